Context: an optimization exercise on an open-source flow, tuned for small area. The choices shown serve that exercise and are no tape-out recipe. In this exercise RTL edits were held to simulation tests only and were not proved equivalent to the original. Runs are listed by start time; runs that overlapped did not see each other's results, and the first one shown may already differ from the original design. The series may have gaps, and a smaller design here may also do less where the tests do not look. No activity file was given, so power comes from the tool's default toggle rates.

$ cat design.v
parameter	INIT_PER	   =	24000;
parameter	REF_PER		=	1024;
parameter	SC_CL		  =	3;
parameter	SC_RCD		=	3;
parameter	SC_RRD		=	7;
parameter	SC_PM		  =	1;
parameter	SC_BL		  =	1;
parameter	SDR_BL		=	(SC_PM == 1) ? 3'b111	:
							        (SC_BL == 1) ? 3'b000	:
							        (SC_BL == 2) ? 3'b001 :
							        (SC_BL == 4) ? 3'b010 : 3'b011;
parameter	SDR_BT		=	1'b0;	 
parameter	SDR_CL		=	(SC_CL == 2) ? 3'b10 : 3'b11;
module control_interface(
        CLK,
        RESET_N,
        CMD,
        ADDR,
        REF_ACK,
		INIT_ACK,
        CM_ACK,
        NOP,
        READA,
        WRITEA,
        REFRESH,
        PRECHARGE,
        LOAD_MODE,
        SADDR,
        REF_REQ,
		INIT_REQ,
        CMD_ACK
        );
parameter	INIT_PER	   =	24000;
parameter	REF_PER		=	1024;
parameter	SC_CL		  =	3;
parameter	SC_RCD		=	3;
parameter	SC_RRD		=	7;
parameter	SC_PM		  =	1;
parameter	SC_BL		  =	1;
parameter	SDR_BL		=	(SC_PM == 1) ? 3'b111	:
							        (SC_BL == 1) ? 3'b000	:
							        (SC_BL == 2) ? 3'b001 :
							        (SC_BL == 4) ? 3'b010 : 3'b011;
parameter	SDR_BT		=	1'b0;	 
parameter	SDR_CL		=	(SC_CL == 2) ? 3'b10 : 3'b11;
input                           CLK;                     
input                           RESET_N;                 
input   [2:0]                   CMD;                     
input   [23-1:0]            ADDR;                    
input                           REF_ACK;                 
input							INIT_ACK;				 
input                           CM_ACK;                  
output                          NOP;                     
output                          READA;                   
output                          WRITEA;                  
output                          REFRESH;                 
output                          PRECHARGE;               
output                          LOAD_MODE;               
output  [23-1:0]            SADDR;                   
output                          REF_REQ;                 
output                          INIT_REQ;                
output                          CMD_ACK;                 
reg                             NOP;
reg                             READA;
reg                             WRITEA;
reg                             REFRESH;
reg                             PRECHARGE;
reg                             LOAD_MODE;
reg     [23-1:0]            SADDR;
reg                             REF_REQ;
reg                             INIT_REQ;
reg                             CMD_ACK;
reg     [15:0]                  timer;
reg		[15:0]					init_timer;
always @(posedge CLK or negedge RESET_N)
begin
        if (RESET_N == 0) 
        begin
                NOP             <= 0;
                READA           <= 0;
                WRITEA          <= 0;
                SADDR           <= 0;
        end
        else
        begin
                SADDR <= ADDR;                                   
                if (CMD == 3'b000)                               
                        NOP <= 1;
                else
                        NOP <= 0;
                if (CMD == 3'b001)                               
                        READA <= 1;
                else
                        READA <= 0;
                if (CMD == 3'b010)                               
                        WRITEA <= 1;
                else
                        WRITEA <= 0;
        end
end
always @(posedge CLK or negedge RESET_N)
begin
        if (RESET_N == 0)
                CMD_ACK <= 0;
        else
                if ((CM_ACK == 1) & (CMD_ACK == 0))
                        CMD_ACK <= 1;
                else
                        CMD_ACK <= 0;
end
always @(posedge CLK or negedge RESET_N) begin
        if (RESET_N == 0) 
        begin
                timer           <= 0;
                REF_REQ         <= 0;
        end        
        else 
        begin
                if (REF_ACK == 1)
				begin
                	timer <= REF_PER;
					REF_REQ	<=0;
				end
				else if (INIT_REQ == 1)
				begin
                	timer <= REF_PER+200;
					REF_REQ	<=0;					
				end
                else
                	timer <= timer - 1'b1;
                if (timer==0)
                    REF_REQ    <= 1;
        end
end
always @(posedge CLK or negedge RESET_N) begin
        if (RESET_N == 0) 
        begin
                init_timer      <= 0;
				REFRESH         <= 0;
                PRECHARGE      	<= 0; 
				LOAD_MODE		<= 0;
				INIT_REQ		<= 0;
        end        
        else 
        begin
                if ( init_timer  < (INIT_PER+201))
					init_timer 	<= init_timer+1;
				if (init_timer < INIT_PER)
				begin
					REFRESH		<=0;
					PRECHARGE	<=0;
					LOAD_MODE	<=0;
					INIT_REQ	<=1;
				end
				else if(init_timer == (INIT_PER+20))
				begin
					REFRESH		<=0;
					PRECHARGE	<=1;
					LOAD_MODE	<=0;
					INIT_REQ	<=0;
				end
				else if( 	(init_timer == (INIT_PER+40))	||
							(init_timer == (INIT_PER+60))	||
							(init_timer == (INIT_PER+80))	||
							(init_timer == (INIT_PER+100))	||
							(init_timer == (INIT_PER+120))	||
							(init_timer == (INIT_PER+140))	||
							(init_timer == (INIT_PER+160))	||
							(init_timer == (INIT_PER+180))	)
				begin
					REFRESH		<=1;
					PRECHARGE	<=0;
					LOAD_MODE	<=0;
					INIT_REQ	<=0;
				end
				else if(init_timer == (INIT_PER+200))
				begin
					REFRESH		<=0;
					PRECHARGE	<=0;
					LOAD_MODE	<=1;
					INIT_REQ	<=0;				
				end
				else
				begin
					REFRESH		<=0;
					PRECHARGE	<=0;
					LOAD_MODE	<=0;
					INIT_REQ	<=0;									
				end
        end
end
endmodule
module command(
        CLK,
        RESET_N,
        SADDR,
        NOP,
        READA,
        WRITEA,
        REFRESH,
        PRECHARGE,
        LOAD_MODE,
        REF_REQ,
		INIT_REQ,
		PM_STOP,
		PM_DONE,
        REF_ACK,
        CM_ACK,
        OE,
        SA,
        BA,
        CS_N,
        CKE,
        RAS_N,
        CAS_N,
        WE_N
        );
parameter	INIT_PER	   =	24000;
parameter	REF_PER		=	1024;
parameter	SC_CL		  =	3;
parameter	SC_RCD		=	3;
parameter	SC_RRD		=	7;
parameter	SC_PM		  =	1;
parameter	SC_BL		  =	1;
parameter	SDR_BL		=	(SC_PM == 1) ? 3'b111	:
							        (SC_BL == 1) ? 3'b000	:
							        (SC_BL == 2) ? 3'b001 :
							        (SC_BL == 4) ? 3'b010 : 3'b011;
parameter	SDR_BT		=	1'b0;	 
parameter	SDR_CL		=	(SC_CL == 2) ? 3'b10 : 3'b11;
input                           CLK;                     
input                           RESET_N;                 
input   [23-1:0]            SADDR;                   
input                           NOP;                     
input                           READA;                   
input                           WRITEA;                  
input                           REFRESH;                 
input                           PRECHARGE;               
input                           LOAD_MODE;               
input                           REF_REQ;                 
input							INIT_REQ;				 
input							PM_STOP;				 
input							PM_DONE;				 
output                          REF_ACK;                 
output                          CM_ACK;                  
output                          OE;                      
output  [11:0]                  SA;                      
output  [1:0]                   BA;                      
output  [1:0]                   CS_N;                    
output                          CKE;                     
output                          RAS_N;                   
output                          CAS_N;                   
output                          WE_N;                    
reg                             CM_ACK;
reg                             REF_ACK;
reg                             OE;
reg     [11:0]                  SA;
reg     [1:0]                   BA;
reg     [1:0]                   CS_N;
reg                             CKE;
reg                             RAS_N;
reg                             CAS_N;
reg                             WE_N;
reg                             do_reada;
reg                             do_writea;
reg                             do_refresh;
reg                             do_precharge;
reg                             do_load_mode;
reg								do_initial;
reg                             command_done;
reg     [7:0]                   command_delay;
reg     [1:0]                   rw_shift;
reg                             do_act;
reg                             rw_flag;
reg                             do_rw;
reg     [6:0]                   oe_shift;
reg                             oe1;
reg                             oe2;
reg                             oe3;
reg                             oe4;
reg     [3:0]                   rp_shift;
reg                             rp_done;
reg								ex_read;
reg								ex_write;
wire    [12 - 1:0]        rowaddr;
wire    [8 - 1:0]        coladdr;
wire    [2 - 1:0]       bankaddr;
assign   rowaddr   = SADDR[8 + 12 - 1: 8];           
assign   coladdr   = SADDR[0 + 8 - 1:0];            
assign   bankaddr  = SADDR[20 + 2 - 1:20];         
always @(posedge CLK or negedge RESET_N)
begin
        if (RESET_N == 0) 
        begin
                do_reada        <= 0;
                do_writea       <= 0;
                do_refresh      <= 0;
                do_precharge    <= 0;
                do_load_mode    <= 0;
				do_initial		<= 0;
                command_done    <= 0;
                command_delay   <= 0;
                rw_flag         <= 0;
                rp_shift        <= 0;
                rp_done         <= 0;
				ex_read			<= 0;
				ex_write		<= 0;
        end
        else
        begin
			if( INIT_REQ == 1 )
			begin
                do_reada        <= 0;
                do_writea       <= 0;
                do_refresh      <= 0;
                do_precharge    <= 0;
                do_load_mode    <= 0;
				do_initial		<= 1;
                command_done    <= 0;
                command_delay   <= 0;
                rw_flag         <= 0;
                rp_shift        <= 0;
                rp_done         <= 0;
				ex_read			<= 0;
				ex_write		<= 0;
			end
			else
			begin
				do_initial		<= 0;
                if ((REF_REQ == 1 | REFRESH == 1) & command_done == 0 & do_refresh == 0 & rp_done == 0          
                        & do_reada == 0 & do_writea == 0)
                        do_refresh <= 1;         
                else
                        do_refresh <= 0;
                if ((READA == 1) & (command_done == 0) & (do_reada == 0) & (rp_done == 0) & (REF_REQ == 0))     
                begin
				        do_reada <= 1;
						ex_read <= 1;
				end
                else
                        do_reada <= 0;
                if ((WRITEA == 1) & (command_done == 0) & (do_writea == 0) & (rp_done == 0) & (REF_REQ == 0))   
                begin
				        do_writea <= 1;
						ex_write <= 1;
				end
                else
                        do_writea <= 0;
                if ((PRECHARGE == 1) & (command_done == 0) & (do_precharge == 0))	 
                        do_precharge <= 1;
                else
                        do_precharge <= 0;
                if ((LOAD_MODE == 1) & (command_done == 0) & (do_load_mode == 0))	 
                        do_load_mode <= 1;
                else
                        do_load_mode <= 0;
                if ((do_refresh == 1) | (do_reada == 1) | (do_writea == 1) | (do_precharge == 1)
                     | (do_load_mode == 1))
                begin
                        command_delay <= 8'b11111111;
                        command_done  <= 1;
                        rw_flag <= do_reada;                                                  
                end
                else
                begin
                        command_done        <= command_delay[0];                 
                        command_delay		<= (command_delay>>1);
                end 
                if (command_delay[0] == 0 & command_done == 1)
                begin
                	rp_shift <= 4'b1111;
                	rp_done <= 1;
                end
                else
                begin						
					if(SC_PM == 0)
					begin
						rp_shift	<= (rp_shift>>1);
                    	rp_done		<= rp_shift[0];
					end
					else
					begin
						if( (ex_read == 0) && (ex_write == 0) )
						begin
							rp_shift	<= (rp_shift>>1);
        	            	rp_done		<= rp_shift[0];
						end
						else
						begin
							if( PM_STOP==1 )
							begin
								rp_shift	<= (rp_shift>>1);
        	      		      	rp_done     <= rp_shift[0];
								ex_read		<= 1'b0;
								ex_write	<= 1'b0;
							end					
						end
					end
                end
			end
        end
end
always @(posedge CLK or negedge RESET_N)
begin
        if (RESET_N == 0)
        begin
                oe_shift <= 0;
                oe1      <= 0;
                oe2      <= 0;
                oe3      <= 0;
                oe4      <= 0;
                OE       <= 0;
        end
        else
        begin
                if (SC_PM == 0)
                begin
                        if (do_writea == 1)
                        begin
                                if (SC_BL == 1)				 
                                        oe_shift <= 0;		 
                                else if (SC_BL == 2)
                                        oe_shift <= 1;
                                else if (SC_BL == 4)
                                        oe_shift <= 7;
                                else if (SC_BL == 8)
                                        oe_shift <= 127;
                                oe1 <= 1;
                        end
                        else 
                        begin
                                oe_shift <= (oe_shift>>1);
                                oe1  <= oe_shift[0];
                                oe2  <= oe1;
                                oe3  <= oe2;
                                oe4  <= oe3;
                                if (SC_RCD == 2)
                                        OE <= oe3;
                                else
                                        OE <= oe4;
                        end
                end
                else
                begin
                        if (do_writea == 1)					  
                                oe4   <= 1;
                        else if (do_precharge == 1 | do_reada == 1 | do_refresh==1 | do_initial == 1 | PM_STOP==1 )
                                oe4   <= 0;
                        OE <= oe4;
                end
        end
end
always @(posedge CLK or negedge RESET_N)
begin
        if (RESET_N == 0)
        begin
                rw_shift <= 0;
                do_rw    <= 0;
        end
        else
        begin
                if ((do_reada == 1) | (do_writea == 1))
                begin
                        if (SC_RCD == 1)                           
                                do_rw <= 1;
                        else if (SC_RCD == 2)
                                rw_shift <= 1;
                        else if (SC_RCD == 3)
                                rw_shift <= 2;
                end
                else
                begin
                        rw_shift <= (rw_shift>>1);
                        do_rw    <= rw_shift[0];
                end 
        end
end              
always @(posedge CLK or negedge RESET_N) 
begin
        if (RESET_N == 0) 
        begin
                CM_ACK   <= 0;
                REF_ACK  <= 0;
        end
        else
        begin
                if (do_refresh == 1 & REF_REQ == 1)                    
                        REF_ACK <= 1;
                else if ((do_refresh == 1) | (do_reada == 1) | (do_writea == 1) | (do_precharge == 1)    
                         | (do_load_mode))
                        CM_ACK <= 1;
                else
                begin
                        REF_ACK <= 0;
                        CM_ACK  <= 0;
                end
        end
end 
always @(posedge CLK ) begin
        if (RESET_N==0) begin
                SA    <= 0;
                BA    <= 0;
                CS_N  <= 1;
                RAS_N <= 1;
                CAS_N <= 1;
                WE_N  <= 1;
                CKE   <= 0;
        end
        else begin
                CKE <= 1;
                if (do_writea == 1 | do_reada == 1)     
                        SA <= rowaddr;
                else
                        SA <= coladdr;                  
                if ((do_rw==1) | (do_precharge))
                        SA[10] <= !SC_PM;               
                if (do_precharge==1 | do_load_mode==1)
                        BA <= 0;                        
                else
                        BA <= bankaddr[1:0];            
                if (do_refresh==1 | do_precharge==1 | do_load_mode==1 | do_initial==1)
                        CS_N <= 0;                                     
                else                                                   
                begin
                        CS_N[0] <= SADDR[23-1];                    
                        CS_N[1] <= ~SADDR[23-1];                   
                end
				if(do_load_mode==1)
				SA	  <= {2'b00,SDR_CL,SDR_BT,SDR_BL};
                if ( do_refresh==1 ) begin                         
                        RAS_N <= 0;
                        CAS_N <= 0;
                        WE_N  <= 1;
                end
                else if ((do_precharge==1) & ((oe4 == 1) | (rw_flag == 1))) begin       
                        RAS_N <= 1;
                        CAS_N <= 1;
                        WE_N  <= 0;
                end
                else if (do_precharge==1) begin                  
                        RAS_N <= 0;
                        CAS_N <= 1;
                        WE_N  <= 0;
                end
                else if (do_load_mode==1) begin                  
                        RAS_N <= 0;
                        CAS_N <= 0;
                        WE_N  <= 0;
                end
                else if (do_reada == 1 | do_writea == 1) begin   
                        RAS_N <= 0;
                        CAS_N <= 1;
                        WE_N  <= 1;
                end
                else if (do_rw == 1) begin                       
                        RAS_N <= 1;
                        CAS_N <= 0;
                        WE_N  <= rw_flag;
                end
				else if (do_initial ==1) begin
                        RAS_N <= 1;
                        CAS_N <= 1;
                        WE_N  <= 1;				
				end
                else begin                                       
                        RAS_N <= 1;
                        CAS_N <= 1;
                        WE_N  <= 1;
                end
        end 
end
endmodule
module sdr_data_path(
        CLK,
        RESET_N,
        DATAIN,
        DM,
        DQOUT,
        DQM
        );
parameter	INIT_PER	   =	24000;
parameter	REF_PER		=	1024;
parameter	SC_CL		  =	3;
parameter	SC_RCD		=	3;
parameter	SC_RRD		=	7;
parameter	SC_PM		  =	1;
parameter	SC_BL		  =	1;
parameter	SDR_BL		=	(SC_PM == 1) ? 3'b111	:
							        (SC_BL == 1) ? 3'b000	:
							        (SC_BL == 2) ? 3'b001 :
							        (SC_BL == 4) ? 3'b010 : 3'b011;
parameter	SDR_BT		=	1'b0;	 
parameter	SDR_CL		=	(SC_CL == 2) ? 3'b10 : 3'b11;
input                           CLK;                     
input                           RESET_N;                 
input   [16-1:0]            DATAIN;                  
input   [16/8-1:0]          DM;                      
output  [16-1:0]            DQOUT;
output  [16/8-1:0]          DQM;                     
reg     [16/8-1:0]          DQM;
always @(posedge CLK or negedge RESET_N)
begin
        if (RESET_N == 0) 
		DQM		<= 16/8-1'hF;
        else
 		DQM		<=	DM;                 
end
assign DQOUT = DATAIN;
endmodule
module Sdram_Control (
		RESET_N,
		CLK,
		WR1_ADDR,
		WR1_MAX_ADDR,
		WR1_LENGTH,
		WR1_LOAD,
		WR1_FIFO_Q,
		WR1_FIFO_RUSEDW,
		WR1_FIFO_RDREQ,
		RD1_ADDR,
		RD1_MAX_ADDR,
		RD1_LENGTH,
		RD1_LOAD,
		RD1_FIFO_DATA,
		RD1_FIFO_WRREQ,
		RD1_FIFO_WUSEDW,
		SA,
		BA,
		CS_N,
		CKE,
		RAS_N,
		CAS_N,
		WE_N,
		DQ_IN,
		DQ_OUT,
		DQ_OE,
		DQM
);
parameter	INIT_PER	   =	24000;
parameter	REF_PER		=	1024;
parameter	SC_CL		  =	3;
parameter	SC_RCD		=	3;
parameter	SC_RRD		=	7;
parameter	SC_PM		  =	1;
parameter	SC_BL		  =	1;
parameter	SDR_BL		=	(SC_PM == 1) ? 3'b111	:
							        (SC_BL == 1) ? 3'b000	:
							        (SC_BL == 2) ? 3'b001 :
							        (SC_BL == 4) ? 3'b010 : 3'b011;
parameter	SDR_BT		=	1'b0;	 
parameter	SDR_CL		=	(SC_CL == 2) ? 3'b10 : 3'b11;
input                           RESET_N;                 
input                           CLK;
input   [23-1:0]            WR1_ADDR;                
input   [23-1:0]            WR1_MAX_ADDR;            
input          [10:0]           WR1_LENGTH;              
input                           WR1_LOAD;                
input   [16-1:0]            WR1_FIFO_Q;              
input           [9:0]           WR1_FIFO_RUSEDW;         
output                          WR1_FIFO_RDREQ;          
input   [23-1:0]            RD1_ADDR;                
input   [23-1:0]            RD1_MAX_ADDR;            
input          [10:0]           RD1_LENGTH;              
input                           RD1_LOAD;                
output  [16-1:0]            RD1_FIFO_DATA;           
output                          RD1_FIFO_WRREQ;          
input           [9:0]           RD1_FIFO_WUSEDW;         
output        [11:0]            SA;                      
output         [1:0]            BA;                      
output         [1:0]            CS_N;                    
output                          CKE;                     
output                          RAS_N;                   
output                          CAS_N;                   
output                          WE_N;                    
input   [16-1:0]            DQ_IN;                   
output  [16-1:0]            DQ_OUT;                  
output                          DQ_OE;                   
output [16/8-1:0]           DQM;                     
reg		[23-1:0]			        mADDR;					         
reg		       [10:0]			        mLENGTH;				         
reg		[23-1:0]			        rWR1_ADDR;			         
reg		[23-1:0]			        rWR1_MAX_ADDR;	         
reg		       [10:0]		 	        rWR1_LENGTH;		         
reg		[23-1:0]			        rRD1_ADDR;			         
reg		[23-1:0]			        rRD1_MAX_ADDR;	         
reg		       [10:0]			        rRD1_LENGTH;		         
reg		       [1:0]			        WR_MASK;				         
reg		       [1:0]			        RD_MASK;				         
reg								              mWR_DONE;				         
reg								              mRD_DONE;				         
reg								              mWR,Pre_WR;			         
reg							      	        mRD,Pre_RD;			         
reg 	          [9:0] 		          ST;						           
reg		       [1:0] 			        CMD;					           
reg								              PM_STOP;				         
reg								              PM_DONE;				         
reg								              Read;					           
reg								              Write;					         
reg	   [16-1:0]             mDATAOUT;                
wire   [16-1:0]             mDATAIN;                 
wire   [16-1:0]             mDATAIN1;                
wire                            CMDACK;                  
reg  [16/8-1:0]             DQM;                     
reg          [11:0]             SA;                      
reg           [1:0]             BA;                      
reg           [1:0]             CS_N;                    
reg                             CKE;                     
reg                             RAS_N;                   
reg                             CAS_N;                   
reg                             WE_N;                    
wire    [16-1:0]            DQOUT;					         
wire  [16/8-1:0]            IDQM;                    
wire          [12:0]            ISA;                     
wire           [1:0]            IBA;                     
wire           [1:0]            ICS_N;                   
wire                            ICKE;                    
wire                            IRAS_N;                  
wire                            ICAS_N;                  
wire                            IWE_N;                   
reg						      		        OUT_VALID;			         
reg								              IN_REQ;					         
wire           [10:0]		        write_side_fifo_rusedw1;
wire           [10:0]		        read_side_fifo_wusedw1;
wire    [23-1:0]            saddr;
wire                            load_mode;
wire                            nop;
wire                            reada;
wire                            writea;
wire                            refresh;
wire                            precharge;
wire                            oe;
wire							              ref_ack;
wire							              ref_req;
wire							              init_req;
wire							              cm_ack;
wire							              active;
control_interface  u_control_interface (
        .CLK(CLK),
        .RESET_N(RESET_N),
        .CMD(CMD),
        .ADDR(mADDR),
        .REF_ACK(ref_ack),
        .CM_ACK(cm_ack),
        .NOP(nop),
        .READA(reada),
        .WRITEA(writea),
        .REFRESH(refresh),
        .PRECHARGE(precharge),
        .LOAD_MODE(load_mode),
        .SADDR(saddr),
        .REF_REQ(ref_req),
				.INIT_REQ(init_req),
        .CMD_ACK(CMDACK) );
command  u_command (
         .CLK(CLK),
         .RESET_N(RESET_N),
         .SADDR(saddr),
         .NOP(nop),
         .READA(reada),
         .WRITEA(writea),
         .REFRESH(refresh),
				 .LOAD_MODE(load_mode),
         .PRECHARGE(precharge),
         .REF_REQ(ref_req),
				 .INIT_REQ(init_req),
         .REF_ACK(ref_ack),
         .CM_ACK(cm_ack),
         .OE(oe),
				 .PM_STOP(PM_STOP),
				 .PM_DONE(PM_DONE),
         .SA(ISA),
         .BA(IBA),
         .CS_N(ICS_N),
         .CKE(ICKE),
         .RAS_N(IRAS_N),
         .CAS_N(ICAS_N),
         .WE_N(IWE_N) );
sdr_data_path  u_sdr_data_path (
         .CLK(CLK),
         .RESET_N(RESET_N),
         .DATAIN(mDATAIN),
         .DM(2'b00),
         .DQOUT(DQOUT),
         .DQM(IDQM) );
assign mDATAIN1                = WR1_FIFO_Q;
assign write_side_fifo_rusedw1 = {1'b0, WR1_FIFO_RUSEDW};
assign WR1_FIFO_RDREQ          = IN_REQ && WR_MASK[0];
assign read_side_fifo_wusedw1  = {1'b0, RD1_FIFO_WUSEDW};
assign RD1_FIFO_WRREQ          = OUT_VALID && RD_MASK[0];
assign RD1_FIFO_DATA           = mDATAOUT;
assign mDATAIN = mDATAIN1; 
assign DQ_OUT = DQOUT;
assign DQ_OE  = oe;
wire   [16-1:0]             DQ = oe ? DQOUT : DQ_IN;
assign active	=	Read | Write;
always @ (posedge CLK)
begin
	  SA      <= (ST==SC_CL+mLENGTH) ? 12'h200	:	ISA;
    BA      <= IBA;
    CS_N    <= ICS_N;
    CKE     <= ICKE;
    RAS_N   <= (ST==SC_CL+mLENGTH) ? 1'b0 : IRAS_N;
    CAS_N   <= (ST==SC_CL+mLENGTH) ? 1'b1 : ICAS_N;
    WE_N    <= (ST==SC_CL+mLENGTH) ? 1'b0 : IWE_N;
	  PM_STOP	<= (ST==SC_CL+mLENGTH) ? 1'b1 : 1'b0;
	  PM_DONE	<= (ST==SC_CL+SC_RCD+mLENGTH+2)	?	1'b1 : 1'b0;
	  DQM		  <= (active && (ST>=SC_CL) )	 ? (((ST==SC_CL+mLENGTH) && Write)?	2'b11	:	2'b0	)	:	2'b11;
	  mDATAOUT<= DQ;
end
always@(posedge CLK or negedge RESET_N)
begin
	if(!RESET_N)
	begin
		CMD			  <= 0;
		ST			  <= 0;
		Pre_RD	  <= 0;
		Pre_WR	  <= 0;
		Read		  <= 0;
		Write		  <= 0;
		OUT_VALID	<= 0;
		IN_REQ		<= 0;
		mWR_DONE	<= 0;
		mRD_DONE	<= 0;
	end
	else
	begin
		Pre_RD	<=	mRD;
		Pre_WR	<=	mWR;
		case (ST)
		0:	begin
				if (!Pre_WR && mWR)
				begin
					Read	<=	0;
					Write	<=	1;
					CMD		<=	2'b10;
					ST		<=	1;
				end
				else if (!Pre_RD && mRD)
				begin
					Read	<=	1;
					Write	<=	0;
					CMD		<=	2'b01;
					ST		<=	1;
				end
		end
		1:	begin
				if (CMDACK)
				begin
					CMD   <=  2'b00;
					ST    <=  2;
				end
		end
		default:  begin	
				if (ST!=SC_CL+SC_RCD+mLENGTH+1)
				  ST    <=  ST+1;
				else
				  ST    <=  0;
		end
		endcase
		if (Write)
		begin
			if (ST==SC_CL-1)
			  IN_REQ	<=	1;
			else if (ST==SC_CL+mLENGTH-1)
			  IN_REQ	<=	0;
			else if (ST==SC_CL+SC_RCD+mLENGTH)
			begin
				Write 	<=	0;
				mWR_DONE<=	1;
			end
		end
		else
		  mWR_DONE  <=	0;
		if (Read)
		begin
			if (ST==SC_CL+SC_RCD+1)
			  OUT_VALID	<=	1;
			else if (ST==SC_CL+SC_RCD+mLENGTH+1)
			begin
				OUT_VALID	<=	0;
				Read		  <=	0;
				mRD_DONE	<=	1;
			end
		end
		else
		  mRD_DONE	  <=	0;
	end
end
always@(posedge CLK)
	if (!RESET_N)
	begin
		rWR1_ADDR		  <=	WR1_ADDR;
		rRD1_ADDR		  <=	RD1_ADDR;
		rWR1_MAX_ADDR	<=	WR1_MAX_ADDR;
		rRD1_MAX_ADDR	<=	RD1_MAX_ADDR;
		rWR1_LENGTH		<=	WR1_LENGTH;
		rRD1_LENGTH		<=	RD1_LENGTH;
	end
	else
	begin
    if (mWR_DONE&&WR_MASK[0])
		begin
			if(rWR1_ADDR < rWR1_MAX_ADDR-rWR1_LENGTH)
				rWR1_ADDR	<= rWR1_ADDR+rWR1_LENGTH;
			else
				rWR1_ADDR	<= WR1_ADDR;
		end
		if (mRD_DONE&&RD_MASK[0])
		begin
			if(rRD1_ADDR<rRD1_MAX_ADDR-rRD1_LENGTH)
				rRD1_ADDR	<=	rRD1_ADDR+rRD1_LENGTH;
			else
				rRD1_ADDR	<=	RD1_ADDR;
		end
	end
always@(posedge CLK or negedge RESET_N)
	if (!RESET_N)
	begin
		mWR		<=	0;
		mRD		<=	0;
		mADDR   <=	0;
		mLENGTH	<=	0;
		RD_MASK <=	0;  
		WR_MASK <=	0;
	end
	else
	begin
		if ( (mWR==0) && (mRD==0) && (ST==0) &&
			(WR_MASK==0)	&&	(RD_MASK==0) &&
			(WR1_LOAD==0)	
			&&	(RD1_LOAD==0)
			)
		begin
			if ( ( write_side_fifo_rusedw1 >= rWR1_LENGTH  ) && (rWR1_LENGTH!=0) )
			begin
				mADDR	  <=	rWR1_ADDR;
				mLENGTH	<=	rWR1_LENGTH;
				WR_MASK	<=	2'b01;
				RD_MASK	<=	2'b00;
				mWR		  <=	1;
				mRD		  <=	0;
			end
			else if ( (read_side_fifo_wusedw1 < rRD1_LENGTH) )
			begin
				mADDR	  <=	rRD1_ADDR;
				mLENGTH	<=	rRD1_LENGTH;
				WR_MASK	<=	2'b00;
				RD_MASK	<=	2'b01;
				mWR		  <=	0;
				mRD		  <=	1;				
			end
		end
		if (mRD_DONE)
		begin
			RD_MASK	<=	0;
			mRD		  <=	0;
		end		
		else if (mWR_DONE)
		begin
			WR_MASK	<=	0;
			mWR		  <=	0;
		end
	end
endmodule
$ cat run.sh
#!/bin/bash
# synth_recipe.tcl (not shown) runs the flow's synth.tcl, then flattens the netlist and writes it again
# the make line also repeats each setting of config.mk as NAME=value (left out here)
make -C /OpenROAD-flow-scripts/flow DESIGN_CONFIG=/design/flow/config.mk WORK_HOME=/design/flow/orfs CLKGATE_MAP_FILE= SYNTH_SCRIPT=/design/flow/synth_recipe.tcl finish
$ cat config.mk
export PLATFORM = sky130hd
export DESIGN_NAME = Sdram_Control
export DESIGN_NICKNAME = Sdram_Control
export VERILOG_FILES = /design/flow/design.v
export SDC_FILE = /design/flow/constraint.sdc
export NUM_CORES = 8
export LEC_CHECK = 0
export CAP_MARGIN = 20
export CORE_MARGIN = 2
export CORE_UTILIZATION = 40
export SLEW_MARGIN = 20
$ cat constraint.sdc
create_clock -name core_clock -period 10.0 [get_ports {CLK}]
set_input_delay 2.0000 -clock core_clock [delete_from_list [all_inputs] [get_ports {CLK}]]
set_output_delay 2.0000 -clock core_clock [all_outputs]
set_load 0.01 [all_outputs]
==> results.toml, run 1 <==
[floorplan]
coreArea_um2 = 43900
io-pin-count = 227
fp.dieArea_um2 = 45900
rows = 77
die_y_um = 214
start_util_pct = 40.2
die_x_um = 214

[sta]
timing.final.crit_share_pct = 51.9
rsz0062_at_grt = "no"
setup_viol = 0
fin_ws_ns = 4.81
maxSlewViolCount = 0
tns_ns = 0
max_freq_ghz = 0.193
fin_worst_skew_ns = 0.0121
tightest_slew_ns = 1.04
finalHoldViolations = 0
min_period_ns = 5.19
max_slew_margin_pct = 30.5

[final_layout]
layout_commonest_cell = "clkdlybuf4s50_1"
antenna_cells = 0
fin_nets = 2193
layout_common_cells = "225 x clkdlybuf4s50_1, 151 x dfrtp_1, 124 x nor2_1"
drive_above_1_share_pct = 7.21
post-route-cell-area_um2 = 21600
areaGrowthSynthToFinish_pct = 22.1

[power]
p_switching_mw = 1.56
power_density_nw_per_um2 = 213
comb_power_share_pct = 30.2
clkPwrFrac_pct = 29.2
p_total_mw = 4.59
p_int_mw = 3.04
p_seq_share_pct = 40.5
p_leak_nw = 8.82
swShare_pct = 33.9
peakVddDrop_v = 0.000129

[routing]
post_drt_wl_per_cell_um = 18.3
highest_layer = "met4"
routed-wl-met2_mm = 21.2
viasPerCell = 5.35
wl_met3_mm = 2.62
routed_wl_mm = 46.1
drt_first_iter_violations = 775
dr.pass1.iters = 5
wl_met1_mm = 20.7
final_antenna_net_count = 0
vias = 13500
remaining_drc_errors = 0

[grt]
grt-ovfl-total = 0
antenna_found_initial = 0
grt_max_degree = 75
grt_pass1_wl_mm = 73.2
grtUsageTotal_pct = 20.0
grt_pass1_vias = 13500

[synth]
synth.top_cell.area_share_pct = 21.4
synthArstFlopShare_pct = 46.7
synthTopCellsByArea = "dfrtp_1 21%, edfxtp_1 19%, ha_1 8.6%, dfxtp_1 6.6%, xnor2_1 5.4%"
synth_area_leader_cell = "dfrtp_1"
synth-edff-count = 114
synth_area_um2 = 17700
yosysSeqAreaShare_pct = 47.3
synth_cell_type_count = 80
synth_nets = 1992
syn_avg_cell_area_um2 = 10.4
synth_flop_cell = "dfrtp_1"
synth_cells = 1697
ys.warnings.count = 7
synth-seq-cells = 323

[setup_path]
r2r-end = "rWR1_ADDR[6]"
reg2reg_depth = 19
r2r_slack_ns = 4.81
r2r-start = "rWR1_LENGTH[1]"
startpoint_type = "flip-flop"
endpoint = "rWR1_ADDR[6]"
arrival_ns = 5.50
cp_max_fo = 22
worstSetupPathType = "reg -> reg"
crit_required_ns = 10.31
crit_start = "rWR1_LENGTH[1]"
critPathCaptureType = "flip-flop"

[status]
status = "timing/DRC/antenna clean"

[clock_tree]
cts_tree = "built"
path_clk_slew_ns = 0.05
cts_setup_buffers = 0
cts_hold_buf = 0
htree_num_levels = 2
cts_resized = 0
numCtsBuffers = 38
clock-sinks = 323
cts_max_path_buffers = 3
clockRootBuffer = "clkbuf_16"
worstSkewPairLatency_ns = 0.56

[worst_hold_path]
hp-class = "reg -> reg"
min_from = "u_command.CKE"

[placed_design]
postPlaceCellArea_um2 = 20400
post-dp-hpwl_mm = 35.3
gp_congestion = 0.960
io_buffers = 226
pre_cts_ws_ns = 4.64

[run]
maxCapViolCount = 0
[cells by family after synthesis]
kind of cell | share of synthesized area (%)
xor+xnor | 7.97
simple gates | 16.8
buf+inv | 3.67
compound gates | 12.2
flops | 47.3
mux | 3.01
fa+ha+maj | 9.02
[worst max-delay path: stages, from the launching register on]
cell	delay [ns]
edfxtp_1	0.43
inv_1	0.23
ha_1	0.28
nor2b_1	0.12
o21ai_0	0.25
a21boi_0	0.15
o21ai_0	0.36
a211oi_1	0.17
o31ai_1	0.74
nor3b_1	0.32
xnor2_1	0.16
ha_1	0.26
nor2b_1	0.13
o21ai_0	0.15
a21oi_1	0.09
o21a_1	0.16
o21ai_0	0.19
o211ai_1	0.16
buf_4	0.27
mux2_2	0.31
[synthesized netlist by cell type, types with 15 or more instances]
| master | count |
|---|---|
| dfrtp_1 | 151 |
| nor2_1 | 124 |
| ha_1 | 121 |
| edfxtp_1 | 114 |
| nand2_1 | 108 |
| xnor2_1 | 108 |
| a21oi_1 | 83 |
| o21ai_0 | 80 |
| inv_1 | 70 |
| dfxtp_1 | 58 |
| nor3_1 | 58 |
| xor2_1 | 51 |
| nand3_1 | 50 |
| mux2_2 | 41 |
| and3_1 | 38 |
| clkbuf_1 | 37 |
| a221o_1 | 34 |
| and2_1 | 31 |
| nor2b_1 | 29 |
| a31oi_1 | 20 |
| a21o_1 | 19 |
| buf_4 | 19 |
| nor4_1 | 19 |
| or3_1 | 19 |
| nand2b_1 | 18 |
| o21a_1 | 15 |
[per-stage QoR]
stage,cells,utilization [%],hold slack (ns)
after floorplan,1697,-,0.310
after global placement,2450,46.4,0.313
after detailed placement,2450,46.4,0.312
after CTS,2519,49.1,0.333
after global routing,2519,49.1,0.340
final,2519,49.1,0.331
[flip-flops by register name, indices dropped and copies added, names as in the netlist, 8 cells and up]
name / count
u_command.SA: 12
rRD1_MAX_ADDR: 23
rWR1_MAX_ADDR: 23
u_control_interface.init_timer: 16
u_control_interface.timer: 16
mLENGTH: 11
u_control_interface.SADDR: 23
rRD1_LENGTH: 11
rWR1_LENGTH: 11
mDATAOUT: 16
u_command.command_delay: 8
ST: 10
mADDR: 23
SA: 12
rRD1_ADDR: 23
rWR1_ADDR: 23
[cell type report]
type,count,area (um2)
Clock buffer,53,1100
Clock inverter,16,114
Fill cell,4089,22300
Inverter,71,268
Multi-Input combinational cell,1230,8680
Sequential cell,323,8360
Tap cell,592,741
Timing Repair Buffer,234,2320
[routing by layer]
metal  GRT usage (%)  vias to the layer above
li1                -                     6531
met1            26.8                     6433
met2            32.7                      447
met3            2.99                       78
met4            7.59                        0
met5               0                        -
[worst min-delay path by stage]
stage / endpoint / slack (ns) / depth (start not counted)
2_1_floorplan: BA[0] / 0.31 / 0
3_3_place_gp: BA[0] / 0.31 / 0
3_5_place_dp: CS_N[0] / 0.31 / 0
4_1_cts: CS_N[0] / 0.33 / 0
5_1_grt: CS_N[0] / 0.34 / 0
6_report: CKE / 0.33 / 0
[power groups by stage]
stage                     clock network [mW]  logic, mW  registers (mW)
after CTS                               1.38       1.38            1.86
after floorplan                            0       1.08            1.73
after detailed placement                   0       1.38            1.88
final                                   1.34       1.39            1.86
after global routing                    1.43       1.54            1.90
after global placement                     0       1.35            1.88
==> inputs of run 2 (changes only) <==
==> design.v (replaced) <==
parameter	INIT_PER	   =	24000;
parameter	REF_PER		=	1024;
parameter	SC_CL		  =	3;
parameter	SC_RCD		=	3;
parameter	SC_RRD		=	7;
parameter	SC_PM		  =	1;
parameter	SC_BL		  =	1;
parameter	SDR_BL		=	(SC_PM == 1) ? 3'b111	:
							        (SC_BL == 1) ? 3'b000	:
							        (SC_BL == 2) ? 3'b001 :
							        (SC_BL == 4) ? 3'b010 : 3'b011;
parameter	SDR_BT		=	1'b0;	 
parameter	SDR_CL		=	(SC_CL == 2) ? 3'b10 : 3'b11;
module Sdram_Control (
		RESET_N, CLK,
		WR1_ADDR, WR1_MAX_ADDR, WR1_LENGTH, WR1_LOAD,
		WR1_FIFO_Q, WR1_FIFO_RUSEDW, WR1_FIFO_RDREQ,
		RD1_ADDR, RD1_MAX_ADDR, RD1_LENGTH, RD1_LOAD,
		RD1_FIFO_DATA, RD1_FIFO_WRREQ, RD1_FIFO_WUSEDW,
		SA, BA, CS_N, CKE, RAS_N, CAS_N, WE_N,
		DQ_IN, DQ_OUT, DQ_OE, DQM
);
parameter	INIT_PER	   =	24000;
parameter	REF_PER		=	1024;
parameter	SC_CL		  =	3;
parameter	SC_RCD		=	3;
parameter	SC_RRD		=	7;
parameter	SC_PM		  =	1;
parameter	SC_BL		  =	1;
parameter	SDR_BL		=	(SC_PM == 1) ? 3'b111	:
							        (SC_BL == 1) ? 3'b000	:
							        (SC_BL == 2) ? 3'b001 :
							        (SC_BL == 4) ? 3'b010 : 3'b011;
parameter	SDR_BT		=	1'b0;	 
parameter	SDR_CL		=	(SC_CL == 2) ? 3'b10 : 3'b11;
input                           RESET_N;
input                           CLK;
input   [23-1:0]            WR1_ADDR;
input   [23-1:0]            WR1_MAX_ADDR;
input          [10:0]           WR1_LENGTH;
input                           WR1_LOAD;
input   [16-1:0]            WR1_FIFO_Q;
input           [9:0]           WR1_FIFO_RUSEDW;
output                          WR1_FIFO_RDREQ;
input   [23-1:0]            RD1_ADDR;
input   [23-1:0]            RD1_MAX_ADDR;
input          [10:0]           RD1_LENGTH;
input                           RD1_LOAD;
output  [16-1:0]            RD1_FIFO_DATA;
output                          RD1_FIFO_WRREQ;
input           [9:0]           RD1_FIFO_WUSEDW;
output        [11:0]            SA;
output         [1:0]            BA;
output         [1:0]            CS_N;
output                          CKE;
output                          RAS_N;
output                          CAS_N;
output                          WE_N;
input   [16-1:0]            DQ_IN;
output  [16-1:0]            DQ_OUT;
output                          DQ_OE;
output [16/8-1:0]           DQM;
localparam [15:0] T_TOP  = INIT_PER + REF_PER + 201;    
localparam [15:0] T_REF  = REF_PER;
reg  [22:0] rWR1_ADDR, rRD1_ADDR, rWR1_MAX, rRD1_MAX;
reg   [8:0] rWR1_LEN, rRD1_LEN;
reg         mWR, mRD;         
reg   [2:0] U;                
reg   [8:0] R;                
reg         in_req, out_valid, rdone, cmd_d, CMD_ACK, dqm_r;
reg  [22:0] A;                
reg  [15:0] mDATAOUT;
wire cnt   = U[2] | U[1];
wire st0   = (U == 3'd0);
wire st1   = (U == 3'd1);
wire endc  = cnt & (R == 9'h1FB);    
wire frc   = cnt & (R == 9'h1FF);    
wire rq0   = cnt & (R == 9'h000);    
wire Write = mWR & ~st0 & ~endc;
wire Read  = mRD & ~st0;
wire start = st0 & (mWR | (mRD & ~rdone));
wire idle  = ~mWR & ~mRD & st0 & ~WR1_LOAD & ~RD1_LOAD;
wire wcond = ({1'b0, WR1_FIFO_RUSEDW} >= {2'b0, rWR1_LEN}) && (rWR1_LEN != 9'd0);
wire rcond = ({1'b0, RD1_FIFO_WUSEDW} <  {2'b0, rRD1_LEN});
wire  [8:0] len_s = mWR ? rWR1_LEN : rRD1_LEN;
wire [22:0] max_s = mWR ? rWR1_MAX : rRD1_MAX;
wire [23:0] nxt   = {1'b0, A} + {15'd0, len_s};
wire        mflag = (max_s[22:9] == 14'd0) && (max_s[8:0] < len_s);
wire        cont  = nxt < {mflag, max_s};
reg  [15:0] T;
reg         REF_REQ, LOAD_MODE, do_initial;
wire INIT_REQ  = ~REF_REQ & (T >= REF_PER + 201) & (T <= REF_PER + INIT_PER + 200);
wire PRECHARGE = ~REF_REQ & (T == REF_PER + 180);
wire REFRESH   = ~REF_REQ & ((T == REF_PER + 160) | (T == REF_PER + 140) |
                             (T == REF_PER + 120) | (T == REF_PER + 100) |
                             (T == REF_PER +  80) | (T == REF_PER +  60) |
                             (T == REF_PER +  40) | (T == REF_PER +  20));
reg do_reada, do_writea, do_refresh, do_precharge, do_load_mode;
reg [3:0] J;           
reg [2:0] P;           
reg rw_flag, ex, oe4, OE, do_rw, CM_ACK, REF_ACK;
reg [1:0] rw_shift;
wire command_done = (J != 4'd0);
wire rp_done      = (P != 3'd0);
wire do_any = do_refresh | do_reada | do_writea | do_precharge | do_load_mode;
wire READA  = cmd_d & mRD;
wire WRITEA = cmd_d & mWR;
wire PM_STOP;
reg c_r1, c_ras, c_cas, c_we, c_act, c_a10, c_lm, c_baz, c_csall;
reg s_r2, s_ras, s_cas, s_we, s_act, s_a10, s_lm, s_baz, s_csall, s_frc;
assign PM_STOP = s_frc;
always @(posedge CLK)
	if (!RESET_N) begin
		rWR1_ADDR <= WR1_ADDR;
		rRD1_ADDR <= RD1_ADDR;
		rWR1_MAX  <= WR1_MAX_ADDR;
		rRD1_MAX  <= RD1_MAX_ADDR;
		rWR1_LEN  <= WR1_LENGTH[8:0];
		rRD1_LEN  <= RD1_LENGTH[8:0];
	end else begin
		if (endc & mWR)
			rWR1_ADDR <= cont ? nxt[22:0] : WR1_ADDR;
		if (rdone)
			rRD1_ADDR <= cont ? nxt[22:0] : RD1_ADDR;
	end
always @(posedge CLK or negedge RESET_N)
	if (!RESET_N) begin
		mWR <= 1'b0; mRD <= 1'b0; U <= 3'd0;
		in_req <= 1'b0; out_valid <= 1'b0; rdone <= 1'b0;
		cmd_d <= 1'b0; CMD_ACK <= 1'b0; A <= 23'd0;
	end else begin
		if (idle & wcond)
			mWR <= 1'b1;
		else if (idle & rcond)
			mRD <= 1'b1;
		if (rdone)
			mRD <= 1'b0;
		else if (endc & mWR)
			mWR <= 1'b0;
		if (st0) begin
			if (start) U <= 3'd1;
		end else if (st1) begin
			if (CMD_ACK) U <= 3'd2;
		end else if (endc)
			U <= 3'd0;
		else if (U != 3'd7)
			U <= U + 3'd1;
		if (mWR & (U == 3'd2))
			in_req <= 1'b1;
		else if (mWR & rq0)
			in_req <= 1'b0;
		out_valid <= Read & (U == 3'd7) & ~endc;
		rdone     <= Read & endc;
		cmd_d     <= st1;
		CMD_ACK   <= CM_ACK & ~CMD_ACK;
		if (cmd_d)
			A <= mWR ? rWR1_ADDR : rRD1_ADDR;
	end
always @(posedge CLK) begin
	if (st0)
		R <= len_s;
	else if (cnt)
		R <= R - 9'd1;
	dqm_r    <= ~(Read | Write) | ~(U[2] | (U[1] & U[0])) | (frc & Write);
	mDATAOUT <= OE ? WR1_FIFO_Q : DQ_IN;
end
always @(posedge CLK or negedge RESET_N)
	if (!RESET_N) begin
		T <= T_TOP; REF_REQ <= 1'b0; LOAD_MODE <= 1'b0; do_initial <= 1'b0;
	end else begin
		T          <= REF_ACK ? T_REF : T - 16'd1;
		REF_REQ    <= (T == 16'd0) | (REF_REQ & ~REF_ACK);
		LOAD_MODE  <= ~REF_REQ & (T == REF_PER + 1);
		do_initial <= INIT_REQ;
	end
always @(posedge CLK or negedge RESET_N)
	if (!RESET_N) begin
		do_reada <= 0; do_writea <= 0; do_refresh <= 0; do_precharge <= 0; do_load_mode <= 0;
		J <= 0; P <= 0; rw_flag <= 0; ex <= 0;
	end else if (INIT_REQ) begin
		do_reada <= 0; do_writea <= 0; do_refresh <= 0; do_precharge <= 0; do_load_mode <= 0;
		J <= 0; P <= 0; rw_flag <= 0; ex <= 0;
	end else begin
		do_refresh   <= (REF_REQ | REFRESH) & ~command_done & ~do_refresh & ~rp_done & ~do_reada & ~do_writea;
		do_reada     <= READA  & ~command_done & ~do_reada  & ~rp_done & ~REF_REQ;
		do_writea    <= WRITEA & ~command_done & ~do_writea & ~rp_done & ~REF_REQ;
		if ((READA  & ~command_done & ~do_reada  & ~rp_done & ~REF_REQ) |
		    (WRITEA & ~command_done & ~do_writea & ~rp_done & ~REF_REQ))
			ex <= 1'b1;
		do_precharge <= PRECHARGE & ~command_done & ~do_precharge;
		do_load_mode <= LOAD_MODE & ~command_done & ~do_load_mode;
		if (do_any) begin
			J <= 4'd9;
			rw_flag <= do_reada;
		end else if (J != 4'd0)
			J <= J - 4'd1;
		if (J == 4'd1)
			P <= 3'd5;
		else if (~ex) begin
			if (P != 3'd0) P <= P - 3'd1;
		end else if (PM_STOP) begin
			if (P != 3'd0) P <= P - 3'd1;
			ex <= 1'b0;
		end
	end
always @(posedge CLK or negedge RESET_N)
	if (!RESET_N) begin
		oe4 <= 0; OE <= 0; rw_shift <= 0; do_rw <= 0; CM_ACK <= 0; REF_ACK <= 0;
	end else begin
		if (do_writea)
			oe4 <= 1'b1;
		else if (do_precharge | do_reada | do_refresh | do_initial | PM_STOP)
			oe4 <= 1'b0;
		OE <= oe4;
		if (do_reada | do_writea)
			rw_shift <= 2'b10;
		else begin
			rw_shift <= rw_shift >> 1;
			do_rw    <= rw_shift[0];
		end
		if (do_refresh & REF_REQ)
			REF_ACK <= 1'b1;
		else if (do_any)
			CM_ACK <= 1'b1;
		else begin
			REF_ACK <= 1'b0;
			CM_ACK  <= 1'b0;
		end
	end
always @(posedge CLK or negedge RESET_N)
	if (!RESET_N) begin
		c_r1 <= 0; c_ras <= 1; c_cas <= 1; c_we <= 1;
		c_act <= 0; c_a10 <= 0; c_lm <= 0; c_baz <= 0; c_csall <= 0;
		s_r2 <= 0; s_ras <= 1; s_cas <= 1; s_we <= 1;
		s_act <= 0; s_a10 <= 0; s_lm <= 0; s_baz <= 0; s_csall <= 0; s_frc <= 0;
	end else begin
		c_r1    <= 1'b1;
		c_act   <= do_writea | do_reada;
		c_a10   <= do_rw | do_precharge;
		c_lm    <= do_load_mode;
		c_baz   <= do_precharge | do_load_mode;
		c_csall <= do_refresh | do_precharge | do_load_mode | do_initial;
		if (do_refresh)                              {c_ras, c_cas, c_we} <= 3'b001;
		else if (do_precharge & (oe4 | rw_flag))     {c_ras, c_cas, c_we} <= 3'b110;
		else if (do_precharge)                       {c_ras, c_cas, c_we} <= 3'b010;
		else if (do_load_mode)                       {c_ras, c_cas, c_we} <= 3'b000;
		else if (do_reada | do_writea)               {c_ras, c_cas, c_we} <= 3'b011;
		else if (do_rw)                              {c_ras, c_cas, c_we} <= {2'b10, rw_flag};
		else                                         {c_ras, c_cas, c_we} <= 3'b111;
		s_r2    <= c_r1;
		s_act   <= c_act;
		s_a10   <= c_a10;
		s_lm    <= c_lm;
		s_baz   <= c_baz;
		s_csall <= c_csall;
		s_frc   <= frc;
		s_ras   <= frc ? 1'b0 : c_ras;
		s_cas   <= frc ? 1'b1 : c_cas;
		s_we    <= frc ? 1'b0 : c_we;
	end
wire [11:0] sa_rc = s_act ? {A[19], A[18] & ~s_a10, A[17:8]} : {4'd0, A[7:0]};
assign SA    = s_frc ? 12'h200 : s_lm ? {2'b00, SDR_CL, SDR_BT, SDR_BL} : sa_rc;
assign BA    = s_baz ? 2'b00 : A[21:20];
assign CS_N  = ~s_r2 ? 2'b01 : s_csall ? 2'b00 : {~A[22], A[22]};
assign CKE   = s_r2;
assign RAS_N = s_ras;
assign CAS_N = s_cas;
assign WE_N  = s_we;
assign DQM   = {dqm_r, dqm_r};
assign DQ_OUT = WR1_FIFO_Q;
assign DQ_OE  = OE;
assign WR1_FIFO_RDREQ = in_req;
assign RD1_FIFO_WRREQ = out_valid;
assign RD1_FIFO_DATA  = mDATAOUT;
endmodule
==> run 2 against run 1 <==
Compared with the run above:
- register-to-register slack lost 0.89 ns
- sequential cell count is 96 lower
- clock power is about 30% lower
- critical path type unchanged
- still clean on timing, DRC and antenna
- utilization is 3.0 points higher
- first-iteration DRC count fell by 44%
- via count shrank 39%
- fmax decreased by 15%
- power fell by 48%
==> results.toml, run 2 <==
[synth]
syn_avg_cell_area_um2 = 11.5
synth_cell_type_count = 85
synth_area_um2 = 11800
synth_area_leader_cell = "edfxtp_1"
synth.top_cell.area_share_pct = 30.4
synthArstFlopShare_pct = 40.1
synth_cells = 1019
yosysMostFrequentCell = "edfxtp_1"
synth-seq-cells = 227
synth_nets = 1263
yosysSeqAreaShare_pct = 52.7
synthTopCellsByArea = "edfxtp_1 30%, dfrtp_1 17%, ha_1 7.8%, mux2_2 5.0%, mux2i_1 4.3%"
synth-edff-count = 119
synth_top_cells_by_count = "119 x edfxtp_1, 93 x nor2_1, 79 x dfrtp_1"
ys.warnings.count = 1
synth_flop_cell = "edfxtp_1"

[placed_design]
placed_cells = 1579
post-dp-hpwl_mm = 20.8
io_buffers = 222
gp_congestion = 0.857
postPlaceCellArea_um2 = 14200

[floorplan]
coreArea_um2 = 28900
rows = 62
start_util_pct = 40.8
die_x_um = 176
fp.dieArea_um2 = 30800
io-pin-count = 227
die_y_um = 176

[sta]
finalHoldViolations = 0
max_slew_margin_pct = 36.9
fin_worst_skew_ns = 0.0245
setup_viol = 0
rsz0062_at_grt = "no"
tightest_slew_ns = 0.942
tns_ns = 0
max_freq_ghz = 0.164
min_period_ns = 6.08
timing.final.crit_share_pct = 60.8
maxSlewViolCount = 0

[setup_path]
endpoint = "rWR1_ADDR[20]"
path_depth = 15
r2r-end = "rWR1_ADDR[20]"
arrival_ns = 6.34
worstSetupPathType = "reg -> reg"
cp_max_fo = 51
crit_buf_inv = 2
crit_required_ns = 10.25
r2r-start = "mWR"
crit_family = "compound AO/OA/AOI/OAI gates"
cp_cell_sequence = "o21ai_0, inv_1, fa_1, and2b_1, o31ai_2, a221oi_2, o211ai_1, xnor2_1, ha_1, nand4_1, nor4_1, o311ai_1, nand3_2, buf_4, mux2_2"
startpoint_type = "flip-flop"
r2r_slack_ns = 3.92
slowest_stage = "dfrtp_4"
max_stage_delay_ns = 0.67
crit_start = "mWR"
reg2reg_depth = 15
critPathCaptureType = "flip-flop"

[routing]
final_antenna_net_count = 0
viasPerCell = 5.07
remaining_drc_errors = 0
dr.pass1.iters = 7
routed_wl_mm = 28.3
vias = 8229
drt_first_iter_violations = 433
post_drt_wl_per_cell_um = 17.4

[final_layout]
post-route-cell-area_um2 = 15100
instances_no_fill = 1624
antenna_cells = 0
final_util_pct = 52.2
layout_commonest_cell = "clkdlybuf4s50_1"
drive_above_1_share_pct = 10.9
areaGrowthSynthToFinish_pct = 27.9
fin_nets = 1466
layout_common_cells = "221 x clkdlybuf4s50_1, 119 x edfxtp_1, 93 x nor2_1"

[run]
maxCapViolCount = 0

[grt]
busiest_layer = "met2"
grtUsageMet2_pct = 30.8
grt_pass1_vias = 8239
grt_max_degree = 69
grt.met3_usage_pct = 2.32
antenna_found_initial = 0
grtUsageTotal_pct = 18.2
grt-ovfl-total = 0
grt_pass1_wl_mm = 44.3
grtUsageMet1_pct = 25.2

[clock_tree]
htree_num_levels = 1
cts_resized = 0
cts_hold_buf = 0
worstSkewPairLatency_ns = 0.52
cts_setup_buffers = 0
clock-sinks = 227
cts_tree = "built"
cts_max_path_buffers = 3
path_clk_slew_ns = 0.06
numCtsBuffers = 25
clockRootBuffer = "clkbuf_16"

[worst_hold_path]
hold-path-cell-count = 0
hp-class = "reg -> reg"

[power]
peakVddDrop_v = 0.000105
p_leak_nw = 6.35
power_density_nw_per_um2 = 159

[status]
status = "timing/DRC/antenna clean"
## run 2: stage by stage
stage          setup WS (ns)  power, mW  hold WS [ns]
3_5_place_dp            3.88       1.48         0.335
3_3_place_gp            4.01       1.47         0.333
2_1_floorplan           5.44       1.31         0.331
5_1_grt                 3.36       2.51         0.355
6_report                3.92       2.40         0.348
4_1_cts                 3.85       2.42         0.346
## run 2: worst min path at each step
stage	from	end	slack, ns
2_1_floorplan	c_a10	s_a10	0.33
3_3_place_gp	c_a10	s_a10	0.33
3_5_place_dp	c_a10	s_a10	0.33
4_1_cts	c_a10	s_a10	0.35
5_1_grt	c_csall	s_csall	0.36
6_report	c_csall	s_csall	0.35
## run 2: power by group
part,switching [mW],total [mW],internal (mW)
Sequential,0.0266,1.08,1.05
Clock,0.364,0.936,0.573
Combinational,0.186,0.379,0.193
Total,0.576,2.40,1.82
## run 2: layout make-up
cell class / count / area, um2
Fill cell: 2583 / 13800
Sequential cell: 227 / 6210
Multi-Input combinational cell: 671 / 4990
Timing Repair Buffer: 232 / 2290
Clock buffer: 31 / 668
Tap cell: 384 / 480
Inverter: 65 / 244
Clock inverter: 14 / 163
## run 2: layer usage
layer	up-vias	part of all wire, %
li1	4070	-
met1	3936	46
met2	188	48
met3	35	4.3
met4	0	1.6
met5	-	0
## run 2: cells by family (layout without fill, tap and decap cells)
kind of cell | Yosys count | in the layout | share of synthesized area (%)
simple gates | 279 | 279 | 12.1
other cells | 1 | 1 | 0.0319
buf+inv | 121 | 342 | 4.92
flops | 227 | 227 | 52.7
mux | 108 | 108 | 9.82
fa+ha+maj | 74 | 74 | 7.93
compound gates | 167 | 167 | 9.28
xor+xnor | 42 | 42 | 3.13
==> inputs of run 3 (changes only) <==
==> flow/run.sh (new file) <==
#!/bin/bash
# Standard ORFS layout; the port buffers use the smallest buffer cell.
set -euo pipefail
bash standard.sh finish 'BUFFER_PORTS_ARGS=-buffer_cell sky130_fd_sc_hd__buf_1' > standard_make.log 2>&1
==> standard.sh (new file) <==
#!/bin/bash
# synth_recipe.tcl (not shown) runs the flow's synth.tcl, then flattens the netlist and writes it again
# the make line also repeats each setting of config.mk as NAME=value (left out here)
make -C /OpenROAD-flow-scripts/flow DESIGN_CONFIG=/design/flow/config.mk WORK_HOME=/design/flow/orfs CLKGATE_MAP_FILE= SYNTH_SCRIPT=/design/flow/synth_recipe.tcl "${@:-finish}"
removed: run.sh
==> run 3 against run 2 <==
Compared with the run above:
- still clean
- critical path depth unchanged
- sequential share of layout area is 3.9 points higher
- sequential power barely moved
- die area is the same
- worst setup slack better by 0.037 ns
- synthesized area did not move
- worst hold slack lost 0.00089 ns
- critical endpoint is now rWR1_ADDR[22]
- largest power group unchanged
==> results.toml, run 3 <==
[synth]
synth-edff-count = 119
synth_area_leader_cell = "edfxtp_1"
synth_top_family_by_area = "simple AND/OR/NAND/NOR gates"
synthXorXnorAreaFrac_pct = 3.13
synth_nets = 1263
synth_flop_cell = "edfxtp_1"
synth_cell_type_count = 85
synth.top_cell.area_share_pct = 30.4
synthArstFlopShare_pct = 40.1
synth_fa_ha_area_share_pct = 7.93
synth.area.mux_share_pct = 9.82
synth_compound_area_share_pct = 9.28
synth-seq-cells = 227
syn_avg_cell_area_um2 = 11.5
synthSimpleGateAreaFrac_pct = 12.1
yosysMostFrequentCell = "edfxtp_1"
yosysSeqAreaShare_pct = 52.7
synthTopCellsByArea = "edfxtp_1 30%, dfrtp_1 17%, ha_1 7.8%, mux2_2 5.0%, mux2i_1 4.3%"
synth_area_um2 = 11800
synth_cells = 1019
ys.warnings.count = 1
synth_top_cells_by_count = "119 x edfxtp_1, 93 x nor2_1, 79 x dfrtp_1"

[clock_tree]
cts_setup_buffers = 0
numCtsBuffers = 27
clock-sinks = 227
cts_hold_buf = 0
clockRootBuffer = "clkbuf_16"
path_clk_slew_ns = 0.06
worstSkewPairLatency_ns = 0.53
cts_tree = "built"
cts_max_path_buffers = 3
htree_num_levels = 1
cts_resized = 0

[final_layout]
layout_common_cells = "221 x buf_1, 119 x edfxtp_1, 93 x nor2_1"
drive_above_1_share_pct = 11.6
final_util_pct = 47.6
layout_commonest_cell = "buf_1"
post-route-cell-area_um2 = 13700
areaGrowthSynthToFinish_pct = 16.8
antenna_cells = 0
fillers = 2681
fin_nets = 1468

[grt]
grtUsageTotal_pct = 18.0
grt-ovfl-total = 0
grt_pass1_vias = 8283
grt_pass1_wl_mm = 44.0
grt_max_degree = 67
antenna_found_initial = 0

[setup_path]
crit_buf_inv = 2
max_stage_delay_ns = 0.71
crit_family = "compound AO/OA/AOI/OAI gates"
arrival_ns = 6.32
cp_max_fo = 51
crit_required_ns = 10.28
slowest_stage = "dfrtp_4"
critPathCaptureType = "flip-flop"
cp_cell_sequence = "o21ai_0, inv_1, fa_1, and2b_1, o31ai_2, a221oi_2, o211ai_1, xnor2_1, ha_1, nand4_1, nor4_1, o311ai_1, nand3_2, buf_4, mux2_2"
startpoint_type = "flip-flop"
worstSetupPathType = "reg -> reg"

[sta]
min_period_ns = 6.05
maxSlewViolCount = 0
max_freq_ghz = 0.165
max_slew_margin_pct = 37.3
tns_ns = 0
finalHoldViolations = 0
rsz0062_at_grt = "no"
tightest_slew_ns = 0.937
setup_viol = 0
fin_worst_skew_ns = 0.0148
timing.final.crit_share_pct = 60.5

[placed_design]
post-dp-hpwl_mm = 20.4
io_buffers = 222
gp_congestion = 0.802
postPlaceCellArea_um2 = 12800

[floorplan]
rows = 62
die_x_um = 176
fp.dieArea_um2 = 30800
start_util_pct = 40.8
die_y_um = 176
coreArea_um2 = 28900
io-pin-count = 227

[power]
p_leak_nw = 5.79
peakVddDrop_v = 0.000126
power_density_nw_per_um2 = 175

[routing]
post_drt_wl_per_cell_um = 17.2
viasPerCell = 5.07
routed_wl_mm = 28.0
remaining_drc_errors = 0
final_antenna_net_count = 0
drt_first_iter_violations = 567
dr.pass1.iters = 5
vias = 8259

[run]
maxCapViolCount = 0

[worst_hold_path]
hp-class = "reg -> reg"

[status]
status = "timing/DRC/antenna clean"
## run 3: cell counts after synthesis
Identical to the previous run, type by type.
## run 3: worst paths after layout
path / start / endpoint / slack (ns) / cells after the start
setup / recovery: mWR / rWR1_ADDR[22] / 3.95 / 15
hold / removal: c_r1 / s_r2 / 0.35 / 0
setup reg to reg: mWR / rWR1_ADDR[22] / 3.95 / 15
hold reg to reg: c_r1 / s_r2 / 0.35 / 0
max in group asynchronous: RESET_N / s_csall / 7.35 / 2
min in group asynchronous: RESET_N / A[4] / 1.45 / 1
## run 3: layout make-up
type / instances / area (um2) / area share (%)
tap: 384 / 480 / 3.50
clock buffer: 35 / 726 / 5.28
timing repair buffer: 232 / 912 / 6.64
sequential: 227 / 6210 / 45.2
multi-input combinational: 671 / 4990 / 36.3
clock inverter: 14 / 180 / 1.31
inverter: 65 / 244 / 1.77
## run 3: logic make-up (layout without fill, tap and decap cells)
logic type,count (synthesis),in the layout
compound gates,167,167
xor+xnor,42,42
fa+ha+maj,74,74
flops,227,227
other cells,1,1
simple gates,279,279
mux,108,108
buf+inv,121,346
## run 3: worst register-to-register path, stage by stage, from the launching register on
cell and delay, ns:
dfrtp_4 0.71, o21ai_0 0.65, inv_1 0.20, fa_1 0.46
and2b_1 0.27, o31ai_2 0.09, a221oi_2 0.60, o211ai_1 0.22
xnor2_1 0.43, ha_1 0.24, nand4_1 0.15, nor4_1 0.46
o311ai_1 0.22, nand3_2 0.11, buf_4 0.53, mux2_2 0.44
## run 3: per-layer routing
| metal | track usage [%] | vias to the layer above | part of all wire, % |
|---|---|---|---|
| met5 | 0 | - | 0 |
| met4 | 4.86 | 0 | 2.1 |
| met3 | 2.77 | 46 | 5.3 |
| met2 | 29.5 | 229 | 47 |
| met1 | 24.9 | 3908 | 46 |
| li1 | - | 4076 | - |
## run 3: power by group
| part | total [mW] | switching [mW] | internal (mW) | leakage, nW |
|---|---|---|---|---|
| Sequential | 1.08 | 0.0269 | 1.05 | 2.40 |
| Combinational | 0.322 | 0.186 | 0.136 | 2.95 |
| Clock | 1.00 | 0.390 | 0.614 | 0.436 |
## run 3: metrics by stage
stage	hold WS (ns)	setup WS, ns	power, mW	instances
after floorplan	0.331	5.44	1.31	1019
after global placement	0.333	4.02	1.42	1579
after detailed placement	0.335	3.92	1.42	1579
after CTS	0.348	3.91	2.43	1628
after global routing	0.357	3.67	2.52	1628
final	0.347	3.95	2.41	1628
==> inputs of run 4 (changes only) <==
==> run.sh (new file) <==
#!/bin/bash
# synth_recipe.tcl (not shown) runs the flow's synth.tcl, then flattens the netlist and writes it again
# the make line also repeats each setting of config.mk as NAME=value (left out here)
make -C /OpenROAD-flow-scripts/flow DESIGN_CONFIG=/design/flow/config.mk WORK_HOME=/design/flow/orfs CLKGATE_MAP_FILE= SYNTH_SCRIPT=/design/flow/synth_recipe.tcl finish
--- a/config.mk
+++ b/config.mk
@@ -8,4 +8,5 @@
 export CAP_MARGIN = 20
 export CORE_MARGIN = 2
 export CORE_UTILIZATION = 40
+export CTS_BUF_LIST = sky130_fd_sc_hd__clkbuf_4
 export SLEW_MARGIN = 20
removed: flow/run.sh
removed: standard.sh
==> run 4 against run 3 <==
Compared with the run above:
- fmax shrank 0.84%
- wire length grew 2.3%
- via count grew 3.4%
- power shrank 3.4%
- clock power shrank 13%
- global-route usage grew 0.44 points
- die area is the same
- worst hold slack lost 0.0042 ns
- worst setup slack lost 0.051 ns
- combinational power grew 18%
- final area grew 9.7%
- highest routed layer unchanged
==> results.toml, run 4 <==
[status]
status = "timing/DRC/antenna clean"

[clock_tree]
worstSkewPairLatency_ns = 0.71
clock-sinks = 227
cts_max_path_buffers = 3
clockRootBuffer = "clkbuf_4"
cts_setup_buffers = 0
path_clk_slew_ns = 0.07
cts_hold_buf = 0
cts_resized = 0
cts_tree = "built"
htree_num_levels = 2
numCtsBuffers = 61

[final_layout]
fin_nets = 1502
instances_no_fill = 1695
regArea_um2 = 6210
areaGrowthSynthToFinish_pct = 28.1
drive_above_1_share_pct = 15.8
fillers = 2621
layout_commonest_cell = "clkdlybuf4s50_1"
layout_common_cells = "221 x clkdlybuf4s50_1, 119 x edfxtp_1, 103 x clkbuf_4"
multiInputGateArea_um2 = 4990

[setup_path]
cp_max_fo = 51
startpoint_type = "flip-flop"
r2r-end = "rRD1_ADDR[22]"
reg2reg_depth = 15
crit_required_ns = 10.43
r2r_slack_ns = 3.90
worstSetupPathType = "reg -> reg"
r2r-start = "mWR"
arrival_ns = 6.53
critPathCaptureType = "flip-flop"

[synth]
synth-edff-count = 119
synth_top_cells_by_count = "119 x edfxtp_1, 93 x nor2_1, 79 x dfrtp_1"
synth_cell_type_count = 85
synth_flop_cell = "edfxtp_1"
synthTopCellsByArea = "edfxtp_1 30%, dfrtp_1 17%, ha_1 7.8%, mux2_2 5.0%, mux2i_1 4.3%"
synth_cells = 1019
ys.warnings.count = 1
yosysMostFrequentCell = "edfxtp_1"
synthArstFlopShare_pct = 40.1
synth_area_um2 = 11800
synth_area_leader_cell = "edfxtp_1"
syn_avg_cell_area_um2 = 11.5
synth_nets = 1263
synth.top_cell.area_share_pct = 30.4
yosysSeqAreaShare_pct = 52.7
synth-seq-cells = 227

[grt]
grtUsageTotal_pct = 18.4
grt_pass1_wl_mm = 44.5
grt_pass1_vias = 8506
antenna_found_initial = 1
grt-ovfl-total = 0
grt_max_degree = 69

[power]
power_density_nw_per_um2 = 154
p_leak_nw = 6.46
peakVddDrop_v = 0.0000640

[sta]
max_freq_ghz = 0.164
fin_worst_skew_ns = 0.0558
maxSlewViolCount = 0
tns_ns = 0
tightest_slew_ns = 0.948
finalHoldViolations = 0
timing.final.crit_share_pct = 61.0
min_period_ns = 6.10
setup_viol = 0
max_slew_margin_pct = 36.5
rsz0062_at_grt = "no"

[placed_design]
gp_congestion = 0.857
io_buffers = 222
post-dp-hpwl_mm = 20.8
placed_cells = 1579

[worst_hold_path]
hold-path-cell-count = 0
hp-class = "reg -> reg"
min_to = "s_lm"
min_from = "c_lm"

[run]
maxCapViolCount = 0

[routing]
viasPerCell = 5.04
final_antenna_net_count = 0
vias = 8540
drt_first_iter_violations = 438
routed_wl_mm = 28.6
dr.pass1.iters = 5
remaining_drc_errors = 0
post_drt_wl_per_cell_um = 16.9

[floorplan]
coreArea_um2 = 28900
fp.dieArea_um2 = 30800
rows = 62
start_util_pct = 40.8
io-pin-count = 227
die_y_um = 176
die_x_um = 176
==> run 4: metal layers <==
| layer | share of wire, % | up-vias | routed length (um) | global-route usage, % |
|---|---|---|---|---|
| met5 | 0 | - | 0 | 0 |
| met4 | 1.8 | 0 | 513 | 5.44 |
| met3 | 5.3 | 41 | 1530 | 3.33 |
| met2 | 48 | 230 | 13700 | 30.5 |
| met1 | 45 | 4074 | 12900 | 24.8 |
| li1 | - | 4195 | - | - |
==> run 4: report_power, final <==
group          internal, mW  switching (mW)  total [mW]  leakage, nW
clock                 0.486           0.380       0.866        0.504
sequential             1.05          0.0266        1.08         2.40
combinational         0.193           0.186       0.379         3.55
==> run 4: worst max-delay path, cell delays in order (launching register included) <==
cell,delay [ns]
dfrtp_4,0.67
o21ai_0,0.63
inv_1,0.22
fa_1,0.47
and2b_1,0.27
o31ai_2,0.09
a221oi_2,0.59
o211ai_1,0.21
xnor2_1,0.47
ha_1,0.24
nand4_1,0.15
nor4_1,0.51
o311ai_1,0.23
nand3_2,0.12
buf_4,0.52
mux2_2,0.41
==> run 4: kinds of logic after synthesis <==
group,Yosys count,share of synthesized area [%]
AND/OR/NAND/NOR,279,12.1
flip-flops,227,52.7
AO/OA/AOI/OAI,167,9.28
buffers and inverters,121,4.92
multiplexers,108,9.82
adder cells (fa/ha/maj),74,7.93
XOR/XNOR,42,3.13
other,1,0.0319
==> run 4: how the worst max path moves through the flow <==
stage	from	to	slack, ns
after floorplan	mWR	rRD1_ADDR[4]	5.44
after global placement	mWR	rWR1_ADDR[21]	4.01
after detailed placement	mWR	rRD1_ADDR[17]	3.88
after CTS	mWR	rWR1_ADDR[2]	3.86
after global routing	mWR	rRD1_ADDR[22]	3.36
final	mWR	rRD1_ADDR[22]	3.90
==> run 4: stage by stage <==
| step | worst slack (ns) | hold WS [ns] | utilization [%] | power [mW] | instance area, um2 |
|---|---|---|---|---|---|
| global route | 3.36 | 0.349 | 52.2 | 2.45 | 15100 |
| global placement | 4.01 | 0.333 | 49.3 | 1.47 | 14200 |
| CTS | 3.86 | 0.341 | 52.2 | 2.36 | 15100 |
| floorplan | 5.44 | 0.331 | - | 1.31 | 11800 |
| finish | 3.90 | 0.343 | 52.2 | 2.32 | 15100 |
| detailed placement | 3.88 | 0.335 | 49.3 | 1.48 | 14200 |
==> run 4: layout make-up <==
cell class | instances | share of cell area [%]
tap | 384 | 3.19
clock buffer | 103 | 5.13
timing repair buffer | 232 | 15.2
inverter | 65 | 1.62
antenna | 1 | 0.0166
clock inverter | 12 | 0.498
multi-input combinational | 671 | 33.1
sequential | 227 | 41.2
==> inputs of run 5 (changes only) <==
--- a/design.v
+++ b/design.v
@@ -62,6 +62,44 @@
 output [16/8-1:0]           DQM;
 localparam [15:0] T_TOP  = INIT_PER + REF_PER + 201;    
 localparam [15:0] T_REF  = REF_PER;
+function automatic lt23(input [22:0] a, input [22:0] b);
+	integer i; reg l;
+	begin
+		l = 1'b0;
+		for (i = 0; i < 23; i = i + 1)
+			l = (~a[i] & b[i]) | (~a[i] & l) | (b[i] & l);
+		lt23 = l;
+	end
+endfunction
+function automatic [8:0] dec9(input [8:0] x);
+	integer i; reg b;
+	begin
+		b = 1'b1;
+		for (i = 0; i < 9; i = i + 1) begin
+			dec9[i] = x[i] ^ b;
+			b = b & ~x[i];
+		end
+	end
+endfunction
+function automatic [15:0] dec16(input [15:0] x);
+	integer i; reg b;
+	begin
+		b = 1'b1;
+		for (i = 0; i < 16; i = i + 1) begin
+			dec16[i] = x[i] ^ b;
+			b = b & ~x[i];
+		end
+	end
+endfunction
+function automatic lt10(input [9:0] a, input [9:0] b);
+	integer i; reg l;
+	begin
+		l = 1'b0;
+		for (i = 0; i < 10; i = i + 1)
+			l = (~a[i] & b[i]) | (~a[i] & l) | (b[i] & l);
+		lt10 = l;
+	end
+endfunction
 reg  [22:0] rWR1_ADDR, rRD1_ADDR, rWR1_MAX, rRD1_MAX;
 reg   [8:0] rWR1_LEN, rRD1_LEN;
 reg         mWR, mRD;         
@@ -80,13 +118,22 @@
 wire Read  = mRD & ~st0;
 wire start = st0 & (mWR | (mRD & ~rdone));
 wire idle  = ~mWR & ~mRD & st0 & ~WR1_LOAD & ~RD1_LOAD;
-wire wcond = ({1'b0, WR1_FIFO_RUSEDW} >= {2'b0, rWR1_LEN}) && (rWR1_LEN != 9'd0);
-wire rcond = ({1'b0, RD1_FIFO_WUSEDW} <  {2'b0, rRD1_LEN});
+wire wcond = ~lt10(WR1_FIFO_RUSEDW, {1'b0, rWR1_LEN}) && (rWR1_LEN != 9'd0);
+wire rcond = lt10(RD1_FIFO_WUSEDW, {1'b0, rRD1_LEN});
 wire  [8:0] len_s = mWR ? rWR1_LEN : rRD1_LEN;
 wire [22:0] max_s = mWR ? rWR1_MAX : rRD1_MAX;
-wire [23:0] nxt   = {1'b0, A} + {15'd0, len_s};
-wire        mflag = (max_s[22:9] == 14'd0) && (max_s[8:0] < len_s);
-wire        cont  = nxt < {mflag, max_s};
+reg  [23:0] nxt;             
+always @* begin : add_nxt
+	integer i; reg c;
+	c = 1'b0;
+	for (i = 0; i < 23; i = i + 1) begin
+		nxt[i] = A[i] ^ (i < 9 ? len_s[i] : 1'b0) ^ c;
+		c = (A[i] & (i < 9 ? len_s[i] : 1'b0)) | (c & (A[i] ^ (i < 9 ? len_s[i] : 1'b0)));
+	end
+	nxt[23] = c;
+end
+wire        mflag = (max_s[22:9] == 14'd0) && lt10({1'b0, max_s[8:0]}, {1'b0, len_s});
+wire        cont  = nxt[23] ? (mflag & lt23(nxt[22:0], max_s)) : (mflag | lt23(nxt[22:0], max_s));
 reg  [15:0] T;
 reg         REF_REQ, LOAD_MODE, do_initial;
 wire INIT_REQ  = ~REF_REQ & (T >= REF_PER + 201) & (T <= REF_PER + INIT_PER + 200);
@@ -106,8 +153,10 @@
 wire READA  = cmd_d & mRD;
 wire WRITEA = cmd_d & mWR;
 wire PM_STOP;
-reg c_r1, c_ras, c_cas, c_we, c_act, c_a10, c_lm, c_baz, c_csall;
-reg s_r2, s_ras, s_cas, s_we, s_act, s_a10, s_lm, s_baz, s_csall, s_frc;
+reg c_r1, c_ras, c_cas, c_we, c_init;
+reg s_r2, s_ras, s_cas, s_we, s_init, s_frc;
+wire c_act = rw_shift[1];      
+wire s_act = rw_shift[0];      
 assign PM_STOP = s_frc;
 always @(posedge CLK)
 	if (!RESET_N) begin
@@ -123,7 +172,7 @@
 		if (rdone)
 			rRD1_ADDR <= cont ? nxt[22:0] : RD1_ADDR;
 	end
-always @(posedge CLK or negedge RESET_N)
+always @(posedge CLK)
 	if (!RESET_N) begin
 		mWR <= 1'b0; mRD <= 1'b0; U <= 3'd0;
 		in_req <= 1'b0; out_valid <= 1'b0; rdone <= 1'b0;
@@ -160,20 +209,20 @@
 	if (st0)
 		R <= len_s;
 	else if (cnt)
-		R <= R - 9'd1;
+		R <= dec9(R);
 	dqm_r    <= ~(Read | Write) | ~(U[2] | (U[1] & U[0])) | (frc & Write);
-	mDATAOUT <= OE ? WR1_FIFO_Q : DQ_IN;
+	mDATAOUT <= DQ_IN;    
 end
-always @(posedge CLK or negedge RESET_N)
+always @(posedge CLK)
 	if (!RESET_N) begin
 		T <= T_TOP; REF_REQ <= 1'b0; LOAD_MODE <= 1'b0; do_initial <= 1'b0;
 	end else begin
-		T          <= REF_ACK ? T_REF : T - 16'd1;
+		T          <= REF_ACK ? T_REF : dec16(T);
 		REF_REQ    <= (T == 16'd0) | (REF_REQ & ~REF_ACK);
 		LOAD_MODE  <= ~REF_REQ & (T == REF_PER + 1);
 		do_initial <= INIT_REQ;
 	end
-always @(posedge CLK or negedge RESET_N)
+always @(posedge CLK)
 	if (!RESET_N) begin
 		do_reada <= 0; do_writea <= 0; do_refresh <= 0; do_precharge <= 0; do_load_mode <= 0;
 		J <= 0; P <= 0; rw_flag <= 0; ex <= 0;
@@ -203,7 +252,7 @@
 			ex <= 1'b0;
 		end
 	end
-always @(posedge CLK or negedge RESET_N)
+always @(posedge CLK)
 	if (!RESET_N) begin
 		oe4 <= 0; OE <= 0; rw_shift <= 0; do_rw <= 0; CM_ACK <= 0; REF_ACK <= 0;
 	end else begin
@@ -227,19 +276,13 @@
 			CM_ACK  <= 1'b0;
 		end
 	end
-always @(posedge CLK or negedge RESET_N)
-	if (!RESET_N) begin
-		c_r1 <= 0; c_ras <= 1; c_cas <= 1; c_we <= 1;
-		c_act <= 0; c_a10 <= 0; c_lm <= 0; c_baz <= 0; c_csall <= 0;
-		s_r2 <= 0; s_ras <= 1; s_cas <= 1; s_we <= 1;
-		s_act <= 0; s_a10 <= 0; s_lm <= 0; s_baz <= 0; s_csall <= 0; s_frc <= 0;
+always @(posedge CLK)
+	if (!RESET_N) begin
+		c_r1 <= 0; c_ras <= 1; c_cas <= 1; c_we <= 1; c_init <= 0;
+		s_r2 <= 0; s_ras <= 1; s_cas <= 1; s_we <= 1; s_init <= 0; s_frc <= 0;
 	end else begin
 		c_r1    <= 1'b1;
-		c_act   <= do_writea | do_reada;
-		c_a10   <= do_rw | do_precharge;
-		c_lm    <= do_load_mode;
-		c_baz   <= do_precharge | do_load_mode;
-		c_csall <= do_refresh | do_precharge | do_load_mode | do_initial;
+		c_init  <= do_initial;
 		if (do_refresh)                              {c_ras, c_cas, c_we} <= 3'b001;
 		else if (do_precharge & (oe4 | rw_flag))     {c_ras, c_cas, c_we} <= 3'b110;
 		else if (do_precharge)                       {c_ras, c_cas, c_we} <= 3'b010;
@@ -248,24 +291,22 @@
 		else if (do_rw)                              {c_ras, c_cas, c_we} <= {2'b10, rw_flag};
 		else                                         {c_ras, c_cas, c_we} <= 3'b111;
 		s_r2    <= c_r1;
-		s_act   <= c_act;
-		s_a10   <= c_a10;
-		s_lm    <= c_lm;
-		s_baz   <= c_baz;
-		s_csall <= c_csall;
+		s_init  <= c_init;
 		s_frc   <= frc;
-		s_ras   <= frc ? 1'b0 : c_ras;
-		s_cas   <= frc ? 1'b1 : c_cas;
-		s_we    <= frc ? 1'b0 : c_we;
-	end
+		{s_ras, s_cas, s_we} <= {c_ras, c_cas, c_we};
+	end
+wire s_lm    = ~s_ras & ~s_cas & ~s_we;                  
+wire s_baz   = ~s_we & (s_cas | ~s_ras);                 
+wire s_csall = (~s_ras & (~s_cas | ~s_we)) | (s_cas & ~s_we) | s_init;   
+wire s_a10   = (s_ras & ~s_cas) | (s_cas & ~s_we);       
 wire [11:0] sa_rc = s_act ? {A[19], A[18] & ~s_a10, A[17:8]} : {4'd0, A[7:0]};
 assign SA    = s_frc ? 12'h200 : s_lm ? {2'b00, SDR_CL, SDR_BT, SDR_BL} : sa_rc;
 assign BA    = s_baz ? 2'b00 : A[21:20];
 assign CS_N  = ~s_r2 ? 2'b01 : s_csall ? 2'b00 : {~A[22], A[22]};
 assign CKE   = s_r2;
-assign RAS_N = s_ras;
-assign CAS_N = s_cas;
-assign WE_N  = s_we;
+assign RAS_N = s_ras & ~s_frc;
+assign CAS_N = s_cas | s_frc;
+assign WE_N  = s_we & ~s_frc;
 assign DQM   = {dqm_r, dqm_r};
 assign DQ_OUT = WR1_FIFO_Q;
 assign DQ_OE  = OE;
==> flow/run.sh (new file) <==
#!/bin/bash
# Standard ORFS layout; the port buffers use the smallest buffer cell.
set -euo pipefail
bash standard.sh finish 'BUFFER_PORTS_ARGS=-buffer_cell sky130_fd_sc_hd__buf_1' > standard_make.log 2>&1
==> standard.sh (new file) <==
#!/bin/bash
# synth_recipe.tcl (not shown) runs the flow's synth.tcl, then flattens the netlist and writes it again
# the make line also repeats each setting of config.mk as NAME=value (left out here)
make -C /OpenROAD-flow-scripts/flow DESIGN_CONFIG=/design/flow/config.mk WORK_HOME=/design/flow/orfs CLKGATE_MAP_FILE= SYNTH_SCRIPT=/design/flow/synth_recipe.tcl "${@:-finish}"
--- a/config.mk
+++ b/config.mk
@@ -8,5 +8,6 @@
 export CAP_MARGIN = 20
 export CORE_MARGIN = 2
 export CORE_UTILIZATION = 40
-export CTS_BUF_LIST = sky130_fd_sc_hd__clkbuf_4
+export CTS_CLUSTER_DIAMETER = 80
+export CTS_CLUSTER_SIZE = 20
 export SLEW_MARGIN = 20
removed: run.sh
==> run 5 against run 4 <==
Compared with the run above:
- first-iteration DRC count grew 35%
- sequential share of layout area increased by 6.6 points
- fmax fell by 32%
- worst setup slack worse by 2.8 ns
- power grew 3.3%
- clock power fell by 31%
- final cell count is 17% lower
- count of clock-buffer cells in the layout shrank 81
- clock skew down 0.040 ns
- critical path type unchanged
==> results.toml, run 5 <==
[sta]
min_period_ns = 8.92
holdWs_ns = 0.411
rsz0062_at_grt = "no"
fin_worst_skew_ns = 0.0159
tightest_slew_ns = 0.805
max_freq_ghz = 0.112
maxSlewViolCount = 0
timing.final.crit_share_pct = 89.2
max_slew_margin_pct = 46.3
setup_viol = 0
tns_ns = 0
finalHoldViolations = 0

[status]
status = "timing/DRC/antenna clean"

[grt]
grt_max_degree = 56
grtUsageTotal_pct = 17.9
grt_pass1_vias = 7093
grt-ovfl-total = 0
antenna_found_initial = 0
grt_pass1_wl_mm = 37.9

[clock_tree]
cts_max_path_buffers = 3
clockRootBuffer = "clkbuf_16"
path_clk_slew_ns = 0.08
cts_setup_buffers = 0
cts_resized = 0
worstSkewPairLatency_ns = 0.48
cts_tree = "built"
numCtsBuffers = 15
clock-sinks = 220
cts_hold_buf = 0
htree_num_levels = 1

[synth]
synthTopCellsByArea = "edfxtp_1 35%, dfxtp_1 20%, ha_1 5.8%, mux2i_1 5.8%, nor2_1 2.8%"
synth-edff-count = 119
synth_cells = 898
synth_area_leader_cell = "edfxtp_1"
syn_avg_cell_area_um2 = 11.5
synth_nets = 1124
synth_area_um2 = 10300
synthArstFlopShare_pct = 0
synth_cell_type_count = 69
ys.warnings.count = 1
synth_top_cells_by_count = "119 x edfxtp_1, 101 x dfxtp_1, 77 x nor2_1"
synth-seq-cells = 220
yosysSeqAreaShare_pct = 54.2
synth_flop_cell = "edfxtp_1"
yosysMostFrequentCell = "edfxtp_1"
synth.top_cell.area_share_pct = 34.6

[setup_path]
crit_path_frequent_cell = "ha_1"
max_stage_delay_ns = 0.69
reg2reg_depth = 36
critPathCaptureType = "flip-flop"
startpoint_type = "flip-flop"
crit_required_ns = 10.24
arrival_ns = 9.16
cp_max_fo = 42
worstSetupPathType = "reg -> reg"
slowest_stage = "dfxtp_4"

[final_layout]
final_util_pct = 46.4
layout_commonest_cell = "buf_1"
fin_nets = 1292
instances_no_fill = 1404
drive_above_1_share_pct = 6.42
antenna_cells = 0
areaGrowthSynthToFinish_pct = 13.4
layout_common_cells = "190 x buf_1, 119 x edfxtp_1, 100 x dfxtp_1"

[routing]
viasPerCell = 5.23
vias = 7345
final_antenna_net_count = 0
remaining_drc_errors = 0
post_drt_wl_per_cell_um = 17.6
routed_wl_mm = 24.7
drt_first_iter_violations = 590
dr.pass1.iters = 5

[placed_design]
io_buffers = 190
post-dp-hpwl_mm = 18.3
gp_congestion = 0.823
placed_cells = 1379

[power]
power_density_nw_per_um2 = 205
p_leak_nw = 4.32
peakVddDrop_v = 0.000156

[floorplan]
die_x_um = 165
io-pin-count = 227
fp.dieArea_um2 = 27100
rows = 58
die_y_um = 165
start_util_pct = 40.9
coreArea_um2 = 25300

[run]
maxCapViolCount = 0

[worst_hold_path]
hp-class = "reg -> reg"
hold-path-cell-count = 1
==> run 5: path summary, 6_finish.rpt <==
| path | from | to | slack, ns |
|---|---|---|---|
| setup / recovery | mWR | rWR1_ADDR[3] | 1.08 |
| hold / removal | c_we | s_we | 0.41 |
| setup reg to reg | mWR | rWR1_ADDR[3] | 1.08 |
| hold reg to reg | c_we | s_we | 0.41 |
==> run 5: layout make-up <==
cell class                 instances  area, um2
sequential                       220       5600
fill                            2398      13500
inverter                          64        241
tap                              330        413
clock inverter                     3       27.5
clock buffer                      22        402
multi-input combinational        564       4230
timing repair buffer             201        796
==> run 5: kinds of logic (layout without fill, tap and decap cells) <==
group	after synthesis	count (layout)	synth area share (%)
XOR/XNOR	5	5	0.424
adder cells (fa/ha/maj)	69	69	8.71
AND/OR/NAND/NOR	230	230	11.2
AO/OA/AOI/OAI	177	177	12.3
multiplexers	83	83	8.32
buffers and inverters	114	290	4.97
flip-flops	220	220	54.2
==> run 5: stage by stage <==
step,instance area [um2],setup slack (ns),power (mW)
3_3_place_gp,11300,1.16,1.81
3_5_place_dp,11300,1.12,1.82
6_report,11700,1.08,2.40
4_1_cts,11700,1.09,2.42
2_1_floorplan,10300,1.32,1.64
5_1_grt,11700,0.530,2.54
==> run 5: power by group <==
part / switching [mW] / internal [mW]
Clock: 0.311 / 0.285
Sequential: 0.0801 / 1.10
Combinational: 0.368 / 0.261
Total: 0.759 / 1.64
==> run 5: critical path: cells and delay by family, from the launching register on <==
family | cells | cell delay [ns]
flops | 1 | 0.69
buf+inv | 4 | 0.22
mux | 2 | 0.86
fa+ha+maj | 22 | 5.37
simple gates | 3 | 0.75
compound gates | 5 | 0.75
==> run 5: metal layers <==
metal / global-route usage [%] / wire, um / vias up
met3: 3.89 / 1690 / 28
met2: 29.0 / 11300 / 198
met1: 25.1 / 11400 / 3488
met5: 0 / 0 / -
li1: - / - / 3631
met4: 3.28 / 322 / 0
==> inputs of run 6 (changes only) <==
--- a/config.mk
+++ b/config.mk
@@ -8,6 +8,6 @@
 export CAP_MARGIN = 20
 export CORE_MARGIN = 2
 export CORE_UTILIZATION = 40
-export CTS_CLUSTER_DIAMETER = 80
-export CTS_CLUSTER_SIZE = 20
+export CTS_CLUSTER_DIAMETER = 60
+export CTS_CLUSTER_SIZE = 26
 export SLEW_MARGIN = 20
==> run 6 against run 5 <==
Compared with the run above:
- clock power is 48% higher
- final area is 3.2% higher
- register-to-register slack hardly changed
- count of clock-buffer cells in the layout is 3 higher
- power is 12% higher
- die area stayed put
- combinational power hardly changed
- via count is 1.0% higher
- non-clock buffer count stayed put
- clock skew is 0.00057 ns higher
- global-route usage is 0.18 points higher
- utilization is 1.5 points higher
==> results.toml, run 6 <==
[floorplan]
start_util_pct = 40.9
coreArea_um2 = 25300
io-pin-count = 227
rows = 58
fp.dieArea_um2 = 27100
die_y_um = 165
die_x_um = 165

[clock_tree]
numCtsBuffers = 22
cts_setup_buffers = 0
htree_num_levels = 1
cts_max_path_buffers = 3
worstSkewPairLatency_ns = 0.52
cts_hold_buf = 0
cts_resized = 0
path_clk_slew_ns = 0.08
clockRootBuffer = "clkbuf_16"
cts_tree = "built"
clock-sinks = 220

[synth]
synth_cell_type_count = 69
yosysSeqAreaShare_pct = 54.2
synth_area_leader_cell = "edfxtp_1"
synth_top_cells_by_count = "119 x edfxtp_1, 101 x dfxtp_1, 77 x nor2_1"
synth_nets = 1124
synth_cells = 898
synth_area_um2 = 10300
ys.warnings.count = 1
syn_avg_cell_area_um2 = 11.5
synth.top_cell.area_share_pct = 34.6
yosysMostFrequentCell = "edfxtp_1"
synthTopCellsByArea = "edfxtp_1 35%, dfxtp_1 20%, ha_1 5.8%, mux2i_1 5.8%, nor2_1 2.8%"
synth_flop_cell = "edfxtp_1"
synthArstFlopShare_pct = 0
synth-edff-count = 119
synth-seq-cells = 220

[routing]
final_antenna_net_count = 0
remaining_drc_errors = 0
dr.pass1.iters = 4
routed_wl_mm = 24.9
viasPerCell = 5.23
drt_first_iter_violations = 607
vias = 7420
post_drt_wl_per_cell_um = 17.5

[sta]
fin_ws_ns = 1.07
tns_ns = 0
rsz0062_at_grt = "no"
finalHoldViolations = 0
maxSlewViolCount = 0
fin_worst_skew_ns = 0.0164
timing.final.crit_share_pct = 89.3
setup_viol = 0
tightest_slew_ns = 0.814
min_period_ns = 8.93
max_freq_ghz = 0.112
holdWs_ns = 0.408
max_slew_margin_pct = 45.7

[grt]
busiest_layer = "met2"
grtUsageMet2_pct = 29.0
grt_max_degree = 56
grt_pass1_wl_mm = 38.2
grtUsageTotal_pct = 18.1
grt-ovfl-total = 0
antenna_found_initial = 0
grt_pass1_vias = 7160
grtUsageMet1_pct = 25.0
grt.met3_usage_pct = 3.84

[final_layout]
layout_commonest_cell = "buf_1"
drive_above_1_share_pct = 8.26
antenna_cells = 0
fin_nets = 1299
fillers = 2360
areaGrowthSynthToFinish_pct = 17.0
final_util_pct = 47.9
layout_common_cells = "190 x buf_1, 119 x edfxtp_1, 100 x dfxtp_1"

[setup_path]
crit_path_frequent_cell = "ha_1"
crit_required_ns = 10.26
critPathCaptureType = "flip-flop"
slowest_stage = "dfxtp_4"
startpoint_type = "flip-flop"
arrival_ns = 9.19
cp_max_fo = 42
worstSetupPathType = "reg -> reg"
max_stage_delay_ns = 0.68

[worst_hold_path]
hp-class = "reg -> reg"

[placed_design]
io_buffers = 190
gp_congestion = 0.823
pre_cts_ws_ns = 1.12
post-dp-hpwl_mm = 18.3

[power]
p_leak_nw = 4.49
p_total_mw = 2.69
power_density_nw_per_um2 = 222
peakVddDrop_v = 0.000167

[status]
status = "timing/DRC/antenna clean"

[run]
maxCapViolCount = 0
## run 6: cell count changes in the layout (fill, tap and decap cells not counted)
cell       change
clkbuf_16      +9
clkinv_8       +7
clkbuf_1       -6
inv_6          +3
clkinv_4       +2
clkinv_2       -1
inv_12         +1
inv_4          -1
inv_8          +1
## run 6: logic make-up after synthesis
| kind of cell | synth area share, % |
|---|---|
| AO/OA/AOI/OAI | 12.3 |
| XOR/XNOR | 0.424 |
| adder cells (fa/ha/maj) | 8.71 |
| buffers and inverters | 4.97 |
| flip-flops | 54.2 |
| multiplexers | 8.32 |
| AND/OR/NAND/NOR | 11.2 |
## run 6: area by class of cell
cell class | count | area [um2] | area share (%)
clock buffers | 25 | 604 | 5.00
repair buffers | 201 | 796 | 6.58
well taps | 330 | 413 | 3.42
multi-input cells | 564 | 4230 | 35.0
clock inverters | 15 | 201 | 1.67
inverters | 64 | 241 | 2.00
flip-flops and latches | 220 | 5600 | 46.3
## run 6: power breakdown
part,internal [mW],total (mW),switching [mW]
Combinational,0.261,0.632,0.370
Clock,0.467,0.882,0.414
Sequential,1.10,1.18,0.0797
## run 6: path summary, 6_finish.rpt
path,slack (ns),start,end,cells past startpoint
max,1.07,mWR,rRD1_ADDR[7],36
min,0.41,c_we,s_we,1
min reg2reg,0.41,c_we,s_we,1
max reg2reg,1.07,mWR,rRD1_ADDR[7],36
## run 6: through the flow
step | instances | cell area, um2
finish | 1419 | 12100
global route | 1419 | 12100
CTS | 1419 | 12100
detailed placement | 1379 | 11300
global placement | 1379 | 11300
floorplan | 898 | 10300
## run 6: worst max-delay path: cells and delay by family (launching register included)
family	cells	cell delay [ns]
buffers and inverters	4	0.22
multiplexers	2	0.85
flip-flops	1	0.68
adder cells (fa/ha/maj)	22	5.38
AND/OR/NAND/NOR	3	0.74
AO/OA/AOI/OAI	5	0.76
## run 6: per-layer routing
| layer | wire length (um) | vias up |
|---|---|---|
| met4 | 421 | 0 |
| met5 | 0 | - |
| met1 | 11500 | 3519 |
| met2 | 11300 | 200 |
| met3 | 1650 | 34 |
| li1 | - | 3667 |
==> inputs of run 7 (changes only) <==
==> flow/run.sh (replaced) <==
#!/bin/bash
set -euo pipefail
bash standard.sh finish 'BUFFER_PORTS_ARGS=-buffer_cell sky130_fd_sc_hd__buf_1' 'CTS_ARGS=-sink_clustering_enable -repair_clock_nets -sink_clustering_size 24 -sink_clustering_max_diameter 90 -dont_use_dummy_load' > standard_make.log 2>&1
--- a/config.mk
+++ b/config.mk
@@ -8,6 +8,4 @@
 export CAP_MARGIN = 20
 export CORE_MARGIN = 2
 export CORE_UTILIZATION = 40
-export CTS_CLUSTER_DIAMETER = 60
-export CTS_CLUSTER_SIZE = 26
 export SLEW_MARGIN = 20
==> run 7 against run 6 <==
Compared with the run above:
- via count down 1.5%
- sequential share of layout area up 1.8 points
- final cell count is 1.8% lower
- synthesized cell count unchanged
- final area down 3.8%
- clock skew grew 0.039 ns
- combinational power is essentially flat
- sequential cell count is the same
- register-to-register slack better by 0.03 ns
- power down 13%
- largest power group unchanged
- global-route usage is 0.34 points lower
- non-clock buffer count unchanged
==> results.toml, run 7 <==
[setup_path]
max_stage_delay_ns = 0.69
endpoint = "rRD1_ADDR[7]"
r2r_slack_ns = 1.10
slowest_stage = "dfxtp_4"
startpoint_type = "flip-flop"
cp_max_fo = 42
crit_required_ns = 10.24
reg2reg_depth = 36
r2r-end = "rRD1_ADDR[7]"
crit_start = "mWR"
arrival_ns = 9.14
critPathCaptureType = "flip-flop"
r2r-start = "mWR"
crit_path_frequent_cell = "ha_1"
worstSetupPathType = "reg -> reg"

[floorplan]
rows = 58
fp.dieArea_um2 = 27100
start_util_pct = 40.9
die_y_um = 165
io-pin-count = 227
coreArea_um2 = 25300
die_x_um = 165

[synth]
synth_flop_cell = "edfxtp_1"
synth-edff-count = 119
yosysSeqAreaShare_pct = 54.2
synth.top_cell.area_share_pct = 34.6
synth_cells = 898
yosysMostFrequentCell = "edfxtp_1"
synth_area_leader_cell = "edfxtp_1"
ys.warnings.count = 1
synth-seq-cells = 220
synth_area_um2 = 10300
synth_cell_type_count = 69
synth_nets = 1124
synthArstFlopShare_pct = 0
synthTopCellsByArea = "edfxtp_1 35%, dfxtp_1 20%, ha_1 5.8%, mux2i_1 5.8%, nor2_1 2.8%"
syn_avg_cell_area_um2 = 11.5
synth_top_cells_by_count = "119 x edfxtp_1, 101 x dfxtp_1, 77 x nor2_1"

[clock_tree]
cts_max_path_buffers = 3
cts_resized = 0
worstSkewPairLatency_ns = 0.50
htree_num_levels = 1
path_clk_slew_ns = 0.09
cts_tree = "built"
clockRootBuffer = "clkbuf_16"
clock-sinks = 220
cts_hold_buf = 0
numCtsBuffers = 14
cts_setup_buffers = 0

[power]
p_leak_nw = 4.28
power_density_nw_per_um2 = 201
peakVddDrop_v = 0.000168
p_total_mw = 2.34

[grt]
grt_pass1_wl_mm = 37.6
antenna_found_initial = 0
grt-ovfl-total = 0
grt.met3_usage_pct = 3.57
busiest_layer = "met2"
grtUsageMet2_pct = 29.1
grt_max_degree = 56
grt_pass1_vias = 7050
grtUsageTotal_pct = 17.8
grtUsageMet1_pct = 24.8

[final_layout]
drive_above_1_share_pct = 6.11
layout_commonest_cell = "buf_1"
post-route-cell-area_um2 = 11600
fin_nets = 1291
instances_no_fill = 1393
antenna_cells = 0
areaGrowthSynthToFinish_pct = 12.6
layout_common_cells = "190 x buf_1, 119 x edfxtp_1, 100 x dfxtp_1"
fillers = 2398

[sta]
max_freq_ghz = 0.112
min_period_ns = 8.90
rsz0062_at_grt = "no"
finalHoldViolations = 0
tns_ns = 0
maxSlewViolCount = 0
timing.final.crit_share_pct = 89.0
fin_worst_skew_ns = 0.0556
max_slew_margin_pct = 45.4
tightest_slew_ns = 0.811
setup_viol = 0
fin_ws_ns = 1.10

[status]
status = "timing/DRC/antenna clean"

[placed_design]
placed_cells = 1379
pre_cts_ws_ns = 1.12
gp_congestion = 0.823
postPlaceCellArea_um2 = 11300
post-dp-hpwl_mm = 18.3
io_buffers = 190

[routing]
remaining_drc_errors = 0
drt_first_iter_violations = 533
routed_wl_mm = 24.5
post_drt_wl_per_cell_um = 17.6
dr.pass1.iters = 5
viasPerCell = 5.24
final_antenna_net_count = 0
vias = 7306

[run]
maxCapViolCount = 0

[worst_hold_path]
hp-class = "reg -> reg"
-- run 7: where the power goes --
group	switching (mW)	internal, mW	total (mW)
Combinational	0.368	0.261	0.629
Clock	0.287	0.251	0.538
Sequential	0.0795	1.10	1.18
Total	0.735	1.61	2.34
-- run 7: layout make-up --
| type | count | area (um2) | share of cell area (%) |
|---|---|---|---|
| tap | 330 | 413 | 3.55 |
| multi-input combinational | 564 | 4230 | 36.4 |
| clock buffer | 14 | 350 | 3.01 |
| timing repair buffer | 201 | 796 | 6.84 |
| sequential | 220 | 5600 | 48.1 |
| inverter | 64 | 241 | 2.08 |
-- run 7: cells by family (layout without fill, tap and decap cells) --
logic type      Yosys count  after routing  synth area share, %
flops                   220            220                 54.2
buf+inv                 114            279                 4.97
compound gates          177            177                 12.3
simple gates            230            230                 11.2
fa+ha+maj                69             69                 8.71
xor+xnor                  5              5                0.424
mux                      83             83                 8.32
-- run 7: worst min-delay path by stage --
stage	startpoint	end	slack [ns]	depth (start not counted)
after floorplan	c_cas	s_cas	0.39	1
after global placement	c_ras	s_ras	0.39	1
after detailed placement	c_ras	s_ras	0.39	1
after CTS	c_we	s_we	0.37	1
after global routing	c_we	s_we	0.38	1
final	c_we	s_we	0.37	1
-- run 7: per-layer routing --
metal,share of wire [%],wire length (um)
met3,6.6,1620
met2,46,11300
met1,46,11300
met5,0,0
met4,1.2,297
-- run 7: metrics by stage --
step	util [%]	hold WS, ns
2_1_floorplan	-	0.386
4_1_cts	46.1	0.374
5_1_grt	46.1	0.382
3_3_place_gp	44.7	0.388
3_5_place_dp	44.7	0.395
6_report	46.1	0.368
-- run 7: critical path, delay by kind of cell (launching register included) --
family / cells / cell delay (ns)
buf+inv: 4 / 0.22
fa+ha+maj: 22 / 5.36
compound gates: 5 / 0.75
mux: 2 / 0.85
flops: 1 / 0.69
simple gates: 3 / 0.74
==> inputs of run 8 (changes only) <==
==> flow/run.sh (replaced) <==
#!/bin/bash
set -euo pipefail
bash standard.sh finish 'BUFFER_PORTS_ARGS=-buffer_cell sky130_fd_sc_hd__buf_1' 'CTS_ARGS=-sink_clustering_enable -repair_clock_nets -sink_clustering_size 30 -sink_clustering_max_diameter 100 -dont_use_dummy_load' > standard_make.log 2>&1
==> run 8 against run 7 <==
Compared with the run above:
- clock power fell by 7.2%
- sequential share of layout area rose by 0.21 points
- synthesized area stayed put
- non-clock buffer count is the same
- critical endpoint is now rWR1_ADDR[1]
- largest cell class unchanged
- highest routed layer unchanged
==> results.toml, run 8 <==
[status]
status = "timing/DRC/antenna clean"

[grt]
grt_pass1_wl_mm = 37.5
grt-ovfl-total = 0
grtUsageTotal_pct = 17.8
grt_pass1_vias = 7011
antenna_found_initial = 0
grt_max_degree = 56

[synth]
synth_area_um2 = 10300
synth_compound_area_share_pct = 12.3
synth_top_family_by_area = "compound AO/OA/AOI/OAI gates"
synthSimpleGateAreaFrac_pct = 11.2
ys.warnings.count = 1
synth_top_cells_by_count = "119 x edfxtp_1, 101 x dfxtp_1, 77 x nor2_1"
synth.top_cell.area_share_pct = 34.6
synth.area.mux_share_pct = 8.32
yosysMostFrequentCell = "edfxtp_1"
synth_cell_type_count = 69
synth-edff-count = 119
synth_cells = 898
synth-seq-cells = 220
synthTopCellsByArea = "edfxtp_1 35%, dfxtp_1 20%, ha_1 5.8%, mux2i_1 5.8%, nor2_1 2.8%"
synthArstFlopShare_pct = 0
synth_flop_cell = "edfxtp_1"
synthXorXnorAreaFrac_pct = 0.424
synth_nets = 1124
synth_area_leader_cell = "edfxtp_1"
syn_avg_cell_area_um2 = 11.5
yosysSeqAreaShare_pct = 54.2
synth_fa_ha_area_share_pct = 8.71

[placed_design]
gp_congestion = 0.823
placed_cells = 1379
io_buffers = 190
post-dp-hpwl_mm = 18.3

[floorplan]
fp.dieArea_um2 = 27100
coreArea_um2 = 25300
start_util_pct = 40.9
io-pin-count = 227
die_x_um = 165
rows = 58
die_y_um = 165

[setup_path]
crit_path_frequent_cell = "ha_1"
slowest_stage = "dfxtp_4"
worstSetupPathType = "reg -> reg"
max_stage_delay_ns = 0.70
cp_max_fo = 42
critPathCaptureType = "flip-flop"
crit_required_ns = 10.30
arrival_ns = 9.21
startpoint_type = "flip-flop"

[sta]
tns_ns = 0
timing.final.crit_share_pct = 89.0
min_period_ns = 8.90
tightest_slew_ns = 0.789
holdWs_ns = 0.407
setup_viol = 0
max_freq_ghz = 0.112
max_slew_margin_pct = 47.4
finalHoldViolations = 0
fin_worst_skew_ns = 0.0715
rsz0062_at_grt = "no"
maxSlewViolCount = 0

[clock_tree]
cts_max_path_buffers = 3
path_clk_slew_ns = 0.12
cts_resized = 0
cts_tree = "built"
htree_num_levels = 1
cts_hold_buf = 0
clock-sinks = 220
cts_setup_buffers = 0
numCtsBuffers = 12
clockRootBuffer = "clkbuf_16"
worstSkewPairLatency_ns = 0.50

[routing]
vias = 7341
final_antenna_net_count = 0
routed_wl_mm = 24.6
post_drt_wl_per_cell_um = 17.7
drt_first_iter_violations = 543
viasPerCell = 5.28
remaining_drc_errors = 0
dr.pass1.iters = 5

[final_layout]
instances_no_fill = 1391
fin_nets = 1289
layout_common_cells = "190 x buf_1, 119 x edfxtp_1, 100 x dfxtp_1"
layout_commonest_cell = "buf_1"
areaGrowthSynthToFinish_pct = 12.1
drive_above_1_share_pct = 5.94
antenna_cells = 0

[power]
power_density_nw_per_um2 = 199
p_leak_nw = 4.25
p_total_mw = 2.31
peakVddDrop_v = 0.000113

[worst_hold_path]
hp-class = "reg -> reg"

[run]
maxCapViolCount = 0
-- run 8: per-stage QoR --
stage | util [%] | instance area (um2) | setup WS (ns)
2_1_floorplan | - | 10300 | 1.32
3_3_place_gp | 44.7 | 11300 | 1.16
3_5_place_dp | 44.7 | 11300 | 1.12
4_1_cts | 45.9 | 11600 | 1.08
5_1_grt | 45.9 | 11600 | 0.488
6_report | 45.9 | 11600 | 1.10
-- run 8: layout make-up --
class                           count  area, um2
Fill cell                        2402      13700
Sequential cell                   220       5600
Multi-Input combinational cell    564       4230
Timing Repair Buffer              201        796
Tap cell                          330        413
Clock buffer                       12        300
Inverter                           64        241
-- run 8: kinds of logic after synthesis --
family / count (synthesis)
simple gates: 230
xor+xnor: 5
fa+ha+maj: 69
buf+inv: 114
mux: 83
compound gates: 177
flops: 220
-- run 8: critical path: cells and delay by family (launching register included) --
kind,cells,cell delay (ns)
buffers and inverters,5,0.51
flip-flops,1,0.70
AO/OA/AOI/OAI,5,0.74
AND/OR/NAND/NOR,3,0.73
adder cells (fa/ha/maj),22,5.36
multiplexers,2,0.65
-- run 8: per-layer routing --
metal  routed length [um]  GRT usage, %
met5                    0             0
met4                  251          2.69
met3                 1960          3.69
met2                11200          28.9
met1                11200          25.0
-- run 8: final timing paths --
kind              from           end  slack [ns]  depth (start not counted)
hold reg to reg   c_we          s_we        0.41                          1
hold / removal    c_we          s_we        0.41                          1
setup / recovery   mWR  rWR1_ADDR[1]        1.10                         37
setup reg to reg   mWR  rWR1_ADDR[1]        1.10                         37
-- run 8: report_power, final --
group          leakage (nW)  internal, mW  switching [mW]
clock                 0.148         0.217           0.282
sequential             2.00          1.10          0.0801
combinational          2.10         0.261           0.370
==> inputs of run 9 (changes only) <==
--- a/config.mk
+++ b/config.mk
@@ -5,7 +5,7 @@
 export SDC_FILE = /design/flow/constraint.sdc
 export NUM_CORES = 8
 export LEC_CHECK = 0
-export CAP_MARGIN = 20
+export CAP_MARGIN = 0
 export CORE_MARGIN = 2
 export CORE_UTILIZATION = 40
-export SLEW_MARGIN = 20
+export SLEW_MARGIN = 0
==> run 9 against run 8 <==
Compared with the run above:
- still clean
- final area stayed put
- fmax stayed put
- first-iteration DRC count stayed put
- combinational power hardly changed
- sequential power hardly changed
- worst setup slack stayed put
- critical path depth stayed put
- clock power hardly changed
- synthesized cell count stayed put
- sequential share of layout area stayed put
- clock skew stayed put
- power stayed put
- critical path type unchanged
- largest cell class unchanged
==> results.toml, run 9 <==
[status]
status = "timing/DRC/antenna clean"

[synth]
synth_top_family_by_area = "compound AO/OA/AOI/OAI gates"
synth_area_leader_cell = "edfxtp_1"
synthTopCellsByArea = "edfxtp_1 35%, dfxtp_1 20%, ha_1 5.8%, mux2i_1 5.8%, nor2_1 2.8%"
synth_compound_area_share_pct = 12.3
synth_fa_ha_area_share_pct = 8.71
synth_cells = 898
synth.top_cell.area_share_pct = 34.6
synth_cell_type_count = 69
synthSimpleGateAreaFrac_pct = 11.2
synthArstFlopShare_pct = 0
synth-edff-count = 119
syn_avg_cell_area_um2 = 11.5
yosysMostFrequentCell = "edfxtp_1"
synth_flop_cell = "edfxtp_1"
synthXorXnorAreaFrac_pct = 0.424
synth_top_cells_by_count = "119 x edfxtp_1, 101 x dfxtp_1, 77 x nor2_1"
ys.warnings.count = 1
synth-seq-cells = 220
synth_nets = 1124
yosysSeqAreaShare_pct = 54.2
synth.area.mux_share_pct = 8.32
synth_area_um2 = 10300

[routing]
drt_first_iter_violations = 543
viasPerCell = 5.28
remaining_drc_errors = 0
final_antenna_net_count = 0
vias = 7341
dr.pass1.iters = 5
routed_wl_mm = 24.6
post_drt_wl_per_cell_um = 17.7

[worst_hold_path]
min_from = "c_we"
min_to = "s_we"
hp-class = "reg -> reg"
hold-path-cell-count = 1

[final_layout]
layout_common_cells = "190 x buf_1, 119 x edfxtp_1, 100 x dfxtp_1"
drive_above_1_share_pct = 5.94
antenna_cells = 0
fin_nets = 1289
fillers = 2402
areaGrowthSynthToFinish_pct = 12.1
final_util_pct = 45.9
layout_commonest_cell = "buf_1"

[run]
maxCapViolCount = 0

[setup_path]
reg2reg_depth = 37
crit_required_ns = 10.30
crit_family = "adder cells"
slowest_stage = "dfxtp_4"
critPathCaptureType = "flip-flop"
worstSetupPathType = "reg -> reg"
crit_path_frequent_cell = "ha_1"
r2r-end = "rWR1_ADDR[1]"
cp_max_fo = 42
crit_buf_inv = 5
max_stage_delay_ns = 0.70
arrival_ns = 9.21
r2r-start = "mWR"
r2r_slack_ns = 1.10
startpoint_type = "flip-flop"

[floorplan]
die_x_um = 165
coreArea_um2 = 25300
fp.dieArea_um2 = 27100
start_util_pct = 40.9
io-pin-count = 227
rows = 58
die_y_um = 165

[clock_tree]
htree_num_levels = 1
path_clk_slew_ns = 0.12
cts_hold_buf = 0
cts_setup_buffers = 0
clockRootBuffer = "clkbuf_16"
cts_resized = 0
worstSkewPairLatency_ns = 0.50
cts_max_path_buffers = 3
clock-sinks = 220
cts_tree = "built"
numCtsBuffers = 12

[sta]
fin_worst_skew_ns = 0.0715
rsz0062_at_grt = "no"
maxSlewViolCount = 0
max_slew_margin_pct = 47.4
min_period_ns = 8.90
fin_ws_ns = 1.10
finalHoldViolations = 0
timing.final.crit_share_pct = 89.0
holdWs_ns = 0.407
setup_viol = 0
tns_ns = 0
tightest_slew_ns = 0.789
max_freq_ghz = 0.112

[grt]
antenna_found_initial = 0
grt_pass1_wl_mm = 37.5
grt-ovfl-total = 0
grt_pass1_vias = 7011
grtUsageTotal_pct = 17.8
grt_max_degree = 56

[power]
p_int_mw = 1.57
swShare_pct = 31.8
clkPwrFrac_pct = 21.6
p_seq_share_pct = 51.0
power_density_nw_per_um2 = 199
peakVddDrop_v = 0.000113
p_leak_nw = 4.25
p_switching_mw = 0.732
comb_power_share_pct = 27.4

[placed_design]
gp_congestion = 0.823
post-dp-hpwl_mm = 18.3
io_buffers = 190
pre_cts_ws_ns = 1.12
-- run 9: logic make-up after synthesis --
group / after synthesis
simple gates: 230
flops: 220
compound gates: 177
buf+inv: 114
mux: 83
fa+ha+maj: 69
xor+xnor: 5
-- run 9: cell type report --
| cell class | instances | area (um2) | area share, % |
|---|---|---|---|
| Tap cell | 330 | 413 | 3.56 |
| Multi-Input combinational cell | 564 | 4230 | 36.6 |
| Inverter | 64 | 241 | 2.08 |
| Sequential cell | 220 | 5600 | 48.3 |
| Timing Repair Buffer | 201 | 796 | 6.87 |
| Clock buffer | 12 | 300 | 2.59 |
-- run 9: worst max-delay path by stage --
stage,startpoint,end,slack [ns],depth (start not counted)
5_1_grt,mWR,rWR1_ADDR[1],0.49,37
3_5_place_dp,mWR,rRD1_ADDR[2],1.12,36
4_1_cts,mWR,rWR1_ADDR[1],1.08,37
2_1_floorplan,mWR,rRD1_ADDR[0],1.32,41
3_3_place_gp,mWR,rWR1_ADDR[7],1.16,36
6_report,mWR,rWR1_ADDR[1],1.10,37
-- run 9: per-stage QoR --
stage | power, mW | cell area, um2 | std cells
after detailed placement | 1.82 | 11300 | 1379
after CTS | 2.32 | 11600 | 1391
after floorplan | 1.64 | 10300 | 898
after global placement | 1.81 | 11300 | 1379
after global routing | 2.44 | 11600 | 1391
final | 2.31 | 11600 | 1391
-- run 9: worst register-to-register path: cells and delay by family (launching register included) --
| kind | cells | cell delay (ns) |
|---|---|---|
| fa+ha+maj | 22 | 5.36 |
| simple gates | 3 | 0.74 |
| compound gates | 5 | 0.74 |
| flops | 1 | 0.70 |
| mux | 2 | 0.66 |
| buf+inv | 5 | 0.52 |
-- run 9: layer usage --
| metal | up-vias | global-route usage, % | share of wire, % | routed length (um) |
|---|---|---|---|---|
| li1 | 3614 | - | - | - |
| met1 | 3461 | 25.0 | 45 | 11200 |
| met2 | 237 | 28.9 | 46 | 11200 |
| met3 | 29 | 3.69 | 8.0 | 1960 |
| met4 | 0 | 2.69 | 1.0 | 251 |
| met5 | - | 0 | 0 | 0 |
-- run 9: power by group through the flow --
| stage | registers, mW | clock network (mW) | logic, mW |
|---|---|---|---|
| detailed placement | 1.20 | 0 | 0.625 |
| global route | 1.19 | 0.545 | 0.704 |
| global placement | 1.19 | 0 | 0.614 |
| floorplan | 1.17 | 0 | 0.469 |
| finish | 1.18 | 0.499 | 0.631 |
| CTS | 1.18 | 0.516 | 0.629 |
==> inputs of run 10 (changes only) <==
==> flow/run.sh (replaced) <==
#!/bin/bash
set -euo pipefail
bash standard.sh finish 'BUFFER_PORTS_ARGS=-buffer_cell sky130_fd_sc_hd__buf_1' 'CTS_ARGS=-sink_clustering_enable -repair_clock_nets -sink_clustering_size 30 -sink_clustering_max_diameter 160 -dont_use_dummy_load' > standard_make.log 2>&1
--- a/config.mk
+++ b/config.mk
@@ -5,7 +5,7 @@
 export SDC_FILE = /design/flow/constraint.sdc
 export NUM_CORES = 8
 export LEC_CHECK = 0
-export CAP_MARGIN = 0
+export CAP_MARGIN = 20
 export CORE_MARGIN = 2
 export CORE_UTILIZATION = 40
-export SLEW_MARGIN = 0
+export SLEW_MARGIN = 20
==> run 10 against run 9 <==
Compared with the run above:
- highest routed layer unchanged
- worst hold slack better by 0.011 ns
- synthesized area unchanged
- register-to-register slack worse by 0.03 ns
- utilization down 0.099 points
- worst setup slack worse by 0.034 ns
- sequential cell count unchanged
- largest cell class unchanged
- count of clock-buffer cells in the layout down 1
- via count down 0.53%
- wire length down 0.50%
- critical endpoint is now rWR1_ADDR[8]
- fmax down 0.38%
==> results.toml, run 10 <==
[synth]
synth_area_um2 = 10300
synth-edff-count = 119
synth-seq-cells = 220
synth_flop_cell = "edfxtp_1"
yosysMostFrequentCell = "edfxtp_1"
ys.warnings.count = 1
synth.top_cell.area_share_pct = 34.6
yosysSeqAreaShare_pct = 54.2
synth_top_cells_by_count = "119 x edfxtp_1, 101 x dfxtp_1, 77 x nor2_1"
synth_cell_type_count = 69
synth_cells = 898
synthArstFlopShare_pct = 0
synthTopCellsByArea = "edfxtp_1 35%, dfxtp_1 20%, ha_1 5.8%, mux2i_1 5.8%, nor2_1 2.8%"
synth_nets = 1124
synth_area_leader_cell = "edfxtp_1"
syn_avg_cell_area_um2 = 11.5

[power]
peakVddDrop_v = 0.000130
power_density_nw_per_um2 = 197
p_leak_nw = 4.24

[grt]
grt_max_degree = 56
grt_pass1_vias = 6998
grtUsageTotal_pct = 17.7
grt-ovfl-total = 0
antenna_found_initial = 0
grt_pass1_wl_mm = 37.5

[run]
maxCapViolCount = 0

[setup_path]
r2r_slack_ns = 1.06
cp_max_fo = 42
slowest_stage = "dfxtp_4"
crit_path_frequent_cell = "ha_1"
worstSetupPathType = "reg -> reg"
startpoint_type = "flip-flop"
crit_required_ns = 10.28
max_stage_delay_ns = 0.70
arrival_ns = 9.21
critPathCaptureType = "flip-flop"

[clock_tree]
cts_max_path_buffers = 3
worstSkewPairLatency_ns = 0.48
cts_hold_buf = 0
numCtsBuffers = 11
cts_resized = 0
htree_num_levels = 1
cts_tree = "built"
clockRootBuffer = "clkbuf_16"
cts_setup_buffers = 0
path_clk_slew_ns = 0.12
clock-sinks = 220

[final_layout]
post-route-cell-area_um2 = 11600
drive_above_1_share_pct = 5.85
areaGrowthSynthToFinish_pct = 11.9
fin_nets = 1288
layout_common_cells = "190 x buf_1, 119 x edfxtp_1, 100 x dfxtp_1"
layout_commonest_cell = "buf_1"
antenna_cells = 0

[floorplan]
io-pin-count = 227
fp.dieArea_um2 = 27100
rows = 58
die_x_um = 165
start_util_pct = 40.9
coreArea_um2 = 25300
die_y_um = 165

[sta]
finalHoldViolations = 0
fin_worst_skew_ns = 0.0528
maxSlewViolCount = 0
setup_viol = 0
max_freq_ghz = 0.112
tns_ns = 0
rsz0062_at_grt = "no"
fin_ws_ns = 1.06
tightest_slew_ns = 0.805
max_slew_margin_pct = 46.3
min_period_ns = 8.94
timing.final.crit_share_pct = 89.4

[routing]
dr.pass1.iters = 6
drt_first_iter_violations = 556
vias = 7302
final_antenna_net_count = 0
post_drt_wl_per_cell_um = 17.6
remaining_drc_errors = 0
routed_wl_mm = 24.5
viasPerCell = 5.25

[worst_hold_path]
hp-class = "reg -> reg"

[status]
status = "timing/DRC/antenna clean"

[placed_design]
gp_congestion = 0.823
postPlaceCellArea_um2 = 11300
post-dp-hpwl_mm = 18.3
io_buffers = 190
pre_cts_ws_ns = 1.12
==> run 10: power breakdown <==
part           internal [mW]  switching (mW)
Combinational          0.261           0.370
Clock                  0.200           0.275
Sequential              1.10          0.0797
==> run 10: critical path: cells and delay by family, from the launching register on <==
family	cells	cell delay, ns
buffers and inverters	5	0.50
DFF	1	0.70
AOI/OAI and AO/OA	5	0.76
and+or+nand+nor	3	0.73
adders and majority gates	22	5.37
muxes	2	0.64
==> run 10: logic make-up (layout without fill, tap and decap cells) <==
group,Yosys count,in the layout,synth area share (%)
AND/OR/NAND/NOR,230,230,11.2
flip-flops,220,220,54.2
AO/OA/AOI/OAI,177,177,12.3
buffers and inverters,114,276,4.97
multiplexers,83,83,8.32
adder cells (fa/ha/maj),69,69,8.71
XOR/XNOR,5,5,0.424
==> run 10: final timing paths <==
| kind | start | to | depth (start not counted) |
|---|---|---|---|
| hold reg to reg | c_we | s_we | 1 |
| hold / removal | c_we | s_we | 1 |
| setup reg to reg | mWR | rWR1_ADDR[8] | 37 |
| setup / recovery | mWR | rWR1_ADDR[8] | 37 |
==> run 10: cell type report <==
class | instances | area [um2]
fill | 2402 | 13700
multi-input combinational | 564 | 4230
tap | 330 | 413
timing repair buffer | 201 | 796
sequential | 220 | 5600
inverter | 64 | 241
clock buffer | 11 | 275
==> run 10: layer usage <==
layer / global-route usage, % / vias to the layer above / wire, um
met5: 0 / - / 0
met4: 2.89 / 0 / 239
met3: 3.64 / 21 / 1710
met2: 28.9 / 204 / 11200
met1: 24.9 / 3465 / 11300
li1: - / 3612 / -
==> run 10: through the flow <==
step	power (mW)	hold WS, ns	utilization [%]	std cells
3_3_place_gp	1.81	0.388	44.7	1379
6_report	2.28	0.418	45.8	1390
3_5_place_dp	1.82	0.395	44.7	1379
4_1_cts	2.30	0.421	45.8	1390
2_1_floorplan	1.64	0.386	-	898
5_1_grt	2.42	0.432	45.8	1390
==> inputs of run 11 (changes only) <==
--- a/design.v
+++ b/design.v
@@ -105,7 +105,8 @@
 reg         mWR, mRD;         
 reg   [2:0] U;                
 reg   [8:0] R;                
-reg         in_req, out_valid, rdone, cmd_d, CMD_ACK, dqm_r;
+reg         out_valid, rdone, cmd_d, CMD_ACK;
+reg         cont_r, wdone;
 reg  [22:0] A;                
 reg  [15:0] mDATAOUT;
 wire cnt   = U[2] | U[1];
@@ -114,7 +115,7 @@
 wire endc  = cnt & (R == 9'h1FB);    
 wire frc   = cnt & (R == 9'h1FF);    
 wire rq0   = cnt & (R == 9'h000);    
-wire Write = mWR & ~st0 & ~endc;
+wire Write = mWR & ~st0 & ~wdone;
 wire Read  = mRD & ~st0;
 wire start = st0 & (mWR | (mRD & ~rdone));
 wire idle  = ~mWR & ~mRD & st0 & ~WR1_LOAD & ~RD1_LOAD;
@@ -142,16 +143,17 @@
                              (T == REF_PER + 120) | (T == REF_PER + 100) |
                              (T == REF_PER +  80) | (T == REF_PER +  60) |
                              (T == REF_PER +  40) | (T == REF_PER +  20));
-reg do_reada, do_writea, do_refresh, do_precharge, do_load_mode;
+reg do_rwa, do_refresh, do_precharge, do_load_mode;    
 reg [3:0] J;           
 reg [2:0] P;           
-reg rw_flag, ex, oe4, OE, do_rw, CM_ACK, REF_ACK;
+reg rw_flag, ex, oe4, OE, do_rw, REF_ACK;
+wire CM_ACK = J[3] & J[0] & ~REF_ACK;
 reg [1:0] rw_shift;
 wire command_done = (J != 4'd0);
 wire rp_done      = (P != 3'd0);
-wire do_any = do_refresh | do_reada | do_writea | do_precharge | do_load_mode;
-wire READA  = cmd_d & mRD;
-wire WRITEA = cmd_d & mWR;
+wire do_any = do_refresh | do_rwa | do_precharge | do_load_mode;
+wire do_reada  = do_rwa & mRD;
+wire do_writea = do_rwa & mWR;
 wire PM_STOP;
 reg c_r1, c_ras, c_cas, c_we, c_init;
 reg s_r2, s_ras, s_cas, s_we, s_init, s_frc;
@@ -167,24 +169,26 @@
 		rWR1_LEN  <= WR1_LENGTH[8:0];
 		rRD1_LEN  <= RD1_LENGTH[8:0];
 	end else begin
-		if (endc & mWR)
-			rWR1_ADDR <= cont ? nxt[22:0] : WR1_ADDR;
+		if (wdone)
+			rWR1_ADDR <= cont_r ? nxt[22:0] : WR1_ADDR;
 		if (rdone)
-			rRD1_ADDR <= cont ? nxt[22:0] : RD1_ADDR;
+			rRD1_ADDR <= cont_r ? nxt[22:0] : RD1_ADDR;
 	end
 always @(posedge CLK)
 	if (!RESET_N) begin
 		mWR <= 1'b0; mRD <= 1'b0; U <= 3'd0;
-		in_req <= 1'b0; out_valid <= 1'b0; rdone <= 1'b0;
+		out_valid <= 1'b0; rdone <= 1'b0; wdone <= 1'b0;
 		cmd_d <= 1'b0; CMD_ACK <= 1'b0; A <= 23'd0;
 	end else begin
+		cont_r <= cont;
+		wdone  <= mWR & cnt & (R == 9'h1FC);    
 		if (idle & wcond)
 			mWR <= 1'b1;
 		else if (idle & rcond)
 			mRD <= 1'b1;
 		if (rdone)
 			mRD <= 1'b0;
-		else if (endc & mWR)
+		else if (wdone)
 			mWR <= 1'b0;
 		if (st0) begin
 			if (start) U <= 3'd1;
@@ -194,10 +198,6 @@
 			U <= 3'd0;
 		else if (U != 3'd7)
 			U <= U + 3'd1;
-		if (mWR & (U == 3'd2))
-			in_req <= 1'b1;
-		else if (mWR & rq0)
-			in_req <= 1'b0;
 		out_valid <= Read & (U == 3'd7) & ~endc;
 		rdone     <= Read & endc;
 		cmd_d     <= st1;
@@ -210,7 +210,6 @@
 		R <= len_s;
 	else if (cnt)
 		R <= dec9(R);
-	dqm_r    <= ~(Read | Write) | ~(U[2] | (U[1] & U[0])) | (frc & Write);
 	mDATAOUT <= DQ_IN;    
 end
 always @(posedge CLK)
@@ -224,17 +223,15 @@
 	end
 always @(posedge CLK)
 	if (!RESET_N) begin
-		do_reada <= 0; do_writea <= 0; do_refresh <= 0; do_precharge <= 0; do_load_mode <= 0;
+		do_rwa <= 0; do_refresh <= 0; do_precharge <= 0; do_load_mode <= 0;
 		J <= 0; P <= 0; rw_flag <= 0; ex <= 0;
 	end else if (INIT_REQ) begin
-		do_reada <= 0; do_writea <= 0; do_refresh <= 0; do_precharge <= 0; do_load_mode <= 0;
+		do_rwa <= 0; do_refresh <= 0; do_precharge <= 0; do_load_mode <= 0;
 		J <= 0; P <= 0; rw_flag <= 0; ex <= 0;
 	end else begin
-		do_refresh   <= (REF_REQ | REFRESH) & ~command_done & ~do_refresh & ~rp_done & ~do_reada & ~do_writea;
-		do_reada     <= READA  & ~command_done & ~do_reada  & ~rp_done & ~REF_REQ;
-		do_writea    <= WRITEA & ~command_done & ~do_writea & ~rp_done & ~REF_REQ;
-		if ((READA  & ~command_done & ~do_reada  & ~rp_done & ~REF_REQ) |
-		    (WRITEA & ~command_done & ~do_writea & ~rp_done & ~REF_REQ))
+		do_refresh   <= (REF_REQ | REFRESH) & ~command_done & ~do_refresh & ~rp_done & ~do_rwa;
+		do_rwa       <= cmd_d & ~command_done & ~do_rwa & ~rp_done & ~REF_REQ;
+		if (cmd_d & ~command_done & ~do_rwa & ~rp_done & ~REF_REQ)
 			ex <= 1'b1;
 		do_precharge <= PRECHARGE & ~command_done & ~do_precharge;
 		do_load_mode <= LOAD_MODE & ~command_done & ~do_load_mode;
@@ -254,27 +251,20 @@
 	end
 always @(posedge CLK)
 	if (!RESET_N) begin
-		oe4 <= 0; OE <= 0; rw_shift <= 0; do_rw <= 0; CM_ACK <= 0; REF_ACK <= 0;
+		oe4 <= 0; OE <= 0; rw_shift <= 0; do_rw <= 0; REF_ACK <= 0;
 	end else begin
 		if (do_writea)
 			oe4 <= 1'b1;
 		else if (do_precharge | do_reada | do_refresh | do_initial | PM_STOP)
 			oe4 <= 1'b0;
 		OE <= oe4;
-		if (do_reada | do_writea)
+		if (do_rwa)
 			rw_shift <= 2'b10;
 		else begin
 			rw_shift <= rw_shift >> 1;
 			do_rw    <= rw_shift[0];
 		end
-		if (do_refresh & REF_REQ)
-			REF_ACK <= 1'b1;
-		else if (do_any)
-			CM_ACK <= 1'b1;
-		else begin
-			REF_ACK <= 1'b0;
-			CM_ACK  <= 1'b0;
-		end
+		REF_ACK <= do_refresh & REF_REQ;
 	end
 always @(posedge CLK)
 	if (!RESET_N) begin
@@ -287,7 +277,7 @@
 		else if (do_precharge & (oe4 | rw_flag))     {c_ras, c_cas, c_we} <= 3'b110;
 		else if (do_precharge)                       {c_ras, c_cas, c_we} <= 3'b010;
 		else if (do_load_mode)                       {c_ras, c_cas, c_we} <= 3'b000;
-		else if (do_reada | do_writea)               {c_ras, c_cas, c_we} <= 3'b011;
+		else if (do_rwa)                             {c_ras, c_cas, c_we} <= 3'b011;
 		else if (do_rw)                              {c_ras, c_cas, c_we} <= {2'b10, rw_flag};
 		else                                         {c_ras, c_cas, c_we} <= 3'b111;
 		s_r2    <= c_r1;
@@ -307,10 +297,11 @@
 assign RAS_N = s_ras & ~s_frc;
 assign CAS_N = s_cas | s_frc;
 assign WE_N  = s_we & ~s_frc;
-assign DQM   = {dqm_r, dqm_r};
+wire dqm_n = (U[2] & ~(mWR & s_frc)) | rdone;
+assign DQM   = {~dqm_n, ~dqm_n};
 assign DQ_OUT = WR1_FIFO_Q;
 assign DQ_OE  = OE;
-assign WR1_FIFO_RDREQ = in_req;
+assign WR1_FIFO_RDREQ = mWR & (U[2] | (U[1] & U[0])) & ~R[8];    
 assign RD1_FIFO_WRREQ = out_valid;
 assign RD1_FIFO_DATA  = mDATAOUT;
 endmodule
==> run 11 against run 10 <==
Compared with the run above:
- non-clock buffer count down 3
- clock skew up 0.0028 ns
- register-to-register slack better by 1.6 ns
==> results.toml, run 11 <==
[final_layout]
final_util_pct = 45.3
fin_nets = 1342
layout_commonest_cell = "buf_1"
drive_above_1_share_pct = 3.59
antenna_cells = 0
layout_common_cells = "190 x buf_1, 153 x nand2_1, 120 x edfxtp_1"
areaGrowthSynthToFinish_pct = 11.7
fillers = 2476

[synth]
synth_area_um2 = 10200
syn_avg_cell_area_um2 = 10.7
synth_cell_type_count = 63
synth-edff-count = 120
ys.warnings.count = 1
synth_area_leader_cell = "edfxtp_1"
synthArstFlopShare_pct = 0
synth-seq-cells = 218
yosysMostFrequentCell = "nand2_1"
synth_flop_cell = "edfxtp_1"
synth_nets = 1182
synthTopCellsByArea = "edfxtp_1 35%, dfxtp_1 19%, ha_1 5.9%, nand2_1 5.7%, mux2i_1 5.4%"
yosysSeqAreaShare_pct = 54.6
synth.top_cell.area_share_pct = 35.4
synth_top_cells_by_count = "154 x nand2_1, 120 x edfxtp_1, 98 x dfxtp_1"
synth_cells = 956

[sta]
finalHoldViolations = 0
fin_worst_skew_ns = 0.0556
rsz0062_at_grt = "no"
timing.final.crit_share_pct = 73.6
maxSlewViolCount = 0
max_freq_ghz = 0.136
tns_ns = 0
setup_viol = 0
max_slew_margin_pct = 38.1
min_period_ns = 7.36
tightest_slew_ns = 0.925

[grt]
grtUsageTotal_pct = 17.4
grt-ovfl-total = 0
grt_pass1_vias = 7151
antenna_found_initial = 0
grt_pass1_wl_mm = 36.9
grt_max_degree = 54

[power]
comb_power_share_pct = 28.1
p_seq_share_pct = 51.4
p_switching_mw = 0.728
peakVddDrop_v = 0.000119
clkPwrFrac_pct = 20.6
p_leak_nw = 4.27
swShare_pct = 32.1
power_density_nw_per_um2 = 199
p_int_mw = 1.54

[floorplan]
start_util_pct = 40.6
coreArea_um2 = 25100
rows = 58
die_y_um = 164
die_x_um = 164
io-pin-count = 227
fp.dieArea_um2 = 26800

[clock_tree]
numCtsBuffers = 11
cts_setup_buffers = 0
cts_tree = "built"
clockRootBuffer = "clkbuf_16"
clock-sinks = 218
cts_max_path_buffers = 3
cts_hold_buf = 0
htree_num_levels = 1
worstSkewPairLatency_ns = 0.46
path_clk_slew_ns = 0.12
cts_resized = 0

[setup_path]
worstSetupPathType = "reg -> reg"
cp_max_fo = 29
startpoint_type = "flip-flop"
crit_required_ns = 10.34
crit_path_frequent_cell = "ha_1"
reg2reg_depth = 33
r2r-end = "cont_r"
slowest_stage = "dfxtp_4"
max_stage_delay_ns = 0.58
r2r-start = "mWR"
critPathCaptureType = "flip-flop"
crit_start = "mWR"
r2r_slack_ns = 2.64
arrival_ns = 7.69

[worst_hold_path]
min_from = "c_ras"
min_to = "s_ras"
hp-class = "reg -> reg"
hold-path-cell-count = 1

[status]
status = "timing/DRC/antenna clean"

[placed_design]
post-dp-hpwl_mm = 17.2
gp_congestion = 0.798
io_buffers = 190

[routing]
viasPerCell = 5.05
final_antenna_net_count = 0
vias = 7293
drt_first_iter_violations = 407
post_drt_wl_per_cell_um = 16.2
routed_wl_mm = 23.4
dr.pass1.iters = 4
remaining_drc_errors = 0

[run]
maxCapViolCount = 0
[run 11: cell count changes in the layout (fill, tap and decap cells not counted), sizes merged, moves of 4 or more]
cell / previous run / this run
a22o: 30 / 0
mux2: 23 / 6
mux2i: 60 / 55
o21ai: 16 / 25
nand2: 41 / 154
nand2b: 10 / 14
[run 11: metrics by stage]
step / power, mW / setup WS (ns) / cell area [um2] / hold slack (ns) / cells
floorplan: 1.64 / 2.10 / 10200 / 0.386 / 956
global placement: 1.81 / 2.77 / 11100 / 0.392 / 1433
detailed placement: 1.82 / 2.68 / 11100 / 0.391 / 1433
CTS: 2.29 / 2.64 / 11400 / 0.420 / 1444
global route: 2.42 / 2.23 / 11400 / 0.433 / 1444
finish: 2.27 / 2.64 / 11400 / 0.418 / 1444
[run 11: kinds of logic after synthesis]
| family | synth area share (%) |
|---|---|
| AO/OA/AOI/OAI | 10.0 |
| XOR/XNOR | 0.602 |
| adder cells (fa/ha/maj) | 8.73 |
| buffers and inverters | 4.97 |
| flip-flops | 54.6 |
| multiplexers | 6.10 |
| AND/OR/NAND/NOR | 14.9 |
[run 11: cell type report]
class                   count  area [um2]  share of cell area [%]
clock buffers              11         275                    2.42
inverters                  61         230                    2.02
multi-input cells         626        4120                    36.2
flip-flops and latches    218        5570                    48.9
well taps                 330         413                    3.63
repair buffers            198         773                    6.79
[run 11: power groups by stage]
| stage | Sequential [mW] | Combinational (mW) | Clock [mW] |
|---|---|---|---|
| after CTS | 1.17 | 0.640 | 0.486 |
| after global routing | 1.18 | 0.722 | 0.514 |
| after global placement | 1.18 | 0.628 | 0 |
| final | 1.16 | 0.636 | 0.466 |
| after floorplan | 1.16 | 0.484 | 0 |
| after detailed placement | 1.19 | 0.635 | 0 |
[run 11: worst max-delay path, delay by kind of cell (launching register included)]
family                     cells  cell delay, ns
buffers and inverters          4            0.23
and+or+nand+nor                3            0.42
adders and majority gates     23            5.43
AOI/OAI and AO/OA              2            0.16
muxes                          1            0.40
DFF                            1            0.58
[run 11: how the worst max path moves through the flow]
stage                     slack (ns)  cells past startpoint     end
after floorplan                 2.10                     39  cont_r
after global placement          2.77                     33  cont_r
after detailed placement        2.68                     33  cont_r
after CTS                       2.64                     33  cont_r
after global routing            2.23                     31  cont_r
final                           2.64                     33  cont_r
[run 11: routing by layer]
layer	vias to the layer above	global-route usage [%]	part of all wire, %
li1	3678	-	-
met1	3429	23.5	46
met2	169	30.3	49
met3	17	2.11	4.5
met4	0	3.39	1.2
met5	-	0	0
==> inputs of run 12 (changes only) <==
--- a/design.v
+++ b/design.v
@@ -91,6 +91,36 @@
 		end
 	end
 endfunction
+function automatic [3:0] dec4(input [3:0] x);
+	integer i; reg b;
+	begin
+		b = 1'b1;
+		for (i = 0; i < 4; i = i + 1) begin
+			dec4[i] = x[i] ^ b;
+			b = b & ~x[i];
+		end
+	end
+endfunction
+function automatic [2:0] dec3(input [2:0] x);
+	integer i; reg b;
+	begin
+		b = 1'b1;
+		for (i = 0; i < 3; i = i + 1) begin
+			dec3[i] = x[i] ^ b;
+			b = b & ~x[i];
+		end
+	end
+endfunction
+function automatic [2:0] inc3(input [2:0] x);
+	integer i; reg c;
+	begin
+		c = 1'b1;
+		for (i = 0; i < 3; i = i + 1) begin
+			inc3[i] = x[i] ^ c;
+			c = c & x[i];
+		end
+	end
+endfunction
 function automatic lt10(input [9:0] a, input [9:0] b);
 	integer i; reg l;
 	begin
@@ -146,17 +176,18 @@
 reg do_rwa, do_refresh, do_precharge, do_load_mode;    
 reg [3:0] J;           
 reg [2:0] P;           
-reg rw_flag, ex, oe4, OE, do_rw, REF_ACK;
+reg rw_flag, ex, oe4, OE, do_rw;
+reg c_ras, c_cas, c_we, c_init;
+reg s_ras, s_cas, s_we, s_init, s_frc;
+wire REF_ACK = ~c_ras & ~c_cas & c_we & REF_REQ;
 wire CM_ACK = J[3] & J[0] & ~REF_ACK;
 reg [1:0] rw_shift;
 wire command_done = (J != 4'd0);
-wire rp_done      = (P != 3'd0);
+wire rp_done      = P[2] | (P[1] & P[0]);
 wire do_any = do_refresh | do_rwa | do_precharge | do_load_mode;
 wire do_reada  = do_rwa & mRD;
 wire do_writea = do_rwa & mWR;
 wire PM_STOP;
-reg c_r1, c_ras, c_cas, c_we, c_init;
-reg s_r2, s_ras, s_cas, s_we, s_init, s_frc;
 wire c_act = rw_shift[1];      
 wire s_act = rw_shift[0];      
 assign PM_STOP = s_frc;
@@ -197,7 +228,7 @@
 		end else if (endc)
 			U <= 3'd0;
 		else if (U != 3'd7)
-			U <= U + 3'd1;
+			U <= inc3(U);
 		out_valid <= Read & (U == 3'd7) & ~endc;
 		rdone     <= Read & endc;
 		cmd_d     <= st1;
@@ -239,19 +270,19 @@
 			J <= 4'd9;
 			rw_flag <= do_reada;
 		end else if (J != 4'd0)
-			J <= J - 4'd1;
+			J <= dec4(J);
 		if (J == 4'd1)
-			P <= 3'd5;
+			P <= 3'd7;
 		else if (~ex) begin
-			if (P != 3'd0) P <= P - 3'd1;
+			if (P != 3'd0) P <= dec3(P);
 		end else if (PM_STOP) begin
-			if (P != 3'd0) P <= P - 3'd1;
+			if (P != 3'd0) P <= dec3(P);
 			ex <= 1'b0;
 		end
 	end
 always @(posedge CLK)
 	if (!RESET_N) begin
-		oe4 <= 0; OE <= 0; rw_shift <= 0; do_rw <= 0; REF_ACK <= 0;
+		oe4 <= 0; OE <= 0; rw_shift <= 0; do_rw <= 0;
 	end else begin
 		if (do_writea)
 			oe4 <= 1'b1;
@@ -264,14 +295,12 @@
 			rw_shift <= rw_shift >> 1;
 			do_rw    <= rw_shift[0];
 		end
-		REF_ACK <= do_refresh & REF_REQ;
 	end
 always @(posedge CLK)
 	if (!RESET_N) begin
-		c_r1 <= 0; c_ras <= 1; c_cas <= 1; c_we <= 1; c_init <= 0;
-		s_r2 <= 0; s_ras <= 1; s_cas <= 1; s_we <= 1; s_init <= 0; s_frc <= 0;
+		c_ras <= 1; c_cas <= 1; c_we <= 1; c_init <= 0;
+		s_ras <= 1; s_cas <= 1; s_we <= 1; s_init <= 0; s_frc <= 0;
 	end else begin
-		c_r1    <= 1'b1;
 		c_init  <= do_initial;
 		if (do_refresh)                              {c_ras, c_cas, c_we} <= 3'b001;
 		else if (do_precharge & (oe4 | rw_flag))     {c_ras, c_cas, c_we} <= 3'b110;
@@ -280,7 +309,6 @@
 		else if (do_rwa)                             {c_ras, c_cas, c_we} <= 3'b011;
 		else if (do_rw)                              {c_ras, c_cas, c_we} <= {2'b10, rw_flag};
 		else                                         {c_ras, c_cas, c_we} <= 3'b111;
-		s_r2    <= c_r1;
 		s_init  <= c_init;
 		s_frc   <= frc;
 		{s_ras, s_cas, s_we} <= {c_ras, c_cas, c_we};
@@ -292,8 +320,8 @@
 wire [11:0] sa_rc = s_act ? {A[19], A[18] & ~s_a10, A[17:8]} : {4'd0, A[7:0]};
 assign SA    = s_frc ? 12'h200 : s_lm ? {2'b00, SDR_CL, SDR_BT, SDR_BL} : sa_rc;
 assign BA    = s_baz ? 2'b00 : A[21:20];
-assign CS_N  = ~s_r2 ? 2'b01 : s_csall ? 2'b00 : {~A[22], A[22]};
-assign CKE   = s_r2;
+assign CS_N  = ~CKE ? 2'b01 : s_csall ? 2'b00 : {~A[22], A[22]};
+assign CKE   = ~(((T == T_TOP) | (T == T_TOP - 16'd1)) & ~REF_REQ);
 assign RAS_N = s_ras & ~s_frc;
 assign CAS_N = s_cas | s_frc;
 assign WE_N  = s_we & ~s_frc;
==> flow/run.sh (replaced) <==
#!/bin/bash
# Standard ORFS layout with three changes to how it is made:
#  - synthesis maps with an area-oriented ABC script (flow/abc_area.script);
#    everything before ABC, and so every register, is the standard synthesis;
#  - the port buffers use the smallest buffer cell;
#  - clock tree sinks are clustered into fewer, larger clusters, without dummy loads.
set -euo pipefail
rm -rf scripts_abc
cp -r "$FLOW_HOME/scripts" scripts_abc
cp flow/abc_area.script scripts_abc/abc_speed.script
bash standard.sh finish \
  "SCRIPTS_DIR=$PWD/scripts_abc" \
  'BUFFER_PORTS_ARGS=-buffer_cell sky130_fd_sc_hd__buf_1' \
  'CTS_ARGS=-sink_clustering_enable -repair_clock_nets -sink_clustering_size 28 -sink_clustering_max_diameter 160 -dont_use_dummy_load' \
  > standard_make.log 2>&1
==> flow/abc_area.script (new file) <==
strash
&get -n
&st
&deepsyn -T 120 -t
&dch -f
&nf -a -R 1000
&put
==> run 12 against run 11 <==
Compared with the run above:
- sequential cell count down 3
- fmax is 0.25% higher
- synthesized cell count is 11% lower
- worst hold slack improved by 0.0095 ns
- final area decreased by 5.2%
- largest power group unchanged
==> results.toml, run 12 <==
[setup_path]
cp_max_fo = 40
arrival_ns = 7.56
crit_path_frequent_cell = "ha_1"
critPathCaptureType = "flip-flop"
worstSetupPathType = "reg -> reg"
crit_required_ns = 10.22
max_stage_delay_ns = 0.55
startpoint_type = "flip-flop"
slowest_stage = "buf_4"
reg2reg_depth = 29

[synth]
ys.warnings.count = 1
synth_top_cells_by_count = "160 x nand2_1, 120 x edfxtp_1, 95 x dfxtp_1"
synth_area_um2 = 9460
synthArstFlopShare_pct = 0
synthTopCellsByArea = "edfxtp_1 38%, dfxtp_1 20%, ha_1 6.5%, nand2_1 6.3%, clkinv_1 3.3%"
synth.top_cell.area_share_pct = 38.1
synth_area_leader_cell = "edfxtp_1"
synth_cells = 853
synth_flop_cell = "edfxtp_1"
synth-seq-cells = 215
yosysMostFrequentCell = "nand2_1"
yosysSeqAreaShare_pct = 58.2
synth_cell_type_count = 51
syn_avg_cell_area_um2 = 11.1
synth-edff-count = 120
synth_nets = 1080

[final_layout]
drive_above_1_share_pct = 2.11
antenna_cells = 0
fin_nets = 1274
areaGrowthSynthToFinish_pct = 14.0
fillers = 2223
layout_commonest_cell = "buf_1"
layout_common_cells = "190 x buf_1, 159 x nand2_1, 120 x edfxtp_1"
post-route-cell-area_um2 = 10800

[floorplan]
rows = 56
fp.dieArea_um2 = 24900
coreArea_um2 = 23300
die_x_um = 158
die_y_um = 158
start_util_pct = 40.6
io-pin-count = 227

[grt]
grtUsageTotal_pct = 17.6
grt_pass1_wl_mm = 34.2
grt_max_degree = 57
antenna_found_initial = 0
grt_pass1_vias = 6652
grt-ovfl-total = 0

[clock_tree]
numCtsBuffers = 11
clockRootBuffer = "clkbuf_16"
worstSkewPairLatency_ns = 0.47
cts_hold_buf = 0
htree_num_levels = 1
clock-sinks = 215
cts_tree = "built"
cts_resized = 0
cts_setup_buffers = 0
path_clk_slew_ns = 0.11
cts_max_path_buffers = 3

[routing]
remaining_drc_errors = 0
routed_wl_mm = 22.2
final_antenna_net_count = 0
vias = 7034
drt_first_iter_violations = 497
post_drt_wl_per_cell_um = 16.3
dr.pass1.iters = 6
viasPerCell = 5.16

[power]
power_density_nw_per_um2 = 186
peakVddDrop_v = 0.000141
p_total_mw = 2.00
p_leak_nw = 4.04

[sta]
timing.final.crit_share_pct = 73.4
fin_ws_ns = 2.66
tns_ns = 0
maxSlewViolCount = 0
holdWs_ns = 0.427
tightest_slew_ns = 1.02
min_period_ns = 7.34
max_slew_margin_pct = 32.3
finalHoldViolations = 0
max_freq_ghz = 0.136
rsz0062_at_grt = "no"
setup_viol = 0
fin_worst_skew_ns = 0.0266

[placed_design]
io_buffers = 190
gp_congestion = 0.839
postPlaceCellArea_um2 = 10500
pre_cts_ws_ns = 2.64
post-dp-hpwl_mm = 16.4

[worst_hold_path]
hp-class = "reg -> reg"
hold-path-cell-count = 2

[run]
maxCapViolCount = 0

[status]
status = "timing/DRC/antenna clean"
run 12: logic make-up (layout without fill, tap and decap cells):
family                     after synthesis  in the layout  synth area share [%]
muxes                                   32             32                  3.48
DFF                                    215            215                  58.2
and+or+nand+nor                        296            296                  13.8
adders and majority gates               62             62                  8.70
buffers and inverters                  101            293                  4.68
AOI/OAI and AO/OA                      144            144                  10.9
xor gates and xnor gates                 3              3                 0.278
run 12: path summary, 6_finish.rpt:
kind	start	endpoint	slack [ns]
hold reg to reg	LOAD_MODE	do_load_mode	0.43
setup / recovery	mWR	cont_r	2.66
hold / removal	LOAD_MODE	do_load_mode	0.43
setup reg to reg	mWR	cont_r	2.66
run 12: report_power, final:
group / switching, mW / leakage (nW) / internal (mW) / total, mW
clock: 0.267 / 0.136 / 0.199 / 0.466
combinational: 0.262 / 1.94 / 0.165 / 0.428
sequential: 0.0591 / 1.96 / 1.05 / 1.11
run 12: worst max-delay path: cells and delay by family (launching register included):
kind	cells	cell delay [ns]
DFF	1	0.36
adders and majority gates	20	5.07
muxes	1	0.50
AOI/OAI and AO/OA	5	0.52
buffers and inverters	3	0.68
run 12: area by class of cell:
| class | instances | area (um2) | share of cell area (%) |
|---|---|---|---|
| Clock buffer | 11 | 275 | 2.55 |
| Inverter | 84 | 315 | 2.92 |
| Multi-Input combinational cell | 537 | 3520 | 32.6 |
| Sequential cell | 215 | 5510 | 51.1 |
| Tap cell | 319 | 399 | 3.70 |
| Timing Repair Buffer | 198 | 773 | 7.17 |
run 12: metal layers:
metal / share of wire (%) / wire [um] / global-route usage, % / vias up
met1: 46 / 10300 / 25.2 / 3314
li1: - / - / - / 3453
met5: 0 / 0 / 0 / -
met3: 6.4 / 1420 / 2.60 / 29
met4: 1.9 / 432 / 4.33 / 0
met2: 45 / 10100 / 28.2 / 238
run 12: metrics by stage:
step	instances	utilization, %
final	1364	46.2
after global routing	1364	46.2
after CTS	1364	46.2
after detailed placement	1353	45.0
after global placement	1353	45.0
after floorplan	853	-
==> inputs of run 13 (changes only) <==
--- a/design.v
+++ b/design.v
@@ -143,7 +143,7 @@
 wire st0   = (U == 3'd0);
 wire st1   = (U == 3'd1);
 wire endc  = cnt & (R == 9'h1FB);    
-wire frc   = cnt & (R == 9'h1FF);    
+wire s_frc = cnt & (R == 9'h1FE);    
 wire rq0   = cnt & (R == 9'h000);    
 wire Write = mWR & ~st0 & ~wdone;
 wire Read  = mRD & ~st0;
@@ -166,7 +166,7 @@
 wire        mflag = (max_s[22:9] == 14'd0) && lt10({1'b0, max_s[8:0]}, {1'b0, len_s});
 wire        cont  = nxt[23] ? (mflag & lt23(nxt[22:0], max_s)) : (mflag | lt23(nxt[22:0], max_s));
 reg  [15:0] T;
-reg         REF_REQ, LOAD_MODE, do_initial;
+reg         REF_REQ, LOAD_MODE;
 wire INIT_REQ  = ~REF_REQ & (T >= REF_PER + 201) & (T <= REF_PER + INIT_PER + 200);
 wire PRECHARGE = ~REF_REQ & (T == REF_PER + 180);
 wire REFRESH   = ~REF_REQ & ((T == REF_PER + 160) | (T == REF_PER + 140) |
@@ -177,8 +177,9 @@
 reg [3:0] J;           
 reg [2:0] P;           
 reg rw_flag, ex, oe4, OE, do_rw;
-reg c_ras, c_cas, c_we, c_init;
-reg s_ras, s_cas, s_we, s_init, s_frc;
+reg c_ras, c_cas, c_we;
+reg s_ras, s_cas, s_we;
+wire s_init = ~REF_REQ & (T >= REF_PER + 198) & (T <= REF_PER + INIT_PER + 197);
 wire REF_ACK = ~c_ras & ~c_cas & c_we & REF_REQ;
 wire CM_ACK = J[3] & J[0] & ~REF_ACK;
 reg [1:0] rw_shift;
@@ -245,12 +246,11 @@
 end
 always @(posedge CLK)
 	if (!RESET_N) begin
-		T <= T_TOP; REF_REQ <= 1'b0; LOAD_MODE <= 1'b0; do_initial <= 1'b0;
+		T <= T_TOP; REF_REQ <= 1'b0; LOAD_MODE <= 1'b0;
 	end else begin
 		T          <= REF_ACK ? T_REF : dec16(T);
 		REF_REQ    <= (T == 16'd0) | (REF_REQ & ~REF_ACK);
 		LOAD_MODE  <= ~REF_REQ & (T == REF_PER + 1);
-		do_initial <= INIT_REQ;
 	end
 always @(posedge CLK)
 	if (!RESET_N) begin
@@ -286,7 +286,7 @@
 	end else begin
 		if (do_writea)
 			oe4 <= 1'b1;
-		else if (do_precharge | do_reada | do_refresh | do_initial | PM_STOP)
+		else if (do_precharge | do_reada | do_refresh | PM_STOP)    
 			oe4 <= 1'b0;
 		OE <= oe4;
 		if (do_rwa)
@@ -298,10 +298,9 @@
 	end
 always @(posedge CLK)
 	if (!RESET_N) begin
-		c_ras <= 1; c_cas <= 1; c_we <= 1; c_init <= 0;
-		s_ras <= 1; s_cas <= 1; s_we <= 1; s_init <= 0; s_frc <= 0;
+		c_ras <= 1; c_cas <= 1; c_we <= 1;
+		s_ras <= 1; s_cas <= 1; s_we <= 1;
 	end else begin
-		c_init  <= do_initial;
 		if (do_refresh)                              {c_ras, c_cas, c_we} <= 3'b001;
 		else if (do_precharge & (oe4 | rw_flag))     {c_ras, c_cas, c_we} <= 3'b110;
 		else if (do_precharge)                       {c_ras, c_cas, c_we} <= 3'b010;
@@ -309,8 +308,6 @@
 		else if (do_rwa)                             {c_ras, c_cas, c_we} <= 3'b011;
 		else if (do_rw)                              {c_ras, c_cas, c_we} <= {2'b10, rw_flag};
 		else                                         {c_ras, c_cas, c_we} <= 3'b111;
-		s_init  <= c_init;
-		s_frc   <= frc;
 		{s_ras, s_cas, s_we} <= {c_ras, c_cas, c_we};
 	end
 wire s_lm    = ~s_ras & ~s_cas & ~s_we;                  
==> run 13 against run 12 <==
Compared with the run above:
- still clean on timing, DRC and antenna
- global-route usage grew 0.76 points
- combinational power grew 12%
- clock skew grew 0.0066 ns
- non-clock buffer count grew 2
- utilization is essentially flat
- fmax shrank 1.8%
- sequential power is essentially flat
- final area shrank 0.35%
- critical path type unchanged
- critical endpoint unchanged
- largest cell class unchanged
- largest power group unchanged
- highest routed layer is now met5
==> results.toml, run 13 <==
[status]
status = "timing/DRC/antenna clean"

[setup_path]
max_stage_delay_ns = 0.62
cp_max_fo = 25
r2r-start = "mWR"
crit_start = "mWR"
worstSetupPathType = "reg -> reg"
crit_path_frequent_cell = "ha_1"
slowest_stage = "dfxtp_2"
arrival_ns = 7.71
critPathCaptureType = "flip-flop"
startpoint_type = "flip-flop"
crit_required_ns = 10.24

[synth]
ys.warnings.count = 1
synth.top_cell.area_share_pct = 38.3
syn_avg_cell_area_um2 = 10.9
synth.area.mux_share_pct = 3.47
synth_cell_type_count = 46
synth_top_cells_by_count = "143 x nand2_1, 120 x edfxtp_1, 91 x dfxtp_1"
synthTopCellsByArea = "edfxtp_1 38%, dfxtp_1 19%, ha_1 6.6%, nand2_1 5.7%, clkinv_1 3.4%"
synth-edff-count = 120
synth-seq-cells = 211
synth_cells = 861
synth_compound_area_share_pct = 11.1
yosysMostFrequentCell = "nand2_1"
synthXorXnorAreaFrac_pct = 0.279
synth_top_family_by_area = "simple AND/OR/NAND/NOR gates"
synth_nets = 1089
synthArstFlopShare_pct = 0
yosysSeqAreaShare_pct = 57.7
synth_flop_cell = "edfxtp_1"
synth_fa_ha_area_share_pct = 8.67
synthSimpleGateAreaFrac_pct = 14.2
synth_area_um2 = 9410
synth_area_leader_cell = "edfxtp_1"

[final_layout]
layout_commonest_cell = "buf_1"
layout_common_cells = "190 x buf_1, 142 x nand2_1, 120 x edfxtp_1"
drive_above_1_share_pct = 2.27
antenna_cells = 0
areaGrowthSynthToFinish_pct = 14.2
fin_nets = 1285
final_util_pct = 46.2

[clock_tree]
cts_setup_buffers = 0
path_clk_slew_ns = 0.11
clock-sinks = 211
numCtsBuffers = 11
worstSkewPairLatency_ns = 0.47
htree_num_levels = 1
cts_hold_buf = 0
cts_tree = "built"
cts_resized = 0
cts_max_path_buffers = 3
clockRootBuffer = "clkbuf_16"

[sta]
finalHoldViolations = 0
max_freq_ghz = 0.134
tightest_slew_ns = 1.08
min_period_ns = 7.48
fin_worst_skew_ns = 0.0332
rsz0062_at_grt = "no"
maxSlewViolCount = 0
fin_ws_ns = 2.52
holdWs_ns = 0.423
tns_ns = 0
setup_viol = 0
timing.final.crit_share_pct = 74.8
max_slew_margin_pct = 28.2

[placed_design]
pre_cts_ws_ns = 2.49
post-dp-hpwl_mm = 16.5
io_buffers = 190
gp_congestion = 0.842

[power]
p_total_mw = 2.04
power_density_nw_per_um2 = 190
clkPwrFrac_pct = 22.6
peakVddDrop_v = 0.000148
p_leak_nw = 3.98
p_int_mw = 1.43
p_seq_share_pct = 53.9
comb_power_share_pct = 23.5
swShare_pct = 30.3
p_switching_mw = 0.619

[routing]
routed_wl_mm = 22.4
vias = 7073
dr.pass1.iters = 6
viasPerCell = 5.15
final_antenna_net_count = 0
remaining_drc_errors = 0
drt_first_iter_violations = 495
post_drt_wl_per_cell_um = 16.3

[grt]
antenna_found_initial = 1
grt_pass1_wl_mm = 35.7
grt_pass1_vias = 6838
grtUsageTotal_pct = 18.4
grt_max_degree = 55
grt-ovfl-total = 0

[floorplan]
coreArea_um2 = 23300
io-pin-count = 227
die_y_um = 157
fp.dieArea_um2 = 24800
start_util_pct = 40.4
die_x_um = 157
rows = 56

[run]
maxCapViolCount = 0

[worst_hold_path]
min_from = "LOAD_MODE"
hp-class = "reg -> reg"
run 13: worst max-delay path: cells and delay by family (launching register included):
family | cells | cell delay [ns]
compound gates | 5 | 0.49
fa+ha+maj | 22 | 4.98
buf+inv | 5 | 0.73
flops | 1 | 0.62
mux | 1 | 0.42
run 13: cell type report:
type                       instances  area [um2]
inverter                          84         315
multi-input combinational        549        3540
fill                            2251       12500
timing repair buffer             200         788
clock buffer                      11         275
tap                              319         399
sequential                       211        5430
run 13: routing by layer:
layer / routed length [um] / GRT usage [%] / share of wire, % / vias to the layer above
met5: 11 / 0 / 0.049 / -
met4: 561 / 5.80 / 2.5 / 2
met3: 1340 / 2.92 / 6.0 / 36
met2: 10300 / 30.1 / 46 / 225
met1: 10200 / 25.0 / 46 / 3323
li1: - / - / - / 3487
run 13: final timing paths:
kind                                      to  slack (ns)  cells past startpoint
worst max-delay path                  cont_r        2.52                     33
worst min-delay path            do_load_mode        0.42                      2
worst max register to register        cont_r        2.52                     33
worst min register to register  do_load_mode        0.42                      2
run 13: through the flow:
| step | cells | area, um2 |
|---|---|---|
| final | 1374 | 10700 |
| after global routing | 1374 | 10700 |
| after CTS | 1374 | 10700 |
| after detailed placement | 1363 | 10500 |
| after global placement | 1363 | 10500 |
| after floorplan | 861 | 9410 |
run 13: logic make-up after synthesis:
family	Yosys count
mux	32
simple gates	301
xor+xnor	3
flops	211
buf+inv	101
fa+ha+maj	61
compound gates	152
run 13: power groups by stage:
stage	clock network [mW]	logic (mW)	registers, mW
2_1_floorplan	0	0.344	1.11
3_3_place_gp	0	0.475	1.12
3_5_place_dp	0	0.485	1.12
4_1_cts	0.482	0.487	1.10
5_1_grt	0.505	0.556	1.11
6_report	0.462	0.481	1.10
==> inputs of run 14 (changes only) <==
--- a/design.v
+++ b/design.v
@@ -136,7 +136,7 @@
 reg   [2:0] U;                
 reg   [8:0] R;                
 reg         out_valid, rdone, cmd_d, CMD_ACK;
-reg         cont_r, wdone;
+reg         cont_r;
 reg  [22:0] A;                
 reg  [15:0] mDATAOUT;
 wire cnt   = U[2] | U[1];
@@ -145,6 +145,7 @@
 wire endc  = cnt & (R == 9'h1FB);    
 wire s_frc = cnt & (R == 9'h1FE);    
 wire rq0   = cnt & (R == 9'h000);    
+wire wdone = endc & mWR;
 wire Write = mWR & ~st0 & ~wdone;
 wire Read  = mRD & ~st0;
 wire start = st0 & (mWR | (mRD & ~rdone));
@@ -166,7 +167,7 @@
 wire        mflag = (max_s[22:9] == 14'd0) && lt10({1'b0, max_s[8:0]}, {1'b0, len_s});
 wire        cont  = nxt[23] ? (mflag & lt23(nxt[22:0], max_s)) : (mflag | lt23(nxt[22:0], max_s));
 reg  [15:0] T;
-reg         REF_REQ, LOAD_MODE;
+reg         REF_REQ;
 wire INIT_REQ  = ~REF_REQ & (T >= REF_PER + 201) & (T <= REF_PER + INIT_PER + 200);
 wire PRECHARGE = ~REF_REQ & (T == REF_PER + 180);
 wire REFRESH   = ~REF_REQ & ((T == REF_PER + 160) | (T == REF_PER + 140) |
@@ -179,6 +180,7 @@
 reg rw_flag, ex, oe4, OE, do_rw;
 reg c_ras, c_cas, c_we;
 reg s_ras, s_cas, s_we;
+wire LOAD_MODE = ~REF_REQ & (T == REF_PER) & ~(~s_ras & ~s_cas & s_we);
 wire s_init = ~REF_REQ & (T >= REF_PER + 198) & (T <= REF_PER + INIT_PER + 197);
 wire REF_ACK = ~c_ras & ~c_cas & c_we & REF_REQ;
 wire CM_ACK = J[3] & J[0] & ~REF_ACK;
@@ -209,11 +211,10 @@
 always @(posedge CLK)
 	if (!RESET_N) begin
 		mWR <= 1'b0; mRD <= 1'b0; U <= 3'd0;
-		out_valid <= 1'b0; rdone <= 1'b0; wdone <= 1'b0;
+		out_valid <= 1'b0; rdone <= 1'b0;
 		cmd_d <= 1'b0; CMD_ACK <= 1'b0; A <= 23'd0;
 	end else begin
 		cont_r <= cont;
-		wdone  <= mWR & cnt & (R == 9'h1FC);    
 		if (idle & wcond)
 			mWR <= 1'b1;
 		else if (idle & rcond)
@@ -246,11 +247,10 @@
 end
 always @(posedge CLK)
 	if (!RESET_N) begin
-		T <= T_TOP; REF_REQ <= 1'b0; LOAD_MODE <= 1'b0;
+		T <= T_TOP; REF_REQ <= 1'b0;
 	end else begin
 		T          <= REF_ACK ? T_REF : dec16(T);
 		REF_REQ    <= (T == 16'd0) | (REF_REQ & ~REF_ACK);
-		LOAD_MODE  <= ~REF_REQ & (T == REF_PER + 1);
 	end
 always @(posedge CLK)
 	if (!RESET_N) begin
==> run 14 against run 13 <==
Compared with the run above:
- final area shrank 0.83%
- sequential power is essentially flat
- non-clock buffer count grew 2
- utilization grew 0.59 points
- clock power shrank 2%
- largest cell class unchanged
==> results.toml, run 14 <==
[worst_hold_path]
min_to = "CMD_ACK"
min_from = "CMD_ACK"
hold-path-cell-count = 1
hp-class = "reg -> reg"

[clock_tree]
numCtsBuffers = 11
cts_hold_buf = 0
clockRootBuffer = "clkbuf_16"
clock-sinks = 209
cts_resized = 0
cts_setup_buffers = 0
cts_max_path_buffers = 3
path_clk_slew_ns = 0.11
htree_num_levels = 1
cts_tree = "built"
worstSkewPairLatency_ns = 0.46

[setup_path]
arrival_ns = 7.96
crit_path_frequent_cell = "ha_1"
startpoint_type = "flip-flop"
reg2reg_depth = 31
crit_required_ns = 10.31
critPathCaptureType = "flip-flop"
r2r_slack_ns = 2.35
cp_max_fo = 26
r2r-start = "mWR"
max_stage_delay_ns = 0.82
slowest_stage = "dfxtp_2"
r2r-end = "cont_r"
crit_buf_inv = 4
worstSetupPathType = "reg -> reg"
crit_family = "adder cells"

[synth]
yosysMostFrequentCell = "nor2_1"
synth_area_leader_cell = "edfxtp_1"
synthXorXnorAreaFrac_pct = 0.470
synth.area.mux_share_pct = 2.82
synth_area_um2 = 9310
synth.top_cell.area_share_pct = 38.7
synthArstFlopShare_pct = 0
synth_fa_ha_area_share_pct = 8.76
synth_flop_cell = "edfxtp_1"
synthSimpleGateAreaFrac_pct = 13.2
synth_compound_area_share_pct = 12.1
synth_top_cells_by_count = "163 x nor2_1, 120 x edfxtp_1, 89 x dfxtp_1"
ys.warnings.count = 1
synth-seq-cells = 209
synth_top_family_by_area = "simple AND/OR/NAND/NOR gates"
synth-edff-count = 120
synth_cell_type_count = 51
yosysSeqAreaShare_pct = 57.8
synth_cells = 848
synth_nets = 1076
syn_avg_cell_area_um2 = 11.0
synthTopCellsByArea = "edfxtp_1 39%, dfxtp_1 19%, ha_1 6.7%, nor2_1 6.6%, clkinv_1 3.5%"

[routing]
viasPerCell = 5.10
dr.pass1.iters = 8
final_antenna_net_count = 0
drt_first_iter_violations = 444
vias = 6921
remaining_drc_errors = 0
routed_wl_mm = 22.4
post_drt_wl_per_cell_um = 16.5

[final_layout]
layout_common_cells = "190 x buf_1, 163 x nor2_1, 120 x edfxtp_1"
fin_nets = 1274
antenna_cells = 0
areaGrowthSynthToFinish_pct = 14.5
drive_above_1_share_pct = 2.59
instances_no_fill = 1357
post-route-cell-area_um2 = 10700
layout_commonest_cell = "buf_1"

[sta]
tightest_slew_ns = 1.07
max_freq_ghz = 0.131
fin_ws_ns = 2.35
maxSlewViolCount = 0
finalHoldViolations = 0
holdWs_ns = 0.439
fin_worst_skew_ns = 0.0426
min_period_ns = 7.65
max_slew_margin_pct = 28.6
rsz0062_at_grt = "no"
timing.final.crit_share_pct = 76.5
setup_viol = 0
tns_ns = 0

[placed_design]
postPlaceCellArea_um2 = 10400
placed_cells = 1346
gp_congestion = 0.837
io_buffers = 190
pre_cts_ws_ns = 2.32
post-dp-hpwl_mm = 16.5

[grt]
antenna_found_initial = 0
grt_pass1_vias = 6955
grt-ovfl-total = 0
grt_pass1_wl_mm = 35.9
grt_max_degree = 51
grtUsageTotal_pct = 18.6

[floorplan]
rows = 55
die_y_um = 157
start_util_pct = 40.9
fp.dieArea_um2 = 24500
die_x_um = 157
io-pin-count = 227
coreArea_um2 = 22800

[status]
status = "timing/DRC/antenna clean"

[power]
peakVddDrop_v = 0.000128
power_density_nw_per_um2 = 189
p_leak_nw = 3.90

[run]
maxCapViolCount = 0
-- run 14: cell count changes in the layout (fill, tap and decap cells not counted), sizes merged, moves of 4 or more --
cell	before	now
nor3	9	14
a21oi	38	31
nor2	72	163
and3	4	9
nand2	143	47
nand3	13	9
nor4	9	4
-- run 14: layer usage --
metal  up-vias  track usage, %  wire [um]
met3        32            2.60       1320
met1      3219            25.2      10100
met4         0            4.72        461
li1       3455               -          -
met2       215            31.7      10500
met5         -               0          0
-- run 14: worst max path at each step --
stage | slack (ns) | to | startpoint | depth (start not counted)
after floorplan | 2.11 | cont_r | mWR | 31
final | 2.35 | cont_r | mWR | 31
after global routing | 1.87 | cont_r | mWR | 31
after global placement | 2.39 | cont_r | mWR | 31
after CTS | 2.30 | cont_r | mWR | 31
after detailed placement | 2.32 | cont_r | mWR | 31
-- run 14: power by group --
group | switching, mW | internal, mW | total, mW | leakage (nW)
logic | 0.288 | 0.184 | 0.472 | 1.86
registers | 0.0623 | 1.03 | 1.09 | 1.91
clock network | 0.256 | 0.199 | 0.455 | 0.136
-- run 14: cells by family (layout without fill, tap and decap cells) --
group,Yosys count,in the layout
and+or+nand+nor,283,283
DFF,209,209
AOI/OAI and AO/OA,161,161
buffers and inverters,103,299
adders and majority gates,61,61
muxes,26,26
xor gates and xnor gates,5,5
-- run 14: through the flow --
stage | util [%] | power (mW)
detailed placement | 45.6 | 1.58
finish | 46.8 | 2.02
global placement | 45.6 | 1.57
floorplan | - | 1.43
global route | 46.8 | 2.15
CTS | 46.8 | 2.04
-- run 14: final cells by class --
cell class | count | area (um2)
fill | 2216 | 12100
sequential | 209 | 5390
multi-input combinational | 536 | 3480
timing repair buffer | 202 | 803
tap | 313 | 392
inverter | 86 | 323
clock buffer | 11 | 275
==> inputs of run 15 (changes only) <==
==> flow/run.sh (replaced) <==
#!/bin/bash
set -euo pipefail
bash standard.sh finish 'BUFFER_PORTS_ARGS=-buffer_cell sky130_fd_sc_hd__buf_1' 'CTS_ARGS=-sink_clustering_enable -repair_clock_nets -sink_clustering_size 28 -sink_clustering_max_diameter 160 -dont_use_dummy_load -root_buf sky130_fd_sc_hd__clkbuf_4 -tree_buf sky130_fd_sc_hd__clkbuf_8 -sink_clustering_buffer sky130_fd_sc_hd__clkbuf_16' > standard_make.log 2>&1
removed: flow/abc_area.script
==> run 15 against run 14 <==
Compared with the run above:
- still clean on timing, DRC and antenna
- worst hold slack improved by 0.020 ns
- synthesized area grew 7.5%
- via count is 6.1% higher
- die area rose by 7.3%
- critical path depth up 3
- wire length is 4.0% higher
- sequential share of layout area is 2.3 points lower
- clock power shrank 8.6%
- first-iteration DRC count is 10% higher
- synthesized cell count grew 13%
- register-to-register slack got worse by 0.13 ns
- fmax shrank 1.7%
- critical path type unchanged
- largest power group unchanged
==> results.toml, run 15 <==
[clock_tree]
worstSkewPairLatency_ns = 0.60
cts_tree = "built"
numCtsBuffers = 11
cts_max_path_buffers = 3
cts_hold_buf = 0
path_clk_slew_ns = 0.11
clock-sinks = 209
htree_num_levels = 1
cts_setup_buffers = 0
cts_resized = 0
clockRootBuffer = "clkbuf_4"

[grt]
grt-ovfl-total = 0
grt_pass1_wl_mm = 36.8
antenna_found_initial = 0
grt_pass1_vias = 7192
grtUsageTotal_pct = 17.6
grt_max_degree = 64

[routing]
viasPerCell = 5.12
dr.pass1.iters = 5
remaining_drc_errors = 0
post_drt_wl_per_cell_um = 16.2
routed_wl_mm = 23.3
drt_first_iter_violations = 489
vias = 7346
final_antenna_net_count = 0

[synth]
synth_area_leader_cell = "edfxtp_1"
yosysSeqAreaShare_pct = 53.8
synth_nets = 1183
synth_flop_cell = "edfxtp_1"
synth-edff-count = 120
synth_cells = 955
synth_cell_type_count = 62
synthArstFlopShare_pct = 0
syn_avg_cell_area_um2 = 10.5
yosysMostFrequentCell = "nand2_1"
synth_top_cells_by_count = "155 x nand2_1, 120 x edfxtp_1, 89 x dfxtp_1"
synth-seq-cells = 209
ys.warnings.count = 1
synthTopCellsByArea = "edfxtp_1 36%, dfxtp_1 18%, ha_1 6.3%, nand2_1 5.8%, mux2i_1 5.6%"
synth_area_um2 = 10000
synth.top_cell.area_share_pct = 36.0

[worst_hold_path]
hp-class = "reg -> reg"
hold-path-cell-count = 1
min_to = "s_cas"
min_from = "c_cas"

[setup_path]
crit_required_ns = 10.36
worstSetupPathType = "reg -> reg"
r2r-end = "cont_r"
arrival_ns = 8.14
crit_path_frequent_cell = "ha_1"
startpoint_type = "flip-flop"
r2r_slack_ns = 2.22
cp_max_fo = 25
crit_start = "mWR"
critPathCaptureType = "flip-flop"
r2r-start = "mWR"
max_stage_delay_ns = 0.56
slowest_stage = "dfxtp_4"
reg2reg_depth = 34

[placed_design]
gp_congestion = 0.855
io_buffers = 190
post-dp-hpwl_mm = 17.3

[floorplan]
start_util_pct = 40.9
die_y_um = 162
die_x_um = 162
coreArea_um2 = 24500
rows = 57
fp.dieArea_um2 = 26300
io-pin-count = 227

[sta]
tns_ns = 0
max_slew_margin_pct = 44.5
timing.final.crit_share_pct = 77.8
holdWs_ns = 0.459
max_freq_ghz = 0.129
tightest_slew_ns = 0.832
maxSlewViolCount = 0
fin_worst_skew_ns = 0.0413
rsz0062_at_grt = "no"
min_period_ns = 7.78
finalHoldViolations = 0
setup_viol = 0

[status]
status = "timing/DRC/antenna clean"

[power]
power_density_nw_per_um2 = 193
peakVddDrop_v = 0.000140
p_leak_nw = 4.27
p_total_mw = 2.15

[final_layout]
areaGrowthSynthToFinish_pct = 11.5
fin_nets = 1342
layout_common_cells = "190 x buf_1, 155 x nand2_1, 120 x edfxtp_1"
antenna_cells = 0
drive_above_1_share_pct = 3.78
layout_commonest_cell = "buf_1"
final_util_pct = 45.6

[run]
maxCapViolCount = 0
==> run 15: power by group <==
part           switching [mW]  internal [mW]
Clock                   0.258          0.158
Combinational           0.368          0.243
Sequential             0.0751           1.05
Total                   0.701           1.45
==> run 15: layer usage <==
metal,routed length (um),track usage (%),vias to the layer above
met5,0,0,-
met4,358,3.38,0
met3,1150,2.17,24
met2,10900,29.8,209
met1,10900,24.5,3425
li1,-,-,3688
==> run 15: worst max-delay path: cells and delay by family, from the launching register on <==
family,cells,cell delay [ns]
fa+ha+maj,24,5.78
buf+inv,4,0.22
flops,1,0.56
simple gates,3,0.23
mux,1,0.41
compound gates,2,0.31
==> run 15: stage by stage <==
step | instance area (um2) | instances | setup WS [ns]
floorplan | 10000 | 955 | 1.73
global placement | 10900 | 1425 | 2.27
detailed placement | 10900 | 1425 | 2.22
CTS | 11200 | 1436 | 2.22
global route | 11200 | 1436 | 1.87
finish | 11200 | 1436 | 2.22
==> run 15: final cells by class <==
class	instances	area [um2]
Fill cell	2345	13300
Sequential cell	209	5390
Multi-Input combinational cell	630	4120
Timing Repair Buffer	200	788
Tap cell	324	405
Inverter	62	234
Clock buffer	11	223
==> run 15: cells by family after synthesis <==
kind of cell,after synthesis,share of synthesized area (%)
AND/OR/NAND/NOR,324,14.2
flip-flops,209,53.8
AO/OA/AOI/OAI,160,10.2
buffers and inverters,116,5.03
adder cells (fa/ha/maj),78,9.98
multiplexers,61,6.16
XOR/XNOR,7,0.613
==> run 15: worst max-delay path by stage <==
| stage | end | slack (ns) | cells after the start |
|---|---|---|---|
| final | cont_r | 2.22 | 34 |
| after global routing | cont_r | 1.87 | 34 |
| after CTS | cont_r | 2.22 | 34 |
| after detailed placement | cont_r | 2.22 | 34 |
| after global placement | cont_r | 2.27 | 34 |
| after floorplan | cont_r | 1.73 | 38 |
==> inputs of run 16 (changes only) <==
--- a/design.v
+++ b/design.v
@@ -137,7 +137,9 @@
 reg   [8:0] R;                
 reg         out_valid, rdone, cmd_d, CMD_ACK;
 reg         cont_r;
-reg  [22:0] A;                
+reg   [2:0] A_cb;             
+reg   [7:0] A_col;            
+wire [22:0] A = {A_cb, mWR ? rWR1_ADDR[19:8] : rRD1_ADDR[19:8], A_col};
 reg  [15:0] mDATAOUT;
 wire cnt   = U[2] | U[1];
 wire st0   = (U == 3'd0);
@@ -212,7 +214,7 @@
 	if (!RESET_N) begin
 		mWR <= 1'b0; mRD <= 1'b0; U <= 3'd0;
 		out_valid <= 1'b0; rdone <= 1'b0;
-		cmd_d <= 1'b0; CMD_ACK <= 1'b0; A <= 23'd0;
+		cmd_d <= 1'b0; CMD_ACK <= 1'b0; A_cb <= 3'd0; A_col <= 8'd0;
 	end else begin
 		cont_r <= cont;
 		if (idle & wcond)
@@ -236,7 +238,7 @@
 		cmd_d     <= st1;
 		CMD_ACK   <= CM_ACK & ~CMD_ACK;
 		if (cmd_d)
-			A <= mWR ? rWR1_ADDR : rRD1_ADDR;
+			{A_cb, A_col} <= mWR ? {rWR1_ADDR[22:20], rWR1_ADDR[7:0]} : {rRD1_ADDR[22:20], rRD1_ADDR[7:0]};
 	end
 always @(posedge CLK) begin
 	if (st0)
==> flow/run.sh (replaced) <==
#!/bin/bash
# Standard ORFS layout with three changes to how it is made:
#  - synthesis maps with an area-oriented ABC script (flow/abc_area.script);
#    everything before ABC, and so every register, is the standard synthesis;
#  - the port buffers use the smallest buffer cell;
#  - clock tree sinks are clustered into fewer, larger clusters, without dummy loads.
set -euo pipefail
rm -rf scripts_abc
cp -r "$FLOW_HOME/scripts" scripts_abc
cp flow/abc_area.script scripts_abc/abc_speed.script
bash standard.sh finish \
  "SCRIPTS_DIR=$PWD/scripts_abc" \
  'BUFFER_PORTS_ARGS=-buffer_cell sky130_fd_sc_hd__buf_1' \
  'CTS_ARGS=-sink_clustering_enable -repair_clock_nets -sink_clustering_size 28 -sink_clustering_max_diameter 160 -dont_use_dummy_load -root_buf sky130_fd_sc_hd__clkbuf_4 -tree_buf sky130_fd_sc_hd__clkbuf_8 -sink_clustering_buffer sky130_fd_sc_hd__clkbuf_16' \
  > standard_make.log 2>&1
==> flow/abc_area.script (new file) <==
strash
&get -n
&st
&deepsyn -T 120 -t
&dch -f
&nf -a -R 1000
&put
==> run 16 against run 15 <==
Compared with the run above:
- wire length shrank 8.1%
- final area shrank 7.1%
- critical path type unchanged
- die area shrank 8.8%
- non-clock buffer count is the same
- still clean on timing, DRC and antenna
- critical endpoint unchanged
- worst hold slack lost 0.037 ns
- sequential cell count shrank 12
==> results.toml, run 16 <==
[setup_path]
max_stage_delay_ns = 0.71
startpoint_type = "flip-flop"
crit_family = "adder cells"
critPathCaptureType = "flip-flop"
crit_required_ns = 10.49
crit_buf_inv = 5
worstSetupPathType = "reg -> reg"
cp_max_fo = 22
crit_path_frequent_cell = "ha_1"
arrival_ns = 8.41
slowest_stage = "dfxtp_2"

[power]
power_density_nw_per_um2 = 185
p_leak_nw = 3.75
peakVddDrop_v = 0.0000868

[routing]
routed_wl_mm = 21.4
drt_first_iter_violations = 512
viasPerCell = 5.15
vias = 6790
remaining_drc_errors = 0
final_antenna_net_count = 0
post_drt_wl_per_cell_um = 16.2
dr.pass1.iters = 7

[floorplan]
rows = 55
start_util_pct = 40.4
die_x_um = 155
fp.dieArea_um2 = 24000
io-pin-count = 227
die_y_um = 155
coreArea_um2 = 22500

[sta]
finalHoldViolations = 0
timing.final.crit_share_pct = 79.2
tns_ns = 0
holdWs_ns = 0.422
setup_viol = 0
tightest_slew_ns = 1.05
max_slew_margin_pct = 30.0
fin_worst_skew_ns = 0.0241
maxSlewViolCount = 0
max_freq_ghz = 0.126
min_period_ns = 7.92
rsz0062_at_grt = "no"

[clock_tree]
cts_hold_buf = 0
htree_num_levels = 4
numCtsBuffers = 17
clockRootBuffer = "clkbuf_4"
cts_resized = 0
worstSkewPairLatency_ns = 0.61
cts_setup_buffers = 0
path_clk_slew_ns = 0.10
clock-sinks = 197
cts_tree = "built"
cts_max_path_buffers = 2

[placed_design]
post-dp-hpwl_mm = 16.2
gp_congestion = 0.845
io_buffers = 190
postPlaceCellArea_um2 = 10100

[synth]
synth_area_um2 = 9100
ys.warnings.count = 1
synth_nets = 1060
synthArstFlopShare_pct = 0
synth.top_cell.area_share_pct = 39.6
synth_area_leader_cell = "edfxtp_1"
synth_flop_cell = "edfxtp_1"
synthTopCellsByArea = "edfxtp_1 40%, dfxtp_1 17%, ha_1 6.9%, nor2_1 6.5%, clkinv_1 3.0%"
yosysSeqAreaShare_pct = 56.5
synth-seq-cells = 197
synth_top_cells_by_count = "157 x nor2_1, 120 x edfxtp_1, 77 x dfxtp_1"
synth_cell_type_count = 46
syn_avg_cell_area_um2 = 10.9
yosysMostFrequentCell = "nor2_1"
synth-edff-count = 120
synth_cells = 832

[grt]
grtUsageTotal_pct = 18.2
grt-ovfl-total = 0
grt_max_degree = 72
grt_pass1_vias = 6524
antenna_found_initial = 1
grt_pass1_wl_mm = 33.6

[final_layout]
fin_nets = 1262
areaGrowthSynthToFinish_pct = 14.0
fillers = 2154
post-route-cell-area_um2 = 10400
drive_above_1_share_pct = 2.91
layout_commonest_cell = "buf_1"
layout_common_cells = "190 x buf_1, 157 x nor2_1, 120 x edfxtp_1"

[run]
maxCapViolCount = 0

[status]
status = "timing/DRC/antenna clean"

[worst_hold_path]
hp-class = "reg -> reg"
## run 16: cell count changes after synthesis, moves of 10 or more
cell      delta
a211oi_1    -19
nand2_1    -106
clkinv_1    +70
mux2_1      +15
clkbuf_1    -33
dfxtp_1     -12
mux2i_1     -30
o22ai_1     +11
maj3_2      -10
a222oi_1    +11
inv_1       -60
nor2_1      +77
## run 16: kinds of logic after synthesis
group / count (synthesis) / share of synthesized area, %
mux: 41 / 4.72
xor+xnor: 4 / 0.385
compound gates: 139 / 9.87
simple gates: 291 / 14.1
fa+ha+maj: 71 / 10.1
buf+inv: 89 / 4.37
flops: 197 / 56.5
## run 16: layout make-up
class | instances | area [um2] | area share (%)
sequential | 197 | 5150 | 49.6
multi-input combinational | 546 | 3560 | 34.3
timing repair buffer | 200 | 808 | 7.79
tap | 285 | 357 | 3.44
inverter | 72 | 270 | 2.61
clock buffer | 17 | 228 | 2.20
antenna | 1 | 2.50 | 0.0241
## run 16: power by group
group	internal [mW]	switching (mW)
combinational	0.197	0.293
sequential	0.977	0.0583
clock	0.145	0.244
## run 16: routing by layer
layer,up-vias,wire length [um],global-route usage (%)
met5,-,0,0
met4,0,359,6.22
met3,26,1250,3.67
met2,216,10100,29.5
met1,3168,9700,24.5
li1,3380,-,-
## run 16: worst paths after layout
| path | slack (ns) | to | cells after the start | start |
|---|---|---|---|---|
| setup / recovery | 2.08 | cont_r | 32 | mWR |
| hold / removal | 0.42 | s_we | 1 | c_we |
| setup reg to reg | 2.08 | cont_r | 32 | mWR |
| hold reg to reg | 0.42 | s_we | 1 | c_we |
## run 16: through the flow
stage | cells | util (%) | worst slack, ns | total power [mW]
6_report | 1318 | 46.1 | 2.08 | 1.91
5_1_grt | 1318 | 46.1 | 1.73 | 2.04
4_1_cts | 1317 | 46.1 | 2.08 | 1.93
3_5_place_dp | 1300 | 45.1 | 2.11 | 1.55
3_3_place_gp | 1299 | 44.9 | 2.13 | 1.53
2_1_floorplan | 832 | - | 1.55 | 1.39
==> inputs of run 17 (changes only) <==
--- a/design.v
+++ b/design.v
@@ -60,8 +60,8 @@
 output  [16-1:0]            DQ_OUT;
 output                          DQ_OE;
 output [16/8-1:0]           DQM;
-localparam [15:0] T_TOP  = INIT_PER + REF_PER + 201;    
-localparam [15:0] T_REF  = REF_PER;
+localparam [14:0] T_TOP  = INIT_PER + REF_PER + 201;    
+localparam [14:0] T_REF  = REF_PER;
 function automatic lt23(input [22:0] a, input [22:0] b);
 	integer i; reg l;
 	begin
@@ -81,12 +81,12 @@
 		end
 	end
 endfunction
-function automatic [15:0] dec16(input [15:0] x);
+function automatic [14:0] dec15(input [14:0] x);
 	integer i; reg b;
 	begin
 		b = 1'b1;
-		for (i = 0; i < 16; i = i + 1) begin
-			dec16[i] = x[i] ^ b;
+		for (i = 0; i < 15; i = i + 1) begin
+			dec15[i] = x[i] ^ b;
 			b = b & ~x[i];
 		end
 	end
@@ -168,7 +168,7 @@
 end
 wire        mflag = (max_s[22:9] == 14'd0) && lt10({1'b0, max_s[8:0]}, {1'b0, len_s});
 wire        cont  = nxt[23] ? (mflag & lt23(nxt[22:0], max_s)) : (mflag | lt23(nxt[22:0], max_s));
-reg  [15:0] T;
+reg  [14:0] T;
 reg         REF_REQ;
 wire INIT_REQ  = ~REF_REQ & (T >= REF_PER + 201) & (T <= REF_PER + INIT_PER + 200);
 wire PRECHARGE = ~REF_REQ & (T == REF_PER + 180);
@@ -251,8 +251,8 @@
 	if (!RESET_N) begin
 		T <= T_TOP; REF_REQ <= 1'b0;
 	end else begin
-		T          <= REF_ACK ? T_REF : dec16(T);
-		REF_REQ    <= (T == 16'd0) | (REF_REQ & ~REF_ACK);
+		T          <= REF_ACK ? T_REF : dec15(T);
+		REF_REQ    <= (T == 15'd0) | (REF_REQ & ~REF_ACK);
 	end
 always @(posedge CLK)
 	if (!RESET_N) begin
@@ -320,7 +320,7 @@
 assign SA    = s_frc ? 12'h200 : s_lm ? {2'b00, SDR_CL, SDR_BT, SDR_BL} : sa_rc;
 assign BA    = s_baz ? 2'b00 : A[21:20];
 assign CS_N  = ~CKE ? 2'b01 : s_csall ? 2'b00 : {~A[22], A[22]};
-assign CKE   = ~(((T == T_TOP) | (T == T_TOP - 16'd1)) & ~REF_REQ);
+assign CKE   = ~(((T == T_TOP) | (T == T_TOP - 15'd1)) & ~REF_REQ);
 assign RAS_N = s_ras & ~s_frc;
 assign CAS_N = s_cas | s_frc;
 assign WE_N  = s_we & ~s_frc;
==> run 17 against run 16 <==
Compared with the run above:
- sequential share of layout area grew 0.22 points
- count of clock-buffer cells in the layout stayed put
- sequential cell count down 1
- register-to-register slack got worse by 0.21 ns
- critical endpoint unchanged
- critical path depth is the same
- final area shrank 0.82%
- worst setup slack worse by 0.21 ns
- still clean on timing, DRC and antenna
- sequential power about the same
- fmax down 2.5%
==> results.toml, run 17 <==
[grt]
grt_max_degree = 71
grtUsageMet1_pct = 24.6
busiest_layer = "met2"
antenna_found_initial = 1
grtUsageTotal_pct = 18.9
grt_pass1_wl_mm = 34.6
grt_pass1_vias = 6709
grtUsageMet2_pct = 32.2
grt.met3_usage_pct = 3.08
grt-ovfl-total = 0

[setup_path]
crit_family = "adder cells"
crit_path_frequent_cell = "ha_1"
startpoint_type = "flip-flop"
crit_buf_inv = 6
max_stage_delay_ns = 0.42
arrival_ns = 8.60
cp_max_fo = 23
critPathCaptureType = "flip-flop"
slowest_stage = "mux2_1"
worstSetupPathType = "reg -> reg"
crit_required_ns = 10.48

[routing]
drt_first_iter_violations = 457
dr.pass1.iters = 6
vias = 6814
final_antenna_net_count = 0
routed_wl_mm = 22.0
remaining_drc_errors = 0
viasPerCell = 5.20
post_drt_wl_per_cell_um = 16.8

[power]
swShare_pct = 31.5
peakVddDrop_v = 0.000114
p_int_mw = 1.32
p_seq_share_pct = 53.5
p_total_mw = 1.93
power_density_nw_per_um2 = 187
p_leak_nw = 3.72
p_switching_mw = 0.606
clkPwrFrac_pct = 19.9
comb_power_share_pct = 26.5

[synth]
yosysSeqAreaShare_pct = 56.7
synth_cells = 830
syn_avg_cell_area_um2 = 10.9
synth_nets = 1057
synth.top_cell.area_share_pct = 39.9
synthXorXnorAreaFrac_pct = 0.485
synth.area.mux_share_pct = 4.52
ys.warnings.count = 1
synth-seq-cells = 196
synth_compound_area_share_pct = 10.2
synth_area_um2 = 9030
synthArstFlopShare_pct = 0
synth_fa_ha_area_share_pct = 9.23
synth_flop_cell = "edfxtp_1"
synth_top_cells_by_count = "174 x nor2_1, 120 x edfxtp_1, 78 x clkinv_1"
synth_cell_type_count = 50
yosysMostFrequentCell = "nor2_1"
synthSimpleGateAreaFrac_pct = 14.2
synth_top_family_by_area = "simple AND/OR/NAND/NOR gates"
synthTopCellsByArea = "edfxtp_1 40%, dfxtp_1 17%, nor2_1 7.2%, ha_1 6.8%, clkinv_1 3.2%"
synth_area_leader_cell = "edfxtp_1"
synth-edff-count = 120

[clock_tree]
worstSkewPairLatency_ns = 0.62
path_clk_slew_ns = 0.10
cts_max_path_buffers = 2
clock-sinks = 196
htree_num_levels = 4
numCtsBuffers = 17
cts_tree = "built"
cts_hold_buf = 0
clockRootBuffer = "clkbuf_4"
cts_resized = 0
cts_setup_buffers = 0

[sta]
max_slew_margin_pct = 38.1
maxSlewViolCount = 0
tightest_slew_ns = 0.929
min_period_ns = 8.12
finalHoldViolations = 0
setup_viol = 0
max_freq_ghz = 0.123
timing.final.crit_share_pct = 81.2
fin_worst_skew_ns = 0.0379
tns_ns = 0
holdWs_ns = 0.415
rsz0062_at_grt = "no"

[final_layout]
fillers = 2144
drive_above_1_share_pct = 2.82
post-route-cell-area_um2 = 10300
layout_commonest_cell = "buf_1"
layout_common_cells = "190 x buf_1, 174 x nor2_1, 120 x edfxtp_1"
fin_nets = 1257
areaGrowthSynthToFinish_pct = 13.9

[status]
status = "timing/DRC/antenna clean"

[floorplan]
die_y_um = 154
coreArea_um2 = 22000
io-pin-count = 227
die_x_um = 154
rows = 54
fp.dieArea_um2 = 23800
start_util_pct = 41.0

[worst_hold_path]
hp-class = "reg -> reg"

[placed_design]
post-dp-hpwl_mm = 16.3
postPlaceCellArea_um2 = 10100
io_buffers = 190
gp_congestion = 0.811

[run]
maxCapViolCount = 0
-- run 17: cell types whose count changed after synthesis, moves of 6 or more --
cell      change
clkinv_1      +6
maj3_1        -7
nand2_1       -8
nor2_1       +17
o21ai_0       -6
-- run 17: final timing paths --
kind	start	slack [ns]	cells after the start	end
min	c_cas	0.42	1	s_cas
max reg2reg	mWR	1.88	32	cont_r
min reg2reg	c_cas	0.42	1	s_cas
max	mWR	1.88	32	cont_r
-- run 17: cell families (layout without fill, tap and decap cells) --
logic type / count (synthesis) / count (layout)
AO/OA/AOI/OAI: 137 / 137
XOR/XNOR: 5 / 5
adder cells (fa/ha/maj): 63 / 63
buffers and inverters: 95 / 293
flip-flops: 196 / 196
multiplexers: 39 / 39
other: 0 / 2
AND/OR/NAND/NOR: 295 / 295
-- run 17: power by group through the flow --
| stage | Sequential (mW) | Clock, mW | Combinational (mW) |
|---|---|---|---|
| finish | 1.03 | 0.384 | 0.511 |
| global route | 1.04 | 0.425 | 0.584 |
| CTS | 1.03 | 0.399 | 0.514 |
| detailed placement | 1.05 | 0 | 0.509 |
| global placement | 1.05 | 0 | 0.502 |
| floorplan | 1.04 | 0 | 0.359 |
-- run 17: cell type report --
| class | instances | area (um2) | share of cell area (%) |
|---|---|---|---|
| sequential | 196 | 5130 | 49.8 |
| multi-input combinational | 539 | 3490 | 33.9 |
| timing repair buffer | 198 | 793 | 7.71 |
| tap | 280 | 350 | 3.41 |
| inverter | 78 | 293 | 2.85 |
| clock buffer | 17 | 228 | 2.21 |
| antenna | 2 | 5.00 | 0.0487 |
-- run 17: worst reg2reg max path, delay by kind of cell, from the launching register on --
family	cells	cell delay, ns
AOI/OAI and AO/OA	2	0.41
buffers and inverters	6	0.68
DFF	1	0.34
muxes	1	0.43
adders and majority gates	23	6.18
-- run 17: routing by layer --
| layer | vias to the layer above | part of all wire (%) |
|---|---|---|
| li1 | 3365 | - |
| met1 | 3195 | 44 |
| met2 | 227 | 48 |
| met3 | 27 | 5.8 |
| met4 | 0 | 1.7 |
| met5 | - | 0 |
-- run 17: per-stage QoR --
stage | instances | util (%) | setup slack, ns
final | 1310 | 46.7 | 1.88
after global routing | 1310 | 46.7 | 1.47
after CTS | 1308 | 46.7 | 1.85
after detailed placement | 1291 | 45.6 | 1.88
after global placement | 1290 | 45.5 | 1.96
after floorplan | 830 | - | 1.23
==> inputs of run 18 (changes only) <==
--- a/config.mk
+++ b/config.mk
@@ -7,5 +7,5 @@
 export LEC_CHECK = 0
 export CAP_MARGIN = 20
 export CORE_MARGIN = 2
-export CORE_UTILIZATION = 40
+export CORE_UTILIZATION = 55
 export SLEW_MARGIN = 20
==> run 18 against run 17 <==
Compared with the run above:
- still clean on timing, DRC and antenna
- non-clock buffer count fell by 1
- synthesized cell count did not move
- first-iteration DRC count rose by 13%
- global-route usage rose by 5.6 points
- final cell count fell by 5.1%
- sequential share of layout area rose by 0.45 points
==> results.toml, run 18 <==
[status]
status = "timing/DRC/antenna clean"

[grt]
antenna_found_initial = 0
grt_pass1_wl_mm = 33.4
grtUsageTotal_pct = 24.5
grt_pass1_vias = 6736
grt_max_degree = 71
grt-ovfl-total = 0

[sta]
max_freq_ghz = 0.121
maxSlewViolCount = 0
max_slew_margin_pct = 37.2
rsz0062_at_grt = "no"
min_period_ns = 8.29
setup_viol = 0
holdWs_ns = 0.433
timing.final.crit_share_pct = 82.9
tns_ns = 0
tightest_slew_ns = 0.938
finalHoldViolations = 0
fin_worst_skew_ns = 0.0339

[setup_path]
crit_required_ns = 10.46
cp_max_fo = 32
startpoint_type = "flip-flop"
slowest_stage = "mux2_1"
max_stage_delay_ns = 0.45
crit_buf_inv = 6
crit_path_frequent_cell = "ha_1"
crit_family = "adder cells"
critPathCaptureType = "flip-flop"
worstSetupPathType = "reg -> reg"
arrival_ns = 8.75

[clock_tree]
numCtsBuffers = 17
cts_tree = "built"
clock-sinks = 196
path_clk_slew_ns = 0.09
htree_num_levels = 4
cts_max_path_buffers = 2
cts_resized = 0
clockRootBuffer = "clkbuf_4"
cts_hold_buf = 0
worstSkewPairLatency_ns = 0.61
cts_setup_buffers = 0

[power]
comb_power_share_pct = 26.7
p_total_mw = 1.92
power_density_nw_per_um2 = 188
p_switching_mw = 0.598
swShare_pct = 31.2
p_int_mw = 1.32
p_seq_share_pct = 53.7
clkPwrFrac_pct = 19.6
p_leak_nw = 3.72
peakVddDrop_v = 0.0000917

[floorplan]
die_x_um = 132
io-pin-count = 227
rows = 46
die_y_um = 132
start_util_pct = 56.7
fp.dieArea_um2 = 17500
coreArea_um2 = 15900

[routing]
viasPerCell = 5.47
final_antenna_net_count = 0
remaining_drc_errors = 0
dr.pass1.iters = 5
post_drt_wl_per_cell_um = 16.9
vias = 6804
drt_first_iter_violations = 516
routed_wl_mm = 21.1

[synth]
ys.warnings.count = 1
synth_area_leader_cell = "edfxtp_1"
synth-edff-count = 120
synth-seq-cells = 196
synth_cells = 830
synthTopCellsByArea = "edfxtp_1 40%, dfxtp_1 17%, nor2_1 7.2%, ha_1 6.8%, clkinv_1 3.2%"
yosysMostFrequentCell = "nor2_1"
synth_top_cells_by_count = "174 x nor2_1, 120 x edfxtp_1, 78 x clkinv_1"
yosysSeqAreaShare_pct = 56.7
synth.top_cell.area_share_pct = 39.9
synth_flop_cell = "edfxtp_1"
synthArstFlopShare_pct = 0
synth_cell_type_count = 50
syn_avg_cell_area_um2 = 10.9
synth_area_um2 = 9030
synth_nets = 1057

[final_layout]
antenna_cells = 0
fillers = 1409
fin_nets = 1256
regArea_um2 = 5130
areaGrowthSynthToFinish_pct = 12.9
multiInputGateArea_um2 = 3490
layout_common_cells = "190 x buf_1, 174 x nor2_1, 120 x edfxtp_1"
layout_commonest_cell = "buf_1"
drive_above_1_share_pct = 2.73
final_util_pct = 63.9

[run]
maxCapViolCount = 0

[placed_design]
post-dp-hpwl_mm = 15.7
gp_congestion = 0.854
io_buffers = 190

[worst_hold_path]
hp-class = "reg -> reg"
==> run 18: changes by cell type in the layout (fill, tap and decap cells not counted) <==
cell | previous run | this run
diode_2 | 2 | 0
buf_4 | 7 | 6
==> run 18: per-layer routing <==
layer,vias up,global-route usage (%),share of wire (%)
met5,-,0,0
met4,0,7.13,1.8
met3,33,5.07,7.4
met2,247,40.6,47
met1,3170,32.8,43
li1,3354,-,-
==> run 18: power groups by stage <==
stage	Combinational (mW)	Clock, mW	Sequential [mW]
after global routing	0.588	0.420	1.04
after CTS	0.512	0.386	1.03
after global placement	0.498	0	1.05
after detailed placement	0.507	0	1.05
after floorplan	0.359	0	1.04
final	0.511	0.376	1.03
==> run 18: stage by stage <==
stage               setup slack (ns)  instances  area [um2]
finish                          1.71       1243       10200
global route                    1.45       1243       10200
CTS                             1.76       1243       10200
detailed placement              1.78       1226        9960
global placement                1.91       1225        9940
floorplan                       1.23        830        9030
==> run 18: cells by family after synthesis <==
| group | after synthesis | share of synthesized area (%) |
|---|---|---|
| fa+ha+maj | 63 | 9.23 |
| flops | 196 | 56.7 |
| xor+xnor | 5 | 0.485 |
| compound gates | 137 | 10.2 |
| simple gates | 295 | 14.2 |
| mux | 39 | 4.52 |
| buf+inv | 95 | 4.65 |
==> run 18: cell type report <==
cell class                      instances  area share [%]
Timing Repair Buffer                  197            7.71
Inverter                               78            2.87
Multi-Input combinational cell        539            34.2
Tap cell                              216            2.65
Sequential cell                       196            50.3
Clock buffer                           17            2.23
==> run 18: path summary, 6_finish.rpt <==
kind | startpoint | slack, ns | cells past startpoint | end
worst min-delay path | CMD_ACK | 0.43 | 1 | CMD_ACK
worst min register to register | CMD_ACK | 0.43 | 1 | CMD_ACK
worst max register to register | mWR | 1.71 | 32 | cont_r
worst max-delay path | mWR | 1.71 | 32 | cont_r
==> run 18: worst reg2reg max path: cells and delay by family, from the launching register on <==
kind | cells | cell delay (ns)
multiplexers | 1 | 0.46
AO/OA/AOI/OAI | 2 | 0.45
buffers and inverters | 6 | 0.67
adder cells (fa/ha/maj) | 23 | 6.27
flip-flops | 1 | 0.32
==> inputs of run 19 (changes only) <==
--- a/config.mk
+++ b/config.mk
@@ -7,5 +7,5 @@
 export LEC_CHECK = 0
 export CAP_MARGIN = 20
 export CORE_MARGIN = 2
-export CORE_UTILIZATION = 55
+export CORE_UTILIZATION = 70
 export SLEW_MARGIN = 20
==> run 19 against run 18 <==
Compared with the run above:
- synthesized cell count unchanged
- sequential power about the same
- register-to-register slack improved by 0.25 ns
- global-route usage grew 5.6 points
- wire length shrank 2.1%
- worst setup slack improved by 0.25 ns
- die area fell by 21%
==> results.toml, run 19 <==
[status]
status = "timing/DRC/antenna clean"

[clock_tree]
numCtsBuffers = 17
clockRootBuffer = "clkbuf_4"
clock-sinks = 196
cts_resized = 0
cts_max_path_buffers = 2
cts_tree = "built"
path_clk_slew_ns = 0.08
worstSkewPairLatency_ns = 0.60
cts_hold_buf = 0
cts_setup_buffers = 0
htree_num_levels = 4

[synth]
synth_area_um2 = 9030
synth_flop_cell = "edfxtp_1"
syn_avg_cell_area_um2 = 10.9
synth-seq-cells = 196
synthTopCellsByArea = "edfxtp_1 40%, dfxtp_1 17%, nor2_1 7.2%, ha_1 6.8%, clkinv_1 3.2%"
synthArstFlopShare_pct = 0
synth_area_leader_cell = "edfxtp_1"
synth_nets = 1057
synth-edff-count = 120
ys.warnings.count = 1
synth.top_cell.area_share_pct = 39.9
synth_cells = 830
synth_cell_type_count = 50
yosysSeqAreaShare_pct = 56.7
yosysMostFrequentCell = "nor2_1"
synth_top_cells_by_count = "174 x nor2_1, 120 x edfxtp_1, 78 x clkinv_1"

[placed_design]
placed_cells = 1180
post-dp-hpwl_mm = 15.1
io_buffers = 190
gp_congestion = 0.922

[sta]
tightest_slew_ns = 0.962
max_freq_ghz = 0.124
maxSlewViolCount = 0
min_period_ns = 8.04
finalHoldViolations = 0
max_slew_margin_pct = 35.6
tns_ns = 0
timing.final.crit_share_pct = 80.4
rsz0062_at_grt = "no"
setup_viol = 0
fin_worst_skew_ns = 0.0217

[final_layout]
antenna_cells = 0
fin_nets = 1255
layout_common_cells = "190 x buf_1, 174 x nor2_1, 120 x edfxtp_1"
areaGrowthSynthToFinish_pct = 12.0
instances_no_fill = 1198
drive_above_1_share_pct = 2.63
layout_commonest_cell = "buf_1"

[setup_path]
arrival_ns = 8.52
slowest_stage = "buf_4"
max_stage_delay_ns = 0.63
critPathCaptureType = "flip-flop"
worstSetupPathType = "reg -> reg"
r2r-start = "mWR"
reg2reg_depth = 28
startpoint_type = "flip-flop"
r2r-end = "cont_r"
r2r_slack_ns = 1.96
crit_path_frequent_cell = "ha_1"
crit_required_ns = 10.47
cp_max_fo = 55

[floorplan]
die_y_um = 118
die_x_um = 118
rows = 41
coreArea_um2 = 12600
start_util_pct = 71.6
io-pin-count = 227
fp.dieArea_um2 = 13800

[routing]
dr.pass1.iters = 5
remaining_drc_errors = 0
routed_wl_mm = 20.6
drt_first_iter_violations = 681
post_drt_wl_per_cell_um = 17.2
final_antenna_net_count = 0
vias = 6909
viasPerCell = 5.77

[worst_hold_path]
min_from = "CMD_ACK"
hold-path-cell-count = 1
min_to = "CMD_ACK"
hp-class = "reg -> reg"

[power]
peakVddDrop_v = 0.000127
p_seq_share_pct = 53.8
p_int_mw = 1.32
comb_power_share_pct = 26.8
p_switching_mw = 0.604
p_leak_nw = 3.70
clkPwrFrac_pct = 19.4
power_density_nw_per_um2 = 190
swShare_pct = 31.4

[grt]
antenna_found_initial = 0
grtUsageTotal_pct = 30.1
grt-ovfl-total = 0
grt_pass1_wl_mm = 32.5
grt_max_degree = 71
grt_pass1_vias = 6765

[run]
maxCapViolCount = 0
[run 19: cell count changes in the layout (fill, tap and decap cells not counted), sizes merged]
cell	change
buf	-1
[run 19: power by group through the flow]
stage	Clock, mW	Sequential (mW)	Combinational, mW
global route	0.410	1.05	0.580
global placement	0	1.05	0.487
CTS	0.377	1.03	0.510
floorplan	0	1.04	0.359
detailed placement	0	1.05	0.504
finish	0.374	1.04	0.517
[run 19: logic make-up after synthesis]
logic type	count (synthesis)	synth area share, %
flip-flops	196	56.7
buffers and inverters	95	4.65
AO/OA/AOI/OAI	137	10.2
XOR/XNOR	5	0.485
AND/OR/NAND/NOR	295	14.2
multiplexers	39	4.52
adder cells (fa/ha/maj)	63	9.23
[run 19: layout make-up]
class | instances | area, um2
well taps | 172 | 215
inverters | 78 | 293
flip-flops and latches | 196 | 5130
fillers | 848 | 2500
clock buffers | 17 | 228
repair buffers | 196 | 766
multi-input cells | 539 | 3490
[run 19: metal layers]
metal / part of all wire, % / up-vias / track usage [%] / wire, um
met5: 0 / - / 0 / 0
met4: 1.3 / 0 / 8.43 / 261
met3: 6.8 / 32 / 6.01 / 1400
met2: 50 / 283 / 51.8 / 10300
met1: 42 / 3243 / 39.2 / 8620
li1: - / 3351 / - / -
[run 19: worst max-delay path, delay by kind of cell (launching register included)]
kind | cells | cell delay, ns
buf+inv | 4 | 0.80
compound gates | 3 | 0.75
flops | 1 | 0.37
fa+ha+maj | 21 | 5.98
[run 19: how the worst max path moves through the flow]
stage	start	endpoint	slack (ns)	depth (start not counted)
6_report	mWR	cont_r	1.96	28
5_1_grt	mWR	cont_r	1.58	28
4_1_cts	mWR	cont_r	1.99	28
3_5_place_dp	mWR	cont_r	2.01	28
3_3_place_gp	mWR	cont_r	2.10	28
2_1_floorplan	mWR	cont_r	1.23	31
[run 19: through the flow]
step	power, mW	util (%)	area, um2	setup slack (ns)	hold slack (ns)
6_report	1.93	80.2	10100	1.96	0.431
5_1_grt	2.04	80.2	10100	1.58	0.448
4_1_cts	1.92	80.0	10100	1.99	0.431
3_5_place_dp	1.56	78.2	9870	2.01	0.421
3_3_place_gp	1.53	78.2	9870	2.10	0.409
2_1_floorplan	1.40	-	9030	1.23	0.394
==> inputs of run 20 (changes only) <==
--- a/design.v
+++ b/design.v
@@ -176,7 +176,9 @@
                              (T == REF_PER + 120) | (T == REF_PER + 100) |
                              (T == REF_PER +  80) | (T == REF_PER +  60) |
                              (T == REF_PER +  40) | (T == REF_PER +  20));
-reg do_rwa, do_refresh, do_precharge, do_load_mode;    
+reg do_rwa, do_refresh, do_pl;    
+wire do_precharge = do_pl & (T >= REF_PER);
+wire do_load_mode = do_pl & (T < REF_PER);
 reg [3:0] J;           
 reg [2:0] P;           
 reg rw_flag, ex, oe4, OE, do_rw;
@@ -189,7 +191,7 @@
 reg [1:0] rw_shift;
 wire command_done = (J != 4'd0);
 wire rp_done      = P[2] | (P[1] & P[0]);
-wire do_any = do_refresh | do_rwa | do_precharge | do_load_mode;
+wire do_any = do_refresh | do_rwa | do_pl;
 wire do_reada  = do_rwa & mRD;
 wire do_writea = do_rwa & mWR;
 wire PM_STOP;
@@ -256,18 +258,17 @@
 	end
 always @(posedge CLK)
 	if (!RESET_N) begin
-		do_rwa <= 0; do_refresh <= 0; do_precharge <= 0; do_load_mode <= 0;
+		do_rwa <= 0; do_refresh <= 0; do_pl <= 0;
 		J <= 0; P <= 0; rw_flag <= 0; ex <= 0;
 	end else if (INIT_REQ) begin
-		do_rwa <= 0; do_refresh <= 0; do_precharge <= 0; do_load_mode <= 0;
+		do_rwa <= 0; do_refresh <= 0; do_pl <= 0;
 		J <= 0; P <= 0; rw_flag <= 0; ex <= 0;
 	end else begin
 		do_refresh   <= (REF_REQ | REFRESH) & ~command_done & ~do_refresh & ~rp_done & ~do_rwa;
 		do_rwa       <= cmd_d & ~command_done & ~do_rwa & ~rp_done & ~REF_REQ;
 		if (cmd_d & ~command_done & ~do_rwa & ~rp_done & ~REF_REQ)
 			ex <= 1'b1;
-		do_precharge <= PRECHARGE & ~command_done & ~do_precharge;
-		do_load_mode <= LOAD_MODE & ~command_done & ~do_load_mode;
+		do_pl        <= (PRECHARGE | LOAD_MODE) & ~command_done & ~do_pl;
 		if (do_any) begin
 			J <= 4'd9;
 			rw_flag <= do_reada;
==> flow/abc_area.script (replaced) <==
strash
&get -n
&st
&deepsyn -T 120 -t
&dch -f
&nf -a -p -C 32 -F 8 -A 8 -R 1000
&put
==> run 20 against run 19 <==
Compared with the run above:
- worst hold slack gained 0.017 ns
- register-to-register slack worse by 0.05 ns
- clock power about the same
- utilization shrank 0.29 points
- synthesized area is 0.64% lower
- fmax decreased by 0.62%
- power is 3.3% higher
- still clean
- final cell count shrank 1.1%
- count of clock-buffer cells in the layout unchanged
- sequential share of layout area increased by 0.19 points
- combinational power is 8.7% higher
- global-route usage grew 0.94 points
==> results.toml, run 20 <==
[placed_design]
gp_congestion = 0.929
placed_cells = 1168
io_buffers = 190
post-dp-hpwl_mm = 15.5

[synth]
yosysMostFrequentCell = "nor2_1"
synthTopCellsByArea = "edfxtp_1 40%, dfxtp_1 17%, nor2_1 7.0%, ha_1 6.8%, clkinv_1 3.2%"
synth_flop_cell = "edfxtp_1"
synth-edff-count = 120
synth_nets = 1046
ys.warnings.count = 1
synth.top_cell.area_share_pct = 40.2
synth_area_leader_cell = "edfxtp_1"
synth_top_cells_by_count = "167 x nor2_1, 120 x edfxtp_1, 77 x clkinv_1"
synthArstFlopShare_pct = 0
yosysSeqAreaShare_pct = 56.9
synth_cells = 819
syn_avg_cell_area_um2 = 11.0
synth_cell_type_count = 52
synth_area_um2 = 8970
synth-seq-cells = 195

[final_layout]
drive_above_1_share_pct = 2.57
layout_common_cells = "190 x buf_1, 167 x nor2_1, 120 x edfxtp_1"
areaGrowthSynthToFinish_pct = 11.9
instances_no_fill = 1185
antenna_cells = 0
fin_nets = 1242
layout_commonest_cell = "buf_1"

[routing]
remaining_drc_errors = 0
vias = 7056
viasPerCell = 5.95
final_antenna_net_count = 0
dr.pass1.iters = 7
routed_wl_mm = 20.8
drt_first_iter_violations = 775
post_drt_wl_per_cell_um = 17.5

[power]
p_leak_nw = 3.64
p_total_mw = 1.99
power_density_nw_per_um2 = 198
peakVddDrop_v = 0.000151

[sta]
finalHoldViolations = 0
maxSlewViolCount = 0
fin_worst_skew_ns = 0.0247
tightest_slew_ns = 0.954
holdWs_ns = 0.447
min_period_ns = 8.09
max_slew_margin_pct = 36.4
tns_ns = 0
timing.final.crit_share_pct = 80.9
setup_viol = 0
rsz0062_at_grt = "no"
max_freq_ghz = 0.124

[clock_tree]
cts_setup_buffers = 0
path_clk_slew_ns = 0.09
clockRootBuffer = "clkbuf_4"
cts_resized = 0
cts_tree = "built"
cts_hold_buf = 0
cts_max_path_buffers = 2
htree_num_levels = 4
worstSkewPairLatency_ns = 0.61
numCtsBuffers = 17
clock-sinks = 195

[setup_path]
r2r-end = "cont_r"
crit_path_frequent_cell = "ha_1"
r2r-start = "mWR"
worstSetupPathType = "reg -> reg"
reg2reg_depth = 32
critPathCaptureType = "flip-flop"
crit_required_ns = 10.49
r2r_slack_ns = 1.91
arrival_ns = 8.58
cp_max_fo = 31
startpoint_type = "flip-flop"
max_stage_delay_ns = 0.87
slowest_stage = "dfxtp_2"

[floorplan]
die_x_um = 117
coreArea_um2 = 12600
fp.dieArea_um2 = 13700
start_util_pct = 71.4
rows = 41
io-pin-count = 227
die_y_um = 117

[worst_hold_path]
min_to = "s_ras"
hp-class = "reg -> reg"
min_from = "c_ras"
hold-path-cell-count = 1

[grt]
grt-ovfl-total = 0
grt_pass1_wl_mm = 32.1
grt_pass1_vias = 6929
grt_max_degree = 73
antenna_found_initial = 0
grtUsageTotal_pct = 31.1

[run]
maxCapViolCount = 0

[status]
status = "timing/DRC/antenna clean"
==> run 20: cell count changes in the layout (fill, tap and decap cells not counted), moves of 3 or more <==
cell / before / now
nand3_1: 15 / 8
nor2_1: 174 / 167
a22oi_1: 4 / 9
nand2_1: 41 / 37
nor3_1: 15 / 19
a211oi_1: 4 / 7
a21oi_1: 33 / 36
a41oi_1: 0 / 3
o311ai_0: 4 / 1
==> run 20: metal layers <==
metal	global-route usage (%)	routed length, um
met1	37.6	8050
met2	53.8	10300
met3	7.05	1770
met4	12.9	631
met5	0	0
==> run 20: kinds of logic (layout without fill, tap and decap cells) <==
family                     Yosys count  after routing  synth area share, %
muxes                               37             37                 4.31
AOI/OAI and AO/OA                  148            148                 11.0
adders and majority gates           63             63                 9.28
and+or+nand+nor                    277            277                 13.4
buffers and inverters               94            288                 4.64
DFF                                195            195                 56.9
xor gates and xnor gates             5              5                0.488
==> run 20: area by class of cell <==
| cell class | count | area [um2] |
|---|---|---|
| multi-input combinational | 530 | 3460 |
| inverter | 77 | 289 |
| tap | 172 | 215 |
| sequential | 195 | 5110 |
| clock buffer | 17 | 228 |
| fill | 815 | 2530 |
| timing repair buffer | 194 | 743 |
==> run 20: worst max-delay path, delay by kind of cell (launching register included) <==
family	cells	cell delay, ns
adders and majority gates	24	6.11
muxes	1	0.44
AOI/OAI and AO/OA	2	0.27
buffers and inverters	5	0.30
DFF	1	0.87
==> run 20: power by group <==
part	total (mW)	internal (mW)	switching, mW
clock network	0.375	0.145	0.230
registers	1.05	0.984	0.0679
logic	0.562	0.216	0.346
==> run 20: how the worst max path moves through the flow <==
| stage | from | endpoint | cells past startpoint |
|---|---|---|---|
| 2_1_floorplan | mWR | cont_r | 32 |
| 3_3_place_gp | mWR | cont_r | 32 |
| 3_5_place_dp | mWR | cont_r | 32 |
| 4_1_cts | mWR | cont_r | 32 |
| 5_1_grt | mWR | cont_r | 32 |
| 6_report | mWR | cont_r | 32 |
==> run 20: per-stage QoR <==
| stage | setup slack, ns | util [%] | cell area, um2 |
|---|---|---|---|
| finish | 1.91 | 79.9 | 10000 |
| global route | 1.53 | 79.9 | 10000 |
| CTS | 1.90 | 79.9 | 10000 |
| detailed placement | 1.94 | 78.0 | 9810 |
| global placement | 2.11 | 78.0 | 9810 |
| floorplan | 1.50 | - | 8970 |
==> inputs of run 21 (changes only) <==
==> flow/run.sh (replaced) <==
#!/bin/bash
# Standard ORFS layout with these changes to how it is made:
#  - synthesis maps with an area-oriented ABC script (flow/abc_area.script) and
#    leaves adders to ABC instead of mapping them to adder cells first; the rest
#    of synthesis, and so every register, is the standard synthesis's;
#  - the port buffers use the smallest buffer cell;
#  - the clock tree clusters its sinks into fewer, larger clusters, without
#    dummy loads, and uses a small root buffer.
set -euo pipefail
rm -rf scripts_abc
cp -r "$FLOW_HOME/scripts" scripts_abc
cp flow/abc_area.script scripts_abc/abc_speed.script
bash standard.sh finish \
  "SCRIPTS_DIR=$PWD/scripts_abc" \
  'ADDER_MAP_FILE=' \
  'BUFFER_PORTS_ARGS=-buffer_cell sky130_fd_sc_hd__buf_1' \
  'CTS_ARGS=-sink_clustering_enable -repair_clock_nets -sink_clustering_size 28 -sink_clustering_max_diameter 160 -dont_use_dummy_load -root_buf sky130_fd_sc_hd__clkbuf_4 -tree_buf sky130_fd_sc_hd__clkbuf_8 -sink_clustering_buffer sky130_fd_sc_hd__clkbuf_16' \
  > standard_make.log 2>&1
==> flow/abc_area.script (replaced) <==
strash
&get -n
&st
&deepsyn -T 120 -t
&put
dch -f
amap -m -F 4 -A 8
==> run 21 against run 20 <==
Compared with the run above:
- critical endpoint unchanged
- final area down 4.2%
- critical path type unchanged
- critical path depth increased by 11
- fmax up 15%
- largest power group unchanged
- clock power hardly changed
- synthesized cell count increased by 5.3%
- sequential cell count stayed put
- worst hold slack gained 0.014 ns
- power fell by 20%
- still clean
- clock skew rose by 0.0027 ns
- worst setup slack better by 1.1 ns
==> results.toml, run 21 <==
[status]
status = "timing/DRC/antenna clean"

[synth]
synth_top_cells_by_count = "139 x nor2_1, 120 x edfxtp_1, 117 x clkinv_1"
synth-edff-count = 120
syn_avg_cell_area_um2 = 9.93
synth_nets = 1032
synth_cell_type_count = 42
synth_flop_cell = "edfxtp_1"
ys.warnings.count = 1
synth_area_um2 = 8560
yosysMostFrequentCell = "nor2_1"
yosysSeqAreaShare_pct = 59.6
synth_cells = 862
synth_area_leader_cell = "edfxtp_1"
synth.top_cell.area_share_pct = 42.1
synthArstFlopShare_pct = 0
synth-seq-cells = 195
synthTopCellsByArea = "edfxtp_1 42%, dfxtp_1 18%, nor2_1 6.1%, clkinv_1 5.1%, a21oi_1 5.0%"

[grt]
grt_pass1_wl_mm = 31.6
antenna_found_initial = 0
grt_max_degree = 73
grt-ovfl-total = 0
grtUsageTotal_pct = 31.2
grt_pass1_vias = 6787

[power]
clkPwrFrac_pct = 23.7
peakVddDrop_v = 0.000148
p_switching_mw = 0.425
p_leak_nw = 3.21
swShare_pct = 26.8
power_density_nw_per_um2 = 165
comb_power_share_pct = 16.6
p_seq_share_pct = 59.7
p_int_mw = 1.16
p_total_mw = 1.59

[run]
maxCapViolCount = 0

[final_layout]
drive_above_1_share_pct = 2.74
fin_nets = 1231
layout_common_cells = "190 x buf_1, 139 x nor2_1, 120 x edfxtp_1"
areaGrowthSynthToFinish_pct = 12.3
fillers = 822
layout_commonest_cell = "buf_1"
antenna_cells = 0

[routing]
dr.pass1.iters = 6
routed_wl_mm = 20.3
post_drt_wl_per_cell_um = 16.8
drt_first_iter_violations = 931
viasPerCell = 6.08
vias = 7328
final_antenna_net_count = 0
remaining_drc_errors = 0

[sta]
setup_viol = 0
timing.final.crit_share_pct = 70.1
tns_ns = 0
fin_ws_ns = 2.99
rsz0062_at_grt = "no"
max_slew_margin_pct = 32.9
finalHoldViolations = 0
fin_worst_skew_ns = 0.0274
maxSlewViolCount = 0
max_freq_ghz = 0.143
tightest_slew_ns = 0.996
min_period_ns = 7.01

[clock_tree]
cts_max_path_buffers = 2
clock-sinks = 195
htree_num_levels = 4
cts_tree = "built"
cts_resized = 0
clockRootBuffer = "clkbuf_4"
numCtsBuffers = 17
worstSkewPairLatency_ns = 0.60
cts_setup_buffers = 0
path_clk_slew_ns = 0.08
cts_hold_buf = 0

[setup_path]
crit_family = "simple AND/OR/NAND/NOR gates"
cp_max_fo = 21
crit_required_ns = 10.45
worstSetupPathType = "reg -> reg"
max_stage_delay_ns = 0.64
critPathCaptureType = "flip-flop"
crit_buf_inv = 9
crit_path_frequent_cell = "nor2_1"
arrival_ns = 7.46
slowest_stage = "o22ai_1"
startpoint_type = "flip-flop"
r2r_slack_ns = 2.99

[placed_design]
post-dp-hpwl_mm = 14.9
pre_cts_ws_ns = 3.16
io_buffers = 190
gp_congestion = 0.920

[worst_hold_path]
hp-class = "reg -> reg"

[floorplan]
die_x_um = 115
start_util_pct = 71.5
io-pin-count = 227
fp.dieArea_um2 = 13100
coreArea_um2 = 12000
die_y_um = 115
rows = 40
-- run 21: cell count changes in the layout (fill, tap and decap cells not counted), moves of 8 or more --
cell	change
o22ai_1	+40
fa_1	-8
ha_1	-49
or2_0	+8
o22a_1	+19
mux2i_1	-24
o21ai_0	+29
clkinv_1	+39
mux2_1	-13
a21oi_1	+49
nor2_1	-28
-- run 21: final cells by class --
class,instances,area (um2),share of cell area [%]
Timing Repair Buffer,197,766,7.96
Multi-Input combinational cell,533,2890,30.1
Clock buffer,17,228,2.37
Sequential cell,195,5110,53.1
Tap cell,147,184,1.91
Inverter,117,440,4.58
-- run 21: power by group through the flow --
stage | clock (mW) | sequential (mW) | combinational, mW
final | 0.376 | 0.948 | 0.264
after global routing | 0.404 | 0.954 | 0.294
after CTS | 0.376 | 0.947 | 0.260
after detailed placement | 0 | 0.966 | 0.259
after global placement | 0 | 0.963 | 0.253
after floorplan | 0 | 0.963 | 0.179
-- run 21: stage by stage --
step	cells	instance area [um2]	util, %	hold slack, ns
finish	1206	9610	80.4	0.461
global route	1206	9610	80.4	0.474
CTS	1206	9610	80.4	0.461
detailed placement	1189	9390	78.5	0.436
global placement	1189	9390	78.5	0.434
floorplan	862	8560	-	0.399
-- run 21: final timing paths --
check | cells after the start | from | end
worst max-delay path | 43 | mWR | cont_r
worst min register to register | 1 | ex | ex
worst min-delay path | 1 | ex | ex
worst max register to register | 43 | mWR | cont_r
-- run 21: cell families (layout without fill, tap and decap cells) --
family | Yosys count | in the layout | share of synthesized area, %
buffers and inverters | 134 | 331 | 6.62
flip-flops | 195 | 195 | 59.6
AND/OR/NAND/NOR | 243 | 243 | 12.3
AO/OA/AOI/OAI | 290 | 290 | 21.4
-- run 21: metal layers --
metal | part of all wire, % | track usage [%]
met1 | 40 | 41.5
met2 | 48 | 51.5
met3 | 11 | 8.10
met4 | 1.4 | 8.29
met5 | 0 | 0
==> inputs of run 22 (changes only) <==
--- a/design.v
+++ b/design.v
@@ -208,9 +208,9 @@
 		rRD1_LEN  <= RD1_LENGTH[8:0];
 	end else begin
 		if (wdone)
-			rWR1_ADDR <= cont_r ? nxt[22:0] : WR1_ADDR;
+			rWR1_ADDR <= cont ? nxt[22:0] : WR1_ADDR;
 		if (rdone)
-			rRD1_ADDR <= cont_r ? nxt[22:0] : RD1_ADDR;
+			rRD1_ADDR <= cont ? nxt[22:0] : RD1_ADDR;
 	end
 always @(posedge CLK)
 	if (!RESET_N) begin
@@ -218,7 +218,6 @@
 		out_valid <= 1'b0; rdone <= 1'b0;
 		cmd_d <= 1'b0; CMD_ACK <= 1'b0; A_cb <= 3'd0; A_col <= 8'd0;
 	end else begin
-		cont_r <= cont;
 		if (idle & wcond)
 			mWR <= 1'b1;
 		else if (idle & rcond)
==> run 22 against run 21 <==
Compared with the run above:
- still clean
- die area decreased by 0.21%
- clock power decreased by 1%
- critical path depth decreased by 4
- register-to-register slack got worse by 1.0 ns
- via count decreased by 2.1%
- sequential share of layout area decreased by 0.35 points
==> results.toml, run 22 <==
[synth]
synth_flop_cell = "edfxtp_1"
synthArstFlopShare_pct = 0
synth_cell_type_count = 48
synth_top_cells_by_count = "119 x edfxtp_1, 107 x clkinv_1, 98 x nor2_1"
synth.top_cell.area_share_pct = 41.8
yosysMostFrequentCell = "edfxtp_1"
synth_cells = 853
synthTopCellsByArea = "edfxtp_1 42%, dfxtp_1 18%, o21ai_0 5.2%, clkinv_1 4.7%, nor2_1 4.3%"
yosysSeqAreaShare_pct = 59.4
synth_area_leader_cell = "edfxtp_1"
syn_avg_cell_area_um2 = 10.0
synth-seq-cells = 194
synth_nets = 1023
synth-edff-count = 119
ys.warnings.count = 1
synth_area_um2 = 8540

[routing]
dr.pass1.iters = 5
post_drt_wl_per_cell_um = 16.6
routed_wl_mm = 19.9
remaining_drc_errors = 0
drt_first_iter_violations = 852
vias = 7176
final_antenna_net_count = 0
viasPerCell = 5.98

[setup_path]
crit_family = "simple AND/OR/NAND/NOR gates"
cp_max_fo = 36
worstSetupPathType = "reg -> reg"
slowest_stage = "clkinv_1"
arrival_ns = 8.38
critPathCaptureType = "flip-flop"
max_stage_delay_ns = 0.75
r2r_slack_ns = 1.96
crit_required_ns = 10.34
startpoint_type = "flip-flop"
crit_buf_inv = 2
crit_path_frequent_cell = "nor2_1"

[final_layout]
fillers = 800
areaGrowthSynthToFinish_pct = 12.7
regArea_um2 = 5080
final_util_pct = 80.4
antenna_cells = 0
layout_common_cells = "190 x buf_1, 119 x edfxtp_1, 106 x clkinv_1"
drive_above_1_share_pct = 2.94
fin_nets = 1225
multiInputGateArea_um2 = 2940
instances_no_fill = 1200
layout_commonest_cell = "buf_1"
post-route-cell-area_um2 = 9620

[sta]
finalHoldViolations = 0
setup_viol = 0
holdWs_ns = 0.446
maxSlewViolCount = 0
timing.final.crit_share_pct = 80.4
min_period_ns = 8.04
tightest_slew_ns = 1.10
tns_ns = 0
fin_worst_skew_ns = 0.0269
fin_ws_ns = 1.96
max_freq_ghz = 0.124
rsz0062_at_grt = "no"
max_slew_margin_pct = 25.9

[clock_tree]
cts_setup_buffers = 0
cts_hold_buf = 0
clock-sinks = 194
worstSkewPairLatency_ns = 0.61
numCtsBuffers = 17
cts_resized = 0
clockRootBuffer = "clkbuf_4"
htree_num_levels = 4
cts_tree = "built"
path_clk_slew_ns = 0.07
cts_max_path_buffers = 2

[floorplan]
fp.dieArea_um2 = 13100
rows = 40
die_y_um = 114
die_x_um = 114
coreArea_um2 = 12000
io-pin-count = 227
start_util_pct = 71.4

[grt]
grtUsageTotal_pct = 30.9
busiest_layer = "met2"
grtUsageMet1_pct = 41.0
grt_pass1_vias = 6468
grt_pass1_wl_mm = 30.8
antenna_found_initial = 0
grt_max_degree = 80
grt.met3_usage_pct = 7.57
grt-ovfl-total = 0
grtUsageMet2_pct = 50.7

[placed_design]
postPlaceCellArea_um2 = 9390
pre_cts_ws_ns = 2.11
gp_congestion = 0.950
placed_cells = 1183
post-dp-hpwl_mm = 14.4
io_buffers = 190

[power]
p_total_mw = 1.60
peakVddDrop_v = 0.000173
power_density_nw_per_um2 = 166
p_leak_nw = 3.34

[status]
status = "timing/DRC/antenna clean"

[run]
maxCapViolCount = 0

[worst_hold_path]
hp-class = "reg -> reg"
-- run 22: path summary, 6_finish.rpt --
| path | start | endpoint | depth (start not counted) |
|---|---|---|---|
| max | mWR | rWR1_ADDR[2] | 39 |
| min | CMD_ACK | CMD_ACK | 1 |
| max reg2reg | mWR | rWR1_ADDR[2] | 39 |
| min reg2reg | CMD_ACK | CMD_ACK | 1 |
-- run 22: layout make-up --
class	instances	share of cell area [%]
Inverter	107	4.17
Timing Repair Buffer	200	8.19
Multi-Input combinational cell	535	30.6
Tap cell	147	1.91
Sequential cell	194	52.8
Clock buffer	17	2.37
-- run 22: logic make-up after synthesis --
logic type / synth area share, %
AOI/OAI and AO/OA: 21.5
and+or+nand+nor: 12.8
DFF: 59.4
buffers and inverters: 6.20
xor gates and xnor gates: 0.103
-- run 22: where the power goes --
group / switching, mW / internal (mW) / total, mW
combinational: 0.173 / 0.104 / 0.277
sequential: 0.0300 / 0.921 / 0.951
clock: 0.227 / 0.145 / 0.371
total: 0.430 / 1.17 / 1.60
-- run 22: metal layers --
| layer | vias up | part of all wire (%) |
|---|---|---|
| met3 | 33 | 8.7 |
| met5 | - | 0 |
| met2 | 332 | 48 |
| met4 | 0 | 1.7 |
| li1 | 3522 | - |
| met1 | 3289 | 41 |
==> inputs of run 23 (changes only) <==
--- a/design.v
+++ b/design.v
@@ -136,7 +136,6 @@
 reg   [2:0] U;                
 reg   [8:0] R;                
 reg         out_valid, rdone, cmd_d, CMD_ACK;
-reg         cont_r;
 reg   [2:0] A_cb;             
 reg   [7:0] A_col;            
 wire [22:0] A = {A_cb, mWR ? rWR1_ADDR[19:8] : rRD1_ADDR[19:8], A_col};
@@ -146,7 +145,6 @@
 wire st1   = (U == 3'd1);
 wire endc  = cnt & (R == 9'h1FB);    
 wire s_frc = cnt & (R == 9'h1FE);    
-wire rq0   = cnt & (R == 9'h000);    
 wire wdone = endc & mWR;
 wire Write = mWR & ~st0 & ~wdone;
 wire Read  = mRD & ~st0;
@@ -195,7 +193,6 @@
 wire do_reada  = do_rwa & mRD;
 wire do_writea = do_rwa & mWR;
 wire PM_STOP;
-wire c_act = rw_shift[1];      
 wire s_act = rw_shift[0];      
 assign PM_STOP = s_frc;
 always @(posedge CLK)
==> run 23 against run 22 <==
Compared with the run above:
- fmax fell by 0.28%
- wire length fell by 0.48%
- combinational power barely moved
- sequential power barely moved
- largest power group unchanged
- count of clock-buffer cells in the layout did not move
- final cell count did not move
- clock skew fell by 0.0011 ns
==> results.toml, run 23 <==
[status]
status = "timing/DRC/antenna clean"

[setup_path]
max_stage_delay_ns = 0.75
crit_path_frequent_cell = "nor2_1"
arrival_ns = 8.41
critPathCaptureType = "flip-flop"
startpoint_type = "flip-flop"
crit_buf_inv = 2
slowest_stage = "clkinv_1"
worstSetupPathType = "reg -> reg"
crit_required_ns = 10.34
crit_family = "simple AND/OR/NAND/NOR gates"
r2r_slack_ns = 1.94
reg2reg_depth = 39
r2r-end = "rWR1_ADDR[2]"
cp_max_fo = 36
r2r-start = "mWR"

[synth]
synth_top_family_by_area = "compound AO/OA/AOI/OAI gates"
synthTopCellsByArea = "edfxtp_1 42%, dfxtp_1 18%, o21ai_0 5.2%, clkinv_1 4.7%, nor2_1 4.3%"
synth_cell_type_count = 48
synth_area_leader_cell = "edfxtp_1"
syn_avg_cell_area_um2 = 10.0
synth.area.mux_share_pct = 0
synth_cells = 853
synth-edff-count = 119
synth_area_um2 = 8540
synthXorXnorAreaFrac_pct = 0.103
yosysMostFrequentCell = "edfxtp_1"
synth-seq-cells = 194
synth_nets = 1023
synth_flop_cell = "edfxtp_1"
yosysSeqAreaShare_pct = 59.4
synth_top_cells_by_count = "119 x edfxtp_1, 107 x clkinv_1, 98 x nor2_1"
synth.top_cell.area_share_pct = 41.8
ys.warnings.count = 1
synthArstFlopShare_pct = 0
synthSimpleGateAreaFrac_pct = 12.8
synth_compound_area_share_pct = 21.5
synth_fa_ha_area_share_pct = 0

[floorplan]
io-pin-count = 227
start_util_pct = 71.4
coreArea_um2 = 12000
fp.dieArea_um2 = 13100
die_y_um = 114
die_x_um = 114
rows = 40

[power]
clkPwrFrac_pct = 23.1
p_leak_nw = 3.34
comb_power_share_pct = 17.3
power_density_nw_per_um2 = 166
p_int_mw = 1.17
p_switching_mw = 0.428
peakVddDrop_v = 0.000172
p_seq_share_pct = 59.5
swShare_pct = 26.8

[final_layout]
final_util_pct = 80.4
layout_common_cells = "190 x buf_1, 119 x edfxtp_1, 106 x clkinv_1"
drive_above_1_share_pct = 2.94
fillers = 800
layout_commonest_cell = "buf_1"
antenna_cells = 0
fin_nets = 1225
areaGrowthSynthToFinish_pct = 12.7

[sta]
min_period_ns = 8.06
finalHoldViolations = 0
tns_ns = 0
setup_viol = 0
fin_ws_ns = 1.94
fin_worst_skew_ns = 0.0258
maxSlewViolCount = 0
max_slew_margin_pct = 25.6
rsz0062_at_grt = "no"
tightest_slew_ns = 1.10
max_freq_ghz = 0.124
timing.final.crit_share_pct = 80.6

[routing]
post_drt_wl_per_cell_um = 16.5
viasPerCell = 6.01
final_antenna_net_count = 0
dr.pass1.iters = 6
remaining_drc_errors = 0
vias = 7213
drt_first_iter_violations = 751
routed_wl_mm = 19.8

[clock_tree]
cts_setup_buffers = 0
cts_hold_buf = 0
htree_num_levels = 4
clock-sinks = 194
worstSkewPairLatency_ns = 0.61
cts_tree = "built"
cts_resized = 0
path_clk_slew_ns = 0.07
numCtsBuffers = 17
clockRootBuffer = "clkbuf_4"
cts_max_path_buffers = 2

[worst_hold_path]
min_from = "CMD_ACK"
min_to = "CMD_ACK"
hp-class = "reg -> reg"
hold-path-cell-count = 1

[grt]
antenna_found_initial = 0
grt_max_degree = 80
grt_pass1_vias = 6468
grt-ovfl-total = 0
grtUsageTotal_pct = 30.9
grt_pass1_wl_mm = 30.8

[run]
maxCapViolCount = 0

[placed_design]
gp_congestion = 0.950
post-dp-hpwl_mm = 14.4
pre_cts_ws_ns = 2.11
io_buffers = 190
[run 23: cell counts in the layout (fill, tap and decap cells not counted)]
No cell type changed its count.
[run 23: final cells by class]
class	instances	area, um2	area share, %
flip-flops and latches	194	5080	52.8
multi-input cells	535	2940	30.6
inverters	107	402	4.17
repair buffers	200	788	8.19
well taps	147	184	1.91
clock buffers	17	228	2.37
[run 23: worst reg2reg max path, delay by kind of cell (launching register included)]
| kind | cells | cell delay (ns) |
|---|---|---|
| simple gates | 20 | 3.10 |
| compound gates | 17 | 3.02 |
| buf+inv | 2 | 1.00 |
| flops | 1 | 0.67 |
[run 23: logic make-up (layout without fill, tap and decap cells)]
logic type / count (synthesis) / count (layout)
xor+xnor: 1 / 1
compound gates: 284 / 284
buf+inv: 124 / 324
flops: 194 / 194
simple gates: 250 / 250
[run 23: through the flow]
step	hold WS (ns)	instance area, um2	instances	power (mW)
floorplan	0.400	8540	853	1.15
global placement	0.429	9390	1183	1.23
detailed placement	0.431	9390	1183	1.24
CTS	0.450	9620	1200	1.60
global route	0.472	9620	1200	1.67
finish	0.446	9620	1200	1.60
[run 23: power by group through the flow]
| stage | Sequential (mW) | Combinational (mW) | Clock [mW] |
|---|---|---|---|
| after floorplan | 0.963 | 0.190 | 0 |
| after global placement | 0.966 | 0.266 | 0 |
| after detailed placement | 0.968 | 0.272 | 0 |
| after CTS | 0.950 | 0.274 | 0.375 |
| after global routing | 0.957 | 0.309 | 0.405 |
| final | 0.951 | 0.277 | 0.370 |
[run 23: routing by layer]
layer / global-route usage (%) / vias to the layer above / part of all wire [%]
li1: - / 3523 / -
met1: 41.0 / 3271 / 40
met2: 50.7 / 383 / 49
met3: 7.57 / 36 / 9.3
met4: 9.43 / 0 / 1.8
met5: 0 / - / 0
[run 23: how the worst max path moves through the flow]
stage	endpoint	slack [ns]	start	cells past startpoint
floorplan	rRD1_ADDR[12]	0.81	mWR	37
global placement	rWR1_ADDR[2]	2.39	mWR	39
detailed placement	rRD1_ADDR[7]	2.11	mWR	40
CTS	rWR1_ADDR[2]	2.02	mWR	39
global route	rWR1_ADDR[8]	1.04	mWR	43
finish	rWR1_ADDR[2]	1.94	mWR	39
==> inputs of run 24 (changes only) <==
--- a/flow/run.sh
+++ b/flow/run.sh
@@ -12,7 +12,7 @@
 cp flow/abc_area.script scripts_abc/abc_speed.script
 bash standard.sh finish \
   "SCRIPTS_DIR=$PWD/scripts_abc" \
-  'ADDER_MAP_FILE=' \
+  'ADDER_MAP_FILE=' 'SYNTH_INSBUF=0' \
   'BUFFER_PORTS_ARGS=-buffer_cell sky130_fd_sc_hd__buf_1' \
   'CTS_ARGS=-sink_clustering_enable -repair_clock_nets -sink_clustering_size 28 -sink_clustering_max_diameter 160 -dont_use_dummy_load -root_buf sky130_fd_sc_hd__clkbuf_4 -tree_buf sky130_fd_sc_hd__clkbuf_8 -sink_clustering_buffer sky130_fd_sc_hd__clkbuf_16' \
   > standard_make.log 2>&1
--- a/config.mk
+++ b/config.mk
@@ -8,4 +8,5 @@
 export CAP_MARGIN = 20
 export CORE_MARGIN = 2
 export CORE_UTILIZATION = 70
+export GPL_TIMING_DRIVEN = 0
 export SLEW_MARGIN = 20
==> run 24 against run 23 <==
Compared with the run above:
- sequential cell count stayed put
- combinational power is 4% higher
- largest cell class unchanged
- fmax is 11% lower
- power is 1.0% higher
- sequential power hardly changed
- count of clock-buffer cells in the layout stayed put
- still clean
- non-clock buffer count is 6 lower
- critical path depth stayed put
==> results.toml, run 24 <==
[status]
status = "timing/DRC/antenna clean"

[synth]
synth-edff-count = 119
synth_nets = 1006
synthTopCellsByArea = "edfxtp_1 42%, dfxtp_1 18%, o21ai_0 5.3%, clkinv_1 4.8%, nor2_1 4.4%"
synth_flop_cell = "edfxtp_1"
ys.warnings.count = 1
synth_area_leader_cell = "edfxtp_1"
synth_cell_type_count = 47
synth_top_cells_by_count = "119 x edfxtp_1, 107 x clkinv_1, 98 x nor2_1"
syn_avg_cell_area_um2 = 10.1
synth_area_um2 = 8410
synthArstFlopShare_pct = 0
synth_cells = 836
yosysMostFrequentCell = "edfxtp_1"
synth.top_cell.area_share_pct = 42.5
synth-seq-cells = 194
yosysSeqAreaShare_pct = 60.3

[grt]
antenna_found_initial = 0
grt_pass1_wl_mm = 32.8
grtUsageTotal_pct = 32.9
grt_pass1_vias = 6912
grt_max_degree = 81
grt-ovfl-total = 0

[setup_path]
arrival_ns = 9.37
critPathCaptureType = "flip-flop"
r2r-start = "mWR"
reg2reg_depth = 39
crit_path_frequent_cell = "nor2_1"
cp_max_fo = 36
slowest_stage = "clkinv_1"
worstSetupPathType = "reg -> reg"
r2r-end = "rRD1_ADDR[1]"
crit_buf_inv = 4
max_stage_delay_ns = 0.95
crit_required_ns = 10.36
crit_family = "simple AND/OR/NAND/NOR gates"
startpoint_type = "flip-flop"
r2r_slack_ns = 0.99

[floorplan]
fp.dieArea_um2 = 12900
coreArea_um2 = 11900
die_y_um = 114
rows = 40
die_x_um = 114
io-pin-count = 227
start_util_pct = 70.9

[final_layout]
post-route-cell-area_um2 = 9680
fillers = 770
layout_common_cells = "190 x buf_1, 119 x edfxtp_1, 105 x clkinv_1"
multiInputGateArea_um2 = 2970
areaGrowthSynthToFinish_pct = 15.0
fin_nets = 1219
layout_commonest_cell = "buf_1"
regArea_um2 = 5080
final_util_pct = 81.6
drive_above_1_share_pct = 2.87
antenna_cells = 0

[clock_tree]
clockRootBuffer = "clkbuf_4"
cts_tree = "built"
cts_setup_buffers = 0
cts_resized = 0
path_clk_slew_ns = 0.08
cts_max_path_buffers = 2
htree_num_levels = 4
cts_hold_buf = 0
worstSkewPairLatency_ns = 0.62
clock-sinks = 194
numCtsBuffers = 17

[routing]
dr.pass1.iters = 6
remaining_drc_errors = 0
post_drt_wl_per_cell_um = 17.4
viasPerCell = 6.09
final_antenna_net_count = 0
routed_wl_mm = 20.8
drt_first_iter_violations = 829
vias = 7271

[placed_design]
postPlaceCellArea_um2 = 9450
gp_congestion = 0.931
io_buffers = 190
post-dp-hpwl_mm = 14.8

[power]
peakVddDrop_v = 0.000179
swShare_pct = 27.3
power_density_nw_per_um2 = 167
p_switching_mw = 0.441
p_int_mw = 1.17
p_seq_share_pct = 59.0
p_leak_nw = 3.35
clkPwrFrac_pct = 23.3
comb_power_share_pct = 17.8

[worst_hold_path]
min_to = "CMD_ACK"
hold-path-cell-count = 1
min_from = "CMD_ACK"
hp-class = "reg -> reg"

[sta]
rsz0062_at_grt = "no"
max_freq_ghz = 0.111
fin_worst_skew_ns = 0.0258
timing.final.crit_share_pct = 90.1
setup_viol = 0
finalHoldViolations = 0
tightest_slew_ns = 1.05
max_slew_margin_pct = 29.4
min_period_ns = 9.01
maxSlewViolCount = 0

[run]
maxCapViolCount = 0
-- run 24: cell types whose count changed in the layout (fill, tap and decap cells not counted), moves of 2 or more --
cell     before  now
buf_16        0    2
buf_4        10    0
buf_12        0    2
nor3_2        0    3
o21ai_2       2    0
nor3_1       22   19
o21ai_4       0    2
-- run 24: layer usage --
layer	track usage (%)	wire length [um]	up-vias
met5	2.35	0	-
met4	13.1	538	0
met3	9.83	2180	59
met2	53.6	9980	422
met1	41.6	8090	3273
li1	-	-	3517
-- run 24: worst max-delay path by stage --
stage               startpoint            end  slack (ns)  depth (start not counted)
global placement           mWR   rWR1_ADDR[1]       -2.43                         37
finish                     mWR   rRD1_ADDR[1]        0.99                         39
CTS                        mWR   rRD1_ADDR[1]        1.23                         39
detailed placement         mWR   rRD1_ADDR[1]        1.34                         39
floorplan                  mWR  rRD1_ADDR[12]        0.81                         37
global route               mWR   rRD1_ADDR[7]        0.16                         40
-- run 24: metrics by stage --
stage	cells	setup TNS (ns)	worst slack (ns)	total power, mW	hold WS [ns]
after floorplan	836	0	0.811	1.15	0.400
after global routing	1194	0	0.159	1.68	0.465
after detailed placement	1177	0	1.34	1.25	0.423
after global placement	1173	-76.48	-2.43	1.23	0.423
after CTS	1194	0	1.23	1.61	0.443
final	1194	0	0.987	1.61	0.439
-- run 24: final cells by class --
cell class	count	area share [%]
inverter	107	4.22
multi-input combinational	535	30.7
clock buffer	17	2.35
timing repair buffer	194	8.35
tap	147	1.90
sequential	194	52.5
-- run 24: worst reg2reg max path: cells and delay by family, from the launching register on --
| family | cells | cell delay (ns) |
|---|---|---|
| simple gates | 20 | 3.52 |
| buf+inv | 4 | 1.66 |
| compound gates | 15 | 2.93 |
| flops | 1 | 0.64 |
-- run 24: power by group through the flow --
stage / logic (mW) / registers [mW] / clock network (mW)
global placement: 0.261 / 0.969 / 0
detailed placement: 0.279 / 0.969 / 0
floorplan: 0.183 / 0.963 / 0
finish: 0.287 / 0.952 / 0.376
CTS: 0.282 / 0.951 / 0.375
global route: 0.320 / 0.958 / 0.404
-- run 24: cell families after synthesis --
logic type	count (synthesis)	synth area share (%)
AND/OR/NAND/NOR	250	13.0
flip-flops	194	60.3
AO/OA/AOI/OAI	284	21.8
XOR/XNOR	1	0.104
buffers and inverters	107	4.77
==> inputs of run 25 (changes only) <==
--- a/design.v
+++ b/design.v
@@ -136,6 +136,7 @@
 reg   [2:0] U;                
 reg   [8:0] R;                
 reg         out_valid, rdone, cmd_d, CMD_ACK;
+reg         cont_r;
 reg   [2:0] A_cb;             
 reg   [7:0] A_col;            
 wire [22:0] A = {A_cb, mWR ? rWR1_ADDR[19:8] : rRD1_ADDR[19:8], A_col};
@@ -145,6 +146,7 @@
 wire st1   = (U == 3'd1);
 wire endc  = cnt & (R == 9'h1FB);    
 wire s_frc = cnt & (R == 9'h1FE);    
+wire rq0   = cnt & (R == 9'h000);    
 wire wdone = endc & mWR;
 wire Write = mWR & ~st0 & ~wdone;
 wire Read  = mRD & ~st0;
@@ -193,6 +195,7 @@
 wire do_reada  = do_rwa & mRD;
 wire do_writea = do_rwa & mWR;
 wire PM_STOP;
+wire c_act = rw_shift[1];      
 wire s_act = rw_shift[0];      
 assign PM_STOP = s_frc;
 always @(posedge CLK)
@@ -205,9 +208,9 @@
 		rRD1_LEN  <= RD1_LENGTH[8:0];
 	end else begin
 		if (wdone)
-			rWR1_ADDR <= cont ? nxt[22:0] : WR1_ADDR;
+			rWR1_ADDR <= cont_r ? nxt[22:0] : WR1_ADDR;
 		if (rdone)
-			rRD1_ADDR <= cont ? nxt[22:0] : RD1_ADDR;
+			rRD1_ADDR <= cont_r ? nxt[22:0] : RD1_ADDR;
 	end
 always @(posedge CLK)
 	if (!RESET_N) begin
@@ -215,6 +218,7 @@
 		out_valid <= 1'b0; rdone <= 1'b0;
 		cmd_d <= 1'b0; CMD_ACK <= 1'b0; A_cb <= 3'd0; A_col <= 8'd0;
 	end else begin
+		cont_r <= cont;
 		if (idle & wcond)
 			mWR <= 1'b1;
 		else if (idle & rcond)
--- a/flow/run.sh
+++ b/flow/run.sh
@@ -12,7 +12,7 @@
 cp flow/abc_area.script scripts_abc/abc_speed.script
 bash standard.sh finish \
   "SCRIPTS_DIR=$PWD/scripts_abc" \
-  'ADDER_MAP_FILE=' 'SYNTH_INSBUF=0' \
+  'ADDER_MAP_FILE=' \
   'BUFFER_PORTS_ARGS=-buffer_cell sky130_fd_sc_hd__buf_1' \
   'CTS_ARGS=-sink_clustering_enable -repair_clock_nets -sink_clustering_size 28 -sink_clustering_max_diameter 160 -dont_use_dummy_load -root_buf sky130_fd_sc_hd__clkbuf_4 -tree_buf sky130_fd_sc_hd__clkbuf_8 -sink_clustering_buffer sky130_fd_sc_hd__clkbuf_16' \
   > standard_make.log 2>&1
--- a/config.mk
+++ b/config.mk
@@ -7,6 +7,5 @@
 export LEC_CHECK = 0
 export CAP_MARGIN = 20
 export CORE_MARGIN = 2
-export CORE_UTILIZATION = 70
-export GPL_TIMING_DRIVEN = 0
+export CORE_UTILIZATION = 85
 export SLEW_MARGIN = 20
==> run 25 against run 24 <==
Compared with the run above:
- the flow now stops in global placement
- synthesized area grew 1.7%
- synthesized cell count grew 3.1%
==> results.toml, run 25 <==
[status]
status = "did not finish"
lastStage = "global placement"
first-error = "[ERROR GPL-0301] Utilization 103.003 % exceeds 100%."

[placed_design]
io_buffers = 190

[floorplan]
io-pin-count = 227
die_y_um = 104
start_util_pct = 87.6
die_x_um = 104
rows = 36

[synth]
synth_cell_type_count = 42
synth.top_cell.area_share_pct = 42.1
synth_cells = 862
ys.warnings.count = 1
synth_flop_cell = "edfxtp_1"
synth_nets = 1032
synth-edff-count = 120
synth_top_cells_by_count = "139 x nor2_1, 120 x edfxtp_1, 117 x clkinv_1"
synthSimpleGateAreaFrac_pct = 12.3
synth_top_family_by_area = "compound AO/OA/AOI/OAI gates"
synthXorXnorAreaFrac_pct = 0
yosysSeqAreaShare_pct = 59.6
synthTopCellsByArea = "edfxtp_1 42%, dfxtp_1 18%, nor2_1 6.1%, clkinv_1 5.1%, a21oi_1 5.0%"
synthArstFlopShare_pct = 0
synth_fa_ha_area_share_pct = 0
syn_avg_cell_area_um2 = 9.93
synth_area_um2 = 8560
synth_compound_area_share_pct = 21.4
synth_area_leader_cell = "edfxtp_1"
synth-seq-cells = 195
yosysMostFrequentCell = "nor2_1"
synth.area.mux_share_pct = 0
==> run 25: cell types whose count changed after synthesis, moves of 17 or more <==
cell and delta:
nand2_1 -42, o22a_1 +18, a22o_1 -21, nor2_1 +41
a21oi_1 +36, buf_4 +17, o21ai_0 -28
==> run 25: cells by family after synthesis <==
group / count (synthesis)
buf+inv: 134
simple gates: 243
flops: 195
compound gates: 290
==> inputs of run 26 (changes only) <==
--- a/config.mk
+++ b/config.mk
@@ -7,5 +7,6 @@
 export LEC_CHECK = 0
 export CAP_MARGIN = 20
 export CORE_MARGIN = 2
-export CORE_UTILIZATION = 85
+export CORE_UTILIZATION = 70
+export PLACE_DENSITY = 0.9
 export SLEW_MARGIN = 20
==> run 26 against run 25 <==
Compared with the run above:
- the run now finishes clean
- synthesized cell count is the same
- synthesized area is the same
==> results.toml, run 26 <==
[status]
status = "timing/DRC/antenna clean"

[clock_tree]
clockRootBuffer = "clkbuf_4"
cts_setup_buffers = 0
numCtsBuffers = 17
cts_hold_buf = 0
cts_tree = "built"
htree_num_levels = 4
cts_resized = 0
path_clk_slew_ns = 0.08
cts_max_path_buffers = 2
worstSkewPairLatency_ns = 0.63
clock-sinks = 195

[synth]
yosysMostFrequentCell = "nor2_1"
synth_cells = 862
synth-seq-cells = 195
synth_flop_cell = "edfxtp_1"
synthTopCellsByArea = "edfxtp_1 42%, dfxtp_1 18%, nor2_1 6.1%, clkinv_1 5.1%, a21oi_1 5.0%"
synthArstFlopShare_pct = 0
synth_top_cells_by_count = "139 x nor2_1, 120 x edfxtp_1, 117 x clkinv_1"
yosysSeqAreaShare_pct = 59.6
ys.warnings.count = 1
synth_cell_type_count = 42
synth_area_um2 = 8560
synth_nets = 1032
syn_avg_cell_area_um2 = 9.93
synth-edff-count = 120
synth.top_cell.area_share_pct = 42.1
synth_area_leader_cell = "edfxtp_1"

[final_layout]
multiInputGateArea_um2 = 2890
areaGrowthSynthToFinish_pct = 12.5
layout_common_cells = "190 x buf_1, 139 x nor2_1, 120 x edfxtp_1"
layout_commonest_cell = "buf_1"
fillers = 729
fin_nets = 1233
drive_above_1_share_pct = 2.92
regArea_um2 = 5110

[power]
peakVddDrop_v = 0.000130
power_density_nw_per_um2 = 166
p_leak_nw = 3.22
p_total_mw = 1.60

[sta]
rsz0062_at_grt = "no"
fin_worst_skew_ns = 0.0327
tns_ns = 0
maxSlewViolCount = 0
finalHoldViolations = 0
setup_viol = 0
tightest_slew_ns = 1.05
min_period_ns = 7.97
timing.final.crit_share_pct = 79.7
max_freq_ghz = 0.126
max_slew_margin_pct = 29.5

[grt]
grt-ovfl-total = 0
grt_max_degree = 80
grtUsageTotal_pct = 33.0
grt_pass1_wl_mm = 33.2
grt_pass1_vias = 7141
antenna_found_initial = 1

[setup_path]
slowest_stage = "clkinv_1"
startpoint_type = "flip-flop"
arrival_ns = 8.44
crit_required_ns = 10.47
critPathCaptureType = "flip-flop"
cp_max_fo = 51
crit_path_frequent_cell = "nor2_1"
max_stage_delay_ns = 0.77
worstSetupPathType = "reg -> reg"
r2r_slack_ns = 2.03

[run]
maxCapViolCount = 0

[routing]
dr.pass1.iters = 6
remaining_drc_errors = 0
drt_first_iter_violations = 850
viasPerCell = 6.26
routed_wl_mm = 21.4
vias = 7564
post_drt_wl_per_cell_um = 17.7
final_antenna_net_count = 0

[worst_hold_path]
hp-class = "reg -> reg"

[placed_design]
gp_congestion = 0.917
io_buffers = 190
post-dp-hpwl_mm = 15.4

[floorplan]
die_y_um = 115
io-pin-count = 227
rows = 40
coreArea_um2 = 12000
start_util_pct = 71.5
die_x_um = 115
fp.dieArea_um2 = 13100
==> run 26: cell counts after synthesis <==
No cell type changed its count.
==> run 26: final cells by class <==
class	count	share of cell area (%)
Inverter	117	4.56
Tap cell	147	1.91
Antenna cell	1	0.0260
Sequential cell	195	53.0
Timing Repair Buffer	199	8.11
Clock buffer	17	2.36
Multi-Input combinational cell	533	30.0
==> run 26: path summary, 6_finish.rpt <==
path | from | end | cells after the start
setup / recovery | mWR | cont_r | 44
hold / removal | CMD_ACK | CMD_ACK | 1
hold reg to reg | CMD_ACK | CMD_ACK | 1
setup reg to reg | mWR | cont_r | 44
==> run 26: kinds of logic after synthesis <==
kind of cell / count (synthesis) / share of synthesized area (%)
AO/OA/AOI/OAI: 290 / 21.4
AND/OR/NAND/NOR: 243 / 12.3
flip-flops: 195 / 59.6
buffers and inverters: 134 / 6.62
==> run 26: power breakdown <==
part	leakage, nW	internal [mW]	switching (mW)	total [mW]
sequential	1.78	0.921	0.0280	0.949
clock	0.120	0.145	0.234	0.379
combinational	1.32	0.0967	0.173	0.270
total	3.22	1.16	0.435	1.60
==> run 26: routing by layer <==
metal | vias to the layer above | track usage, % | wire length, um
li1 | 3563 | - | -
met4 | 0 | 13.9 | 639
met3 | 73 | 8.42 | 2280
met1 | 3459 | 41.2 | 8160
met5 | - | 0 | 0
met2 | 469 | 55.0 | 10300
==> run 26: stage by stage <==
stage               worst slack [ns]  util, %  area (um2)  hold WS (ns)  std cells
floorplan                       2.49        -        8560         0.399        862
detailed placement              2.39     78.6        9400         0.419       1191
global route                    1.27     80.5        9630         0.438       1209
finish                          2.03     80.5        9630         0.424       1209
global placement                2.75     78.6        9400         0.415       1191
CTS                             2.27     80.5        9630         0.428       1208
==> run 26: worst max-delay path: cells and delay by family (launching register included) <==
family	cells	cell delay (ns)
AND/OR/NAND/NOR	23	3.27
buffers and inverters	10	2.14
AO/OA/AOI/OAI	11	2.08
flip-flops	1	0.31
==> inputs of run 27 (changes only) <==
--- a/flow/run.sh
+++ b/flow/run.sh
@@ -14,5 +14,5 @@
   "SCRIPTS_DIR=$PWD/scripts_abc" \
   'ADDER_MAP_FILE=' \
   'BUFFER_PORTS_ARGS=-buffer_cell sky130_fd_sc_hd__buf_1' \
-  'CTS_ARGS=-sink_clustering_enable -repair_clock_nets -sink_clustering_size 28 -sink_clustering_max_diameter 160 -dont_use_dummy_load -root_buf sky130_fd_sc_hd__clkbuf_4 -tree_buf sky130_fd_sc_hd__clkbuf_8 -sink_clustering_buffer sky130_fd_sc_hd__clkbuf_16' \
+  'CTS_ARGS=-sink_clustering_enable -repair_clock_nets -sink_clustering_size 28 -sink_clustering_max_diameter 120 -dont_use_dummy_load -buf_list sky130_fd_sc_hd__clkbuf_16 -root_buf sky130_fd_sc_hd__clkbuf_4' \
   > standard_make.log 2>&1
--- a/config.mk
+++ b/config.mk
@@ -8,5 +8,4 @@
 export CAP_MARGIN = 20
 export CORE_MARGIN = 2
 export CORE_UTILIZATION = 70
-export PLACE_DENSITY = 0.9
 export SLEW_MARGIN = 20
==> run 27 against run 26 <==
Compared with the run above:
- final area increased by 1.7%
- critical path type unchanged
- highest routed layer unchanged
- critical endpoint unchanged
- count of clock-buffer cells in the layout unchanged
- clock skew down 0.012 ns
- critical path depth is 1 lower
- synthesized cell count unchanged
- power increased by 9.7%
- fmax up 10%
- combinational power about the same
- final cell count down 0.25%
- worst hold slack better by 0.032 ns
==> results.toml, run 27 <==
[routing]
drt_first_iter_violations = 881
post_drt_wl_per_cell_um = 17.7
remaining_drc_errors = 0
vias = 7422
final_antenna_net_count = 0
viasPerCell = 6.15
dr.pass1.iters = 6
routed_wl_mm = 21.3

[setup_path]
worstSetupPathType = "reg -> reg"
critPathCaptureType = "flip-flop"
crit_required_ns = 10.60
cp_max_fo = 21
startpoint_type = "flip-flop"
slowest_stage = "o22ai_1"
max_stage_delay_ns = 0.64
arrival_ns = 7.82
crit_path_frequent_cell = "nor2_1"
r2r_slack_ns = 2.78

[final_layout]
antenna_cells = 0
areaGrowthSynthToFinish_pct = 14.4
layout_commonest_cell = "buf_1"
drive_above_1_share_pct = 2.74
fillers = 772
fin_nets = 1231
final_util_pct = 81.9
layout_common_cells = "190 x buf_1, 139 x nor2_1, 120 x edfxtp_1"

[floorplan]
coreArea_um2 = 12000
fp.dieArea_um2 = 13100
rows = 40
start_util_pct = 71.5
die_y_um = 115
die_x_um = 115
io-pin-count = 227

[synth]
synth_area_um2 = 8560
synth-edff-count = 120
synth.top_cell.area_share_pct = 42.1
synth_top_cells_by_count = "139 x nor2_1, 120 x edfxtp_1, 117 x clkinv_1"
synthArstFlopShare_pct = 0
synthTopCellsByArea = "edfxtp_1 42%, dfxtp_1 18%, nor2_1 6.1%, clkinv_1 5.1%, a21oi_1 5.0%"
ys.warnings.count = 1
syn_avg_cell_area_um2 = 9.93
synth_cells = 862
synth_area_leader_cell = "edfxtp_1"
synth_flop_cell = "edfxtp_1"
yosysSeqAreaShare_pct = 59.6
yosysMostFrequentCell = "nor2_1"
synth_nets = 1032
synth_cell_type_count = 42
synth-seq-cells = 195

[placed_design]
io_buffers = 190
gp_congestion = 0.920
post-dp-hpwl_mm = 14.9

[power]
swShare_pct = 26.0
p_int_mw = 1.30
p_switching_mw = 0.455
p_seq_share_pct = 54.2
p_leak_nw = 3.30
clkPwrFrac_pct = 30.5
peakVddDrop_v = 0.000176
power_density_nw_per_um2 = 179
comb_power_share_pct = 15.3

[clock_tree]
clockRootBuffer = "clkbuf_4"
htree_num_levels = 4
cts_resized = 0
numCtsBuffers = 17
clock-sinks = 195
cts_setup_buffers = 0
worstSkewPairLatency_ns = 0.75
cts_tree = "built"
cts_max_path_buffers = 2
cts_hold_buf = 0
path_clk_slew_ns = 0.07

[sta]
finalHoldViolations = 0
maxSlewViolCount = 0
setup_viol = 0
max_freq_ghz = 0.139
timing.final.crit_share_pct = 72.2
max_slew_margin_pct = 33.8
tns_ns = 0
tightest_slew_ns = 0.983
rsz0062_at_grt = "no"
min_period_ns = 7.22
fin_worst_skew_ns = 0.0203

[grt]
grt_max_degree = 73
grt_pass1_wl_mm = 32.9
grtUsageTotal_pct = 32.6
grt-ovfl-total = 0
grt_pass1_vias = 6996
antenna_found_initial = 0

[worst_hold_path]
hp-class = "reg -> reg"

[status]
status = "timing/DRC/antenna clean"

[run]
maxCapViolCount = 0
-- run 27: final timing paths --
path	from	end	depth (start not counted)
min	ex	ex	1
max	mWR	cont_r	43
max reg2reg	mWR	cont_r	43
min reg2reg	ex	ex	1
-- run 27: cells by family after synthesis --
logic type             after synthesis  share of synthesized area [%]
AO/OA/AOI/OAI                      290                           21.4
AND/OR/NAND/NOR                    243                           12.3
flip-flops                         195                           59.6
buffers and inverters              134                           6.62
-- run 27: per-stage QoR --
step / cells / power [mW] / hold WS (ns) / setup WS [ns] / cell area [um2]
detailed placement: 1189 / 1.22 / 0.436 / 3.16 / 9390
global placement: 1189 / 1.22 / 0.434 / 3.34 / 9390
floorplan: 862 / 1.14 / 0.399 / 2.49 / 8560
global route: 1206 / 1.81 / 0.473 / 1.88 / 9790
CTS: 1206 / 1.74 / 0.459 / 2.92 / 9790
finish: 1206 / 1.75 / 0.456 / 2.78 / 9790
-- run 27: cell type report --
cell class                      instances  area (um2)  area share [%]
Inverter                              117         440            4.50
Clock buffer                           17         408            4.16
Tap cell                              147         184            1.88
Timing Repair Buffer                  197         766            7.82
Sequential cell                       195        5110            52.1
Multi-Input combinational cell        533        2890            29.5
-- run 27: power by group through the flow --
stage / registers (mW) / logic [mW] / clock network, mW
finish: 0.950 / 0.268 / 0.535
global route: 0.955 / 0.296 / 0.560
CTS: 0.949 / 0.264 / 0.532
detailed placement: 0.966 / 0.259 / 0
global placement: 0.963 / 0.253 / 0
floorplan: 0.963 / 0.179 / 0
-- run 27: critical path, delay by kind of cell, from the launching register on --
kind / cells / cell delay [ns]
simple gates: 23 / 3.28
flops: 1 / 0.33
compound gates: 11 / 2.01
buf+inv: 9 / 1.42
-- run 27: routing by layer --
layer	track usage, %	up-vias	wire length, um
met5	0	-	0
met4	11.3	0	397
met3	7.83	41	2200
met2	54.3	432	10500
met1	42.3	3401	8240
li1	-	3548	-
==> inputs of run 28 (changes only) <==
--- a/flow/run.sh
+++ b/flow/run.sh
@@ -14,5 +14,5 @@
   "SCRIPTS_DIR=$PWD/scripts_abc" \
   'ADDER_MAP_FILE=' \
   'BUFFER_PORTS_ARGS=-buffer_cell sky130_fd_sc_hd__buf_1' \
-  'CTS_ARGS=-sink_clustering_enable -repair_clock_nets -sink_clustering_size 28 -sink_clustering_max_diameter 120 -dont_use_dummy_load -buf_list sky130_fd_sc_hd__clkbuf_16 -root_buf sky130_fd_sc_hd__clkbuf_4' \
+  'CTS_ARGS=-sink_clustering_enable -repair_clock_nets -sink_clustering_size 25 -sink_clustering_max_diameter 100 -dont_use_dummy_load -buf_list sky130_fd_sc_hd__clkbuf_16 -root_buf sky130_fd_sc_hd__clkbuf_4' \
   > standard_make.log 2>&1
==> run 28 against run 27 <==
Compared with the run above:
- worst setup slack stayed put
- sequential power about the same
- utilization unchanged
- fmax unchanged
- wire length unchanged
- global-route usage is the same
==> results.toml, run 28 <==
[grt]
grt-ovfl-total = 0
antenna_found_initial = 0
grt_pass1_wl_mm = 32.9
grtUsageTotal_pct = 32.6
grt_max_degree = 73
grt_pass1_vias = 6996

[clock_tree]
cts_hold_buf = 0
clockRootBuffer = "clkbuf_4"
path_clk_slew_ns = 0.07
worstSkewPairLatency_ns = 0.75
cts_tree = "built"
numCtsBuffers = 17
cts_setup_buffers = 0
cts_max_path_buffers = 2
htree_num_levels = 4
clock-sinks = 195
cts_resized = 0

[status]
status = "timing/DRC/antenna clean"

[sta]
max_freq_ghz = 0.139
setup_viol = 0
fin_worst_skew_ns = 0.0203
min_period_ns = 7.22
holdWs_ns = 0.456
maxSlewViolCount = 0
max_slew_margin_pct = 33.8
tightest_slew_ns = 0.983
finalHoldViolations = 0
tns_ns = 0
rsz0062_at_grt = "no"
timing.final.crit_share_pct = 72.2

[synth]
synthTopCellsByArea = "edfxtp_1 42%, dfxtp_1 18%, nor2_1 6.1%, clkinv_1 5.1%, a21oi_1 5.0%"
synth-edff-count = 120
synth_area_leader_cell = "edfxtp_1"
yosysMostFrequentCell = "nor2_1"
syn_avg_cell_area_um2 = 9.93
synth_nets = 1032
yosysSeqAreaShare_pct = 59.6
synth_cells = 862
synth_cell_type_count = 42
ys.warnings.count = 1
synth_top_cells_by_count = "139 x nor2_1, 120 x edfxtp_1, 117 x clkinv_1"
synth_flop_cell = "edfxtp_1"
synth-seq-cells = 195
synth.top_cell.area_share_pct = 42.1
synth_area_um2 = 8560
synthArstFlopShare_pct = 0

[final_layout]
antenna_cells = 0
layout_commonest_cell = "buf_1"
fillers = 772
instances_no_fill = 1206
drive_above_1_share_pct = 2.74
areaGrowthSynthToFinish_pct = 14.4
fin_nets = 1231
layout_common_cells = "190 x buf_1, 139 x nor2_1, 120 x edfxtp_1"

[setup_path]
crit_required_ns = 10.60
max_stage_delay_ns = 0.64
r2r_slack_ns = 2.78
r2r-end = "cont_r"
slowest_stage = "o22ai_1"
crit_path_frequent_cell = "nor2_1"
critPathCaptureType = "flip-flop"
worstSetupPathType = "reg -> reg"
crit_start = "mWR"
arrival_ns = 7.82
cp_max_fo = 21
r2r-start = "mWR"
reg2reg_depth = 43
startpoint_type = "flip-flop"
endpoint = "cont_r"

[routing]
dr.pass1.iters = 6
drt_first_iter_violations = 881
final_antenna_net_count = 0
routed_wl_mm = 21.3
vias = 7422
post_drt_wl_per_cell_um = 17.7
viasPerCell = 6.15
remaining_drc_errors = 0

[floorplan]
start_util_pct = 71.5
io-pin-count = 227
die_y_um = 115
rows = 40
coreArea_um2 = 12000
fp.dieArea_um2 = 13100
die_x_um = 115

[power]
p_leak_nw = 3.30
power_density_nw_per_um2 = 179
peakVddDrop_v = 0.000176
p_total_mw = 1.75

[placed_design]
placed_cells = 1189
io_buffers = 190
gp_congestion = 0.920
post-dp-hpwl_mm = 14.9

[worst_hold_path]
hp-class = "reg -> reg"

[run]
maxCapViolCount = 0
[run 28: cell counts after synthesis]
Identical to the previous run, type by type.
[run 28: worst min path at each step]
stage | endpoint | depth (start not counted) | from
6_report | ex | 1 | ex
5_1_grt | CMD_ACK | 1 | CMD_ACK
4_1_cts | ex | 1 | ex
3_5_place_dp | s_we | 1 | c_we
3_3_place_gp | ex | 1 | ex
2_1_floorplan | CMD_ACK | 1 | CMD_ACK
[run 28: cell type report]
type	instances	area, um2	area share (%)
multi-input combinational	533	2890	29.5
timing repair buffer	197	766	7.82
tap	147	184	1.88
clock buffer	17	408	4.16
sequential	195	5110	52.1
inverter	117	440	4.50
[run 28: stage by stage]
stage	area, um2	utilization [%]	worst slack [ns]
after detailed placement	9390	78.5	3.16
after global routing	9790	81.9	1.88
after CTS	9790	81.9	2.92
after floorplan	8560	-	2.49
after global placement	9390	78.5	3.34
final	9790	81.9	2.78
[run 28: where the power goes]
| group | total, mW | internal (mW) | switching (mW) |
|---|---|---|---|
| Clock | 0.535 | 0.279 | 0.256 |
| Combinational | 0.268 | 0.0966 | 0.172 |
| Sequential | 0.950 | 0.922 | 0.0277 |
[run 28: cells by family (layout without fill, tap and decap cells)]
kind of cell	after synthesis	in the layout	synth area share, %
compound gates	290	290	21.4
flops	195	195	59.6
buf+inv	134	331	6.62
simple gates	243	243	12.3
[run 28: metal layers]
metal / vias up / wire, um / global-route usage [%]
met5: - / 0 / 0
met4: 0 / 397 / 11.3
li1: 3548 / - / -
met3: 41 / 2200 / 7.83
met1: 3401 / 8240 / 42.3
met2: 432 / 10500 / 54.3
[run 28: worst max-delay path, delay by kind of cell, from the launching register on]
| family | cells | cell delay (ns) |
|---|---|---|
| AO/OA/AOI/OAI | 11 | 2.01 |
| buffers and inverters | 9 | 1.42 |
| flip-flops | 1 | 0.33 |
| AND/OR/NAND/NOR | 23 | 3.28 |
==> inputs of run 29 (changes only) <==
--- a/design.v
+++ b/design.v
@@ -135,13 +135,14 @@
 reg         mWR, mRD;         
 reg   [2:0] U;                
 reg   [8:0] R;                
-reg         out_valid, rdone, cmd_d, CMD_ACK;
+reg         out_valid, cmd_d, CMD_ACK;
 reg         cont_r;
 reg   [2:0] A_cb;             
 reg   [7:0] A_col;            
 wire [22:0] A = {A_cb, mWR ? rWR1_ADDR[19:8] : rRD1_ADDR[19:8], A_col};
 reg  [15:0] mDATAOUT;
 wire cnt   = U[2] | U[1];
+wire rdone;
 wire st0   = (U == 3'd0);
 wire st1   = (U == 3'd1);
 wire endc  = cnt & (R == 9'h1FB);    
@@ -150,6 +151,7 @@
 wire wdone = endc & mWR;
 wire Write = mWR & ~st0 & ~wdone;
 wire Read  = mRD & ~st0;
+assign rdone = st0 & mRD & (R == 9'h1FA);
 wire start = st0 & (mWR | (mRD & ~rdone));
 wire idle  = ~mWR & ~mRD & st0 & ~WR1_LOAD & ~RD1_LOAD;
 wire wcond = ~lt10(WR1_FIFO_RUSEDW, {1'b0, rWR1_LEN}) && (rWR1_LEN != 9'd0);
@@ -215,7 +217,7 @@
 always @(posedge CLK)
 	if (!RESET_N) begin
 		mWR <= 1'b0; mRD <= 1'b0; U <= 3'd0;
-		out_valid <= 1'b0; rdone <= 1'b0;
+		out_valid <= 1'b0;
 		cmd_d <= 1'b0; CMD_ACK <= 1'b0; A_cb <= 3'd0; A_col <= 8'd0;
 	end else begin
 		cont_r <= cont;
@@ -236,7 +238,6 @@
 		else if (U != 3'd7)
 			U <= inc3(U);
 		out_valid <= Read & (U == 3'd7) & ~endc;
-		rdone     <= Read & endc;
 		cmd_d     <= st1;
 		CMD_ACK   <= CM_ACK & ~CMD_ACK;
 		if (cmd_d)
--- a/flow/run.sh
+++ b/flow/run.sh
@@ -14,5 +14,5 @@
   "SCRIPTS_DIR=$PWD/scripts_abc" \
   'ADDER_MAP_FILE=' \
   'BUFFER_PORTS_ARGS=-buffer_cell sky130_fd_sc_hd__buf_1' \
-  'CTS_ARGS=-sink_clustering_enable -repair_clock_nets -sink_clustering_size 25 -sink_clustering_max_diameter 100 -dont_use_dummy_load -buf_list sky130_fd_sc_hd__clkbuf_16 -root_buf sky130_fd_sc_hd__clkbuf_4' \
+  'CTS_ARGS=-sink_clustering_enable -repair_clock_nets -sink_clustering_size 28 -sink_clustering_max_diameter 160 -dont_use_dummy_load -root_buf sky130_fd_sc_hd__clkbuf_4 -tree_buf sky130_fd_sc_hd__clkbuf_8 -sink_clustering_buffer sky130_fd_sc_hd__clkbuf_16' \
   > standard_make.log 2>&1
==> run 29 against run 28 <==
Compared with the run above:
- wire length is 2.9% lower
- still clean
- final cell count is 0.25% higher
- largest power group unchanged
- worst hold slack worse by 0.015 ns
- die area is 0.19% lower
- final area is 1.9% lower
- global-route usage fell by 0.50 points
- critical path depth decreased by 12
- clock skew grew 0.0032 ns
- highest routed layer unchanged
- clock power shrank about 30%
- register-to-register slack improved by 0.78 ns
==> results.toml, run 29 <==
[routing]
drt_first_iter_violations = 848
viasPerCell = 6.08
final_antenna_net_count = 0
routed_wl_mm = 20.7
remaining_drc_errors = 0
vias = 7347
dr.pass1.iters = 6
post_drt_wl_per_cell_um = 17.1

[grt]
grt_pass1_wl_mm = 32.0
antenna_found_initial = 0
grt-ovfl-total = 0
grt_pass1_vias = 6685
grtUsageTotal_pct = 32.1
grt_max_degree = 80

[sta]
timing.final.crit_share_pct = 64.3
max_slew_margin_pct = 24.5
rsz0062_at_grt = "no"
max_freq_ghz = 0.155
finalHoldViolations = 0
min_period_ns = 6.43
fin_worst_skew_ns = 0.0235
setup_viol = 0
maxSlewViolCount = 0
tightest_slew_ns = 1.13
tns_ns = 0

[synth]
synth_flop_cell = "edfxtp_1"
ys.warnings.count = 1
synth_cells = 865
synth.area.mux_share_pct = 0
yosysSeqAreaShare_pct = 59.5
yosysMostFrequentCell = "nor2_1"
synth_compound_area_share_pct = 21.2
synth_area_um2 = 8540
syn_avg_cell_area_um2 = 9.87
synth_top_family_by_area = "compound AO/OA/AOI/OAI gates"
synth_top_cells_by_count = "139 x nor2_1, 120 x edfxtp_1, 108 x clkinv_1"
synthSimpleGateAreaFrac_pct = 13.1
synthXorXnorAreaFrac_pct = 0
synth-seq-cells = 194
synth.top_cell.area_share_pct = 42.2
synth_cell_type_count = 41
synth_area_leader_cell = "edfxtp_1"
synth_fa_ha_area_share_pct = 0
synth-edff-count = 120
synth_nets = 1035
synthArstFlopShare_pct = 0
synthTopCellsByArea = "edfxtp_1 42%, dfxtp_1 17%, nor2_1 6.1%, a21oi_1 5.8%, clkinv_1 4.7%"

[setup_path]
crit_required_ns = 10.35
crit_path_frequent_cell = "nor2_1"
startpoint_type = "flip-flop"
crit_buf_inv = 2
arrival_ns = 6.78
critPathCaptureType = "flip-flop"
cp_max_fo = 46
slowest_stage = "or3_1"
max_stage_delay_ns = 0.44
worstSetupPathType = "reg -> reg"
crit_family = "simple AND/OR/NAND/NOR gates"

[worst_hold_path]
hp-class = "reg -> reg"

[power]
peakVddDrop_v = 0.000162
power_density_nw_per_um2 = 189
p_leak_nw = 3.27

[placed_design]
io_buffers = 190
postPlaceCellArea_um2 = 9380
gp_congestion = 0.889
post-dp-hpwl_mm = 15.1

[final_layout]
fin_nets = 1234
post-route-cell-area_um2 = 9600
drive_above_1_share_pct = 2.73
layout_common_cells = "190 x buf_1, 139 x nor2_1, 120 x edfxtp_1"
fillers = 791
antenna_cells = 0
areaGrowthSynthToFinish_pct = 12.5
layout_commonest_cell = "buf_1"

[floorplan]
rows = 40
die_x_um = 114
coreArea_um2 = 12000
start_util_pct = 71.4
fp.dieArea_um2 = 13100
die_y_um = 114
io-pin-count = 227

[clock_tree]
htree_num_levels = 4
cts_resized = 0
numCtsBuffers = 17
worstSkewPairLatency_ns = 0.62
cts_hold_buf = 0
cts_setup_buffers = 0
clockRootBuffer = "clkbuf_4"
path_clk_slew_ns = 0.08
clock-sinks = 194
cts_tree = "built"
cts_max_path_buffers = 2

[run]
maxCapViolCount = 0

[status]
status = "timing/DRC/antenna clean"
run 29: cells by family after synthesis:
logic type,after synthesis
AO/OA/AOI/OAI,289
buffers and inverters,125
flip-flops,194
AND/OR/NAND/NOR,257
run 29: stage by stage:
stage / power, mW / cells / setup slack (ns) / hold slack, ns / utilization, %
6_report: 1.82 / 1209 / 3.57 / 0.441 / 80.3
5_1_grt: 1.91 / 1209 / 2.75 / 0.453 / 80.3
4_1_cts: 1.81 / 1209 / 3.66 / 0.442 / 80.3
3_5_place_dp: 1.45 / 1192 / 3.66 / 0.428 / 78.4
3_3_place_gp: 1.43 / 1192 / 3.84 / 0.433 / 78.4
2_1_floorplan: 1.32 / 865 / 2.70 / 0.393 / -
run 29: power breakdown:
part	switching (mW)	internal [mW]
Clock	0.230	0.145
Sequential	0.0393	0.942
Combinational	0.296	0.164
Total	0.566	1.25
run 29: path summary, 6_finish.rpt:
kind | to | depth (start not counted) | start | slack (ns)
worst min register to register | CMD_ACK | 1 | CMD_ACK | 0.44
worst max register to register | cont_r | 31 | mWR | 3.57
worst min-delay path | CMD_ACK | 1 | CMD_ACK | 0.44
worst max-delay path | cont_r | 31 | mWR | 3.57
run 29: metal layers:
metal  part of all wire, %  routed length, um  vias up  global-route usage [%]
li1                      -                  -     3558                       -
met1                    40               8220     3357                    42.7
met2                    48               9940      381                    51.4
met3                   9.7               2020       51                    8.79
met4                   2.6                532        0                    11.5
met5                     0                  0        -                       0
run 29: final cells by class:
cell class / instances / area, um2 / area share [%]
tap: 147 / 184 / 1.92
sequential: 194 / 5080 / 52.9
multi-input combinational: 546 / 2940 / 30.6
timing repair buffer: 197 / 766 / 7.97
inverter: 108 / 405 / 4.22
clock buffer: 17 / 228 / 2.37
==> inputs of run 30 (changes only) <==
--- a/config.mk
+++ b/config.mk
@@ -7,5 +7,5 @@
 export LEC_CHECK = 0
 export CAP_MARGIN = 20
 export CORE_MARGIN = 2
-export CORE_UTILIZATION = 70
+export CORE_UTILIZATION = 60
 export SLEW_MARGIN = 20
==> run 30 against run 29 <==
Compared with the run above:
- first-iteration DRC count fell by 14%
- synthesized area unchanged
- final cell count increased by 2.7%
- via count fell by 1.6%
- fmax decreased by 0.72%
- clock skew grew 0.010 ns
- final area grew 0.43%
- wire length fell by 1.3%
- worst hold slack got worse by 0.0026 ns
- combinational power hardly changed
- die area is 16% higher
- worst setup slack lost 0.047 ns
==> results.toml, run 30 <==
[status]
status = "timing/DRC/antenna clean"

[synth]
synth_area_leader_cell = "edfxtp_1"
yosysMostFrequentCell = "nor2_1"
yosysSeqAreaShare_pct = 59.5
synthArstFlopShare_pct = 0
synth-seq-cells = 194
synth_nets = 1035
synth_top_cells_by_count = "139 x nor2_1, 120 x edfxtp_1, 108 x clkinv_1"
synth_flop_cell = "edfxtp_1"
synth_cell_type_count = 41
synth.top_cell.area_share_pct = 42.2
synth_area_um2 = 8540
synth_cells = 865
syn_avg_cell_area_um2 = 9.87
synthTopCellsByArea = "edfxtp_1 42%, dfxtp_1 17%, nor2_1 6.1%, a21oi_1 5.8%, clkinv_1 4.7%"
ys.warnings.count = 1
synth-edff-count = 120

[grt]
grtUsageTotal_pct = 27.8
grtUsageMet2_pct = 43.6
grt.met3_usage_pct = 6.87
grt_max_degree = 90
grt_pass1_vias = 6571
busiest_layer = "met2"
grtUsageMet1_pct = 38.1
grt_pass1_wl_mm = 31.9
grt-ovfl-total = 0
antenna_found_initial = 0

[sta]
max_slew_margin_pct = 30.9
fin_ws_ns = 3.52
min_period_ns = 6.48
timing.final.crit_share_pct = 64.8
max_freq_ghz = 0.154
tightest_slew_ns = 1.03
maxSlewViolCount = 0
finalHoldViolations = 0
rsz0062_at_grt = "no"
tns_ns = 0
setup_viol = 0
fin_worst_skew_ns = 0.0337

[floorplan]
io-pin-count = 227
start_util_pct = 61.5
fp.dieArea_um2 = 15200
coreArea_um2 = 13900
rows = 43
die_x_um = 123
die_y_um = 123

[clock_tree]
clockRootBuffer = "clkbuf_4"
htree_num_levels = 4
path_clk_slew_ns = 0.08
worstSkewPairLatency_ns = 0.62
cts_resized = 0
cts_tree = "built"
clock-sinks = 194
numCtsBuffers = 17
cts_setup_buffers = 0
cts_hold_buf = 0
cts_max_path_buffers = 2

[final_layout]
areaGrowthSynthToFinish_pct = 12.9
post-route-cell-area_um2 = 9650
multiInputGateArea_um2 = 2940
regArea_um2 = 5080
antenna_cells = 0
drive_above_1_share_pct = 2.73
layout_common_cells = "190 x buf_1, 139 x nor2_1, 120 x edfxtp_1"
fin_nets = 1234
fillers = 1122
layout_commonest_cell = "buf_1"

[routing]
routed_wl_mm = 20.4
vias = 7233
final_antenna_net_count = 0
viasPerCell = 5.82
remaining_drc_errors = 0
dr.pass1.iters = 8
drt_first_iter_violations = 732
post_drt_wl_per_cell_um = 16.5

[placed_design]
gp_congestion = 0.865
postPlaceCellArea_um2 = 9420
post-dp-hpwl_mm = 14.8
pre_cts_ws_ns = 3.68
io_buffers = 190

[setup_path]
crit_buf_inv = 2
crit_family = "simple AND/OR/NAND/NOR gates"
worstSetupPathType = "reg -> reg"
startpoint_type = "flip-flop"
arrival_ns = 6.82
crit_required_ns = 10.34
cp_max_fo = 46
crit_path_frequent_cell = "nor2_1"
path_depth = 31
max_stage_delay_ns = 0.44
slowest_stage = "or3_1"
reg2reg_depth = 31
critPathCaptureType = "flip-flop"

[worst_hold_path]
hold-path-cell-count = 1
hp-class = "reg -> reg"

[power]
peakVddDrop_v = 0.000160
power_density_nw_per_um2 = 188
p_leak_nw = 3.27

[run]
maxCapViolCount = 0
==> run 30: cell counts in the layout (fill, tap and decap cells not counted) <==
Identical to the previous run, type by type.
==> run 30: area by class of cell <==
cell class	count	share of cell area, %
multi-input combinational	546	30.4
timing repair buffer	197	7.94
tap	180	2.33
clock buffer	17	2.36
sequential	194	52.7
inverter	108	4.20
==> run 30: report_power, final <==
group	internal, mW	switching (mW)	leakage, nW
registers	0.942	0.0374	1.77
clock network	0.145	0.229	0.120
logic	0.164	0.295	1.38
total	1.25	0.562	3.27
==> run 30: metrics by stage <==
step | total power [mW] | hold slack (ns) | utilization [%] | std cells
4_1_cts | 1.81 | 0.448 | 69.5 | 1242
2_1_floorplan | 1.32 | 0.393 | - | 865
6_report | 1.81 | 0.439 | 69.5 | 1242
3_5_place_dp | 1.45 | 0.437 | 67.8 | 1225
3_3_place_gp | 1.44 | 0.436 | 67.8 | 1225
5_1_grt | 1.91 | 0.471 | 69.5 | 1242
==> run 30: final timing paths <==
path	slack, ns	endpoint	start
setup / recovery	3.52	cont_r	mWR
hold reg to reg	0.44	CMD_ACK	CMD_ACK
setup reg to reg	3.52	cont_r	mWR
hold / removal	0.44	CMD_ACK	CMD_ACK
==> run 30: per-layer routing <==
layer	vias to the layer above	wire (um)
met5	-	0
met4	0	495
met3	52	1720
met2	306	9520
met1	3323	8700
li1	3552	-
==> run 30: worst reg2reg max path: cells and delay by family (launching register included) <==
family	cells	cell delay [ns]
simple gates	16	2.86
compound gates	13	2.55
buf+inv	2	0.49
flops	1	0.32
==> run 30: kinds of logic (layout without fill, tap and decap cells) <==
group	count (synthesis)	count (layout)	share of synthesized area [%]
DFF	194	194	59.5
AOI/OAI and AO/OA	289	289	21.2
buffers and inverters	125	322	6.24
and+or+nand+nor	257	257	13.1
==> inputs of run 31 (changes only) <==
--- a/config.mk
+++ b/config.mk
@@ -7,5 +7,5 @@
 export LEC_CHECK = 0
 export CAP_MARGIN = 20
 export CORE_MARGIN = 2
-export CORE_UTILIZATION = 60
+export CORE_UTILIZATION = 75
 export SLEW_MARGIN = 20
==> run 31 against run 30 <==
Compared with the run above:
- sequential share of layout area up 0.23 points
- wire length up 18%
- critical path depth up 1
- register-to-register slack worse by 0.67 ns
- synthesized cell count unchanged
- highest routed layer unchanged
- sequential cell count unchanged
- fmax down 9.4%
==> results.toml, run 31 <==
[status]
status = "timing/DRC/antenna clean"

[power]
p_int_mw = 1.25
p_switching_mw = 0.620
swShare_pct = 33.1
p_leak_nw = 3.27
clkPwrFrac_pct = 20.5
peakVddDrop_v = 0.000174
p_seq_share_pct = 52.6
comb_power_share_pct = 27.0
power_density_nw_per_um2 = 195

[synth]
synth_top_family_by_area = "compound AO/OA/AOI/OAI gates"
synth_area_um2 = 8540
synthArstFlopShare_pct = 0
synth_area_leader_cell = "edfxtp_1"
syn_avg_cell_area_um2 = 9.87
ys.warnings.count = 1
synth_flop_cell = "edfxtp_1"
synth_fa_ha_area_share_pct = 0
synthXorXnorAreaFrac_pct = 0
yosysSeqAreaShare_pct = 59.5
synthTopCellsByArea = "edfxtp_1 42%, dfxtp_1 17%, nor2_1 6.1%, a21oi_1 5.8%, clkinv_1 4.7%"
synth.area.mux_share_pct = 0
synth-edff-count = 120
synth.top_cell.area_share_pct = 42.2
yosysMostFrequentCell = "nor2_1"
synth_cells = 865
synthSimpleGateAreaFrac_pct = 13.1
synth_top_cells_by_count = "139 x nor2_1, 120 x edfxtp_1, 108 x clkinv_1"
synth_nets = 1035
synth_cell_type_count = 41
synth_compound_area_share_pct = 21.2
synth-seq-cells = 194

[routing]
viasPerCell = 6.62
vias = 7965
remaining_drc_errors = 0
final_antenna_net_count = 0
dr.pass1.iters = 7
routed_wl_mm = 24.1
post_drt_wl_per_cell_um = 20.1
drt_first_iter_violations = 1203

[sta]
rsz0062_at_grt = "no"
min_period_ns = 7.15
max_slew_margin_pct = 27.5
fin_worst_skew_ns = 0.0256
maxSlewViolCount = 0
finalHoldViolations = 0
tns_ns = 0
tightest_slew_ns = 1.08
timing.final.crit_share_pct = 71.5
fin_ws_ns = 2.85
setup_viol = 0
max_freq_ghz = 0.140

[clock_tree]
cts_setup_buffers = 0
cts_max_path_buffers = 2
clock-sinks = 194
htree_num_levels = 4
worstSkewPairLatency_ns = 0.65
numCtsBuffers = 17
clockRootBuffer = "clkbuf_4"
cts_hold_buf = 0
cts_resized = 0
path_clk_slew_ns = 0.09
cts_tree = "built"

[run]
maxCapViolCount = 0

[grt]
grt_max_degree = 90
grtUsageTotal_pct = 39.7
grt-ovfl-total = 0
antenna_found_initial = 0
grt_pass1_wl_mm = 38.1
grt_pass1_vias = 7710

[final_layout]
areaGrowthSynthToFinish_pct = 12.4
antenna_cells = 0
layout_common_cells = "190 x buf_1, 139 x nor2_1, 120 x edfxtp_1"
layout_commonest_cell = "buf_1"
fillers = 566
drive_above_1_share_pct = 2.82
instances_no_fill = 1203
fin_nets = 1235

[worst_hold_path]
hp-class = "reg -> reg"

[placed_design]
gp_congestion = 0.874
io_buffers = 190
placed_cells = 1186
pre_cts_ws_ns = 3.31
post-dp-hpwl_mm = 16.4

[setup_path]
critPathCaptureType = "flip-flop"
cp_max_fo = 47
crit_path_frequent_cell = "nor2_1"
crit_buf_inv = 3
startpoint_type = "flip-flop"
arrival_ns = 7.52
crit_family = "simple AND/OR/NAND/NOR gates"
crit_required_ns = 10.37
max_stage_delay_ns = 0.48
slowest_stage = "buf_4"
worstSetupPathType = "reg -> reg"

[floorplan]
coreArea_um2 = 11000
die_x_um = 111
rows = 38
start_util_pct = 77.8
io-pin-count = 227
fp.dieArea_um2 = 12300
die_y_um = 111
## run 31: power groups by stage
stage                     logic, mW  registers [mW]  clock network, mW
after floorplan               0.322           0.997                  0
after global placement        0.436           0.994                  0
after detailed placement      0.461           0.999                  0
after CTS                     0.481           0.983              0.379
after global routing          0.538           0.991              0.405
final                         0.505           0.985              0.383
## run 31: cell type report
type	instances	area (um2)	share of cell area (%)
Sequential cell	194	5080	53.0
Tap cell	140	175	1.82
Timing Repair Buffer	198	773	8.05
Inverter	108	405	4.22
Multi-Input combinational cell	546	2940	30.6
Clock buffer	17	228	2.37
## run 31: routing by layer
layer	GRT usage, %	wire [um]	share of wire [%]	vias to the layer above
met3	10.1	2910	12	154
met4	19.9	1310	5.4	0
met1	47.8	8130	34	3580
met2	66.7	11800	49	668
met5	0	0	0	-
li1	-	-	-	3563
## run 31: kinds of logic after synthesis
group                  count (synthesis)
AOI/OAI and AO/OA                    289
buffers and inverters                125
DFF                                  194
and+or+nand+nor                      257
## run 31: per-stage QoR
step	power, mW	area (um2)	hold WS, ns	util [%]
floorplan	1.32	8540	0.393	-
CTS	1.84	9600	0.449	87.4
global route	1.93	9600	0.461	87.4
detailed placement	1.46	9380	0.432	85.4
global placement	1.43	9380	0.431	85.4
finish	1.87	9600	0.436	87.4
## run 31: final timing paths
check,startpoint,endpoint,slack [ns],depth (start not counted)
setup / recovery,mWR,cont_r,2.85,32
hold / removal,CMD_ACK,CMD_ACK,0.44,1
setup reg to reg,mWR,cont_r,2.85,32
hold reg to reg,CMD_ACK,CMD_ACK,0.44,1
## run 31: worst register-to-register path: cells and delay by family, from the launching register on
kind / cells / cell delay (ns)
simple gates: 16 / 3.12
flops: 1 / 0.32
compound gates: 13 / 2.57
buf+inv: 3 / 0.86

[port drivers added, routing unchanged]
The results above use ideal ports. As a check the final layouts listed here were re-extracted and re-timed, cells and wires unchanged.
Step 1 sets driving cells, clkbuf_16 on the clock port and buf_2 on the other inputs (assumed; they add their load-dependent delay and slew).
Step 2 moves the port delays by t, midway between the first and last clock arrival at a register: inputs arrive t later, outputs are due t later. That takes back most of the time a late clock gives input paths.
Three values: ideal ports, drivers, drivers and shift; two values: the first two.
| run | t, ns | slack for setup (ns) | latest minus earliest clock arrival (ns) |
|---|---|---|---|
| run 1 | 0.607 | 4.806 / 4.806 / 4.685 | 0.013 / 0.013 |
| run 2 | 0.558 | 3.916 / 3.916 / 3.916 | 0.024 / 0.024 |
| run 3 | 0.571 | 3.953 / 3.953 / 3.953 | 0.015 / 0.015 |
| run 4 | 0.727 | 3.902 / 3.902 / 3.902 | 0.056 / 0.056 |
| run 5 | 0.515 | 1.078 / 1.078 / 1.078 | 0.016 / 0.016 |
| run 6 | 0.554 | 1.072 / 1.072 / 1.072 | 0.018 / 0.019 |
| run 7 | 0.507 | 1.098 / 1.098 / 1.098 | 0.057 / 0.056 |
| run 8 | 0.508 | 1.096 / 1.096 / 1.096 | 0.072 / 0.071 |
| run 9 | 0.508 | 1.096 / 1.096 / 1.096 | 0.072 / 0.071 |
| run 10 | 0.493 | 1.062 / 1.062 / 1.062 | 0.053 / 0.053 |
| run 11 | 0.490 | 2.643 / 2.643 / 2.643 | 0.078 / 0.077 |
| run 12 | 0.499 | 2.661 / 2.661 / 2.661 | 0.026 / 0.027 |
| run 13 | 0.503 | 2.524 / 2.524 / 2.524 | 0.036 / 0.036 |
| run 14 | 0.488 | 2.352 / 2.352 / 2.352 | 0.050 / 0.050 |
| run 15 | 0.616 | 2.219 / 2.219 / 2.219 | 0.050 / 0.050 |
| run 16 | 0.635 | 2.084 / 2.084 / 2.084 | 0.025 / 0.025 |
| run 17 | 0.643 | 1.878 / 1.878 / 1.878 | 0.040 / 0.041 |
| run 18 | 0.627 | 1.706 / 1.706 / 1.706 | 0.041 / 0.041 |
| run 19 | 0.625 | 1.956 / 1.956 / 1.956 | 0.026 / 0.025 |
| run 20 | 0.637 | 1.906 / 1.906 / 1.906 | 0.027 / 0.027 |
| run 21 | 0.625 | 2.991 / 2.991 / 2.991 | 0.029 / 0.030 |
| run 22 | 0.633 | 1.959 / 1.959 / 1.959 | 0.027 / 0.027 |
| run 23 | 0.635 | 1.937 / 1.937 / 1.937 | 0.026 / 0.026 |
| run 24 | 0.645 | 0.987 / 0.987 / 0.987 | 0.027 / 0.026 |
| run 26 | 0.650 | 2.032 / 2.032 / 2.032 | 0.034 / 0.034 |
| run 27 | 0.778 | 2.784 / 2.784 / 2.784 | 0.022 / 0.021 |
| run 28 | 0.778 | 2.784 / 2.784 / 2.784 | 0.022 / 0.021 |
| run 29 | 0.646 | 3.566 / 3.566 / 3.566 | 0.024 / 0.024 |
| run 30 | 0.641 | 3.519 / 3.519 / 3.519 | 0.034 / 0.034 |
| run 31 | 0.670 | 2.847 / 2.847 / 2.847 | 0.032 / 0.032 |
After both steps setup and hold are still met in every run listed. For run 1, which loses most, drivers alone change the setup slack by 0.000 ns; drivers and shift together by -0.121 ns.
